This design comes from an exercise in tuning for small area, a short achievable clock period and few clock cycles per item on the open sky130 flow, not from production work. Where RTL was checked, it was by simulation tests only, not by an equivalence proof against the original. The runs stand in the order in which they began. Some may have run side by side, so a run need not build on the results above it, and the first need not be the original design. Not every run is shown, and edits may drop behaviour that the tests do not exercise. The RTL of runs 2 to 4, 9 and 30 was laid out without a check of its function.

File: config.mk
export PLATFORM = sky130hd
export DESIGN_NAME = multipli
export DESIGN_NICKNAME = multipli
export VERILOG_FILES = /design/flow/design.v
export SDC_FILE = /design/flow/constraint.sdc
export NUM_CORES = 4
export LEC_CHECK = 0
export CAP_MARGIN = 20
export CORE_MARGIN = 2
export CORE_UTILIZATION = 40
export SLEW_MARGIN = 20
File: constraint.sdc
create_clock -name core_clock -period 5.0 [get_ports {CLOCK}]
set_input_delay 1.0000 -clock core_clock [delete_from_list [all_inputs] [get_ports {CLOCK}]]
set_output_delay 1.0000 -clock core_clock [all_outputs]
set_load 0.01 [all_outputs]
File: design.v
module multipli
#(parameter int N = 32)
(
	input  logic                        CLOCK,
	input  logic                        RESET,     
	input  logic                        START,
	input  logic signed [N-1:0]         A,B,
	output logic signed [2*N-1:0]       S,
	output logic                        END_MULT
);
typedef enum logic [2:0] { idle, init, op, shift, notify } var_states;
var_states state;
logic signed [N+1:0]  ACCU;      
logic signed [N-1:0]  LO,M;      
logic                      X;		  
logic [$clog2(N+2)-1:0] COUNT;   
logic [2:0] q;                        
assign q = {LO[1:0], X};              
logic signed [N+1:0] Mext;
assign Mext = M; 
always_ff @(posedge CLOCK or negedge RESET) begin
    if (!RESET) begin
        state    <= idle;
        END_MULT <= 1'b0;
        ACCU     <= '0;
        LO       <= '0;
        M        <= '0;
        X        <= 1'b0;
        COUNT    <= '0;
    end else begin
        unique case (state)
            idle: begin
                END_MULT <= 1'b0;
                if (START) state <= init;
            end
            init: begin
                ACCU  <= '0;
                LO    <= $signed(A);      
                M     <= $signed(B);       
                X     <= 1'b0;
                COUNT <= '0;
                state <= op;
            end
            op: begin
                unique case (q)
                    3'b000, 3'b111: ACCU <= ACCU;                 
                    3'b001, 3'b010: ACCU <= ACCU + Mext;         
                    3'b011:         ACCU <= ACCU + (Mext <<< 1);  
                    3'b100:         ACCU <= ACCU - (Mext <<< 1);   
                    3'b101, 3'b110: ACCU <= ACCU - Mext;         
                    default:        ACCU <= ACCU;
                endcase
                COUNT <= COUNT + 2;
                state <= shift;
            end
            shift: begin
				{ACCU, LO, X} <= $signed({ACCU, LO, X}) >>> 2;                     
                if (COUNT >= N)
                    state <= notify;
                else
                    state <= op;
            end
            notify: begin
                END_MULT <= 1'b1;                   
                if (!START) state <= idle;
            end
            default: state <= idle;
        endcase
    end
end
assign S = {ACCU[N-1:0], LO};
endmodule
File: run.sh
#!/bin/bash
# synth_recipe.tcl (not shown) runs the flow's synth.tcl, then flattens the netlist and writes it again
# the make line also repeats each setting of config.mk as NAME=value (left out here)
make -C /OpenROAD-flow-scripts/flow DESIGN_CONFIG=/design/flow/config.mk WORK_HOME=/design/flow/orfs CLKGATE_MAP_FILE= SYNTH_SCRIPT=/design/flow/synth_recipe.tcl finish
==> flow_metrics.py, run 1 <==
metrics = {
    "clocking": {
        "postCtsHoldBufs": 0,
        "cts-root-buf": "clkbuf_16",
        "cts_buffer_depth": 2,
        "cts_sinks": 108,
        "htree_levels": 3,
        "path_clk_slew_ns": 0.09,
        "cts_buffers": 9,
        "clock_latency_ns": 0.38,
        "cts_tree": "yes",
    },
    "detailed_routing": {
        "wl_per_cell_um": 19.0,
        "final_antenna_net_count": 0,
        "finalWirelength_um": 29500,
        "drc": 0,
        "first_pass_iters": 6,
        "drt-initial-drc-count": 657,
        "vias_per_cell": 5.66,
        "vias": 8805,
    },
    "global_route": {
        "grt_pass1_vias": 8615,
        "grt_antenna_before_repair": 0,
        "grt_pass1_wl_um": 46600,
        "grt_util_all_layers": 0.241,
        "overflow": 0,
        "grt_max_degree": 45,
    },
    "setup_path": {
        "crit_buf_inv": 1,
        "critPathMaxStageDelay_ns": 0.44,
        "cpMaxStageDelayCell": "or4_4",
        "rr_endpoint": "ACCU[28]",
        "end_kind": "register",
        "crit_fanout": 4,
        "critPathArrivalTime_ns": 4.99,
        "cp.required_ns": 5.25,
        "rrSetupSlack_ns": 0.26,
        "worstSetupStartpointType": "register",
        "cp_top_family": "compound AO/OA/AOI/OAI gates",
        "reg2reg_depth": 18,
        "crit_type": "register to register",
        "crit_chain": "or3_1 > or4_4 > or3_4 > nor4_4 > nor3b_2 > buf_4 > nor2_1 > xnor2_1 > ha_1 > a21o_1 > a21o_1 > a2111oi_2 > a21oi_2 > a221oi_2 > o21ai_0 > xnor2_1 > a222oi_1 > o21ai_0",
        "rr_startpoint": "M[1]",
    },
    "sta": {
        "finClkSkew_ns": 0.0137,
        "setup_viol": 0,
        "final_max_slew_viol_count": 0,
        "maxSlewHeadroom": 0.308,
        "fmax_ghz": 0.211,
        "worst_pin_slew_ns": 1.04,
        "timing.final.crit_share": 0.947,
        "hold_violations": 0,
        "period_needed_ns": 4.74,
        "hold_ws_ns": 0.477,
    },
    "synth": {
        "async_reset_ff_frac": 1.00,
        "ys.flop_type": "dfrtp_1",
        "syn_nets": 1277,
        "syn_inst": 1141,
        "synth_seq_cells": 108,
        "syn_area_um2": 9510,
        "yosysWarnings": 1,
        "synth_edf_count": 0,
        "synth_area_per_cell_um2": 8.34,
        "seq_area_frac_synth": 0.284,
        "ys_types": 66,
    },
    "die": {
        "ios": 132,
        "start_util": 0.406,
        "core-area_um2": 23400,
        "dieArea_um2": 25000,
        "fp.dieH_um": 158,
        "num_rows": 56,
        "fp.dieW_um": 158,
    },
    "hold_path": {
        "min_path_type": "register to register",
        "holdCritStartpoint": "COUNT[4]",
        "holdPathEnd": "COUNT[4]",
        "holdPathStages": 1,
    },
    "layout": {
        "multi_input_area_um2": 6380,
        "fin_nets": 1368,
        "antenna_cells": 0,
        "area_growth_pct": 20.7,
        "n_fill_cell": 2339,
        "seqCellArea_um2": 2700,
        "drive_above_1_share": 0.0905,
    },
    "outcome": {
        "status": "timing/DRC/antenna clean",
    },
    "job": {
        "maxCapViolCount": 0,
    },
    "placement": {
        "globalplace.congestion": 0.920,
        "hpwlAfterDp_um": 22400,
        "io_buffers": 131,
    },
}
synth_stat cells (3+ instances only):
master      n  share of area
a211o_1     5         0.0046
a31oi_1     7         0.0046
and2_1      4         0.0026
mux2i_1    36          0.038
or4_1       4         0.0032
a22oi_1    12         0.0095
inv_1      23         0.0091
nand3_1    22          0.012
o211ai_1    8         0.0063
xnor2_1    71          0.065
a221oi_1   10         0.0092
nor3b_1     3         0.0024
nand2_1   125          0.049
mux2_2     31          0.037
a221o_1     3         0.0032
a211oi_1    8         0.0063
o21a_1     10         0.0079
nand2b_1   13         0.0085
buf_1       6         0.0024
o31ai_1     6         0.0047
nor2_1     95          0.037
dfrtp_1   108           0.28
a21boi_0    4         0.0032
or2_2       3         0.0020
a21oi_1    76          0.040
o21bai_1    7         0.0055
nor2b_1     5         0.0033
a222oi_1    8         0.0084
a41oi_1     3         0.0028
nand4_1    10         0.0066
buf_4      32          0.025
ha_1       67          0.088
clkbuf_1   45          0.018
a21o_1     36          0.028
o21ai_0   109          0.057
nor4_1      4         0.0026
or3_1       9         0.0059
xor2_1     47          0.043
o22ai_1     3         0.0020
nor3_1     21          0.011
and3_1     11         0.0072
worst reg2reg max path: stages (launching register included):
cell	delay, ns
dfrtp_1	0.41
or3_1	0.37
or4_4	0.44
or3_4	0.37
nor4_4	0.17
nor3b_2	0.20
buf_4	0.14
nor2_1	0.05
xnor2_1	0.13
ha_1	0.32
a21o_1	0.20
a21o_1	0.20
a2111oi_2	0.44
a21oi_2	0.16
a221oi_2	0.29
o21ai_0	0.14
xnor2_1	0.15
a222oi_1	0.28
o21ai_0	0.15
metrics by stage:
step	area, µm²	cells	setup TNS, ns	worst slack [ns]	utilization
floorplan	9510	1141	0	0.143	-
global placement	11000	1540	0	0.150	0.472
detailed placement	11000	1540	0	0.0759	0.472
CTS	11400	1556	0	0.0497	0.487
global route	11500	1556	-0.000630	-0.000630	0.491
finish	11500	1556	0	0.265	0.491
layout by cell type, fill, tap and decap left out, types with 31 or more instances in the layout:
| cell type | n |
|---|---|
| clkdlybuf4s50_1 | 130 |
| nand2_1 | 125 |
| o21ai_0 | 109 |
| dfrtp_1 | 107 |
| nor2_1 | 91 |
| a21oi_1 | 73 |
| xnor2_1 | 71 |
| ha_1 | 67 |
| xor2_1 | 47 |
| mux2i_1 | 36 |
| a21o_1 | 36 |
| buf_4 | 34 |
| mux2_2 | 31 |
routing by layer:
layer	vias to the layer above	global-route usage	part of all wire
li1	4271	-	-
met5	-	0	0
met3	32	0.0424	0.068
met2	322	0.379	0.45
met1	4180	0.343	0.47
met4	0	0.0601	0.012
worst max-delay path by stage:
stage / start / end / slack (ns) / cells after the start
floorplan: M[2] / ACCU[28] / 0.14 / 17
global placement: M[1] / ACCU[28] / 0.15 / 18
detailed placement: M[1] / ACCU[28] / 0.08 / 18
CTS: M[1] / ACCU[28] / 0.05 / 18
global route: M[1] / ACCU[21] / -0.0006 / 19
finish: M[1] / ACCU[28] / 0.26 / 18
flip-flops by register name (all words and copies together), names as in the netlist:
signal	flops
LO	32
END_MULT	1
M	32
ACCU	34
state	3
X	1
COUNT	5
final cells by class:
| class | instances | share of cell area |
|---|---|---|
| clock buffers | 9 | 0.0196 |
| clock inverters | 7 | 0.0115 |
| inverters | 23 | 0.00752 |
| multi-input cells | 926 | 0.556 |
| flip-flops and latches | 108 | 0.235 |
| well taps | 319 | 0.0348 |
| repair buffers | 164 | 0.136 |
cell families (layout without fill, tap and decap cells):
| kind of cell | after synthesis | count (layout) | synth area share |
|---|---|---|---|
| muxes | 67 | 67 | 0.0746 |
| and+or+nand+nor | 339 | 339 | 0.163 |
| DFF | 108 | 108 | 0.284 |
| buffers and inverters | 107 | 203 | 0.0556 |
| xor gates and xnor gates | 118 | 118 | 0.109 |
| adders and majority gates | 69 | 69 | 0.0923 |
| AOI/OAI and AO/OA | 333 | 333 | 0.221 |
what timing repair did:
item                                    CTS  global route
endpoints found under the setup margin    0            11
hold endpoints to repair                  0             0
gates resized for setup                   0            16
buffers inserted                          0             0
Testbench counts, summed over its fixed seeds: cycles 59,184, items 1,600.
Power of run 1 is left out: the tool's default activity adds up to more than one toggle a clock period on the data nets, which glitch-free logic cannot reach.
==> run 2: changes to the inputs <==
==> design.v (replaced) <==
module multipli
#(parameter int N = 32)
(
	input  logic                        CLOCK,
	input  logic                        RESET,
	input  logic                        START,
	input  logic signed [N-1:0]         A,B,
	output logic signed [2*N-1:0]       S,
	output logic                        END_MULT
);
localparam int D  = 2;           
localparam int R  = 2*D;         
localparam int K  = N/R;         
localparam int CW = (K > 1) ? $clog2(K) : 1;
localparam int W  = N + R;       
logic [CW-1:0]  COUNT;
logic [N-1:0]   ACC, LO;
logic           go, first, last;
assign go    = START & ~END_MULT;
assign first = (COUNT == '0);
assign last  = (COUNT == CW'(K-1));
logic [N:0]     Ax;
logic [R:0]     abits;
assign Ax    = {A, 1'b0};
assign abits = Ax[R*COUNT +: R+1];
logic [W-1:0] pp [D];
logic [D-1:0] neg;
always_comb begin
    for (int i = 0; i < D; i++) begin
        logic [2:0] q;
        logic       s1, s2;
        logic [N:0] m;
        q      = abits[2*i +: 3];
        s1     = q[0] ^ q[1];
        s2     = (q == 3'b011) | (q == 3'b100);
        neg[i] = q[2] & ~(q[1] & q[0]);
        m      = ({N+1{s1}} & {B[N-1], B}) | ({N+1{s2}} & {B, 1'b0});
        m      = m ^ {N+1{neg[i]}};
        pp[i]  = W'($signed(m)) << (2*i);
    end
end
logic [W-1:0] accx, negs, T;
always_comb begin
    accx = first ? '0 : W'($signed(ACC));
    negs = '0;
    for (int i = 0; i < D; i++) negs[2*i] = neg[i];
    T = accx + negs;
    for (int i = 0; i < D; i++) T = T + pp[i];
end
always_ff @(posedge CLOCK or negedge RESET) begin
    if (!RESET) begin
        END_MULT <= 1'b0;
        COUNT    <= '0;
    end else begin
        if (go) begin
            COUNT    <= last ? '0 : COUNT + 1'b1;
            END_MULT <= last;
        end else if (!START) begin
            END_MULT <= 1'b0;
        end
    end
end
always_ff @(posedge CLOCK) begin
    if (!END_MULT) begin
        ACC <= T[W-1:R];
        LO  <= {T[R-1:0], LO[N-1:R]};
    end
end
assign S = {ACC, LO};
endmodule
==> flow_metrics.py, run 2 <==
metrics = {
    "clocking": {
        "cts_tree": "yes",
        "postCtsHoldBufs": 0,
        "clock_latency_ns": 0.35,
        "htree_levels": 3,
        "cts_buffers": 9,
        "cts_buffer_depth": 2,
        "path_clk_slew_ns": 0.06,
        "cts_sinks": 68,
        "cts-root-buf": "clkbuf_16",
    },
    "detailed_routing": {
        "vias": 6769,
        "drt-initial-drc-count": 372,
        "wl_per_cell_um": 20.2,
        "finalWirelength_um": 24700,
        "vias_per_cell": 5.52,
        "final_antenna_net_count": 0,
        "first_pass_iters": 5,
        "drc": 0,
    },
    "synth": {
        "syn_nets": 864,
        "ys.flop_type": "edfxtp_1",
        "synth_area_per_cell_um2": 10.5,
        "async_reset_ff_frac": 0.0588,
        "yosysWarnings": 2,
        "synth_seq_cells": 68,
        "synth_top_cell_by_area": "edfxtp_1",
        "synth_top_area_frac": 0.266,
        "yosysMostFrequentCell": "xnor2_1",
        "synth_edf_count": 64,
        "synth_common_cells": "xnor2_1 (82), ha_1 (74), edfxtp_1 (64)",
        "ys_types": 57,
        "synth_area_leaders": "edfxtp_1 (27%), ha_1 (13%), xnor2_1 (9.9%)",
        "syn_area_um2": 7220,
        "syn_inst": 688,
        "seq_area_frac_synth": 0.280,
    },
    "die": {
        "ios": 132,
        "fp.dieH_um": 138,
        "start_util": 0.405,
        "num_rows": 49,
        "fp.dieW_um": 138,
        "dieArea_um2": 19100,
        "core-area_um2": 17800,
    },
    "layout": {
        "final_common_cell": "buf_4",
        "drive_above_1_share": 0.471,
        "area_growth_pct": 67.4,
        "final_cell_mix": "buf_4 (158), clkdlybuf4s50_1 (99), edfxtp_1 (64)",
        "top_regs": "ACC: 32 flops, LO: 32 flops, COUNT: 3 flops",
        "antenna_cells": 0,
        "fin_nets": 1169,
    },
    "global_route": {
        "grt_max_degree": 47,
        "grt_antenna_before_repair": 0,
        "grt_pass1_wl_um": 38300,
        "grt_util_all_layers": 0.251,
        "overflow": 0,
        "grt_pass1_vias": 7226,
    },
    "setup_path": {
        "rrSetupSlack_ns": -0.20,
        "crit_fanout": 13,
        "end_kind": "register",
        "cp.required_ns": 5.10,
        "worstSetupStartpointType": "primary input",
        "critPathArrivalTime_ns": 5.46,
        "crit_type": "primary input to register",
    },
    "sta": {
        "fmax_ghz": 0.187,
        "period_needed_ns": 5.36,
        "finalSetupTns_ns": -4.88,
        "hold_violations": 0,
        "finClkSkew_ns": 0.00839,
        "final_max_slew_viol_count": 0,
        "timing.final.crit_share": 1.07,
        "worst_pin_slew_ns": 0.648,
        "grt_setup_unrepaired": "true",
        "fin_ws_ns": -0.359,
        "maxSlewHeadroom": 0.568,
        "setup_viol": 25,
    },
    "job": {
        "maxCapViolCount": 0,
    },
    "outcome": {
        "status": "complete, but fails checks",
        "violations": "setup timing",
    },
    "placement": {
        "globalplace.congestion": 0.888,
        "io_buffers": 131,
        "hpwlAfterDp_um": 17400,
    },
    "hold_path": {
        "min_path_type": "register to register",
    },
}
[run 2: logic make-up (layout without fill, tap and decap cells)]
kind of cell             count (synthesis)  after routing  synth area share
adder cells (fa/ha/maj)                109            109             0.225
multiplexers                            19             19            0.0404
XOR/XNOR                                93             93             0.113
AND/OR/NAND/NOR                        162            162             0.117
buffers and inverters                   60            370            0.0385
AO/OA/AOI/OAI                          177            177             0.186
flip-flops                              68             68             0.280
[run 2: area by class of cell]
cell class,instances,area (µm²)
Tap cell,229,287
Sequential cell,68,2020
Clock buffer,9,225
Multi-Input combinational cell,560,6370
Fill cell,1277,5750
Clock inverter,7,81.3
Timing Repair Buffer,331,3020
Inverter,23,86.3
[run 2: path summary, 6_finish.rpt]
path,start,end,cells past startpoint
max,A[12],ACC[26],19
min,LO[10],LO[6],0
max reg2reg,COUNT[0],ACC[26],18
min reg2reg,LO[10],LO[6],0
max in group asynchronous,RESET,COUNT[0],1
min in group asynchronous,RESET,COUNT[0],1
[run 2: worst max-delay path, cell delays in order]
cell and delay [ns]:
buf_6 0.09, mux4_2 0.47, mux2i_2 0.20, inv_1 0.07, ha_2 0.19, mux2_4 0.30
buf_4 0.15, buf_12 0.15, a22oi_2 0.25, xnor2_4 0.11, fa_1 0.58, ha_4 0.23
ha_4 0.27, nand4_1 0.22, nor4_4 0.37, o211ai_1 0.20, a31oi_2 0.36, a221oi_2 0.11
xnor2_1 0.14
[run 2: repair_timing]
action	CTS	global route
endpoints found under the setup margin	30	29
gates cloned	2	0
buffers inserted	31	18
pin swaps	111	42
resized for setup	242	79
endpoints found under the hold margin	0	0
[run 2: layer usage]
layer | global-route usage | routed length [µm] | up-vias
met4 | 0.0886 | 659 | 0
met2 | 0.434 | 12600 | 189
met5 | 0 | 0 | -
met3 | 0.0416 | 1050 | 52
met1 | 0.317 | 10400 | 3368
li1 | - | - | 3160
[run 2: metrics by stage]
step	setup slack, ns	instance area, µm²	cells	util	hold slack [ns]
3_3_place_gp	-1.09	10200	1168	0.570	0.432
6_report	-0.359	12100	1227	0.678	0.448
4_1_cts	-0.290	11600	1213	0.652	0.453
3_5_place_dp	-1.16	10200	1168	0.570	0.433
5_1_grt	-0.528	12100	1227	0.678	0.459
2_1_floorplan	-0.358	7510	688	-	0.499
Power of run 2 is left out for the same reason.
==> run 3: changes to the inputs <==
==> design.v (replaced) <==
module multipli
#(parameter int N = 32)
(
	input  logic                        CLOCK,
	input  logic                        RESET,
	input  logic                        START,
	input  logic signed [N-1:0]         A,B,
	output logic signed [2*N-1:0]       S,
	output logic                        END_MULT
);
logic [2:0] COUNT;
logic [31:0] ACC, LO;
logic go, first, last;
assign go    = START & ~END_MULT;
assign first = (COUNT == 3'd0);
assign last  = (COUNT == 3'd7);
logic XB;
logic [4:0] ab;
assign ab = first ? {A[3:0], 1'b0} : {LO[3:0], XB};
logic [1:0] one, two, ng;
logic [32:0] m [2];
logic [32:0] Bl, Bh;
assign Bl = {B[31], B};
assign Bh = {B, 1'b0};
always_comb begin
    for (int i = 0; i < 2; i++) begin
        one[i] = ab[2*i] ^ ab[2*i+1];
        two[i] = (ab[2*i+2] & ~ab[2*i+1] & ~ab[2*i]) | (~ab[2*i+2] & ab[2*i+1] & ab[2*i]);
        ng[i]  = ab[2*i+2] & ~(ab[2*i+1] & ab[2*i]);
        m[i]   = (({33{one[i]}} & Bl) | ({33{two[i]}} & Bh)) ^ {33{ng[i]}};
    end
end
logic [31:0] ag;
assign ag = ACC & {32{~first}};
logic fs0;
logic fc0;
logic fs1;
logic fc1;
logic fs2;
logic fc2;
logic fs3;
logic fc3;
logic fs4;
logic fc4;
logic fs5;
logic fc5;
logic fs6;
logic fc6;
logic fs7;
logic fc7;
logic fs8;
logic fc8;
logic fs9;
logic fc9;
logic fs10;
logic fc10;
logic fs11;
logic fc11;
logic fs12;
logic fc12;
logic fs13;
logic fc13;
logic fs14;
logic fc14;
logic fs15;
logic fc15;
logic fs16;
logic fc16;
logic fs17;
logic fc17;
logic fs18;
logic fc18;
logic fs19;
logic fc19;
logic fs20;
logic fc20;
logic fs21;
logic fc21;
logic fs22;
logic fc22;
logic fs23;
logic fc23;
logic fs24;
logic fc24;
logic fs25;
logic fc25;
logic fs26;
logic fc26;
logic fs27;
logic fc27;
logic fs28;
logic fc28;
logic fs29;
logic fc29;
logic fs30;
logic fc30;
logic fs31;
logic fc31;
logic fs32;
logic fc32;
logic fs33;
logic fc33;
logic fs34;
logic fc34;
logic fs35;
logic fc35;
logic fs36;
logic fc36;
logic fs37;
logic fc37;
logic fs38;
logic fc38;
logic fs39;
logic fc39;
logic fs40;
logic fc40;
logic fs41;
logic fc41;
logic fs42;
logic fc42;
logic fs43;
logic fc43;
logic fs44;
logic fc44;
logic fs45;
logic fc45;
logic fs46;
logic fc46;
logic fs47;
logic fc47;
logic fs48;
logic fc48;
logic fs49;
logic fc49;
logic fs50;
logic fc50;
logic fs51;
logic fc51;
logic fs52;
logic fc52;
logic fs53;
logic fc53;
logic fs54;
logic fc54;
logic fs55;
logic fc55;
logic fs56;
logic fc56;
logic fs57;
logic fc57;
logic fs58;
logic fc58;
logic fs59;
logic fc59;
logic fs60;
logic fc60;
logic fs61;
logic fc61;
logic fs62;
logic fc62;
logic fs63;
logic fc63;
assign fs0 = ag[0] ^ ng[0] ^ m[0][0];
assign fc0 = (ag[0] & ng[0]) | (ag[0] & m[0][0]) | (ng[0] & m[0][0]);
assign fs1 = ag[1] ^ m[0][1] ^ fc0;
assign fc1 = (ag[1] & m[0][1]) | (ag[1] & fc0) | (m[0][1] & fc0);
assign fs2 = ag[2] ^ ng[1] ^ m[0][2];
assign fc2 = (ag[2] & ng[1]) | (ag[2] & m[0][2]) | (ng[1] & m[0][2]);
assign fs3 = m[1][0] ^ fs2 ^ fc1;
assign fc3 = (m[1][0] & fs2) | (m[1][0] & fc1) | (fs2 & fc1);
assign fs4 = ag[3] ^ m[0][3] ^ m[1][1];
assign fc4 = (ag[3] & m[0][3]) | (ag[3] & m[1][1]) | (m[0][3] & m[1][1]);
assign fs5 = fc2 ^ fs4 ^ fc3;
assign fc5 = (fc2 & fs4) | (fc2 & fc3) | (fs4 & fc3);
assign fs6 = ag[4] ^ m[0][4] ^ m[1][2];
assign fc6 = (ag[4] & m[0][4]) | (ag[4] & m[1][2]) | (m[0][4] & m[1][2]);
assign fs7 = fc4 ^ fs6 ^ fc5;
assign fc7 = (fc4 & fs6) | (fc4 & fc5) | (fs6 & fc5);
assign fs8 = ag[5] ^ m[0][5] ^ m[1][3];
assign fc8 = (ag[5] & m[0][5]) | (ag[5] & m[1][3]) | (m[0][5] & m[1][3]);
assign fs9 = fc6 ^ fs8 ^ fc7;
assign fc9 = (fc6 & fs8) | (fc6 & fc7) | (fs8 & fc7);
assign fs10 = ag[6] ^ m[0][6] ^ m[1][4];
assign fc10 = (ag[6] & m[0][6]) | (ag[6] & m[1][4]) | (m[0][6] & m[1][4]);
assign fs11 = fc8 ^ fs10 ^ fc9;
assign fc11 = (fc8 & fs10) | (fc8 & fc9) | (fs10 & fc9);
assign fs12 = ag[7] ^ m[0][7] ^ m[1][5];
assign fc12 = (ag[7] & m[0][7]) | (ag[7] & m[1][5]) | (m[0][7] & m[1][5]);
assign fs13 = fc10 ^ fs12 ^ fc11;
assign fc13 = (fc10 & fs12) | (fc10 & fc11) | (fs12 & fc11);
assign fs14 = ag[8] ^ m[0][8] ^ m[1][6];
assign fc14 = (ag[8] & m[0][8]) | (ag[8] & m[1][6]) | (m[0][8] & m[1][6]);
assign fs15 = fc12 ^ fs14 ^ fc13;
assign fc15 = (fc12 & fs14) | (fc12 & fc13) | (fs14 & fc13);
assign fs16 = ag[9] ^ m[0][9] ^ m[1][7];
assign fc16 = (ag[9] & m[0][9]) | (ag[9] & m[1][7]) | (m[0][9] & m[1][7]);
assign fs17 = fc14 ^ fs16 ^ fc15;
assign fc17 = (fc14 & fs16) | (fc14 & fc15) | (fs16 & fc15);
assign fs18 = ag[10] ^ m[0][10] ^ m[1][8];
assign fc18 = (ag[10] & m[0][10]) | (ag[10] & m[1][8]) | (m[0][10] & m[1][8]);
assign fs19 = fc16 ^ fs18 ^ fc17;
assign fc19 = (fc16 & fs18) | (fc16 & fc17) | (fs18 & fc17);
assign fs20 = ag[11] ^ m[0][11] ^ m[1][9];
assign fc20 = (ag[11] & m[0][11]) | (ag[11] & m[1][9]) | (m[0][11] & m[1][9]);
assign fs21 = fc18 ^ fs20 ^ fc19;
assign fc21 = (fc18 & fs20) | (fc18 & fc19) | (fs20 & fc19);
assign fs22 = ag[12] ^ m[0][12] ^ m[1][10];
assign fc22 = (ag[12] & m[0][12]) | (ag[12] & m[1][10]) | (m[0][12] & m[1][10]);
assign fs23 = fc20 ^ fs22 ^ fc21;
assign fc23 = (fc20 & fs22) | (fc20 & fc21) | (fs22 & fc21);
assign fs24 = ag[13] ^ m[0][13] ^ m[1][11];
assign fc24 = (ag[13] & m[0][13]) | (ag[13] & m[1][11]) | (m[0][13] & m[1][11]);
assign fs25 = fc22 ^ fs24 ^ fc23;
assign fc25 = (fc22 & fs24) | (fc22 & fc23) | (fs24 & fc23);
assign fs26 = ag[14] ^ m[0][14] ^ m[1][12];
assign fc26 = (ag[14] & m[0][14]) | (ag[14] & m[1][12]) | (m[0][14] & m[1][12]);
assign fs27 = fc24 ^ fs26 ^ fc25;
assign fc27 = (fc24 & fs26) | (fc24 & fc25) | (fs26 & fc25);
assign fs28 = ag[15] ^ m[0][15] ^ m[1][13];
assign fc28 = (ag[15] & m[0][15]) | (ag[15] & m[1][13]) | (m[0][15] & m[1][13]);
assign fs29 = fc26 ^ fs28 ^ fc27;
assign fc29 = (fc26 & fs28) | (fc26 & fc27) | (fs28 & fc27);
assign fs30 = ag[16] ^ m[0][16] ^ m[1][14];
assign fc30 = (ag[16] & m[0][16]) | (ag[16] & m[1][14]) | (m[0][16] & m[1][14]);
assign fs31 = fc28 ^ fs30 ^ fc29;
assign fc31 = (fc28 & fs30) | (fc28 & fc29) | (fs30 & fc29);
assign fs32 = ag[17] ^ m[0][17] ^ m[1][15];
assign fc32 = (ag[17] & m[0][17]) | (ag[17] & m[1][15]) | (m[0][17] & m[1][15]);
assign fs33 = fc30 ^ fs32 ^ fc31;
assign fc33 = (fc30 & fs32) | (fc30 & fc31) | (fs32 & fc31);
assign fs34 = ag[18] ^ m[0][18] ^ m[1][16];
assign fc34 = (ag[18] & m[0][18]) | (ag[18] & m[1][16]) | (m[0][18] & m[1][16]);
assign fs35 = fc32 ^ fs34 ^ fc33;
assign fc35 = (fc32 & fs34) | (fc32 & fc33) | (fs34 & fc33);
assign fs36 = ag[19] ^ m[0][19] ^ m[1][17];
assign fc36 = (ag[19] & m[0][19]) | (ag[19] & m[1][17]) | (m[0][19] & m[1][17]);
assign fs37 = fc34 ^ fs36 ^ fc35;
assign fc37 = (fc34 & fs36) | (fc34 & fc35) | (fs36 & fc35);
assign fs38 = ag[20] ^ m[0][20] ^ m[1][18];
assign fc38 = (ag[20] & m[0][20]) | (ag[20] & m[1][18]) | (m[0][20] & m[1][18]);
assign fs39 = fc36 ^ fs38 ^ fc37;
assign fc39 = (fc36 & fs38) | (fc36 & fc37) | (fs38 & fc37);
assign fs40 = ag[21] ^ m[0][21] ^ m[1][19];
assign fc40 = (ag[21] & m[0][21]) | (ag[21] & m[1][19]) | (m[0][21] & m[1][19]);
assign fs41 = fc38 ^ fs40 ^ fc39;
assign fc41 = (fc38 & fs40) | (fc38 & fc39) | (fs40 & fc39);
assign fs42 = ag[22] ^ m[0][22] ^ m[1][20];
assign fc42 = (ag[22] & m[0][22]) | (ag[22] & m[1][20]) | (m[0][22] & m[1][20]);
assign fs43 = fc40 ^ fs42 ^ fc41;
assign fc43 = (fc40 & fs42) | (fc40 & fc41) | (fs42 & fc41);
assign fs44 = ag[23] ^ m[0][23] ^ m[1][21];
assign fc44 = (ag[23] & m[0][23]) | (ag[23] & m[1][21]) | (m[0][23] & m[1][21]);
assign fs45 = fc42 ^ fs44 ^ fc43;
assign fc45 = (fc42 & fs44) | (fc42 & fc43) | (fs44 & fc43);
assign fs46 = ag[24] ^ m[0][24] ^ m[1][22];
assign fc46 = (ag[24] & m[0][24]) | (ag[24] & m[1][22]) | (m[0][24] & m[1][22]);
assign fs47 = fc44 ^ fs46 ^ fc45;
assign fc47 = (fc44 & fs46) | (fc44 & fc45) | (fs46 & fc45);
assign fs48 = ag[25] ^ m[0][25] ^ m[1][23];
assign fc48 = (ag[25] & m[0][25]) | (ag[25] & m[1][23]) | (m[0][25] & m[1][23]);
assign fs49 = fc46 ^ fs48 ^ fc47;
assign fc49 = (fc46 & fs48) | (fc46 & fc47) | (fs48 & fc47);
assign fs50 = ag[26] ^ m[0][26] ^ m[1][24];
assign fc50 = (ag[26] & m[0][26]) | (ag[26] & m[1][24]) | (m[0][26] & m[1][24]);
assign fs51 = fc48 ^ fs50 ^ fc49;
assign fc51 = (fc48 & fs50) | (fc48 & fc49) | (fs50 & fc49);
assign fs52 = ag[27] ^ m[0][27] ^ m[1][25];
assign fc52 = (ag[27] & m[0][27]) | (ag[27] & m[1][25]) | (m[0][27] & m[1][25]);
assign fs53 = fc50 ^ fs52 ^ fc51;
assign fc53 = (fc50 & fs52) | (fc50 & fc51) | (fs52 & fc51);
assign fs54 = ag[28] ^ m[0][28] ^ m[1][26];
assign fc54 = (ag[28] & m[0][28]) | (ag[28] & m[1][26]) | (m[0][28] & m[1][26]);
assign fs55 = fc52 ^ fs54 ^ fc53;
assign fc55 = (fc52 & fs54) | (fc52 & fc53) | (fs54 & fc53);
assign fs56 = ag[29] ^ m[0][29] ^ m[1][27];
assign fc56 = (ag[29] & m[0][29]) | (ag[29] & m[1][27]) | (m[0][29] & m[1][27]);
assign fs57 = fc54 ^ fs56 ^ fc55;
assign fc57 = (fc54 & fs56) | (fc54 & fc55) | (fs56 & fc55);
assign fs58 = ag[30] ^ m[0][30] ^ m[1][28];
assign fc58 = (ag[30] & m[0][30]) | (ag[30] & m[1][28]) | (m[0][30] & m[1][28]);
assign fs59 = fc56 ^ fs58 ^ fc57;
assign fc59 = (fc56 & fs58) | (fc56 & fc57) | (fs58 & fc57);
assign fs60 = 1'b1 ^ ~ag[31] ^ m[0][31];
assign fc60 = (1'b1 & ~ag[31]) | (1'b1 & m[0][31]) | (~ag[31] & m[0][31]);
assign fs61 = m[1][29] ^ fc58 ^ fs60;
assign fc61 = (m[1][29] & fc58) | (m[1][29] & fs60) | (fc58 & fs60);
assign fs62 = ~m[0][32] ^ m[1][30] ^ fc60;
assign fc62 = (~m[0][32] & m[1][30]) | (~m[0][32] & fc60) | (m[1][30] & fc60);
assign fs63 = 1'b1 ^ m[1][31] ^ fc62;
assign fc63 = (1'b1 & m[1][31]) | (1'b1 & fc62) | (m[1][31] & fc62);
logic [35:0] X, Y, T;
assign X[0] = fs0;
assign Y[0] = 1'b0;
assign X[1] = fs1;
assign Y[1] = 1'b0;
assign X[2] = fs3;
assign Y[2] = 1'b0;
assign X[3] = fs5;
assign Y[3] = 1'b0;
assign X[4] = fs7;
assign Y[4] = 1'b0;
assign X[5] = fs9;
assign Y[5] = 1'b0;
assign X[6] = fs11;
assign Y[6] = 1'b0;
assign X[7] = fs13;
assign Y[7] = 1'b0;
assign X[8] = fs15;
assign Y[8] = 1'b0;
assign X[9] = fs17;
assign Y[9] = 1'b0;
assign X[10] = fs19;
assign Y[10] = 1'b0;
assign X[11] = fs21;
assign Y[11] = 1'b0;
assign X[12] = fs23;
assign Y[12] = 1'b0;
assign X[13] = fs25;
assign Y[13] = 1'b0;
assign X[14] = fs27;
assign Y[14] = 1'b0;
assign X[15] = fs29;
assign Y[15] = 1'b0;
assign X[16] = fs31;
assign Y[16] = 1'b0;
assign X[17] = fs33;
assign Y[17] = 1'b0;
assign X[18] = fs35;
assign Y[18] = 1'b0;
assign X[19] = fs37;
assign Y[19] = 1'b0;
assign X[20] = fs39;
assign Y[20] = 1'b0;
assign X[21] = fs41;
assign Y[21] = 1'b0;
assign X[22] = fs43;
assign Y[22] = 1'b0;
assign X[23] = fs45;
assign Y[23] = 1'b0;
assign X[24] = fs47;
assign Y[24] = 1'b0;
assign X[25] = fs49;
assign Y[25] = 1'b0;
assign X[26] = fs51;
assign Y[26] = 1'b0;
assign X[27] = fs53;
assign Y[27] = 1'b0;
assign X[28] = fs55;
assign Y[28] = 1'b0;
assign X[29] = fs57;
assign Y[29] = 1'b0;
assign X[30] = fs59;
assign Y[30] = 1'b0;
assign X[31] = fc59;
assign Y[31] = fs61;
assign X[32] = fc61;
assign Y[32] = fs62;
assign X[33] = fs63;
assign Y[33] = 1'b0;
assign X[34] = ~m[1][32];
assign Y[34] = fc63;
assign X[35] = 1'b1;
assign Y[35] = 1'b0;
assign T = X + Y;
always_ff @(posedge CLOCK or negedge RESET) begin
    if (!RESET) begin
        END_MULT <= 1'b0;
        COUNT    <= '0;
    end else begin
        if (go) begin
            COUNT    <= last ? '0 : COUNT + 1'b1;
            END_MULT <= last;
        end else if (!START) begin
            END_MULT <= 1'b0;
        end
    end
end
always_ff @(posedge CLOCK) begin
    if (!END_MULT) begin
        ACC <= T[35:4];
        LO  <= {T[3:0], first ? A[31:4] : LO[31:4]};
        XB  <= first ? A[3] : LO[3];
    end
end
assign S = {ACC, LO};
endmodule
==> flow_metrics.py, run 3 <==
metrics = {
    "layout": {
        "finalInstanceArea_um2": 8430,
        "area_growth_pct": 41.1,
        "fin_cells": 902,
        "drive_above_1_share": 0.258,
        "final_common_cell": "clkdlybuf4s50_1",
        "antenna_cells": 0,
        "fin_nets": 852,
        "final_cell_mix": "clkdlybuf4s50_1 (128), buf_4 (104), nand2_1 (95)",
        "top_regs": "ACC: 32 flops, LO: 32 flops, COUNT: 3 flops",
    },
    "sta": {
        "worst_pin_slew_ns": 0.623,
        "maxSlewHeadroom": 0.584,
        "fin_ws_ns": -8.29,
        "finClkSkew_ns": 0.0129,
        "fmax_ghz": 0.0752,
        "period_needed_ns": 13.29,
        "setup_viol": 28,
        "hold_violations": 0,
        "grt_setup_unrepaired": "true",
        "timing.final.crit_share": 2.66,
        "finalSetupTns_ns": -131.52,
        "final_max_slew_viol_count": 0,
    },
    "setup_path": {
        "cp_top_family": "adder cells",
        "critPathArrivalTime_ns": 13.51,
        "cpMaxStageDelayCell": "fa_1",
        "end_kind": "register",
        "crit_fanout": 4,
        "rrSetupSlack_ns": -8.28,
        "cp.required_ns": 5.22,
        "critPathMaxStageDelay_ns": 0.56,
        "crit_buf_inv": 8,
        "worstSetupStartpointType": "primary input",
        "crit_type": "primary input to register",
        "critPathMostFrequentCell": "fa_2",
    },
    "synth": {
        "syn_area_um2": 5970,
        "ys.flop_type": "edfxtp_1",
        "syn_nets": 680,
        "yosysWarnings": 2,
        "syn_inst": 541,
        "synth_top_cell_by_area": "edfxtp_1",
        "async_reset_ff_frac": 0.0580,
        "synth_edf_count": 65,
        "synth_area_leaders": "edfxtp_1 (33%), fa_1 (21%), a221o_1 (9.9%)",
        "synth_top_area_frac": 0.327,
        "yosysMostFrequentCell": "nand2_1",
        "synth_seq_cells": 69,
        "seq_area_frac_synth": 0.344,
        "ys_types": 39,
        "synth_common_cells": "nand2_1 (96), a221oi_1 (66), edfxtp_1 (65)",
        "synth_area_per_cell_um2": 11.0,
    },
    "placement": {
        "io_buffers": 131,
        "place_ws_ns": -8.96,
        "hpwlAfterDp_um": 12200,
        "globalplace.congestion": 0.785,
        "dp.cells": 881,
        "placed_area_um2": 8060,
    },
    "clocking": {
        "cts_buffer_depth": 2,
        "clock_latency_ns": 0.35,
        "htree_levels": 3,
        "cts-root-buf": "clkbuf_16",
        "cts_sinks": 69,
        "cts_buffers": 9,
        "postCtsHoldBufs": 0,
        "cts_tree": "yes",
        "path_clk_slew_ns": 0.07,
    },
    "detailed_routing": {
        "wl_per_cell_um": 18.5,
        "finalWirelength_um": 16700,
        "final_antenna_net_count": 0,
        "drc": 0,
        "drt-initial-drc-count": 385,
        "vias_per_cell": 5.70,
        "vias": 5138,
        "first_pass_iters": 5,
    },
    "die": {
        "start_util": 0.411,
        "fp.dieH_um": 126,
        "dieArea_um2": 15900,
        "fp.dieW_um": 126,
        "core-area_um2": 14500,
        "ios": 132,
        "num_rows": 44,
    },
    "global_route": {
        "grt_util_all_layers": 0.214,
        "grt_pass1_vias": 5186,
        "grt_max_degree": 46,
        "grt_antenna_before_repair": 0,
        "overflow": 0,
        "grt_pass1_wl_um": 27100,
    },
    "hold_path": {
        "min_path_type": "register to register",
    },
    "outcome": {
        "violations": "setup timing",
        "status": "complete, but fails checks",
    },
    "job": {
        "maxCapViolCount": 0,
    },
}
## run 3: worst paths after layout
check	depth (start not counted)	end	from
max in group asynchronous	1	COUNT[2]	RESET
setup / recovery	46	ACC[28]	A[0]
hold / removal	2	LO[27]	LO[31]
min in group asynchronous	1	COUNT[0]	RESET
setup reg to reg	47	ACC[28]	COUNT[0]
hold reg to reg	2	LO[27]	LO[31]
## run 3: worst register-to-register path, delay by kind of cell (launching register included)
kind	cells	cell delay, ns
AOI/OAI and AO/OA	3	0.30
adders and majority gates	34	11.41
buffers and inverters	7	0.50
DFF	1	0.39
and+or+nand+nor	3	0.54
## run 3: metrics by stage
step / utilization / hold WS [ns]
after detailed placement: 0.555 / 0.539
after CTS: 0.579 / 0.554
after floorplan: - / 0.553
after global routing: 0.580 / 0.573
after global placement: 0.555 / 0.526
final: 0.580 / 0.543
## run 3: cells by family after synthesis
kind of cell               synth area share
AOI/OAI and AO/OA                     0.221
xor gates and xnor gates            0.00587
adders and majority gates             0.229
buffers and inverters                0.0704
DFF                                   0.344
muxes                                0.0115
and+or+nand+nor                       0.119
## run 3: final cells by class
cell class / instances / area, µm²
timing repair buffer: 238 / 2120
clock buffer: 9 / 225
tap: 184 / 230
sequential: 69 / 2050
fill: 1277 / 6110
multi-input combinational: 374 / 3670
inverter: 21 / 81.3
clock inverter: 7 / 53.8
## run 3: per-layer routing
metal | wire (µm) | vias to the layer above | track usage | share of wire
li1 | - | 2381 | - | -
met1 | 7180 | 2558 | 0.285 | 0.43
met2 | 8280 | 171 | 0.357 | 0.50
met3 | 770 | 28 | 0.0314 | 0.046
met4 | 439 | 0 | 0.0795 | 0.026
met5 | 0 | - | 0 | 0
## run 3: what timing repair did
item,4_1_cts,5_1_grt
gates cloned,0,0
gates resized for setup,18,4
buffers inserted,5,1
setup endpoints to repair,29,28
hold endpoints to repair,0,0
pin swaps,4,0
Power of run 3 is left out for the same reason.
==> run 4: changes to the inputs <==
==> design.v (replaced) <==
module multipli
#(parameter int N = 32)
(
	input  logic                        CLOCK,
	input  logic                        RESET,
	input  logic                        START,
	input  logic signed [N-1:0]         A,B,
	output logic signed [2*N-1:0]       S,
	output logic                        END_MULT
);
logic [1:0] COUNT;
logic [31:0] ACC, LO;
logic go, first, last;
assign go    = START & ~END_MULT;
assign first = (COUNT == 2'd0);
assign last  = (COUNT == 2'd3);
logic XB;
logic [8:0] ab;
assign ab = first ? {A[7:0], 1'b0} : {LO[7:0], XB};
logic [3:0] one, two, ng;
logic [32:0] m [4];
logic [32:0] Bl, Bh;
assign Bl = {B[31], B};
assign Bh = {B, 1'b0};
always_comb begin
    for (int i = 0; i < 4; i++) begin
        one[i] = ab[2*i] ^ ab[2*i+1];
        two[i] = (ab[2*i+2] & ~ab[2*i+1] & ~ab[2*i]) | (~ab[2*i+2] & ab[2*i+1] & ab[2*i]);
        ng[i]  = ab[2*i+2] & ~(ab[2*i+1] & ab[2*i]);
        m[i]   = (({33{one[i]}} & Bl) | ({33{two[i]}} & Bh)) ^ {33{ng[i]}};
    end
end
logic [31:0] ag;
assign ag = ACC & {32{~first}};
logic fs0;
logic fc0;
logic fs1;
logic fc1;
logic fs2;
logic fc2;
logic fs3;
logic fc3;
logic fs4;
logic fc4;
logic fs5;
logic fc5;
logic fs6;
logic fc6;
logic fs7;
logic fc7;
logic fs8;
logic fc8;
logic fs9;
logic fc9;
logic fs10;
logic fc10;
logic fs11;
logic fc11;
logic fs12;
logic fc12;
logic fs13;
logic fc13;
logic fs14;
logic fc14;
logic fs15;
logic fc15;
logic fs16;
logic fc16;
logic fs17;
logic fc17;
logic fs18;
logic fc18;
logic fs19;
logic fc19;
logic fs20;
logic fc20;
logic fs21;
logic fc21;
logic fs22;
logic fc22;
logic fs23;
logic fc23;
logic fs24;
logic fc24;
logic fs25;
logic fc25;
logic fs26;
logic fc26;
logic fs27;
logic fc27;
logic fs28;
logic fc28;
logic fs29;
logic fc29;
logic fs30;
logic fc30;
logic fs31;
logic fc31;
logic fs32;
logic fc32;
logic fs33;
logic fc33;
logic fs34;
logic fc34;
logic fs35;
logic fc35;
logic fs36;
logic fc36;
logic fs37;
logic fc37;
logic fs38;
logic fc38;
logic fs39;
logic fc39;
logic fs40;
logic fc40;
logic fs41;
logic fc41;
logic fs42;
logic fc42;
logic fs43;
logic fc43;
logic fs44;
logic fc44;
logic fs45;
logic fc45;
logic fs46;
logic fc46;
logic fs47;
logic fc47;
logic fs48;
logic fc48;
logic fs49;
logic fc49;
logic fs50;
logic fc50;
logic fs51;
logic fc51;
logic fs52;
logic fc52;
logic fs53;
logic fc53;
logic fs54;
logic fc54;
logic fs55;
logic fc55;
logic fs56;
logic fc56;
logic fs57;
logic fc57;
logic fs58;
logic fc58;
logic fs59;
logic fc59;
logic fs60;
logic fc60;
logic fs61;
logic fc61;
logic fs62;
logic fc62;
logic fs63;
logic fc63;
logic fs64;
logic fc64;
logic fs65;
logic fc65;
logic fs66;
logic fc66;
logic fs67;
logic fc67;
logic fs68;
logic fc68;
logic fs69;
logic fc69;
logic fs70;
logic fc70;
logic fs71;
logic fc71;
logic fs72;
logic fc72;
logic fs73;
logic fc73;
logic fs74;
logic fc74;
logic fs75;
logic fc75;
logic fs76;
logic fc76;
logic fs77;
logic fc77;
logic fs78;
logic fc78;
logic fs79;
logic fc79;
logic fs80;
logic fc80;
logic fs81;
logic fc81;
logic fs82;
logic fc82;
logic fs83;
logic fc83;
logic fs84;
logic fc84;
logic fs85;
logic fc85;
logic fs86;
logic fc86;
logic fs87;
logic fc87;
logic fs88;
logic fc88;
logic fs89;
logic fc89;
logic fs90;
logic fc90;
logic fs91;
logic fc91;
logic fs92;
logic fc92;
logic fs93;
logic fc93;
logic fs94;
logic fc94;
logic fs95;
logic fc95;
logic fs96;
logic fc96;
logic fs97;
logic fc97;
logic fs98;
logic fc98;
logic fs99;
logic fc99;
logic fs100;
logic fc100;
logic fs101;
logic fc101;
logic fs102;
logic fc102;
logic fs103;
logic fc103;
logic fs104;
logic fc104;
logic fs105;
logic fc105;
logic fs106;
logic fc106;
logic fs107;
logic fc107;
logic fs108;
logic fc108;
logic fs109;
logic fc109;
logic fs110;
logic fc110;
logic fs111;
logic fc111;
logic fs112;
logic fc112;
logic fs113;
logic fc113;
logic fs114;
logic fc114;
logic fs115;
logic fc115;
logic fs116;
logic fc116;
logic fs117;
logic fc117;
logic fs118;
logic fc118;
logic fs119;
logic fc119;
logic fs120;
logic fc120;
logic fs121;
logic fc121;
logic fs122;
logic fc122;
logic fs123;
logic fc123;
logic fs124;
logic fc124;
logic fs125;
logic fc125;
logic fs126;
logic fc126;
logic fs127;
logic fc127;
assign fs0 = ag[0] ^ ng[0] ^ m[0][0];
assign fc0 = (ag[0] & ng[0]) | (ag[0] & m[0][0]) | (ng[0] & m[0][0]);
assign fs1 = ag[1] ^ m[0][1] ^ fc0;
assign fc1 = (ag[1] & m[0][1]) | (ag[1] & fc0) | (m[0][1] & fc0);
assign fs2 = ag[2] ^ ng[1] ^ m[0][2];
assign fc2 = (ag[2] & ng[1]) | (ag[2] & m[0][2]) | (ng[1] & m[0][2]);
assign fs3 = m[1][0] ^ fs2 ^ fc1;
assign fc3 = (m[1][0] & fs2) | (m[1][0] & fc1) | (fs2 & fc1);
assign fs4 = ag[3] ^ m[0][3] ^ m[1][1];
assign fc4 = (ag[3] & m[0][3]) | (ag[3] & m[1][1]) | (m[0][3] & m[1][1]);
assign fs5 = fc2 ^ fs4 ^ fc3;
assign fc5 = (fc2 & fs4) | (fc2 & fc3) | (fs4 & fc3);
assign fs6 = ag[4] ^ ng[2] ^ m[0][4];
assign fc6 = (ag[4] & ng[2]) | (ag[4] & m[0][4]) | (ng[2] & m[0][4]);
assign fs7 = m[1][2] ^ m[2][0] ^ fc4;
assign fc7 = (m[1][2] & m[2][0]) | (m[1][2] & fc4) | (m[2][0] & fc4);
assign fs8 = fs6 ^ fs7 ^ fc5;
assign fc8 = (fs6 & fs7) | (fs6 & fc5) | (fs7 & fc5);
assign fs9 = ag[5] ^ m[0][5] ^ m[1][3];
assign fc9 = (ag[5] & m[0][5]) | (ag[5] & m[1][3]) | (m[0][5] & m[1][3]);
assign fs10 = m[2][1] ^ fc6 ^ fs9;
assign fc10 = (m[2][1] & fc6) | (m[2][1] & fs9) | (fc6 & fs9);
assign fs11 = fc7 ^ fs10 ^ fc8;
assign fc11 = (fc7 & fs10) | (fc7 & fc8) | (fs10 & fc8);
assign fs12 = ag[6] ^ ng[3] ^ m[0][6];
assign fc12 = (ag[6] & ng[3]) | (ag[6] & m[0][6]) | (ng[3] & m[0][6]);
assign fs13 = m[1][4] ^ m[2][2] ^ m[3][0];
assign fc13 = (m[1][4] & m[2][2]) | (m[1][4] & m[3][0]) | (m[2][2] & m[3][0]);
assign fs14 = fc9 ^ fs12 ^ fs13;
assign fc14 = (fc9 & fs12) | (fc9 & fs13) | (fs12 & fs13);
assign fs15 = fc10 ^ fs14 ^ fc11;
assign fc15 = (fc10 & fs14) | (fc10 & fc11) | (fs14 & fc11);
assign fs16 = ag[7] ^ m[0][7] ^ m[1][5];
assign fc16 = (ag[7] & m[0][7]) | (ag[7] & m[1][5]) | (m[0][7] & m[1][5]);
assign fs17 = m[2][3] ^ m[3][1] ^ fc12;
assign fc17 = (m[2][3] & m[3][1]) | (m[2][3] & fc12) | (m[3][1] & fc12);
assign fs18 = fc13 ^ fs16 ^ fc14;
assign fc18 = (fc13 & fs16) | (fc13 & fc14) | (fs16 & fc14);
assign fs19 = fs17 ^ fs18 ^ fc15;
assign fc19 = (fs17 & fs18) | (fs17 & fc15) | (fs18 & fc15);
assign fs20 = ag[8] ^ m[0][8] ^ m[1][6];
assign fc20 = (ag[8] & m[0][8]) | (ag[8] & m[1][6]) | (m[0][8] & m[1][6]);
assign fs21 = m[2][4] ^ m[3][2] ^ fc16;
assign fc21 = (m[2][4] & m[3][2]) | (m[2][4] & fc16) | (m[3][2] & fc16);
assign fs22 = fs20 ^ fc17 ^ fs21;
assign fc22 = (fs20 & fc17) | (fs20 & fs21) | (fc17 & fs21);
assign fs23 = fc18 ^ fs22 ^ fc19;
assign fc23 = (fc18 & fs22) | (fc18 & fc19) | (fs22 & fc19);
assign fs24 = ag[9] ^ m[0][9] ^ m[1][7];
assign fc24 = (ag[9] & m[0][9]) | (ag[9] & m[1][7]) | (m[0][9] & m[1][7]);
assign fs25 = m[2][5] ^ m[3][3] ^ fc20;
assign fc25 = (m[2][5] & m[3][3]) | (m[2][5] & fc20) | (m[3][3] & fc20);
assign fs26 = fs24 ^ fc21 ^ fs25;
assign fc26 = (fs24 & fc21) | (fs24 & fs25) | (fc21 & fs25);
assign fs27 = fc22 ^ fs26 ^ fc23;
assign fc27 = (fc22 & fs26) | (fc22 & fc23) | (fs26 & fc23);
assign fs28 = ag[10] ^ m[0][10] ^ m[1][8];
assign fc28 = (ag[10] & m[0][10]) | (ag[10] & m[1][8]) | (m[0][10] & m[1][8]);
assign fs29 = m[2][6] ^ m[3][4] ^ fc24;
assign fc29 = (m[2][6] & m[3][4]) | (m[2][6] & fc24) | (m[3][4] & fc24);
assign fs30 = fs28 ^ fc25 ^ fs29;
assign fc30 = (fs28 & fc25) | (fs28 & fs29) | (fc25 & fs29);
assign fs31 = fc26 ^ fs30 ^ fc27;
assign fc31 = (fc26 & fs30) | (fc26 & fc27) | (fs30 & fc27);
assign fs32 = ag[11] ^ m[0][11] ^ m[1][9];
assign fc32 = (ag[11] & m[0][11]) | (ag[11] & m[1][9]) | (m[0][11] & m[1][9]);
assign fs33 = m[2][7] ^ m[3][5] ^ fc28;
assign fc33 = (m[2][7] & m[3][5]) | (m[2][7] & fc28) | (m[3][5] & fc28);
assign fs34 = fs32 ^ fc29 ^ fs33;
assign fc34 = (fs32 & fc29) | (fs32 & fs33) | (fc29 & fs33);
assign fs35 = fc30 ^ fs34 ^ fc31;
assign fc35 = (fc30 & fs34) | (fc30 & fc31) | (fs34 & fc31);
assign fs36 = ag[12] ^ m[0][12] ^ m[1][10];
assign fc36 = (ag[12] & m[0][12]) | (ag[12] & m[1][10]) | (m[0][12] & m[1][10]);
assign fs37 = m[2][8] ^ m[3][6] ^ fc32;
assign fc37 = (m[2][8] & m[3][6]) | (m[2][8] & fc32) | (m[3][6] & fc32);
assign fs38 = fs36 ^ fc33 ^ fs37;
assign fc38 = (fs36 & fc33) | (fs36 & fs37) | (fc33 & fs37);
assign fs39 = fc34 ^ fs38 ^ fc35;
assign fc39 = (fc34 & fs38) | (fc34 & fc35) | (fs38 & fc35);
assign fs40 = ag[13] ^ m[0][13] ^ m[1][11];
assign fc40 = (ag[13] & m[0][13]) | (ag[13] & m[1][11]) | (m[0][13] & m[1][11]);
assign fs41 = m[2][9] ^ m[3][7] ^ fc36;
assign fc41 = (m[2][9] & m[3][7]) | (m[2][9] & fc36) | (m[3][7] & fc36);
assign fs42 = fs40 ^ fc37 ^ fs41;
assign fc42 = (fs40 & fc37) | (fs40 & fs41) | (fc37 & fs41);
assign fs43 = fc38 ^ fs42 ^ fc39;
assign fc43 = (fc38 & fs42) | (fc38 & fc39) | (fs42 & fc39);
assign fs44 = ag[14] ^ m[0][14] ^ m[1][12];
assign fc44 = (ag[14] & m[0][14]) | (ag[14] & m[1][12]) | (m[0][14] & m[1][12]);
assign fs45 = m[2][10] ^ m[3][8] ^ fc40;
assign fc45 = (m[2][10] & m[3][8]) | (m[2][10] & fc40) | (m[3][8] & fc40);
assign fs46 = fs44 ^ fc41 ^ fs45;
assign fc46 = (fs44 & fc41) | (fs44 & fs45) | (fc41 & fs45);
assign fs47 = fc42 ^ fs46 ^ fc43;
assign fc47 = (fc42 & fs46) | (fc42 & fc43) | (fs46 & fc43);
assign fs48 = ag[15] ^ m[0][15] ^ m[1][13];
assign fc48 = (ag[15] & m[0][15]) | (ag[15] & m[1][13]) | (m[0][15] & m[1][13]);
assign fs49 = m[2][11] ^ m[3][9] ^ fc44;
assign fc49 = (m[2][11] & m[3][9]) | (m[2][11] & fc44) | (m[3][9] & fc44);
assign fs50 = fs48 ^ fc45 ^ fs49;
assign fc50 = (fs48 & fc45) | (fs48 & fs49) | (fc45 & fs49);
assign fs51 = fc46 ^ fs50 ^ fc47;
assign fc51 = (fc46 & fs50) | (fc46 & fc47) | (fs50 & fc47);
assign fs52 = ag[16] ^ m[0][16] ^ m[1][14];
assign fc52 = (ag[16] & m[0][16]) | (ag[16] & m[1][14]) | (m[0][16] & m[1][14]);
assign fs53 = m[2][12] ^ m[3][10] ^ fc48;
assign fc53 = (m[2][12] & m[3][10]) | (m[2][12] & fc48) | (m[3][10] & fc48);
assign fs54 = fs52 ^ fc49 ^ fs53;
assign fc54 = (fs52 & fc49) | (fs52 & fs53) | (fc49 & fs53);
assign fs55 = fc50 ^ fs54 ^ fc51;
assign fc55 = (fc50 & fs54) | (fc50 & fc51) | (fs54 & fc51);
assign fs56 = ag[17] ^ m[0][17] ^ m[1][15];
assign fc56 = (ag[17] & m[0][17]) | (ag[17] & m[1][15]) | (m[0][17] & m[1][15]);
assign fs57 = m[2][13] ^ m[3][11] ^ fc52;
assign fc57 = (m[2][13] & m[3][11]) | (m[2][13] & fc52) | (m[3][11] & fc52);
assign fs58 = fs56 ^ fc53 ^ fs57;
assign fc58 = (fs56 & fc53) | (fs56 & fs57) | (fc53 & fs57);
assign fs59 = fc54 ^ fs58 ^ fc55;
assign fc59 = (fc54 & fs58) | (fc54 & fc55) | (fs58 & fc55);
assign fs60 = ag[18] ^ m[0][18] ^ m[1][16];
assign fc60 = (ag[18] & m[0][18]) | (ag[18] & m[1][16]) | (m[0][18] & m[1][16]);
assign fs61 = m[2][14] ^ m[3][12] ^ fc56;
assign fc61 = (m[2][14] & m[3][12]) | (m[2][14] & fc56) | (m[3][12] & fc56);
assign fs62 = fs60 ^ fc57 ^ fs61;
assign fc62 = (fs60 & fc57) | (fs60 & fs61) | (fc57 & fs61);
assign fs63 = fc58 ^ fs62 ^ fc59;
assign fc63 = (fc58 & fs62) | (fc58 & fc59) | (fs62 & fc59);
assign fs64 = ag[19] ^ m[0][19] ^ m[1][17];
assign fc64 = (ag[19] & m[0][19]) | (ag[19] & m[1][17]) | (m[0][19] & m[1][17]);
assign fs65 = m[2][15] ^ m[3][13] ^ fc60;
assign fc65 = (m[2][15] & m[3][13]) | (m[2][15] & fc60) | (m[3][13] & fc60);
assign fs66 = fs64 ^ fc61 ^ fs65;
assign fc66 = (fs64 & fc61) | (fs64 & fs65) | (fc61 & fs65);
assign fs67 = fc62 ^ fs66 ^ fc63;
assign fc67 = (fc62 & fs66) | (fc62 & fc63) | (fs66 & fc63);
assign fs68 = ag[20] ^ m[0][20] ^ m[1][18];
assign fc68 = (ag[20] & m[0][20]) | (ag[20] & m[1][18]) | (m[0][20] & m[1][18]);
assign fs69 = m[2][16] ^ m[3][14] ^ fc64;
assign fc69 = (m[2][16] & m[3][14]) | (m[2][16] & fc64) | (m[3][14] & fc64);
assign fs70 = fs68 ^ fc65 ^ fs69;
assign fc70 = (fs68 & fc65) | (fs68 & fs69) | (fc65 & fs69);
assign fs71 = fc66 ^ fs70 ^ fc67;
assign fc71 = (fc66 & fs70) | (fc66 & fc67) | (fs70 & fc67);
assign fs72 = ag[21] ^ m[0][21] ^ m[1][19];
assign fc72 = (ag[21] & m[0][21]) | (ag[21] & m[1][19]) | (m[0][21] & m[1][19]);
assign fs73 = m[2][17] ^ m[3][15] ^ fc68;
assign fc73 = (m[2][17] & m[3][15]) | (m[2][17] & fc68) | (m[3][15] & fc68);
assign fs74 = fs72 ^ fc69 ^ fs73;
assign fc74 = (fs72 & fc69) | (fs72 & fs73) | (fc69 & fs73);
assign fs75 = fc70 ^ fs74 ^ fc71;
assign fc75 = (fc70 & fs74) | (fc70 & fc71) | (fs74 & fc71);
assign fs76 = ag[22] ^ m[0][22] ^ m[1][20];
assign fc76 = (ag[22] & m[0][22]) | (ag[22] & m[1][20]) | (m[0][22] & m[1][20]);
assign fs77 = m[2][18] ^ m[3][16] ^ fc72;
assign fc77 = (m[2][18] & m[3][16]) | (m[2][18] & fc72) | (m[3][16] & fc72);
assign fs78 = fs76 ^ fc73 ^ fs77;
assign fc78 = (fs76 & fc73) | (fs76 & fs77) | (fc73 & fs77);
assign fs79 = fc74 ^ fs78 ^ fc75;
assign fc79 = (fc74 & fs78) | (fc74 & fc75) | (fs78 & fc75);
assign fs80 = ag[23] ^ m[0][23] ^ m[1][21];
assign fc80 = (ag[23] & m[0][23]) | (ag[23] & m[1][21]) | (m[0][23] & m[1][21]);
assign fs81 = m[2][19] ^ m[3][17] ^ fc76;
assign fc81 = (m[2][19] & m[3][17]) | (m[2][19] & fc76) | (m[3][17] & fc76);
assign fs82 = fs80 ^ fc77 ^ fs81;
assign fc82 = (fs80 & fc77) | (fs80 & fs81) | (fc77 & fs81);
assign fs83 = fc78 ^ fs82 ^ fc79;
assign fc83 = (fc78 & fs82) | (fc78 & fc79) | (fs82 & fc79);
assign fs84 = ag[24] ^ m[0][24] ^ m[1][22];
assign fc84 = (ag[24] & m[0][24]) | (ag[24] & m[1][22]) | (m[0][24] & m[1][22]);
assign fs85 = m[2][20] ^ m[3][18] ^ fc80;
assign fc85 = (m[2][20] & m[3][18]) | (m[2][20] & fc80) | (m[3][18] & fc80);
assign fs86 = fs84 ^ fc81 ^ fs85;
assign fc86 = (fs84 & fc81) | (fs84 & fs85) | (fc81 & fs85);
assign fs87 = fc82 ^ fs86 ^ fc83;
assign fc87 = (fc82 & fs86) | (fc82 & fc83) | (fs86 & fc83);
assign fs88 = ag[25] ^ m[0][25] ^ m[1][23];
assign fc88 = (ag[25] & m[0][25]) | (ag[25] & m[1][23]) | (m[0][25] & m[1][23]);
assign fs89 = m[2][21] ^ m[3][19] ^ fc84;
assign fc89 = (m[2][21] & m[3][19]) | (m[2][21] & fc84) | (m[3][19] & fc84);
assign fs90 = fs88 ^ fc85 ^ fs89;
assign fc90 = (fs88 & fc85) | (fs88 & fs89) | (fc85 & fs89);
assign fs91 = fc86 ^ fs90 ^ fc87;
assign fc91 = (fc86 & fs90) | (fc86 & fc87) | (fs90 & fc87);
assign fs92 = ag[26] ^ m[0][26] ^ m[1][24];
assign fc92 = (ag[26] & m[0][26]) | (ag[26] & m[1][24]) | (m[0][26] & m[1][24]);
assign fs93 = m[2][22] ^ m[3][20] ^ fc88;
assign fc93 = (m[2][22] & m[3][20]) | (m[2][22] & fc88) | (m[3][20] & fc88);
assign fs94 = fs92 ^ fc89 ^ fs93;
assign fc94 = (fs92 & fc89) | (fs92 & fs93) | (fc89 & fs93);
assign fs95 = fc90 ^ fs94 ^ fc91;
assign fc95 = (fc90 & fs94) | (fc90 & fc91) | (fs94 & fc91);
assign fs96 = ag[27] ^ m[0][27] ^ m[1][25];
assign fc96 = (ag[27] & m[0][27]) | (ag[27] & m[1][25]) | (m[0][27] & m[1][25]);
assign fs97 = m[2][23] ^ m[3][21] ^ fc92;
assign fc97 = (m[2][23] & m[3][21]) | (m[2][23] & fc92) | (m[3][21] & fc92);
assign fs98 = fs96 ^ fc93 ^ fs97;
assign fc98 = (fs96 & fc93) | (fs96 & fs97) | (fc93 & fs97);
assign fs99 = fc94 ^ fs98 ^ fc95;
assign fc99 = (fc94 & fs98) | (fc94 & fc95) | (fs98 & fc95);
assign fs100 = ag[28] ^ m[0][28] ^ m[1][26];
assign fc100 = (ag[28] & m[0][28]) | (ag[28] & m[1][26]) | (m[0][28] & m[1][26]);
assign fs101 = m[2][24] ^ m[3][22] ^ fc96;
assign fc101 = (m[2][24] & m[3][22]) | (m[2][24] & fc96) | (m[3][22] & fc96);
assign fs102 = fs100 ^ fc97 ^ fs101;
assign fc102 = (fs100 & fc97) | (fs100 & fs101) | (fc97 & fs101);
assign fs103 = fc98 ^ fs102 ^ fc99;
assign fc103 = (fc98 & fs102) | (fc98 & fc99) | (fs102 & fc99);
assign fs104 = ag[29] ^ m[0][29] ^ m[1][27];
assign fc104 = (ag[29] & m[0][29]) | (ag[29] & m[1][27]) | (m[0][29] & m[1][27]);
assign fs105 = m[2][25] ^ m[3][23] ^ fc100;
assign fc105 = (m[2][25] & m[3][23]) | (m[2][25] & fc100) | (m[3][23] & fc100);
assign fs106 = fs104 ^ fc101 ^ fs105;
assign fc106 = (fs104 & fc101) | (fs104 & fs105) | (fc101 & fs105);
assign fs107 = fc102 ^ fs106 ^ fc103;
assign fc107 = (fc102 & fs106) | (fc102 & fc103) | (fs106 & fc103);
assign fs108 = ag[30] ^ m[0][30] ^ m[1][28];
assign fc108 = (ag[30] & m[0][30]) | (ag[30] & m[1][28]) | (m[0][30] & m[1][28]);
assign fs109 = m[2][26] ^ m[3][24] ^ fc104;
assign fc109 = (m[2][26] & m[3][24]) | (m[2][26] & fc104) | (m[3][24] & fc104);
assign fs110 = fs108 ^ fc105 ^ fs109;
assign fc110 = (fs108 & fc105) | (fs108 & fs109) | (fc105 & fs109);
assign fs111 = fc106 ^ fs110 ^ fc107;
assign fc111 = (fc106 & fs110) | (fc106 & fc107) | (fs110 & fc107);
assign fs112 = 1'b1 ^ ~ag[31] ^ m[0][31];
assign fc112 = (1'b1 & ~ag[31]) | (1'b1 & m[0][31]) | (~ag[31] & m[0][31]);
assign fs113 = m[1][29] ^ m[2][27] ^ m[3][25];
assign fc113 = (m[1][29] & m[2][27]) | (m[1][29] & m[3][25]) | (m[2][27] & m[3][25]);
assign fs114 = fc108 ^ fs112 ^ fs113;
assign fc114 = (fc108 & fs112) | (fc108 & fs113) | (fs112 & fs113);
assign fs115 = fc109 ^ fs114 ^ fc110;
assign fc115 = (fc109 & fs114) | (fc109 & fc110) | (fs114 & fc110);
assign fs116 = ~m[0][32] ^ m[1][30] ^ m[2][28];
assign fc116 = (~m[0][32] & m[1][30]) | (~m[0][32] & m[2][28]) | (m[1][30] & m[2][28]);
assign fs117 = m[3][26] ^ fc112 ^ fc113;
assign fc117 = (m[3][26] & fc112) | (m[3][26] & fc113) | (fc112 & fc113);
assign fs118 = fs116 ^ fc114 ^ fs117;
assign fc118 = (fs116 & fc114) | (fs116 & fs117) | (fc114 & fs117);
assign fs119 = 1'b1 ^ m[1][31] ^ m[2][29];
assign fc119 = (1'b1 & m[1][31]) | (1'b1 & m[2][29]) | (m[1][31] & m[2][29]);
assign fs120 = m[3][27] ^ fc116 ^ fs119;
assign fc120 = (m[3][27] & fc116) | (m[3][27] & fs119) | (fc116 & fs119);
assign fs121 = fc117 ^ fs120 ^ fc118;
assign fc121 = (fc117 & fs120) | (fc117 & fc118) | (fs120 & fc118);
assign fs122 = ~m[1][32] ^ m[2][30] ^ m[3][28];
assign fc122 = (~m[1][32] & m[2][30]) | (~m[1][32] & m[3][28]) | (m[2][30] & m[3][28]);
assign fs123 = fc119 ^ fs122 ^ fc120;
assign fc123 = (fc119 & fs122) | (fc119 & fc120) | (fs122 & fc120);
assign fs124 = 1'b1 ^ m[2][31] ^ m[3][29];
assign fc124 = (1'b1 & m[2][31]) | (1'b1 & m[3][29]) | (m[2][31] & m[3][29]);
assign fs125 = fc122 ^ fs124 ^ fc123;
assign fc125 = (fc122 & fs124) | (fc122 & fc123) | (fs124 & fc123);
assign fs126 = ~m[2][32] ^ m[3][30] ^ fc124;
assign fc126 = (~m[2][32] & m[3][30]) | (~m[2][32] & fc124) | (m[3][30] & fc124);
assign fs127 = 1'b1 ^ m[3][31] ^ fc126;
assign fc127 = (1'b1 & m[3][31]) | (1'b1 & fc126) | (m[3][31] & fc126);
logic [39:0] X, Y, T;
assign X[0] = fs0;
assign Y[0] = 1'b0;
assign X[1] = fs1;
assign Y[1] = 1'b0;
assign X[2] = fs3;
assign Y[2] = 1'b0;
assign X[3] = fs5;
assign Y[3] = 1'b0;
assign X[4] = fs8;
assign Y[4] = 1'b0;
assign X[5] = fs11;
assign Y[5] = 1'b0;
assign X[6] = fs15;
assign Y[6] = 1'b0;
assign X[7] = fs19;
assign Y[7] = 1'b0;
assign X[8] = fs23;
assign Y[8] = 1'b0;
assign X[9] = fs27;
assign Y[9] = 1'b0;
assign X[10] = fs31;
assign Y[10] = 1'b0;
assign X[11] = fs35;
assign Y[11] = 1'b0;
assign X[12] = fs39;
assign Y[12] = 1'b0;
assign X[13] = fs43;
assign Y[13] = 1'b0;
assign X[14] = fs47;
assign Y[14] = 1'b0;
assign X[15] = fs51;
assign Y[15] = 1'b0;
assign X[16] = fs55;
assign Y[16] = 1'b0;
assign X[17] = fs59;
assign Y[17] = 1'b0;
assign X[18] = fs63;
assign Y[18] = 1'b0;
assign X[19] = fs67;
assign Y[19] = 1'b0;
assign X[20] = fs71;
assign Y[20] = 1'b0;
assign X[21] = fs75;
assign Y[21] = 1'b0;
assign X[22] = fs79;
assign Y[22] = 1'b0;
assign X[23] = fs83;
assign Y[23] = 1'b0;
assign X[24] = fs87;
assign Y[24] = 1'b0;
assign X[25] = fs91;
assign Y[25] = 1'b0;
assign X[26] = fs95;
assign Y[26] = 1'b0;
assign X[27] = fs99;
assign Y[27] = 1'b0;
assign X[28] = fs103;
assign Y[28] = 1'b0;
assign X[29] = fs107;
assign Y[29] = 1'b0;
assign X[30] = fs111;
assign Y[30] = 1'b0;
assign X[31] = fc111;
assign Y[31] = fs115;
assign X[32] = fc115;
assign Y[32] = fs118;
assign X[33] = fs121;
assign Y[33] = 1'b0;
assign X[34] = fc121;
assign Y[34] = fs123;
assign X[35] = fs125;
assign Y[35] = 1'b0;
assign X[36] = fc125;
assign Y[36] = fs126;
assign X[37] = fs127;
assign Y[37] = 1'b0;
assign X[38] = ~m[3][32];
assign Y[38] = fc127;
assign X[39] = 1'b1;
assign Y[39] = 1'b0;
assign T = X + Y;
always_ff @(posedge CLOCK or negedge RESET) begin
    if (!RESET) begin
        END_MULT <= 1'b0;
        COUNT    <= '0;
    end else begin
        if (go) begin
            COUNT    <= last ? '0 : COUNT + 1'b1;
            END_MULT <= last;
        end else if (!START) begin
            END_MULT <= 1'b0;
        end
    end
end
always_ff @(posedge CLOCK) begin
    if (!END_MULT) begin
        ACC <= T[39:8];
        LO  <= {T[7:0], first ? A[31:8] : LO[31:8]};
        XB  <= first ? A[7] : LO[7];
    end
end
assign S = {ACC, LO};
endmodule
==> flow_metrics.py, run 4 <==
metrics = {
    "outcome": {
        "status": "complete, but fails checks",
        "violations": "setup timing",
    },
    "clocking": {
        "htree_levels": 3,
        "cts-root-buf": "clkbuf_16",
        "cts_buffer_depth": 2,
        "clock_latency_ns": 0.36,
        "cts_tree": "yes",
        "path_clk_slew_ns": 0.08,
        "postCtsHoldBufs": 0,
        "cts_buffers": 9,
        "cts_sinks": 68,
    },
    "global_route": {
        "overflow": 0,
        "grt_max_degree": 66,
        "grt_antenna_before_repair": 0,
        "grt_util_all_layers": 0.235,
        "grt_pass1_vias": 8222,
        "grt_pass1_wl_um": 45100,
    },
    "sta": {
        "grt_setup_unrepaired": "true",
        "period_needed_ns": 13.22,
        "maxSlewHeadroom": 0.405,
        "hold_violations": 0,
        "timing.final.crit_share": 2.64,
        "fin_ws_ns": -8.22,
        "final_max_slew_viol_count": 0,
        "finClkSkew_ns": 0.0171,
        "fmax_ghz": 0.0757,
        "worst_pin_slew_ns": 0.893,
        "setup_viol": 31,
    },
    "setup_path": {
        "critPathMostFrequentCell": "fa_2",
        "end_kind": "register",
        "worstSetupStartpointType": "primary input",
        "cpMaxStageDelayCell": "fa_1",
        "crit_fanout": 3,
        "critPathMaxStageDelay_ns": 0.53,
        "cp.required_ns": 5.12,
        "critPathArrivalTime_ns": 13.34,
        "crit_type": "primary input to register",
    },
    "synth": {
        "async_reset_ff_frac": 0.0441,
        "synth_top_area_frac": 0.262,
        "ys.flop_type": "edfxtp_1",
        "yosysMostFrequentCell": "a221oi_1",
        "synthMuxAreaShare": 0.0417,
        "synth_area_leaders": "fa_1 (26%), edfxtp_1 (21%), a221oi_1 (12%)",
        "syn_area_um2": 9470,
        "synth_seq_cells": 68,
        "synth_common_cells": "a221oi_1 (130), fa_1 (124), inv_1 (120)",
        "seq_area_frac_synth": 0.214,
        "synth_area_per_cell_um2": 10.9,
        "synth_top_family_by_area": "adder cells",
        "yosysWarnings": 2,
        "synth-compound-area-share": 0.268,
        "synth_simple_gate_area_share": 0.0576,
        "syn_nets": 1077,
        "synthXorXnorAreaFrac": 0.0370,
        "synth_edf_count": 65,
        "ys_types": 59,
        "synth_fa_ha_area_frac": 0.282,
        "synth_top_cell_by_area": "fa_1",
        "syn_inst": 871,
    },
    "die": {
        "num_rows": 56,
        "ios": 132,
        "fp.dieH_um": 158,
        "fp.dieW_um": 158,
        "start_util": 0.406,
        "dieArea_um2": 24900,
        "core-area_um2": 23300,
    },
    "detailed_routing": {
        "finalWirelength_um": 27900,
        "vias_per_cell": 5.75,
        "final_antenna_net_count": 0,
        "wl_per_cell_um": 19.7,
        "drc": 0,
        "drt-initial-drc-count": 704,
        "vias": 8151,
        "first_pass_iters": 5,
    },
    "layout": {
        "top_regs": "ACC: 32 flops, LO: 32 flops, COUNT: 2 flops",
        "drive_above_1_share": 0.317,
        "area_growth_pct": 33.8,
        "final_cell_mix": "buf_4 (185), a221oi_1 (129), clkdlybuf4s50_1 (126)",
        "fin_cells": 1417,
        "antenna_cells": 0,
        "fin_nets": 1299,
        "final_common_cell": "buf_4",
    },
    "placement": {
        "globalplace.congestion": 0.906,
        "hpwlAfterDp_um": 21000,
        "dp.cells": 1389,
        "io_buffers": 131,
    },
    "hold_path": {
        "min_path_type": "register to register",
    },
    "job": {
        "maxCapViolCount": 0,
    },
}
-- run 4: cell count changes in the layout (fill, tap and decap cells not counted), sizes merged, moves of 51 or more --
cell    delta
fa        +62
buf       +83
a221o     -51
a221oi   +104
nand2     -81
inv      +102
-- run 4: path summary, 6_finish.rpt --
kind	start	end	slack, ns	cells after the start
worst max-delay path	A[0]	ACC[29]	-8.22	45
worst max register to register	COUNT[1]	ACC[29]	-8.21	46
min in group asynchronous	RESET	END_MULT	0.82	1
worst min register to register	END_MULT	END_MULT	0.55	1
worst min-delay path	END_MULT	END_MULT	0.55	1
max in group asynchronous	RESET	COUNT[1]	4.03	1
-- run 4: per-layer routing --
metal / vias up / routed length, µm / track usage
met2: 319 / 13900 / 0.401
li1: 3723 / - / -
met5: - / 0 / 0
met4: 0 / 543 / 0.0576
met1: 4068 / 11900 / 0.313
met3: 41 / 1650 / 0.0370
-- run 4: kinds of logic (layout without fill, tap and decap cells) --
family,Yosys count,after routing
DFF,68,68
adders and majority gates,139,139
buffers and inverters,232,459
AOI/OAI and AO/OA,264,264
xor gates and xnor gates,40,40
and+or+nand+nor,95,95
muxes,33,33
-- run 4: per-stage QoR --
step           worst slack (ns)  TNS [ns]  hold slack [ns]  utilization  cell area, µm²
3_3_place_gp              -9.17   -185.98            0.529        0.522           12200
3_5_place_dp              -9.30   -188.62            0.549        0.522           12200
4_1_cts                   -8.30   -157.09            0.567        0.541           12600
2_1_floorplan             -8.65   -171.68            0.533            -            9650
6_report                  -8.22   -155.55            0.555        0.543           12700
5_1_grt                   -8.60   -164.39            0.586        0.543           12700
-- run 4: critical path: cells and delay by family --
family / cells / cell delay [ns]
compound gates: 3 / 0.29
fa+ha+maj: 33 / 11.13
buf+inv: 6 / 0.35
xor+xnor: 2 / 0.30
mux: 1 / 0.26
-- run 4: cell type report --
cell class,count,area (µm²)
tap,319,399
clock inverter,7,82.6
fill,2083,10700
multi-input combinational,571,6750
inverter,123,462
timing repair buffer,320,2730
clock buffer,9,225
sequential,68,2030
-- run 4: timing repair --
item,in CTS,in global routing
gates resized for setup,32,7
endpoints found under the setup margin,33,31
pin swaps,17,5
hold endpoints to repair,0,0
cloned,0,0
setup buffers,10,4
Power of run 4 is left out for the same reason.
--- run 5: outline of the changes from run 4 ---
design.v: 650 -> 1378 lines; modules unchanged: 0
  multipli: edited, 650 -> 1378 lines, shown in part
==> module multipli, changes in run 5, first 109 of 1481 lines <==
@@ -9,12 +9,14 @@
 	output logic                        END_MULT
 );
 logic [1:0] COUNT;
-logic [31:0] ACC, LO;
+logic [32:0] AX, AY;
+logic [7:0] XL, YL;
+logic [23:0] LO;
+logic CL, XB;
 logic go, first, last;
 assign go    = START & ~END_MULT;
 assign first = (COUNT == 2'd0);
 assign last  = (COUNT == 2'd3);
-logic XB;
 logic [8:0] ab;
 assign ab = first ? {A[7:0], 1'b0} : {LO[7:0], XB};
 logic [3:0] one, two, ng;
@@ -30,12 +32,74 @@
         m[i]   = (({33{one[i]}} & Bl) | ({33{two[i]}} & Bh)) ^ {33{ng[i]}};
     end
 end
-logic [31:0] ag;
-assign ag = ACC & {32{~first}};
+logic [32:0] xg, yg;
+assign xg = AX & {33{~first}};
+assign yg = AY & {33{~first}};
+logic [1:0] tt, sx;
+assign tt = xg[32:31] + yg[32:31];
+assign sx = {tt == 2'd0, tt == 2'd3};
+logic hs0;
+logic hc0;
+logic hs1;
+logic hc1;
+logic hs2;
+logic hc2;
+logic hs3;
+logic hc3;
+logic hs4;
+logic hc4;
+logic hs5;
+logic hc5;
+logic hs6;
+logic hc6;
+logic hs7;
+logic hc7;
+logic hs8;
+logic hc8;
+logic hs9;
+logic hc9;
+logic hs10;
+logic hc10;
+logic hs11;
+logic hc11;
+logic hs12;
+logic hc12;
+logic hs13;
+logic hc13;
+logic hs14;
+logic hc14;
+logic hs15;
+logic hc15;
+logic hs16;
+logic hc16;
+logic hs17;
+logic hc17;
+logic hs18;
+logic hc18;
+logic hs19;
+logic hc19;
+logic hs20;
+logic hc20;
+logic hs21;
+logic hc21;
+logic hs22;
+logic hc22;
+logic hs23;
+logic hc23;
+logic hs24;
+logic hc24;
+logic hs25;
+logic hc25;
+logic hs26;
+logic hc26;
 logic fs0;
 logic fc0;
+logic hs27;
+logic hc27;
 logic fs1;
 logic fc1;
+logic hs28;
+logic hc28;
 logic fs2;
 logic fc2;
 logic fs3;
@@ -142,8 +206,14 @@
 logic fc53;
 logic fs54;
 logic fc54;
+logic hs29;
+logic hc29;
 logic fs55;
 logic fc55;
+logic hs30;
+logic hc30;
+logic hs31;
+logic hc31;
 logic fs56;
 logic fc56;
 logic fs57;
==> flow_metrics.py, run 5 <==
metrics = {
    "sta": {
        "final_max_slew_viol_count": 0,
        "finalSetupTns_ns": 0,
        "finClkSkew_ns": 0.0134,
        "hold_violations": 0,
        "period_needed_ns": 4.79,
        "maxSlewHeadroom": 0.446,
        "timing.final.crit_share": 0.957,
        "worst_pin_slew_ns": 0.830,
        "grt_setup_unrepaired": "false",
        "fmax_ghz": 0.209,
        "setup_viol": 0,
    },
    "die": {
        "num_rows": 63,
        "core-area_um2": 29700,
        "start_util": 0.406,
        "dieArea_um2": 31600,
        "ios": 132,
        "fp.dieH_um": 178,
        "fp.dieW_um": 178,
    },
    "synth": {
        "yosysWarnings": 2,
        "seq_area_frac_synth": 0.264,
        "synth_area_leaders": "edfxtp_1 (26%), fa_1 (21%), ha_1 (8.3%)",
        "synthMuxAreaShare": 0.0301,
        "synth-compound-area-share": 0.117,
        "syn_inst": 1152,
        "syn_area_um2": 12100,
        "synth_edf_count": 103,
        "synth_seq_cells": 107,
        "ys_types": 54,
        "synth_top_area_frac": 0.256,
        "async_reset_ff_frac": 0.0280,
        "synth_area_per_cell_um2": 10.5,
        "ys.flop_type": "edfxtp_1",
        "yosysMostFrequentCell": "inv_1",
        "synth_fa_ha_area_frac": 0.295,
        "syn_nets": 1427,
        "synth_simple_gate_area_share": 0.0659,
        "synth_top_family_by_area": "adder cells",
        "synth_common_cells": "inv_1 (180), fa_1 (128), a22oi_1 (124)",
        "synth_top_cell_by_area": "edfxtp_1",
        "synthXorXnorAreaFrac": 0.115,
    },
    "clocking": {
        "cts-root-buf": "clkbuf_16",
        "clock_latency_ns": 0.37,
        "htree_levels": 3,
        "path_clk_slew_ns": 0.09,
        "cts_resized": 0,
        "cts_tree": "yes",
        "cts_buffer_depth": 2,
        "cts_sinks": 107,
        "cts_buffers": 9,
    },
    "global_route": {
        "grt_antenna_before_repair": 1,
        "overflow": 0,
        "grt_max_degree": 58,
        "grt_pass1_wl_um": 47200,
        "grt_pass1_vias": 8529,
        "grt_util_all_layers": 0.194,
    },
    "placement": {
        "io_buffers": 131,
        "globalplace.congestion": 0.830,
        "hpwlAfterDp_um": 22800,
    },
    "layout": {
        "fin_nets": 1472,
        "top_regs": "AX: 31 flops, AY: 31 flops, LO: 24 flops",
        "area_growth_pct": 14.7,
        "final_cell_mix": "inv_1 (179), clkdlybuf4s50_1 (131), fa_1 (128)",
        "drive_above_1_share": 0.0715,
        "final_common_cell": "inv_1",
    },
    "setup_path": {
        "worstSetupStartpointType": "register",
        "crit_fanout": 5,
        "cp.required_ns": 4.00,
        "end_kind": "primary output",
        "crit_type": "register to primary output",
        "critPathArrivalTime_ns": 3.79,
    },
    "detailed_routing": {
        "drt-initial-drc-count": 566,
        "final_antenna_net_count": 0,
        "finalWirelength_um": 29400,
        "drc": 0,
        "wl_per_cell_um": 18.5,
        "vias": 8097,
        "vias_per_cell": 5.08,
        "first_pass_iters": 7,
    },
    "outcome": {
        "status": "timing/DRC/antenna clean",
    },
    "hold_path": {
        "min_path_type": "register to register",
    },
    "job": {
        "maxCapViolCount": 0,
    },
}
-- run 5: changes by cell type after synthesis, moves of 40 or more --
cell and delta:
clkbuf_1 -52, nor2b_1 +55, a221oi_1 -130, a221oi_2 -40, ha_1 +65, xnor2_1 +86, a22oi_1 +124, inv_1 +60
-- run 5: area by class of cell --
cell class                 instances  area [µm²]
clock inverter                     7        97.6
sequential                       107        3190
inverter                         182         686
antenna                            1        2.50
tap                              390         488
clock buffer                       9         225
fill                            2752       15900
multi-input combinational        742        7580
timing repair buffer             155        1580
-- run 5: stage by stage --
step	instance area (µm²)	utilization	hold WS [ns]	setup WS, ns	cells
after floorplan	12100	-	0.533	0.749	1152
after global placement	13500	0.455	0.550	0.195	1575
after detailed placement	13500	0.455	0.570	0.175	1575
after CTS	13800	0.465	0.589	0.159	1591
after global routing	13800	0.466	0.608	0.0378	1593
final	13800	0.466	0.580	0.214	1593
-- run 5: path summary, 6_finish.rpt --
path                       startpoint  endpoint  slack [ns]  cells after the start
max                             XL[0]     S[60]        0.21                     13
min                          COUNT[0]  COUNT[0]        0.58                      1
max reg2reg                  COUNT[0]     YL[7]        0.70                     13
min reg2reg                  COUNT[0]  COUNT[0]        0.58                      1
max in group asynchronous       RESET  END_MULT        4.06                      1
min in group asynchronous       RESET  COUNT[1]        0.80                      1
-- run 5: cell families after synthesis --
| kind of cell | after synthesis |
|---|---|
| xor+xnor | 159 |
| buf+inv | 303 |
| flops | 107 |
| fa+ha+maj | 208 |
| compound gates | 196 |
| mux | 33 |
| simple gates | 146 |
-- run 5: critical path: stages, from the launching register on --
cell,delay (ns)
edfxtp_1,0.34
inv_1,0.05
fa_1,0.46
nand2b_1,0.21
a211oi_2,0.32
o2111ai_1,0.29
a21oi_2,0.18
buf_4,0.19
o211ai_1,0.19
buf_4,0.19
a31oi_1,0.21
nor2_1,0.08
xnor2_1,0.14
clkdlybuf4s50_1,0.55
-- run 5: layer usage --
layer	global-route usage	share of wire	up-vias
li1	-	-	3865
met1	0.266	0.45	4052
met5	0	0	-
met4	0.0389	0.0089	0
met3	0.0214	0.037	15
met2	0.333	0.50	165
-- run 5: timing repair --
item,CTS,global route
hold buffers,0,0
endpoints found under the setup margin,0,1
buffers inserted,0,1
Testbench counts for the RTL of run 5, summed over its fixed seeds: cycles 7,992, items 1,600.
Power of run 5 is left out for the same reason.
==> run 6: changes to the inputs <==
==> flow/run.sh (new file) <==
#!/bin/bash
# Layout flow: the standard flow (standard.sh), with the port buffers
# that global placement inserts made from sky130_fd_sc_hd__buf_1 instead of
# the default pick; the resizer upsizes them where timing or slew needs it.
set -e
export BUFFER_PORTS_ARGS="-buffer_cell sky130_fd_sc_hd__buf_1"
bash standard.sh > standard.log 2>&1
==> standard.sh (new file) <==
#!/bin/bash
# synth_recipe.tcl (not shown) runs the flow's synth.tcl, then flattens the netlist and writes it again
# the make line also repeats each setting of config.mk as NAME=value (left out here)
make -C /OpenROAD-flow-scripts/flow DESIGN_CONFIG=/design/flow/config.mk WORK_HOME=/design/flow/orfs CLKGATE_MAP_FILE= SYNTH_SCRIPT=/design/flow/synth_recipe.tcl "${@:-finish}"
removed: run.sh
==> flow_metrics.py, run 6 <==
metrics = {
    "sta": {
        "finClkSkew_ns": 0.0164,
        "maxSlewHeadroom": 0.431,
        "finalSetupTns_ns": 0,
        "period_needed_ns": 4.55,
        "worst_pin_slew_ns": 0.852,
        "setup_viol": 0,
        "hold_violations": 0,
        "final_max_slew_viol_count": 0,
        "grt_setup_unrepaired": "false",
        "fmax_ghz": 0.220,
        "timing.final.crit_share": 0.909,
    },
    "placement": {
        "io_buffers": 131,
        "globalplace.congestion": 0.847,
        "hpwlAfterDp_um": 22200,
        "dp.cells": 1571,
        "placed_area_um2": 12600,
    },
    "synth": {
        "synth_top_area_frac": 0.256,
        "yosysMostFrequentCell": "inv_1",
        "ys.flop_type": "edfxtp_1",
        "synth_area_per_cell_um2": 10.5,
        "seq_area_frac_synth": 0.264,
        "yosysWarnings": 2,
        "synth_common_cells": "inv_1 (180), fa_1 (128), a22oi_1 (124)",
        "synth_top_cell_by_area": "edfxtp_1",
        "ys_types": 54,
        "synth_edf_count": 103,
        "synth_area_leaders": "edfxtp_1 (26%), fa_1 (21%), ha_1 (8.3%)",
        "syn_inst": 1152,
        "synth_seq_cells": 107,
        "async_reset_ff_frac": 0.0280,
        "syn_nets": 1427,
        "syn_area_um2": 12100,
    },
    "detailed_routing": {
        "vias_per_cell": 5.11,
        "finalWirelength_um": 28600,
        "final_antenna_net_count": 0,
        "drt-initial-drc-count": 567,
        "first_pass_iters": 5,
        "wl_per_cell_um": 18.0,
        "drc": 0,
        "vias": 8119,
    },
    "global_route": {
        "grt_max_degree": 62,
        "grt_antenna_before_repair": 3,
        "grt_util_all_layers": 0.187,
        "grt_pass1_wl_um": 45900,
        "grt_pass1_vias": 8320,
        "overflow": 0,
    },
    "outcome": {
        "status": "timing/DRC/antenna clean",
    },
    "clocking": {
        "cts_buffers": 9,
        "clock_latency_ns": 0.37,
        "cts-root-buf": "clkbuf_16",
        "htree_levels": 3,
        "cts_sinks": 107,
        "path_clk_slew_ns": 0.09,
        "postCtsHoldBufs": 0,
        "cts_tree": "yes",
        "cts_resized": 0,
        "cts_buffer_depth": 2,
        "post_cts_buffers": 0,
    },
    "setup_path": {
        "crit_chain": "inv_1 > fa_1 > nand2b_1 > a211oi_2 > o2111ai_1 > a21oi_2 > o211ai_1 > nand3_1 > a31o_2 > xor2_1 > buf_1",
        "worstSetupStartpointType": "register",
        "reg2reg_depth": 13,
        "cpMaxStageDelayCell": "a21oi_2",
        "critPathArrivalTime_ns": 3.55,
        "crit_fanout": 5,
        "cp.required_ns": 4.00,
        "critPathMaxStageDelay_ns": 0.54,
        "crit_type": "register to primary output",
        "end_kind": "primary output",
    },
    "die": {
        "fp.dieW_um": 178,
        "core-area_um2": 29700,
        "ios": 132,
        "dieArea_um2": 31600,
        "num_rows": 63,
        "fp.dieH_um": 178,
        "start_util": 0.406,
    },
    "layout": {
        "seqCellArea_um2": 3190,
        "multi_input_area_um2": 7580,
        "drive_above_1_share": 0.0677,
        "n_fill_cell": 2890,
        "finalInstanceArea_um2": 12900,
        "final_cell_mix": "inv_1 (179), buf_1 (131), fa_1 (128)",
        "area_growth_pct": 6.93,
        "top_regs": "AX: 31 flops, AY: 31 flops, LO: 24 flops",
        "final_common_cell": "inv_1",
        "fin_nets": 1467,
        "fin_cells": 1590,
    },
    "job": {
        "maxCapViolCount": 0,
    },
    "hold_path": {
        "min_path_type": "primary input to asynchronous set/reset pin",
    },
}
run 6: cell counts after synthesis:
Identical to the previous run, type by type.
run 6: kinds of logic (layout without fill, tap and decap cells):
logic type / Yosys count / in the layout / share of synthesized area
AO/OA/AOI/OAI: 196 / 196 / 0.117
XOR/XNOR: 159 / 159 / 0.115
adder cells (fa/ha/maj): 208 / 208 / 0.295
buffers and inverters: 303 / 348 / 0.112
flip-flops: 107 / 107 / 0.264
multiplexers: 33 / 33 / 0.0301
other: 0 / 3 / 0
AND/OR/NAND/NOR: 146 / 146 / 0.0659
run 6: layer usage:
metal | up-vias | GRT usage | wire, µm
met1 | 4066 | 0.258 | 13000
met4 | 0 | 0.0502 | 513
li1 | 3858 | - | -
met5 | - | 0 | 0
met2 | 168 | 0.310 | 13900
met3 | 27 | 0.0261 | 1210
run 6: final cells by class:
class                      count  area share
inverter                     182      0.0531
tap                          390      0.0378
multi-input combinational    742       0.587
antenna                        3    0.000582
timing repair buffer         150      0.0491
sequential                   107       0.247
clock buffer                   9      0.0174
clock inverter                 7     0.00804
run 6: path summary, 6_finish.rpt:
check,startpoint,end,slack [ns]
min in group core_clock,COUNT[0],COUNT[0],0.58
hold reg to reg,COUNT[0],COUNT[0],0.58
max in group asynchronous,RESET,END_MULT,4.43
setup reg to reg,COUNT[0],YL[4],0.80
hold / removal,RESET,COUNT[1],0.42
setup / recovery,XL[0],S[62],0.45
run 6: stage by stage:
stage / util / hold WS [ns] / worst slack, ns
6_report: 0.434 / 0.416 / 0.453
2_1_floorplan: - / 0.533 / 0.749
3_3_place_gp: 0.423 / 0.551 / 0.572
5_1_grt: 0.434 / 0.405 / 0.172
3_5_place_dp: 0.423 / 0.563 / 0.563
4_1_cts: 0.434 / 0.403 / 0.350
run 6: worst max-delay path: cells and delay by family (launching register included):
kind / cells / cell delay [ns]
flops: 1 / 0.34
simple gates: 2 / 0.38
fa+ha+maj: 1 / 0.45
buf+inv: 2 / 0.24
compound gates: 5 / 1.61
xor+xnor: 1 / 0.14
Power of run 6 is left out for the same reason.
==> run 7: changes to the inputs <==
==> design.v (replaced) <==
module multipli
#(parameter int N = 32)
(
	input  logic                        CLOCK,
	input  logic                        RESET,
	input  logic                        START,
	input  logic signed [N-1:0]         A,B,
	output logic signed [2*N-1:0]       S,
	output logic                        END_MULT
);
logic [1:0] COUNT;
logic [40:0] X, Y;
logic [23:0] LO;
logic XB;
logic go, first, last;
assign go    = START & ~END_MULT;
assign first = (COUNT == 2'd0);
assign last  = (COUNT == 2'd3);
logic [8:0] ab;
assign ab = first ? {A[7:0], 1'b0} : {LO[7:0], XB};
logic [3:0] one, two, ng;
logic [32:0] m [4];
logic [32:0] Bl, Bh;
assign Bl = {B[31], B};
assign Bh = {B, 1'b0};
always_comb begin
    for (int i = 0; i < 4; i++) begin
        one[i] = ab[2*i] ^ ab[2*i+1];
        two[i] = (ab[2*i+2] & ~ab[2*i+1] & ~ab[2*i]) | (~ab[2*i+2] & ab[2*i+1] & ab[2*i]);
        ng[i]  = ab[2*i+2] & ~(ab[2*i+1] & ab[2*i]);
        m[i]   = (({33{one[i]}} & Bl) | ({33{two[i]}} & Bh)) ^ {33{ng[i]}};
    end
end
logic fa_p0, fa_g0;
assign fa_p0 = X[0] ^ Y[0];
assign fa_g0 = X[0] & Y[0];
logic fa_p1, fa_g1;
assign fa_p1 = X[1] ^ Y[1];
assign fa_g1 = X[1] & Y[1];
logic fa_p2, fa_g2;
assign fa_p2 = X[2] ^ Y[2];
assign fa_g2 = X[2] & Y[2];
logic fa_p3, fa_g3;
assign fa_p3 = X[3] ^ Y[3];
assign fa_g3 = X[3] & Y[3];
logic fa_p4, fa_g4;
assign fa_p4 = X[4] ^ Y[4];
assign fa_g4 = X[4] & Y[4];
logic fa_p5, fa_g5;
assign fa_p5 = X[5] ^ Y[5];
assign fa_g5 = X[5] & Y[5];
logic fa_p6, fa_g6;
assign fa_p6 = X[6] ^ Y[6];
assign fa_g6 = X[6] & Y[6];
logic fa_p7, fa_g7;
assign fa_p7 = X[7] ^ Y[7];
assign fa_g7 = X[7] & Y[7];
logic fa_p8, fa_g8;
assign fa_p8 = X[8] ^ Y[8];
assign fa_g8 = X[8] & Y[8];
logic fa_p9, fa_g9;
assign fa_p9 = X[9] ^ Y[9];
assign fa_g9 = X[9] & Y[9];
logic fa_p10, fa_g10;
assign fa_p10 = X[10] ^ Y[10];
assign fa_g10 = X[10] & Y[10];
logic fa_p11, fa_g11;
assign fa_p11 = X[11] ^ Y[11];
assign fa_g11 = X[11] & Y[11];
logic fa_p12, fa_g12;
assign fa_p12 = X[12] ^ Y[12];
assign fa_g12 = X[12] & Y[12];
logic fa_p13, fa_g13;
assign fa_p13 = X[13] ^ Y[13];
assign fa_g13 = X[13] & Y[13];
logic fa_p14, fa_g14;
assign fa_p14 = X[14] ^ Y[14];
assign fa_g14 = X[14] & Y[14];
logic fa_p15, fa_g15;
assign fa_p15 = X[15] ^ Y[15];
assign fa_g15 = X[15] & Y[15];
logic fa_p16, fa_g16;
assign fa_p16 = X[16] ^ Y[16];
assign fa_g16 = X[16] & Y[16];
logic fa_p17, fa_g17;
assign fa_p17 = X[17] ^ Y[17];
assign fa_g17 = X[17] & Y[17];
logic fa_p18, fa_g18;
assign fa_p18 = X[18] ^ Y[18];
assign fa_g18 = X[18] & Y[18];
logic fa_p19, fa_g19;
assign fa_p19 = X[19] ^ Y[19];
assign fa_g19 = X[19] & Y[19];
logic fa_p20, fa_g20;
assign fa_p20 = X[20] ^ Y[20];
assign fa_g20 = X[20] & Y[20];
logic fa_p21, fa_g21;
assign fa_p21 = X[21] ^ Y[21];
assign fa_g21 = X[21] & Y[21];
logic fa_p22, fa_g22;
assign fa_p22 = X[22] ^ Y[22];
assign fa_g22 = X[22] & Y[22];
logic fa_p23, fa_g23;
assign fa_p23 = X[23] ^ Y[23];
assign fa_g23 = X[23] & Y[23];
logic fa_p24, fa_g24;
assign fa_p24 = X[24] ^ Y[24];
assign fa_g24 = X[24] & Y[24];
logic fa_p25, fa_g25;
assign fa_p25 = X[25] ^ Y[25];
assign fa_g25 = X[25] & Y[25];
logic fa_p26, fa_g26;
assign fa_p26 = X[26] ^ Y[26];
assign fa_g26 = X[26] & Y[26];
logic fa_p27, fa_g27;
assign fa_p27 = X[27] ^ Y[27];
assign fa_g27 = X[27] & Y[27];
logic fa_p28, fa_g28;
assign fa_p28 = X[28] ^ Y[28];
assign fa_g28 = X[28] & Y[28];
logic fa_p29, fa_g29;
assign fa_p29 = X[29] ^ Y[29];
assign fa_g29 = X[29] & Y[29];
logic fa_p30, fa_g30;
assign fa_p30 = X[30] ^ Y[30];
assign fa_g30 = X[30] & Y[30];
logic fa_p31, fa_g31;
assign fa_p31 = X[31] ^ Y[31];
assign fa_g31 = X[31] & Y[31];
logic fa_p32, fa_g32;
assign fa_p32 = X[32] ^ Y[32];
assign fa_g32 = X[32] & Y[32];
logic fa_p33, fa_g33;
assign fa_p33 = X[33] ^ Y[33];
assign fa_g33 = X[33] & Y[33];
logic fa_p34, fa_g34;
assign fa_p34 = X[34] ^ Y[34];
assign fa_g34 = X[34] & Y[34];
logic fa_p35, fa_g35;
assign fa_p35 = X[35] ^ Y[35];
assign fa_g35 = X[35] & Y[35];
logic fa_p36, fa_g36;
assign fa_p36 = X[36] ^ Y[36];
assign fa_g36 = X[36] & Y[36];
logic fa_p37, fa_g37;
assign fa_p37 = X[37] ^ Y[37];
assign fa_g37 = X[37] & Y[37];
logic fa_p38, fa_g38;
assign fa_p38 = X[38] ^ Y[38];
assign fa_g38 = X[38] & Y[38];
logic fa_p39, fa_g39;
assign fa_p39 = X[39] ^ Y[39];
assign fa_g39 = X[39] & Y[39];
logic fa_p40, fa_g40;
assign fa_p40 = X[40] ^ Y[40];
assign fa_g40 = X[40] & Y[40];
logic fa_G0_1, fa_P0_1;
assign fa_G0_1 = fa_g0 | (fa_p0 & 1'b0);
assign fa_P0_1 = fa_p0 & 1'b0;
logic fa_G0_3, fa_P0_3;
assign fa_G0_3 = fa_g2 | (fa_p2 & fa_g1);
assign fa_P0_3 = fa_p2 & fa_p1;
logic fa_G0_5, fa_P0_5;
assign fa_G0_5 = fa_g4 | (fa_p4 & fa_g3);
assign fa_P0_5 = fa_p4 & fa_p3;
logic fa_G0_7, fa_P0_7;
assign fa_G0_7 = fa_g6 | (fa_p6 & fa_g5);
assign fa_P0_7 = fa_p6 & fa_p5;
logic fa_G0_9, fa_P0_9;
assign fa_G0_9 = fa_g8 | (fa_p8 & fa_g7);
assign fa_P0_9 = fa_p8 & fa_p7;
logic fa_G0_11, fa_P0_11;
assign fa_G0_11 = fa_g10 | (fa_p10 & fa_g9);
assign fa_P0_11 = fa_p10 & fa_p9;
logic fa_G0_13, fa_P0_13;
assign fa_G0_13 = fa_g12 | (fa_p12 & fa_g11);
assign fa_P0_13 = fa_p12 & fa_p11;
logic fa_G0_15, fa_P0_15;
assign fa_G0_15 = fa_g14 | (fa_p14 & fa_g13);
assign fa_P0_15 = fa_p14 & fa_p13;
logic fa_G0_17, fa_P0_17;
assign fa_G0_17 = fa_g16 | (fa_p16 & fa_g15);
assign fa_P0_17 = fa_p16 & fa_p15;
logic fa_G0_19, fa_P0_19;
assign fa_G0_19 = fa_g18 | (fa_p18 & fa_g17);
assign fa_P0_19 = fa_p18 & fa_p17;
logic fa_G0_21, fa_P0_21;
assign fa_G0_21 = fa_g20 | (fa_p20 & fa_g19);
assign fa_P0_21 = fa_p20 & fa_p19;
logic fa_G0_23, fa_P0_23;
assign fa_G0_23 = fa_g22 | (fa_p22 & fa_g21);
assign fa_P0_23 = fa_p22 & fa_p21;
logic fa_G0_25, fa_P0_25;
assign fa_G0_25 = fa_g24 | (fa_p24 & fa_g23);
assign fa_P0_25 = fa_p24 & fa_p23;
logic fa_G0_27, fa_P0_27;
assign fa_G0_27 = fa_g26 | (fa_p26 & fa_g25);
assign fa_P0_27 = fa_p26 & fa_p25;
logic fa_G0_29, fa_P0_29;
assign fa_G0_29 = fa_g28 | (fa_p28 & fa_g27);
assign fa_P0_29 = fa_p28 & fa_p27;
logic fa_G0_31, fa_P0_31;
assign fa_G0_31 = fa_g30 | (fa_p30 & fa_g29);
assign fa_P0_31 = fa_p30 & fa_p29;
logic fa_G0_33, fa_P0_33;
assign fa_G0_33 = fa_g32 | (fa_p32 & fa_g31);
assign fa_P0_33 = fa_p32 & fa_p31;
logic fa_G0_35, fa_P0_35;
assign fa_G0_35 = fa_g34 | (fa_p34 & fa_g33);
assign fa_P0_35 = fa_p34 & fa_p33;
logic fa_G0_37, fa_P0_37;
assign fa_G0_37 = fa_g36 | (fa_p36 & fa_g35);
assign fa_P0_37 = fa_p36 & fa_p35;
logic fa_G0_39, fa_P0_39;
assign fa_G0_39 = fa_g38 | (fa_p38 & fa_g37);
assign fa_P0_39 = fa_p38 & fa_p37;
logic fa_G0_41, fa_P0_41;
assign fa_G0_41 = fa_g40 | (fa_p40 & fa_g39);
assign fa_P0_41 = fa_p40 & fa_p39;
logic fa_G1_2, fa_P1_2;
assign fa_G1_2 = fa_g1 | (fa_p1 & fa_G0_1);
assign fa_P1_2 = fa_p1 & fa_P0_1;
logic fa_G1_3, fa_P1_3;
assign fa_G1_3 = fa_G0_3 | (fa_P0_3 & fa_G0_1);
assign fa_P1_3 = fa_P0_3 & fa_P0_1;
logic fa_G1_6, fa_P1_6;
assign fa_G1_6 = fa_g5 | (fa_p5 & fa_G0_5);
assign fa_P1_6 = fa_p5 & fa_P0_5;
logic fa_G1_7, fa_P1_7;
assign fa_G1_7 = fa_G0_7 | (fa_P0_7 & fa_G0_5);
assign fa_P1_7 = fa_P0_7 & fa_P0_5;
logic fa_G1_10, fa_P1_10;
assign fa_G1_10 = fa_g9 | (fa_p9 & fa_G0_9);
assign fa_P1_10 = fa_p9 & fa_P0_9;
logic fa_G1_11, fa_P1_11;
assign fa_G1_11 = fa_G0_11 | (fa_P0_11 & fa_G0_9);
assign fa_P1_11 = fa_P0_11 & fa_P0_9;
logic fa_G1_14, fa_P1_14;
assign fa_G1_14 = fa_g13 | (fa_p13 & fa_G0_13);
assign fa_P1_14 = fa_p13 & fa_P0_13;
logic fa_G1_15, fa_P1_15;
assign fa_G1_15 = fa_G0_15 | (fa_P0_15 & fa_G0_13);
assign fa_P1_15 = fa_P0_15 & fa_P0_13;
logic fa_G1_18, fa_P1_18;
assign fa_G1_18 = fa_g17 | (fa_p17 & fa_G0_17);
assign fa_P1_18 = fa_p17 & fa_P0_17;
logic fa_G1_19, fa_P1_19;
assign fa_G1_19 = fa_G0_19 | (fa_P0_19 & fa_G0_17);
assign fa_P1_19 = fa_P0_19 & fa_P0_17;
logic fa_G1_22, fa_P1_22;
assign fa_G1_22 = fa_g21 | (fa_p21 & fa_G0_21);
assign fa_P1_22 = fa_p21 & fa_P0_21;
logic fa_G1_23, fa_P1_23;
assign fa_G1_23 = fa_G0_23 | (fa_P0_23 & fa_G0_21);
assign fa_P1_23 = fa_P0_23 & fa_P0_21;
logic fa_G1_26, fa_P1_26;
assign fa_G1_26 = fa_g25 | (fa_p25 & fa_G0_25);
assign fa_P1_26 = fa_p25 & fa_P0_25;
logic fa_G1_27, fa_P1_27;
assign fa_G1_27 = fa_G0_27 | (fa_P0_27 & fa_G0_25);
assign fa_P1_27 = fa_P0_27 & fa_P0_25;
logic fa_G1_30, fa_P1_30;
assign fa_G1_30 = fa_g29 | (fa_p29 & fa_G0_29);
assign fa_P1_30 = fa_p29 & fa_P0_29;
logic fa_G1_31, fa_P1_31;
assign fa_G1_31 = fa_G0_31 | (fa_P0_31 & fa_G0_29);
assign fa_P1_31 = fa_P0_31 & fa_P0_29;
logic fa_G1_34, fa_P1_34;
assign fa_G1_34 = fa_g33 | (fa_p33 & fa_G0_33);
assign fa_P1_34 = fa_p33 & fa_P0_33;
logic fa_G1_35, fa_P1_35;
assign fa_G1_35 = fa_G0_35 | (fa_P0_35 & fa_G0_33);
assign fa_P1_35 = fa_P0_35 & fa_P0_33;
logic fa_G1_38, fa_P1_38;
assign fa_G1_38 = fa_g37 | (fa_p37 & fa_G0_37);
assign fa_P1_38 = fa_p37 & fa_P0_37;
logic fa_G1_39, fa_P1_39;
assign fa_G1_39 = fa_G0_39 | (fa_P0_39 & fa_G0_37);
assign fa_P1_39 = fa_P0_39 & fa_P0_37;
logic fa_G2_4, fa_P2_4;
assign fa_G2_4 = fa_g3 | (fa_p3 & fa_G1_3);
assign fa_P2_4 = fa_p3 & fa_P1_3;
logic fa_G2_5, fa_P2_5;
assign fa_G2_5 = fa_G0_5 | (fa_P0_5 & fa_G1_3);
assign fa_P2_5 = fa_P0_5 & fa_P1_3;
logic fa_G2_6, fa_P2_6;
assign fa_G2_6 = fa_G1_6 | (fa_P1_6 & fa_G1_3);
assign fa_P2_6 = fa_P1_6 & fa_P1_3;
logic fa_G2_7, fa_P2_7;
assign fa_G2_7 = fa_G1_7 | (fa_P1_7 & fa_G1_3);
assign fa_P2_7 = fa_P1_7 & fa_P1_3;
logic fa_G2_12, fa_P2_12;
assign fa_G2_12 = fa_g11 | (fa_p11 & fa_G1_11);
assign fa_P2_12 = fa_p11 & fa_P1_11;
logic fa_G2_13, fa_P2_13;
assign fa_G2_13 = fa_G0_13 | (fa_P0_13 & fa_G1_11);
assign fa_P2_13 = fa_P0_13 & fa_P1_11;
logic fa_G2_14, fa_P2_14;
assign fa_G2_14 = fa_G1_14 | (fa_P1_14 & fa_G1_11);
assign fa_P2_14 = fa_P1_14 & fa_P1_11;
logic fa_G2_15, fa_P2_15;
assign fa_G2_15 = fa_G1_15 | (fa_P1_15 & fa_G1_11);
assign fa_P2_15 = fa_P1_15 & fa_P1_11;
logic fa_G2_20, fa_P2_20;
assign fa_G2_20 = fa_g19 | (fa_p19 & fa_G1_19);
assign fa_P2_20 = fa_p19 & fa_P1_19;
logic fa_G2_21, fa_P2_21;
assign fa_G2_21 = fa_G0_21 | (fa_P0_21 & fa_G1_19);
assign fa_P2_21 = fa_P0_21 & fa_P1_19;
logic fa_G2_22, fa_P2_22;
assign fa_G2_22 = fa_G1_22 | (fa_P1_22 & fa_G1_19);
assign fa_P2_22 = fa_P1_22 & fa_P1_19;
logic fa_G2_23, fa_P2_23;
assign fa_G2_23 = fa_G1_23 | (fa_P1_23 & fa_G1_19);
assign fa_P2_23 = fa_P1_23 & fa_P1_19;
logic fa_G2_28, fa_P2_28;
assign fa_G2_28 = fa_g27 | (fa_p27 & fa_G1_27);
assign fa_P2_28 = fa_p27 & fa_P1_27;
logic fa_G2_29, fa_P2_29;
assign fa_G2_29 = fa_G0_29 | (fa_P0_29 & fa_G1_27);
assign fa_P2_29 = fa_P0_29 & fa_P1_27;
logic fa_G2_30, fa_P2_30;
assign fa_G2_30 = fa_G1_30 | (fa_P1_30 & fa_G1_27);
assign fa_P2_30 = fa_P1_30 & fa_P1_27;
logic fa_G2_31, fa_P2_31;
assign fa_G2_31 = fa_G1_31 | (fa_P1_31 & fa_G1_27);
assign fa_P2_31 = fa_P1_31 & fa_P1_27;
logic fa_G2_36, fa_P2_36;
assign fa_G2_36 = fa_g35 | (fa_p35 & fa_G1_35);
assign fa_P2_36 = fa_p35 & fa_P1_35;
logic fa_G2_37, fa_P2_37;
assign fa_G2_37 = fa_G0_37 | (fa_P0_37 & fa_G1_35);
assign fa_P2_37 = fa_P0_37 & fa_P1_35;
logic fa_G2_38, fa_P2_38;
assign fa_G2_38 = fa_G1_38 | (fa_P1_38 & fa_G1_35);
assign fa_P2_38 = fa_P1_38 & fa_P1_35;
logic fa_G2_39, fa_P2_39;
assign fa_G2_39 = fa_G1_39 | (fa_P1_39 & fa_G1_35);
assign fa_P2_39 = fa_P1_39 & fa_P1_35;
logic fa_G3_8, fa_P3_8;
assign fa_G3_8 = fa_g7 | (fa_p7 & fa_G2_7);
assign fa_P3_8 = fa_p7 & fa_P2_7;
logic fa_G3_9, fa_P3_9;
assign fa_G3_9 = fa_G0_9 | (fa_P0_9 & fa_G2_7);
assign fa_P3_9 = fa_P0_9 & fa_P2_7;
logic fa_G3_10, fa_P3_10;
assign fa_G3_10 = fa_G1_10 | (fa_P1_10 & fa_G2_7);
assign fa_P3_10 = fa_P1_10 & fa_P2_7;
logic fa_G3_11, fa_P3_11;
assign fa_G3_11 = fa_G1_11 | (fa_P1_11 & fa_G2_7);
assign fa_P3_11 = fa_P1_11 & fa_P2_7;
logic fa_G3_12, fa_P3_12;
assign fa_G3_12 = fa_G2_12 | (fa_P2_12 & fa_G2_7);
assign fa_P3_12 = fa_P2_12 & fa_P2_7;
logic fa_G3_13, fa_P3_13;
assign fa_G3_13 = fa_G2_13 | (fa_P2_13 & fa_G2_7);
assign fa_P3_13 = fa_P2_13 & fa_P2_7;
logic fa_G3_14, fa_P3_14;
assign fa_G3_14 = fa_G2_14 | (fa_P2_14 & fa_G2_7);
assign fa_P3_14 = fa_P2_14 & fa_P2_7;
logic fa_G3_15, fa_P3_15;
assign fa_G3_15 = fa_G2_15 | (fa_P2_15 & fa_G2_7);
assign fa_P3_15 = fa_P2_15 & fa_P2_7;
logic fa_G3_24, fa_P3_24;
assign fa_G3_24 = fa_g23 | (fa_p23 & fa_G2_23);
assign fa_P3_24 = fa_p23 & fa_P2_23;
logic fa_G3_25, fa_P3_25;
assign fa_G3_25 = fa_G0_25 | (fa_P0_25 & fa_G2_23);
assign fa_P3_25 = fa_P0_25 & fa_P2_23;
logic fa_G3_26, fa_P3_26;
assign fa_G3_26 = fa_G1_26 | (fa_P1_26 & fa_G2_23);
assign fa_P3_26 = fa_P1_26 & fa_P2_23;
logic fa_G3_27, fa_P3_27;
assign fa_G3_27 = fa_G1_27 | (fa_P1_27 & fa_G2_23);
assign fa_P3_27 = fa_P1_27 & fa_P2_23;
logic fa_G3_28, fa_P3_28;
assign fa_G3_28 = fa_G2_28 | (fa_P2_28 & fa_G2_23);
assign fa_P3_28 = fa_P2_28 & fa_P2_23;
logic fa_G3_29, fa_P3_29;
assign fa_G3_29 = fa_G2_29 | (fa_P2_29 & fa_G2_23);
assign fa_P3_29 = fa_P2_29 & fa_P2_23;
logic fa_G3_30, fa_P3_30;
assign fa_G3_30 = fa_G2_30 | (fa_P2_30 & fa_G2_23);
assign fa_P3_30 = fa_P2_30 & fa_P2_23;
logic fa_G3_31, fa_P3_31;
assign fa_G3_31 = fa_G2_31 | (fa_P2_31 & fa_G2_23);
assign fa_P3_31 = fa_P2_31 & fa_P2_23;
logic fa_G3_40, fa_P3_40;
assign fa_G3_40 = fa_g39 | (fa_p39 & fa_G2_39);
assign fa_P3_40 = fa_p39 & fa_P2_39;
logic fa_G3_41, fa_P3_41;
assign fa_G3_41 = fa_G0_41 | (fa_P0_41 & fa_G2_39);
assign fa_P3_41 = fa_P0_41 & fa_P2_39;
logic fa_G4_16, fa_P4_16;
assign fa_G4_16 = fa_g15 | (fa_p15 & fa_G3_15);
assign fa_P4_16 = fa_p15 & fa_P3_15;
logic fa_G4_17, fa_P4_17;
assign fa_G4_17 = fa_G0_17 | (fa_P0_17 & fa_G3_15);
assign fa_P4_17 = fa_P0_17 & fa_P3_15;
logic fa_G4_18, fa_P4_18;
assign fa_G4_18 = fa_G1_18 | (fa_P1_18 & fa_G3_15);
assign fa_P4_18 = fa_P1_18 & fa_P3_15;
logic fa_G4_19, fa_P4_19;
assign fa_G4_19 = fa_G1_19 | (fa_P1_19 & fa_G3_15);
assign fa_P4_19 = fa_P1_19 & fa_P3_15;
logic fa_G4_20, fa_P4_20;
assign fa_G4_20 = fa_G2_20 | (fa_P2_20 & fa_G3_15);
assign fa_P4_20 = fa_P2_20 & fa_P3_15;
logic fa_G4_21, fa_P4_21;
assign fa_G4_21 = fa_G2_21 | (fa_P2_21 & fa_G3_15);
assign fa_P4_21 = fa_P2_21 & fa_P3_15;
logic fa_G4_22, fa_P4_22;
assign fa_G4_22 = fa_G2_22 | (fa_P2_22 & fa_G3_15);
assign fa_P4_22 = fa_P2_22 & fa_P3_15;
logic fa_G4_23, fa_P4_23;
assign fa_G4_23 = fa_G2_23 | (fa_P2_23 & fa_G3_15);
assign fa_P4_23 = fa_P2_23 & fa_P3_15;
logic fa_G4_24, fa_P4_24;
assign fa_G4_24 = fa_G3_24 | (fa_P3_24 & fa_G3_15);
assign fa_P4_24 = fa_P3_24 & fa_P3_15;
logic fa_G4_25, fa_P4_25;
assign fa_G4_25 = fa_G3_25 | (fa_P3_25 & fa_G3_15);
assign fa_P4_25 = fa_P3_25 & fa_P3_15;
logic fa_G4_26, fa_P4_26;
assign fa_G4_26 = fa_G3_26 | (fa_P3_26 & fa_G3_15);
assign fa_P4_26 = fa_P3_26 & fa_P3_15;
logic fa_G4_27, fa_P4_27;
assign fa_G4_27 = fa_G3_27 | (fa_P3_27 & fa_G3_15);
assign fa_P4_27 = fa_P3_27 & fa_P3_15;
logic fa_G4_28, fa_P4_28;
assign fa_G4_28 = fa_G3_28 | (fa_P3_28 & fa_G3_15);
assign fa_P4_28 = fa_P3_28 & fa_P3_15;
logic fa_G4_29, fa_P4_29;
assign fa_G4_29 = fa_G3_29 | (fa_P3_29 & fa_G3_15);
assign fa_P4_29 = fa_P3_29 & fa_P3_15;
logic fa_G4_30, fa_P4_30;
assign fa_G4_30 = fa_G3_30 | (fa_P3_30 & fa_G3_15);
assign fa_P4_30 = fa_P3_30 & fa_P3_15;
logic fa_G4_31, fa_P4_31;
assign fa_G4_31 = fa_G3_31 | (fa_P3_31 & fa_G3_15);
assign fa_P4_31 = fa_P3_31 & fa_P3_15;
logic fa_G5_32, fa_P5_32;
assign fa_G5_32 = fa_g31 | (fa_p31 & fa_G4_31);
assign fa_P5_32 = fa_p31 & fa_P4_31;
logic fa_G5_33, fa_P5_33;
assign fa_G5_33 = fa_G0_33 | (fa_P0_33 & fa_G4_31);
assign fa_P5_33 = fa_P0_33 & fa_P4_31;
logic fa_G5_34, fa_P5_34;
assign fa_G5_34 = fa_G1_34 | (fa_P1_34 & fa_G4_31);
assign fa_P5_34 = fa_P1_34 & fa_P4_31;
logic fa_G5_35, fa_P5_35;
assign fa_G5_35 = fa_G1_35 | (fa_P1_35 & fa_G4_31);
assign fa_P5_35 = fa_P1_35 & fa_P4_31;
logic fa_G5_36, fa_P5_36;
assign fa_G5_36 = fa_G2_36 | (fa_P2_36 & fa_G4_31);
assign fa_P5_36 = fa_P2_36 & fa_P4_31;
logic fa_G5_37, fa_P5_37;
assign fa_G5_37 = fa_G2_37 | (fa_P2_37 & fa_G4_31);
assign fa_P5_37 = fa_P2_37 & fa_P4_31;
logic fa_G5_38, fa_P5_38;
assign fa_G5_38 = fa_G2_38 | (fa_P2_38 & fa_G4_31);
assign fa_P5_38 = fa_P2_38 & fa_P4_31;
logic fa_G5_39, fa_P5_39;
assign fa_G5_39 = fa_G2_39 | (fa_P2_39 & fa_G4_31);
assign fa_P5_39 = fa_P2_39 & fa_P4_31;
logic fa_G5_40, fa_P5_40;
assign fa_G5_40 = fa_G3_40 | (fa_P3_40 & fa_G4_31);
assign fa_P5_40 = fa_P3_40 & fa_P4_31;
logic fa_G5_41, fa_P5_41;
assign fa_G5_41 = fa_G3_41 | (fa_P3_41 & fa_G4_31);
assign fa_P5_41 = fa_P3_41 & fa_P4_31;
logic fa_s0;
assign fa_s0 = fa_p0 ^ 1'b0;
logic fa_s1;
assign fa_s1 = fa_p1 ^ fa_G0_1;
logic fa_s2;
assign fa_s2 = fa_p2 ^ fa_G1_2;
logic fa_s3;
assign fa_s3 = fa_p3 ^ fa_G1_3;
logic fa_s4;
assign fa_s4 = fa_p4 ^ fa_G2_4;
logic fa_s5;
assign fa_s5 = fa_p5 ^ fa_G2_5;
logic fa_s6;
assign fa_s6 = fa_p6 ^ fa_G2_6;
logic fa_s7;
assign fa_s7 = fa_p7 ^ fa_G2_7;
logic fa_s8;
assign fa_s8 = fa_p8 ^ fa_G3_8;
logic fa_s9;
assign fa_s9 = fa_p9 ^ fa_G3_9;
logic fa_s10;
assign fa_s10 = fa_p10 ^ fa_G3_10;
logic fa_s11;
assign fa_s11 = fa_p11 ^ fa_G3_11;
logic fa_s12;
assign fa_s12 = fa_p12 ^ fa_G3_12;
logic fa_s13;
assign fa_s13 = fa_p13 ^ fa_G3_13;
logic fa_s14;
assign fa_s14 = fa_p14 ^ fa_G3_14;
logic fa_s15;
assign fa_s15 = fa_p15 ^ fa_G3_15;
logic fa_s16;
assign fa_s16 = fa_p16 ^ fa_G4_16;
logic fa_s17;
assign fa_s17 = fa_p17 ^ fa_G4_17;
logic fa_s18;
assign fa_s18 = fa_p18 ^ fa_G4_18;
logic fa_s19;
assign fa_s19 = fa_p19 ^ fa_G4_19;
logic fa_s20;
assign fa_s20 = fa_p20 ^ fa_G4_20;
logic fa_s21;
assign fa_s21 = fa_p21 ^ fa_G4_21;
logic fa_s22;
assign fa_s22 = fa_p22 ^ fa_G4_22;
logic fa_s23;
assign fa_s23 = fa_p23 ^ fa_G4_23;
logic fa_s24;
assign fa_s24 = fa_p24 ^ fa_G4_24;
logic fa_s25;
assign fa_s25 = fa_p25 ^ fa_G4_25;
logic fa_s26;
assign fa_s26 = fa_p26 ^ fa_G4_26;
logic fa_s27;
assign fa_s27 = fa_p27 ^ fa_G4_27;
logic fa_s28;
assign fa_s28 = fa_p28 ^ fa_G4_28;
logic fa_s29;
assign fa_s29 = fa_p29 ^ fa_G4_29;
logic fa_s30;
assign fa_s30 = fa_p30 ^ fa_G4_30;
logic fa_s31;
assign fa_s31 = fa_p31 ^ fa_G4_31;
logic fa_s32;
assign fa_s32 = fa_p32 ^ fa_G5_32;
logic fa_s33;
assign fa_s33 = fa_p33 ^ fa_G5_33;
logic fa_s34;
assign fa_s34 = fa_p34 ^ fa_G5_34;
logic fa_s35;
assign fa_s35 = fa_p35 ^ fa_G5_35;
logic fa_s36;
assign fa_s36 = fa_p36 ^ fa_G5_36;
logic fa_s37;
assign fa_s37 = fa_p37 ^ fa_G5_37;
logic fa_s38;
assign fa_s38 = fa_p38 ^ fa_G5_38;
logic fa_s39;
assign fa_s39 = fa_p39 ^ fa_G5_39;
logic fa_s40;
assign fa_s40 = fa_p40 ^ fa_G5_40;
logic [40:0] F;
assign F = {fa_s40, fa_s39, fa_s38, fa_s37, fa_s36, fa_s35, fa_s34, fa_s33, fa_s32, fa_s31, fa_s30, fa_s29, fa_s28, fa_s27, fa_s26, fa_s25, fa_s24, fa_s23, fa_s22, fa_s21, fa_s20, fa_s19, fa_s18, fa_s17, fa_s16, fa_s15, fa_s14, fa_s13, fa_s12, fa_s11, fa_s10, fa_s9, fa_s8, fa_s7, fa_s6, fa_s5, fa_s4, fa_s3, fa_s2, fa_s1, fa_s0};
logic [32:0] ag;
assign ag = F[40:8] & {33{~first}};
logic hs0;
logic hc0;
logic hs1;
logic hc1;
logic fs0;
logic fc0;
logic hs2;
logic hc2;
logic fs1;
logic fc1;
logic hs3;
logic hc3;
logic fs2;
logic fc2;
logic hs4;
logic hc4;
logic fs3;
logic fc3;
logic hs5;
logic hc5;
logic fs4;
logic fc4;
logic hs6;
logic hc6;
logic fs5;
logic fc5;
logic hs7;
logic hc7;
logic fs6;
logic fc6;
logic hs8;
logic hc8;
logic fs7;
logic fc7;
logic hs9;
logic hc9;
logic fs8;
logic fc8;
logic hs10;
logic hc10;
logic fs9;
logic fc9;
logic hs11;
logic hc11;
logic fs10;
logic fc10;
logic hs12;
logic hc12;
logic fs11;
logic fc11;
logic hs13;
logic hc13;
logic fs12;
logic fc12;
logic hs14;
logic hc14;
logic fs13;
logic fc13;
logic hs15;
logic hc15;
logic fs14;
logic fc14;
logic hs16;
logic hc16;
logic fs15;
logic fc15;
logic hs17;
logic hc17;
logic fs16;
logic fc16;
logic hs18;
logic hc18;
logic fs17;
logic fc17;
logic hs19;
logic hc19;
logic fs18;
logic fc18;
logic hs20;
logic hc20;
logic fs19;
logic fc19;
logic hs21;
logic hc21;
logic fs20;
logic fc20;
logic hs22;
logic hc22;
logic fs21;
logic fc21;
logic hs23;
logic hc23;
logic fs22;
logic fc22;
logic hs24;
logic hc24;
logic fs23;
logic fc23;
logic hs25;
logic hc25;
logic fs24;
logic fc24;
logic hs26;
logic hc26;
logic fs25;
logic fc25;
logic hs27;
logic hc27;
logic fs26;
logic fc26;
logic hs28;
logic hc28;
logic fs27;
logic fc27;
logic hs29;
logic hc29;
logic hs30;
logic hc30;
logic fs28;
logic fc28;
logic fs29;
logic fc29;
logic fs30;
logic fc30;
logic fs31;
logic fc31;
logic fs32;
logic fc32;
logic fs33;
logic fc33;
logic fs34;
logic fc34;
logic fs35;
logic fc35;
logic fs36;
logic fc36;
logic fs37;
logic fc37;
logic fs38;
logic fc38;
logic fs39;
logic fc39;
logic fs40;
logic fc40;
logic fs41;
logic fc41;
logic fs42;
logic fc42;
logic fs43;
logic fc43;
logic fs44;
logic fc44;
logic fs45;
logic fc45;
logic fs46;
logic fc46;
logic fs47;
logic fc47;
logic fs48;
logic fc48;
logic fs49;
logic fc49;
logic fs50;
logic fc50;
logic fs51;
logic fc51;
logic fs52;
logic fc52;
logic fs53;
logic fc53;
logic fs54;
logic fc54;
logic fs55;
logic fc55;
logic fs56;
logic fc56;
logic fs57;
logic fc57;
logic fs58;
logic fc58;
logic hs31;
logic hc31;
logic hs32;
logic hc32;
logic hs33;
logic hc33;
logic fs59;
logic fc59;
logic fs60;
logic fc60;
logic fs61;
logic fc61;
logic fs62;
logic fc62;
logic fs63;
logic fc63;
logic fs64;
logic fc64;
logic fs65;
logic fc65;
logic fs66;
logic fc66;
logic fs67;
logic fc67;
logic fs68;
logic fc68;
logic fs69;
logic fc69;
logic fs70;
logic fc70;
logic fs71;
logic fc71;
logic fs72;
logic fc72;
logic fs73;
logic fc73;
logic fs74;
logic fc74;
logic fs75;
logic fc75;
logic fs76;
logic fc76;
logic fs77;
logic fc77;
logic fs78;
logic fc78;
logic fs79;
logic fc79;
logic fs80;
logic fc80;
logic fs81;
logic fc81;
logic fs82;
logic fc82;
logic fs83;
logic fc83;
logic fs84;
logic fc84;
logic fs85;
logic fc85;
logic fs86;
logic fc86;
logic fs87;
logic fc87;
logic fs88;
logic fc88;
logic fs89;
logic fc89;
logic fs90;
logic fc90;
logic fs91;
logic fc91;
logic fs92;
logic fc92;
logic fs93;
logic fc93;
logic hs34;
logic hc34;
assign hs0 = ng[2] ^ m[0][4];
assign hc0 = ng[2] & m[0][4];
assign hs1 = m[0][5] ^ m[1][3];
assign hc1 = m[0][5] & m[1][3];
assign fs0 = ng[3] ^ m[0][6] ^ m[1][4];
assign fc0 = (ng[3] & m[0][6]) | (ng[3] & m[1][4]) | (m[0][6] & m[1][4]);
assign hs2 = m[2][2] ^ m[3][0];
assign hc2 = m[2][2] & m[3][0];
assign fs1 = m[0][7] ^ m[1][5] ^ m[2][3];
assign fc1 = (m[0][7] & m[1][5]) | (m[0][7] & m[2][3]) | (m[1][5] & m[2][3]);
assign hs3 = m[3][1] ^ ag[7];
assign hc3 = m[3][1] & ag[7];
assign fs2 = m[0][8] ^ m[1][6] ^ m[2][4];
assign fc2 = (m[0][8] & m[1][6]) | (m[0][8] & m[2][4]) | (m[1][6] & m[2][4]);
assign hs4 = m[3][2] ^ ag[8];
assign hc4 = m[3][2] & ag[8];
assign fs3 = m[0][9] ^ m[1][7] ^ m[2][5];
assign fc3 = (m[0][9] & m[1][7]) | (m[0][9] & m[2][5]) | (m[1][7] & m[2][5]);
assign hs5 = m[3][3] ^ ag[9];
assign hc5 = m[3][3] & ag[9];
assign fs4 = m[0][10] ^ m[1][8] ^ m[2][6];
assign fc4 = (m[0][10] & m[1][8]) | (m[0][10] & m[2][6]) | (m[1][8] & m[2][6]);
assign hs6 = m[3][4] ^ ag[10];
assign hc6 = m[3][4] & ag[10];
assign fs5 = m[0][11] ^ m[1][9] ^ m[2][7];
assign fc5 = (m[0][11] & m[1][9]) | (m[0][11] & m[2][7]) | (m[1][9] & m[2][7]);
assign hs7 = m[3][5] ^ ag[11];
assign hc7 = m[3][5] & ag[11];
assign fs6 = m[0][12] ^ m[1][10] ^ m[2][8];
assign fc6 = (m[0][12] & m[1][10]) | (m[0][12] & m[2][8]) | (m[1][10] & m[2][8]);
assign hs8 = m[3][6] ^ ag[12];
assign hc8 = m[3][6] & ag[12];
assign fs7 = m[0][13] ^ m[1][11] ^ m[2][9];
assign fc7 = (m[0][13] & m[1][11]) | (m[0][13] & m[2][9]) | (m[1][11] & m[2][9]);
assign hs9 = m[3][7] ^ ag[13];
assign hc9 = m[3][7] & ag[13];
assign fs8 = m[0][14] ^ m[1][12] ^ m[2][10];
assign fc8 = (m[0][14] & m[1][12]) | (m[0][14] & m[2][10]) | (m[1][12] & m[2][10]);
assign hs10 = m[3][8] ^ ag[14];
assign hc10 = m[3][8] & ag[14];
assign fs9 = m[0][15] ^ m[1][13] ^ m[2][11];
assign fc9 = (m[0][15] & m[1][13]) | (m[0][15] & m[2][11]) | (m[1][13] & m[2][11]);
assign hs11 = m[3][9] ^ ag[15];
assign hc11 = m[3][9] & ag[15];
assign fs10 = m[0][16] ^ m[1][14] ^ m[2][12];
assign fc10 = (m[0][16] & m[1][14]) | (m[0][16] & m[2][12]) | (m[1][14] & m[2][12]);
assign hs12 = m[3][10] ^ ag[16];
assign hc12 = m[3][10] & ag[16];
assign fs11 = m[0][17] ^ m[1][15] ^ m[2][13];
assign fc11 = (m[0][17] & m[1][15]) | (m[0][17] & m[2][13]) | (m[1][15] & m[2][13]);
assign hs13 = m[3][11] ^ ag[17];
assign hc13 = m[3][11] & ag[17];
assign fs12 = m[0][18] ^ m[1][16] ^ m[2][14];
assign fc12 = (m[0][18] & m[1][16]) | (m[0][18] & m[2][14]) | (m[1][16] & m[2][14]);
assign hs14 = m[3][12] ^ ag[18];
assign hc14 = m[3][12] & ag[18];
assign fs13 = m[0][19] ^ m[1][17] ^ m[2][15];
assign fc13 = (m[0][19] & m[1][17]) | (m[0][19] & m[2][15]) | (m[1][17] & m[2][15]);
assign hs15 = m[3][13] ^ ag[19];
assign hc15 = m[3][13] & ag[19];
assign fs14 = m[0][20] ^ m[1][18] ^ m[2][16];
assign fc14 = (m[0][20] & m[1][18]) | (m[0][20] & m[2][16]) | (m[1][18] & m[2][16]);
assign hs16 = m[3][14] ^ ag[20];
assign hc16 = m[3][14] & ag[20];
assign fs15 = m[0][21] ^ m[1][19] ^ m[2][17];
assign fc15 = (m[0][21] & m[1][19]) | (m[0][21] & m[2][17]) | (m[1][19] & m[2][17]);
assign hs17 = m[3][15] ^ ag[21];
assign hc17 = m[3][15] & ag[21];
assign fs16 = m[0][22] ^ m[1][20] ^ m[2][18];
assign fc16 = (m[0][22] & m[1][20]) | (m[0][22] & m[2][18]) | (m[1][20] & m[2][18]);
assign hs18 = m[3][16] ^ ag[22];
assign hc18 = m[3][16] & ag[22];
assign fs17 = m[0][23] ^ m[1][21] ^ m[2][19];
assign fc17 = (m[0][23] & m[1][21]) | (m[0][23] & m[2][19]) | (m[1][21] & m[2][19]);
assign hs19 = m[3][17] ^ ag[23];
assign hc19 = m[3][17] & ag[23];
assign fs18 = m[0][24] ^ m[1][22] ^ m[2][20];
assign fc18 = (m[0][24] & m[1][22]) | (m[0][24] & m[2][20]) | (m[1][22] & m[2][20]);
assign hs20 = m[3][18] ^ ag[24];
assign hc20 = m[3][18] & ag[24];
assign fs19 = m[0][25] ^ m[1][23] ^ m[2][21];
assign fc19 = (m[0][25] & m[1][23]) | (m[0][25] & m[2][21]) | (m[1][23] & m[2][21]);
assign hs21 = m[3][19] ^ ag[25];
assign hc21 = m[3][19] & ag[25];
assign fs20 = m[0][26] ^ m[1][24] ^ m[2][22];
assign fc20 = (m[0][26] & m[1][24]) | (m[0][26] & m[2][22]) | (m[1][24] & m[2][22]);
assign hs22 = m[3][20] ^ ag[26];
assign hc22 = m[3][20] & ag[26];
assign fs21 = m[0][27] ^ m[1][25] ^ m[2][23];
assign fc21 = (m[0][27] & m[1][25]) | (m[0][27] & m[2][23]) | (m[1][25] & m[2][23]);
assign hs23 = m[3][21] ^ ag[27];
assign hc23 = m[3][21] & ag[27];
assign fs22 = m[0][28] ^ m[1][26] ^ m[2][24];
assign fc22 = (m[0][28] & m[1][26]) | (m[0][28] & m[2][24]) | (m[1][26] & m[2][24]);
assign hs24 = m[3][22] ^ ag[28];
assign hc24 = m[3][22] & ag[28];
assign fs23 = m[0][29] ^ m[1][27] ^ m[2][25];
assign fc23 = (m[0][29] & m[1][27]) | (m[0][29] & m[2][25]) | (m[1][27] & m[2][25]);
assign hs25 = m[3][23] ^ ag[29];
assign hc25 = m[3][23] & ag[29];
assign fs24 = m[0][30] ^ m[1][28] ^ m[2][26];
assign fc24 = (m[0][30] & m[1][28]) | (m[0][30] & m[2][26]) | (m[1][28] & m[2][26]);
assign hs26 = m[3][24] ^ ag[30];
assign hc26 = m[3][24] & ag[30];
assign fs25 = m[0][31] ^ m[1][29] ^ m[2][27];
assign fc25 = (m[0][31] & m[1][29]) | (m[0][31] & m[2][27]) | (m[1][29] & m[2][27]);
assign hs27 = m[3][25] ^ ag[31];
assign hc27 = m[3][25] & ag[31];
assign fs26 = ~m[0][32] ^ m[1][30] ^ m[2][28];
assign fc26 = (~m[0][32] & m[1][30]) | (~m[0][32] & m[2][28]) | (m[1][30] & m[2][28]);
assign hs28 = m[3][26] ^ ~ag[32];
assign hc28 = m[3][26] & ~ag[32];
assign fs27 = 1'b1 ^ m[1][31] ^ m[2][29];
assign fc27 = (1'b1 & m[1][31]) | (1'b1 & m[2][29]) | (m[1][31] & m[2][29]);
assign hs29 = ng[1] ^ m[0][2];
assign hc29 = ng[1] & m[0][2];
assign hs30 = m[0][3] ^ m[1][1];
assign hc30 = m[0][3] & m[1][1];
assign fs28 = m[1][2] ^ m[2][0] ^ hs0;
assign fc28 = (m[1][2] & m[2][0]) | (m[1][2] & hs0) | (m[2][0] & hs0);
assign fs29 = m[2][1] ^ hc0 ^ hs1;
assign fc29 = (m[2][1] & hc0) | (m[2][1] & hs1) | (hc0 & hs1);
assign fs30 = hc1 ^ hs2 ^ ag[6];
assign fc30 = (hc1 & hs2) | (hc1 & ag[6]) | (hs2 & ag[6]);
assign fs31 = hc2 ^ fc0 ^ fs1;
assign fc31 = (hc2 & fc0) | (hc2 & fs1) | (fc0 & fs1);
assign fs32 = fc1 ^ fs2 ^ hc3;
assign fc32 = (fc1 & fs2) | (fc1 & hc3) | (fs2 & hc3);
assign fs33 = fc2 ^ fs3 ^ hc4;
assign fc33 = (fc2 & fs3) | (fc2 & hc4) | (fs3 & hc4);
assign fs34 = fc3 ^ fs4 ^ hc5;
assign fc34 = (fc3 & fs4) | (fc3 & hc5) | (fs4 & hc5);
assign fs35 = fc4 ^ fs5 ^ hc6;
assign fc35 = (fc4 & fs5) | (fc4 & hc6) | (fs5 & hc6);
assign fs36 = fc5 ^ fs6 ^ hc7;
assign fc36 = (fc5 & fs6) | (fc5 & hc7) | (fs6 & hc7);
assign fs37 = fc6 ^ fs7 ^ hc8;
assign fc37 = (fc6 & fs7) | (fc6 & hc8) | (fs7 & hc8);
assign fs38 = fc7 ^ fs8 ^ hc9;
assign fc38 = (fc7 & fs8) | (fc7 & hc9) | (fs8 & hc9);
assign fs39 = fc8 ^ fs9 ^ hc10;
assign fc39 = (fc8 & fs9) | (fc8 & hc10) | (fs9 & hc10);
assign fs40 = fc9 ^ fs10 ^ hc11;
assign fc40 = (fc9 & fs10) | (fc9 & hc11) | (fs10 & hc11);
assign fs41 = fc10 ^ fs11 ^ hc12;
assign fc41 = (fc10 & fs11) | (fc10 & hc12) | (fs11 & hc12);
assign fs42 = fc11 ^ fs12 ^ hc13;
assign fc42 = (fc11 & fs12) | (fc11 & hc13) | (fs12 & hc13);
assign fs43 = fc12 ^ fs13 ^ hc14;
assign fc43 = (fc12 & fs13) | (fc12 & hc14) | (fs13 & hc14);
assign fs44 = fc13 ^ fs14 ^ hc15;
assign fc44 = (fc13 & fs14) | (fc13 & hc15) | (fs14 & hc15);
assign fs45 = fc14 ^ fs15 ^ hc16;
assign fc45 = (fc14 & fs15) | (fc14 & hc16) | (fs15 & hc16);
assign fs46 = fc15 ^ fs16 ^ hc17;
assign fc46 = (fc15 & fs16) | (fc15 & hc17) | (fs16 & hc17);
assign fs47 = fc16 ^ fs17 ^ hc18;
assign fc47 = (fc16 & fs17) | (fc16 & hc18) | (fs17 & hc18);
assign fs48 = fc17 ^ fs18 ^ hc19;
assign fc48 = (fc17 & fs18) | (fc17 & hc19) | (fs18 & hc19);
assign fs49 = fc18 ^ fs19 ^ hc20;
assign fc49 = (fc18 & fs19) | (fc18 & hc20) | (fs19 & hc20);
assign fs50 = fc19 ^ fs20 ^ hc21;
assign fc50 = (fc19 & fs20) | (fc19 & hc21) | (fs20 & hc21);
assign fs51 = fc20 ^ fs21 ^ hc22;
assign fc51 = (fc20 & fs21) | (fc20 & hc22) | (fs21 & hc22);
assign fs52 = fc21 ^ fs22 ^ hc23;
assign fc52 = (fc21 & fs22) | (fc21 & hc23) | (fs22 & hc23);
assign fs53 = fc22 ^ fs23 ^ hc24;
assign fc53 = (fc22 & fs23) | (fc22 & hc24) | (fs23 & hc24);
assign fs54 = fc23 ^ fs24 ^ hc25;
assign fc54 = (fc23 & fs24) | (fc23 & hc25) | (fs24 & hc25);
assign fs55 = fc24 ^ fs25 ^ hc26;
assign fc55 = (fc24 & fs25) | (fc24 & hc26) | (fs25 & hc26);
assign fs56 = fc25 ^ fs26 ^ hc27;
assign fc56 = (fc25 & fs26) | (fc25 & hc27) | (fs26 & hc27);
assign fs57 = m[3][27] ^ fc26 ^ fs27;
assign fc57 = (m[3][27] & fc26) | (m[3][27] & fs27) | (fc26 & fs27);
assign fs58 = ~m[1][32] ^ m[2][30] ^ m[3][28];
assign fc58 = (~m[1][32] & m[2][30]) | (~m[1][32] & m[3][28]) | (m[2][30] & m[3][28]);
assign hs31 = 1'b1 ^ m[2][31];
assign hc31 = 1'b1 & m[2][31];
assign hs32 = ng[0] ^ m[0][0];
assign hc32 = ng[0] & m[0][0];
assign hs33 = m[0][1] ^ ag[1];
assign hc33 = m[0][1] & ag[1];
assign fs59 = m[1][0] ^ hs29 ^ ag[2];
assign fc59 = (m[1][0] & hs29) | (m[1][0] & ag[2]) | (hs29 & ag[2]);
assign fs60 = hc29 ^ hs30 ^ ag[3];
assign fc60 = (hc29 & hs30) | (hc29 & ag[3]) | (hs30 & ag[3]);
assign fs61 = hc30 ^ ag[4] ^ fs28;
assign fc61 = (hc30 & ag[4]) | (hc30 & fs28) | (ag[4] & fs28);
assign fs62 = ag[5] ^ fc28 ^ fs29;
assign fc62 = (ag[5] & fc28) | (ag[5] & fs29) | (fc28 & fs29);
assign fs63 = fs0 ^ fc29 ^ fs30;
assign fc63 = (fs0 & fc29) | (fs0 & fs30) | (fc29 & fs30);
assign fs64 = hs3 ^ fc30 ^ fs31;
assign fc64 = (hs3 & fc30) | (hs3 & fs31) | (fc30 & fs31);
assign fs65 = hs4 ^ fc31 ^ fs32;
assign fc65 = (hs4 & fc31) | (hs4 & fs32) | (fc31 & fs32);
assign fs66 = hs5 ^ fc32 ^ fs33;
assign fc66 = (hs5 & fc32) | (hs5 & fs33) | (fc32 & fs33);
assign fs67 = hs6 ^ fc33 ^ fs34;
assign fc67 = (hs6 & fc33) | (hs6 & fs34) | (fc33 & fs34);
assign fs68 = hs7 ^ fc34 ^ fs35;
assign fc68 = (hs7 & fc34) | (hs7 & fs35) | (fc34 & fs35);
assign fs69 = hs8 ^ fc35 ^ fs36;
assign fc69 = (hs8 & fc35) | (hs8 & fs36) | (fc35 & fs36);
assign fs70 = hs9 ^ fc36 ^ fs37;
assign fc70 = (hs9 & fc36) | (hs9 & fs37) | (fc36 & fs37);
assign fs71 = hs10 ^ fc37 ^ fs38;
assign fc71 = (hs10 & fc37) | (hs10 & fs38) | (fc37 & fs38);
assign fs72 = hs11 ^ fc38 ^ fs39;
assign fc72 = (hs11 & fc38) | (hs11 & fs39) | (fc38 & fs39);
assign fs73 = hs12 ^ fc39 ^ fs40;
assign fc73 = (hs12 & fc39) | (hs12 & fs40) | (fc39 & fs40);
assign fs74 = hs13 ^ fc40 ^ fs41;
assign fc74 = (hs13 & fc40) | (hs13 & fs41) | (fc40 & fs41);
assign fs75 = hs14 ^ fc41 ^ fs42;
assign fc75 = (hs14 & fc41) | (hs14 & fs42) | (fc41 & fs42);
assign fs76 = hs15 ^ fc42 ^ fs43;
assign fc76 = (hs15 & fc42) | (hs15 & fs43) | (fc42 & fs43);
assign fs77 = hs16 ^ fc43 ^ fs44;
assign fc77 = (hs16 & fc43) | (hs16 & fs44) | (fc43 & fs44);
assign fs78 = hs17 ^ fc44 ^ fs45;
assign fc78 = (hs17 & fc44) | (hs17 & fs45) | (fc44 & fs45);
assign fs79 = hs18 ^ fc45 ^ fs46;
assign fc79 = (hs18 & fc45) | (hs18 & fs46) | (fc45 & fs46);
assign fs80 = hs19 ^ fc46 ^ fs47;
assign fc80 = (hs19 & fc46) | (hs19 & fs47) | (fc46 & fs47);
assign fs81 = hs20 ^ fc47 ^ fs48;
assign fc81 = (hs20 & fc47) | (hs20 & fs48) | (fc47 & fs48);
assign fs82 = hs21 ^ fc48 ^ fs49;
assign fc82 = (hs21 & fc48) | (hs21 & fs49) | (fc48 & fs49);
assign fs83 = hs22 ^ fc49 ^ fs50;
assign fc83 = (hs22 & fc49) | (hs22 & fs50) | (fc49 & fs50);
assign fs84 = hs23 ^ fc50 ^ fs51;
assign fc84 = (hs23 & fc50) | (hs23 & fs51) | (fc50 & fs51);
assign fs85 = hs24 ^ fc51 ^ fs52;
assign fc85 = (hs24 & fc51) | (hs24 & fs52) | (fc51 & fs52);
assign fs86 = hs25 ^ fc52 ^ fs53;
assign fc86 = (hs25 & fc52) | (hs25 & fs53) | (fc52 & fs53);
assign fs87 = hs26 ^ fc53 ^ fs54;
assign fc87 = (hs26 & fc53) | (hs26 & fs54) | (fc53 & fs54);
assign fs88 = hs27 ^ fc54 ^ fs55;
assign fc88 = (hs27 & fc54) | (hs27 & fs55) | (fc54 & fs55);
assign fs89 = hs28 ^ fc55 ^ fs56;
assign fc89 = (hs28 & fc55) | (hs28 & fs56) | (fc55 & fs56);
assign fs90 = hc28 ^ fc56 ^ fs57;
assign fc90 = (hc28 & fc56) | (hc28 & fs57) | (fc56 & fs57);
assign fs91 = fc27 ^ fs58 ^ fc57;
assign fc91 = (fc27 & fs58) | (fc27 & fc57) | (fs58 & fc57);
assign fs92 = m[3][29] ^ hs31 ^ fc58;
assign fc92 = (m[3][29] & hs31) | (m[3][29] & fc58) | (hs31 & fc58);
assign fs93 = ~m[2][32] ^ m[3][30] ^ hc31;
assign fc93 = (~m[2][32] & m[3][30]) | (~m[2][32] & hc31) | (m[3][30] & hc31);
assign hs34 = 1'b1 ^ m[3][31];
assign hc34 = 1'b1 & m[3][31];
always_ff @(posedge CLOCK or negedge RESET) begin
    if (!RESET) begin
        END_MULT <= 1'b0;
        COUNT    <= '0;
    end else begin
        if (go) begin
            COUNT    <= last ? '0 : COUNT + 1'b1;
            END_MULT <= last;
        end else if (!START) begin
            END_MULT <= 1'b0;
        end
    end
end
always_ff @(posedge CLOCK) begin
    if (!END_MULT) begin
        X[0] <= hs32;
        X[1] <= hc32;
        X[2] <= hc33;
        X[3] <= fc59;
        X[4] <= fc60;
        X[5] <= fc61;
        X[6] <= fc62;
        X[7] <= fc63;
        X[8] <= fc64;
        X[9] <= fc65;
        X[10] <= fc66;
        X[11] <= fc67;
        X[12] <= fc68;
        X[13] <= fc69;
        X[14] <= fc70;
        X[15] <= fc71;
        X[16] <= fc72;
        X[17] <= fc73;
        X[18] <= fc74;
        X[19] <= fc75;
        X[20] <= fc76;
        X[21] <= fc77;
        X[22] <= fc78;
        X[23] <= fc79;
        X[24] <= fc80;
        X[25] <= fc81;
        X[26] <= fc82;
        X[27] <= fc83;
        X[28] <= fc84;
        X[29] <= fc85;
        X[30] <= fc86;
        X[31] <= fc87;
        X[32] <= fc88;
        X[33] <= fc89;
        X[34] <= fc90;
        X[35] <= fc91;
        X[36] <= fc92;
        X[37] <= fc93;
        X[38] <= hc34;
        X[39] <= 1'b1;
        X[40] <= 1'b1;
        Y[0] <= ag[0];
        Y[1] <= hs33;
        Y[2] <= fs59;
        Y[3] <= fs60;
        Y[4] <= fs61;
        Y[5] <= fs62;
        Y[6] <= fs63;
        Y[7] <= fs64;
        Y[8] <= fs65;
        Y[9] <= fs66;
        Y[10] <= fs67;
        Y[11] <= fs68;
        Y[12] <= fs69;
        Y[13] <= fs70;
        Y[14] <= fs71;
        Y[15] <= fs72;
        Y[16] <= fs73;
        Y[17] <= fs74;
        Y[18] <= fs75;
        Y[19] <= fs76;
        Y[20] <= fs77;
        Y[21] <= fs78;
        Y[22] <= fs79;
        Y[23] <= fs80;
        Y[24] <= fs81;
        Y[25] <= fs82;
        Y[26] <= fs83;
        Y[27] <= fs84;
        Y[28] <= fs85;
        Y[29] <= fs86;
        Y[30] <= fs87;
        Y[31] <= fs88;
        Y[32] <= fs89;
        Y[33] <= fs90;
        Y[34] <= fs91;
        Y[35] <= fs92;
        Y[36] <= fs93;
        Y[37] <= hs34;
        Y[38] <= ~m[3][32];
        Y[39] <= 1'b0;
        Y[40] <= 1'b0;
        LO <= first ? A[31:8] : {F[7:0], LO[23:8]};
    end
end
always_ff @(posedge CLOCK) begin
    XB <= first ? A[7] : LO[7];
end
assign S = {F[39:0], LO};
endmodule
==> run.sh (new file) <==
#!/bin/bash
# synth_recipe.tcl (not shown) runs the flow's synth.tcl, then flattens the netlist and writes it again
# the make line also repeats each setting of config.mk as NAME=value (left out here)
make -C /OpenROAD-flow-scripts/flow DESIGN_CONFIG=/design/flow/config.mk WORK_HOME=/design/flow/orfs CLKGATE_MAP_FILE= SYNTH_SCRIPT=/design/flow/synth_recipe.tcl finish
removed: flow/run.sh
removed: standard.sh
==> flow_metrics.py, run 7 <==
metrics = {
    "setup_path": {
        "worstSetupStartpointType": "register",
        "rr_startpoint": "X[14]",
        "crit_chain": "ha_1 > a21oi_1 > o21ai_0 > a31oi_1 > nand2_1 > a211oi_2 > o21bai_1 > a21oi_1 > xnor2_1 > clkdlybuf4s50_1",
        "crit_buf_inv": 1,
        "crit_path_start": "X[14]",
        "crit_fanout": 6,
        "critPathMaxStageDelay_ns": 0.58,
        "crit_type": "register to primary output",
        "cp_top_family": "compound AO/OA/AOI/OAI gates",
        "cp.required_ns": 4.00,
        "critPathMostFrequentCell": "a21oi_1",
        "cpMaxStageDelayCell": "clkdlybuf4s50_1",
        "critPathArrivalTime_ns": 3.70,
        "end_kind": "primary output",
    },
    "layout": {
        "fin_nets": 1243,
        "top_regs": "X: 39 flops, Y: 39 flops, LO: 24 flops",
        "drive_above_1_share": 0.0806,
        "antenna_cells": 0,
        "fin_cells": 1346,
        "area_growth_pct": 16.0,
        "final_common_cell": "xnor2_1",
        "n_fill_cell": 2432,
        "multi_input_area_um2": 6840,
        "final_cell_mix": "xnor2_1 (136), clkdlybuf4s50_1 (131), a22oi_1 (122)",
        "seqCellArea_um2": 3160,
    },
    "clocking": {
        "path_clk_slew_ns": 0.09,
        "htree_levels": 3,
        "cts_buffers": 9,
        "cts_sinks": 106,
        "clock_latency_ns": 0.37,
        "cts-root-buf": "clkbuf_16",
        "postCtsHoldBufs": 0,
        "cts_buffer_depth": 2,
        "post_cts_buffers": 0,
        "cts_tree": "yes",
        "cts_resized": 0,
    },
    "sta": {
        "finClkSkew_ns": 0.0169,
        "hold_violations": 0,
        "fmax_ghz": 0.213,
        "worst_pin_slew_ns": 0.746,
        "fin_ws_ns": 0.295,
        "final_max_slew_viol_count": 0,
        "timing.final.crit_share": 0.941,
        "setup_viol": 0,
        "maxSlewHeadroom": 0.503,
        "period_needed_ns": 4.70,
        "grt_setup_unrepaired": "false",
        "finalSetupTns_ns": 0,
    },
    "synth": {
        "synth_seq_cells": 106,
        "synth_top_area_frac": 0.285,
        "ys_types": 61,
        "seq_area_frac_synth": 0.293,
        "yosysMostFrequentCell": "xnor2_1",
        "syn_inst": 956,
        "ys.flop_type": "edfxtp_1",
        "yosysWarnings": 2,
        "synth_common_cells": "xnor2_1 (136), a22oi_1 (122), edfxtp_1 (102)",
        "synth_area_leaders": "edfxtp_1 (28%), fa_1 (18%), xnor2_1 (11%)",
        "synth_top_cell_by_area": "edfxtp_1",
        "async_reset_ff_frac": 0.0283,
        "synth_edf_count": 102,
        "syn_area_um2": 10800,
        "syn_nets": 1199,
        "synth_area_per_cell_um2": 11.3,
    },
    "global_route": {
        "grt_max_degree": 54,
        "grt_util_all_layers": 0.197,
        "grt_antenna_before_repair": 1,
        "use_met3": 0.0299,
        "grt_pass1_wl_um": 43400,
        "grt_pass1_vias": 7550,
        "gr-usage-met2": 0.325,
        "overflow": 0,
        "grt_busiest_layer": "met2",
        "grt_util_met1": 0.276,
    },
    "detailed_routing": {
        "drt-initial-drc-count": 598,
        "finalWirelength_um": 26900,
        "vias": 7354,
        "wl_per_cell_um": 20.0,
        "final_antenna_net_count": 0,
        "vias_per_cell": 5.46,
        "drc": 0,
        "first_pass_iters": 6,
    },
    "die": {
        "start_util": 0.404,
        "ios": 132,
        "core-area_um2": 26700,
        "num_rows": 60,
        "fp.dieW_um": 168,
        "fp.dieH_um": 168,
        "dieArea_um2": 28200,
    },
    "placement": {
        "io_buffers": 131,
        "globalplace.congestion": 0.787,
        "dp.cells": 1330,
        "place_ws_ns": 0.470,
        "hpwlAfterDp_um": 20100,
    },
    "hold_path": {
        "min_path_type": "register to register",
        "holdCritStartpoint": "COUNT[0]",
    },
    "outcome": {
        "status": "timing/DRC/antenna clean",
    },
    "job": {
        "maxCapViolCount": 0,
    },
}
-- run 7: changes by cell type in the layout (fill, tap and decap cells not counted), moves of 9 or more --
cell / change
nor2b_1: -59
buf_12: +9
inv_1: -135
nor2_1: -9
clkdlybuf4s50_1: +131
buf_1: -131
xnor2_1: +41
fa_1: -30
xor2_1: -41
and2_1: +29
-- run 7: path summary, 6_finish.rpt --
path,slack (ns),cells after the start,end
worst max-delay path,0.30,10,S[50]
min in group asynchronous,0.80,1,END_MULT
worst min-delay path,0.59,1,COUNT[0]
worst min register to register,0.59,1,COUNT[0]
max in group asynchronous,4.06,1,COUNT[0]
worst max register to register,0.54,12,Y[19]
-- run 7: layer usage --
metal | routed length (µm) | vias up | share of wire
li1 | - | 3411 | -
met2 | 13100 | 253 | 0.48
met3 | 1530 | 20 | 0.057
met5 | 0 | - | 0
met1 | 12000 | 3670 | 0.45
met4 | 337 | 0 | 0.013
-- run 7: logic make-up after synthesis --
family	Yosys count	synth area share
flops	106	0.293
buf+inv	165	0.0766
fa+ha+maj	176	0.273
xor+xnor	159	0.129
simple gates	113	0.0567
mux	31	0.0316
compound gates	206	0.139
-- run 7: layout make-up --
class,instances,area share
clock inverter,7,0.00711
tap,341,0.0342
multi-input combinational,685,0.547
clock buffer,9,0.0180
sequential,106,0.253
timing repair buffer,151,0.126
inverter,47,0.0143
-- run 7: worst reg2reg max path, cell delays in order, from the launching register on --
cell and delay (ns):
edfxtp_1 0.38, ha_1 0.37, a21oi_1 0.18, o21ai_0 0.11, a31oi_1 0.52, nand2_1 0.33, a211oi_2 0.30, o21bai_1 0.13
a21oi_1 0.28, mux2_1 0.40, ha_1 0.23, fa_1 0.50, fa_1 0.48
-- run 7: through the flow --
step | cell area (µm²) | util | hold slack, ns
final | 12500 | 0.469 | 0.587
after global placement | 12200 | 0.457 | 0.545
after detailed placement | 12200 | 0.457 | 0.560
after floorplan | 10800 | - | 0.533
after global routing | 12500 | 0.469 | 0.611
after CTS | 12500 | 0.469 | 0.582
Testbench counts for the RTL of run 7, summed over its fixed seeds: cycles 7,992, items 1,600.
Power of run 7 is left out for the same reason.
==> run 8: changes to the inputs <==
==> flow/run.sh (new file) <==
#!/bin/bash
# Layout flow: the standard flow (standard.sh), with the port buffers
# that global placement inserts made from sky130_fd_sc_hd__buf_1 instead of
# the default pick; the resizer upsizes them where timing or slew needs it.
set -e
export BUFFER_PORTS_ARGS="-buffer_cell sky130_fd_sc_hd__buf_1"
bash standard.sh > standard.log 2>&1
==> standard.sh (new file) <==
#!/bin/bash
# synth_recipe.tcl (not shown) runs the flow's synth.tcl, then flattens the netlist and writes it again
# the make line also repeats each setting of config.mk as NAME=value (left out here)
make -C /OpenROAD-flow-scripts/flow DESIGN_CONFIG=/design/flow/config.mk WORK_HOME=/design/flow/orfs CLKGATE_MAP_FILE= SYNTH_SCRIPT=/design/flow/synth_recipe.tcl "${@:-finish}"
removed: run.sh
==> flow_metrics.py, run 8 <==
metrics = {
    "detailed_routing": {
        "dr_wl_met2_um": 13400,
        "wl_per_cell_um": 20.7,
        "wl_met1_um": 12200,
        "first_pass_iters": 5,
        "finalWirelength_um": 27900,
        "top_layer": "met4",
        "vias_per_cell": 5.59,
        "drt-initial-drc-count": 689,
        "dr_wl_met3_um": 1810,
        "vias": 7536,
        "drc": 0,
        "final_antenna_net_count": 0,
    },
    "clocking": {
        "cts_resized": 0,
        "cts_tree": "yes",
        "htree_levels": 3,
        "postCtsHoldBufs": 0,
        "cts_buffer_depth": 2,
        "cts_buffers": 9,
        "cts_sinks": 106,
        "cts-root-buf": "clkbuf_16",
        "path_clk_slew_ns": 0.09,
        "post_cts_buffers": 0,
        "clock_latency_ns": 0.37,
    },
    "setup_path": {
        "end_kind": "register",
        "crit_type": "register to register",
        "cp.required_ns": 5.10,
        "critPathArrivalTime_ns": 4.53,
        "worstSetupStartpointType": "register",
        "crit_fanout": 23,
        "rr_endpoint": "Y[7]",
        "crit_path_start": "COUNT[0]",
        "rr_startpoint": "COUNT[0]",
        "reg2reg_depth": 13,
        "rrSetupSlack_ns": 0.57,
    },
    "sta": {
        "hold_violations": 0,
        "worst_pin_slew_ns": 0.942,
        "final_max_slew_viol_count": 0,
        "finalSetupTns_ns": 0,
        "finClkSkew_ns": 0.0204,
        "setup_viol": 0,
        "period_needed_ns": 4.43,
        "fmax_ghz": 0.226,
        "maxSlewHeadroom": 0.372,
        "grt_setup_unrepaired": "false",
        "timing.final.crit_share": 0.886,
    },
    "layout": {
        "seqCellArea_um2": 3160,
        "n_fill_cell": 2494,
        "final_common_cell": "xnor2_1",
        "top_regs": "X: 39 flops, Y: 39 flops, LO: 24 flops",
        "final_cell_mix": "xnor2_1 (136), buf_1 (131), a22oi_1 (122)",
        "fin_util": 0.436,
        "drive_above_1_share": 0.0825,
        "finalInstanceArea_um2": 11600,
        "multi_input_area_um2": 6840,
        "area_growth_pct": 7.96,
        "fin_nets": 1244,
    },
    "placement": {
        "hpwlAfterDp_um": 20700,
        "globalplace.congestion": 0.834,
        "placed_area_um2": 11300,
        "io_buffers": 131,
    },
    "job": {
        "maxCapViolCount": 0,
    },
    "hold_path": {
        "min_path_type": "primary input to asynchronous set/reset pin",
    },
    "outcome": {
        "status": "timing/DRC/antenna clean",
    },
    "global_route": {
        "grt_max_degree": 56,
        "grt_pass1_vias": 7701,
        "grt_antenna_before_repair": 0,
        "grt_util_all_layers": 0.200,
        "overflow": 0,
        "grt_pass1_wl_um": 43900,
    },
    "synth": {
        "yosysWarnings": 2,
        "synth_top_area_frac": 0.285,
        "yosysMostFrequentCell": "xnor2_1",
        "synth_edf_count": 102,
        "syn_nets": 1199,
        "ys.flop_type": "edfxtp_1",
        "ys_types": 61,
        "synth_area_leaders": "edfxtp_1 (28%), fa_1 (18%), xnor2_1 (11%)",
        "synth_seq_cells": 106,
        "seq_area_frac_synth": 0.293,
        "syn_area_um2": 10800,
        "synth_top_cell_by_area": "edfxtp_1",
        "async_reset_ff_frac": 0.0283,
        "synth_common_cells": "xnor2_1 (136), a22oi_1 (122), edfxtp_1 (102)",
        "synth_area_per_cell_um2": 11.3,
        "syn_inst": 956,
    },
    "die": {
        "start_util": 0.404,
        "num_rows": 60,
        "fp.dieH_um": 168,
        "dieArea_um2": 28200,
        "fp.dieW_um": 168,
        "core-area_um2": 26700,
        "ios": 132,
    },
}
run 8: cell counts after synthesis:
Identical to the previous run, type by type.
run 8: logic make-up after synthesis:
family,Yosys count,share of synthesized area
fa+ha+maj,176,0.273
simple gates,113,0.0567
compound gates,206,0.139
buf+inv,165,0.0766
mux,31,0.0316
flops,106,0.293
xor+xnor,159,0.129
run 8: through the flow:
step | cells | worst slack, ns | hold slack [ns]
global route | 1347 | 0.281 | 0.418
global placement | 1331 | 0.218 | 0.545
finish | 1348 | 0.569 | 0.414
floorplan | 956 | 0.741 | 0.533
CTS | 1347 | 0.516 | 0.407
detailed placement | 1331 | 0.225 | 0.566
run 8: cell type report:
cell class                 count  share of cell area
multi-input combinational    685               0.589
inverter                      47              0.0154
tap                          341              0.0367
clock buffer                   9              0.0194
sequential                   106               0.272
timing repair buffer         152              0.0602
antenna                        1            0.000215
clock inverter                 7             0.00765
run 8: critical path, cell delays in order (launching register included):
cell and delay [ns]:
dfrtp_1 0.42, inv_1 0.07, ha_2 0.25, buf_4 0.31, mux2i_1 0.22, buf_4 0.18
inv_1 0.06, ha_1 0.21, nor2_4 0.58, inv_1 0.35, fa_1 0.46, inv_1 0.10
fa_1 0.44, fa_1 0.48
run 8: worst max path at each step:
stage	endpoint
floorplan	Y[10]
global placement	Y[20]
detailed placement	Y[29]
CTS	Y[29]
global route	Y[13]
finish	Y[7]
run 8: routing by layer:
metal | track usage | up-vias
li1 | - | 3419
met1 | 0.267 | 3757
met2 | 0.335 | 321
met3 | 0.0369 | 39
met4 | 0.0560 | 0
met5 | 0 | -
Power of run 8 is left out for the same reason.
==> run 9: changes to the inputs <==
--- a/design.v
+++ b/design.v
@@ -13,23 +13,32 @@
 logic [23:0] LO;
 logic XB;
 logic go, first, last;
+logic [1:0] NF;     
 assign go    = START & ~END_MULT;
-assign first = (COUNT == 2'd0);
+assign first = ~NF[0];
 assign last  = (COUNT == 2'd3);
-logic [8:0] ab;
-assign ab = first ? {A[7:0], 1'b0} : {LO[7:0], XB};
-logic [3:0] one, two, ng;
+logic [8:0] ab [2];
+always_comb
+    for (int k = 0; k < 2; k++)
+        ab[k] = NF[k] ? {LO[7:0], XB} : {A[7:0], 1'b0};
+logic [3:0] one [2], two [2], ng [2];
 logic [32:0] m [4];
 logic [32:0] Bl, Bh;
 assign Bl = {B[31], B};
 assign Bh = {B, 1'b0};
 always_comb begin
-    for (int i = 0; i < 4; i++) begin
-        one[i] = ab[2*i] ^ ab[2*i+1];
-        two[i] = (ab[2*i+2] & ~ab[2*i+1] & ~ab[2*i]) | (~ab[2*i+2] & ab[2*i+1] & ab[2*i]);
-        ng[i]  = ab[2*i+2] & ~(ab[2*i+1] & ab[2*i]);
-        m[i]   = (({33{one[i]}} & Bl) | ({33{two[i]}} & Bh)) ^ {33{ng[i]}};
-    end
+    for (int k = 0; k < 2; k++)
+        for (int i = 0; i < 4; i++) begin
+            one[k][i] = ab[k][2*i] ^ ab[k][2*i+1];
+            two[k][i] = (ab[k][2*i+2] & ~ab[k][2*i+1] & ~ab[k][2*i]) | (~ab[k][2*i+2] & ab[k][2*i+1] & ab[k][2*i]);
+            ng[k][i]  = ab[k][2*i+2] & ~(ab[k][2*i+1] & ab[k][2*i]);
+        end
+    for (int i = 0; i < 4; i++)
+        for (int j = 0; j < 33; j++) begin
+            int k;
+            k = j * 2 / 33;
+            m[i][j] = ((one[k][i] & Bl[j]) | (two[k][i] & Bh[j])) ^ ng[k][i];
+        end
 end
 logic fa_p0, fa_g0;
 assign fa_p0 = X[0] ^ Y[0];
@@ -813,12 +822,12 @@
 logic fc93;
 logic hs34;
 logic hc34;
-assign hs0 = ng[2] ^ m[0][4];
-assign hc0 = ng[2] & m[0][4];
+assign hs0 = ng[0][2] ^ m[0][4];
+assign hc0 = ng[0][2] & m[0][4];
 assign hs1 = m[0][5] ^ m[1][3];
 assign hc1 = m[0][5] & m[1][3];
-assign fs0 = ng[3] ^ m[0][6] ^ m[1][4];
-assign fc0 = (ng[3] & m[0][6]) | (ng[3] & m[1][4]) | (m[0][6] & m[1][4]);
+assign fs0 = ng[0][3] ^ m[0][6] ^ m[1][4];
+assign fc0 = (ng[0][3] & m[0][6]) | (ng[0][3] & m[1][4]) | (m[0][6] & m[1][4]);
 assign hs2 = m[2][2] ^ m[3][0];
 assign hc2 = m[2][2] & m[3][0];
 assign fs1 = m[0][7] ^ m[1][5] ^ m[2][3];
@@ -927,8 +936,8 @@
 assign hc28 = m[3][26] & ~ag[32];
 assign fs27 = 1'b1 ^ m[1][31] ^ m[2][29];
 assign fc27 = (1'b1 & m[1][31]) | (1'b1 & m[2][29]) | (m[1][31] & m[2][29]);
-assign hs29 = ng[1] ^ m[0][2];
-assign hc29 = ng[1] & m[0][2];
+assign hs29 = ng[0][1] ^ m[0][2];
+assign hc29 = ng[0][1] & m[0][2];
 assign hs30 = m[0][3] ^ m[1][1];
 assign hc30 = m[0][3] & m[1][1];
 assign fs28 = m[1][2] ^ m[2][0] ^ hs0;
@@ -995,8 +1004,8 @@
 assign fc58 = (~m[1][32] & m[2][30]) | (~m[1][32] & m[3][28]) | (m[2][30] & m[3][28]);
 assign hs31 = 1'b1 ^ m[2][31];
 assign hc31 = 1'b1 & m[2][31];
-assign hs32 = ng[0] ^ m[0][0];
-assign hc32 = ng[0] & m[0][0];
+assign hs32 = ng[0][0] ^ m[0][0];
+assign hc32 = ng[0][0] & m[0][0];
 assign hs33 = m[0][1] ^ ag[1];
 assign hc33 = m[0][1] & ag[1];
 assign fs59 = m[1][0] ^ hs29 ^ ag[2];
@@ -1075,10 +1084,12 @@
     if (!RESET) begin
         END_MULT <= 1'b0;
         COUNT    <= '0;
+        NF       <= '0;
     end else begin
         if (go) begin
             COUNT    <= last ? '0 : COUNT + 1'b1;
             END_MULT <= last;
+            NF       <= {2{~last}};
         end else if (!START) begin
             END_MULT <= 1'b0;
         end
@@ -1172,7 +1183,7 @@
     end
 end
 always_ff @(posedge CLOCK) begin
-    XB <= first ? A[7] : LO[7];
+    XB <= NF[0] ? LO[7] : A[7];
 end
 assign S = {F[39:0], LO};
 endmodule
==> flow_metrics.py, run 9 <==
metrics = {
    "synth": {
        "async_reset_ff_frac": 0.0374,
        "ys.flop_type": "edfxtp_1",
        "synth-compound-area-share": 0.138,
        "syn_area_um2": 10800,
        "synth_area_leaders": "edfxtp_1 (28%), fa_1 (18%), xnor2_1 (11%)",
        "synth_common_cells": "xnor2_1 (135), a22oi_1 (122), edfxtp_1 (102)",
        "yosysMostFrequentCell": "xnor2_1",
        "synth_top_area_frac": 0.283,
        "yosysWarnings": 6,
        "synth_seq_cells": 107,
        "seq_area_frac_synth": 0.294,
        "syn_inst": 963,
        "synthXorXnorAreaFrac": 0.127,
        "synth_top_cell_by_area": "edfxtp_1",
        "synth_simple_gate_area_share": 0.0538,
        "synth_edf_count": 102,
        "synth_area_per_cell_um2": 11.2,
        "ys_types": 59,
        "synthMuxAreaShare": 0.0391,
        "syn_nets": 1206,
        "synth_top_family_by_area": "adder cells",
        "synth_fa_ha_area_frac": 0.272,
    },
    "clocking": {
        "cts_buffer_depth": 2,
        "path_clk_slew_ns": 0.09,
        "htree_levels": 3,
        "cts-root-buf": "clkbuf_16",
        "clock_latency_ns": 0.38,
        "post_cts_buffers": 0,
        "postCtsHoldBufs": 0,
        "cts_resized": 0,
        "cts_tree": "yes",
        "cts_sinks": 107,
        "cts_buffers": 9,
    },
    "sta": {
        "grt_setup_unrepaired": "false",
        "timing.final.crit_share": 0.881,
        "finClkSkew_ns": 0.0221,
        "final_max_slew_viol_count": 0,
        "finalSetupTns_ns": 0,
        "worst_pin_slew_ns": 0.855,
        "period_needed_ns": 4.40,
        "maxSlewHeadroom": 0.430,
        "fmax_ghz": 0.227,
        "setup_viol": 0,
        "hold_violations": 0,
    },
    "layout": {
        "area_growth_pct": 7.66,
        "top_regs": "X: 39 flops, Y: 39 flops, LO: 24 flops",
        "antenna_cells": 0,
        "final_cell_mix": "xnor2_1 (135), buf_1 (131), a22oi_1 (122)",
        "final_common_cell": "xnor2_1",
        "drive_above_1_share": 0.0787,
        "n_fill_cell": 2546,
        "fin_nets": 1242,
    },
    "setup_path": {
        "end_kind": "primary output",
        "critPathArrivalTime_ns": 3.40,
        "crit_type": "register to primary output",
        "cp.required_ns": 4.00,
        "crit_fanout": 5,
        "worstSetupStartpointType": "register",
    },
    "global_route": {
        "grt_pass1_vias": 7350,
        "grt_max_degree": 63,
        "grt_util_all_layers": 0.196,
        "grt_pass1_wl_um": 43000,
        "overflow": 0,
        "grt_antenna_before_repair": 1,
    },
    "detailed_routing": {
        "drc": 0,
        "wl_per_cell_um": 20.2,
        "vias": 7429,
        "first_pass_iters": 5,
        "drt-initial-drc-count": 664,
        "vias_per_cell": 5.52,
        "final_antenna_net_count": 0,
        "finalWirelength_um": 27200,
    },
    "die": {
        "fp.dieH_um": 168,
        "dieArea_um2": 28400,
        "core-area_um2": 26700,
        "fp.dieW_um": 168,
        "start_util": 0.404,
        "ios": 132,
        "num_rows": 60,
    },
    "placement": {
        "hpwlAfterDp_um": 20300,
        "io_buffers": 131,
        "globalplace.congestion": 0.820,
    },
    "hold_path": {
        "min_path_type": "primary input to asynchronous set/reset pin",
    },
    "job": {
        "maxCapViolCount": 0,
    },
    "outcome": {
        "status": "timing/DRC/antenna clean",
    },
}
[run 9: cell types whose count changed in the layout (fill, tap and decap cells not counted), moves of 6 or more]
cell | before | now
and3_1 | 9 | 2
and2_1 | 29 | 20
nor2_1 | 9 | 16
nor3_1 | 3 | 9
mux2i_1 | 7 | 13
[run 9: final cells by class]
class                           instances  area [µm²]  share of cell area
Clock buffer                            9         225              0.0194
Clock inverter                          7         109             0.00935
Sequential cell                       107        3180               0.274
Timing Repair Buffer                  147         662              0.0569
Tap cell                              341         427              0.0367
Inverter                               42         160              0.0138
Multi-Input combinational cell        692        6870               0.590
[run 9: cell families (layout without fill, tap and decap cells)]
| logic type | after synthesis | in the layout |
|---|---|---|
| AOI/OAI and AO/OA | 207 | 207 |
| xor gates and xnor gates | 157 | 157 |
| adders and majority gates | 176 | 176 |
| buffers and inverters | 164 | 205 |
| DFF | 107 | 107 |
| muxes | 39 | 39 |
| and+or+nand+nor | 113 | 113 |
[run 9: metrics by stage]
stage | instances | utilization | hold WS [ns] | worst slack (ns) | instance area (µm²)
global placement | 1329 | 0.423 | 0.490 | 0.594 | 11300
finish | 1345 | 0.435 | 0.445 | 0.596 | 11600
detailed placement | 1329 | 0.423 | 0.505 | 0.554 | 11300
global route | 1345 | 0.435 | 0.457 | 0.393 | 11600
floorplan | 963 | - | 0.480 | 0.991 | 10800
CTS | 1345 | 0.435 | 0.447 | 0.589 | 11600
[run 9: worst max-delay path, stage by stage (launching register included)]
cell and delay (ns):
edfxtp_1 0.40, ha_1 0.38, and4_1 0.25, and4_1 0.21
o21ai_1 0.11, a21oi_2 0.43, o211ai_1 0.18, nor2b_1 0.20
fa_1 0.39, xnor2_1 0.29, buf_1 0.19
[run 9: final timing paths]
kind / start / end / slack [ns] / cells after the start
max: X[12] / S[56] / 0.60 / 10
min: RESET / END_MULT / 0.45 / 1
max reg2reg: X[1] / Y[17] / 0.64 / 13
min reg2reg: COUNT[0] / COUNT[0] / 0.52 / 1
max in group asynchronous: RESET / NF[0] / 4.35 / 1
min in group core_clock: COUNT[0] / COUNT[0] / 0.52 / 1
[run 9: layer usage]
layer | vias to the layer above | share of wire | GRT usage
met5 | - | 0.00044 | 0
met4 | 2 | 0.014 | 0.0412
met3 | 19 | 0.049 | 0.0287
met2 | 231 | 0.46 | 0.315
met1 | 3743 | 0.47 | 0.281
li1 | 3434 | - | -
Power of run 9 is left out for the same reason.
==> run 10: changes to the inputs <==
==> design.v: back to that of run 7 <==
--- a/config.mk
+++ b/config.mk
@@ -8,4 +8,5 @@
 export CAP_MARGIN = 20
 export CORE_MARGIN = 2
 export CORE_UTILIZATION = 40
+export SETUP_SLACK_MARGIN = 0.4
 export SLEW_MARGIN = 20
==> flow_metrics.py, run 10 <==
metrics = {
    "outcome": {
        "status": "timing/DRC/antenna clean",
    },
    "sta": {
        "hold_violations": 0,
        "final_max_slew_viol_count": 0,
        "period_needed_ns": 4.40,
        "fmax_ghz": 0.228,
        "finalSetupTns_ns": 0,
        "timing.final.crit_share": 0.879,
        "setup_viol": 0,
        "finClkSkew_ns": 0.0213,
        "worst_pin_slew_ns": 0.796,
        "maxSlewHeadroom": 0.463,
        "hold_ws_ns": 0.412,
        "grt_setup_unrepaired": "false",
    },
    "setup_path": {
        "rrSetupSlack_ns": 0.60,
        "cp.required_ns": 5.10,
        "reg2reg_depth": 13,
        "crit_path_start": "COUNT[0]",
        "rr_startpoint": "COUNT[0]",
        "crit_type": "register to register",
        "critPathArrivalTime_ns": 4.50,
        "crit_fanout": 23,
        "critPathCapture": "Y[7]",
        "worstSetupStartpointType": "register",
        "rr_endpoint": "Y[7]",
        "end_kind": "register",
    },
    "hold_path": {
        "min_path_type": "primary input to asynchronous set/reset pin",
    },
    "layout": {
        "fin_nets": 1244,
        "final_common_cell": "xnor2_1",
        "top_regs": "X: 39 flops, Y: 39 flops, LO: 24 flops",
        "area_growth_pct": 8.07,
        "drive_above_1_share": 0.0825,
        "final_cell_mix": "xnor2_1 (136), buf_1 (131), a22oi_1 (122)",
    },
    "synth": {
        "synth_seq_cells": 106,
        "ys_types": 61,
        "synth_area_per_cell_um2": 11.3,
        "seq_area_frac_synth": 0.293,
        "syn_nets": 1199,
        "synth_common_cells": "xnor2_1 (136), a22oi_1 (122), edfxtp_1 (102)",
        "yosysWarnings": 2,
        "synth_top_cell_by_area": "edfxtp_1",
        "syn_inst": 956,
        "async_reset_ff_frac": 0.0283,
        "synth_top_area_frac": 0.285,
        "yosysMostFrequentCell": "xnor2_1",
        "ys.flop_type": "edfxtp_1",
        "syn_area_um2": 10800,
        "synth_edf_count": 102,
        "synth_area_leaders": "edfxtp_1 (28%), fa_1 (18%), xnor2_1 (11%)",
    },
    "clocking": {
        "cts_tree": "yes",
        "clock_latency_ns": 0.37,
        "cts_buffer_depth": 2,
        "postCtsHoldBufs": 0,
        "cts_sinks": 106,
        "path_clk_slew_ns": 0.10,
        "htree_levels": 3,
        "cts_buffers": 9,
        "cts-root-buf": "clkbuf_16",
    },
    "detailed_routing": {
        "final_antenna_net_count": 0,
        "wl_per_cell_um": 20.7,
        "finalWirelength_um": 28000,
        "first_pass_iters": 5,
        "drt-initial-drc-count": 731,
        "vias": 7560,
        "drc": 0,
        "vias_per_cell": 5.61,
    },
    "die": {
        "start_util": 0.404,
        "num_rows": 60,
        "fp.dieH_um": 168,
        "ios": 132,
        "fp.dieW_um": 168,
        "dieArea_um2": 28200,
        "core-area_um2": 26700,
    },
    "global_route": {
        "grt_pass1_wl_um": 43900,
        "grt_util_all_layers": 0.200,
        "grt_max_degree": 56,
        "overflow": 0,
        "grt_antenna_before_repair": 0,
        "grt_pass1_vias": 7701,
    },
    "placement": {
        "io_buffers": 131,
        "hpwlAfterDp_um": 20700,
        "globalplace.congestion": 0.834,
    },
    "job": {
        "maxCapViolCount": 0,
    },
}
[run 10: final cells by class]
cell class	instances	area, µm²
diodes	1	2.50
clock buffers	9	225
repair buffers	152	703
well taps	341	427
multi-input cells	685	6850
flip-flops and latches	106	3160
clock inverters	7	88.8
inverters	47	179
fillers	2493	15000
[run 10: cells by family after synthesis]
kind of cell    count (synthesis)  share of synthesized area
buf+inv                       165                     0.0766
flops                         106                      0.293
xor+xnor                      159                      0.129
simple gates                  113                     0.0567
compound gates                206                      0.139
fa+ha+maj                     176                      0.273
mux                            31                     0.0316
[run 10: how the worst min path moves through the flow]
stage | startpoint | end | cells after the start
detailed placement | COUNT[0] | COUNT[0] | 1
global placement | COUNT[0] | COUNT[0] | 1
finish | RESET | END_MULT | 1
global route | RESET | END_MULT | 1
CTS | RESET | END_MULT | 1
floorplan | COUNT[0] | COUNT[0] | 1
[run 10: stage by stage]
stage | worst slack [ns] | utilization | area, µm² | cells
after floorplan | 0.741 | - | 10800 | 956
after global placement | 0.218 | 0.424 | 11300 | 1331
after detailed placement | 0.225 | 0.424 | 11300 | 1331
after CTS | 0.516 | 0.436 | 11600 | 1347
after global routing | 0.401 | 0.436 | 11600 | 1347
final | 0.604 | 0.436 | 11600 | 1348
[run 10: worst max-delay path, stage by stage, from the launching register on]
cell	delay [ns]
dfrtp_1	0.42
inv_1	0.07
ha_2	0.25
buf_4	0.32
mux2i_1	0.22
buf_4	0.17
inv_1	0.06
ha_1	0.21
nor2_4	0.56
inv_1	0.35
fa_1	0.45
inv_1	0.09
fa_1	0.44
fa_1	0.48
[run 10: routing by layer]
| layer | share of wire | global-route usage | up-vias |
|---|---|---|---|
| met5 | 0 | 0 | - |
| met4 | 0.019 | 0.0560 | 0 |
| met3 | 0.074 | 0.0369 | 41 |
| met2 | 0.48 | 0.335 | 341 |
| met1 | 0.43 | 0.267 | 3760 |
| li1 | - | - | 3418 |
[run 10: repair_timing]
| item | in CTS | in global routing |
|---|---|---|
| buffers inserted | 0 | 0 |
| setup endpoints to repair | 0 | 33 |
| resized for setup | 0 | 2 |
Testbench counts for the RTL of run 10, summed over its fixed seeds: cycles 7,992, items 1,600.
Power of run 10 is left out for the same reason.
==> run 11: changes to the inputs <==
--- a/config.mk
+++ b/config.mk
@@ -7,6 +7,6 @@
 export LEC_CHECK = 0
 export CAP_MARGIN = 20
 export CORE_MARGIN = 2
-export CORE_UTILIZATION = 40
-export SETUP_SLACK_MARGIN = 0.4
+export CORE_UTILIZATION = 60
+export PLACE_DENSITY = 0.75
 export SLEW_MARGIN = 20
==> flow_metrics.py, run 11 <==
metrics = {
    "synth": {
        "synth_fa_ha_area_frac": 0.273,
        "synth_seq_cells": 106,
        "synth_area_leaders": "edfxtp_1 (28%), fa_1 (18%), xnor2_1 (11%)",
        "synth_top_area_frac": 0.285,
        "synthMuxAreaShare": 0.0316,
        "ys_types": 61,
        "yosysWarnings": 2,
        "ys.flop_type": "edfxtp_1",
        "synth_top_cell_by_area": "edfxtp_1",
        "synth_area_per_cell_um2": 11.3,
        "synth_top_family_by_area": "adder cells",
        "async_reset_ff_frac": 0.0283,
        "syn_inst": 956,
        "syn_nets": 1199,
        "synthXorXnorAreaFrac": 0.129,
        "synth_simple_gate_area_share": 0.0567,
        "synth-compound-area-share": 0.139,
        "synth_edf_count": 102,
        "syn_area_um2": 10800,
        "seq_area_frac_synth": 0.293,
        "synth_common_cells": "xnor2_1 (136), a22oi_1 (122), edfxtp_1 (102)",
        "yosysMostFrequentCell": "xnor2_1",
    },
    "layout": {
        "antenna_cells": 0,
        "fin_nets": 1241,
        "final_common_cell": "xnor2_1",
        "area_growth_pct": 6.31,
        "final_cell_mix": "xnor2_1 (136), buf_1 (131), a22oi_1 (122)",
        "fin_util": 0.657,
        "finalInstanceArea_um2": 11400,
        "drive_above_1_share": 0.0788,
        "top_regs": "X: 39 flops, Y: 39 flops, LO: 24 flops",
    },
    "detailed_routing": {
        "first_pass_iters": 6,
        "finalWirelength_um": 25100,
        "drc": 0,
        "drt-initial-drc-count": 659,
        "vias_per_cell": 6.01,
        "wl_per_cell_um": 20.4,
        "vias": 7382,
        "final_antenna_net_count": 0,
    },
    "sta": {
        "fmax_ghz": 0.221,
        "maxSlewHeadroom": 0.325,
        "finalSetupTns_ns": 0,
        "finClkSkew_ns": 0.0190,
        "setup_viol": 0,
        "hold_violations": 0,
        "period_needed_ns": 4.52,
        "timing.final.crit_share": 0.904,
        "grt_setup_unrepaired": "false",
        "worst_pin_slew_ns": 1.01,
        "final_max_slew_viol_count": 0,
    },
    "clocking": {
        "cts_tree": "yes",
        "cts_buffer_depth": 2,
        "cts-root-buf": "clkbuf_16",
        "cts_buffers": 9,
        "clock_latency_ns": 0.37,
        "cts_sinks": 106,
        "post_cts_buffers": 0,
        "htree_levels": 3,
        "postCtsHoldBufs": 0,
        "cts_resized": 0,
        "path_clk_slew_ns": 0.08,
    },
    "placement": {
        "globalplace.congestion": 0.839,
        "hpwlAfterDp_um": 18800,
        "placed_area_um2": 11100,
        "io_buffers": 131,
    },
    "setup_path": {
        "reg2reg_depth": 11,
        "rr_startpoint": "COUNT[0]",
        "critPathArrivalTime_ns": 4.62,
        "cp.required_ns": 5.10,
        "rrSetupSlack_ns": 0.48,
        "rr_endpoint": "Y[20]",
        "worstSetupStartpointType": "register",
        "crit_fanout": 18,
        "crit_type": "register to register",
        "end_kind": "register",
    },
    "hold_path": {
        "min_path_type": "primary input to asynchronous set/reset pin",
    },
    "die": {
        "ios": 132,
        "dieArea_um2": 19000,
        "fp.dieH_um": 138,
        "start_util": 0.618,
        "num_rows": 48,
        "fp.dieW_um": 138,
        "core-area_um2": 17400,
    },
    "global_route": {
        "grt_pass1_vias": 7387,
        "grt_pass1_wl_um": 39500,
        "grt_antenna_before_repair": 1,
        "overflow": 0,
        "grt_max_degree": 63,
        "grt_util_all_layers": 0.275,
    },
    "outcome": {
        "status": "timing/DRC/antenna clean",
    },
    "job": {
        "maxCapViolCount": 0,
    },
}
[run 11: cell count changes in the layout (fill, tap and decap cells not counted)]
cell / before / now
ha_1: 76 / 77
ha_2: 2 / 1
clkinv_8: 2 / 1
diode_2: 1 / 0
o21ai_4: 1 / 0
o21ai_2: 1 / 2
inv_8: 2 / 3
buf_4: 16 / 14
buf_6: 1 / 0
[run 11: worst max path at each step]
| stage | start | end | slack (ns) | cells after the start |
|---|---|---|---|---|
| floorplan | A[1] | Y[10] | 0.74 | 9 |
| CTS | COUNT[0] | Y[25] | 0.50 | 11 |
| global route | COUNT[0] | Y[23] | 0.26 | 11 |
| finish | COUNT[0] | Y[20] | 0.48 | 11 |
| global placement | A[3] | Y[20] | 0.55 | 10 |
| detailed placement | COUNT[0] | Y[20] | 0.51 | 11 |
[run 11: critical path, cell delays in order, from the launching register on]
cell,delay (ns)
dfrtp_1,0.42
inv_1,0.07
ha_2,0.48
mux2i_1,0.51
nand2_1,0.13
o21ai_2,0.80
buf_4,0.31
a22oi_1,0.10
xnor2_1,0.17
ha_1,0.23
fa_1,0.52
fa_1,0.51
[run 11: cell families after synthesis]
group	count (synthesis)
AOI/OAI and AO/OA	206
adders and majority gates	176
buffers and inverters	165
xor gates and xnor gates	159
and+or+nand+nor	113
DFF	106
muxes	31
[run 11: layout make-up]
type	count	area, µm²
tap	225	282
fill	1391	5970
clock buffer	9	225
inverter	47	179
sequential	106	3160
timing repair buffer	149	677
multi-input combinational	685	6840
clock inverter	7	83.8
[run 11: per-stage QoR]
step	cells	worst slack (ns)	hold WS (ns)
after global placement	1212	0.545	0.548
after detailed placement	1212	0.511	0.571
final	1228	0.481	0.431
after floorplan	956	0.741	0.533
after CTS	1228	0.497	0.427
after global routing	1228	0.262	0.437
[run 11: routing by layer]
| metal | up-vias | track usage | part of all wire |
|---|---|---|---|
| li1 | 3405 | - | - |
| met1 | 3632 | 0.394 | 0.44 |
| met2 | 313 | 0.445 | 0.48 |
| met3 | 32 | 0.0369 | 0.068 |
| met4 | 0 | 0.0692 | 0.017 |
| met5 | - | 0 | 0 |
Power of run 11 is left out for the same reason.
==> run 12: changes to the inputs <==
--- a/design.v
+++ b/design.v
@@ -13,23 +13,32 @@
 logic [23:0] LO;
 logic XB;
 logic go, first, last;
+logic [0:0] NF;     
 assign go    = START & ~END_MULT;
-assign first = (COUNT == 2'd0);
+assign first = ~NF[0];
 assign last  = (COUNT == 2'd3);
-logic [8:0] ab;
-assign ab = first ? {A[7:0], 1'b0} : {LO[7:0], XB};
-logic [3:0] one, two, ng;
+logic [8:0] ab [1];
+always_comb
+    for (int k = 0; k < 1; k++)
+        ab[k] = NF[k] ? {LO[7:0], XB} : {A[7:0], 1'b0};
+logic [3:0] one [1], two [1], ng [1];
 logic [32:0] m [4];
 logic [32:0] Bl, Bh;
 assign Bl = {B[31], B};
 assign Bh = {B, 1'b0};
 always_comb begin
-    for (int i = 0; i < 4; i++) begin
-        one[i] = ab[2*i] ^ ab[2*i+1];
-        two[i] = (ab[2*i+2] & ~ab[2*i+1] & ~ab[2*i]) | (~ab[2*i+2] & ab[2*i+1] & ab[2*i]);
-        ng[i]  = ab[2*i+2] & ~(ab[2*i+1] & ab[2*i]);
-        m[i]   = (({33{one[i]}} & Bl) | ({33{two[i]}} & Bh)) ^ {33{ng[i]}};
-    end
+    for (int k = 0; k < 1; k++)
+        for (int i = 0; i < 4; i++) begin
+            one[k][i] = ab[k][2*i] ^ ab[k][2*i+1];
+            two[k][i] = (ab[k][2*i+2] & ~ab[k][2*i+1] & ~ab[k][2*i]) | (~ab[k][2*i+2] & ab[k][2*i+1] & ab[k][2*i]);
+            ng[k][i]  = ab[k][2*i+2] & ~(ab[k][2*i+1] & ab[k][2*i]);
+        end
+    for (int i = 0; i < 4; i++)
+        for (int j = 0; j < 33; j++) begin
+            int k;
+            k = j * 1 / 33;
+            m[i][j] = ((one[k][i] & Bl[j]) | (two[k][i] & Bh[j])) ^ ng[k][i];
+        end
 end
 logic fa_p0, fa_g0;
 assign fa_p0 = X[0] ^ Y[0];
@@ -553,126 +562,76 @@
 assign fa_s40 = fa_p40 ^ fa_G5_40;
 logic [40:0] F;
 assign F = {fa_s40, fa_s39, fa_s38, fa_s37, fa_s36, fa_s35, fa_s34, fa_s33, fa_s32, fa_s31, fa_s30, fa_s29, fa_s28, fa_s27, fa_s26, fa_s25, fa_s24, fa_s23, fa_s22, fa_s21, fa_s20, fa_s19, fa_s18, fa_s17, fa_s16, fa_s15, fa_s14, fa_s13, fa_s12, fa_s11, fa_s10, fa_s9, fa_s8, fa_s7, fa_s6, fa_s5, fa_s4, fa_s3, fa_s2, fa_s1, fa_s0};
+logic [32:0] na;
+always_comb begin
+    na = '0;
+    for (int k = 0; k < 16; k++)
+        na[2*k] = A[2*k+1] & ~(A[2*k] & (k == 0 ? 1'b0 : A[2*k-1]));
+end
 logic [32:0] ag;
-assign ag = F[40:8] & {33{~first}};
+assign ag = first ? na : F[40:8];
 logic hs0;
 logic hc0;
-logic hs1;
-logic hc1;
 logic fs0;
 logic fc0;
-logic hs2;
-logic hc2;
 logic fs1;
 logic fc1;
-logic hs3;
-logic hc3;
 logic fs2;
 logic fc2;
-logic hs4;
-logic hc4;
 logic fs3;
 logic fc3;
-logic hs5;
-logic hc5;
 logic fs4;
 logic fc4;
-logic hs6;
-logic hc6;
 logic fs5;
 logic fc5;
-logic hs7;
-logic hc7;
 logic fs6;
 logic fc6;
-logic hs8;
-logic hc8;
 logic fs7;
 logic fc7;
-logic hs9;
-logic hc9;
 logic fs8;
 logic fc8;
-logic hs10;
-logic hc10;
 logic fs9;
 logic fc9;
-logic hs11;
-logic hc11;
 logic fs10;
 logic fc10;
-logic hs12;
-logic hc12;
 logic fs11;
 logic fc11;
-logic hs13;
-logic hc13;
 logic fs12;
 logic fc12;
-logic hs14;
-logic hc14;
 logic fs13;
 logic fc13;
-logic hs15;
-logic hc15;
 logic fs14;
 logic fc14;
-logic hs16;
-logic hc16;
 logic fs15;
 logic fc15;
-logic hs17;
-logic hc17;
 logic fs16;
 logic fc16;
-logic hs18;
-logic hc18;
 logic fs17;
 logic fc17;
-logic hs19;
-logic hc19;
 logic fs18;
 logic fc18;
-logic hs20;
-logic hc20;
 logic fs19;
 logic fc19;
-logic hs21;
-logic hc21;
 logic fs20;
 logic fc20;
-logic hs22;
-logic hc22;
 logic fs21;
 logic fc21;
-logic hs23;
-logic hc23;
 logic fs22;
 logic fc22;
-logic hs24;
-logic hc24;
 logic fs23;
 logic fc23;
-logic hs25;
-logic hc25;
 logic fs24;
 logic fc24;
-logic hs26;
-logic hc26;
 logic fs25;
 logic fc25;
-logic hs27;
-logic hc27;
+logic hs1;
+logic hc1;
+logic hs2;
+logic hc2;
 logic fs26;
 logic fc26;
-logic hs28;
-logic hc28;
 logic fs27;
 logic fc27;
-logic hs29;
-logic hc29;
-logic hs30;
-logic hc30;
 logic fs28;
 logic fc28;
 logic fs29;
@@ -729,18 +688,16 @@
 logic fc54;
 logic fs55;
 logic fc55;
+logic hs3;
+logic hc3;
+logic hs4;
+logic hc4;
 logic fs56;
 logic fc56;
 logic fs57;
 logic fc57;
 logic fs58;
 logic fc58;
-logic hs31;
-logic hc31;
-logic hs32;
-logic hc32;
-logic hs33;
-logic hc33;
 logic fs59;
 logic fc59;
 logic fs60;
@@ -803,282 +760,210 @@
 logic fc88;
 logic fs89;
 logic fc89;
-logic fs90;
-logic fc90;
-logic fs91;
-logic fc91;
-logic fs92;
-logic fc92;
-logic fs93;
-logic fc93;
-logic hs34;
-logic hc34;
-assign hs0 = ng[2] ^ m[0][4];
-assign hc0 = ng[2] & m[0][4];
-assign hs1 = m[0][5] ^ m[1][3];
-assign hc1 = m[0][5] & m[1][3];
-assign fs0 = ng[3] ^ m[0][6] ^ m[1][4];
-assign fc0 = (ng[3] & m[0][6]) | (ng[3] & m[1][4]) | (m[0][6] & m[1][4]);
-assign hs2 = m[2][2] ^ m[3][0];
-assign hc2 = m[2][2] & m[3][0];
-assign fs1 = m[0][7] ^ m[1][5] ^ m[2][3];
-assign fc1 = (m[0][7] & m[1][5]) | (m[0][7] & m[2][3]) | (m[1][5] & m[2][3]);
-assign hs3 = m[3][1] ^ ag[7];
-assign hc3 = m[3][1] & ag[7];
-assign fs2 = m[0][8] ^ m[1][6] ^ m[2][4];
-assign fc2 = (m[0][8] & m[1][6]) | (m[0][8] & m[2][4]) | (m[1][6] & m[2][4]);
-assign hs4 = m[3][2] ^ ag[8];
-assign hc4 = m[3][2] & ag[8];
-assign fs3 = m[0][9] ^ m[1][7] ^ m[2][5];
-assign fc3 = (m[0][9] & m[1][7]) | (m[0][9] & m[2][5]) | (m[1][7] & m[2][5]);
-assign hs5 = m[3][3] ^ ag[9];
-assign hc5 = m[3][3] & ag[9];
-assign fs4 = m[0][10] ^ m[1][8] ^ m[2][6];
-assign fc4 = (m[0][10] & m[1][8]) | (m[0][10] & m[2][6]) | (m[1][8] & m[2][6]);
-assign hs6 = m[3][4] ^ ag[10];
-assign hc6 = m[3][4] & ag[10];
-assign fs5 = m[0][11] ^ m[1][9] ^ m[2][7];
-assign fc5 = (m[0][11] & m[1][9]) | (m[0][11] & m[2][7]) | (m[1][9] & m[2][7]);
-assign hs7 = m[3][5] ^ ag[11];
-assign hc7 = m[3][5] & ag[11];
-assign fs6 = m[0][12] ^ m[1][10] ^ m[2][8];
-assign fc6 = (m[0][12] & m[1][10]) | (m[0][12] & m[2][8]) | (m[1][10] & m[2][8]);
-assign hs8 = m[3][6] ^ ag[12];
-assign hc8 = m[3][6] & ag[12];
-assign fs7 = m[0][13] ^ m[1][11] ^ m[2][9];
-assign fc7 = (m[0][13] & m[1][11]) | (m[0][13] & m[2][9]) | (m[1][11] & m[2][9]);
-assign hs9 = m[3][7] ^ ag[13];
-assign hc9 = m[3][7] & ag[13];
-assign fs8 = m[0][14] ^ m[1][12] ^ m[2][10];
-assign fc8 = (m[0][14] & m[1][12]) | (m[0][14] & m[2][10]) | (m[1][12] & m[2][10]);
-assign hs10 = m[3][8] ^ ag[14];
-assign hc10 = m[3][8] & ag[14];
-assign fs9 = m[0][15] ^ m[1][13] ^ m[2][11];
-assign fc9 = (m[0][15] & m[1][13]) | (m[0][15] & m[2][11]) | (m[1][13] & m[2][11]);
-assign hs11 = m[3][9] ^ ag[15];
-assign hc11 = m[3][9] & ag[15];
-assign fs10 = m[0][16] ^ m[1][14] ^ m[2][12];
-assign fc10 = (m[0][16] & m[1][14]) | (m[0][16] & m[2][12]) | (m[1][14] & m[2][12]);
-assign hs12 = m[3][10] ^ ag[16];
-assign hc12 = m[3][10] & ag[16];
-assign fs11 = m[0][17] ^ m[1][15] ^ m[2][13];
-assign fc11 = (m[0][17] & m[1][15]) | (m[0][17] & m[2][13]) | (m[1][15] & m[2][13]);
-assign hs13 = m[3][11] ^ ag[17];
-assign hc13 = m[3][11] & ag[17];
-assign fs12 = m[0][18] ^ m[1][16] ^ m[2][14];
-assign fc12 = (m[0][18] & m[1][16]) | (m[0][18] & m[2][14]) | (m[1][16] & m[2][14]);
-assign hs14 = m[3][12] ^ ag[18];
-assign hc14 = m[3][12] & ag[18];
-assign fs13 = m[0][19] ^ m[1][17] ^ m[2][15];
-assign fc13 = (m[0][19] & m[1][17]) | (m[0][19] & m[2][15]) | (m[1][17] & m[2][15]);
-assign hs15 = m[3][13] ^ ag[19];
-assign hc15 = m[3][13] & ag[19];
-assign fs14 = m[0][20] ^ m[1][18] ^ m[2][16];
-assign fc14 = (m[0][20] & m[1][18]) | (m[0][20] & m[2][16]) | (m[1][18] & m[2][16]);
-assign hs16 = m[3][14] ^ ag[20];
-assign hc16 = m[3][14] & ag[20];
-assign fs15 = m[0][21] ^ m[1][19] ^ m[2][17];
-assign fc15 = (m[0][21] & m[1][19]) | (m[0][21] & m[2][17]) | (m[1][19] & m[2][17]);
-assign hs17 = m[3][15] ^ ag[21];
-assign hc17 = m[3][15] & ag[21];
-assign fs16 = m[0][22] ^ m[1][20] ^ m[2][18];
-assign fc16 = (m[0][22] & m[1][20]) | (m[0][22] & m[2][18]) | (m[1][20] & m[2][18]);
-assign hs18 = m[3][16] ^ ag[22];
-assign hc18 = m[3][16] & ag[22];
-assign fs17 = m[0][23] ^ m[1][21] ^ m[2][19];
-assign fc17 = (m[0][23] & m[1][21]) | (m[0][23] & m[2][19]) | (m[1][21] & m[2][19]);
-assign hs19 = m[3][17] ^ ag[23];
-assign hc19 = m[3][17] & ag[23];
-assign fs18 = m[0][24] ^ m[1][22] ^ m[2][20];
-assign fc18 = (m[0][24] & m[1][22]) | (m[0][24] & m[2][20]) | (m[1][22] & m[2][20]);
-assign hs20 = m[3][18] ^ ag[24];
-assign hc20 = m[3][18] & ag[24];
-assign fs19 = m[0][25] ^ m[1][23] ^ m[2][21];
-assign fc19 = (m[0][25] & m[1][23]) | (m[0][25] & m[2][21]) | (m[1][23] & m[2][21]);
-assign hs21 = m[3][19] ^ ag[25];
-assign hc21 = m[3][19] & ag[25];
-assign fs20 = m[0][26] ^ m[1][24] ^ m[2][22];
-assign fc20 = (m[0][26] & m[1][24]) | (m[0][26] & m[2][22]) | (m[1][24] & m[2][22]);
-assign hs22 = m[3][20] ^ ag[26];
-assign hc22 = m[3][20] & ag[26];
-assign fs21 = m[0][27] ^ m[1][25] ^ m[2][23];
-assign fc21 = (m[0][27] & m[1][25]) | (m[0][27] & m[2][23]) | (m[1][25] & m[2][23]);
-assign hs23 = m[3][21] ^ ag[27];
-assign hc23 = m[3][21] & ag[27];
-assign fs22 = m[0][28] ^ m[1][26] ^ m[2][24];
-assign fc22 = (m[0][28] & m[1][26]) | (m[0][28] & m[2][24]) | (m[1][26] & m[2][24]);
-assign hs24 = m[3][22] ^ ag[28];
-assign hc24 = m[3][22] & ag[28];
-assign fs23 = m[0][29] ^ m[1][27] ^ m[2][25];
-assign fc23 = (m[0][29] & m[1][27]) | (m[0][29] & m[2][25]) | (m[1][27] & m[2][25]);
-assign hs25 = m[3][23] ^ ag[29];
-assign hc25 = m[3][23] & ag[29];
-assign fs24 = m[0][30] ^ m[1][28] ^ m[2][26];
-assign fc24 = (m[0][30] & m[1][28]) | (m[0][30] & m[2][26]) | (m[1][28] & m[2][26]);
-assign hs26 = m[3][24] ^ ag[30];
-assign hc26 = m[3][24] & ag[30];
-assign fs25 = m[0][31] ^ m[1][29] ^ m[2][27];
-assign fc25 = (m[0][31] & m[1][29]) | (m[0][31] & m[2][27]) | (m[1][29] & m[2][27]);
-assign hs27 = m[3][25] ^ ag[31];
-assign hc27 = m[3][25] & ag[31];
-assign fs26 = ~m[0][32] ^ m[1][30] ^ m[2][28];
-assign fc26 = (~m[0][32] & m[1][30]) | (~m[0][32] & m[2][28]) | (m[1][30] & m[2][28]);
-assign hs28 = m[3][26] ^ ~ag[32];
-assign hc28 = m[3][26] & ~ag[32];
-assign fs27 = 1'b1 ^ m[1][31] ^ m[2][29];
-assign fc27 = (1'b1 & m[1][31]) | (1'b1 & m[2][29]) | (m[1][31] & m[2][29]);
-assign hs29 = ng[1] ^ m[0][2];
-assign hc29 = ng[1] & m[0][2];
-assign hs30 = m[0][3] ^ m[1][1];
-assign hc30 = m[0][3] & m[1][1];
-assign fs28 = m[1][2] ^ m[2][0] ^ hs0;
-assign fc28 = (m[1][2] & m[2][0]) | (m[1][2] & hs0) | (m[2][0] & hs0);
-assign fs29 = m[2][1] ^ hc0 ^ hs1;
-assign fc29 = (m[2][1] & hc0) | (m[2][1] & hs1) | (hc0 & hs1);
-assign fs30 = hc1 ^ hs2 ^ ag[6];
-assign fc30 = (hc1 & hs2) | (hc1 & ag[6]) | (hs2 & ag[6]);
-assign fs31 = hc2 ^ fc0 ^ fs1;
-assign fc31 = (hc2 & fc0) | (hc2 & fs1) | (fc0 & fs1);
-assign fs32 = fc1 ^ fs2 ^ hc3;
-assign fc32 = (fc1 & fs2) | (fc1 & hc3) | (fs2 & hc3);
-assign fs33 = fc2 ^ fs3 ^ hc4;
-assign fc33 = (fc2 & fs3) | (fc2 & hc4) | (fs3 & hc4);
-assign fs34 = fc3 ^ fs4 ^ hc5;
-assign fc34 = (fc3 & fs4) | (fc3 & hc5) | (fs4 & hc5);
-assign fs35 = fc4 ^ fs5 ^ hc6;
-assign fc35 = (fc4 & fs5) | (fc4 & hc6) | (fs5 & hc6);
-assign fs36 = fc5 ^ fs6 ^ hc7;
-assign fc36 = (fc5 & fs6) | (fc5 & hc7) | (fs6 & hc7);
-assign fs37 = fc6 ^ fs7 ^ hc8;
-assign fc37 = (fc6 & fs7) | (fc6 & hc8) | (fs7 & hc8);
-assign fs38 = fc7 ^ fs8 ^ hc9;
-assign fc38 = (fc7 & fs8) | (fc7 & hc9) | (fs8 & hc9);
-assign fs39 = fc8 ^ fs9 ^ hc10;
-assign fc39 = (fc8 & fs9) | (fc8 & hc10) | (fs9 & hc10);
-assign fs40 = fc9 ^ fs10 ^ hc11;
-assign fc40 = (fc9 & fs10) | (fc9 & hc11) | (fs10 & hc11);
-assign fs41 = fc10 ^ fs11 ^ hc12;
-assign fc41 = (fc10 & fs11) | (fc10 & hc12) | (fs11 & hc12);
-assign fs42 = fc11 ^ fs12 ^ hc13;
-assign fc42 = (fc11 & fs12) | (fc11 & hc13) | (fs12 & hc13);
-assign fs43 = fc12 ^ fs13 ^ hc14;
-assign fc43 = (fc12 & fs13) | (fc12 & hc14) | (fs13 & hc14);
-assign fs44 = fc13 ^ fs14 ^ hc15;
-assign fc44 = (fc13 & fs14) | (fc13 & hc15) | (fs14 & hc15);
-assign fs45 = fc14 ^ fs15 ^ hc16;
-assign fc45 = (fc14 & fs15) | (fc14 & hc16) | (fs15 & hc16);
-assign fs46 = fc15 ^ fs16 ^ hc17;
-assign fc46 = (fc15 & fs16) | (fc15 & hc17) | (fs16 & hc17);
-assign fs47 = fc16 ^ fs17 ^ hc18;
-assign fc47 = (fc16 & fs17) | (fc16 & hc18) | (fs17 & hc18);
-assign fs48 = fc17 ^ fs18 ^ hc19;
-assign fc48 = (fc17 & fs18) | (fc17 & hc19) | (fs18 & hc19);
-assign fs49 = fc18 ^ fs19 ^ hc20;
-assign fc49 = (fc18 & fs19) | (fc18 & hc20) | (fs19 & hc20);
-assign fs50 = fc19 ^ fs20 ^ hc21;
-assign fc50 = (fc19 & fs20) | (fc19 & hc21) | (fs20 & hc21);
-assign fs51 = fc20 ^ fs21 ^ hc22;
-assign fc51 = (fc20 & fs21) | (fc20 & hc22) | (fs21 & hc22);
-assign fs52 = fc21 ^ fs22 ^ hc23;
-assign fc52 = (fc21 & fs22) | (fc21 & hc23) | (fs22 & hc23);
-assign fs53 = fc22 ^ fs23 ^ hc24;
-assign fc53 = (fc22 & fs23) | (fc22 & hc24) | (fs23 & hc24);
-assign fs54 = fc23 ^ fs24 ^ hc25;
-assign fc54 = (fc23 & fs24) | (fc23 & hc25) | (fs24 & hc25);
-assign fs55 = fc24 ^ fs25 ^ hc26;
-assign fc55 = (fc24 & fs25) | (fc24 & hc26) | (fs25 & hc26);
-assign fs56 = fc25 ^ fs26 ^ hc27;
-assign fc56 = (fc25 & fs26) | (fc25 & hc27) | (fs26 & hc27);
-assign fs57 = m[3][27] ^ fc26 ^ fs27;
-assign fc57 = (m[3][27] & fc26) | (m[3][27] & fs27) | (fc26 & fs27);
-assign fs58 = ~m[1][32] ^ m[2][30] ^ m[3][28];
-assign fc58 = (~m[1][32] & m[2][30]) | (~m[1][32] & m[3][28]) | (m[2][30] & m[3][28]);
-assign hs31 = 1'b1 ^ m[2][31];
-assign hc31 = 1'b1 & m[2][31];
-assign hs32 = ng[0] ^ m[0][0];
-assign hc32 = ng[0] & m[0][0];
-assign hs33 = m[0][1] ^ ag[1];
-assign hc33 = m[0][1] & ag[1];
-assign fs59 = m[1][0] ^ hs29 ^ ag[2];
-assign fc59 = (m[1][0] & hs29) | (m[1][0] & ag[2]) | (hs29 & ag[2]);
-assign fs60 = hc29 ^ hs30 ^ ag[3];
-assign fc60 = (hc29 & hs30) | (hc29 & ag[3]) | (hs30 & ag[3]);
-assign fs61 = hc30 ^ ag[4] ^ fs28;
-assign fc61 = (hc30 & ag[4]) | (hc30 & fs28) | (ag[4] & fs28);
-assign fs62 = ag[5] ^ fc28 ^ fs29;
-assign fc62 = (ag[5] & fc28) | (ag[5] & fs29) | (fc28 & fs29);
-assign fs63 = fs0 ^ fc29 ^ fs30;
-assign fc63 = (fs0 & fc29) | (fs0 & fs30) | (fc29 & fs30);
-assign fs64 = hs3 ^ fc30 ^ fs31;
-assign fc64 = (hs3 & fc30) | (hs3 & fs31) | (fc30 & fs31);
-assign fs65 = hs4 ^ fc31 ^ fs32;
-assign fc65 = (hs4 & fc31) | (hs4 & fs32) | (fc31 & fs32);
-assign fs66 = hs5 ^ fc32 ^ fs33;
-assign fc66 = (hs5 & fc32) | (hs5 & fs33) | (fc32 & fs33);
-assign fs67 = hs6 ^ fc33 ^ fs34;
-assign fc67 = (hs6 & fc33) | (hs6 & fs34) | (fc33 & fs34);
-assign fs68 = hs7 ^ fc34 ^ fs35;
-assign fc68 = (hs7 & fc34) | (hs7 & fs35) | (fc34 & fs35);
-assign fs69 = hs8 ^ fc35 ^ fs36;
-assign fc69 = (hs8 & fc35) | (hs8 & fs36) | (fc35 & fs36);
-assign fs70 = hs9 ^ fc36 ^ fs37;
-assign fc70 = (hs9 & fc36) | (hs9 & fs37) | (fc36 & fs37);
-assign fs71 = hs10 ^ fc37 ^ fs38;
-assign fc71 = (hs10 & fc37) | (hs10 & fs38) | (fc37 & fs38);
-assign fs72 = hs11 ^ fc38 ^ fs39;
-assign fc72 = (hs11 & fc38) | (hs11 & fs39) | (fc38 & fs39);
-assign fs73 = hs12 ^ fc39 ^ fs40;
-assign fc73 = (hs12 & fc39) | (hs12 & fs40) | (fc39 & fs40);
-assign fs74 = hs13 ^ fc40 ^ fs41;
-assign fc74 = (hs13 & fc40) | (hs13 & fs41) | (fc40 & fs41);
-assign fs75 = hs14 ^ fc41 ^ fs42;
-assign fc75 = (hs14 & fc41) | (hs14 & fs42) | (fc41 & fs42);
-assign fs76 = hs15 ^ fc42 ^ fs43;
-assign fc76 = (hs15 & fc42) | (hs15 & fs43) | (fc42 & fs43);
-assign fs77 = hs16 ^ fc43 ^ fs44;
-assign fc77 = (hs16 & fc43) | (hs16 & fs44) | (fc43 & fs44);
-assign fs78 = hs17 ^ fc44 ^ fs45;
-assign fc78 = (hs17 & fc44) | (hs17 & fs45) | (fc44 & fs45);
-assign fs79 = hs18 ^ fc45 ^ fs46;
-assign fc79 = (hs18 & fc45) | (hs18 & fs46) | (fc45 & fs46);
-assign fs80 = hs19 ^ fc46 ^ fs47;
-assign fc80 = (hs19 & fc46) | (hs19 & fs47) | (fc46 & fs47);
-assign fs81 = hs20 ^ fc47 ^ fs48;
-assign fc81 = (hs20 & fc47) | (hs20 & fs48) | (fc47 & fs48);
-assign fs82 = hs21 ^ fc48 ^ fs49;
-assign fc82 = (hs21 & fc48) | (hs21 & fs49) | (fc48 & fs49);
-assign fs83 = hs22 ^ fc49 ^ fs50;
-assign fc83 = (hs22 & fc49) | (hs22 & fs50) | (fc49 & fs50);
-assign fs84 = hs23 ^ fc50 ^ fs51;
-assign fc84 = (hs23 & fc50) | (hs23 & fs51) | (fc50 & fs51);
-assign fs85 = hs24 ^ fc51 ^ fs52;
-assign fc85 = (hs24 & fc51) | (hs24 & fs52) | (fc51 & fs52);
-assign fs86 = hs25 ^ fc52 ^ fs53;
-assign fc86 = (hs25 & fc52) | (hs25 & fs53) | (fc52 & fs53);
-assign fs87 = hs26 ^ fc53 ^ fs54;
-assign fc87 = (hs26 & fc53) | (hs26 & fs54) | (fc53 & fs54);
-assign fs88 = hs27 ^ fc54 ^ fs55;
-assign fc88 = (hs27 & fc54) | (hs27 & fs55) | (fc54 & fs55);
-assign fs89 = hs28 ^ fc55 ^ fs56;
-assign fc89 = (hs28 & fc55) | (hs28 & fs56) | (fc55 & fs56);
-assign fs90 = hc28 ^ fc56 ^ fs57;
-assign fc90 = (hc28 & fc56) | (hc28 & fs57) | (fc56 & fs57);
-assign fs91 = fc27 ^ fs58 ^ fc57;
-assign fc91 = (fc27 & fs58) | (fc27 & fc57) | (fs58 & fc57);
-assign fs92 = m[3][29] ^ hs31 ^ fc58;
-assign fc92 = (m[3][29] & hs31) | (m[3][29] & fc58) | (hs31 & fc58);
-assign fs93 = ~m[2][32] ^ m[3][30] ^ hc31;
-assign fc93 = (~m[2][32] & m[3][30]) | (~m[2][32] & hc31) | (m[3][30] & hc31);
-assign hs34 = 1'b1 ^ m[3][31];
-assign hc34 = 1'b1 & m[3][31];
+logic hs5;
+logic hc5;
+assign hs0 = m[0][6] ^ m[1][4];
+assign hc0 = m[0][6] & m[1][4];
+assign fs0 = m[0][7] ^ m[1][5] ^ m[2][3];
+assign fc0 = (m[0][7] & m[1][5]) | (m[0][7] & m[2][3]) | (m[1][5] & m[2][3]);
+assign fs1 = m[0][8] ^ m[1][6] ^ m[2][4];
+assign fc1 = (m[0][8] & m[1][6]) | (m[0][8] & m[2][4]) | (m[1][6] & m[2][4]);
+assign fs2 = m[0][9] ^ m[1][7] ^ m[2][5];
+assign fc2 = (m[0][9] & m[1][7]) | (m[0][9] & m[2][5]) | (m[1][7] & m[2][5]);
+assign fs3 = m[0][10] ^ m[1][8] ^ m[2][6];
+assign fc3 = (m[0][10] & m[1][8]) | (m[0][10] & m[2][6]) | (m[1][8] & m[2][6]);
+assign fs4 = m[0][11] ^ m[1][9] ^ m[2][7];
+assign fc4 = (m[0][11] & m[1][9]) | (m[0][11] & m[2][7]) | (m[1][9] & m[2][7]);
+assign fs5 = m[0][12] ^ m[1][10] ^ m[2][8];
+assign fc5 = (m[0][12] & m[1][10]) | (m[0][12] & m[2][8]) | (m[1][10] & m[2][8]);
+assign fs6 = m[0][13] ^ m[1][11] ^ m[2][9];
+assign fc6 = (m[0][13] & m[1][11]) | (m[0][13] & m[2][9]) | (m[1][11] & m[2][9]);
+assign fs7 = m[0][14] ^ m[1][12] ^ m[2][10];
+assign fc7 = (m[0][14] & m[1][12]) | (m[0][14] & m[2][10]) | (m[1][12] & m[2][10]);
+assign fs8 = m[0][15] ^ m[1][13] ^ m[2][11];
+assign fc8 = (m[0][15] & m[1][13]) | (m[0][15] & m[2][11]) | (m[1][13] & m[2][11]);
+assign fs9 = m[0][16] ^ m[1][14] ^ m[2][12];
+assign fc9 = (m[0][16] & m[1][14]) | (m[0][16] & m[2][12]) | (m[1][14] & m[2][12]);
+assign fs10 = m[0][17] ^ m[1][15] ^ m[2][13];
+assign fc10 = (m[0][17] & m[1][15]) | (m[0][17] & m[2][13]) | (m[1][15] & m[2][13]);
+assign fs11 = m[0][18] ^ m[1][16] ^ m[2][14];
+assign fc11 = (m[0][18] & m[1][16]) | (m[0][18] & m[2][14]) | (m[1][16] & m[2][14]);
+assign fs12 = m[0][19] ^ m[1][17] ^ m[2][15];
+assign fc12 = (m[0][19] & m[1][17]) | (m[0][19] & m[2][15]) | (m[1][17] & m[2][15]);
+assign fs13 = m[0][20] ^ m[1][18] ^ m[2][16];
+assign fc13 = (m[0][20] & m[1][18]) | (m[0][20] & m[2][16]) | (m[1][18] & m[2][16]);
+assign fs14 = m[0][21] ^ m[1][19] ^ m[2][17];
+assign fc14 = (m[0][21] & m[1][19]) | (m[0][21] & m[2][17]) | (m[1][19] & m[2][17]);
+assign fs15 = m[0][22] ^ m[1][20] ^ m[2][18];
+assign fc15 = (m[0][22] & m[1][20]) | (m[0][22] & m[2][18]) | (m[1][20] & m[2][18]);
+assign fs16 = m[0][23] ^ m[1][21] ^ m[2][19];
+assign fc16 = (m[0][23] & m[1][21]) | (m[0][23] & m[2][19]) | (m[1][21] & m[2][19]);
+assign fs17 = m[0][24] ^ m[1][22] ^ m[2][20];
+assign fc17 = (m[0][24] & m[1][22]) | (m[0][24] & m[2][20]) | (m[1][22] & m[2][20]);
+assign fs18 = m[0][25] ^ m[1][23] ^ m[2][21];
+assign fc18 = (m[0][25] & m[1][23]) | (m[0][25] & m[2][21]) | (m[1][23] & m[2][21]);
+assign fs19 = m[0][26] ^ m[1][24] ^ m[2][22];
+assign fc19 = (m[0][26] & m[1][24]) | (m[0][26] & m[2][22]) | (m[1][24] & m[2][22]);
+assign fs20 = m[0][27] ^ m[1][25] ^ m[2][23];
+assign fc20 = (m[0][27] & m[1][25]) | (m[0][27] & m[2][23]) | (m[1][25] & m[2][23]);
+assign fs21 = m[0][28] ^ m[1][26] ^ m[2][24];
+assign fc21 = (m[0][28] & m[1][26]) | (m[0][28] & m[2][24]) | (m[1][26] & m[2][24]);
+assign fs22 = m[0][29] ^ m[1][27] ^ m[2][25];
+assign fc22 = (m[0][29] & m[1][27]) | (m[0][29] & m[2][25]) | (m[1][27] & m[2][25]);
+assign fs23 = m[0][30] ^ m[1][28] ^ m[2][26];
+assign fc23 = (m[0][30] & m[1][28]) | (m[0][30] & m[2][26]) | (m[1][28] & m[2][26]);
+assign fs24 = m[0][31] ^ m[1][29] ^ m[2][27];
+assign fc24 = (m[0][31] & m[1][29]) | (m[0][31] & m[2][27]) | (m[1][29] & m[2][27]);
+assign fs25 = ~m[0][32] ^ m[1][30] ^ m[2][28];
+assign fc25 = (~m[0][32] & m[1][30]) | (~m[0][32] & m[2][28]) | (m[1][30] & m[2][28]);
+assign hs1 = 1'b1 ^ m[1][31];
+assign hc1 = 1'b1 & m[1][31];
+assign hs2 = m[0][4] ^ m[1][2];
+assign hc2 = m[0][4] & m[1][2];
+assign fs26 = m[0][5] ^ m[1][3] ^ m[2][1];
+assign fc26 = (m[0][5] & m[1][3]) | (m[0][5] & m[2][1]) | (m[1][3] & m[2][1]);
+assign fs27 = m[2][2] ^ m[3][0] ^ hs0;
+assign fc27 = (m[2][2] & m[3][0]) | (m[2][2] & hs0) | (m[3][0] & hs0);
+assign fs28 = m[3][1] ^ hc0 ^ ag[7];
+assign fc28 = (m[3][1] & hc0) | (m[3][1] & ag[7]) | (hc0 & ag[7]);
+assign fs29 = m[3][2] ^ ag[8] ^ fc0;
+assign fc29 = (m[3][2] & ag[8]) | (m[3][2] & fc0) | (ag[8] & fc0);
+assign fs30 = m[3][3] ^ ag[9] ^ fc1;
+assign fc30 = (m[3][3] & ag[9]) | (m[3][3] & fc1) | (ag[9] & fc1);
+assign fs31 = m[3][4] ^ ag[10] ^ fc2;
+assign fc31 = (m[3][4] & ag[10]) | (m[3][4] & fc2) | (ag[10] & fc2);
+assign fs32 = m[3][5] ^ ag[11] ^ fc3;
+assign fc32 = (m[3][5] & ag[11]) | (m[3][5] & fc3) | (ag[11] & fc3);
+assign fs33 = m[3][6] ^ ag[12] ^ fc4;
+assign fc33 = (m[3][6] & ag[12]) | (m[3][6] & fc4) | (ag[12] & fc4);
+assign fs34 = m[3][7] ^ ag[13] ^ fc5;
+assign fc34 = (m[3][7] & ag[13]) | (m[3][7] & fc5) | (ag[13] & fc5);
+assign fs35 = m[3][8] ^ ag[14] ^ fc6;
+assign fc35 = (m[3][8] & ag[14]) | (m[3][8] & fc6) | (ag[14] & fc6);
+assign fs36 = m[3][9] ^ ag[15] ^ fc7;
+assign fc36 = (m[3][9] & ag[15]) | (m[3][9] & fc7) | (ag[15] & fc7);
+assign fs37 = m[3][10] ^ ag[16] ^ fc8;
+assign fc37 = (m[3][10] & ag[16]) | (m[3][10] & fc8) | (ag[16] & fc8);
+assign fs38 = m[3][11] ^ ag[17] ^ fc9;
+assign fc38 = (m[3][11] & ag[17]) | (m[3][11] & fc9) | (ag[17] & fc9);
+assign fs39 = m[3][12] ^ ag[18] ^ fc10;
+assign fc39 = (m[3][12] & ag[18]) | (m[3][12] & fc10) | (ag[18] & fc10);
+assign fs40 = m[3][13] ^ ag[19] ^ fc11;
+assign fc40 = (m[3][13] & ag[19]) | (m[3][13] & fc11) | (ag[19] & fc11);
+assign fs41 = m[3][14] ^ ag[20] ^ fc12;
+assign fc41 = (m[3][14] & ag[20]) | (m[3][14] & fc12) | (ag[20] & fc12);
+assign fs42 = m[3][15] ^ ag[21] ^ fc13;
+assign fc42 = (m[3][15] & ag[21]) | (m[3][15] & fc13) | (ag[21] & fc13);
+assign fs43 = m[3][16] ^ ag[22] ^ fc14;
+assign fc43 = (m[3][16] & ag[22]) | (m[3][16] & fc14) | (ag[22] & fc14);
+assign fs44 = m[3][17] ^ ag[23] ^ fc15;
+assign fc44 = (m[3][17] & ag[23]) | (m[3][17] & fc15) | (ag[23] & fc15);
+assign fs45 = m[3][18] ^ ag[24] ^ fc16;
+assign fc45 = (m[3][18] & ag[24]) | (m[3][18] & fc16) | (ag[24] & fc16);
+assign fs46 = m[3][19] ^ ag[25] ^ fc17;
+assign fc46 = (m[3][19] & ag[25]) | (m[3][19] & fc17) | (ag[25] & fc17);
+assign fs47 = m[3][20] ^ ag[26] ^ fc18;
+assign fc47 = (m[3][20] & ag[26]) | (m[3][20] & fc18) | (ag[26] & fc18);
+assign fs48 = m[3][21] ^ ag[27] ^ fc19;
+assign fc48 = (m[3][21] & ag[27]) | (m[3][21] & fc19) | (ag[27] & fc19);
+assign fs49 = m[3][22] ^ ag[28] ^ fc20;
+assign fc49 = (m[3][22] & ag[28]) | (m[3][22] & fc20) | (ag[28] & fc20);
+assign fs50 = m[3][23] ^ ag[29] ^ fc21;
+assign fc50 = (m[3][23] & ag[29]) | (m[3][23] & fc21) | (ag[29] & fc21);
+assign fs51 = m[3][24] ^ ag[30] ^ fc22;
+assign fc51 = (m[3][24] & ag[30]) | (m[3][24] & fc22) | (ag[30] & fc22);
+assign fs52 = m[3][25] ^ ag[31] ^ fc23;
+assign fc52 = (m[3][25] & ag[31]) | (m[3][25] & fc23) | (ag[31] & fc23);
+assign fs53 = m[3][26] ^ ~ag[32] ^ fc24;
+assign fc53 = (m[3][26] & ~ag[32]) | (m[3][26] & fc24) | (~ag[32] & fc24);
+assign fs54 = m[2][29] ^ m[3][27] ^ hs1;
+assign fc54 = (m[2][29] & m[3][27]) | (m[2][29] & hs1) | (m[3][27] & hs1);
+assign fs55 = ~m[1][32] ^ m[2][30] ^ m[3][28];
+assign fc55 = (~m[1][32] & m[2][30]) | (~m[1][32] & m[3][28]) | (m[2][30] & m[3][28]);
+assign hs3 = 1'b1 ^ m[2][31];
+assign hc3 = 1'b1 & m[2][31];
+assign hs4 = m[0][2] ^ m[1][0];
+assign hc4 = m[0][2] & m[1][0];
+assign fs56 = m[0][3] ^ m[1][1] ^ ag[3];
+assign fc56 = (m[0][3] & m[1][1]) | (m[0][3] & ag[3]) | (m[1][1] & ag[3]);
+assign fs57 = m[2][0] ^ hs2 ^ ag[4];
+assign fc57 = (m[2][0] & hs2) | (m[2][0] & ag[4]) | (hs2 & ag[4]);
+assign fs58 = hc2 ^ ag[5] ^ fs26;
+assign fc58 = (hc2 & ag[5]) | (hc2 & fs26) | (ag[5] & fs26);
+assign fs59 = ag[6] ^ fc26 ^ fs27;
+assign fc59 = (ag[6] & fc26) | (ag[6] & fs27) | (fc26 & fs27);
+assign fs60 = fs0 ^ fc27 ^ fs28;
+assign fc60 = (fs0 & fc27) | (fs0 & fs28) | (fc27 & fs28);
+assign fs61 = fs1 ^ fc28 ^ fs29;
+assign fc61 = (fs1 & fc28) | (fs1 & fs29) | (fc28 & fs29);
+assign fs62 = fs2 ^ fc29 ^ fs30;
+assign fc62 = (fs2 & fc29) | (fs2 & fs30) | (fc29 & fs30);
+assign fs63 = fs3 ^ fc30 ^ fs31;
+assign fc63 = (fs3 & fc30) | (fs3 & fs31) | (fc30 & fs31);
+assign fs64 = fs4 ^ fc31 ^ fs32;
+assign fc64 = (fs4 & fc31) | (fs4 & fs32) | (fc31 & fs32);
+assign fs65 = fs5 ^ fc32 ^ fs33;
+assign fc65 = (fs5 & fc32) | (fs5 & fs33) | (fc32 & fs33);
+assign fs66 = fs6 ^ fc33 ^ fs34;
+assign fc66 = (fs6 & fc33) | (fs6 & fs34) | (fc33 & fs34);
+assign fs67 = fs7 ^ fc34 ^ fs35;
+assign fc67 = (fs7 & fc34) | (fs7 & fs35) | (fc34 & fs35);
+assign fs68 = fs8 ^ fc35 ^ fs36;
+assign fc68 = (fs8 & fc35) | (fs8 & fs36) | (fc35 & fs36);
+assign fs69 = fs9 ^ fc36 ^ fs37;
+assign fc69 = (fs9 & fc36) | (fs9 & fs37) | (fc36 & fs37);
+assign fs70 = fs10 ^ fc37 ^ fs38;
+assign fc70 = (fs10 & fc37) | (fs10 & fs38) | (fc37 & fs38);
+assign fs71 = fs11 ^ fc38 ^ fs39;
+assign fc71 = (fs11 & fc38) | (fs11 & fs39) | (fc38 & fs39);
+assign fs72 = fs12 ^ fc39 ^ fs40;
+assign fc72 = (fs12 & fc39) | (fs12 & fs40) | (fc39 & fs40);
+assign fs73 = fs13 ^ fc40 ^ fs41;
+assign fc73 = (fs13 & fc40) | (fs13 & fs41) | (fc40 & fs41);
+assign fs74 = fs14 ^ fc41 ^ fs42;
+assign fc74 = (fs14 & fc41) | (fs14 & fs42) | (fc41 & fs42);
+assign fs75 = fs15 ^ fc42 ^ fs43;
+assign fc75 = (fs15 & fc42) | (fs15 & fs43) | (fc42 & fs43);
+assign fs76 = fs16 ^ fc43 ^ fs44;
+assign fc76 = (fs16 & fc43) | (fs16 & fs44) | (fc43 & fs44);
+assign fs77 = fs17 ^ fc44 ^ fs45;
+assign fc77 = (fs17 & fc44) | (fs17 & fs45) | (fc44 & fs45);
+assign fs78 = fs18 ^ fc45 ^ fs46;
+assign fc78 = (fs18 & fc45) | (fs18 & fs46) | (fc45 & fs46);
+assign fs79 = fs19 ^ fc46 ^ fs47;
+assign fc79 = (fs19 & fc46) | (fs19 & fs47) | (fc46 & fs47);
+assign fs80 = fs20 ^ fc47 ^ fs48;
+assign fc80 = (fs20 & fc47) | (fs20 & fs48) | (fc47 & fs48);
+assign fs81 = fs21 ^ fc48 ^ fs49;
+assign fc81 = (fs21 & fc48) | (fs21 & fs49) | (fc48 & fs49);
+assign fs82 = fs22 ^ fc49 ^ fs50;
+assign fc82 = (fs22 & fc49) | (fs22 & fs50) | (fc49 & fs50);
+assign fs83 = fs23 ^ fc50 ^ fs51;
+assign fc83 = (fs23 & fc50) | (fs23 & fs51) | (fc50 & fs51);
+assign fs84 = fs24 ^ fc51 ^ fs52;
+assign fc84 = (fs24 & fc51) | (fs24 & fs52) | (fc51 & fs52);
+assign fs85 = fs25 ^ fc52 ^ fs53;
+assign fc85 = (fs25 & fc52) | (fs25 & fs53) | (fc52 & fs53);
+assign fs86 = fc25 ^ fc53 ^ fs54;
+assign fc86 = (fc25 & fc53) | (fc25 & fs54) | (fc53 & fs54);
+assign fs87 = hc1 ^ fs55 ^ fc54;
+assign fc87 = (hc1 & fs55) | (hc1 & fc54) | (fs55 & fc54);
+assign fs88 = m[3][29] ^ hs3 ^ fc55;
+assign fc88 = (m[3][29] & hs3) | (m[3][29] & fc55) | (hs3 & fc55);
+assign fs89 = ~m[2][32] ^ m[3][30] ^ hc3;
+assign fc89 = (~m[2][32] & m[3][30]) | (~m[2][32] & hc3) | (m[3][30] & hc3);
+assign hs5 = 1'b1 ^ m[3][31];
+assign hc5 = 1'b1 & m[3][31];
 always_ff @(posedge CLOCK or negedge RESET) begin
     if (!RESET) begin
         END_MULT <= 1'b0;
         COUNT    <= '0;
+        NF       <= '0;
     end else begin
         if (go) begin
             COUNT    <= last ? '0 : COUNT + 1'b1;
             END_MULT <= last;
+            NF       <= {1{~last}};
         end else if (!START) begin
             END_MULT <= 1'b0;
         end
@@ -1086,85 +971,85 @@
 end
 always_ff @(posedge CLOCK) begin
     if (!END_MULT) begin
-        X[0] <= hs32;
-        X[1] <= hc32;
-        X[2] <= hc33;
-        X[3] <= fc59;
-        X[4] <= fc60;
-        X[5] <= fc61;
-        X[6] <= fc62;
-        X[7] <= fc63;
-        X[8] <= fc64;
-        X[9] <= fc65;
-        X[10] <= fc66;
-        X[11] <= fc67;
-        X[12] <= fc68;
-        X[13] <= fc69;
-        X[14] <= fc70;
-        X[15] <= fc71;
-        X[16] <= fc72;
-        X[17] <= fc73;
-        X[18] <= fc74;
-        X[19] <= fc75;
-        X[20] <= fc76;
-        X[21] <= fc77;
-        X[22] <= fc78;
-        X[23] <= fc79;
-        X[24] <= fc80;
-        X[25] <= fc81;
-        X[26] <= fc82;
-        X[27] <= fc83;
-        X[28] <= fc84;
-        X[29] <= fc85;
-        X[30] <= fc86;
-        X[31] <= fc87;
-        X[32] <= fc88;
-        X[33] <= fc89;
-        X[34] <= fc90;
-        X[35] <= fc91;
-        X[36] <= fc92;
-        X[37] <= fc93;
-        X[38] <= hc34;
+        X[0] <= m[0][0];
+        X[1] <= m[0][1];
+        X[2] <= hs4;
+        X[3] <= hc4;
+        X[4] <= fc56;
+        X[5] <= fc57;
+        X[6] <= fc58;
+        X[7] <= fc59;
+        X[8] <= fc60;
+        X[9] <= fc61;
+        X[10] <= fc62;
+        X[11] <= fc63;
+        X[12] <= fc64;
+        X[13] <= fc65;
+        X[14] <= fc66;
+        X[15] <= fc67;
+        X[16] <= fc68;
+        X[17] <= fc69;
+        X[18] <= fc70;
+        X[19] <= fc71;
+        X[20] <= fc72;
+        X[21] <= fc73;
+        X[22] <= fc74;
+        X[23] <= fc75;
+        X[24] <= fc76;
+        X[25] <= fc77;
+        X[26] <= fc78;
+        X[27] <= fc79;
+        X[28] <= fc80;
+        X[29] <= fc81;
+        X[30] <= fc82;
+        X[31] <= fc83;
+        X[32] <= fc84;
+        X[33] <= fc85;
+        X[34] <= fc86;
+        X[35] <= fc87;
+        X[36] <= fc88;
+        X[37] <= fc89;
+        X[38] <= hc5;
         X[39] <= 1'b1;
         X[40] <= 1'b1;
         Y[0] <= ag[0];
-        Y[1] <= hs33;
-        Y[2] <= fs59;
-        Y[3] <= fs60;
-        Y[4] <= fs61;
-        Y[5] <= fs62;
-        Y[6] <= fs63;
-        Y[7] <= fs64;
-        Y[8] <= fs65;
-        Y[9] <= fs66;
-        Y[10] <= fs67;
-        Y[11] <= fs68;
-        Y[12] <= fs69;
-        Y[13] <= fs70;
-        Y[14] <= fs71;
-        Y[15] <= fs72;
-        Y[16] <= fs73;
-        Y[17] <= fs74;
-        Y[18] <= fs75;
-        Y[19] <= fs76;
-        Y[20] <= fs77;
-        Y[21] <= fs78;
-        Y[22] <= fs79;
-        Y[23] <= fs80;
-        Y[24] <= fs81;
-        Y[25] <= fs82;
-        Y[26] <= fs83;
-        Y[27] <= fs84;
-        Y[28] <= fs85;
-        Y[29] <= fs86;
-        Y[30] <= fs87;
-        Y[31] <= fs88;
-        Y[32] <= fs89;
-        Y[33] <= fs90;
-        Y[34] <= fs91;
-        Y[35] <= fs92;
-        Y[36] <= fs93;
-        Y[37] <= hs34;
+        Y[1] <= ag[1];
+        Y[2] <= ag[2];
+        Y[3] <= fs56;
+        Y[4] <= fs57;
+        Y[5] <= fs58;
+        Y[6] <= fs59;
+        Y[7] <= fs60;
+        Y[8] <= fs61;
+        Y[9] <= fs62;
+        Y[10] <= fs63;
+        Y[11] <= fs64;
+        Y[12] <= fs65;
+        Y[13] <= fs66;
+        Y[14] <= fs67;
+        Y[15] <= fs68;
+        Y[16] <= fs69;
+        Y[17] <= fs70;
+        Y[18] <= fs71;
+        Y[19] <= fs72;
+        Y[20] <= fs73;
+        Y[21] <= fs74;
+        Y[22] <= fs75;
+        Y[23] <= fs76;
+        Y[24] <= fs77;
+        Y[25] <= fs78;
+        Y[26] <= fs79;
+        Y[27] <= fs80;
+        Y[28] <= fs81;
+        Y[29] <= fs82;
+        Y[30] <= fs83;
+        Y[31] <= fs84;
+        Y[32] <= fs85;
+        Y[33] <= fs86;
+        Y[34] <= fs87;
+        Y[35] <= fs88;
+        Y[36] <= fs89;
+        Y[37] <= hs5;
         Y[38] <= ~m[3][32];
         Y[39] <= 1'b0;
         Y[40] <= 1'b0;
@@ -1172,7 +1057,7 @@
     end
 end
 always_ff @(posedge CLOCK) begin
-    XB <= first ? A[7] : LO[7];
+    XB <= NF[0] ? LO[7] : A[7];
 end
 assign S = {F[39:0], LO};
 endmodule
--- a/config.mk
+++ b/config.mk
@@ -7,6 +7,5 @@
 export LEC_CHECK = 0
 export CAP_MARGIN = 20
 export CORE_MARGIN = 2
-export CORE_UTILIZATION = 60
-export PLACE_DENSITY = 0.75
+export CORE_UTILIZATION = 40
 export SLEW_MARGIN = 20
==> flow_metrics.py, run 12 <==
metrics = {
    "outcome": {
        "status": "timing/DRC/antenna clean",
    },
    "detailed_routing": {
        "vias_per_cell": 5.46,
        "final_antenna_net_count": 0,
        "wl_per_cell_um": 19.8,
        "vias": 7903,
        "drc": 0,
        "finalWirelength_um": 28600,
        "drt-initial-drc-count": 813,
        "first_pass_iters": 5,
    },
    "hold_path": {
        "min_path_type": "primary input to asynchronous set/reset pin",
    },
    "placement": {
        "globalplace.congestion": 0.850,
        "place_ws_ns": 0.718,
        "hpwlAfterDp_um": 22100,
        "io_buffers": 131,
        "placed_area_um2": 11400,
    },
    "clocking": {
        "cts_buffers": 9,
        "cts-root-buf": "clkbuf_16",
        "cts_tree": "yes",
        "cts_sinks": 107,
        "post_cts_buffers": 0,
        "postCtsHoldBufs": 0,
        "cts_resized": 0,
        "htree_levels": 3,
        "clock_latency_ns": 0.36,
        "path_clk_slew_ns": 0.08,
        "cts_buffer_depth": 2,
    },
    "synth": {
        "yosysWarnings": 6,
        "synth_top_cell_by_area": "edfxtp_1",
        "synth_area_per_cell_um2": 10.2,
        "synth_area_leaders": "edfxtp_1 (28%), fa_1 (17%), xnor2_1 (8.8%)",
        "ys_types": 61,
        "synth_seq_cells": 107,
        "synth_top_area_frac": 0.282,
        "synth_edf_count": 102,
        "syn_nets": 1271,
        "syn_area_um2": 10900,
        "yosysMostFrequentCell": "a22oi_1",
        "synth_common_cells": "a22oi_1 (122), inv_1 (115), xnor2_1 (109)",
        "syn_inst": 1062,
        "seq_area_frac_synth": 0.293,
        "async_reset_ff_frac": 0.0374,
        "ys.flop_type": "edfxtp_1",
    },
    "setup_path": {
        "crit_type": "register to primary output",
        "end_kind": "primary output",
        "worstSetupStartpointType": "register",
        "crit_fanout": 5,
        "critPathArrivalTime_ns": 3.28,
        "cp.required_ns": 4.00,
    },
    "job": {
        "maxCapViolCount": 0,
    },
    "layout": {
        "final_common_cell": "buf_1",
        "top_regs": "X: 39 flops, Y: 39 flops, LO: 24 flops",
        "fin_nets": 1308,
        "area_growth_pct": 7.96,
        "finalInstanceArea_um2": 11700,
        "final_cell_mix": "buf_1 (131), a22oi_1 (122), inv_1 (114)",
        "n_fill_cell": 2573,
        "drive_above_1_share": 0.0697,
    },
    "sta": {
        "maxSlewHeadroom": 0.501,
        "timing.final.crit_share": 0.857,
        "hold_violations": 0,
        "period_needed_ns": 4.28,
        "fmax_ghz": 0.233,
        "hold_ws_ns": 0.455,
        "finalSetupTns_ns": 0,
        "fin_ws_ns": 0.717,
        "worst_pin_slew_ns": 0.748,
        "finClkSkew_ns": 0.0157,
        "setup_viol": 0,
        "grt_setup_unrepaired": "false",
        "final_max_slew_viol_count": 0,
    },
    "die": {
        "dieArea_um2": 28500,
        "num_rows": 60,
        "core-area_um2": 26800,
        "fp.dieW_um": 169,
        "ios": 132,
        "fp.dieH_um": 169,
        "start_util": 0.406,
    },
    "global_route": {
        "overflow": 0,
        "grt_antenna_before_repair": 3,
        "grt_max_degree": 56,
        "grt_pass1_wl_um": 44800,
        "grt_util_all_layers": 0.204,
        "grt_pass1_vias": 7817,
    },
}
[run 12: cell types whose count changed after synthesis, sizes merged, moves of 6 or more]
cell    previous run  this run
nor3               5        11
ha                78        47
xnor2            136       109
nor2              14        36
xor2              23        49
a21oi             23        31
inv               46       115
clkbuf            61        68
nand2             30        59
and2              29         6
[run 12: cell type report]
class | instances | area, µm² | area share
well taps | 341 | 427 | 0.0364
repair buffers | 149 | 714 | 0.0609
clock buffers | 9 | 225 | 0.0192
diodes | 2 | 5.00 | 0.000427
multi-input cells | 717 | 6670 | 0.568
inverters | 115 | 434 | 0.0370
flip-flops and latches | 107 | 3180 | 0.271
clock inverters | 7 | 77.6 | 0.00661
[run 12: cells by family after synthesis]
family / after synthesis / share of synthesized area
buffers and inverters: 238 / 0.0979
AO/OA/AOI/OAI: 232 / 0.155
XOR/XNOR: 158 / 0.127
AND/OR/NAND/NOR: 153 / 0.0655
adder cells (fa/ha/maj): 142 / 0.229
flip-flops: 107 / 0.293
multiplexers: 32 / 0.0322
[run 12: layer usage]
layer	wire length [µm]	global-route usage	vias up
met5	13	0	-
li1	-	-	3684
met4	431	0.0517	2
met1	13100	0.285	3860
met3	2150	0.0435	26
met2	13000	0.322	331
[run 12: per-stage QoR]
step | utilization | instances
floorplan | - | 1062
global placement | 0.426 | 1429
detailed placement | 0.426 | 1429
CTS | 0.438 | 1445
global route | 0.438 | 1445
finish | 0.438 | 1447
[run 12: worst max-delay path: stages (launching register included)]
cell	delay (ns)
edfxtp_1	0.38
ha_1	0.36
a21oi_1	0.10
o21ai_0	0.25
nand3_1	0.21
a211oi_2	0.27
buf_4	0.18
o211a_1	0.31
o2111a_1	0.27
nor2_1	0.09
o311ai_0	0.30
buf_1	0.19
[run 12: worst paths after layout]
path / start / to / slack, ns / depth (start not counted)
worst max-delay path: X[6] / S[62] / 0.72 / 11
worst min-delay path: RESET / COUNT[0] / 0.45 / 1
worst max register to register: X[3] / Y[14] / 0.83 / 13
worst min register to register: COUNT[1] / COUNT[1] / 0.52 / 1
max in group asynchronous: RESET / NF / 4.35 / 1
min in group core_clock: COUNT[1] / COUNT[1] / 0.52 / 1
Testbench counts for the RTL of run 12, summed over its fixed seeds: cycles 7,992, items 1,600.
Power of run 12 is left out for the same reason.
==> run 13: changes to the inputs <==
==> flow/run.sh (replaced) <==
#!/bin/bash
# Layout flow: the standard flow (standard.sh) with two changes.
# 1. The port buffers that global placement inserts are made from
#    sky130_fd_sc_hd__buf_1 instead of the default pick; the resizer upsizes
#    them where timing or slew needs it.
# 2. After the standard synthesis, flow/fixinv.py removes inverters around
#    the full-adder cells (an adder with all inputs and outputs complemented
#    is the same adder) and swaps gates for their complements where that
#    saves an inverter. Registers are not touched.
# Each tool's output goes to a log of its own in this folder.
set -e
export BUFFER_PORTS_ARGS="-buffer_cell sky130_fd_sc_hd__buf_1"
RES=orfs/results/sky130hd/multipli/base
OR=$(command -v openroad || echo /OpenROAD-flow-scripts/tools/install/OpenROAD/bin/openroad)
bash standard.sh synth > synth.log 2>&1
cp $RES/1_synth.odb $RES/1_synth_std.odb
"$OR" -python -no_init flow/fixinv.py $RES/1_synth_std.odb $RES/1_synth.odb > fixinv.log 2>&1
bash standard.sh > standard.log 2>&1
==> flow/fixinv.py (new file) <==
"""Remove inverters around full-adder cells.

A full adder is self-dual: FA(~a, ~b, ~c) = (~sum, ~cout). Each adder gets
a polarity (flipped or not), chosen by local search to minimise the number
of inverters needed; then every net that feeds or leaves an adder is rewired
with at most one inverter for the loads that need its complement.

usage: openroad -python -no_init fixinv.py IN.odb OUT.odb
"""
import sys
import random
import odb

db = odb.dbDatabase.create()
odb.read_db(db, sys.argv[1])
blk = db.getChip().getBlock()
INV_MASTER = db.findMaster("sky130_fd_sc_hd__inv_1")
FA_IN = ("A", "B", "CIN")
FA_OUT = ("SUM", "COUT")
INV_AREA = 3.7536
# drivers whose complement is another cell with the same inputs:
# cell -> (complement cell, output pin, complement's output pin, area change)
PAIRS = {}
def pair(a, b, pa, pb, da):
    PAIRS["sky130_fd_sc_hd__" + a] = ("sky130_fd_sc_hd__" + b, pa, pb, da)
    PAIRS["sky130_fd_sc_hd__" + b] = ("sky130_fd_sc_hd__" + a, pb, pa, -da)
pair("xor2_1", "xnor2_1", "X", "Y", 0.0)
pair("nand2_1", "and2_1", "Y", "X", 2.5024)
pair("nor2_1", "or2_1", "Y", "X", 2.5024)
pair("a21oi_1", "a21o_1", "Y", "X", 2.5024)
pair("o21ai_0", "o21a_1", "Y", "X", 2.5024)
pair("a22oi_1", "a22o_1", "Y", "X", 1.2512)


def mname(inst):
    return inst.getMaster().getName()


def is_inv(inst):
    return mname(inst).startswith("sky130_fd_sc_hd__inv_")


def is_fa(inst):
    return mname(inst).startswith("sky130_fd_sc_hd__fa_")


def driver(net):
    for it in net.getITerms():
        if it.isOutputSignal():
            return it
    return None


def loads(net):
    return [it for it in net.getITerms() if it.isInputSignal()]


fas = [i for i in blk.getInsts() if is_fa(i)]
fa_id = {f.getId(): k for k, f in enumerate(fas)}
NFA = len(fas)

# source nets: nets driven by an adder, or feeding an adder pin directly or
# through one inverter
src = {}
for f in fas:
    for p in FA_OUT:
        n = f.findITerm(p).getNet()
        if n is not None:
            src[n.getId()] = n
    for p in FA_IN:
        n = f.findITerm(p).getNet()
        d = driver(n)
        if d is not None and is_inv(d.getInst()):
            n = d.getInst().findITerm("A").getNet()
        src[n.getId()] = n

# per source net: driver adder (or None) and consumers (iterm, inv)
nets = []
frozen_fa = set()
for nid, n in src.items():
    d = driver(n)
    dfa = fa_id.get(d.getInst().getId()) if d is not None and is_fa(d.getInst()) else None
    if dfa is None and d is not None and mname(d.getInst()) in PAIRS and d.getMTerm().getName() == PAIRS[mname(d.getInst())][1]:
        fas.append(d.getInst())
        dfa = len(fas) - 1
        fa_id[d.getInst().getId()] = dfa
    cons = []
    invs = []
    frozen = len(n.getBTerms()) > 0
    for it in loads(n):
        g = it.getInst()
        if is_inv(g):
            y = g.findITerm("Y").getNet()
            invs.append(g)
            if y is None:
                continue
            if len(y.getBTerms()) > 0:
                frozen = True
            for it2 in loads(y):
                cons.append((it2, 1))
        else:
            cons.append((it, 0))
    nets.append(dict(net=n, dfa=dfa, cons=cons, invs=invs, frozen=frozen))

for e in nets:
    if e["frozen"]:
        if e["dfa"] is not None:
            frozen_fa.add(e["dfa"])
        for it, inv in e["cons"]:
            g = it.getInst()
            if is_fa(g):
                frozen_fa.add(fa_id[g.getId()])


def cons_fa(it):
    g = it.getInst()
    if is_fa(g) and it.getMTerm().getName() in FA_IN:
        return fa_id[g.getId()]
    return None

fas_all = fas


for e in nets:
    e["cf"] = [(cons_fa(it), inv) for it, inv in e["cons"]]

# nets touching each adder
touch = [[] for _ in fas]
for k, e in enumerate(nets):
    s = set()
    if e["dfa"] is not None:
        s.add(e["dfa"])
    for f, inv in e["cf"]:
        if f is not None:
            s.add(f)
    for f in s:
        touch[f].append(k)

pol = [0] * len(fas)


def need(e, f, inv):
    pd = pol[e["dfa"]] if e["dfa"] is not None else 0
    pc = pol[f] if f is not None else 0
    return inv ^ pc ^ pd


def cost_net(e):
    if e["frozen"]:
        return INV_AREA * len(e["invs"])
    return INV_AREA if any(need(e, f, inv) for f, inv in e["cf"]) else 0


def swap_cost(f):
    if f < NFA or not pol[f]:
        return 0.0
    return PAIRS[mname(fas[f])][3]


def total():
    return sum(cost_net(e) for e in nets) + sum(swap_cost(f) for f in range(len(fas)))


def delta(f):
    before = sum(cost_net(nets[k]) for k in touch[f]) + swap_cost(f)
    pol[f] ^= 1
    after = sum(cost_net(nets[k]) for k in touch[f]) + swap_cost(f)
    pol[f] ^= 1
    return after - before


orig_inv = sum(1 for i in blk.getInsts() if is_inv(i))
best = total()
best_pol = list(pol)
print("adders %d, flippable drivers %d, managed nets %d, inverters now %d, model %.1f" % (NFA, len(fas) - NFA, len(nets), orig_inv, best))
rng = random.Random(1)
free = [f for f in range(len(fas)) if f not in frozen_fa]
cur = best
for rnd in range(200):
    improved = True
    while improved:
        improved = False
        rng.shuffle(free)
        for f in free:
            d = delta(f)
            if d < -1e-9:
                pol[f] ^= 1
                cur += d
                improved = True
    if cur < best - 1e-9:
        best = cur
        best_pol = list(pol)
    # perturb
    pol = list(best_pol)
    cur = best
    for f in rng.sample(free, max(1, len(free) // 10)):
        pol[f] ^= 1
    cur = total()
pol = best_pol
print("model after search: %.1f" % total())

nid = [0]
def new_net():
    nid[0] += 1
    return odb.dbNet_create(blk, "fxn_%d" % nid[0])


for e in nets:
    if e["frozen"]:
        continue
    n = e["net"]
    # detach consumers and drop the old inverters
    for it, inv in e["cons"]:
        it.disconnect()
    for g in e["invs"]:
        y = g.findITerm("Y").getNet()
        odb.dbInst_destroy(g)
        if y is not None and len(y.getITerms()) == 0 and len(y.getBTerms()) == 0:
            odb.dbNet_destroy(y)
    comp = None
    for (it, inv), (f, _) in zip(e["cons"], e["cf"]):
        if need(e, f, inv):
            if comp is None:
                comp = new_net()
                nid[0] += 1
                g = odb.dbInst_create(blk, INV_MASTER, "fxi_%d" % nid[0])
                g.findITerm("A").connect(n)
                g.findITerm("Y").connect(comp)
            it.connect(comp)
        else:
            it.connect(n)
# apply: swap flipped drivers for their complements
for f in range(NFA, len(fas)):
    if not pol[f]:
        continue
    old = fas[f]
    cm, po, pn, _ = PAIRS[mname(old)]
    nid[0] += 1
    new = odb.dbInst_create(blk, db.findMaster(cm), "fxs_%d" % nid[0])
    for it in old.getITerms():
        n = it.getNet()
        nm = it.getMTerm().getName()
        if n is None or nm in ("VPWR", "VGND", "VPB", "VNB"):
            continue
        it.disconnect()
        new.findITerm(pn if nm == po else nm).connect(n)
    odb.dbInst_destroy(old)



print("flipped %d adders, swapped %d drivers; inverters %d -> %d" % (sum(pol[:NFA]), sum(pol[NFA:]), orig_inv, sum(1 for i in blk.getInsts() if is_inv(i))))
odb.write_db(db, sys.argv[2])
==> flow_metrics.py, run 13 <==
metrics = {
    "outcome": {
        "status": "timing/DRC/antenna clean",
    },
    "synth": {
        "syn_area_um2": 10600,
        "yosysWarnings": 6,
        "syn_nets": 1192,
        "synth_area_per_cell_um2": 10.8,
        "syn_inst": 983,
    },
    "layout": {
        "fin_nets": 1231,
        "top_regs": "X: 39 flops, Y: 39 flops, LO: 24 flops",
        "final_common_cell": "xnor2_1",
        "drive_above_1_share": 0.0769,
        "area_growth_pct": 8.11,
        "fin_cells": 1363,
        "finalInstanceArea_um2": 11500,
        "final_cell_mix": "xnor2_1 (139), buf_1 (131), a22oi_1 (122)",
    },
    "setup_path": {
        "end_kind": "primary output",
        "crit_type": "register to primary output",
        "worstSetupStartpointType": "register",
        "critPathArrivalTime_ns": 3.62,
        "reg2reg_depth": 12,
        "rr_startpoint": "X[14]",
        "rrSetupSlack_ns": 0.73,
        "cp.required_ns": 4.00,
        "crit_fanout": 5,
        "rr_endpoint": "Y[30]",
    },
    "global_route": {
        "grt_max_degree": 55,
        "grt_util_all_layers": 0.211,
        "grt_pass1_vias": 7611,
        "overflow": 0,
        "gr-usage-met2": 0.337,
        "grt_busiest_layer": "met2",
        "grt_util_met1": 0.302,
        "grt_antenna_before_repair": 1,
        "use_met3": 0.0375,
        "grt_pass1_wl_um": 45400,
    },
    "placement": {
        "hpwlAfterDp_um": 22200,
        "dp.cells": 1346,
        "globalplace.congestion": 0.846,
        "io_buffers": 131,
        "placed_area_um2": 11100,
    },
    "detailed_routing": {
        "drc": 0,
        "final_antenna_net_count": 0,
        "finalWirelength_um": 29200,
        "wl_per_cell_um": 21.4,
        "first_pass_iters": 5,
        "vias": 7768,
        "drt-initial-drc-count": 796,
        "vias_per_cell": 5.70,
    },
    "clocking": {
        "cts_buffers": 9,
        "post_cts_buffers": 0,
        "cts-root-buf": "clkbuf_16",
        "cts_sinks": 107,
        "postCtsHoldBufs": 0,
        "path_clk_slew_ns": 0.09,
        "cts_tree": "yes",
        "cts_resized": 0,
        "clock_latency_ns": 0.38,
        "cts_buffer_depth": 2,
        "htree_levels": 3,
    },
    "die": {
        "num_rows": 59,
        "ios": 132,
        "fp.dieH_um": 167,
        "start_util": 0.407,
        "core-area_um2": 26100,
        "fp.dieW_um": 167,
        "dieArea_um2": 27800,
    },
    "job": {
        "maxCapViolCount": 0,
    },
    "sta": {
        "maxSlewHeadroom": 0.519,
        "worst_pin_slew_ns": 0.721,
        "finalSetupTns_ns": 0,
        "final_max_slew_viol_count": 0,
        "grt_setup_unrepaired": "false",
        "hold_violations": 0,
        "setup_viol": 0,
        "fmax_ghz": 0.217,
        "finClkSkew_ns": 0.0187,
        "period_needed_ns": 4.62,
        "timing.final.crit_share": 0.923,
    },
    "hold_path": {
        "min_path_type": "primary input to asynchronous set/reset pin",
    },
}
-- run 13: layer usage --
layer  part of all wire  wire (µm)  vias up
met2               0.47      13700      368
met3              0.081       2370       27
met4              0.012        343        0
met5                  0          0        -
met1               0.44      12800     3837
li1                   -          -     3536
-- run 13: worst max path at each step --
stage / start / endpoint / cells past startpoint
2_1_floorplan: A[1] / Y[10] / 9
3_3_place_gp: A[3] / Y[14] / 10
3_5_place_dp: A[3] / Y[14] / 10
4_1_cts: Y[14] / S[62] / 10
5_1_grt: X[6] / S[62] / 11
6_report: X[14] / S[62] / 10
-- run 13: cell type report --
cell class | count | area, µm²
Inverter | 36 | 138
Clock inverter | 7 | 93.8
Sequential cell | 107 | 3180
Timing Repair Buffer | 151 | 704
Multi-Input combinational cell | 717 | 6700
Antenna cell | 1 | 2.50
Tap cell | 335 | 419
Clock buffer | 9 | 225
Fill cell | 2530 | 14600
-- run 13: through the flow --
stage	hold WS [ns]	util	worst slack, ns
global placement	0.492	0.428	0.717
CTS	0.436	0.440	0.307
detailed placement	0.503	0.428	0.693
floorplan	0.480	-	0.928
finish	0.439	0.440	0.383
global route	0.453	0.440	0.107
-- run 13: critical path, stage by stage (launching register included) --
cell	delay, ns
edfxtp_1	0.42
ha_1	0.37
nand2_1	0.06
o21ai_0	0.34
o21ba_2	0.22
nor2_1	0.45
o211a_1	0.42
o2111a_1	0.28
nor2_1	0.09
o311ai_0	0.39
buf_1	0.20
Power of run 13 is left out for the same reason.
==> run 14: changes to the inputs <==
--- a/design.v
+++ b/design.v
@@ -824,58 +824,58 @@
 assign fc26 = (m[0][5] & m[1][3]) | (m[0][5] & m[2][1]) | (m[1][3] & m[2][1]);
 assign fs27 = m[2][2] ^ m[3][0] ^ hs0;
 assign fc27 = (m[2][2] & m[3][0]) | (m[2][2] & hs0) | (m[3][0] & hs0);
-assign fs28 = m[3][1] ^ hc0 ^ ag[7];
-assign fc28 = (m[3][1] & hc0) | (m[3][1] & ag[7]) | (hc0 & ag[7]);
-assign fs29 = m[3][2] ^ ag[8] ^ fc0;
-assign fc29 = (m[3][2] & ag[8]) | (m[3][2] & fc0) | (ag[8] & fc0);
-assign fs30 = m[3][3] ^ ag[9] ^ fc1;
-assign fc30 = (m[3][3] & ag[9]) | (m[3][3] & fc1) | (ag[9] & fc1);
-assign fs31 = m[3][4] ^ ag[10] ^ fc2;
-assign fc31 = (m[3][4] & ag[10]) | (m[3][4] & fc2) | (ag[10] & fc2);
-assign fs32 = m[3][5] ^ ag[11] ^ fc3;
-assign fc32 = (m[3][5] & ag[11]) | (m[3][5] & fc3) | (ag[11] & fc3);
-assign fs33 = m[3][6] ^ ag[12] ^ fc4;
-assign fc33 = (m[3][6] & ag[12]) | (m[3][6] & fc4) | (ag[12] & fc4);
-assign fs34 = m[3][7] ^ ag[13] ^ fc5;
-assign fc34 = (m[3][7] & ag[13]) | (m[3][7] & fc5) | (ag[13] & fc5);
-assign fs35 = m[3][8] ^ ag[14] ^ fc6;
-assign fc35 = (m[3][8] & ag[14]) | (m[3][8] & fc6) | (ag[14] & fc6);
-assign fs36 = m[3][9] ^ ag[15] ^ fc7;
-assign fc36 = (m[3][9] & ag[15]) | (m[3][9] & fc7) | (ag[15] & fc7);
-assign fs37 = m[3][10] ^ ag[16] ^ fc8;
-assign fc37 = (m[3][10] & ag[16]) | (m[3][10] & fc8) | (ag[16] & fc8);
-assign fs38 = m[3][11] ^ ag[17] ^ fc9;
-assign fc38 = (m[3][11] & ag[17]) | (m[3][11] & fc9) | (ag[17] & fc9);
-assign fs39 = m[3][12] ^ ag[18] ^ fc10;
-assign fc39 = (m[3][12] & ag[18]) | (m[3][12] & fc10) | (ag[18] & fc10);
-assign fs40 = m[3][13] ^ ag[19] ^ fc11;
-assign fc40 = (m[3][13] & ag[19]) | (m[3][13] & fc11) | (ag[19] & fc11);
-assign fs41 = m[3][14] ^ ag[20] ^ fc12;
-assign fc41 = (m[3][14] & ag[20]) | (m[3][14] & fc12) | (ag[20] & fc12);
-assign fs42 = m[3][15] ^ ag[21] ^ fc13;
-assign fc42 = (m[3][15] & ag[21]) | (m[3][15] & fc13) | (ag[21] & fc13);
-assign fs43 = m[3][16] ^ ag[22] ^ fc14;
-assign fc43 = (m[3][16] & ag[22]) | (m[3][16] & fc14) | (ag[22] & fc14);
-assign fs44 = m[3][17] ^ ag[23] ^ fc15;
-assign fc44 = (m[3][17] & ag[23]) | (m[3][17] & fc15) | (ag[23] & fc15);
-assign fs45 = m[3][18] ^ ag[24] ^ fc16;
-assign fc45 = (m[3][18] & ag[24]) | (m[3][18] & fc16) | (ag[24] & fc16);
-assign fs46 = m[3][19] ^ ag[25] ^ fc17;
-assign fc46 = (m[3][19] & ag[25]) | (m[3][19] & fc17) | (ag[25] & fc17);
-assign fs47 = m[3][20] ^ ag[26] ^ fc18;
-assign fc47 = (m[3][20] & ag[26]) | (m[3][20] & fc18) | (ag[26] & fc18);
-assign fs48 = m[3][21] ^ ag[27] ^ fc19;
-assign fc48 = (m[3][21] & ag[27]) | (m[3][21] & fc19) | (ag[27] & fc19);
-assign fs49 = m[3][22] ^ ag[28] ^ fc20;
-assign fc49 = (m[3][22] & ag[28]) | (m[3][22] & fc20) | (ag[28] & fc20);
-assign fs50 = m[3][23] ^ ag[29] ^ fc21;
-assign fc50 = (m[3][23] & ag[29]) | (m[3][23] & fc21) | (ag[29] & fc21);
-assign fs51 = m[3][24] ^ ag[30] ^ fc22;
-assign fc51 = (m[3][24] & ag[30]) | (m[3][24] & fc22) | (ag[30] & fc22);
-assign fs52 = m[3][25] ^ ag[31] ^ fc23;
-assign fc52 = (m[3][25] & ag[31]) | (m[3][25] & fc23) | (ag[31] & fc23);
-assign fs53 = m[3][26] ^ ~ag[32] ^ fc24;
-assign fc53 = (m[3][26] & ~ag[32]) | (m[3][26] & fc24) | (~ag[32] & fc24);
+assign fs28 = m[3][1] ^ hc0 ^ fs0;
+assign fc28 = (m[3][1] & hc0) | (m[3][1] & fs0) | (hc0 & fs0);
+assign fs29 = m[3][2] ^ fc0 ^ fs1;
+assign fc29 = (m[3][2] & fc0) | (m[3][2] & fs1) | (fc0 & fs1);
+assign fs30 = m[3][3] ^ fc1 ^ fs2;
+assign fc30 = (m[3][3] & fc1) | (m[3][3] & fs2) | (fc1 & fs2);
+assign fs31 = m[3][4] ^ fc2 ^ fs3;
+assign fc31 = (m[3][4] & fc2) | (m[3][4] & fs3) | (fc2 & fs3);
+assign fs32 = m[3][5] ^ fc3 ^ fs4;
+assign fc32 = (m[3][5] & fc3) | (m[3][5] & fs4) | (fc3 & fs4);
+assign fs33 = m[3][6] ^ fc4 ^ fs5;
+assign fc33 = (m[3][6] & fc4) | (m[3][6] & fs5) | (fc4 & fs5);
+assign fs34 = m[3][7] ^ fc5 ^ fs6;
+assign fc34 = (m[3][7] & fc5) | (m[3][7] & fs6) | (fc5 & fs6);
+assign fs35 = m[3][8] ^ fc6 ^ fs7;
+assign fc35 = (m[3][8] & fc6) | (m[3][8] & fs7) | (fc6 & fs7);
+assign fs36 = m[3][9] ^ fc7 ^ fs8;
+assign fc36 = (m[3][9] & fc7) | (m[3][9] & fs8) | (fc7 & fs8);
+assign fs37 = m[3][10] ^ fc8 ^ fs9;
+assign fc37 = (m[3][10] & fc8) | (m[3][10] & fs9) | (fc8 & fs9);
+assign fs38 = m[3][11] ^ fc9 ^ fs10;
+assign fc38 = (m[3][11] & fc9) | (m[3][11] & fs10) | (fc9 & fs10);
+assign fs39 = m[3][12] ^ fc10 ^ fs11;
+assign fc39 = (m[3][12] & fc10) | (m[3][12] & fs11) | (fc10 & fs11);
+assign fs40 = m[3][13] ^ fc11 ^ fs12;
+assign fc40 = (m[3][13] & fc11) | (m[3][13] & fs12) | (fc11 & fs12);
+assign fs41 = m[3][14] ^ fc12 ^ fs13;
+assign fc41 = (m[3][14] & fc12) | (m[3][14] & fs13) | (fc12 & fs13);
+assign fs42 = m[3][15] ^ fc13 ^ fs14;
+assign fc42 = (m[3][15] & fc13) | (m[3][15] & fs14) | (fc13 & fs14);
+assign fs43 = m[3][16] ^ fc14 ^ fs15;
+assign fc43 = (m[3][16] & fc14) | (m[3][16] & fs15) | (fc14 & fs15);
+assign fs44 = m[3][17] ^ fc15 ^ fs16;
+assign fc44 = (m[3][17] & fc15) | (m[3][17] & fs16) | (fc15 & fs16);
+assign fs45 = m[3][18] ^ fc16 ^ fs17;
+assign fc45 = (m[3][18] & fc16) | (m[3][18] & fs17) | (fc16 & fs17);
+assign fs46 = m[3][19] ^ fc17 ^ fs18;
+assign fc46 = (m[3][19] & fc17) | (m[3][19] & fs18) | (fc17 & fs18);
+assign fs47 = m[3][20] ^ fc18 ^ fs19;
+assign fc47 = (m[3][20] & fc18) | (m[3][20] & fs19) | (fc18 & fs19);
+assign fs48 = m[3][21] ^ fc19 ^ fs20;
+assign fc48 = (m[3][21] & fc19) | (m[3][21] & fs20) | (fc19 & fs20);
+assign fs49 = m[3][22] ^ fc20 ^ fs21;
+assign fc49 = (m[3][22] & fc20) | (m[3][22] & fs21) | (fc20 & fs21);
+assign fs50 = m[3][23] ^ fc21 ^ fs22;
+assign fc50 = (m[3][23] & fc21) | (m[3][23] & fs22) | (fc21 & fs22);
+assign fs51 = m[3][24] ^ fc22 ^ fs23;
+assign fc51 = (m[3][24] & fc22) | (m[3][24] & fs23) | (fc22 & fs23);
+assign fs52 = m[3][25] ^ fc23 ^ fs24;
+assign fc52 = (m[3][25] & fc23) | (m[3][25] & fs24) | (fc23 & fs24);
+assign fs53 = m[3][26] ^ fc24 ^ fs25;
+assign fc53 = (m[3][26] & fc24) | (m[3][26] & fs25) | (fc24 & fs25);
 assign fs54 = m[2][29] ^ m[3][27] ^ hs1;
 assign fc54 = (m[2][29] & m[3][27]) | (m[2][29] & hs1) | (m[3][27] & hs1);
 assign fs55 = ~m[1][32] ^ m[2][30] ^ m[3][28];
@@ -888,64 +888,64 @@
 assign fc56 = (m[0][3] & m[1][1]) | (m[0][3] & ag[3]) | (m[1][1] & ag[3]);
 assign fs57 = m[2][0] ^ hs2 ^ ag[4];
 assign fc57 = (m[2][0] & hs2) | (m[2][0] & ag[4]) | (hs2 & ag[4]);
-assign fs58 = hc2 ^ ag[5] ^ fs26;
-assign fc58 = (hc2 & ag[5]) | (hc2 & fs26) | (ag[5] & fs26);
-assign fs59 = ag[6] ^ fc26 ^ fs27;
-assign fc59 = (ag[6] & fc26) | (ag[6] & fs27) | (fc26 & fs27);
-assign fs60 = fs0 ^ fc27 ^ fs28;
-assign fc60 = (fs0 & fc27) | (fs0 & fs28) | (fc27 & fs28);
-assign fs61 = fs1 ^ fc28 ^ fs29;
-assign fc61 = (fs1 & fc28) | (fs1 & fs29) | (fc28 & fs29);
-assign fs62 = fs2 ^ fc29 ^ fs30;
-assign fc62 = (fs2 & fc29) | (fs2 & fs30) | (fc29 & fs30);
-assign fs63 = fs3 ^ fc30 ^ fs31;
-assign fc63 = (fs3 & fc30) | (fs3 & fs31) | (fc30 & fs31);
-assign fs64 = fs4 ^ fc31 ^ fs32;
-assign fc64 = (fs4 & fc31) | (fs4 & fs32) | (fc31 & fs32);
-assign fs65 = fs5 ^ fc32 ^ fs33;
-assign fc65 = (fs5 & fc32) | (fs5 & fs33) | (fc32 & fs33);
-assign fs66 = fs6 ^ fc33 ^ fs34;
-assign fc66 = (fs6 & fc33) | (fs6 & fs34) | (fc33 & fs34);
-assign fs67 = fs7 ^ fc34 ^ fs35;
-assign fc67 = (fs7 & fc34) | (fs7 & fs35) | (fc34 & fs35);
-assign fs68 = fs8 ^ fc35 ^ fs36;
-assign fc68 = (fs8 & fc35) | (fs8 & fs36) | (fc35 & fs36);
-assign fs69 = fs9 ^ fc36 ^ fs37;
-assign fc69 = (fs9 & fc36) | (fs9 & fs37) | (fc36 & fs37);
-assign fs70 = fs10 ^ fc37 ^ fs38;
-assign fc70 = (fs10 & fc37) | (fs10 & fs38) | (fc37 & fs38);
-assign fs71 = fs11 ^ fc38 ^ fs39;
-assign fc71 = (fs11 & fc38) | (fs11 & fs39) | (fc38 & fs39);
-assign fs72 = fs12 ^ fc39 ^ fs40;
-assign fc72 = (fs12 & fc39) | (fs12 & fs40) | (fc39 & fs40);
-assign fs73 = fs13 ^ fc40 ^ fs41;
-assign fc73 = (fs13 & fc40) | (fs13 & fs41) | (fc40 & fs41);
-assign fs74 = fs14 ^ fc41 ^ fs42;
-assign fc74 = (fs14 & fc41) | (fs14 & fs42) | (fc41 & fs42);
-assign fs75 = fs15 ^ fc42 ^ fs43;
-assign fc75 = (fs15 & fc42) | (fs15 & fs43) | (fc42 & fs43);
-assign fs76 = fs16 ^ fc43 ^ fs44;
-assign fc76 = (fs16 & fc43) | (fs16 & fs44) | (fc43 & fs44);
-assign fs77 = fs17 ^ fc44 ^ fs45;
-assign fc77 = (fs17 & fc44) | (fs17 & fs45) | (fc44 & fs45);
-assign fs78 = fs18 ^ fc45 ^ fs46;
-assign fc78 = (fs18 & fc45) | (fs18 & fs46) | (fc45 & fs46);
-assign fs79 = fs19 ^ fc46 ^ fs47;
-assign fc79 = (fs19 & fc46) | (fs19 & fs47) | (fc46 & fs47);
-assign fs80 = fs20 ^ fc47 ^ fs48;
-assign fc80 = (fs20 & fc47) | (fs20 & fs48) | (fc47 & fs48);
-assign fs81 = fs21 ^ fc48 ^ fs49;
-assign fc81 = (fs21 & fc48) | (fs21 & fs49) | (fc48 & fs49);
-assign fs82 = fs22 ^ fc49 ^ fs50;
-assign fc82 = (fs22 & fc49) | (fs22 & fs50) | (fc49 & fs50);
-assign fs83 = fs23 ^ fc50 ^ fs51;
-assign fc83 = (fs23 & fc50) | (fs23 & fs51) | (fc50 & fs51);
-assign fs84 = fs24 ^ fc51 ^ fs52;
-assign fc84 = (fs24 & fc51) | (fs24 & fs52) | (fc51 & fs52);
-assign fs85 = fs25 ^ fc52 ^ fs53;
-assign fc85 = (fs25 & fc52) | (fs25 & fs53) | (fc52 & fs53);
-assign fs86 = fc25 ^ fc53 ^ fs54;
-assign fc86 = (fc25 & fc53) | (fc25 & fs54) | (fc53 & fs54);
+assign fs58 = hc2 ^ fs26 ^ ag[5];
+assign fc58 = (hc2 & fs26) | (hc2 & ag[5]) | (fs26 & ag[5]);
+assign fs59 = fc26 ^ fs27 ^ ag[6];
+assign fc59 = (fc26 & fs27) | (fc26 & ag[6]) | (fs27 & ag[6]);
+assign fs60 = fc27 ^ ag[7] ^ fs28;
+assign fc60 = (fc27 & ag[7]) | (fc27 & fs28) | (ag[7] & fs28);
+assign fs61 = fc28 ^ ag[8] ^ fs29;
+assign fc61 = (fc28 & ag[8]) | (fc28 & fs29) | (ag[8] & fs29);
+assign fs62 = fc29 ^ ag[9] ^ fs30;
+assign fc62 = (fc29 & ag[9]) | (fc29 & fs30) | (ag[9] & fs30);
+assign fs63 = fc30 ^ ag[10] ^ fs31;
+assign fc63 = (fc30 & ag[10]) | (fc30 & fs31) | (ag[10] & fs31);
+assign fs64 = fc31 ^ ag[11] ^ fs32;
+assign fc64 = (fc31 & ag[11]) | (fc31 & fs32) | (ag[11] & fs32);
+assign fs65 = fc32 ^ ag[12] ^ fs33;
+assign fc65 = (fc32 & ag[12]) | (fc32 & fs33) | (ag[12] & fs33);
+assign fs66 = fc33 ^ ag[13] ^ fs34;
+assign fc66 = (fc33 & ag[13]) | (fc33 & fs34) | (ag[13] & fs34);
+assign fs67 = fc34 ^ ag[14] ^ fs35;
+assign fc67 = (fc34 & ag[14]) | (fc34 & fs35) | (ag[14] & fs35);
+assign fs68 = fc35 ^ ag[15] ^ fs36;
+assign fc68 = (fc35 & ag[15]) | (fc35 & fs36) | (ag[15] & fs36);
+assign fs69 = fc36 ^ ag[16] ^ fs37;
+assign fc69 = (fc36 & ag[16]) | (fc36 & fs37) | (ag[16] & fs37);
+assign fs70 = fc37 ^ ag[17] ^ fs38;
+assign fc70 = (fc37 & ag[17]) | (fc37 & fs38) | (ag[17] & fs38);
+assign fs71 = fc38 ^ ag[18] ^ fs39;
+assign fc71 = (fc38 & ag[18]) | (fc38 & fs39) | (ag[18] & fs39);
+assign fs72 = fc39 ^ ag[19] ^ fs40;
+assign fc72 = (fc39 & ag[19]) | (fc39 & fs40) | (ag[19] & fs40);
+assign fs73 = fc40 ^ ag[20] ^ fs41;
+assign fc73 = (fc40 & ag[20]) | (fc40 & fs41) | (ag[20] & fs41);
+assign fs74 = fc41 ^ ag[21] ^ fs42;
+assign fc74 = (fc41 & ag[21]) | (fc41 & fs42) | (ag[21] & fs42);
+assign fs75 = fc42 ^ ag[22] ^ fs43;
+assign fc75 = (fc42 & ag[22]) | (fc42 & fs43) | (ag[22] & fs43);
+assign fs76 = fc43 ^ ag[23] ^ fs44;
+assign fc76 = (fc43 & ag[23]) | (fc43 & fs44) | (ag[23] & fs44);
+assign fs77 = fc44 ^ ag[24] ^ fs45;
+assign fc77 = (fc44 & ag[24]) | (fc44 & fs45) | (ag[24] & fs45);
+assign fs78 = fc45 ^ ag[25] ^ fs46;
+assign fc78 = (fc45 & ag[25]) | (fc45 & fs46) | (ag[25] & fs46);
+assign fs79 = fc46 ^ ag[26] ^ fs47;
+assign fc79 = (fc46 & ag[26]) | (fc46 & fs47) | (ag[26] & fs47);
+assign fs80 = fc47 ^ ag[27] ^ fs48;
+assign fc80 = (fc47 & ag[27]) | (fc47 & fs48) | (ag[27] & fs48);
+assign fs81 = fc48 ^ ag[28] ^ fs49;
+assign fc81 = (fc48 & ag[28]) | (fc48 & fs49) | (ag[28] & fs49);
+assign fs82 = fc49 ^ ag[29] ^ fs50;
+assign fc82 = (fc49 & ag[29]) | (fc49 & fs50) | (ag[29] & fs50);
+assign fs83 = fc50 ^ ag[30] ^ fs51;
+assign fc83 = (fc50 & ag[30]) | (fc50 & fs51) | (ag[30] & fs51);
+assign fs84 = fc51 ^ ag[31] ^ fs52;
+assign fc84 = (fc51 & ag[31]) | (fc51 & fs52) | (ag[31] & fs52);
+assign fs85 = fc52 ^ ~ag[32] ^ fs53;
+assign fc85 = (fc52 & ~ag[32]) | (fc52 & fs53) | (~ag[32] & fs53);
+assign fs86 = fc25 ^ fs54 ^ fc53;
+assign fc86 = (fc25 & fs54) | (fc25 & fc53) | (fs54 & fc53);
 assign fs87 = hc1 ^ fs55 ^ fc54;
 assign fc87 = (hc1 & fs55) | (hc1 & fc54) | (fs55 & fc54);
 assign fs88 = m[3][29] ^ hs3 ^ fc55;
==> flow/run.sh (replaced) <==
#!/bin/bash
# Layout flow: the standard flow (standard.sh), with the port buffers
# that global placement inserts made from sky130_fd_sc_hd__buf_1 instead of
# the default pick; the resizer upsizes them where timing or slew needs it.
set -e
export BUFFER_PORTS_ARGS="-buffer_cell sky130_fd_sc_hd__buf_1"
bash standard.sh > standard.log 2>&1
removed: flow/fixinv.py
==> flow_metrics.py, run 14 <==
metrics = {
    "die": {
        "fp.dieW_um": 167,
        "start_util": 0.408,
        "ios": 132,
        "num_rows": 59,
        "dieArea_um2": 27900,
        "fp.dieH_um": 167,
        "core-area_um2": 26100,
    },
    "synth": {
        "synth_top_family_by_area": "adder cells",
        "synth_top_cell_by_area": "edfxtp_1",
        "synth_fa_ha_area_frac": 0.234,
        "synth_common_cells": "a22oi_1 (122), inv_1 (118), edfxtp_1 (102)",
        "syn_inst": 1025,
        "seq_area_frac_synth": 0.299,
        "synth_area_leaders": "edfxtp_1 (29%), fa_1 (18%), a22oi_1 (8.6%)",
        "ys_types": 56,
        "ys.flop_type": "edfxtp_1",
        "synthXorXnorAreaFrac": 0.130,
        "yosysMostFrequentCell": "a22oi_1",
        "synth-compound-area-share": 0.148,
        "async_reset_ff_frac": 0.0374,
        "synth_top_area_frac": 0.288,
        "synth_simple_gate_area_share": 0.0554,
        "yosysWarnings": 6,
        "synth_seq_cells": 107,
        "syn_nets": 1234,
        "syn_area_um2": 10600,
        "synthMuxAreaShare": 0.0341,
        "synth_edf_count": 102,
        "synth_area_per_cell_um2": 10.4,
    },
    "sta": {
        "fmax_ghz": 0.211,
        "hold_ws_ns": 0.455,
        "setup_viol": 0,
        "hold_violations": 0,
        "maxSlewHeadroom": 0.517,
        "finalSetupTns_ns": 0,
        "finClkSkew_ns": 0.0139,
        "grt_setup_unrepaired": "false",
        "worst_pin_slew_ns": 0.724,
        "timing.final.crit_share": 0.948,
        "final_max_slew_viol_count": 0,
        "period_needed_ns": 4.74,
    },
    "detailed_routing": {
        "vias_per_cell": 5.48,
        "vias": 7707,
        "first_pass_iters": 6,
        "finalWirelength_um": 28600,
        "final_antenna_net_count": 0,
        "drc": 0,
        "drt-initial-drc-count": 799,
        "wl_per_cell_um": 20.3,
    },
    "layout": {
        "fin_nets": 1275,
        "final_cell_mix": "buf_1 (131), a22oi_1 (122), inv_1 (117)",
        "drive_above_1_share": 0.0719,
        "top_regs": "X: 39 flops, Y: 39 flops, LO: 24 flops",
        "final_common_cell": "buf_1",
        "area_growth_pct": 7.99,
        "antenna_cells": 0,
    },
    "setup_path": {
        "critPathArrivalTime_ns": 3.74,
        "cp.required_ns": 4.00,
        "crit_fanout": 5,
        "worstSetupStartpointType": "register",
        "crit_type": "register to primary output",
        "end_kind": "primary output",
    },
    "global_route": {
        "overflow": 0,
        "grt_max_degree": 57,
        "grt_pass1_vias": 7736,
        "grt_util_all_layers": 0.206,
        "grt_antenna_before_repair": 3,
        "grt_pass1_wl_um": 45100,
    },
    "hold_path": {
        "min_path_type": "primary input to asynchronous set/reset pin",
    },
    "placement": {
        "globalplace.congestion": 0.859,
        "hpwlAfterDp_um": 21500,
        "io_buffers": 131,
    },
    "clocking": {
        "path_clk_slew_ns": 0.08,
        "clock_latency_ns": 0.36,
        "htree_levels": 3,
        "postCtsHoldBufs": 0,
        "cts_buffers": 9,
        "cts_buffer_depth": 2,
        "cts_sinks": 107,
        "cts-root-buf": "clkbuf_16",
        "cts_resized": 0,
        "post_cts_buffers": 0,
        "cts_tree": "yes",
    },
    "outcome": {
        "status": "timing/DRC/antenna clean",
    },
    "job": {
        "maxCapViolCount": 0,
    },
}
## run 14: cell count changes in the layout (fill, tap and decap cells not counted), moves of 4 or more
cell	previous run	this run
xnor2_1	139	60
nand2_1	50	54
o21a_1	3	7
xor2_1	19	98
clkinv_8	4	0
and3_1	14	8
nand2b_1	4	0
inv_1	35	117
nor2_1	31	20
a21o_1	22	10
and2_1	14	9
## run 14: layer usage
metal  vias up  wire (µm)  track usage
met4         6        342       0.0435
met2       305      13000        0.327
li1       3542          -            -
met1      3827      13000        0.289
met3        27       2190       0.0485
met5         -         30            0
## run 14: final timing paths
check / start / endpoint / slack, ns / cells after the start
worst min register to register: COUNT[1] / COUNT[1] / 0.52 / 1
worst max-delay path: X[12] / S[58] / 0.26 / 10
max in group asynchronous: RESET / NF / 4.35 / 1
worst max register to register: NF / Y[17] / 0.71 / 12
worst min-delay path: RESET / END_MULT / 0.45 / 1
min in group core_clock: COUNT[1] / COUNT[1] / 0.52 / 1
## run 14: cell type report
type                       count  area [µm²]
tap                          335         419
clock inverter                 7        76.3
inverter                     118         445
fill                        2469       14600
clock buffer                   9         225
sequential                   107        3180
multi-input combinational    680        6450
timing repair buffer         150         697
## run 14: kinds of logic (layout without fill, tap and decap cells)
logic type               after synthesis  count (layout)
buffers and inverters                238             284
AO/OA/AOI/OAI                        220             220
flip-flops                           107             107
adder cells (fa/ha/maj)              142             142
AND/OR/NAND/NOR                      127             127
XOR/XNOR                             158             158
multiplexers                          33              33
## run 14: critical path, stage by stage, from the launching register on
cell	delay (ns)
edfxtp_1	0.39
ha_1	0.38
and4_1	0.25
nand4_1	0.09
or3_1	0.38
a21oi_1	0.56
o21ai_0	0.26
a21oi_1	0.32
a211oi_1	0.13
nor3_1	0.42
buf_1	0.20
## run 14: per-stage QoR
step	instances	cell area, µm²	utilization	setup WS, ns
after global placement	1390	11200	0.429	0.560
final	1406	11500	0.441	0.259
after global routing	1406	11500	0.441	0.00924
after CTS	1406	11500	0.441	0.226
after detailed placement	1390	11200	0.429	0.520
after floorplan	1025	10600	-	0.719
Testbench counts for the RTL of run 14, summed over its fixed seeds: cycles 7,992, items 1,600.
Power of run 14 is left out for the same reason.
==> run 15: changes to the inputs <==
==> flow/run.sh (replaced) <==
#!/bin/bash
# Layout flow: the standard flow (standard.sh) with two changes.
# 1. The port buffers that global placement inserts are made from
#    sky130_fd_sc_hd__buf_1 instead of the default pick; the resizer upsizes
#    them where timing or slew needs it.
# 2. After the standard synthesis, flow/fixinv.py removes inverters around
#    the full-adder cells (an adder with all inputs and outputs complemented
#    is the same adder) and swaps gates for their complements where that
#    saves an inverter. Registers are not touched.
# Each tool's output goes to a log of its own in this folder.
set -e
export BUFFER_PORTS_ARGS="-buffer_cell sky130_fd_sc_hd__buf_1"
RES=orfs/results/sky130hd/multipli/base
OR=$(command -v openroad || echo /OpenROAD-flow-scripts/tools/install/OpenROAD/bin/openroad)
bash standard.sh synth > synth.log 2>&1
cp $RES/1_synth.odb $RES/1_synth_std.odb
"$OR" -python -no_init flow/fixinv.py $RES/1_synth_std.odb $RES/1_synth.odb > fixinv.log 2>&1
bash standard.sh > standard.log 2>&1
==> flow/fixinv.py: back to that of run 13 <==
==> flow_metrics.py, run 15 <==
metrics = {
    "hold_path": {
        "min_path_type": "primary input to asynchronous set/reset pin",
    },
    "die": {
        "core-area_um2": 25300,
        "dieArea_um2": 27100,
        "fp.dieH_um": 165,
        "fp.dieW_um": 165,
        "ios": 132,
        "start_util": 0.408,
        "num_rows": 58,
    },
    "layout": {
        "final_common_cell": "xnor2_1",
        "n_fill_cell": 2408,
        "multi_input_area_um2": 6470,
        "final_cell_mix": "xnor2_1 (141), buf_1 (131), a22oi_1 (122)",
        "seqCellArea_um2": 3180,
        "antenna_cells": 0,
        "top_regs": "X: 39 flops, Y: 39 flops, LO: 24 flops",
        "fin_nets": 1176,
        "area_growth_pct": 7.94,
        "drive_above_1_share": 0.0761,
    },
    "sta": {
        "period_needed_ns": 4.75,
        "timing.final.crit_share": 0.950,
        "finalSetupTns_ns": 0,
        "hold_violations": 0,
        "final_max_slew_viol_count": 0,
        "setup_viol": 0,
        "worst_pin_slew_ns": 0.807,
        "maxSlewHeadroom": 0.462,
        "fmax_ghz": 0.210,
        "finClkSkew_ns": 0.0198,
        "grt_setup_unrepaired": "false",
    },
    "synth": {
        "syn_area_um2": 10300,
        "synth_area_per_cell_um2": 11.1,
        "syn_inst": 929,
        "yosysWarnings": 6,
        "syn_nets": 1138,
    },
    "setup_path": {
        "cp_top_family": "compound AO/OA/AOI/OAI gates",
        "crit_buf_inv": 1,
        "crit_type": "register to primary output",
        "cpMaxStageDelayCell": "a21oi_1",
        "crit_cells": 10,
        "rr_endpoint": "Y[22]",
        "cp.required_ns": 4.00,
        "rr_startpoint": "NF",
        "critPathMaxStageDelay_ns": 0.52,
        "critPathCapture": "S[58]",
        "rrSetupSlack_ns": 0.78,
        "crit_path_start": "X[13]",
        "crit_chain": "ha_1 > and4_1 > nand4_1 > or3_1 > a21oi_1 > o21ai_0 > a21oi_1 > a211oi_1 > nor3_1 > buf_1",
        "critPathArrivalTime_ns": 3.75,
        "crit_fanout": 5,
        "worstSetupStartpointType": "register",
        "critPathMostFrequentCell": "a21oi_1",
        "end_kind": "primary output",
        "reg2reg_depth": 9,
    },
    "detailed_routing": {
        "drc": 0,
        "vias": 7373,
        "drt-initial-drc-count": 807,
        "wl_per_cell_um": 21.7,
        "finalWirelength_um": 28200,
        "vias_per_cell": 5.66,
        "first_pass_iters": 5,
        "final_antenna_net_count": 0,
    },
    "clocking": {
        "cts_sinks": 107,
        "clock_latency_ns": 0.37,
        "post_cts_buffers": 0,
        "path_clk_slew_ns": 0.08,
        "htree_levels": 3,
        "cts-root-buf": "clkbuf_16",
        "cts_buffer_depth": 2,
        "cts_resized": 0,
        "cts_tree": "yes",
        "cts_buffers": 9,
        "postCtsHoldBufs": 0,
    },
    "global_route": {
        "grt_pass1_wl_um": 43700,
        "grt_pass1_vias": 7510,
        "grt_util_all_layers": 0.212,
        "grt_max_degree": 64,
        "grt_antenna_before_repair": 0,
        "overflow": 0,
    },
    "job": {
        "maxCapViolCount": 0,
    },
    "placement": {
        "globalplace.congestion": 0.831,
        "hpwlAfterDp_um": 21000,
        "io_buffers": 131,
    },
    "outcome": {
        "status": "timing/DRC/antenna clean",
    },
}
==> run 15: area by class of cell <==
cell class	count	area share
clock buffer	9	0.0202
clock inverter	7	0.00540
inverter	22	0.00765
multi-input combinational	680	0.582
sequential	107	0.286
tap	330	0.0371
timing repair buffer	147	0.0618
==> run 15: stage by stage <==
step           cell area [µm²]  setup WS, ns  hold WS (ns)  instances   util
6_report                 11100         0.248         0.451       1302  0.440
5_1_grt                  11100        0.0728         0.452       1302  0.440
4_1_cts                  11100         0.249         0.448       1302  0.440
3_5_place_dp             10800         0.522         0.503       1286  0.429
3_3_place_gp             10800         0.595         0.492       1286  0.429
2_1_floorplan            10300         0.861         0.480        929      -
==> run 15: worst min path at each step <==
stage | cells after the start | startpoint | endpoint
5_1_grt | 1 | RESET | COUNT[0]
4_1_cts | 1 | RESET | END_MULT
3_5_place_dp | 1 | COUNT[1] | COUNT[1]
2_1_floorplan | 1 | COUNT[0] | COUNT[0]
3_3_place_gp | 1 | COUNT[1] | COUNT[1]
6_report | 1 | RESET | END_MULT
==> run 15: per-layer routing <==
layer	GRT usage	vias to the layer above	routed length, µm
li1	-	3350	-
met1	0.294	3691	12600
met2	0.333	307	12900
met3	0.0419	25	2140
met4	0.0723	0	540
met5	0	-	0
Power of run 15 is left out for the same reason.
==> run 16: changes to the inputs <==
--- a/config.mk
+++ b/config.mk
@@ -8,4 +8,5 @@
 export CAP_MARGIN = 20
 export CORE_MARGIN = 2
 export CORE_UTILIZATION = 40
+export SETUP_SLACK_MARGIN = 0.8
 export SLEW_MARGIN = 20
==> flow_metrics.py, run 16 <==
metrics = {
    "placement": {
        "globalplace.congestion": 0.831,
        "io_buffers": 131,
        "placed_area_um2": 10800,
        "hpwlAfterDp_um": 21000,
    },
    "sta": {
        "grt_setup_unrepaired": "true",
        "finalSetupTns_ns": 0,
        "hold_violations": 0,
        "period_needed_ns": 4.26,
        "maxSlewHeadroom": 0.460,
        "timing.final.crit_share": 0.851,
        "finClkSkew_ns": 0.0183,
        "worst_pin_slew_ns": 0.809,
        "setup_viol": 0,
        "final_max_slew_viol_count": 0,
        "fmax_ghz": 0.235,
    },
    "synth": {
        "syn_area_um2": 10300,
        "synth_area_per_cell_um2": 11.1,
        "syn_nets": 1138,
        "syn_inst": 929,
        "yosysWarnings": 6,
    },
    "clocking": {
        "cts_buffers": 9,
        "cts-root-buf": "clkbuf_16",
        "clock_latency_ns": 0.37,
        "cts_sinks": 107,
        "path_clk_slew_ns": 0.08,
        "cts_tree": "yes",
        "cts_buffer_depth": 2,
        "htree_levels": 3,
        "postCtsHoldBufs": 0,
    },
    "die": {
        "fp.dieW_um": 165,
        "fp.dieH_um": 165,
        "start_util": 0.408,
        "ios": 132,
        "core-area_um2": 25300,
        "dieArea_um2": 27100,
        "num_rows": 58,
    },
    "hold_path": {
        "min_path_type": "primary input to asynchronous set/reset pin",
    },
    "detailed_routing": {
        "final_antenna_net_count": 0,
        "wl_per_cell_um": 21.8,
        "first_pass_iters": 6,
        "vias_per_cell": 5.70,
        "drt-initial-drc-count": 817,
        "drc": 0,
        "vias": 7544,
        "finalWirelength_um": 28800,
    },
    "outcome": {
        "status": "timing/DRC/antenna clean",
    },
    "global_route": {
        "grt_util_all_layers": 0.215,
        "grt_max_degree": 64,
        "grt_pass1_vias": 7627,
        "grt_pass1_wl_um": 44400,
        "grt_antenna_before_repair": 0,
        "overflow": 0,
    },
    "setup_path": {
        "crit_type": "register to primary output",
        "worstSetupStartpointType": "register",
        "end_kind": "primary output",
        "critPathArrivalTime_ns": 3.26,
        "cp.required_ns": 4.00,
        "crit_fanout": 3,
    },
    "layout": {
        "finalInstanceArea_um2": 11500,
        "top_regs": "X: 39 flops, Y: 39 flops, LO: 24 flops",
        "drive_above_1_share": 0.135,
        "antenna_cells": 0,
        "fin_nets": 1197,
        "final_cell_mix": "xnor2_1 (139), buf_1 (124), a22oi_1 (122)",
        "final_common_cell": "xnor2_1",
        "area_growth_pct": 11.8,
    },
    "job": {
        "maxCapViolCount": 0,
    },
}
run 16: path summary, 6_finish.rpt:
path / startpoint / end / slack [ns] / depth (start not counted)
setup / recovery: Y[24] / S[62] / 0.74 / 11
hold / removal: RESET / END_MULT / 0.45 / 1
setup reg to reg: NF / Y[18] / 0.88 / 9
hold reg to reg: COUNT[1] / COUNT[1] / 0.52 / 1
max in group asynchronous: RESET / NF / 4.35 / 1
min in group core_clock: COUNT[1] / COUNT[1] / 0.52 / 1
run 16: layer usage:
layer	vias to the layer above	global-route usage	routed length, µm
met1	3817	0.298	12800
li1	3389	-	-
met3	30	0.0417	2190
met4	0	0.0711	564
met5	-	0	0
met2	308	0.340	13300
run 16: repair_timing:
action	CTS	global route
resized for setup	27	23
pin swaps	20	13
endpoints found under the setup margin	25	67
setup buffers	14	7
run 16: final cells by class:
class | count | area, µm²
clock buffer | 9 | 225
clock inverter | 7 | 60.1
fill | 2381 | 13700
inverter | 22 | 85.1
multi-input combinational | 680 | 6690
sequential | 107 | 3180
tap | 330 | 413
timing repair buffer | 168 | 863
run 16: metrics by stage:
stage	std cells	setup WS, ns	util	hold WS (ns)
finish	1323	0.744	0.456	0.449
global placement	1286	0.595	0.429	0.492
CTS	1316	0.756	0.451	0.448
floorplan	929	0.861	-	0.480
global route	1323	0.625	0.456	0.452
detailed placement	1286	0.522	0.429	0.503
run 16: critical path: stages, from the launching register on:
cell      delay [ns]
edfxtp_1        0.42
ha_4            0.26
a211o_1         0.29
a21oi_4         0.17
a21oi_2         0.08
a221o_1         0.40
a21oi_2         0.18
a21oi_2         0.09
o311a_1         0.33
or3_4           0.38
and2_4          0.17
buf_6           0.11
Power of run 16 is left out for the same reason.
==> run 17: changes to the inputs <==
==> design.v: back to that of run 12 <==
==> flow/run.sh (replaced) <==
#!/bin/bash
# Layout flow: the standard flow (standard.sh), with the port buffers
# that global placement inserts made from sky130_fd_sc_hd__buf_1 instead of
# the default pick; the resizer upsizes them where timing or slew needs it.
set -e
export BUFFER_PORTS_ARGS="-buffer_cell sky130_fd_sc_hd__buf_1"
bash standard.sh > standard.log 2>&1
removed: flow/fixinv.py
==> flow_metrics.py, run 17 <==
metrics = {
    "synth": {
        "synth_area_leaders": "edfxtp_1 (28%), fa_1 (17%), xnor2_1 (8.8%)",
        "seq_area_frac_synth": 0.293,
        "syn_area_um2": 10900,
        "synth_common_cells": "a22oi_1 (122), inv_1 (115), xnor2_1 (109)",
        "yosysWarnings": 6,
        "yosysMostFrequentCell": "a22oi_1",
        "ys.flop_type": "edfxtp_1",
        "async_reset_ff_frac": 0.0374,
        "synth_top_area_frac": 0.282,
        "syn_inst": 1062,
        "synth_area_per_cell_um2": 10.2,
        "syn_nets": 1271,
        "synth_seq_cells": 107,
        "ys_types": 61,
        "synth_edf_count": 102,
        "synth_top_cell_by_area": "edfxtp_1",
    },
    "setup_path": {
        "cp.required_ns": 4.00,
        "rr_startpoint": "X[24]",
        "reg2reg_depth": 12,
        "worstSetupStartpointType": "register",
        "rrSetupSlack_ns": 0.98,
        "critPathArrivalTime_ns": 3.15,
        "end_kind": "primary output",
        "crit_fanout": 5,
        "rr_endpoint": "Y[32]",
        "crit_type": "register to primary output",
    },
    "detailed_routing": {
        "first_pass_iters": 7,
        "top_layer": "met5",
        "vias": 7954,
        "vias_per_cell": 5.47,
        "dr_wl_met3_um": 2220,
        "final_antenna_net_count": 0,
        "wl_per_cell_um": 19.8,
        "finalWirelength_um": 28800,
        "drt-initial-drc-count": 815,
        "dr_wl_met2_um": 13100,
        "wl_met1_um": 13000,
        "drc": 0,
    },
    "outcome": {
        "status": "timing/DRC/antenna clean",
    },
    "global_route": {
        "grt_antenna_before_repair": 3,
        "overflow": 0,
        "grt_max_degree": 56,
        "grt_pass1_wl_um": 44800,
        "grt_pass1_vias": 7819,
        "grt_util_all_layers": 0.204,
    },
    "die": {
        "dieArea_um2": 28500,
        "fp.dieW_um": 169,
        "num_rows": 60,
        "start_util": 0.406,
        "ios": 132,
        "fp.dieH_um": 169,
        "core-area_um2": 26800,
    },
    "clocking": {
        "cts_tree": "yes",
        "clock_latency_ns": 0.36,
        "htree_levels": 3,
        "cts_buffers": 9,
        "path_clk_slew_ns": 0.08,
        "cts_sinks": 107,
        "cts_buffer_depth": 2,
        "cts-root-buf": "clkbuf_16",
        "postCtsHoldBufs": 0,
    },
    "layout": {
        "area_growth_pct": 9.52,
        "n_fill_cell": 2558,
        "fin_nets": 1314,
        "finalInstanceArea_um2": 11900,
        "drive_above_1_share": 0.0955,
        "top_regs": "X: 39 flops, Y: 39 flops, LO: 24 flops",
        "final_common_cell": "buf_1",
        "final_cell_mix": "buf_1 (127), a22oi_1 (122), inv_1 (114)",
    },
    "sta": {
        "timing.final.crit_share": 0.831,
        "fmax_ghz": 0.241,
        "hold_ws_ns": 0.452,
        "period_needed_ns": 4.15,
        "setup_viol": 0,
        "grt_setup_unrepaired": "true",
        "finalSetupTns_ns": 0,
        "maxSlewHeadroom": 0.496,
        "finClkSkew_ns": 0.0150,
        "hold_violations": 0,
        "worst_pin_slew_ns": 0.755,
        "final_max_slew_viol_count": 0,
    },
    "placement": {
        "hpwlAfterDp_um": 22100,
        "placed_area_um2": 11400,
        "globalplace.congestion": 0.850,
        "io_buffers": 131,
    },
    "hold_path": {
        "min_path_type": "primary input to asynchronous set/reset pin",
    },
    "job": {
        "maxCapViolCount": 0,
    },
}
==> run 17: final cells by class <==
type	count	area, µm²	area share
Tap cell	341	427	0.0358
Timing Repair Buffer	155	764	0.0642
Multi-Input combinational cell	717	6790	0.570
Antenna cell	2	5.00	0.000420
Clock buffer	9	225	0.0189
Clock inverter	7	77.6	0.00652
Sequential cell	107	3180	0.268
Inverter	115	434	0.0365
==> run 17: worst max-delay path by stage <==
stage	start	end	slack, ns
after floorplan	A[1]	Y[8]	0.93
after global placement	A[1]	Y[28]	0.74
final	Y[1]	S[58]	0.85
after detailed placement	A[1]	Y[28]	0.72
after CTS	X[6]	S[62]	0.79
after global routing	X[1]	S[62]	0.76
==> run 17: timing repair <==
| item | in CTS | in global routing |
|---|---|---|
| resized for setup | 6 | 25 |
| setup endpoints to repair | 7 | 27 |
| pin swaps | 1 | 7 |
| buffers inserted | 1 | 5 |
==> run 17: logic make-up after synthesis <==
| kind of cell | share of synthesized area |
|---|---|
| buf+inv | 0.0979 |
| compound gates | 0.155 |
| xor+xnor | 0.127 |
| simple gates | 0.0655 |
| fa+ha+maj | 0.229 |
| flops | 0.293 |
| mux | 0.0322 |
==> run 17: through the flow <==
step / worst slack, ns / cells / util
after floorplan: 0.925 / 1062 / -
after global placement: 0.743 / 1429 / 0.426
after detailed placement: 0.718 / 1429 / 0.426
after CTS: 0.786 / 1446 / 0.438
after global routing: 0.756 / 1451 / 0.444
final: 0.847 / 1453 / 0.444
==> run 17: metal layers <==
metal,track usage,vias up
met5,0,-
li1,-,3694
met1,0.285,3900
met3,0.0435,24
met4,0.0517,2
met2,0.322,334
==> run 17: critical path, stage by stage, from the launching register on <==
cell and delay (ns):
edfxtp_1 0.41, ha_1 0.30, a21o_1 0.14, nand4_1 0.18, a21o_1 0.27, a211oi_2 0.20, buf_4 0.18, o211a_2 0.31
nor2_2 0.09, o21ai_0 0.31, xor2_1 0.24, buf_1 0.17
Testbench counts for the RTL of run 17, summed over its fixed seeds: cycles 7,992, items 1,600.
Power of run 17 is left out for the same reason.
==> run 18: changes to the inputs <==
--- a/config.mk
+++ b/config.mk
@@ -5,8 +5,8 @@
 export SDC_FILE = /design/flow/constraint.sdc
 export NUM_CORES = 4
 export LEC_CHECK = 0
+export ABC_AREA = 1
 export CAP_MARGIN = 20
 export CORE_MARGIN = 2
 export CORE_UTILIZATION = 40
-export SETUP_SLACK_MARGIN = 0.8
 export SLEW_MARGIN = 20
==> flow_metrics.py, run 18 <==
metrics = {
    "sta": {
        "period_needed_ns": 4.12,
        "hold_violations": 0,
        "finClkSkew_ns": 0.0115,
        "setup_viol": 0,
        "timing.final.crit_share": 0.823,
        "final_max_slew_viol_count": 0,
        "worst_pin_slew_ns": 1.10,
        "hold_ws_ns": 0.454,
        "finalSetupTns_ns": 0,
        "grt_setup_unrepaired": "false",
        "fmax_ghz": 0.243,
        "maxSlewHeadroom": 0.264,
    },
    "die": {
        "fp.dieW_um": 171,
        "fp.dieH_um": 171,
        "core-area_um2": 27600,
        "num_rows": 61,
        "ios": 132,
        "dieArea_um2": 29200,
        "start_util": 0.404,
    },
    "layout": {
        "fin_cells": 1698,
        "final_common_cell": "nand2_1",
        "fin_nets": 1524,
        "drive_above_1_share": 0.0583,
        "antenna_cells": 0,
        "final_cell_mix": "nand2_1 (258), inv_1 (212), buf_1 (131)",
        "area_growth_pct": 6.67,
        "top_regs": "X: 39 flops, Y: 39 flops, LO: 24 flops",
    },
    "synth": {
        "synth_area_leaders": "edfxtp_1 (28%), fa_1 (17%), nand2_1 (8.7%)",
        "synth_top_cell_by_area": "edfxtp_1",
        "synth_common_cells": "nand2_1 (258), inv_1 (213), o22ai_1 (110)",
        "syn_nets": 1460,
        "synth_edf_count": 102,
        "async_reset_ff_frac": 0.0374,
        "seq_area_frac_synth": 0.286,
        "synth_top_area_frac": 0.275,
        "syn_area_um2": 11100,
        "synth_area_per_cell_um2": 8.89,
        "ys.flop_type": "edfxtp_1",
        "synth_seq_cells": 107,
        "yosysWarnings": 6,
        "ys_types": 42,
        "syn_inst": 1251,
        "yosysMostFrequentCell": "nand2_1",
    },
    "placement": {
        "globalplace.congestion": 0.891,
        "hpwlAfterDp_um": 22600,
        "dp.cells": 1682,
        "io_buffers": 131,
    },
    "clocking": {
        "cts_buffer_depth": 2,
        "cts_sinks": 107,
        "clock_latency_ns": 0.37,
        "cts_tree": "yes",
        "post_cts_buffers": 0,
        "cts_resized": 0,
        "path_clk_slew_ns": 0.08,
        "htree_levels": 3,
        "cts-root-buf": "clkbuf_16",
        "cts_buffers": 9,
        "postCtsHoldBufs": 0,
    },
    "global_route": {
        "overflow": 0,
        "grt_max_degree": 58,
        "grt_pass1_vias": 8390,
        "grt_pass1_wl_um": 45900,
        "grt_util_all_layers": 0.207,
        "grt_antenna_before_repair": 0,
    },
    "setup_path": {
        "crit_fanout": 27,
        "reg2reg_depth": 13,
        "crit_type": "register to register",
        "critPathArrivalTime_ns": 4.22,
        "rr_endpoint": "Y[11]",
        "rr_startpoint": "NF",
        "cp.required_ns": 5.10,
        "end_kind": "register",
        "crit_path_start": "NF",
        "rrSetupSlack_ns": 0.88,
        "worstSetupStartpointType": "register",
    },
    "detailed_routing": {
        "drc": 0,
        "final_antenna_net_count": 0,
        "vias_per_cell": 5.06,
        "first_pass_iters": 6,
        "drt-initial-drc-count": 663,
        "wl_per_cell_um": 17.4,
        "vias": 8592,
        "finalWirelength_um": 29500,
    },
    "hold_path": {
        "min_path_type": "primary input to asynchronous set/reset pin",
    },
    "outcome": {
        "status": "timing/DRC/antenna clean",
    },
    "job": {
        "maxCapViolCount": 0,
    },
}
[run 18: layout make-up]
| type | count | area (µm²) |
|---|---|---|
| Sequential cell | 107 | 3180 |
| Timing Repair Buffer | 144 | 589 |
| Inverter | 218 | 823 |
| Tap cell | 378 | 473 |
| Multi-Input combinational cell | 835 | 6500 |
| Clock buffer | 9 | 225 |
| Fill cell | 2729 | 15700 |
| Clock inverter | 7 | 67.6 |
[run 18: worst max-delay path by stage]
stage               endpoint  slack (ns)
global route           Y[10]        0.64
floorplan              Y[11]        1.19
finish                 Y[11]        0.88
global placement        Y[9]        0.64
detailed placement      Y[9]        0.65
CTS                     Y[9]        0.88
[run 18: kinds of logic (layout without fill, tap and decap cells)]
logic type | after synthesis | count (layout) | share of synthesized area
fa+ha+maj | 142 | 142 | 0.224
flops | 107 | 107 | 0.286
xor+xnor | 146 | 146 | 0.115
buf+inv | 309 | 378 | 0.129
simple gates | 359 | 359 | 0.134
compound gates | 188 | 188 | 0.112
[run 18: through the flow]
| step | utilization | worst slack, ns | instance area (µm²) |
|---|---|---|---|
| floorplan | - | 1.19 | 11100 |
| global placement | 0.420 | 0.637 | 11600 |
| detailed placement | 0.420 | 0.648 | 11600 |
| CTS | 0.431 | 0.882 | 11900 |
| global route | 0.431 | 0.644 | 11900 |
| finish | 0.431 | 0.884 | 11900 |
[run 18: worst max-delay path, stage by stage, from the launching register on]
cell	delay [ns]
dfrtp_2	0.76
inv_4	0.17
nand2_2	0.12
nand2_2	0.08
inv_2	0.13
nor3_2	0.07
a31oi_4	0.66
o22ai_1	0.17
xnor2_1	0.21
fa_1	0.48
inv_1	0.08
fa_1	0.41
inv_1	0.08
fa_1	0.41
[run 18: per-layer routing]
layer	up-vias	wire length, µm	track usage
li1	4130	-	-
met1	4168	12900	0.275
met2	254	14200	0.345
met3	40	1620	0.0308
met4	0	849	0.0721
met5	-	0	0
Power of run 18 is left out for the same reason.
==> run 19: changes to the inputs <==
==> design.v: back to that of run 14 <==
==> flow/run.sh (replaced) <==
#!/bin/bash
# Layout flow: the standard flow (standard.sh) with two changes.
# 1. The port buffers that global placement inserts are made from
#    sky130_fd_sc_hd__buf_1 instead of the default pick; the resizer upsizes
#    them where timing or slew needs it.
# 2. After the standard synthesis, flow/fixinv.py removes inverters around
#    the full-adder cells (an adder with all inputs and outputs complemented
#    is the same adder) and swaps gates for their complements where that
#    saves an inverter. Registers are not touched.
# Each tool's output goes to a log of its own in this folder.
set -e
export BUFFER_PORTS_ARGS="-buffer_cell sky130_fd_sc_hd__buf_1"
RES=orfs/results/sky130hd/multipli/base
OR=$(command -v openroad || echo /OpenROAD-flow-scripts/tools/install/OpenROAD/bin/openroad)
bash standard.sh synth > synth.log 2>&1
cp $RES/1_synth.odb $RES/1_synth_std.odb
"$OR" -python -no_init flow/fixinv.py $RES/1_synth_std.odb $RES/1_synth.odb > fixinv.log 2>&1
bash standard.sh > standard.log 2>&1
==> flow/fixinv.py: back to that of run 13 <==
==> flow_metrics.py, run 19 <==
metrics = {
    "clocking": {
        "clock_latency_ns": 0.38,
        "cts_buffers": 9,
        "cts-root-buf": "clkbuf_16",
        "post_cts_buffers": 0,
        "cts_sinks": 107,
        "htree_levels": 3,
        "postCtsHoldBufs": 0,
        "cts_buffer_depth": 2,
        "path_clk_slew_ns": 0.09,
        "cts_tree": "yes",
        "cts_resized": 0,
    },
    "die": {
        "dieArea_um2": 28700,
        "num_rows": 60,
        "fp.dieW_um": 169,
        "ios": 132,
        "start_util": 0.407,
        "core-area_um2": 26900,
        "fp.dieH_um": 169,
    },
    "layout": {
        "top_regs": "X: 39 flops, Y: 39 flops, LO: 24 flops",
        "final_common_cell": "nand2_1",
        "fin_nets": 1435,
        "fin_cells": 1572,
        "drive_above_1_share": 0.0755,
        "final_cell_mix": "nand2_1 (237), buf_1 (131), xnor2_1 (123)",
        "area_growth_pct": 6.64,
        "antenna_cells": 0,
    },
    "outcome": {
        "status": "timing/DRC/antenna clean",
    },
    "global_route": {
        "grt_pass1_wl_um": 43800,
        "grt_pass1_vias": 8079,
        "grt_util_all_layers": 0.197,
        "overflow": 0,
        "grt_antenna_before_repair": 0,
        "grt_max_degree": 53,
    },
    "placement": {
        "place_ws_ns": 0.666,
        "dp.cells": 1555,
        "hpwlAfterDp_um": 21700,
        "globalplace.congestion": 0.863,
        "io_buffers": 131,
    },
    "setup_path": {
        "rr_startpoint": "NF",
        "cp.required_ns": 5.11,
        "crit_path_start": "NF",
        "crit_type": "register to register",
        "crit_fanout": 33,
        "end_kind": "register",
        "worstSetupStartpointType": "register",
        "critPathArrivalTime_ns": 4.42,
    },
    "sta": {
        "period_needed_ns": 4.31,
        "grt_setup_unrepaired": "false",
        "final_max_slew_viol_count": 0,
        "fin_ws_ns": 0.686,
        "worst_pin_slew_ns": 1.12,
        "hold_violations": 0,
        "maxSlewHeadroom": 0.254,
        "setup_viol": 0,
        "hold_ws_ns": 0.433,
        "finalSetupTns_ns": 0,
        "fmax_ghz": 0.232,
        "finClkSkew_ns": 0.0188,
        "timing.final.crit_share": 0.863,
    },
    "synth": {
        "syn_area_um2": 10900,
        "yosysWarnings": 6,
        "syn_nets": 1367,
        "syn_inst": 1158,
        "synth_area_per_cell_um2": 9.45,
    },
    "detailed_routing": {
        "drt-initial-drc-count": 651,
        "final_antenna_net_count": 0,
        "first_pass_iters": 6,
        "vias": 8205,
        "drc": 0,
        "finalWirelength_um": 28100,
        "vias_per_cell": 5.22,
        "wl_per_cell_um": 17.9,
    },
    "hold_path": {
        "min_path_type": "primary input to asynchronous set/reset pin",
    },
    "job": {
        "maxCapViolCount": 0,
    },
}
## run 19: cell types whose count changed in the layout (fill, tap and decap cells not counted), sizes merged, moves of 3 or more
cell / change
inv: -91
or2: +4
buf: +3
and2: +11
nand2: -20
a21oi: -9
o21bai: +3
xnor2: +24
xor2: -22
nand3: +3
nor2: +4
## run 19: final cells by class
cell class                 count  area [µm²]
clock buffer                   9         225
tap                          341         427
inverter                     128         483
sequential                   107        3180
clock inverter                 7        88.8
fill                        2664       15200
timing repair buffer         147         644
multi-input combinational    833        6620
## run 19: critical path, cell delays in order, from the launching register on
cell     delay (ns)
dfrtp_2        0.61
buf_4          0.34
nand2_1        0.15
nand2_1        0.20
ha_1           0.17
or2_2          0.83
xnor2_1        0.23
fa_1           0.51
fa_1           0.53
fa_1           0.41
## run 19: final timing paths
kind / cells after the start / to / slack, ns
max: 9 / Y[9] / 0.69
min: 1 / END_MULT / 0.43
max reg2reg: 9 / Y[9] / 0.69
min reg2reg: 2 / COUNT[1] / 0.50
max in group asynchronous: 1 / NF / 4.37
min in group core_clock: 2 / COUNT[1] / 0.50
## run 19: through the flow
| stage | instance area (µm²) | util |
|---|---|---|
| 2_1_floorplan | 10900 | - |
| 3_3_place_gp | 11300 | 0.422 |
| 3_5_place_dp | 11300 | 0.422 |
| 4_1_cts | 11600 | 0.433 |
| 5_1_grt | 11700 | 0.434 |
| 6_report | 11700 | 0.434 |
## run 19: layer usage
metal / GRT usage / part of all wire
met1: 0.257 / 0.44
met2: 0.340 / 0.49
met3: 0.0208 / 0.039
met4: 0.0747 / 0.029
met5: 0 / 0
Testbench counts for the RTL of run 19, summed over its fixed seeds: cycles 7,992, items 1,600.
Power of run 19 is left out for the same reason.
==> run 20: changes to the inputs <==
--- a/config.mk
+++ b/config.mk
@@ -5,8 +5,8 @@
 export SDC_FILE = /design/flow/constraint.sdc
 export NUM_CORES = 4
 export LEC_CHECK = 0
-export ABC_AREA = 1
 export CAP_MARGIN = 20
 export CORE_MARGIN = 2
 export CORE_UTILIZATION = 40
+export SETUP_SLACK_MARGIN = 1.2
 export SLEW_MARGIN = 20
==> flow_metrics.py, run 20 <==
metrics = {
    "detailed_routing": {
        "finalWirelength_um": 29200,
        "final_antenna_net_count": 0,
        "vias_per_cell": 5.59,
        "vias": 7688,
        "drt-initial-drc-count": 634,
        "wl_per_cell_um": 21.2,
        "first_pass_iters": 6,
        "drc": 0,
    },
    "layout": {
        "fin_nets": 1250,
        "final_common_cell": "xnor2_1",
        "fin_util": 0.494,
        "top_regs": "X: 39 flops, Y: 39 flops, LO: 24 flops",
        "final_cell_mix": "xnor2_1 (128), a22oi_1 (112), buf_1 (103)",
        "area_growth_pct": 21.1,
        "finalInstanceArea_um2": 12500,
        "n_fill_cell": 2324,
        "multi_input_area_um2": 7120,
        "seqCellArea_um2": 3190,
        "fin_cells": 1376,
        "drive_above_1_share": 0.255,
        "antenna_cells": 0,
    },
    "synth": {
        "syn_area_um2": 10300,
        "yosysWarnings": 6,
        "synth_area_per_cell_um2": 11.1,
        "syn_inst": 929,
        "syn_nets": 1138,
    },
    "sta": {
        "final_max_slew_viol_count": 0,
        "period_needed_ns": 4.20,
        "grt_setup_unrepaired": "true",
        "maxSlewHeadroom": 0.499,
        "finalSetupTns_ns": 0,
        "hold_violations": 0,
        "worst_pin_slew_ns": 0.751,
        "fmax_ghz": 0.238,
        "finClkSkew_ns": 0.0144,
        "timing.final.crit_share": 0.840,
        "setup_viol": 0,
    },
    "setup_path": {
        "cp.required_ns": 4.00,
        "rrSetupSlack_ns": 1.23,
        "critPathArrivalTime_ns": 3.20,
        "worstSetupStartpointType": "register",
        "crit_type": "register to primary output",
        "crit_fanout": 3,
        "end_kind": "primary output",
    },
    "die": {
        "fp.dieW_um": 165,
        "start_util": 0.408,
        "core-area_um2": 25300,
        "fp.dieH_um": 165,
        "ios": 132,
        "num_rows": 58,
        "dieArea_um2": 27100,
    },
    "hold_path": {
        "min_path_type": "primary input to asynchronous set/reset pin",
    },
    "global_route": {
        "grt_util_all_layers": 0.214,
        "overflow": 0,
        "grt_pass1_wl_um": 43900,
        "grt_antenna_before_repair": 0,
        "grt_pass1_vias": 7671,
        "grt_max_degree": 61,
    },
    "placement": {
        "dp.cells": 1286,
        "hpwlAfterDp_um": 20700,
        "io_buffers": 131,
        "globalplace.congestion": 0.865,
        "placed_area_um2": 10800,
    },
    "clocking": {
        "cts_tree": "yes",
        "clock_latency_ns": 0.37,
        "path_clk_slew_ns": 0.09,
        "htree_levels": 3,
        "cts_buffer_depth": 2,
        "postCtsHoldBufs": 0,
        "cts_sinks": 107,
        "cts-root-buf": "clkbuf_16",
        "cts_buffers": 9,
    },
    "outcome": {
        "status": "timing/DRC/antenna clean",
    },
    "job": {
        "maxCapViolCount": 0,
    },
}
==> run 20: cell types whose count changed in the layout (fill, tap and decap cells not counted), moves of 18 or more <==
cell     change
nand2_1    -195
a22oi_1    +112
o22ai_1    -102
inv_1       -98
buf_4       +56
nand3_1     -36
buf_1       -28
a21oi_1     -25
mux2_2      +25
o22ai_2     -21
buf_2       +20
nor2_1      -18
==> run 20: final timing paths <==
| kind | start | endpoint | cells past startpoint |
|---|---|---|---|
| setup reg to reg | NF | Y[12] | 10 |
| setup / recovery | Y[24] | S[62] | 11 |
| max in group asynchronous | RESET | NF | 1 |
| min in group core_clock | COUNT[1] | COUNT[1] | 1 |
| hold reg to reg | COUNT[1] | COUNT[1] | 1 |
| hold / removal | RESET | END_MULT | 1 |
==> run 20: cell type report <==
class / count / area share
Multi-Input combinational cell: 681 / 0.571
Sequential cell: 107 / 0.255
Timing Repair Buffer: 220 / 0.110
Tap cell: 330 / 0.0331
Clock buffer: 10 / 0.0183
Inverter: 22 / 0.00682
Clock inverter: 6 / 0.00541
==> run 20: repair_timing <==
action                                 CTS  global route
setup buffers                           35            36
endpoints found under the hold margin    0             0
setup endpoints to repair               88            85
cloned                                   1             2
pin swaps                               42            81
resized for setup                       77            92
==> run 20: metrics by stage <==
stage	hold slack, ns	setup slack (ns)
2_1_floorplan	0.480	1.17
3_3_place_gp	0.492	0.442
3_5_place_dp	0.500	0.468
4_1_cts	0.445	0.796
5_1_grt	0.452	0.662
6_report	0.445	0.799
==> run 20: per-layer routing <==
layer | vias up | track usage | wire length (µm) | part of all wire
met5 | - | 0 | 0 | 0
met4 | 0 | 0.0708 | 932 | 0.032
met3 | 43 | 0.0374 | 1700 | 0.058
met2 | 274 | 0.344 | 13900 | 0.48
met1 | 3876 | 0.293 | 12700 | 0.43
li1 | 3495 | - | - | -
==> run 20: worst max-delay path, cell delays in order (launching register included) <==
cell and delay, ns:
edfxtp_1 0.42, ha_4 0.26, a211o_1 0.30, a21oi_4 0.17
a21oi_2 0.08, a221o_1 0.41, a21oi_2 0.17, a21oi_2 0.08
o311a_1 0.31, or3_4 0.37, and2_4 0.16, buf_6 0.11
Power of run 20 is left out for the same reason.
==> run 21: changes to the inputs <==
--- a/config.mk
+++ b/config.mk
@@ -5,8 +5,9 @@
 export SDC_FILE = /design/flow/constraint.sdc
 export NUM_CORES = 4
 export LEC_CHECK = 0
+export ABC_AREA = 1
 export CAP_MARGIN = 20
 export CORE_MARGIN = 2
 export CORE_UTILIZATION = 40
-export SETUP_SLACK_MARGIN = 1.2
+export SETUP_SLACK_MARGIN = 1.0
 export SLEW_MARGIN = 20
==> flow_metrics.py, run 21 <==
metrics = {
    "detailed_routing": {
        "wl_per_cell_um": 18.6,
        "vias": 8350,
        "vias_per_cell": 5.26,
        "drt-initial-drc-count": 724,
        "first_pass_iters": 5,
        "drc": 0,
        "finalWirelength_um": 29500,
        "final_antenna_net_count": 0,
    },
    "setup_path": {
        "crit_fanout": 20,
        "worstSetupStartpointType": "register",
        "critPathArrivalTime_ns": 4.01,
        "crit_type": "register to register",
        "rr_startpoint": "NF",
        "reg2reg_depth": 11,
        "crit_path_start": "NF",
        "cp.required_ns": 5.11,
        "end_kind": "register",
    },
    "sta": {
        "hold_violations": 0,
        "setup_viol": 0,
        "final_max_slew_viol_count": 0,
        "timing.final.crit_share": 0.782,
        "worst_pin_slew_ns": 0.813,
        "finalSetupTns_ns": 0,
        "fmax_ghz": 0.256,
        "grt_setup_unrepaired": "true",
        "fin_ws_ns": 1.09,
        "period_needed_ns": 3.91,
        "maxSlewHeadroom": 0.456,
        "finClkSkew_ns": 0.0178,
    },
    "layout": {
        "top_regs": "X: 39 flops, Y: 39 flops, LO: 24 flops",
        "fin_nets": 1449,
        "final_common_cell": "nand2_1",
        "final_cell_mix": "nand2_1 (234), buf_1 (131), xnor2_1 (123)",
        "drive_above_1_share": 0.0916,
        "area_growth_pct": 8.40,
        "antenna_cells": 0,
        "fin_util": 0.441,
    },
    "global_route": {
        "grt_util_all_layers": 0.204,
        "overflow": 0,
        "grt_pass1_vias": 8161,
        "grt_pass1_wl_um": 44800,
        "grt_antenna_before_repair": 0,
        "grt_max_degree": 53,
    },
    "die": {
        "core-area_um2": 26900,
        "dieArea_um2": 28700,
        "ios": 132,
        "fp.dieW_um": 169,
        "num_rows": 60,
        "start_util": 0.407,
        "fp.dieH_um": 169,
    },
    "outcome": {
        "status": "timing/DRC/antenna clean",
    },
    "placement": {
        "place_ws_ns": 0.666,
        "io_buffers": 131,
        "globalplace.congestion": 0.863,
        "hpwlAfterDp_um": 21700,
    },
    "clocking": {
        "cts_tree": "yes",
        "cts_sinks": 107,
        "cts_buffer_depth": 2,
        "htree_levels": 3,
        "path_clk_slew_ns": 0.09,
        "postCtsHoldBufs": 0,
        "cts_buffers": 9,
        "cts-root-buf": "clkbuf_16",
        "clock_latency_ns": 0.37,
    },
    "synth": {
        "synth_area_per_cell_um2": 9.45,
        "syn_inst": 1158,
        "syn_nets": 1367,
        "yosysWarnings": 6,
        "syn_area_um2": 10900,
    },
    "hold_path": {
        "min_path_type": "primary input to asynchronous set/reset pin",
    },
    "job": {
        "maxCapViolCount": 0,
    },
}
run 21: layer usage:
| metal | share of wire | wire length (µm) | GRT usage |
|---|---|---|---|
| met3 | 0.049 | 1450 | 0.0257 |
| met2 | 0.49 | 14500 | 0.346 |
| met4 | 0.033 | 982 | 0.0873 |
| met5 | 0 | 0 | 0 |
| met1 | 0.43 | 12600 | 0.262 |
run 21: through the flow:
step | cells | instance area, µm² | hold slack, ns
floorplan | 1158 | 10900 | 0.446
global placement | 1555 | 11300 | 0.460
CTS | 1573 | 11700 | 0.444
global route | 1586 | 11900 | 0.451
finish | 1586 | 11900 | 0.435
detailed placement | 1555 | 11300 | 0.484
run 21: worst max-delay path, cell delays in order (launching register included):
cell and delay [ns]:
dfrtp_4 0.58, buf_6 0.21, nand2_1 0.10, nand2_2 0.10, inv_2 0.20, nor2_2 0.13
o21ai_4 0.54, o22ai_1 0.17, xnor2_1 0.22, fa_1 0.47, fa_1 0.51, fa_1 0.40
run 21: final timing paths:
kind	to	slack [ns]
max	Y[21]	1.09
min	END_MULT	0.44
max reg2reg	Y[21]	1.09
min reg2reg	COUNT[1]	0.50
max in group asynchronous	NF	4.36
min in group core_clock	COUNT[1]	0.50
run 21: final cells by class:
class	instances	area [µm²]
clock buffers	9	225
clock inverters	7	88.8
fillers	2663	15000
inverters	128	490
multi-input cells	836	6710
flip-flops and latches	107	3190
well taps	341	427
repair buffers	158	742
run 21: what timing repair did:
| action | in CTS | in global routing |
|---|---|---|
| pin swaps | 2 | 4 |
| setup buffers | 0 | 12 |
| cloned | 2 | 1 |
| setup endpoints to repair | 59 | 56 |
| gates resized for setup | 13 | 11 |
Power of run 21 is left out for the same reason.
==> run 22: changes to the inputs <==
==> design.v: back to that of run 12 <==
==> flow/run.sh (replaced) <==
#!/bin/bash
# Layout flow: the standard flow (standard.sh), with the port buffers
# that global placement inserts made from sky130_fd_sc_hd__buf_1 instead of
# the default pick; the resizer upsizes them where timing or slew needs it.
set -e
export BUFFER_PORTS_ARGS="-buffer_cell sky130_fd_sc_hd__buf_1"
bash standard.sh > standard.log 2>&1
removed: flow/fixinv.py
==> flow_metrics.py, run 22 <==
metrics = {
    "synth": {
        "yosysWarnings": 6,
        "synth_area_per_cell_um2": 8.89,
        "ys_types": 42,
        "synthXorXnorAreaFrac": 0.115,
        "synth_fa_ha_area_frac": 0.224,
        "syn_area_um2": 11100,
        "synth_edf_count": 102,
        "synthMuxAreaShare": 0,
        "synth_seq_cells": 107,
        "seq_area_frac_synth": 0.286,
        "syn_nets": 1460,
        "synth-compound-area-share": 0.112,
        "synth_simple_gate_area_share": 0.134,
        "synth_common_cells": "nand2_1 (258), inv_1 (213), o22ai_1 (110)",
        "synth_top_cell_by_area": "edfxtp_1",
        "async_reset_ff_frac": 0.0374,
        "synth_top_family_by_area": "adder cells",
        "ys.flop_type": "edfxtp_1",
        "syn_inst": 1251,
        "yosysMostFrequentCell": "nand2_1",
        "synth_area_leaders": "edfxtp_1 (28%), fa_1 (17%), nand2_1 (8.7%)",
        "synth_top_area_frac": 0.275,
    },
    "die": {
        "core-area_um2": 27600,
        "fp.dieH_um": 171,
        "ios": 132,
        "fp.dieW_um": 171,
        "num_rows": 61,
        "dieArea_um2": 29200,
        "start_util": 0.404,
    },
    "layout": {
        "area_growth_pct": 7.40,
        "fin_util": 0.434,
        "drive_above_1_share": 0.0650,
        "top_regs": "X: 39 flops, Y: 39 flops, LO: 24 flops",
        "antenna_cells": 0,
        "fin_nets": 1528,
        "final_common_cell": "nand2_1",
        "final_cell_mix": "nand2_1 (257), inv_1 (211), buf_1 (130)",
    },
    "clocking": {
        "htree_levels": 3,
        "cts_buffers": 9,
        "cts_tree": "yes",
        "path_clk_slew_ns": 0.08,
        "clock_latency_ns": 0.37,
        "cts-root-buf": "clkbuf_16",
        "cts_buffer_depth": 2,
        "cts_sinks": 107,
    },
    "setup_path": {
        "crit_fanout": 7,
        "crit_chain": "ha_1 > nand3_1 > nand3_2 > nand2_1 > nand2_2 > nand2_1 > nand2_4 > nand2_2 > nand2_4 > inv_1 > fa_1 > xnor2_2 > clkbuf_2",
        "crit_buf_inv": 2,
        "cp.required_ns": 4.00,
        "crit_type": "register to primary output",
        "cpMaxStageDelayCell": "edfxtp_1",
        "critPathMaxStageDelay_ns": 0.48,
        "cp_top_family": "simple AND/OR/NAND/NOR gates",
        "end_kind": "primary output",
        "worstSetupStartpointType": "register",
        "critPathArrivalTime_ns": 2.83,
    },
    "global_route": {
        "grt_pass1_wl_um": 46000,
        "grt_antenna_before_repair": 0,
        "grt_max_degree": 58,
        "grt_util_all_layers": 0.208,
        "overflow": 0,
        "grt_pass1_vias": 8413,
    },
    "sta": {
        "timing.final.crit_share": 0.767,
        "maxSlewHeadroom": 0.499,
        "final_max_slew_viol_count": 0,
        "period_needed_ns": 3.83,
        "hold_violations": 0,
        "grt_setup_unrepaired": "true",
        "fmax_ghz": 0.261,
        "worst_pin_slew_ns": 0.751,
        "finClkSkew_ns": 0.00936,
        "finalSetupTns_ns": 0,
        "setup_viol": 0,
    },
    "outcome": {
        "status": "timing/DRC/antenna clean",
    },
    "detailed_routing": {
        "wl_per_cell_um": 17.6,
        "vias": 8653,
        "drt-initial-drc-count": 745,
        "vias_per_cell": 5.08,
        "first_pass_iters": 5,
        "final_antenna_net_count": 0,
        "finalWirelength_um": 29900,
        "drc": 0,
    },
    "placement": {
        "io_buffers": 131,
        "hpwlAfterDp_um": 22600,
        "globalplace.congestion": 0.891,
    },
    "job": {
        "maxCapViolCount": 0,
    },
    "hold_path": {
        "min_path_type": "primary input to asynchronous set/reset pin",
    },
}
[run 22: kinds of logic after synthesis]
| kind of cell | count (synthesis) |
|---|---|
| flip-flops | 107 |
| AO/OA/AOI/OAI | 188 |
| AND/OR/NAND/NOR | 359 |
| XOR/XNOR | 146 |
| buffers and inverters | 309 |
| adder cells (fa/ha/maj) | 142 |
[run 22: final cells by class]
cell class | count | area, µm²
flip-flops and latches | 107 | 3190
repair buffers | 147 | 617
inverters | 218 | 827
fillers | 2721 | 15600
well taps | 378 | 473
clock buffers | 9 | 225
multi-input cells | 836 | 6550
clock inverters | 7 | 67.6
[run 22: what timing repair did]
| item | CTS | global route |
|---|---|---|
| resized for setup | 2 | 12 |
| buffers inserted | 1 | 2 |
| gates cloned | 0 | 1 |
| hold buffers | 0 | 0 |
| pin swaps | 1 | 1 |
| endpoints found under the setup margin | 37 | 42 |
[run 22: metrics by stage]
stage	setup slack (ns)	area (µm²)	hold slack, ns	cells
after floorplan	1.19	11100	0.446	1251
after global routing	0.992	11900	0.447	1702
after CTS	0.999	11900	0.445	1699
after global placement	0.637	11600	0.460	1682
final	1.17	11900	0.454	1702
after detailed placement	0.648	11600	0.481	1682
[run 22: per-layer routing]
| layer | up-vias | wire, µm | global-route usage | part of all wire |
|---|---|---|---|---|
| met4 | 0 | 887 | 0.0743 | 0.030 |
| met3 | 43 | 1830 | 0.0340 | 0.061 |
| met2 | 260 | 14500 | 0.346 | 0.48 |
| met5 | - | 0 | 0 | 0 |
| met1 | 4211 | 12700 | 0.274 | 0.42 |
| li1 | 4139 | - | - | - |
[run 22: final timing paths]
kind | cells after the start | slack [ns] | end | startpoint
worst max-delay path | 13 | 1.17 | S[56] | X[1]
worst min-delay path | 1 | 0.45 | COUNT[1] | RESET
worst max register to register | 13 | 1.21 | Y[12] | NF
worst min register to register | 2 | 0.50 | COUNT[1] | COUNT[1]
max in group asynchronous | 1 | 4.32 | NF | RESET
min in group core_clock | 2 | 0.50 | COUNT[1] | COUNT[1]
Testbench counts for the RTL of run 22, summed over its fixed seeds: cycles 7,992, items 1,600.
Power of run 22 is left out for the same reason.
==> run 23: changes to the inputs <==
--- a/design.v
+++ b/design.v
@@ -17,22 +17,32 @@
 assign go    = START & ~END_MULT;
 assign first = ~NF[0];
 assign last  = (COUNT == 2'd3);
-logic [8:0] ab [1];
-always_comb
-    for (int k = 0; k < 1; k++)
-        ab[k] = NF[k] ? {LO[7:0], XB} : {A[7:0], 1'b0};
+logic [8:0] aa, al;
+assign aa = {A[7:0], 1'b0};
+assign al = {LO[7:0], XB};
+logic [3:0] oneA, twoA, ngA, oneL, twoL, ngL;
+always_comb begin
+    for (int i = 0; i < 4; i++) begin
+        oneA[i] = aa[2*i] ^ aa[2*i+1];
+        twoA[i] = (aa[2*i+2] & ~aa[2*i+1] & ~aa[2*i]) | (~aa[2*i+2] & aa[2*i+1] & aa[2*i]);
+        ngA[i]  = aa[2*i+2] & ~(aa[2*i+1] & aa[2*i]);
+        oneL[i] = al[2*i] ^ al[2*i+1];
+        twoL[i] = (al[2*i+2] & ~al[2*i+1] & ~al[2*i]) | (~al[2*i+2] & al[2*i+1] & al[2*i]);
+        ngL[i]  = al[2*i+2] & ~(al[2*i+1] & al[2*i]);
+    end
+end
 logic [3:0] one [1], two [1], ng [1];
+always_comb
+    for (int k = 0; k < 1; k++) begin
+        one[k] = NF[k] ? oneL : oneA;
+        two[k] = NF[k] ? twoL : twoA;
+        ng[k]  = NF[k] ? ngL : ngA;
+    end
 logic [32:0] m [4];
 logic [32:0] Bl, Bh;
 assign Bl = {B[31], B};
 assign Bh = {B, 1'b0};
 always_comb begin
-    for (int k = 0; k < 1; k++)
-        for (int i = 0; i < 4; i++) begin
-            one[k][i] = ab[k][2*i] ^ ab[k][2*i+1];
-            two[k][i] = (ab[k][2*i+2] & ~ab[k][2*i+1] & ~ab[k][2*i]) | (~ab[k][2*i+2] & ab[k][2*i+1] & ab[k][2*i]);
-            ng[k][i]  = ab[k][2*i+2] & ~(ab[k][2*i+1] & ab[k][2*i]);
-        end
     for (int i = 0; i < 4; i++)
         for (int j = 0; j < 33; j++) begin
             int k;
@@ -824,58 +834,58 @@
 assign fc26 = (m[0][5] & m[1][3]) | (m[0][5] & m[2][1]) | (m[1][3] & m[2][1]);
 assign fs27 = m[2][2] ^ m[3][0] ^ hs0;
 assign fc27 = (m[2][2] & m[3][0]) | (m[2][2] & hs0) | (m[3][0] & hs0);
-assign fs28 = m[3][1] ^ hc0 ^ ag[7];
-assign fc28 = (m[3][1] & hc0) | (m[3][1] & ag[7]) | (hc0 & ag[7]);
-assign fs29 = m[3][2] ^ ag[8] ^ fc0;
-assign fc29 = (m[3][2] & ag[8]) | (m[3][2] & fc0) | (ag[8] & fc0);
-assign fs30 = m[3][3] ^ ag[9] ^ fc1;
-assign fc30 = (m[3][3] & ag[9]) | (m[3][3] & fc1) | (ag[9] & fc1);
-assign fs31 = m[3][4] ^ ag[10] ^ fc2;
-assign fc31 = (m[3][4] & ag[10]) | (m[3][4] & fc2) | (ag[10] & fc2);
-assign fs32 = m[3][5] ^ ag[11] ^ fc3;
-assign fc32 = (m[3][5] & ag[11]) | (m[3][5] & fc3) | (ag[11] & fc3);
-assign fs33 = m[3][6] ^ ag[12] ^ fc4;
-assign fc33 = (m[3][6] & ag[12]) | (m[3][6] & fc4) | (ag[12] & fc4);
-assign fs34 = m[3][7] ^ ag[13] ^ fc5;
-assign fc34 = (m[3][7] & ag[13]) | (m[3][7] & fc5) | (ag[13] & fc5);
-assign fs35 = m[3][8] ^ ag[14] ^ fc6;
-assign fc35 = (m[3][8] & ag[14]) | (m[3][8] & fc6) | (ag[14] & fc6);
-assign fs36 = m[3][9] ^ ag[15] ^ fc7;
-assign fc36 = (m[3][9] & ag[15]) | (m[3][9] & fc7) | (ag[15] & fc7);
-assign fs37 = m[3][10] ^ ag[16] ^ fc8;
-assign fc37 = (m[3][10] & ag[16]) | (m[3][10] & fc8) | (ag[16] & fc8);
-assign fs38 = m[3][11] ^ ag[17] ^ fc9;
-assign fc38 = (m[3][11] & ag[17]) | (m[3][11] & fc9) | (ag[17] & fc9);
-assign fs39 = m[3][12] ^ ag[18] ^ fc10;
-assign fc39 = (m[3][12] & ag[18]) | (m[3][12] & fc10) | (ag[18] & fc10);
-assign fs40 = m[3][13] ^ ag[19] ^ fc11;
-assign fc40 = (m[3][13] & ag[19]) | (m[3][13] & fc11) | (ag[19] & fc11);
-assign fs41 = m[3][14] ^ ag[20] ^ fc12;
-assign fc41 = (m[3][14] & ag[20]) | (m[3][14] & fc12) | (ag[20] & fc12);
-assign fs42 = m[3][15] ^ ag[21] ^ fc13;
-assign fc42 = (m[3][15] & ag[21]) | (m[3][15] & fc13) | (ag[21] & fc13);
-assign fs43 = m[3][16] ^ ag[22] ^ fc14;
-assign fc43 = (m[3][16] & ag[22]) | (m[3][16] & fc14) | (ag[22] & fc14);
-assign fs44 = m[3][17] ^ ag[23] ^ fc15;
-assign fc44 = (m[3][17] & ag[23]) | (m[3][17] & fc15) | (ag[23] & fc15);
-assign fs45 = m[3][18] ^ ag[24] ^ fc16;
-assign fc45 = (m[3][18] & ag[24]) | (m[3][18] & fc16) | (ag[24] & fc16);
-assign fs46 = m[3][19] ^ ag[25] ^ fc17;
-assign fc46 = (m[3][19] & ag[25]) | (m[3][19] & fc17) | (ag[25] & fc17);
-assign fs47 = m[3][20] ^ ag[26] ^ fc18;
-assign fc47 = (m[3][20] & ag[26]) | (m[3][20] & fc18) | (ag[26] & fc18);
-assign fs48 = m[3][21] ^ ag[27] ^ fc19;
-assign fc48 = (m[3][21] & ag[27]) | (m[3][21] & fc19) | (ag[27] & fc19);
-assign fs49 = m[3][22] ^ ag[28] ^ fc20;
-assign fc49 = (m[3][22] & ag[28]) | (m[3][22] & fc20) | (ag[28] & fc20);
-assign fs50 = m[3][23] ^ ag[29] ^ fc21;
-assign fc50 = (m[3][23] & ag[29]) | (m[3][23] & fc21) | (ag[29] & fc21);
-assign fs51 = m[3][24] ^ ag[30] ^ fc22;
-assign fc51 = (m[3][24] & ag[30]) | (m[3][24] & fc22) | (ag[30] & fc22);
-assign fs52 = m[3][25] ^ ag[31] ^ fc23;
-assign fc52 = (m[3][25] & ag[31]) | (m[3][25] & fc23) | (ag[31] & fc23);
-assign fs53 = m[3][26] ^ ~ag[32] ^ fc24;
-assign fc53 = (m[3][26] & ~ag[32]) | (m[3][26] & fc24) | (~ag[32] & fc24);
+assign fs28 = m[3][1] ^ hc0 ^ fs0;
+assign fc28 = (m[3][1] & hc0) | (m[3][1] & fs0) | (hc0 & fs0);
+assign fs29 = m[3][2] ^ fc0 ^ fs1;
+assign fc29 = (m[3][2] & fc0) | (m[3][2] & fs1) | (fc0 & fs1);
+assign fs30 = m[3][3] ^ fc1 ^ fs2;
+assign fc30 = (m[3][3] & fc1) | (m[3][3] & fs2) | (fc1 & fs2);
+assign fs31 = m[3][4] ^ fc2 ^ fs3;
+assign fc31 = (m[3][4] & fc2) | (m[3][4] & fs3) | (fc2 & fs3);
+assign fs32 = m[3][5] ^ fc3 ^ fs4;
+assign fc32 = (m[3][5] & fc3) | (m[3][5] & fs4) | (fc3 & fs4);
+assign fs33 = m[3][6] ^ fc4 ^ fs5;
+assign fc33 = (m[3][6] & fc4) | (m[3][6] & fs5) | (fc4 & fs5);
+assign fs34 = m[3][7] ^ fc5 ^ fs6;
+assign fc34 = (m[3][7] & fc5) | (m[3][7] & fs6) | (fc5 & fs6);
+assign fs35 = m[3][8] ^ fc6 ^ fs7;
+assign fc35 = (m[3][8] & fc6) | (m[3][8] & fs7) | (fc6 & fs7);
+assign fs36 = m[3][9] ^ fc7 ^ fs8;
+assign fc36 = (m[3][9] & fc7) | (m[3][9] & fs8) | (fc7 & fs8);
+assign fs37 = m[3][10] ^ fc8 ^ fs9;
+assign fc37 = (m[3][10] & fc8) | (m[3][10] & fs9) | (fc8 & fs9);
+assign fs38 = m[3][11] ^ fc9 ^ fs10;
+assign fc38 = (m[3][11] & fc9) | (m[3][11] & fs10) | (fc9 & fs10);
+assign fs39 = m[3][12] ^ fc10 ^ fs11;
+assign fc39 = (m[3][12] & fc10) | (m[3][12] & fs11) | (fc10 & fs11);
+assign fs40 = m[3][13] ^ fc11 ^ fs12;
+assign fc40 = (m[3][13] & fc11) | (m[3][13] & fs12) | (fc11 & fs12);
+assign fs41 = m[3][14] ^ fc12 ^ fs13;
+assign fc41 = (m[3][14] & fc12) | (m[3][14] & fs13) | (fc12 & fs13);
+assign fs42 = m[3][15] ^ fc13 ^ fs14;
+assign fc42 = (m[3][15] & fc13) | (m[3][15] & fs14) | (fc13 & fs14);
+assign fs43 = m[3][16] ^ fc14 ^ fs15;
+assign fc43 = (m[3][16] & fc14) | (m[3][16] & fs15) | (fc14 & fs15);
+assign fs44 = m[3][17] ^ fc15 ^ fs16;
+assign fc44 = (m[3][17] & fc15) | (m[3][17] & fs16) | (fc15 & fs16);
+assign fs45 = m[3][18] ^ fc16 ^ fs17;
+assign fc45 = (m[3][18] & fc16) | (m[3][18] & fs17) | (fc16 & fs17);
+assign fs46 = m[3][19] ^ fc17 ^ fs18;
+assign fc46 = (m[3][19] & fc17) | (m[3][19] & fs18) | (fc17 & fs18);
+assign fs47 = m[3][20] ^ fc18 ^ fs19;
+assign fc47 = (m[3][20] & fc18) | (m[3][20] & fs19) | (fc18 & fs19);
+assign fs48 = m[3][21] ^ fc19 ^ fs20;
+assign fc48 = (m[3][21] & fc19) | (m[3][21] & fs20) | (fc19 & fs20);
+assign fs49 = m[3][22] ^ fc20 ^ fs21;
+assign fc49 = (m[3][22] & fc20) | (m[3][22] & fs21) | (fc20 & fs21);
+assign fs50 = m[3][23] ^ fc21 ^ fs22;
+assign fc50 = (m[3][23] & fc21) | (m[3][23] & fs22) | (fc21 & fs22);
+assign fs51 = m[3][24] ^ fc22 ^ fs23;
+assign fc51 = (m[3][24] & fc22) | (m[3][24] & fs23) | (fc22 & fs23);
+assign fs52 = m[3][25] ^ fc23 ^ fs24;
+assign fc52 = (m[3][25] & fc23) | (m[3][25] & fs24) | (fc23 & fs24);
+assign fs53 = m[3][26] ^ fc24 ^ fs25;
+assign fc53 = (m[3][26] & fc24) | (m[3][26] & fs25) | (fc24 & fs25);
 assign fs54 = m[2][29] ^ m[3][27] ^ hs1;
 assign fc54 = (m[2][29] & m[3][27]) | (m[2][29] & hs1) | (m[3][27] & hs1);
 assign fs55 = ~m[1][32] ^ m[2][30] ^ m[3][28];
@@ -888,64 +898,64 @@
 assign fc56 = (m[0][3] & m[1][1]) | (m[0][3] & ag[3]) | (m[1][1] & ag[3]);
 assign fs57 = m[2][0] ^ hs2 ^ ag[4];
 assign fc57 = (m[2][0] & hs2) | (m[2][0] & ag[4]) | (hs2 & ag[4]);
-assign fs58 = hc2 ^ ag[5] ^ fs26;
-assign fc58 = (hc2 & ag[5]) | (hc2 & fs26) | (ag[5] & fs26);
-assign fs59 = ag[6] ^ fc26 ^ fs27;
-assign fc59 = (ag[6] & fc26) | (ag[6] & fs27) | (fc26 & fs27);
-assign fs60 = fs0 ^ fc27 ^ fs28;
-assign fc60 = (fs0 & fc27) | (fs0 & fs28) | (fc27 & fs28);
-assign fs61 = fs1 ^ fc28 ^ fs29;
-assign fc61 = (fs1 & fc28) | (fs1 & fs29) | (fc28 & fs29);
-assign fs62 = fs2 ^ fc29 ^ fs30;
-assign fc62 = (fs2 & fc29) | (fs2 & fs30) | (fc29 & fs30);
-assign fs63 = fs3 ^ fc30 ^ fs31;
-assign fc63 = (fs3 & fc30) | (fs3 & fs31) | (fc30 & fs31);
-assign fs64 = fs4 ^ fc31 ^ fs32;
-assign fc64 = (fs4 & fc31) | (fs4 & fs32) | (fc31 & fs32);
-assign fs65 = fs5 ^ fc32 ^ fs33;
-assign fc65 = (fs5 & fc32) | (fs5 & fs33) | (fc32 & fs33);
-assign fs66 = fs6 ^ fc33 ^ fs34;
-assign fc66 = (fs6 & fc33) | (fs6 & fs34) | (fc33 & fs34);
-assign fs67 = fs7 ^ fc34 ^ fs35;
-assign fc67 = (fs7 & fc34) | (fs7 & fs35) | (fc34 & fs35);
-assign fs68 = fs8 ^ fc35 ^ fs36;
-assign fc68 = (fs8 & fc35) | (fs8 & fs36) | (fc35 & fs36);
-assign fs69 = fs9 ^ fc36 ^ fs37;
-assign fc69 = (fs9 & fc36) | (fs9 & fs37) | (fc36 & fs37);
-assign fs70 = fs10 ^ fc37 ^ fs38;
-assign fc70 = (fs10 & fc37) | (fs10 & fs38) | (fc37 & fs38);
-assign fs71 = fs11 ^ fc38 ^ fs39;
-assign fc71 = (fs11 & fc38) | (fs11 & fs39) | (fc38 & fs39);
-assign fs72 = fs12 ^ fc39 ^ fs40;
-assign fc72 = (fs12 & fc39) | (fs12 & fs40) | (fc39 & fs40);
-assign fs73 = fs13 ^ fc40 ^ fs41;
-assign fc73 = (fs13 & fc40) | (fs13 & fs41) | (fc40 & fs41);
-assign fs74 = fs14 ^ fc41 ^ fs42;
-assign fc74 = (fs14 & fc41) | (fs14 & fs42) | (fc41 & fs42);
-assign fs75 = fs15 ^ fc42 ^ fs43;
-assign fc75 = (fs15 & fc42) | (fs15 & fs43) | (fc42 & fs43);
-assign fs76 = fs16 ^ fc43 ^ fs44;
-assign fc76 = (fs16 & fc43) | (fs16 & fs44) | (fc43 & fs44);
-assign fs77 = fs17 ^ fc44 ^ fs45;
-assign fc77 = (fs17 & fc44) | (fs17 & fs45) | (fc44 & fs45);
-assign fs78 = fs18 ^ fc45 ^ fs46;
-assign fc78 = (fs18 & fc45) | (fs18 & fs46) | (fc45 & fs46);
-assign fs79 = fs19 ^ fc46 ^ fs47;
-assign fc79 = (fs19 & fc46) | (fs19 & fs47) | (fc46 & fs47);
-assign fs80 = fs20 ^ fc47 ^ fs48;
-assign fc80 = (fs20 & fc47) | (fs20 & fs48) | (fc47 & fs48);
-assign fs81 = fs21 ^ fc48 ^ fs49;
-assign fc81 = (fs21 & fc48) | (fs21 & fs49) | (fc48 & fs49);
-assign fs82 = fs22 ^ fc49 ^ fs50;
-assign fc82 = (fs22 & fc49) | (fs22 & fs50) | (fc49 & fs50);
-assign fs83 = fs23 ^ fc50 ^ fs51;
-assign fc83 = (fs23 & fc50) | (fs23 & fs51) | (fc50 & fs51);
-assign fs84 = fs24 ^ fc51 ^ fs52;
-assign fc84 = (fs24 & fc51) | (fs24 & fs52) | (fc51 & fs52);
-assign fs85 = fs25 ^ fc52 ^ fs53;
-assign fc85 = (fs25 & fc52) | (fs25 & fs53) | (fc52 & fs53);
-assign fs86 = fc25 ^ fc53 ^ fs54;
-assign fc86 = (fc25 & fc53) | (fc25 & fs54) | (fc53 & fs54);
+assign fs58 = hc2 ^ fs26 ^ ag[5];
+assign fc58 = (hc2 & fs26) | (hc2 & ag[5]) | (fs26 & ag[5]);
+assign fs59 = fc26 ^ fs27 ^ ag[6];
+assign fc59 = (fc26 & fs27) | (fc26 & ag[6]) | (fs27 & ag[6]);
+assign fs60 = fc27 ^ ag[7] ^ fs28;
+assign fc60 = (fc27 & ag[7]) | (fc27 & fs28) | (ag[7] & fs28);
+assign fs61 = fc28 ^ ag[8] ^ fs29;
+assign fc61 = (fc28 & ag[8]) | (fc28 & fs29) | (ag[8] & fs29);
+assign fs62 = fc29 ^ ag[9] ^ fs30;
+assign fc62 = (fc29 & ag[9]) | (fc29 & fs30) | (ag[9] & fs30);
+assign fs63 = fc30 ^ ag[10] ^ fs31;
+assign fc63 = (fc30 & ag[10]) | (fc30 & fs31) | (ag[10] & fs31);
+assign fs64 = fc31 ^ ag[11] ^ fs32;
+assign fc64 = (fc31 & ag[11]) | (fc31 & fs32) | (ag[11] & fs32);
+assign fs65 = fc32 ^ ag[12] ^ fs33;
+assign fc65 = (fc32 & ag[12]) | (fc32 & fs33) | (ag[12] & fs33);
+assign fs66 = fc33 ^ ag[13] ^ fs34;
+assign fc66 = (fc33 & ag[13]) | (fc33 & fs34) | (ag[13] & fs34);
+assign fs67 = fc34 ^ ag[14] ^ fs35;
+assign fc67 = (fc34 & ag[14]) | (fc34 & fs35) | (ag[14] & fs35);
+assign fs68 = fc35 ^ ag[15] ^ fs36;
+assign fc68 = (fc35 & ag[15]) | (fc35 & fs36) | (ag[15] & fs36);
+assign fs69 = fc36 ^ ag[16] ^ fs37;
+assign fc69 = (fc36 & ag[16]) | (fc36 & fs37) | (ag[16] & fs37);
+assign fs70 = fc37 ^ ag[17] ^ fs38;
+assign fc70 = (fc37 & ag[17]) | (fc37 & fs38) | (ag[17] & fs38);
+assign fs71 = fc38 ^ ag[18] ^ fs39;
+assign fc71 = (fc38 & ag[18]) | (fc38 & fs39) | (ag[18] & fs39);
+assign fs72 = fc39 ^ ag[19] ^ fs40;
+assign fc72 = (fc39 & ag[19]) | (fc39 & fs40) | (ag[19] & fs40);
+assign fs73 = fc40 ^ ag[20] ^ fs41;
+assign fc73 = (fc40 & ag[20]) | (fc40 & fs41) | (ag[20] & fs41);
+assign fs74 = fc41 ^ ag[21] ^ fs42;
+assign fc74 = (fc41 & ag[21]) | (fc41 & fs42) | (ag[21] & fs42);
+assign fs75 = fc42 ^ ag[22] ^ fs43;
+assign fc75 = (fc42 & ag[22]) | (fc42 & fs43) | (ag[22] & fs43);
+assign fs76 = fc43 ^ ag[23] ^ fs44;
+assign fc76 = (fc43 & ag[23]) | (fc43 & fs44) | (ag[23] & fs44);
+assign fs77 = fc44 ^ ag[24] ^ fs45;
+assign fc77 = (fc44 & ag[24]) | (fc44 & fs45) | (ag[24] & fs45);
+assign fs78 = fc45 ^ ag[25] ^ fs46;
+assign fc78 = (fc45 & ag[25]) | (fc45 & fs46) | (ag[25] & fs46);
+assign fs79 = fc46 ^ ag[26] ^ fs47;
+assign fc79 = (fc46 & ag[26]) | (fc46 & fs47) | (ag[26] & fs47);
+assign fs80 = fc47 ^ ag[27] ^ fs48;
+assign fc80 = (fc47 & ag[27]) | (fc47 & fs48) | (ag[27] & fs48);
+assign fs81 = fc48 ^ ag[28] ^ fs49;
+assign fc81 = (fc48 & ag[28]) | (fc48 & fs49) | (ag[28] & fs49);
+assign fs82 = fc49 ^ ag[29] ^ fs50;
+assign fc82 = (fc49 & ag[29]) | (fc49 & fs50) | (ag[29] & fs50);
+assign fs83 = fc50 ^ ag[30] ^ fs51;
+assign fc83 = (fc50 & ag[30]) | (fc50 & fs51) | (ag[30] & fs51);
+assign fs84 = fc51 ^ ag[31] ^ fs52;
+assign fc84 = (fc51 & ag[31]) | (fc51 & fs52) | (ag[31] & fs52);
+assign fs85 = fc52 ^ ~ag[32] ^ fs53;
+assign fc85 = (fc52 & ~ag[32]) | (fc52 & fs53) | (~ag[32] & fs53);
+assign fs86 = fc25 ^ fs54 ^ fc53;
+assign fc86 = (fc25 & fs54) | (fc25 & fc53) | (fs54 & fc53);
 assign fs87 = hc1 ^ fs55 ^ fc54;
 assign fc87 = (hc1 & fs55) | (hc1 & fc54) | (fs55 & fc54);
 assign fs88 = m[3][29] ^ hs3 ^ fc55;
==> flow_metrics.py, run 23 <==
metrics = {
    "synth": {
        "synth_top_family_by_area": "adder cells",
        "synth_top_area_frac": 0.274,
        "ys.flop_type": "edfxtp_1",
        "synth_common_cells": "nand2_1 (227), inv_1 (214), o22ai_1 (124)",
        "syn_area_um2": 11200,
        "synth_edf_count": 102,
        "synth_area_per_cell_um2": 8.89,
        "synth_seq_cells": 107,
        "syn_inst": 1259,
        "synth_area_leaders": "edfxtp_1 (27%), fa_1 (17%), xor2_1 (8.3%)",
        "seq_area_frac_synth": 0.285,
        "synthMuxAreaShare": 0.00470,
        "synth_simple_gate_area_share": 0.139,
        "synth_fa_ha_area_frac": 0.226,
        "synthXorXnorAreaFrac": 0.113,
        "ys_types": 45,
        "synth_top_cell_by_area": "edfxtp_1",
        "yosysWarnings": 5,
        "async_reset_ff_frac": 0.0374,
        "synth-compound-area-share": 0.105,
        "syn_nets": 1471,
        "yosysMostFrequentCell": "nand2_1",
    },
    "layout": {
        "fin_nets": 1541,
        "final_cell_mix": "nand2_1 (226), inv_1 (213), buf_1 (131)",
        "top_regs": "X: 39 flops, Y: 39 flops, LO: 24 flops",
        "drive_above_1_share": 0.0615,
        "final_common_cell": "nand2_1",
        "antenna_cells": 0,
        "area_growth_pct": 7.69,
    },
    "sta": {
        "setup_viol": 0,
        "period_needed_ns": 3.84,
        "finalSetupTns_ns": 0,
        "worst_pin_slew_ns": 0.759,
        "grt_setup_unrepaired": "true",
        "fmax_ghz": 0.260,
        "timing.final.crit_share": 0.769,
        "fin_ws_ns": 1.16,
        "finClkSkew_ns": 0.0143,
        "hold_violations": 0,
        "final_max_slew_viol_count": 0,
        "maxSlewHeadroom": 0.494,
    },
    "job": {
        "maxCapViolCount": 0,
    },
    "setup_path": {
        "crit_fanout": 10,
        "cp.required_ns": 4.00,
        "end_kind": "primary output",
        "critPathMaxStageDelay_ns": 0.45,
        "reg2reg_depth": 11,
        "critPathArrivalTime_ns": 2.84,
        "crit_type": "register to primary output",
        "rr_endpoint": "Y[21]",
        "worstSetupStartpointType": "register",
        "crit_path_start": "Y[1]",
        "critPathCapture": "S[56]",
        "rrSetupSlack_ns": 1.24,
        "rr_startpoint": "NF",
        "cpMaxStageDelayCell": "edfxtp_1",
        "crit_chain": "ha_1 > nand3_1 > nand3_2 > nand2_1 > nand2_2 > nand2_2 > nand2_8 > nand2_4 > nand2_4 > inv_1 > fa_1 > xor2_2 > inv_1 > buf_1",
    },
    "detailed_routing": {
        "vias_per_cell": 5.05,
        "drc": 0,
        "final_antenna_net_count": 0,
        "first_pass_iters": 5,
        "wl_per_cell_um": 17.0,
        "vias": 8646,
        "drt-initial-drc-count": 847,
        "finalWirelength_um": 29000,
    },
    "clocking": {
        "post_cts_buffers": 0,
        "clock_latency_ns": 0.36,
        "cts_sinks": 107,
        "postCtsHoldBufs": 0,
        "htree_levels": 3,
        "cts_resized": 0,
        "cts-root-buf": "clkbuf_16",
        "cts_buffer_depth": 2,
        "cts_buffers": 9,
        "path_clk_slew_ns": 0.08,
        "cts_tree": "yes",
    },
    "placement": {
        "io_buffers": 131,
        "place_ws_ns": 0.764,
        "hpwlAfterDp_um": 22500,
        "globalplace.congestion": 0.903,
    },
    "global_route": {
        "grt_pass1_wl_um": 45900,
        "grt_pass1_vias": 8466,
        "grt_antenna_before_repair": 0,
        "grt_util_all_layers": 0.204,
        "overflow": 0,
        "grt_max_degree": 62,
    },
    "die": {
        "core-area_um2": 27600,
        "fp.dieW_um": 171,
        "ios": 132,
        "dieArea_um2": 29300,
        "start_util": 0.405,
        "num_rows": 61,
        "fp.dieH_um": 171,
    },
    "hold_path": {
        "min_path_type": "primary input to asynchronous set/reset pin",
    },
    "outcome": {
        "status": "timing/DRC/antenna clean",
    },
}
-- run 23: layout make-up --
cell class,instances,area (µm²)
Multi-Input combinational cell,842,6650
Timing Repair Buffer,146,621
Inverter,223,845
Clock buffer,9,225
Clock inverter,7,51.3
Sequential cell,107,3180
Tap cell,378,473
Fill cell,2835,15600
-- run 23: metrics by stage --
stage | util | instance area, µm² | std cells | hold slack (ns)
floorplan | - | 11200 | 1259 | 0.446
global placement | 0.425 | 11700 | 1696 | 0.457
detailed placement | 0.425 | 11700 | 1696 | 0.476
CTS | 0.435 | 12000 | 1712 | 0.456
global route | 0.436 | 12000 | 1712 | 0.464
finish | 0.436 | 12000 | 1712 | 0.464
-- run 23: worst max-delay path, delay by kind of cell (launching register included) --
family	cells	cell delay, ns
AND/OR/NAND/NOR	8	0.81
adder cells (fa/ha/maj)	2	0.72
flip-flops	1	0.45
buffers and inverters	3	0.27
XOR/XNOR	1	0.21
-- run 23: worst min-delay path by stage --
| stage | startpoint | to |
|---|---|---|
| finish | RESET | END_MULT |
| detailed placement | COUNT[1] | COUNT[1] |
| CTS | RESET | COUNT[1] |
| floorplan | COUNT[1] | COUNT[1] |
| global route | RESET | END_MULT |
| global placement | COUNT[1] | COUNT[1] |
-- run 23: cells by family after synthesis --
kind of cell               count (synthesis)
DFF                                      107
adders and majority gates                145
buffers and inverters                    310
and+or+nand+nor                          360
xor gates and xnor gates                 144
muxes                                      4
AOI/OAI and AO/OA                        189
-- run 23: layer usage --
layer | wire length (µm) | share of wire | up-vias | GRT usage
li1 | - | - | 4166 | -
met5 | 0 | 0 | - | 0
met3 | 1680 | 0.058 | 21 | 0.0258
met1 | 12600 | 0.44 | 4180 | 0.284
met4 | 520 | 0.018 | 0 | 0.0520
met2 | 14200 | 0.49 | 279 | 0.338
Testbench counts for the RTL of run 23, summed over its fixed seeds: cycles 7,992, items 1,600.
Power of run 23 is left out for the same reason.
==> run 24: changes to the inputs <==
==> flow/run.sh (replaced) <==
#!/bin/bash
# Layout flow: the standard flow (standard.sh) with two changes.
# 1. The port buffers that global placement inserts are made from
#    sky130_fd_sc_hd__buf_1 instead of the default pick; the resizer upsizes
#    them where timing or slew needs it.
# 2. After the standard synthesis, flow/fixinv.py removes inverters around
#    the full-adder cells (an adder with all inputs and outputs complemented
#    is the same adder) and swaps gates for their complements where that
#    saves an inverter. Registers are not touched.
# Each tool's output goes to a log of its own in this folder.
set -e
export BUFFER_PORTS_ARGS="-buffer_cell sky130_fd_sc_hd__buf_1"
RES=orfs/results/sky130hd/multipli/base
OR=$(command -v openroad || echo /OpenROAD-flow-scripts/tools/install/OpenROAD/bin/openroad)
bash standard.sh synth > synth.log 2>&1
cp $RES/1_synth.odb $RES/1_synth_std.odb
"$OR" -python -no_init flow/fixinv.py $RES/1_synth_std.odb $RES/1_synth.odb > fixinv.log 2>&1
bash standard.sh > standard.log 2>&1
==> flow/fixinv.py: back to that of run 13 <==
==> flow_metrics.py, run 24 <==
metrics = {
    "sta": {
        "period_needed_ns": 3.90,
        "fmax_ghz": 0.256,
        "setup_viol": 0,
        "grt_setup_unrepaired": "true",
        "worst_pin_slew_ns": 0.709,
        "hold_ws_ns": 0.456,
        "fin_ws_ns": 1.10,
        "finalSetupTns_ns": 0,
        "final_max_slew_viol_count": 0,
        "hold_violations": 0,
        "timing.final.crit_share": 0.781,
        "maxSlewHeadroom": 0.527,
        "finClkSkew_ns": 0.0116,
    },
    "setup_path": {
        "rr_startpoint": "NF",
        "cp_top_family": "simple AND/OR/NAND/NOR gates",
        "crit_type": "register to primary output",
        "reg2reg_depth": 9,
        "critPathMostFrequentCell": "nand2_4",
        "critPathCapture": "S[56]",
        "critPathArrivalTime_ns": 2.90,
        "crit_fanout": 10,
        "rr_endpoint": "Y[30]",
        "cp.required_ns": 4.00,
        "end_kind": "primary output",
        "cpMaxStageDelayCell": "edfxtp_1",
        "crit_cells": 14,
        "crit_buf_inv": 3,
        "rrSetupSlack_ns": 1.29,
        "crit_path_start": "X[2]",
        "crit_chain": "ha_1 > nand2_1 > nand3_2 > nand2_1 > nand2_2 > nand2_2 > nand2_4 > nand2_4 > nand2_4 > fa_1 > inv_1 > xor2_1 > inv_1 > buf_1",
        "critPathMaxStageDelay_ns": 0.39,
        "worstSetupStartpointType": "register",
    },
    "layout": {
        "area_growth_pct": 7.73,
        "top_regs": "X: 39 flops, Y: 39 flops, LO: 24 flops",
        "final_common_cell": "nand2_1",
        "final_cell_mix": "nand2_1 (220), buf_1 (131), o22ai_1 (124)",
        "fin_nets": 1445,
        "drive_above_1_share": 0.0638,
    },
    "global_route": {
        "grt_pass1_wl_um": 44200,
        "grt_antenna_before_repair": 0,
        "overflow": 0,
        "grt_pass1_vias": 7854,
        "grt_util_all_layers": 0.202,
        "grt_max_degree": 56,
    },
    "die": {
        "num_rows": 60,
        "dieArea_um2": 28400,
        "ios": 132,
        "fp.dieW_um": 169,
        "start_util": 0.405,
        "core-area_um2": 26800,
        "fp.dieH_um": 169,
    },
    "synth": {
        "synth_area_per_cell_um2": 9.32,
        "syn_nets": 1376,
        "syn_inst": 1164,
        "syn_area_um2": 10800,
        "yosysWarnings": 5,
    },
    "placement": {
        "place_ws_ns": 0.759,
        "io_buffers": 131,
        "globalplace.congestion": 0.838,
        "hpwlAfterDp_um": 21800,
    },
    "clocking": {
        "post_cts_buffers": 0,
        "cts_buffers": 9,
        "clock_latency_ns": 0.38,
        "cts_buffer_depth": 2,
        "cts-root-buf": "clkbuf_16",
        "path_clk_slew_ns": 0.09,
        "cts_sinks": 107,
        "cts_tree": "yes",
        "postCtsHoldBufs": 0,
        "htree_levels": 3,
    },
    "outcome": {
        "status": "timing/DRC/antenna clean",
    },
    "detailed_routing": {
        "final_antenna_net_count": 0,
        "wl_per_cell_um": 18.1,
        "first_pass_iters": 5,
        "vias_per_cell": 5.18,
        "drt-initial-drc-count": 914,
        "finalWirelength_um": 28600,
        "vias": 8183,
        "drc": 0,
    },
    "hold_path": {
        "min_path_type": "primary input to asynchronous set/reset pin",
    },
    "job": {
        "maxCapViolCount": 0,
    },
}
-- run 24: worst reg2reg max path: cells and delay by family, from the launching register on --
| kind | cells | cell delay, ns |
|---|---|---|
| compound gates | 3 | 0.63 |
| xor+xnor | 1 | 0.22 |
| fa+ha+maj | 3 | 1.43 |
| flops | 1 | 0.43 |
| buf+inv | 2 | 0.74 |
-- run 24: worst min-delay path by stage --
| stage | from | cells after the start | to | slack, ns |
|---|---|---|---|---|
| 2_1_floorplan | COUNT[1] | 2 | COUNT[1] | 0.45 |
| 3_3_place_gp | COUNT[1] | 2 | COUNT[1] | 0.46 |
| 3_5_place_dp | COUNT[1] | 2 | COUNT[1] | 0.47 |
| 4_1_cts | RESET | 1 | END_MULT | 0.45 |
| 5_1_grt | RESET | 1 | COUNT[1] | 0.47 |
| 6_report | RESET | 1 | END_MULT | 0.46 |
-- run 24: metrics by stage --
step                instances  utilization  cell area, µm²
detailed placement       1563        0.424           11400
CTS                      1579        0.436           11700
global placement         1563        0.424           11400
global route             1579        0.436           11700
floorplan                1164            -           10800
finish                   1580        0.436           11700
-- run 24: final cells by class --
| type | instances | area [µm²] |
|---|---|---|
| Clock inverter | 7 | 88.8 |
| Sequential cell | 107 | 3180 |
| Tap cell | 341 | 427 |
| Multi-Input combinational cell | 842 | 6670 |
| Antenna cell | 1 | 2.50 |
| Inverter | 128 | 488 |
| Clock buffer | 9 | 225 |
| Fill cell | 2621 | 15100 |
| Timing Repair Buffer | 145 | 597 |
-- run 24: layer usage --
metal | vias up | routed length, µm | track usage | share of wire
met5 | - | 0 | 0 | 0
li1 | 3983 | - | - | -
met4 | 0 | 398 | 0.0472 | 0.014
met3 | 23 | 1600 | 0.0285 | 0.056
met2 | 252 | 13800 | 0.332 | 0.48
met1 | 3925 | 12800 | 0.284 | 0.45
-- run 24: timing repair --
action	in CTS	in global routing
endpoints found under the hold margin	0	0
endpoints found under the setup margin	0	17
gates resized for setup	0	2
Power of run 24 is left out for the same reason.
==> run 25: changes to the inputs <==
--- a/design.v
+++ b/design.v
@@ -17,32 +17,22 @@
 assign go    = START & ~END_MULT;
 assign first = ~NF[0];
 assign last  = (COUNT == 2'd3);
-logic [8:0] aa, al;
-assign aa = {A[7:0], 1'b0};
-assign al = {LO[7:0], XB};
-logic [3:0] oneA, twoA, ngA, oneL, twoL, ngL;
-always_comb begin
-    for (int i = 0; i < 4; i++) begin
-        oneA[i] = aa[2*i] ^ aa[2*i+1];
-        twoA[i] = (aa[2*i+2] & ~aa[2*i+1] & ~aa[2*i]) | (~aa[2*i+2] & aa[2*i+1] & aa[2*i]);
-        ngA[i]  = aa[2*i+2] & ~(aa[2*i+1] & aa[2*i]);
-        oneL[i] = al[2*i] ^ al[2*i+1];
-        twoL[i] = (al[2*i+2] & ~al[2*i+1] & ~al[2*i]) | (~al[2*i+2] & al[2*i+1] & al[2*i]);
-        ngL[i]  = al[2*i+2] & ~(al[2*i+1] & al[2*i]);
-    end
-end
-logic [3:0] one [1], two [1], ng [1];
+logic [8:0] ab [1];
 always_comb
-    for (int k = 0; k < 1; k++) begin
-        one[k] = NF[k] ? oneL : oneA;
-        two[k] = NF[k] ? twoL : twoA;
-        ng[k]  = NF[k] ? ngL : ngA;
-    end
+    for (int k = 0; k < 1; k++)
+        ab[k] = NF[k] ? {LO[7:0], XB} : {A[7:0], 1'b0};
+logic [3:0] one [1], two [1], ng [1];
 logic [32:0] m [4];
 logic [32:0] Bl, Bh;
 assign Bl = {B[31], B};
 assign Bh = {B, 1'b0};
 always_comb begin
+    for (int k = 0; k < 1; k++)
+        for (int i = 0; i < 4; i++) begin
+            one[k][i] = ab[k][2*i] ^ ab[k][2*i+1];
+            two[k][i] = (ab[k][2*i+2] & ~ab[k][2*i+1] & ~ab[k][2*i]) | (~ab[k][2*i+2] & ab[k][2*i+1] & ab[k][2*i]);
+            ng[k][i]  = ab[k][2*i+2] & ~(ab[k][2*i+1] & ab[k][2*i]);
+        end
     for (int i = 0; i < 4; i++)
         for (int j = 0; j < 33; j++) begin
             int k;
--- a/config.mk
+++ b/config.mk
@@ -9,5 +9,5 @@
 export CAP_MARGIN = 20
 export CORE_MARGIN = 2
 export CORE_UTILIZATION = 40
-export SETUP_SLACK_MARGIN = 1.0
+export SETUP_SLACK_MARGIN = 1.3
 export SLEW_MARGIN = 20
==> flow_metrics.py, run 25 <==
metrics = {
    "setup_path": {
        "crit_fanout": 14,
        "cp.required_ns": 5.10,
        "worstSetupStartpointType": "primary input",
        "crit_type": "primary input to register",
        "end_kind": "register",
        "critPathArrivalTime_ns": 3.76,
    },
    "hold_path": {
        "min_path_type": "primary input to asynchronous set/reset pin",
    },
    "synth": {
        "syn_nets": 1367,
        "syn_inst": 1158,
        "syn_area_um2": 10900,
        "synth_area_per_cell_um2": 9.45,
        "yosysWarnings": 6,
    },
    "die": {
        "num_rows": 60,
        "core-area_um2": 26900,
        "fp.dieW_um": 169,
        "start_util": 0.407,
        "fp.dieH_um": 169,
        "dieArea_um2": 28700,
        "ios": 132,
    },
    "sta": {
        "timing.final.crit_share": 0.732,
        "hold_violations": 0,
        "worst_pin_slew_ns": 0.770,
        "grt_setup_unrepaired": "true",
        "fmax_ghz": 0.273,
        "finalSetupTns_ns": 0,
        "maxSlewHeadroom": 0.487,
        "final_max_slew_viol_count": 0,
        "period_needed_ns": 3.66,
        "setup_viol": 0,
        "finClkSkew_ns": 0.0147,
    },
    "detailed_routing": {
        "final_antenna_net_count": 0,
        "first_pass_iters": 6,
        "wl_per_cell_um": 18.8,
        "vias": 8442,
        "vias_per_cell": 5.28,
        "finalWirelength_um": 30100,
        "drt-initial-drc-count": 777,
        "drc": 0,
    },
    "layout": {
        "fin_nets": 1463,
        "drive_above_1_share": 0.133,
        "n_fill_cell": 2600,
        "top_regs": "X: 39 flops, Y: 39 flops, LO: 24 flops",
        "area_growth_pct": 13.6,
        "final_cell_mix": "nand2_1 (231), buf_1 (130), inv_1 (113), xnor2_1 (113), edfxtp_1 (102)",
        "antenna_cells": 0,
        "finalInstanceArea_um2": 12400,
        "final_common_cell": "nand2_1",
        "multi_input_area_um2": 6970,
        "seqCellArea_um2": 3180,
    },
    "job": {
        "maxCapViolCount": 0,
    },
    "clocking": {
        "postCtsHoldBufs": 0,
        "cts_buffers": 9,
        "htree_levels": 3,
        "cts_tree": "yes",
        "path_clk_slew_ns": 0.09,
        "cts_sinks": 107,
        "cts-root-buf": "clkbuf_16",
        "cts_buffer_depth": 2,
        "clock_latency_ns": 0.37,
    },
    "global_route": {
        "grt_max_degree": 61,
        "grt_util_all_layers": 0.207,
        "grt_pass1_wl_um": 45900,
        "grt_antenna_before_repair": 0,
        "grt_pass1_vias": 8346,
        "overflow": 0,
    },
    "placement": {
        "globalplace.congestion": 0.860,
        "placed_area_um2": 11400,
        "hpwlAfterDp_um": 21500,
        "io_buffers": 131,
    },
    "outcome": {
        "status": "timing/DRC/antenna clean",
    },
}
-- run 25: what timing repair did --
item	4_1_cts	5_1_grt
buffers inserted	9	11
endpoints found under the setup margin	67	63
pin swaps	9	26
gates resized for setup	24	60
gates cloned	2	5
-- run 25: worst paths after layout --
| check | from | to | slack, ns | cells past startpoint |
|---|---|---|---|---|
| worst min-delay path | RESET | COUNT[0] | 0.44 | 1 |
| worst min register to register | COUNT[1] | COUNT[1] | 0.50 | 2 |
| min in group core_clock | COUNT[1] | COUNT[1] | 0.50 | 2 |
| worst max-delay path | A[1] | Y[21] | 1.34 | 13 |
| worst max register to register | NF | Y[21] | 1.38 | 13 |
| max in group asynchronous | RESET | NF | 4.36 | 1 |
-- run 25: layout make-up --
cell class                 count  area share
sequential                   107       0.256
multi-input combinational    836       0.560
tap                          341      0.0343
inverter                     128      0.0402
clock inverter                 6     0.00523
timing repair buffer         172      0.0847
clock buffer                  10      0.0192
-- run 25: through the flow --
stage	std cells	utilization	setup WS, ns	hold WS [ns]
after floorplan	1158	-	1.27	0.446
after global placement	1557	0.423	0.765	0.458
after detailed placement	1557	0.423	0.716	0.477
after CTS	1584	0.445	1.30	0.447
after global routing	1600	0.463	1.22	0.462
final	1600	0.463	1.34	0.440
-- run 25: per-layer routing --
| layer | share of wire | routed length, µm | GRT usage | vias to the layer above |
|---|---|---|---|---|
| met3 | 0.062 | 1850 | 0.0389 | 49 |
| met1 | 0.42 | 12600 | 0.269 | 4088 |
| met4 | 0.037 | 1100 | 0.0784 | 0 |
| met2 | 0.48 | 14500 | 0.344 | 297 |
| met5 | 0 | 0 | 0 | - |
| li1 | - | - | - | 4008 |
-- run 25: worst max-delay path, cell delays in order --
cell and delay (ns):
buf_1 0.11, nand2_1 0.09, nand2_2 0.13, inv_6 0.07
nor3_4 0.19, buf_4 0.15, a31oi_4 0.04, buf_12 0.19
o22ai_1 0.22, xnor2_2 0.12, fa_1 0.57, fa_1 0.43
fa_1 0.43
Testbench counts for the RTL of run 25, summed over its fixed seeds: cycles 7,992, items 1,600.
Power of run 25 is left out for the same reason.
==> run 26: changes to the inputs <==
--- a/design.v
+++ b/design.v
@@ -17,22 +17,32 @@
 assign go    = START & ~END_MULT;
 assign first = ~NF[0];
 assign last  = (COUNT == 2'd3);
-logic [8:0] ab [1];
-always_comb
-    for (int k = 0; k < 1; k++)
-        ab[k] = NF[k] ? {LO[7:0], XB} : {A[7:0], 1'b0};
+logic [8:0] aa, al;
+assign aa = {A[7:0], 1'b0};
+assign al = {LO[7:0], XB};
+logic [3:0] oneA, twoA, ngA, oneL, twoL, ngL;
+always_comb begin
+    for (int i = 0; i < 4; i++) begin
+        oneA[i] = aa[2*i] ^ aa[2*i+1];
+        twoA[i] = (aa[2*i+2] & ~aa[2*i+1] & ~aa[2*i]) | (~aa[2*i+2] & aa[2*i+1] & aa[2*i]);
+        ngA[i]  = aa[2*i+2] & ~(aa[2*i+1] & aa[2*i]);
+        oneL[i] = al[2*i] ^ al[2*i+1];
+        twoL[i] = (al[2*i+2] & ~al[2*i+1] & ~al[2*i]) | (~al[2*i+2] & al[2*i+1] & al[2*i]);
+        ngL[i]  = al[2*i+2] & ~(al[2*i+1] & al[2*i]);
+    end
+end
 logic [3:0] one [1], two [1], ng [1];
+always_comb
+    for (int k = 0; k < 1; k++) begin
+        one[k] = NF[k] ? oneL : oneA;
+        two[k] = NF[k] ? twoL : twoA;
+        ng[k]  = NF[k] ? ngL : ngA;
+    end
 logic [32:0] m [4];
 logic [32:0] Bl, Bh;
 assign Bl = {B[31], B};
 assign Bh = {B, 1'b0};
 always_comb begin
-    for (int k = 0; k < 1; k++)
-        for (int i = 0; i < 4; i++) begin
-            one[k][i] = ab[k][2*i] ^ ab[k][2*i+1];
-            two[k][i] = (ab[k][2*i+2] & ~ab[k][2*i+1] & ~ab[k][2*i]) | (~ab[k][2*i+2] & ab[k][2*i+1] & ab[k][2*i]);
-            ng[k][i]  = ab[k][2*i+2] & ~(ab[k][2*i+1] & ab[k][2*i]);
-        end
     for (int i = 0; i < 4; i++)
         for (int j = 0; j < 33; j++) begin
             int k;
--- a/config.mk
+++ b/config.mk
@@ -9,5 +9,5 @@
 export CAP_MARGIN = 20
 export CORE_MARGIN = 2
 export CORE_UTILIZATION = 40
-export SETUP_SLACK_MARGIN = 1.3
+export SETUP_SLACK_MARGIN = 1.15
 export SLEW_MARGIN = 20
==> flow_metrics.py, run 26 <==
metrics = {
    "setup_path": {
        "crit_type": "primary input to register",
        "reg2reg_depth": 8,
        "rr_startpoint": "NF",
        "crit_chain": "clkbuf_2 > inv_1 > nand2_1 > o211ai_1 > o21ai_4 > buf_4 > o22ai_1 > xnor2_1 > fa_1 > fa_1 > fa_1",
        "worstSetupStartpointType": "primary input",
        "end_kind": "register",
        "critPathMostFrequentCell": "fa_1",
        "crit_fanout": 12,
        "critPathMaxStageDelay_ns": 0.53,
        "rr_endpoint": "Y[8]",
        "critPathArrivalTime_ns": 3.84,
        "cpMaxStageDelayCell": "fa_1",
        "rrSetupSlack_ns": 1.31,
        "cp.required_ns": 5.12,
    },
    "job": {
        "maxCapViolCount": 0,
    },
    "clocking": {
        "cts_tree": "yes",
        "htree_levels": 3,
        "cts_sinks": 107,
        "clock_latency_ns": 0.37,
        "cts_buffer_depth": 2,
        "cts-root-buf": "clkbuf_16",
        "cts_buffers": 9,
        "postCtsHoldBufs": 0,
        "path_clk_slew_ns": 0.08,
    },
    "global_route": {
        "grt_max_degree": 56,
        "overflow": 0,
        "grt_antenna_before_repair": 0,
        "grt_pass1_wl_um": 44200,
        "grt_util_all_layers": 0.202,
        "grt_pass1_vias": 7858,
    },
    "detailed_routing": {
        "vias": 8308,
        "drt-initial-drc-count": 851,
        "finalWirelength_um": 29100,
        "wl_per_cell_um": 18.3,
        "first_pass_iters": 5,
        "vias_per_cell": 5.24,
        "drc": 0,
        "final_antenna_net_count": 0,
    },
    "synth": {
        "syn_area_um2": 10800,
        "syn_inst": 1164,
        "synth_area_per_cell_um2": 9.32,
        "yosysWarnings": 5,
        "syn_nets": 1376,
    },
    "sta": {
        "hold_violations": 0,
        "timing.final.crit_share": 0.744,
        "period_needed_ns": 3.72,
        "finClkSkew_ns": 0.0128,
        "fmax_ghz": 0.269,
        "finalSetupTns_ns": 0,
        "grt_setup_unrepaired": "true",
        "hold_ws_ns": 0.457,
        "maxSlewHeadroom": 0.527,
        "setup_viol": 0,
        "worst_pin_slew_ns": 0.710,
        "final_max_slew_viol_count": 0,
    },
    "die": {
        "num_rows": 60,
        "dieArea_um2": 28400,
        "core-area_um2": 26800,
        "ios": 132,
        "fp.dieH_um": 169,
        "fp.dieW_um": 169,
        "start_util": 0.405,
    },
    "layout": {
        "n_fill_cell": 2601,
        "antenna_cells": 0,
        "fin_cells": 1586,
        "final_cell_mix": "nand2_1 (218), buf_1 (130), o22ai_1 (124)",
        "area_growth_pct": 9.77,
        "finalInstanceArea_um2": 11900,
        "top_regs": "X: 39 flops, Y: 39 flops, LO: 24 flops",
        "fin_nets": 1452,
        "drive_above_1_share": 0.0811,
        "final_common_cell": "nand2_1",
    },
    "placement": {
        "placed_area_um2": 11400,
        "globalplace.congestion": 0.838,
        "dp.cells": 1563,
        "io_buffers": 131,
        "hpwlAfterDp_um": 21800,
    },
    "hold_path": {
        "min_path_type": "primary input to asynchronous set/reset pin",
    },
    "outcome": {
        "status": "timing/DRC/antenna clean",
    },
}
-- run 26: worst max path at each step --
stage                     endpoint  cells past startpoint  from  slack [ns]
final                        Y[30]                     11  A[1]        1.28
after global placement       Y[30]                     11  A[1]        0.84
after CTS                    S[56]                     14  X[2]        1.19
after global routing         Y[29]                     11  A[1]        1.12
after floorplan              Y[24]                      8  A[1]        1.32
after detailed placement     Y[30]                     11  A[1]        0.76
-- run 26: area by class of cell --
type / instances / area, µm² / share of cell area
Multi-Input combinational cell: 843 / 6850 / 0.575
Sequential cell: 107 / 3180 / 0.267
Timing Repair Buffer: 151 / 647 / 0.0543
Inverter: 128 / 488 / 0.0410
Tap cell: 341 / 427 / 0.0358
Clock buffer: 9 / 225 / 0.0189
Clock inverter: 7 / 88.8 / 0.00746
-- run 26: layer usage --
metal  GRT usage  vias to the layer above  share of wire
met3      0.0285                       29          0.056
met4      0.0472                        0          0.015
li1            -                     3997              -
met1       0.284                     4005           0.44
met2       0.333                      277           0.49
met5           0                        -              0
-- run 26: metrics by stage --
stage	utilization	worst slack [ns]
after floorplan	-	1.32
after global placement	0.424	0.839
after detailed placement	0.424	0.759
after CTS	0.436	1.19
after global routing	0.444	1.12
final	0.444	1.28
-- run 26: what timing repair did --
item | CTS | global route
setup buffers | 1 | 5
endpoints found under the setup margin | 3 | 32
cloned | 0 | 1
pin swaps | 0 | 4
gates resized for setup | 3 | 20
-- run 26: worst max-delay path, delay by kind of cell --
kind                       cells  cell delay, ns
AOI/OAI and AO/OA              3            0.65
xor gates and xnor gates       1            0.17
adders and majority gates      3            1.42
buffers and inverters          3            0.49
and+or+nand+nor                1            0.07
Testbench counts for the RTL of run 26, summed over its fixed seeds: cycles 7,992, items 1,600.
Power of run 26 is left out for the same reason.
==> run 27: changes to the inputs <==
--- a/config.mk
+++ b/config.mk
@@ -9,5 +9,5 @@
 export CAP_MARGIN = 20
 export CORE_MARGIN = 2
 export CORE_UTILIZATION = 40
-export SETUP_SLACK_MARGIN = 1.15
+export SETUP_SLACK_MARGIN = 1.7
 export SLEW_MARGIN = 20
==> flow_metrics.py, run 27 <==
metrics = {
    "setup_path": {
        "rrSetupSlack_ns": 1.41,
        "crit_fanout": 8,
        "cp_top_family": "adder cells",
        "cpMaxStageDelayCell": "fa_2",
        "rr_endpoint": "Y[12]",
        "cp.required_ns": 5.10,
        "crit_buf_inv": 4,
        "critPathArrivalTime_ns": 3.77,
        "critPathMostFrequentCell": "fa_2",
        "reg2reg_depth": 10,
        "worstSetupStartpointType": "primary input",
        "critPathMaxStageDelay_ns": 0.55,
        "crit_cells": 11,
        "rr_startpoint": "NF",
        "end_kind": "register",
        "crit_type": "primary input to register",
        "crit_chain": "buf_8 > ha_4 > mux2i_4 > buf_6 > buf_6 > buf_16 > o22ai_4 > xor2_2 > fa_2 > fa_2 > fa_2",
    },
    "global_route": {
        "overflow": 0,
        "grt_pass1_wl_um": 52200,
        "grt_antenna_before_repair": 1,
        "grt_max_degree": 63,
        "grt_util_all_layers": 0.239,
        "grt_pass1_vias": 9257,
    },
    "clocking": {
        "cts-root-buf": "clkbuf_16",
        "htree_levels": 3,
        "cts_sinks": 107,
        "cts_buffers": 9,
        "path_clk_slew_ns": 0.08,
        "clock_latency_ns": 0.36,
        "cts_tree": "yes",
        "cts_buffer_depth": 2,
    },
    "detailed_routing": {
        "first_pass_iters": 7,
        "vias_per_cell": 5.51,
        "drc": 0,
        "finalWirelength_um": 35400,
        "drt-initial-drc-count": 872,
        "wl_per_cell_um": 20.9,
        "final_antenna_net_count": 0,
        "vias": 9341,
    },
    "job": {
        "maxCapViolCount": 0,
    },
    "sta": {
        "hold_violations": 0,
        "setup_viol": 0,
        "fmax_ghz": 0.272,
        "finClkSkew_ns": 0.0101,
        "final_max_slew_viol_count": 0,
        "period_needed_ns": 3.67,
        "timing.final.crit_share": 0.734,
        "grt_setup_unrepaired": "true",
        "finalSetupTns_ns": 0,
        "maxSlewHeadroom": 0.449,
        "worst_pin_slew_ns": 0.827,
    },
    "die": {
        "dieArea_um2": 28400,
        "fp.dieW_um": 169,
        "start_util": 0.405,
        "num_rows": 60,
        "fp.dieH_um": 169,
        "core-area_um2": 26800,
        "ios": 132,
    },
    "placement": {
        "globalplace.congestion": 0.875,
        "dp.cells": 1565,
        "io_buffers": 131,
        "hpwlAfterDp_um": 22300,
    },
    "synth": {
        "synth_area_per_cell_um2": 9.32,
        "syn_inst": 1164,
        "syn_area_um2": 10800,
        "yosysWarnings": 5,
        "syn_nets": 1376,
    },
    "layout": {
        "top_regs": "X: 39 flops, Y: 39 flops, LO: 24 flops",
        "final_cell_mix": "nand2_1 (157), inv_1 (110), edfxtp_1 (102)",
        "fin_cells": 1694,
        "final_common_cell": "nand2_1",
        "area_growth_pct": 40.7,
        "fin_util": 0.569,
        "fin_nets": 1559,
        "drive_above_1_share": 0.396,
    },
    "outcome": {
        "status": "timing/DRC/antenna clean",
    },
    "hold_path": {
        "min_path_type": "primary input to asynchronous set/reset pin",
    },
}
run 27: cell type report:
cell class              instances  area [µm²]
fillers                      2191       11500
multi-input cells             844        8700
flip-flops and latches        107        3180
repair buffers                256        2120
inverters                     128         534
well taps                     341         427
clock buffers                  13         260
clock inverters                 3        23.8
repair inverters                1        8.76
diodes                          1        2.50
run 27: per-layer routing:
layer  GRT usage  part of all wire  up-vias
li1            -                 -     4220
met1       0.312              0.40     4679
met2       0.403              0.50      380
met3      0.0400             0.064       62
met4      0.0847             0.033        0
met5           0                 0        -
run 27: worst max-delay path by stage:
stage,start,end,slack (ns)
CTS,X[17],S[56],1.39
floorplan,A[1],Y[16],1.43
global route,A[4],Y[12],1.31
detailed placement,A[1],Y[17],0.62
global placement,A[1],Y[16],0.71
finish,A[4],Y[12],1.33
run 27: repair_timing:
item	CTS	global route
gates resized for setup	263	197
pin swaps	116	117
endpoints found under the hold margin	0	0
hold buffers	0	0
gates cloned	12	1
setup endpoints to repair	90	95
setup buffers	61	38
run 27: stage by stage:
| step | setup slack, ns | hold slack, ns | instance area (µm²) |
|---|---|---|---|
| finish | 1.33 | 0.459 | 15300 |
| global route | 1.31 | 0.469 | 15300 |
| CTS | 1.39 | 0.466 | 14000 |
| detailed placement | 0.616 | 0.472 | 11700 |
| global placement | 0.713 | 0.459 | 11700 |
| floorplan | 1.43 | 0.446 | 11300 |
run 27: worst register-to-register path, delay by kind of cell (launching register included):
kind            cells  cell delay (ns)
fa+ha+maj           3             1.45
buf+inv             4             0.77
xor+xnor            1             0.25
mux                 1             0.35
flops               1             0.41
compound gates      1             0.10
Power of run 27 is left out for the same reason.
==> run 28: changes to the inputs <==
--- a/config.mk
+++ b/config.mk
@@ -9,5 +9,5 @@
 export CAP_MARGIN = 20
 export CORE_MARGIN = 2
 export CORE_UTILIZATION = 40
-export SETUP_SLACK_MARGIN = 1.7
+export SETUP_SLACK_MARGIN = 1.5
 export SLEW_MARGIN = 20
==> flow_metrics.py, run 28 <==
metrics = {
    "outcome": {
        "status": "timing/DRC/antenna clean",
    },
    "detailed_routing": {
        "first_pass_iters": 5,
        "wl_per_cell_um": 19.5,
        "final_antenna_net_count": 0,
        "drc": 0,
        "drt-initial-drc-count": 704,
        "vias": 8806,
        "vias_per_cell": 5.35,
        "finalWirelength_um": 32100,
    },
    "die": {
        "start_util": 0.405,
        "dieArea_um2": 28400,
        "core-area_um2": 26800,
        "fp.dieW_um": 169,
        "num_rows": 60,
        "fp.dieH_um": 169,
        "ios": 132,
    },
    "sta": {
        "finalSetupTns_ns": 0,
        "worst_pin_slew_ns": 0.789,
        "grt_setup_unrepaired": "true",
        "hold_violations": 0,
        "finClkSkew_ns": 0.0169,
        "fmax_ghz": 0.279,
        "maxSlewHeadroom": 0.474,
        "period_needed_ns": 3.58,
        "final_max_slew_viol_count": 0,
        "setup_viol": 0,
        "timing.final.crit_share": 0.716,
    },
    "synth": {
        "synth_area_per_cell_um2": 9.32,
        "yosysWarnings": 5,
        "syn_inst": 1164,
        "syn_area_um2": 10800,
        "syn_nets": 1376,
    },
    "clocking": {
        "path_clk_slew_ns": 0.09,
        "clock_latency_ns": 0.37,
        "cts_sinks": 107,
        "postCtsHoldBufs": 0,
        "cts_buffers": 9,
        "cts_buffer_depth": 2,
        "htree_levels": 3,
        "cts-root-buf": "clkbuf_16",
        "cts_tree": "yes",
    },
    "global_route": {
        "grt_antenna_before_repair": 0,
        "gr-usage-met2": 0.363,
        "grt_util_all_layers": 0.215,
        "grt_util_met1": 0.281,
        "grt_max_degree": 61,
        "grt_pass1_vias": 8648,
        "grt_busiest_layer": "met2",
        "use_met3": 0.0199,
        "grt_pass1_wl_um": 47200,
        "overflow": 0,
    },
    "layout": {
        "antenna_cells": 0,
        "final_common_cell": "nand2_1",
        "area_growth_pct": 27.4,
        "drive_above_1_share": 0.259,
        "top_regs": "X: 39 flops, Y: 39 flops, LO: 24 flops",
        "final_cell_mix": "nand2_1 (197), inv_1 (112), buf_1 (109)",
        "fin_nets": 1512,
    },
    "hold_path": {
        "min_path_type": "primary input to asynchronous set/reset pin",
    },
    "setup_path": {
        "cpMaxStageDelayCell": "edfxtp_1",
        "end_kind": "primary output",
        "worstSetupStartpointType": "register",
        "critPathMostFrequentCell": "nand2_4",
        "cp_top_family": "adder cells",
        "cp.required_ns": 4.00,
        "critPathMaxStageDelay_ns": 0.43,
        "critPathArrivalTime_ns": 2.58,
        "crit_chain": "ha_4 > nand2_2 > nand2_1 > a21oi_4 > nand2_4 > nand2_4 > nand2_8 > nand2_4 > nand2_4 > fa_2 > inv_2 > xor2_2 > inv_1 > buf_2",
        "crit_fanout": 5,
        "crit_type": "register to primary output",
        "crit_buf_inv": 3,
    },
    "job": {
        "maxCapViolCount": 0,
    },
    "placement": {
        "hpwlAfterDp_um": 22100,
        "io_buffers": 131,
        "globalplace.congestion": 0.814,
    },
}
-- run 28: metrics by stage --
stage / cells / setup WS, ns / utilization / hold WS (ns) / cell area [µm²]
final: 1646 / 1.42 / 0.516 / 0.443 / 13800
after global routing: 1646 / 1.33 / 0.516 / 0.452 / 13800
after CTS: 1609 / 1.46 / 0.471 / 0.447 / 12600
after detailed placement: 1566 / 0.463 / 0.434 / 0.472 / 11600
after global placement: 1566 / 0.564 / 0.434 / 0.459 / 11600
after floorplan: 1164 / 1.43 / - / 0.446 / 11200
-- run 28: final cells by class --
cell class	instances	area (µm²)
tap	341	427
clock buffer	9	225
timing repair inverter	2	17.5
timing repair buffer	209	1430
sequential	107	3180
inverter	128	544
fill	2361	13000
clock inverter	7	65.1
multi-input combinational	843	7930
-- run 28: layer usage --
metal / part of all wire / wire length (µm)
met5: 0 / 0
met4: 0.039 / 1260
met3: 0.044 / 1430
met2: 0.49 / 15900
met1: 0.42 / 13600
-- run 28: worst reg2reg max path: cells and delay by family (launching register included) --
family | cells | cell delay, ns
AOI/OAI and AO/OA | 3 | 0.56
adders and majority gates | 3 | 1.43
xor gates and xnor gates | 1 | 0.23
buffers and inverters | 3 | 0.46
DFF | 1 | 0.53
and+or+nand+nor | 1 | 0.06
-- run 28: timing repair --
item / in CTS / in global routing
setup endpoints to repair: 72 / 77
resized for setup: 95 / 168
buffers inserted: 26 / 27
gates cloned: 1 / 10
pin swaps: 20 / 105
-- run 28: final timing paths --
check                          from  endpoint  slack (ns)  cells past startpoint
max reg2reg                   LO[3]     Y[29]        1.46                     11
min                           RESET  COUNT[1]        0.44                      1
min reg2reg                COUNT[1]  COUNT[1]        0.49                      2
min in group core_clock    COUNT[1]  COUNT[1]        0.49                      2
max in group asynchronous     RESET        NF        4.34                      1
max                            X[4]     S[56]        1.42                     14
Power of run 28 is left out for the same reason.
==> run 29: changes to the inputs <==
--- a/config.mk
+++ b/config.mk
@@ -9,5 +9,5 @@
 export CAP_MARGIN = 20
 export CORE_MARGIN = 2
 export CORE_UTILIZATION = 40
-export SETUP_SLACK_MARGIN = 1.5
+export SETUP_SLACK_MARGIN = 1.3
 export SLEW_MARGIN = 20
==> flow_metrics.py, run 29 <==
metrics = {
    "layout": {
        "final_common_cell": "nand2_1",
        "antenna_cells": 0,
        "final_cell_mix": "nand2_1 (217), buf_1 (129), inv_1 (117), o22ai_1 (117), edfxtp_1 (102)",
        "seqCellArea_um2": 3180,
        "fin_nets": 1459,
        "top_regs": "X: 39 flops, Y: 39 flops, LO: 24 flops",
        "area_growth_pct": 12.0,
        "multi_input_area_um2": 6990,
        "drive_above_1_share": 0.102,
        "n_fill_cell": 2584,
    },
    "setup_path": {
        "crit_fanout": 3,
        "rrSetupSlack_ns": 1.43,
        "worstSetupStartpointType": "register",
        "critPathMaxStageDelay_ns": 0.38,
        "cpMaxStageDelayCell": "edfxtp_1",
        "critPathMostFrequentCell": "nand2_1",
        "end_kind": "primary output",
        "crit_path_start": "X[17]",
        "critPathArrivalTime_ns": 2.62,
        "crit_buf_inv": 4,
        "cp.required_ns": 4.00,
        "rr_startpoint": "NF",
        "crit_type": "register to primary output",
        "cp_top_family": "adder cells",
        "crit_chain": "ha_1 > nand2_1 > inv_1 > nand2_1 > nand2_1 > nand2_1 > nand2_2 > a21oi_4 > nand2_8 > fa_2 > inv_2 > xor2_2 > inv_1 > buf_1",
    },
    "placement": {
        "hpwlAfterDp_um": 21800,
        "globalplace.congestion": 0.838,
        "io_buffers": 131,
    },
    "synth": {
        "syn_nets": 1376,
        "synth_area_per_cell_um2": 9.32,
        "syn_inst": 1164,
        "syn_area_um2": 10800,
        "yosysWarnings": 5,
    },
    "detailed_routing": {
        "drt-initial-drc-count": 838,
        "wl_per_cell_um": 18.5,
        "vias_per_cell": 5.26,
        "finalWirelength_um": 29400,
        "vias": 8372,
        "final_antenna_net_count": 0,
        "first_pass_iters": 5,
        "drc": 0,
    },
    "die": {
        "num_rows": 60,
        "core-area_um2": 26800,
        "dieArea_um2": 28400,
        "ios": 132,
        "fp.dieH_um": 169,
        "fp.dieW_um": 169,
        "start_util": 0.405,
    },
    "global_route": {
        "grt_pass1_wl_um": 44800,
        "grt_pass1_vias": 7941,
        "use_met3": 0.0304,
        "grt_antenna_before_repair": 0,
        "grt_util_met1": 0.286,
        "grt_max_degree": 56,
        "grt_busiest_layer": "met2",
        "grt_util_all_layers": 0.205,
        "overflow": 0,
        "gr-usage-met2": 0.340,
    },
    "job": {
        "maxCapViolCount": 0,
    },
    "clocking": {
        "cts_tree": "yes",
        "htree_levels": 3,
        "cts_sinks": 107,
        "clock_latency_ns": 0.37,
        "postCtsHoldBufs": 0,
        "cts_buffers": 9,
        "path_clk_slew_ns": 0.08,
        "cts_buffer_depth": 2,
        "cts-root-buf": "clkbuf_16",
    },
    "outcome": {
        "status": "timing/DRC/antenna clean",
    },
    "sta": {
        "fmax_ghz": 0.277,
        "finClkSkew_ns": 0.0125,
        "grt_setup_unrepaired": "true",
        "worst_pin_slew_ns": 0.696,
        "maxSlewHeadroom": 0.536,
        "timing.final.crit_share": 0.723,
        "finalSetupTns_ns": 0,
        "final_max_slew_viol_count": 0,
        "setup_viol": 0,
        "period_needed_ns": 3.62,
        "hold_violations": 0,
    },
    "hold_path": {
        "min_path_type": "primary input to asynchronous set/reset pin",
    },
}
run 29: timing repair:
action                                  4_1_cts  5_1_grt
gates cloned                                  1        0
setup buffers                                 7        6
resized for setup                            16       39
pin swaps                                     4        6
endpoints found under the setup margin       42       55
run 29: through the flow:
stage	area [µm²]	util	instances	hold WS, ns	setup slack (ns)
floorplan	10800	-	1164	0.446	1.32
global placement	11400	0.424	1563	0.464	0.839
detailed placement	11400	0.424	1563	0.469	0.759
CTS	11900	0.443	1587	0.452	1.30
global route	12100	0.453	1593	0.469	1.22
finish	12100	0.453	1593	0.459	1.38
run 29: worst paths after layout:
path | endpoint | cells after the start
min in group core_clock | COUNT[1] | 2
worst min register to register | COUNT[1] | 2
worst max-delay path | S[56] | 14
max in group asynchronous | NF | 1
worst min-delay path | END_MULT | 1
worst max register to register | Y[28] | 8
run 29: layer usage:
| layer | part of all wire | vias up | wire, µm |
|---|---|---|---|
| met5 | 0 | - | 0 |
| met4 | 0.013 | 0 | 386 |
| met3 | 0.054 | 23 | 1600 |
| met2 | 0.49 | 264 | 14400 |
| met1 | 0.44 | 4075 | 13000 |
| li1 | - | 4010 | - |
run 29: area by class of cell:
cell class,instances,area share
Timing Repair Buffer,158,0.0600
Multi-Input combinational cell,843,0.576
Inverter,128,0.0408
Tap cell,341,0.0351
Clock buffer,9,0.0185
Clock inverter,7,0.00732
Sequential cell,107,0.262
Power of run 29 is left out for the same reason.
==> run 30: changes to the inputs <==
--- a/design.v
+++ b/design.v
@@ -13,7 +13,7 @@
 logic [23:0] LO;
 logic XB;
 logic go, first, last;
-logic [0:0] NF;     
+logic [1:0] NF;     
 assign go    = START & ~END_MULT;
 assign first = ~NF[0];
 assign last  = (COUNT == 2'd3);
@@ -31,9 +31,9 @@
         ngL[i]  = al[2*i+2] & ~(al[2*i+1] & al[2*i]);
     end
 end
-logic [3:0] one [1], two [1], ng [1];
+logic [3:0] one [2], two [2], ng [2];
 always_comb
-    for (int k = 0; k < 1; k++) begin
+    for (int k = 0; k < 2; k++) begin
         one[k] = NF[k] ? oneL : oneA;
         two[k] = NF[k] ? twoL : twoA;
         ng[k]  = NF[k] ? ngL : ngA;
@@ -46,7 +46,7 @@
     for (int i = 0; i < 4; i++)
         for (int j = 0; j < 33; j++) begin
             int k;
-            k = j * 1 / 33;
+            k = j * 2 / 33;
             m[i][j] = ((one[k][i] & Bl[j]) | (two[k][i] & Bh[j])) ^ ng[k][i];
         end
 end
@@ -973,7 +973,7 @@
         if (go) begin
             COUNT    <= last ? '0 : COUNT + 1'b1;
             END_MULT <= last;
-            NF       <= {1{~last}};
+            NF       <= {2{~last}};
         end else if (!START) begin
             END_MULT <= 1'b0;
         end
==> flow_metrics.py, run 30 <==
metrics = {
    "sta": {
        "fmax_ghz": 0.276,
        "grt_setup_unrepaired": "true",
        "finalSetupTns_ns": 0,
        "final_max_slew_viol_count": 0,
        "period_needed_ns": 3.63,
        "hold_violations": 0,
        "timing.final.crit_share": 0.726,
        "maxSlewHeadroom": 0.408,
        "worst_pin_slew_ns": 0.887,
        "finClkSkew_ns": 0.0101,
        "setup_viol": 0,
    },
    "setup_path": {
        "cp.required_ns": 4.00,
        "cp_top_family": "adder cells",
        "critPathMaxStageDelay_ns": 0.38,
        "cpMaxStageDelayCell": "edfxtp_1",
        "critPathArrivalTime_ns": 2.63,
        "end_kind": "primary output",
        "critPathMostFrequentCell": "nand2_4",
        "crit_buf_inv": 4,
        "crit_fanout": 7,
        "crit_chain": "ha_1 > nand2_1 > inv_1 > a21oi_2 > nand2_4 > nand2_4 > nand2_8 > nand2_4 > nand2_4 > fa_2 > inv_2 > xor2_2 > inv_1 > buf_1",
        "worstSetupStartpointType": "register",
        "crit_type": "register to primary output",
        "rrSetupSlack_ns": 1.47,
    },
    "hold_path": {
        "min_path_type": "primary input to asynchronous set/reset pin",
    },
    "outcome": {
        "status": "timing/DRC/antenna clean",
    },
    "global_route": {
        "grt_busiest_layer": "met2",
        "use_met3": 0.0255,
        "grt_pass1_wl_um": 44800,
        "grt_util_all_layers": 0.203,
        "grt_max_degree": 69,
        "grt_antenna_before_repair": 0,
        "grt_util_met1": 0.273,
        "gr-usage-met2": 0.334,
        "grt_pass1_vias": 8219,
        "overflow": 0,
    },
    "synth": {
        "syn_area_um2": 10800,
        "syn_nets": 1378,
        "syn_inst": 1166,
        "yosysWarnings": 5,
        "synth_area_per_cell_um2": 9.30,
    },
    "layout": {
        "antenna_cells": 0,
        "final_cell_mix": "nand2_1 (219), buf_1 (130), inv_1 (120)",
        "fin_nets": 1469,
        "drive_above_1_share": 0.108,
        "n_fill_cell": 2553,
        "final_common_cell": "nand2_1",
        "area_growth_pct": 12.7,
        "top_regs": "X: 39 flops, Y: 39 flops, LO: 24 flops",
    },
    "detailed_routing": {
        "drc": 0,
        "drt-initial-drc-count": 730,
        "final_antenna_net_count": 0,
        "vias": 8388,
        "first_pass_iters": 5,
        "vias_per_cell": 5.23,
        "finalWirelength_um": 28700,
        "wl_per_cell_um": 17.9,
    },
    "die": {
        "fp.dieW_um": 169,
        "dieArea_um2": 28400,
        "num_rows": 60,
        "start_util": 0.405,
        "fp.dieH_um": 169,
        "core-area_um2": 26800,
        "ios": 132,
    },
    "clocking": {
        "clock_latency_ns": 0.36,
        "htree_levels": 3,
        "cts_buffers": 9,
        "postCtsHoldBufs": 0,
        "cts_sinks": 107,
        "path_clk_slew_ns": 0.08,
        "cts_buffer_depth": 2,
        "cts-root-buf": "clkbuf_16",
        "cts_tree": "yes",
    },
    "placement": {
        "io_buffers": 131,
        "hpwlAfterDp_um": 21600,
        "globalplace.congestion": 0.849,
    },
    "job": {
        "maxCapViolCount": 0,
    },
}
[run 30: changes by cell type in the layout (fill, tap and decap cells not counted), sizes merged]
cell,change
nand3,+1
buf,+10
a21o,+2
xnor2,-1
xor2,+1
o21bai,-1
bufinv,+2
and2,-1
clkinv,-2
or2,-1
inv,+2
o21ai,-2
[run 30: final cells by class]
cell class                      count  area, µm²  area share
Sequential cell                   107       3190       0.261
Clock buffer                       10        229      0.0187
Tap cell                          341        427      0.0349
Timing Repair Buffer              167        801      0.0655
Inverter                          131        504      0.0413
Clock inverter                      6       95.1     0.00778
Multi-Input combinational cell    841       6980       0.571
[run 30: final timing paths]
| path | endpoint | depth (start not counted) | start |
|---|---|---|---|
| worst max-delay path | S[56] | 14 | X[5] |
| worst min-delay path | END_MULT | 1 | RESET |
| worst max register to register | Y[14] | 9 | NF[0] |
| worst min register to register | COUNT[0] | 1 | COUNT[0] |
| max in group asynchronous | NF[0] | 1 | RESET |
| min in group core_clock | COUNT[0] | 1 | COUNT[0] |
[run 30: layer usage]
metal,vias to the layer above,part of all wire
met1,4081,0.43
met5,-,0
met2,237,0.49
met4,0,0.036
met3,43,0.046
li1,4027,-
[run 30: metrics by stage]
stage | hold slack, ns | utilization | setup WS (ns) | cell area, µm² | cells
5_1_grt | 0.458 | 0.456 | 1.24 | 12200 | 1603
6_report | 0.449 | 0.456 | 1.37 | 12200 | 1603
3_5_place_dp | 0.486 | 0.426 | 0.742 | 11400 | 1571
4_1_cts | 0.450 | 0.444 | 1.30 | 11900 | 1591
2_1_floorplan | 0.446 | - | 1.32 | 10800 | 1166
3_3_place_gp | 0.461 | 0.426 | 0.800 | 11400 | 1571
[run 30: repair_timing]
action / CTS / global route
pin swaps: 3 / 9
resized for setup: 21 / 38
setup endpoints to repair: 57 / 58
buffers inserted: 4 / 12
Power of run 30 is left out for the same reason.
==> run 31: changes to the inputs <==
--- a/design.v
+++ b/design.v
@@ -13,7 +13,7 @@
 logic [23:0] LO;
 logic XB;
 logic go, first, last;
-logic [1:0] NF;     
+logic [0:0] NF;     
 assign go    = START & ~END_MULT;
 assign first = ~NF[0];
 assign last  = (COUNT == 2'd3);
@@ -31,9 +31,9 @@
         ngL[i]  = al[2*i+2] & ~(al[2*i+1] & al[2*i]);
     end
 end
-logic [3:0] one [2], two [2], ng [2];
+logic [3:0] one [1], two [1], ng [1];
 always_comb
-    for (int k = 0; k < 2; k++) begin
+    for (int k = 0; k < 1; k++) begin
         one[k] = NF[k] ? oneL : oneA;
         two[k] = NF[k] ? twoL : twoA;
         ng[k]  = NF[k] ? ngL : ngA;
@@ -46,7 +46,7 @@
     for (int i = 0; i < 4; i++)
         for (int j = 0; j < 33; j++) begin
             int k;
-            k = j * 2 / 33;
+            k = j * 1 / 33;
             m[i][j] = ((one[k][i] & Bl[j]) | (two[k][i] & Bh[j])) ^ ng[k][i];
         end
 end
@@ -973,7 +973,7 @@
         if (go) begin
             COUNT    <= last ? '0 : COUNT + 1'b1;
             END_MULT <= last;
-            NF       <= {2{~last}};
+            NF       <= {1{~last}};
         end else if (!START) begin
             END_MULT <= 1'b0;
         end
--- a/config.mk
+++ b/config.mk
@@ -8,6 +8,6 @@
 export ABC_AREA = 1
 export CAP_MARGIN = 20
 export CORE_MARGIN = 2
-export CORE_UTILIZATION = 40
+export CORE_UTILIZATION = 55
 export SETUP_SLACK_MARGIN = 1.3
 export SLEW_MARGIN = 20
==> flow_metrics.py, run 31 <==
metrics = {
    "clocking": {
        "path_clk_slew_ns": 0.09,
        "postCtsHoldBufs": 0,
        "cts_buffers": 9,
        "cts_tree": "yes",
        "cts_buffer_depth": 2,
        "cts_sinks": 107,
        "cts-root-buf": "clkbuf_16",
        "htree_levels": 3,
        "clock_latency_ns": 0.37,
    },
    "sta": {
        "hold_violations": 0,
        "setup_viol": 0,
        "finClkSkew_ns": 0.0122,
        "maxSlewHeadroom": 0.414,
        "finalSetupTns_ns": 0,
        "fmax_ghz": 0.274,
        "final_max_slew_viol_count": 0,
        "period_needed_ns": 3.65,
        "grt_setup_unrepaired": "true",
        "worst_pin_slew_ns": 0.879,
        "timing.final.crit_share": 0.730,
    },
    "global_route": {
        "grt_util_all_layers": 0.278,
        "grt_pass1_wl_um": 43300,
        "overflow": 0,
        "grt_pass1_vias": 7869,
        "grt_max_degree": 66,
        "grt_antenna_before_repair": 0,
    },
    "detailed_routing": {
        "vias_per_cell": 5.55,
        "first_pass_iters": 5,
        "vias": 8463,
        "wl_per_cell_um": 19.1,
        "finalWirelength_um": 29100,
        "final_antenna_net_count": 0,
        "drt-initial-drc-count": 634,
        "drc": 0,
    },
    "synth": {
        "syn_inst": 1164,
        "yosysWarnings": 5,
        "synth_area_per_cell_um2": 9.32,
        "syn_area_um2": 10800,
        "syn_nets": 1376,
    },
    "setup_path": {
        "cp.required_ns": 5.12,
        "crit_fanout": 33,
        "end_kind": "register",
        "worstSetupStartpointType": "primary input",
        "crit_type": "primary input to register",
        "critPathArrivalTime_ns": 3.77,
    },
    "layout": {
        "area_growth_pct": 11.8,
        "fin_nets": 1467,
        "final_common_cell": "nand2_1",
        "antenna_cells": 0,
        "drive_above_1_share": 0.107,
        "top_regs": "X: 39 flops, Y: 39 flops, LO: 24 flops",
        "fin_util": 0.625,
        "final_cell_mix": "nand2_1 (217), buf_1 (130), o22ai_1 (121)",
    },
    "die": {
        "fp.dieW_um": 144,
        "num_rows": 51,
        "dieArea_um2": 20900,
        "core-area_um2": 19400,
        "start_util": 0.559,
        "fp.dieH_um": 144,
        "ios": 132,
    },
    "placement": {
        "io_buffers": 131,
        "globalplace.congestion": 0.878,
        "hpwlAfterDp_um": 21300,
    },
    "outcome": {
        "status": "timing/DRC/antenna clean",
    },
    "job": {
        "maxCapViolCount": 0,
    },
    "hold_path": {
        "min_path_type": "primary input to asynchronous set/reset pin",
    },
}
run 31: worst paths after layout:
check                              start       end  slack, ns  depth (start not counted)
worst max register to register        NF     Y[28]       1.40                          8
worst max-delay path                A[3]     Y[25]       1.35                          9
max in group asynchronous          RESET        NF       4.35                          1
min in group core_clock         COUNT[1]  COUNT[1]       0.48                          2
worst min-delay path               RESET  COUNT[1]       0.44                          1
worst min register to register  COUNT[1]  COUNT[1]       0.48                          2
run 31: layout make-up:
cell class                 count  area [µm²]
sequential                   107        3180
clock buffer                   9         225
tap                          265         332
clock inverter                 7        88.8
fill                        1703        7270
timing repair buffer         167         811
inverter                     128         495
multi-input combinational    842        6990
run 31: metrics by stage:
stage | setup slack [ns] | cells | cell area, µm² | hold slack [ns]
after floorplan | 1.32 | 1164 | 10800 | 0.446
after global placement | 0.790 | 1487 | 11300 | 0.466
after detailed placement | 0.786 | 1487 | 11300 | 0.467
after CTS | 1.30 | 1506 | 11700 | 0.442
after global routing | 1.27 | 1525 | 12100 | 0.442
final | 1.35 | 1525 | 12100 | 0.445
run 31: what timing repair did:
item	CTS	global route
setup endpoints to repair	57	63
buffers inserted	3	19
pin swaps	2	12
resized for setup	21	35
run 31: critical path: stages:
cell	delay (ns)
buf_1	0.20
ha_1	0.30
mux2i_4	0.16
buf_6	0.29
o22ai_1	0.14
xor2_1	0.29
fa_1	0.48
fa_1	0.51
fa_1	0.40
run 31: layer usage:
layer  vias to the layer above  part of all wire  wire (µm)  global-route usage
met3                        38             0.064       1880              0.0533
met1                      4060              0.44      12900               0.391
met4                         0             0.020        578              0.0623
met2                       328              0.47      13800               0.450
met5                         -                 0          0                   0
li1                       4037                 -          -                   -
Testbench counts for the RTL of run 31, summed over its fixed seeds: cycles 7,992, items 1,600.
Power of run 31 is left out for the same reason.
==> run 32: changes to the inputs <==
--- a/config.mk
+++ b/config.mk
@@ -8,6 +8,7 @@
 export ABC_AREA = 1
 export CAP_MARGIN = 20
 export CORE_MARGIN = 2
-export CORE_UTILIZATION = 55
+export CORE_UTILIZATION = 40
+export PLACE_DENSITY = 0.7
 export SETUP_SLACK_MARGIN = 1.3
 export SLEW_MARGIN = 20
==> flow_metrics.py, run 32 <==
metrics = {
    "detailed_routing": {
        "final_antenna_net_count": 0,
        "drc": 0,
        "finalWirelength_um": 30100,
        "vias": 8734,
        "dr_wl_met3_um": 2440,
        "wl_met1_um": 12600,
        "vias_per_cell": 5.49,
        "top_layer": "met4",
        "first_pass_iters": 5,
        "drt-initial-drc-count": 846,
        "dr_wl_met2_um": 14200,
        "wl_per_cell_um": 18.9,
    },
    "placement": {
        "globalplace.congestion": 0.888,
        "hpwlAfterDp_um": 22200,
        "io_buffers": 131,
        "dp.cells": 1564,
        "placed_area_um2": 11400,
    },
    "layout": {
        "drive_above_1_share": 0.0975,
        "fin_nets": 1458,
        "antenna_cells": 0,
        "top_regs": "X: 39 flops, Y: 39 flops, LO: 24 flops",
        "area_growth_pct": 11.7,
        "finalInstanceArea_um2": 12100,
        "final_common_cell": "nand2_1",
        "fin_cells": 1592,
        "final_cell_mix": "nand2_1 (213), buf_1 (130), o22ai_1 (124)",
        "n_fill_cell": 2455,
    },
    "setup_path": {
        "end_kind": "primary output",
        "cpMaxStageDelayCell": "edfxtp_1",
        "worstSetupStartpointType": "register",
        "cp.required_ns": 4.00,
        "critPathMaxStageDelay_ns": 0.46,
        "crit_fanout": 5,
        "crit_type": "register to primary output",
        "critPathMostFrequentCell": "nand2_4",
        "critPathArrivalTime_ns": 2.65,
        "cp_top_family": "adder cells",
        "crit_chain": "ha_4 > nand2_1 > inv_1 > a21oi_2 > nand2_4 > nand2_8 > nand2_8 > nand2_4 > nand2_4 > fa_2 > inv_2 > xor2_2 > inv_1 > buf_1",
        "crit_buf_inv": 4,
    },
    "sta": {
        "grt_setup_unrepaired": "true",
        "maxSlewHeadroom": 0.517,
        "hold_violations": 0,
        "setup_viol": 0,
        "worst_pin_slew_ns": 0.724,
        "finalSetupTns_ns": 0,
        "fmax_ghz": 0.274,
        "timing.final.crit_share": 0.730,
        "final_max_slew_viol_count": 0,
        "period_needed_ns": 3.65,
        "finClkSkew_ns": 0.0189,
    },
    "clocking": {
        "cts_buffer_depth": 2,
        "clock_latency_ns": 0.37,
        "cts-root-buf": "clkbuf_16",
        "path_clk_slew_ns": 0.09,
        "cts_tree": "yes",
        "cts_buffers": 9,
        "postCtsHoldBufs": 0,
        "htree_levels": 3,
        "cts_sinks": 107,
    },
    "global_route": {
        "grt_util_all_layers": 0.208,
        "grt_antenna_before_repair": 0,
        "overflow": 0,
        "grt_pass1_vias": 8414,
        "grt_pass1_wl_um": 45800,
        "grt_max_degree": 54,
    },
    "die": {
        "dieArea_um2": 28400,
        "core-area_um2": 26800,
        "fp.dieH_um": 169,
        "start_util": 0.405,
        "num_rows": 60,
        "fp.dieW_um": 169,
        "ios": 132,
    },
    "synth": {
        "yosysWarnings": 5,
        "syn_nets": 1376,
        "synth_area_per_cell_um2": 9.32,
        "syn_area_um2": 10800,
        "syn_inst": 1164,
    },
    "outcome": {
        "status": "timing/DRC/antenna clean",
    },
    "hold_path": {
        "min_path_type": "primary input to asynchronous set/reset pin",
    },
    "job": {
        "maxCapViolCount": 0,
    },
}
-- run 32: final timing paths --
kind,depth (start not counted),start,slack (ns),end
min,1,RESET,0.45,END_MULT
max,14,X[5],1.35,S[56]
max in group asynchronous,1,RESET,4.34,NF
min in group core_clock,2,COUNT[1],0.49,COUNT[1]
min reg2reg,2,COUNT[1],0.49,COUNT[1]
max reg2reg,8,NF,1.40,Y[28]
-- run 32: repair_timing --
action | in CTS | in global routing
pin swaps | 4 | 7
setup endpoints to repair | 7 | 49
setup buffers | 5 | 6
resized for setup | 23 | 30
cloned | 0 | 1
-- run 32: area by class of cell --
class	count	area [µm²]	share of cell area
Multi-Input combinational cell	843	6950	0.573
Sequential cell	107	3180	0.263
Timing Repair Buffer	157	753	0.0621
Inverter	128	495	0.0409
Tap cell	341	427	0.0352
Clock buffer	9	225	0.0186
Clock inverter	7	88.8	0.00733
-- run 32: metrics by stage --
step / util / worst slack [ns] / hold slack (ns)
2_1_floorplan: - / 1.32 / 0.446
3_3_place_gp: 0.425 / 0.929 / 0.457
3_5_place_dp: 0.425 / 0.899 / 0.468
4_1_cts: 0.444 / 1.27 / 0.450
5_1_grt: 0.452 / 1.22 / 0.452
6_report: 0.452 / 1.35 / 0.451
-- run 32: metal layers --
layer / track usage / vias to the layer above
met5: 0 / -
met4: 0.0731 / 0
met3: 0.0344 / 57
met2: 0.339 / 447
met1: 0.281 / 4217
li1: - / 4013
-- run 32: worst reg2reg max path: cells and delay by family (launching register included) --
family / cells / cell delay [ns]
fa+ha+maj: 3 / 1.54
buf+inv: 2 / 0.72
flops: 1 / 0.43
mux: 1 / 0.27
compound gates: 1 / 0.18
xor+xnor: 1 / 0.18
Power of run 32 is left out for the same reason.

[re-timing with driven ports]
No port has a modelled driver above. Below, the same layouts with a new extraction and two added sets of constraints. Step 1 assumes that a clkbuf_16 drives the clock port and a buf_2 every other input. Step 2, shift: input delay + t, output delay - t, t = (earliest + latest rising clock arrival at the registers) / 2. This alone moves slack from input paths to output paths. Three values: ideal ports, drivers, drivers and shift; two values: the first two.
run | t (ns) | slack for setup (ns) | hold slack, ns | worst data-port slew with drivers (ns)
run 1 | 0.418 | 0.265 / 0.265 / 0.265 | 0.477 / 0.477 / 0.477 | 0.05
run 2 | 0.395 | -0.359 / -0.342 / -0.737 | 0.448 / 0.448 / 0.448 | 0.06
run 3 | 0.383 | -8.293 / -8.284 / -8.667 | 0.543 / 0.543 / 0.543 | 0.06
run 4 | 0.405 | -8.218 / -8.215 / -8.605 | 0.555 / 0.555 / 0.555 | 0.05
run 5 | 0.413 | 0.214 / 0.167 / 0.147 | 0.580 / 0.580 / 0.580 | 0.09
run 6 | 0.412 | 0.453 / 0.406 / 0.577 | 0.416 / 0.396 / 0.575 | 0.10
run 7 | 0.405 | 0.295 / 0.247 / 0.441 | 0.587 / 0.587 / 0.587 | 0.06
run 8 | 0.410 | 0.569 / 0.569 / 0.520 | 0.414 / 0.390 / 0.582 | 0.08
run 9 | 0.412 | 0.596 / 0.549 / 0.507 | 0.445 / 0.421 / 0.525 | 0.07
run 10 | 0.410 | 0.604 / 0.604 / 0.574 | 0.412 / 0.388 / 0.582 | 0.08
run 11 | 0.400 | 0.481 / 0.481 / 0.466 | 0.431 / 0.412 / 0.587 | 0.06
run 12 | 0.398 | 0.717 / 0.672 / 0.664 | 0.455 / 0.435 / 0.524 | 0.08
run 13 | 0.411 | 0.383 / 0.338 / 0.669 | 0.439 / 0.418 / 0.521 | 0.08
run 14 | 0.395 | 0.259 / 0.216 / 0.497 | 0.455 / 0.444 / 0.517 | 0.07
run 15 | 0.406 | 0.248 / 0.207 / 0.523 | 0.451 / 0.435 / 0.519 | 0.05
run 16 | 0.406 | 0.744 / 0.702 / 0.621 | 0.449 / 0.432 / 0.519 | 0.05
run 17 | 0.397 | 0.847 / 0.803 / 0.664 | 0.452 / 0.433 / 0.524 | 0.09
run 18 | 0.408 | 0.884 / 0.884 / 0.597 | 0.454 / 0.434 / 0.499 | 0.06
run 19 | 0.415 | 0.686 / 0.686 / 0.583 | 0.433 / 0.406 / 0.502 | 0.05
run 20 | 0.407 | 0.799 / 0.752 / 0.746 | 0.445 / 0.434 / 0.521 | 0.06
run 21 | 0.411 | 1.092 / 1.092 / 0.792 | 0.435 / 0.410 / 0.501 | 0.05
run 22 | 0.413 | 1.166 / 1.120 / 0.831 | 0.454 / 0.432 / 0.500 | 0.06
run 23 | 0.400 | 1.157 / 1.112 / 0.769 | 0.464 / 0.440 / 0.491 | 0.06
run 24 | 0.417 | 1.097 / 1.050 / 0.800 | 0.456 / 0.434 / 0.487 | 0.06
run 25 | 0.409 | 1.341 / 1.348 / 0.952 | 0.440 / 0.427 / 0.496 | 0.06
run 26 | 0.415 | 1.281 / 1.242 / 0.879 | 0.457 / 0.435 / 0.487 | 0.06
run 27 | 0.404 | 1.330 / 1.325 / 0.921 | 0.459 / 0.435 / 0.481 | 0.08
run 28 | 0.412 | 1.421 / 1.373 / 1.017 | 0.443 / 0.433 / 0.489 | 0.08
run 29 | 0.412 | 1.384 / 1.337 / 1.002 | 0.459 / 0.437 / 0.487 | 0.05
run 30 | 0.402 | 1.372 / 1.324 / 1.004 | 0.449 / 0.424 / 0.498 | 0.06
run 31 | 0.408 | 1.350 / 1.349 / 0.958 | 0.445 / 0.423 / 0.484 | 0.06
run 32 | 0.408 | 1.350 / 1.306 / 0.977 | 0.451 / 0.430 / 0.489 | 0.05
The setup slack of run 27, which loses most, moves by -0.005 ns with the drivers and by -0.409 ns with both steps.
